From an optimization exercise on the open Yosys and OpenROAD flow, aimed at small area, a short achievable clock period and few clock cycles; shortcuts taken in it are not production practice.
Where RTL was checked, it was by simulation tests only, not by an equivalence proof against the original.
Order is by start time. A run may have started before the one above it ended, and the first run may already hold edits.
The series may have gaps, and a smaller design here may also do less where the tests do not look.
The RTL of runs 3, 4, 12, 17 to 20, 23, 25 and 26 was laid out without a check of its function.
In runs 10 to 32 the design's own scripts or RTL, not TritonCTS, make the clock network.
The clock port is modelled as an ideal driver, which makes a skipped or thinned clock tree look cheaper than it is; a real chip needs a root buffer or a tree.

--- flow/config.mk ---
export PLATFORM = sky130hd
export DESIGN_NAME = ELA
export DESIGN_NICKNAME = ELA
export VERILOG_FILES = /design/flow/design.v
export SDC_FILE = /design/flow/constraint.sdc
export NUM_CORES = 4
export LEC_CHECK = 0
export CAP_MARGIN = 40
export CORE_MARGIN = 2
export CORE_UTILIZATION = 20
export GPL_ROUTABILITY_DRIVEN = 1
export PLACE_DENSITY = 0.35
export SLEW_MARGIN = 40
--- flow/constraint.sdc ---
create_clock -name core_clock -period 13.0 [get_ports {clk}]
set_input_delay 2.6000 -clock core_clock [delete_from_list [all_inputs] [get_ports {clk}]]
set_output_delay 2.6000 -clock core_clock [all_outputs]
set_load 0.01 [all_outputs]
--- flow/design.v ---
`timescale 1ns/10ps
module ELA(clk, rst, ready, in_data, data_rd, req, wen, addr, data_wr, done);
	input				clk;
	input				rst;
	input				ready;
	input		[7:0]	in_data;
	input		[7:0]	data_rd;
	output 	reg			req;
	output 	reg			wen;
	output 	reg	[12:0]	addr;
	output 	reg	[7:0]	data_wr;
	output 	reg			done;
localparam S_IDLE = 3'd0, S_ARR = 3'd1, S_PRO = 3'd2, S_TRI = 3'd3, S_DONE = 3'd4;
reg [2:0] st;
reg [6:0] col;
reg [1:0] sub;
reg [4:0] row;
reg [7:0] Ua, Ub, La, Lb, Lc, bestd;
wire arr = (st == S_ARR);
wire pro = (st == S_PRO);
wire tri_ = (st == S_TRI);
wire c127 = (col == 7'd127);
always @(posedge clk or posedge rst) begin
  if (rst) begin
    st <= S_IDLE; col <= 7'd0; sub <= 2'd0; row <= 5'd0;
    req <= 1'b0; wen <= 1'b0; done <= 1'b0;
  end else begin
    req <= 1'b0;
    case (st)
      S_IDLE: if (ready) begin st <= S_ARR; req <= 1'b1; end
      S_ARR: begin
        col <= col + 7'd1;
        if (c127) begin
          if (row == 5'd0) begin row <= 5'd1; req <= 1'b1; end
          else st <= S_PRO;
        end
      end
      S_PRO: begin
        sub <= sub + 2'd1;
        if (sub == 2'd3) st <= S_TRI;
      end
      S_TRI: begin
        if (c127) begin
          sub <= 2'd0; col <= 7'd0;
          if (row == 5'd31) st <= S_DONE;
          else begin st <= S_ARR; row <= row + 5'd1; req <= 1'b1; end
        end else if (sub == 2'd2) begin
          sub <= 2'd0; col <= col + 7'd1;
        end else sub <= sub + 2'd1;
      end
      default: ;
    endcase
    wen  <= arr | (tri_ & (sub == 2'd2 | c127));
    done <= (st == S_DONE);
  end
end
reg [6:0] off;
always @(*) begin
  off = 7'd0;
  if (pro) off = {6'd0, sub == 2'd2};
  else if (tri_) begin
    if (sub == 2'd0) off = {6'd0, ~c127};
    else if (sub == 2'd1) off = 7'd2;
  end
end
wire urow = (pro & sub == 2'd0) | (tri_ & (sub != 2'd1));
wire orow = tri_ & (sub == 2'd2 | c127);
always @(posedge clk) begin
  addr <= {(urow ? row - 5'd1 : row), orow, col + off};
end
wire [7:0] opa = (sub == 2'd1) ? Ua : Ub;
wire [7:0] opb = (sub == 2'd0) ? Lb : (sub == 2'd1) ? Lc : La;
wire [8:0] dif = {1'b0, opa} - {1'b0, opb};
wire [7:0] d = dif[8] ? -dif[7:0] : dif[7:0];
wire [8:0] sum = {1'b0, opa} + {1'b0, opb};
wire take = (sub == 2'd0) | ((col != 7'd0) & (d < bestd));
always @(posedge clk) begin
  if (take) bestd <= d;
  if (arr) data_wr <= in_data;
  else if (take) data_wr <= sum[8:1];
  if (sub == 2'd1) begin Ua <= Ub; Ub <= data_rd; end
  if (sub[1]) begin La <= Lb; Lb <= Lc; Lc <= data_rd; end
end
endmodule
--- flow/run.sh ---
#!/bin/bash
# synth_recipe.tcl (not shown) runs the flow's synth.tcl, then flattens the netlist and writes it again
# the make line also repeats each setting of config.mk as NAME=value (left out here)
make -C /OpenROAD-flow-scripts/flow DESIGN_CONFIG=/design/flow/config.mk WORK_HOME=/design/flow/orfs CLKGATE_MAP_FILE= SYNTH_SCRIPT=/design/flow/synth_recipe.tcl finish
==> results.py, run 1 <==
metrics = {
    "outcome": {
        "status": "timing/DRC/antenna clean",
    },
    "detailed_routing": {
        "ant_nets": 0,
        "detail_route.vias_per_cell": 3.93,
        "dr_total_vias": 2885,
        "drtIter0Drc": 164,
        "wl_per_cell_um": 13.0,
        "drt_pass1_iterations": 4,
        "wl_um": 9530,
        "drc": 0,
    },
    "sta": {
        "worst_slew_pin_slew_ps": 598,
        "report.final.setup_viol": 0,
        "timing.max_slew.rel_slack_pct": 60.2,
        "highest_achievable_clock_rate_ghz": 0.181,
        "final-max-slew-violation-count": 0,
        "fin_crit_ps": 5540,
        "fin_tns_setup_ps": 0,
        "final_hold_vios": 0,
        "finalCritPeriodShare_pct": 42.6,
        "timing.clock.skew_ps": 11.4,
        "grt_setup_unrepaired": "false",
    },
    "global_route": {
        "groute.usage.overall_pct": 8.51,
        "antenna_violations_before_repair": 0,
        "global_route.overflow_total": 0,
        "grt_max_degree": 33,
        "first_global_vias": 3099,
        "grt_pass1_wl_um": 16000,
    },
    "run": {
        "max_cap_violations": 0,
    },
    "worst_setup_path": {
        "critical_path_required_ps": 13040,
        "cp_max_fo": 32,
        "largest_incremental_delay_on_the_critical_path_ps": 730,
        "r2r_setup_slack_ps": 7460,
        "crit_reg_reg_startpoint": "sub[1]",
        "regToRegEndpoint": "data_wr[1]",
        "critical_path_sink": "data_wr[1]",
        "worst_setup_path_start_kind": "flop",
        "cp_slowest_cell": "sky130_fd_sc_hd__dfrtp_2",
        "end_kind": "flop",
        "crit_arrival_ps": 5580,
        "crit_path_cell_trace": "inv_1, ha_1, buf_4, mux2i_1, o21ai_0, inv_1, fa_1, nor2b_2, o31ai_1, xnor2_1, and3_1, nor2_1, xnor2_1, ha_1, a21oi_1, nor2b_1, o21ai_0, o211ai_1, nand2_1, or2_2",
        "critical_path_launch_point": "sub[1]",
        "path_class": "flop to flop",
        "r2r.worst_path.cells": 20,
    },
    "layout": {
        "fin_nets": 502,
        "synth_to_final_area_change_pct": 22.2,
        "layout.filler_cells": 2344,
        "design_area_mm2": 0.00563,
        "post_layout_nonfiller_instances": 735,
        "finish.utilization_pct": 24.9,
        "antenna-diode-count": 0,
        "drive_gt1_share_pct": 10.2,
    },
    "logic_synthesis": {
        "synth_top_flop_cell": "sky130_fd_sc_hd__edfxtp_1",
        "yosysWarningCount": 1,
        "synth_top_cell_by_area": "sky130_fd_sc_hd__edfxtp_1",
        "yosysSeqAreaShare_pct": 53.0,
        "synth.avg_cell_area_um2": 11.5,
        "synth.ff_latch_count": 89,
        "proportion_of_synthesized_flip_flops_having_asynchronous_set_or_reset_pct": 22.5,
        "synth_top_area_share_pct": 36.5,
        "yosys.cell_count.top_type": "sky130_fd_sc_hd__edfxtp_1",
        "yosysUniqueCellTypes": 51,
        "post_synth_most_frequent_cells": "sky130_fd_sc_hd__edfxtp_1 (56), sky130_fd_sc_hd__inv_1 (39), sky130_fd_sc_hd__ha_1 (35), sky130_fd_sc_hd__nand2_1 (35), sky130_fd_sc_hd__o21ai_0 (27)",
        "synthCells": 401,
        "syn_nets": 458,
        "number_of_enable_type_register_cells_in_the_synthesized_netlist": 56,
        "synthTopCellsByArea": "sky130_fd_sc_hd__edfxtp_1 (37%), sky130_fd_sc_hd__dfrtp_1 (11%), sky130_fd_sc_hd__ha_1 (9.5%)",
        "synth_area_mm2": 0.00461,
    },
    "cts": {
        "clkSlewWorstSetupHoldPaths_ps": 70,
        "cts_hold_buf": 0,
        "tritoncts_num_sinks": 89,
        "clock_latency_ps": 350,
        "cts_buffer_depth": 2,
        "post_cts_buffers": 0,
        "ctsHtreeMaxLevel": 3,
        "tritoncts.num_buffers": 9,
        "post_cts_resized": 0,
        "cts_root_buf": "sky130_fd_sc_hd__clkbuf_16",
        "cts_tree": "built",
    },
    "placed_design": {
        "detailed_place_hpwl_um": 7080,
        "placedInstanceArea_mm2": 0.00535,
        "finalWeightedCongestion": 0.725,
        "dp_cells": 719,
        "buffer_ports.inserted": 42,
    },
    "die": {
        "die_width_um": 156,
        "die_area_mm2": 0.0243,
        "coreArea_mm2": 0.0226,
        "io_pins": 43,
        "die_height_um": 156,
        "initial_utilization_pct": 20.3,
        "placementRows": 55,
    },
    "hold_path": {
        "hold_class": "flop to flop",
        "hold-path-cell-count": 0,
    },
}
cells by family (layout without fill, tap and decap cells):
group           after synthesis  after routing  synth area share, %
compound gates               77             77                 10.9
xor+xnor                     31             31                 5.89
fa+ha+maj                    38             38                 10.8
buf+inv                      50             99                 4.21
flops                        89             89                 53.0
mux                          20             20                 4.64
simple gates                 96             96                 10.5
worst max-delay path, delay by kind of cell, from the launching register on:
kind	cells	cell delay [ps]
AO/OA/AOI/OAI	5	1090
multiplexers	1	160
adder cells (fa/ha/maj)	3	1000
AND/OR/NAND/NOR	6	1120
XOR/XNOR	2	470
flip-flops	1	730
buffers and inverters	3	620
registers in the layout, indices dropped and copies added (netlist names):
| signal | count |
|---|---|
| data_wr | 8 |
| row | 5 |
| addr | 13 |
| done | 1 |
| wen | 1 |
| sub | 2 |
| bestd | 8 |
| Ua | 8 |
| Lb | 8 |
| st | 3 |
| La | 8 |
| Ub | 8 |
| col | 7 |
| Lc | 8 |
| req | 1 |
per-stage QoR:
| stage | hold slack [ps] | setup WS [ps] |
|---|---|---|
| after floorplan | 422 | 7410 |
| after global placement | 433 | 7160 |
| after detailed placement | 433 | 7320 |
| after CTS | 446 | 7320 |
| after global routing | 456 | 6800 |
| final | 442 | 7460 |
final cells by class:
class                      instances  area (um^2)  area share, %
clock buffer                       9          225           4.00
clock inverter                     7         53.8          0.955
inverter                          39          146           2.60
multi-input combinational        262         1970           35.0
sequential                        89         2440           43.4
tap                              285          357           6.33
timing repair buffer              44          435           7.73
metal layers:
metal | track usage (%) | wire length, um
met1 | 11.3 | 4880
met2 | 13.1 | 4180
met3 | 2.11 | 277
met4 | 3.80 | 182
met5 | 0 | 0
layout by cell type, fill, tap and decap left out, types with 2 or more instances in the layout:
cell	count
sky130_fd_sc_hd__clkbuf_16	9
sky130_fd_sc_hd__xor2_1	9
sky130_fd_sc_hd__and2_1	2
sky130_fd_sc_hd__a31oi_1	5
sky130_fd_sc_hd__nor2b_1	5
sky130_fd_sc_hd__nor2_4	2
sky130_fd_sc_hd__nor3_1	5
sky130_fd_sc_hd__mux2_2	10
sky130_fd_sc_hd__clkinv_4	2
sky130_fd_sc_hd__buf_4	2
sky130_fd_sc_hd__o21bai_1	3
sky130_fd_sc_hd__nor2_1	20
sky130_fd_sc_hd__nand2_1	35
sky130_fd_sc_hd__a21oi_2	2
sky130_fd_sc_hd__o31ai_1	2
sky130_fd_sc_hd__dfxtp_1	13
sky130_fd_sc_hd__edfxtp_1	56
sky130_fd_sc_hd__dfrtp_1	19
sky130_fd_sc_hd__a21oi_1	19
sky130_fd_sc_hd__a21o_1	3
sky130_fd_sc_hd__and3_1	4
sky130_fd_sc_hd__nand4_1	2
sky130_fd_sc_hd__nand2b_1	8
sky130_fd_sc_hd__clkdlybuf4s50_1	42
sky130_fd_sc_hd__o211ai_1	2
sky130_fd_sc_hd__inv_1	38
sky130_fd_sc_hd__nor4_1	2
sky130_fd_sc_hd__mux2i_1	9
sky130_fd_sc_hd__o21ai_0	27
sky130_fd_sc_hd__xnor2_1	22
sky130_fd_sc_hd__nand3_1	4
sky130_fd_sc_hd__ha_1	35
sky130_fd_sc_hd__nor2_2	2
sky130_fd_sc_hd__inv_6	3
sky130_fd_sc_hd__fa_1	3
sky130_fd_sc_hd__o41ai_1	2
worst min-delay path by stage:
stage / endpoint / slack (ps) / from
2_1_floorplan: Ua[0] / 420 / Ub[0]
6_report: Ua[6] / 440 / Ub[6]
5_1_grt: La[4] / 460 / Lb[4]
4_1_cts: Ua[6] / 450 / Ub[6]
3_5_place_dp: Ua[6] / 430 / Ub[6]
3_3_place_gp: Ua[6] / 430 / Ub[6]
Testbench counts, summed over its fixed seeds: cycles 128,512.
Power of run 1 is left out: the tool's default activity adds up to more than one toggle a clock period on the data nets, which glitch-free logic cannot reach.
==> run 2, diff against run 1 <==
--- a/flow/design.v
+++ b/flow/design.v
@@ -17,3 +17,3 @@
 reg [4:0] row;
-reg [7:0] Ua, Ub, La, Lb, Lc, bestd;
+reg [7:0] bestd;   
 wire arr = (st == S_ARR);
@@ -59,3 +59,3 @@
   off = 7'd0;
-  if (pro) off = {6'd0, sub == 2'd2};
+  if (pro) off = {6'd0, sub == 2'd2};   
   else if (tri_) begin
@@ -65,3 +65,3 @@
 end
-wire urow = (pro & sub == 2'd0) | (tri_ & (sub != 2'd1));
+wire urow = (pro & sub == 2'd1) | (tri_ & (sub != 2'd1));
 wire orow = tri_ & (sub == 2'd2 | c127);
@@ -70,7 +70,9 @@
 end
-wire [7:0] opa = (sub == 2'd1) ? Ua : Ub;
-wire [7:0] opb = (sub == 2'd0) ? Lb : (sub == 2'd1) ? Lc : La;
-wire [8:0] dif = {1'b0, opa} - {1'b0, opb};
+reg [7:0] UA, UB, LA, LB, LC;
+wire u_swap = tri_ & (sub == 2'd0);
+wire u_load = (tri_ & (sub == 2'd1)) | (pro & (sub == 2'd2));
+wire l_ins  = pro | (tri_ & (sub == 2'd2));
+wire [8:0] dif = {1'b0, UA} - {1'b0, LA};
 wire [7:0] d = dif[8] ? -dif[7:0] : dif[7:0];
-wire [8:0] sum = {1'b0, opa} + {1'b0, opb};
+wire [8:0] sum = {1'b0, UA} + {1'b0, LA};
 wire take = (sub == 2'd0) | ((col != 7'd0) & (d < bestd));
@@ -80,4 +82,6 @@
   else if (take) data_wr <= sum[8:1];
-  if (sub == 2'd1) begin Ua <= Ub; Ub <= data_rd; end
-  if (sub[1]) begin La <= Lb; Lb <= Lc; Lc <= data_rd; end
+  if (u_swap) begin UA <= UB; UB <= UA; end
+  else if (u_load) UA <= data_rd;
+  if (l_ins) begin LA <= LC; LB <= data_rd; LC <= LB; end
+  else begin LA <= LB; LB <= LC; LC <= LA; end
 end
==> run 2 against run 1 <==
Compared with the run above: still clean on timing, DRC and antenna; first-iteration DRC count fell by 23%; sequential share of layout area fell by 4.2 points; utilization barely moved; flip-flop and latch count did not move; via count rose by 5.9%; maximum frequency rose by 40%; non-clock buffer count rose by 1; highest routed layer unchanged.
==> results.py, run 2 <==
metrics = {
    "layout": {
        "flip_flop_count_of_the_largest_register_all_copies_and_words_added": 13,
        "layout_common_cells": "sky130_fd_sc_hd__inv_1 (44), sky130_fd_sc_hd__clkdlybuf4s50_1 (42), sky130_fd_sc_hd__dfxtp_1 (37)",
        "layout.filler_cells": 2390,
        "synth_to_final_area_change_pct": 22.2,
        "fin_nets": 520,
        "design_area_mm2": 0.00562,
        "antenna-diode-count": 0,
        "largest_register": "addr",
        "layout.cells.most_common": "sky130_fd_sc_hd__inv_1",
        "drive_gt1_share_pct": 14.6,
    },
    "hold_path": {
        "hold_class": "flop to flop",
    },
    "worst_setup_path": {
        "end_kind": "flop",
        "cpLargestDelayFamily": "compound AO/OA/AOI/OAI gates",
        "cp_slowest_cell": "sky130_fd_sc_hd__nand2b_1",
        "cp_max_fo": 8,
        "timing.critical_path.mode_cell": "sky130_fd_sc_hd__o21ai_0",
        "path_class": "flop to flop",
        "crit_path_cell_trace": "inv_1, ha_1, inv_1, fa_1, a211oi_2, o21ai_0, a21oi_1, o21bai_2, mux2_2, ha_1, a21boi_0, o21a_1, o21ai_0, a21oi_1, o21ai_0, nand2b_1",
        "crit_arrival_ps": 3950,
        "r2r_setup_slack_ps": 9040,
        "critical_path_required_ps": 12990,
        "cp_num_buf_inv": 2,
        "largest_incremental_delay_on_the_critical_path_ps": 430,
        "worst_setup_path_start_kind": "flop",
    },
    "logic_synthesis": {
        "synthTopCellsByArea": "sky130_fd_sc_hd__edfxtp_1 (21%), sky130_fd_sc_hd__dfxtp_1 (16%), sky130_fd_sc_hd__dfrtp_1 (11%)",
        "number_of_enable_type_register_cells_in_the_synthesized_netlist": 32,
        "synth_top_flop_cell": "sky130_fd_sc_hd__dfxtp_1",
        "yosys.cell_count.top_type": "sky130_fd_sc_hd__inv_1",
        "synth_top_area_share_pct": 20.9,
        "synthCells": 418,
        "yosysWarningCount": 1,
        "synth.avg_cell_area_um2": 11.0,
        "post_synth_most_frequent_cells": "sky130_fd_sc_hd__inv_1 (45), sky130_fd_sc_hd__dfxtp_1 (37), sky130_fd_sc_hd__ha_1 (36)",
        "synth_area_mm2": 0.00460,
        "synth.ff_latch_count": 89,
        "yosysUniqueCellTypes": 57,
        "proportion_of_synthesized_flip_flops_having_asynchronous_set_or_reset_pct": 22.5,
        "yosysSeqAreaShare_pct": 47.9,
        "syn_nets": 476,
        "synth_top_cell_by_area": "sky130_fd_sc_hd__edfxtp_1",
    },
    "sta": {
        "timing.max_slew.rel_slack_pct": 62.8,
        "final_hold_vios": 0,
        "final-max-slew-violation-count": 0,
        "grt_setup_unrepaired": "false",
        "fin_tns_setup_ps": 0,
        "finalCritPeriodShare_pct": 30.5,
        "highest_achievable_clock_rate_ghz": 0.252,
        "timing.clock.skew_ps": 8.04,
        "worst_slew_pin_slew_ps": 558,
        "setup_ws_ps": 9040,
        "fin_worst_hold_slack_ps": 472,
        "report.final.setup_viol": 0,
        "fin_crit_ps": 3960,
    },
    "detailed_routing": {
        "drtIter0Drc": 126,
        "detail_route.vias_per_cell": 4.06,
        "wl_um": 10200,
        "drt_pass1_iterations": 4,
        "wl_per_cell_um": 13.6,
        "drc": 0,
        "ant_nets": 0,
        "dr_total_vias": 3055,
    },
    "cts": {
        "clock_latency_ps": 350,
        "post_cts_buffers": 0,
        "cts_buffer_depth": 2,
        "tritoncts.num_buffers": 9,
        "ctsHtreeMaxLevel": 3,
        "cts_tree": "built",
        "cts_hold_buf": 0,
        "cts_root_buf": "sky130_fd_sc_hd__clkbuf_16",
        "clkSlewWorstSetupHoldPaths_ps": 60,
        "tritoncts_num_sinks": 89,
        "post_cts_resized": 0,
    },
    "die": {
        "io_pins": 43,
        "die_width_um": 156,
        "die_area_mm2": 0.0242,
        "coreArea_mm2": 0.0226,
        "die_height_um": 156,
        "initial_utilization_pct": 20.3,
        "placementRows": 55,
    },
    "placed_design": {
        "buffer_ports.inserted": 42,
        "pre_cts_ws_ps": 9050,
        "detailed_place_hpwl_um": 7910,
        "placedInstanceArea_mm2": 0.00532,
        "finalWeightedCongestion": 0.782,
    },
    "run": {
        "max_cap_violations": 0,
    },
    "global_route": {
        "groute.usage.overall_pct": 9.05,
        "grt_max_degree": 25,
        "grt_pass1_wl_um": 16600,
        "global_route.overflow_total": 0,
        "antenna_violations_before_repair": 0,
        "first_global_vias": 3107,
    },
    "outcome": {
        "status": "timing/DRC/antenna clean",
    },
}
[run 2: cell types whose count changed in the layout (fill, tap and decap cells not counted), sizes merged, moves of 3 or more]
| cell | before | now |
|---|---|---|
| edfxtp | 56 | 32 |
| a21o | 4 | 0 |
| mux2i | 9 | 3 |
| nor2b | 6 | 2 |
| mux2 | 11 | 33 |
| or3 | 0 | 3 |
| o21a | 0 | 3 |
| nand3 | 4 | 8 |
| nand2 | 35 | 29 |
| inv | 42 | 46 |
| dfxtp | 13 | 37 |
[run 2: path summary, 6_finish.rpt]
path                             from    endpoint  cells after the start
worst min-delay path            LB[4]       LC[4]                      1
min in group asynchronous         rst      col[2]                      2
worst max-delay path            UA[0]  data_wr[2]                     16
worst max register to register  UA[0]  data_wr[2]                     16
worst min register to register  LB[4]       LC[4]                      1
max in group asynchronous         rst       st[1]                      2
[run 2: cells by family (layout without fill, tap and decap cells)]
logic type	after synthesis	count (layout)	share of synthesized area [%]
buf+inv	57	106	5.38
compound gates	75	75	11.0
mux	36	36	8.73
flops	89	89	47.9
xor+xnor	29	29	5.52
simple gates	93	93	10.4
fa+ha+maj	39	39	11.1
[run 2: cell type report]
cell class / count / area [um^2] / share of cell area (%)
sequential: 89 / 2200 / 39.2
multi-input combinational: 272 / 2150 / 38.3
timing repair buffer: 45 / 443 / 7.88
tap: 285 / 357 / 6.34
clock buffer: 11 / 243 / 4.32
inverter: 45 / 169 / 3.00
clock inverter: 5 / 55.1 / 0.979
[run 2: per-stage QoR]
stage	instances	utilization, %
after floorplan	418	-
after CTS	752	24.8
final	752	24.8
after detailed placement	736	23.5
after global placement	736	23.5
after global routing	752	24.8
[run 2: routing by layer]
layer	part of all wire, %	routed length (um)	track usage (%)
met5	0	0	0
met1	50	5130	12.2
met4	2.0	204	4.63
met3	3.1	315	1.92
met2	45	4590	13.6
Testbench counts for the RTL of run 2, summed over its fixed seeds: cycles 128,512.
Power of run 2 is not shown: the default activity estimate is doubtful for this run.
==> run 3, diff against run 2 <==
==> flow/design.v (replaced) <==
`timescale 1ns/10ps
module ELA(clk, rst, ready, in_data, data_rd, req, wen, addr, data_wr, done);
	input				clk;
	input				rst;
	input				ready;
	input		[7:0]	in_data;
	input		[7:0]	data_rd;
	output 	reg			req;
	output 	reg			wen;
	output 	reg	[12:0]	addr;
	output 	reg	[7:0]	data_wr;
	output 	reg			done;
localparam S_IDLE = 3'd0, S_ARR = 3'd1, S_PRO = 3'd2, S_TRI = 3'd3, S_DONE = 3'd4;
reg [2:0] st;
reg [6:0] col;    
reg [1:0] sub;
reg [4:0] row;    
wire [4:0] row1 = row + 5'd1;
wire arr  = (st == S_ARR);
wire pro  = (st == S_PRO);
wire tri_ = (st == S_TRI);
wire c127 = (col == 7'd127);
wire c0   = (col == 7'd0);
wire last_arr = arr & c127 & (row != 5'd31);   
always @(posedge clk or posedge rst) begin
  if (rst) begin
    st <= S_IDLE; col <= 7'd0; sub <= 2'd0; row <= 5'd31;
    req <= 1'b0; wen <= 1'b0; done <= 1'b0;
  end else begin
    req <= 1'b0;
    case (st)
      S_IDLE: if (ready) begin st <= S_ARR; req <= 1'b1; end
      S_ARR: begin
        if (last_arr) st <= S_PRO;
        else begin
          col <= col + 7'd1;
          if (c127) begin row <= row1; req <= 1'b1; end
        end
      end
      S_PRO: begin
        sub <= sub + 2'd1;
        if (sub == 2'd3) st <= S_TRI;
      end
      S_TRI: begin
        sub <= (sub == 2'd2) ? 2'd0 : sub + 2'd1;
        if (sub == 2'd0) col <= col + 7'd1;
        if (sub == 2'd2 && c127) begin
          col <= 7'd0;
          if (row == 5'd30) st <= S_DONE;
          else begin st <= S_ARR; row <= row1; req <= 1'b1; end
        end
      end
      default: ;
    endcase
    wen  <= (arr & ~last_arr) | (pro & sub == 2'd0) | (tri_ & sub == 2'd2);
    done <= (st == S_DONE);
  end
end
reg [6:0] acol;
reg       urow, orow;
always @(*) begin
  acol = col; urow = 1'b0; orow = 1'b0;
  if (last_arr) acol = 7'd0;                           
  else if (pro) begin
    case (sub)
      2'd0: acol = 7'd127;                             
      2'd1: begin acol = 7'd0; urow = 1'b1; end        
      default: acol = 7'd1;                            
    endcase
  end else if (tri_) begin
    if (sub == 2'd2) begin                             
      urow = 1'b1; orow = 1'b1;
    end else begin                                     
      acol = {col[6:1] + 6'd1, col[0]};
      urow = (sub == 2'd0);
    end
  end
end
always @(posedge clk) begin
  addr <= {(urow ? row : row1), orow, acol};
end
reg [7:0] UA, UB, LA, LB, LC, bestd;
wire u_ld = (tri_ & (sub == 2'd1)) | (pro & (sub == 2'd2));
wire l_ld = (tri_ & (sub == 2'd2)) | (pro & (sub == 2'd0 | sub == 2'd3));
wire [8:0] dif = {1'b0, UA} - {1'b0, LA};
wire [7:0] d = dif[8] ? -dif[7:0] : dif[7:0];
wire [8:0] sum = {1'b0, UA} + {1'b0, LA};
wire take = tri_ & ((sub == 2'd0) |
                    (sub == 2'd1 & (c0 | c127 | d <= bestd)) |
                    (sub == 2'd2 & ~c0 & ~c127 & d < bestd));
always @(posedge clk) begin
  if (take) bestd <= d;
  if (arr) data_wr <= in_data;
  else if (take) data_wr <= sum[8:1];
  UB <= UA;
  UA <= u_ld ? data_rd : UB;
  if (l_ld) LA <= data_rd;
  else begin LA <= LB; LB <= LC; LC <= LA; end
end
endmodule
==> flow/flow/run.sh (new file) <==
#!/bin/bash
export BUFFER_PORTS_ARGS="-buffer_cell sky130_fd_sc_hd__buf_2"
export CTS_ARGS="-sink_clustering_enable -repair_clock_nets -dont_use_dummy_load -sink_clustering_size 60 -sink_clustering_max_diameter 200"
bash standard.sh > standard.log 2>&1
==> flow/standard.sh (new file) <==
#!/bin/bash
# synth_recipe.tcl (not shown) runs the flow's synth.tcl, then flattens the netlist and writes it again
# the make line also repeats each setting of config.mk as NAME=value (left out here)
make -C /OpenROAD-flow-scripts/flow DESIGN_CONFIG=/design/flow/config.mk WORK_HOME=/design/flow/orfs CLKGATE_MAP_FILE= SYNTH_SCRIPT=/design/flow/synth_recipe.tcl "${@:-finish}"
--- a/flow/config.mk
+++ b/flow/config.mk
@@ -9,5 +9,5 @@
 export CORE_MARGIN = 2
-export CORE_UTILIZATION = 20
+export CORE_UTILIZATION = 50
 export GPL_ROUTABILITY_DRIVEN = 1
-export PLACE_DENSITY = 0.35
+export PLACE_DENSITY = 0.6
 export SLEW_MARGIN = 40
removed: flow/run.sh
==> run 3 against run 2 <==
Compared with the run above: utilization is 32 points higher; die area is 60% lower; via count is 1.2% lower; critical endpoint is now bestd[1].
==> results.py, run 3 <==
metrics = {
    "placed_design": {
        "finalWeightedCongestion": 0.862,
        "detailed_place_hpwl_um": 6170,
        "buffer_ports.inserted": 42,
    },
    "global_route": {
        "first_global_vias": 3045,
        "global_route.overflow_total": 0,
        "grt_max_degree": 25,
        "grt_pass1_wl_um": 14400,
        "groute.usage.overall_pct": 18.8,
        "antenna_violations_before_repair": 0,
    },
    "logic_synthesis": {
        "yosysSeqAreaShare_pct": 49.7,
        "synth_top_area_share_pct": 21.6,
        "synth.avg_cell_area_um2": 10.7,
        "synth_area_mm2": 0.00444,
        "number_of_enable_type_register_cells_in_the_synthesized_netlist": 32,
        "synth.ff_latch_count": 89,
        "synth_top_flop_cell": "sky130_fd_sc_hd__dfxtp_1",
        "yosysUniqueCellTypes": 57,
        "synthTopCellsByArea": "sky130_fd_sc_hd__edfxtp_1 (22%), sky130_fd_sc_hd__dfxtp_1 (17%), sky130_fd_sc_hd__ha_1 (10%)",
        "proportion_of_synthesized_flip_flops_having_asynchronous_set_or_reset_pct": 22.5,
        "yosys.cell_count.top_type": "sky130_fd_sc_hd__inv_1",
        "synth_top_cell_by_area": "sky130_fd_sc_hd__edfxtp_1",
        "yosysWarningCount": 1,
        "synthCells": 414,
        "syn_nets": 471,
        "post_synth_most_frequent_cells": "sky130_fd_sc_hd__inv_1 (38), sky130_fd_sc_hd__dfxtp_1 (37), sky130_fd_sc_hd__ha_1 (36)",
    },
    "sta": {
        "fin_crit_ps": 4440,
        "timing.clock.skew_ps": 29.3,
        "final_hold_vios": 0,
        "fin_tns_setup_ps": 0,
        "timing.max_slew.rel_slack_pct": 45.6,
        "final-max-slew-violation-count": 0,
        "report.final.setup_viol": 0,
        "grt_setup_unrepaired": "false",
        "finalCritPeriodShare_pct": 34.2,
        "highest_achievable_clock_rate_ghz": 0.225,
        "worst_slew_pin_slew_ps": 816,
    },
    "worst_setup_path": {
        "critical_path_required_ps": 12970,
        "cp_max_fo": 8,
        "end_kind": "flop",
        "cpLargestDelayFamily": "compound AO/OA/AOI/OAI gates",
        "cp_num_buf_inv": 2,
        "crit_arrival_ps": 4410,
        "cp_slowest_cell": "sky130_fd_sc_hd__a221oi_2",
        "worst_setup_path_start_kind": "flop",
        "path_class": "flop to flop",
        "largest_incremental_delay_on_the_critical_path_ps": 740,
        "crit_path_cell_trace": "inv_1, ha_1, inv_1, fa_1, a211oi_1, o21ai_0, a21oi_1, o21bai_1, mux2_2, ha_1, nor2b_1, o21a_1, o21a_1, o21ai_0, a31oi_1, a221oi_2",
    },
    "die": {
        "io_pins": 43,
        "die_height_um": 98.2,
        "coreArea_mm2": 0.00868,
        "die_area_mm2": 0.00965,
        "placementRows": 34,
        "die_width_um": 98.2,
        "initial_utilization_pct": 51.2,
    },
    "run": {
        "max_cap_violations": 0,
    },
    "layout": {
        "synth_to_final_area_change_pct": 10.2,
        "finish.utilization_pct": 56.4,
        "layout.cells.most_common": "sky130_fd_sc_hd__buf_2",
        "flip_flop_count_of_the_largest_register_all_copies_and_words_added": 13,
        "layout_common_cells": "sky130_fd_sc_hd__buf_2 (42), sky130_fd_sc_hd__inv_1 (38), sky130_fd_sc_hd__dfxtp_1 (37)",
        "antenna-diode-count": 0,
        "layout.filler_cells": 805,
        "largest_register": "addr",
        "fin_nets": 516,
        "drive_gt1_share_pct": 20.1,
    },
    "cts": {
        "cts_hold_buf": 0,
        "post_cts_buffers": 0,
        "clkSlewWorstSetupHoldPaths_ps": 80,
        "ctsHtreeMaxLevel": 3,
        "clock_latency_ps": 360,
        "cts_tree": "built",
        "tritoncts_num_sinks": 89,
        "post_cts_resized": 0,
        "cts_root_buf": "sky130_fd_sc_hd__clkbuf_8",
        "tritoncts.num_buffers": 9,
        "cts_buffer_depth": 2,
    },
    "detailed_routing": {
        "wl_per_cell_um": 14.6,
        "ant_nets": 0,
        "drc": 0,
        "wl_um": 8270,
        "drtIter0Drc": 93,
        "drt_pass1_iterations": 4,
        "detail_route.vias_per_cell": 5.34,
        "dr_total_vias": 3017,
    },
    "outcome": {
        "status": "timing/DRC/antenna clean",
    },
    "hold_path": {
        "hold_class": "flop to flop",
    },
}
run 3: path summary, 6_finish.rpt:
kind                       startpoint  endpoint  slack (ps)  cells past startpoint
setup / recovery                UA[0]  bestd[1]        8560                     16
hold / removal                  UA[0]     UB[0]         380                      0
setup reg to reg                UA[0]  bestd[1]        8560                     16
hold reg to reg                 UA[0]     UB[0]         380                      0
max in group asynchronous         rst    row[4]       10310                      3
min in group asynchronous         rst    col[2]        2170                      2
run 3: cell families after synthesis:
kind of cell	after synthesis	share of synthesized area, %
compound gates	79	11.1
fa+ha+maj	38	11.0
flops	89	49.7
mux	23	5.75
xor+xnor	29	5.72
buf+inv	50	4.51
simple gates	106	12.1
run 3: metal layers:
metal	global-route usage, %	routed length (um)	part of all wire, %
met5	0	0	0
met4	8.32	206	2.5
met3	3.72	263	3.2
met2	31.8	4100	50
met1	23.4	3700	45
run 3: worst reg2reg max path: stages, from the launching register on:
cell and delay [ps]:
sky130_fd_sc_hd__dfxtp_1 330, sky130_fd_sc_hd__inv_1 60, sky130_fd_sc_hd__ha_1 150, sky130_fd_sc_hd__inv_1 50, sky130_fd_sc_hd__fa_1 400, sky130_fd_sc_hd__a211oi_1 330, sky130_fd_sc_hd__o21ai_0 150, sky130_fd_sc_hd__a21oi_1 150
sky130_fd_sc_hd__o21bai_1 170, sky130_fd_sc_hd__mux2_2 340, sky130_fd_sc_hd__ha_1 290, sky130_fd_sc_hd__nor2b_1 130, sky130_fd_sc_hd__o21a_1 160, sky130_fd_sc_hd__o21a_1 160, sky130_fd_sc_hd__o21ai_0 260, sky130_fd_sc_hd__a31oi_1 180
sky130_fd_sc_hd__a221oi_2 740
run 3: layout make-up:
cell class                      count  area [um^2]  share of cell area (%)
Clock buffer                        9          124                    2.53
Multi-Input combinational cell    275         2040                    41.7
Timing Repair Buffer               46          244                    4.98
Sequential cell                    89         2210                    45.1
Tap cell                          108          135                    2.76
Inverter                           38          143                    2.91
run 3: per-stage QoR:
stage               setup WS (ps)  cells  instance area (um^2)  hold WS, ps
floorplan                    8810    414                  4440          355
CTS                          8540    565                  4890          380
global placement             8330    555                  4750          360
global route                 8110    565                  4890          393
finish                       8560    565                  4890          381
detailed placement           8580    556                  4770          364
Power of run 3 is not shown: the default activity estimate is doubtful for this run.
==> run 4, diff against run 3 <==
==> flow/design.v (replaced) <==
`timescale 1ns/10ps
module ELA(clk, rst, ready, in_data, data_rd, req, wen, addr, data_wr, done);
	input				clk;
	input				rst;
	input				ready;
	input		[7:0]	in_data;
	input		[7:0]	data_rd;
	output 	reg			req;
	output 	reg			wen;
	output 	reg	[12:0]	addr;
	output 	reg	[7:0]	data_wr;
	output 	reg			done;
localparam S_IDLE = 3'd0, S_ARR = 3'd1, S_PRO = 3'd2, S_TRI = 3'd3, S_DONE = 3'd4;
reg [2:0] st;
reg [1:0] sub;
wire [4:0] R = addr[12:8];
wire       o = addr[7];
wire [6:0] C = addr[6:0];
wire arr  = (st == S_ARR);
wire pro  = (st == S_PRO);
wire tri_ = (st == S_TRI);
wire arr_end  = arr & (C == 7'd126);
wire last_arr = arr_end & (R != 5'd0);                
wire tri_end  = tri_ & (sub == 2'd2) & (C == 7'd1);   
always @(posedge clk or posedge rst) begin
  if (rst) begin
    st <= S_IDLE; sub <= 2'd0;
    req <= 1'b0; wen <= 1'b0; done <= 1'b0;
  end else begin
    req <= 1'b0;
    case (st)
      S_IDLE: if (ready) begin st <= S_ARR; req <= 1'b1; end
      S_ARR: begin
        if (last_arr) st <= S_PRO;
        else if (arr_end) req <= 1'b1;
      end
      S_PRO: begin
        sub <= sub + 2'd1;
        if (sub == 2'd3) st <= S_TRI;
      end
      S_TRI: begin
        sub <= (sub == 2'd2) ? 2'd0 : sub + 2'd1;
        if (tri_end) begin
          if (R == 5'd31) st <= S_DONE;
          else begin st <= S_ARR; req <= 1'b1; end
        end
      end
      default: ;
    endcase
    wen  <= (arr & ~last_arr) | (pro & sub == 2'd1) |
            (tri_ & sub == 2'd0 & C != 7'd1) | tri_end;
    done <= (st == S_DONE);
  end
end
reg [4:0] dR;
reg [6:0] dC;
reg       nO;
always @(*) begin
  dR = 5'd0; dC = 7'd0; nO = o;
  case (st)
    S_ARR: begin
      dC = last_arr ? 7'd2 : 7'd1;
      if (req) begin dR = {4'd0, 1'b1} + {4'd0, o}; nO = 1'b0; end
    end
    S_PRO: case (sub)
      2'd0: dR = -5'd1;
      2'd1: begin dR = 5'd1; dC = -7'd1; end
      2'd2: dC = 7'd2;
      default: dR = -5'd1;
    endcase
    S_TRI: case (sub)
      2'd0: begin dC = -7'd2; nO = 1'b1; end
      2'd1: begin dR = 5'd1; dC = 7'd3; nO = 1'b0; end
      default: begin
        dR = -5'd1;
        if (C == 7'd1) begin dC = -7'd2; nO = 1'b1; end
      end
    endcase
    default: ;
  endcase
end
always @(posedge clk or posedge rst) begin
  if (rst) addr <= {5'd31, 1'b0, 7'd127};
  else addr <= {R + dR, nO, C + dC};
end
reg [7:0] UA, UB, LA, LB, LC;
reg [7:0] dq, aq, bestd;
wire u_ld = (tri_ & (sub == 2'd0)) | (pro & (sub == 2'd1));
wire l_ld = (tri_ & (sub == 2'd2)) | (pro & (sub == 2'd0 | sub == 2'd3));
wire [8:0] dif = {1'b0, UA} - {1'b0, LA};
wire [8:0] sum = {1'b0, UA} + {1'b0, LA};
wire lt = dq < bestd;
wire le = dq <= bestd;
wire take = tri_ & ((sub == 2'd1) |
                    (sub == 2'd2 & (C == 7'd1 | C == 7'd2 | le)) |
                    (sub == 2'd0 & C != 7'd2 & lt));
always @(posedge clk) begin
  dq <= dif[8] ? -dif[7:0] : dif[7:0];
  aq <= sum[8:1];
  if (take) bestd <= dq;
  if (arr) data_wr <= in_data;
  else if (take) data_wr <= aq;
  UA <= UB;
  UB <= u_ld ? data_rd : UA;
  if (l_ld) LA <= data_rd;
  else begin LA <= LB; LB <= LC; LC <= LA; end
end
endmodule
==> run 4 against run 3 <==
Compared with the run above: die area increased by 0.51%; still clean on timing, DRC and antenna; hold slack got worse by 53 ps; final area increased by 0.66%; worst setup slack improved by 740 ps; clock skew decreased by 14 ps; global-route usage decreased by 1.8 points.
==> results.py, run 4 <==
metrics = {
    "cts": {
        "post_cts_resized": 0,
        "tritoncts.num_buffers": 9,
        "cts_hold_buf": 0,
        "ctsHtreeMaxLevel": 3,
        "clkSlewWorstSetupHoldPaths_ps": 70,
        "cts_buffer_depth": 2,
        "clock_latency_ps": 350,
        "tritoncts_num_sinks": 93,
        "post_cts_buffers": 0,
        "cts_tree": "built",
        "cts_root_buf": "sky130_fd_sc_hd__clkbuf_8",
    },
    "worst_setup_path": {
        "worst_setup_path_start_kind": "flop",
        "end_kind": "output port",
        "cp_slowest_cell": "sky130_fd_sc_hd__dfstp_2",
        "path_class": "flop to output port",
        "crit_arrival_ps": 1100,
        "critical_path_required_ps": 10400,
        "cp_num_buf_inv": 1,
        "cpLargestDelayFamily": "flip-flops",
        "largest_incremental_delay_on_the_critical_path_ps": 610,
        "crit_path_cell_trace": "buf_2",
        "cp_max_fo": 6,
    },
    "layout": {
        "flip_flop_count_of_the_largest_register_all_copies_and_words_added": 13,
        "post_layout_nonfiller_instances": 535,
        "sequential_cell_area_mm2": 0.00230,
        "antenna-diode-count": 0,
        "synth_to_final_area_change_pct": 10.4,
        "layout.filler_cells": 778,
        "multi_input_comb_area_mm2": 0.00199,
        "fin_nets": 493,
        "largest_register": "addr",
        "layout.cells.most_common": "sky130_fd_sc_hd__buf_2",
        "layout_common_cells": "sky130_fd_sc_hd__buf_2 (42), sky130_fd_sc_hd__ha_1 (41), sky130_fd_sc_hd__dfxtp_1 (40), sky130_fd_sc_hd__inv_1 (40)",
        "drive_gt1_share_pct": 20.8,
    },
    "global_route": {
        "first_global_vias": 2844,
        "groute.usage.overall_pct": 17.0,
        "antenna_violations_before_repair": 0,
        "grt_max_degree": 22,
        "use_met3_pct": 2.48,
        "grt_pass1_wl_um": 13200,
        "global_route.overflow_total": 0,
        "grt.met2_usage_pct": 28.8,
        "busiest_layer_in_global_routing": "met2",
        "globalRouteMet1Util_pct": 22.0,
    },
    "die": {
        "coreArea_mm2": 0.00868,
        "die_area_mm2": 0.00970,
        "placementRows": 34,
        "io_pins": 43,
        "die_width_um": 98.5,
        "initial_utilization_pct": 51.4,
        "die_height_um": 98.5,
    },
    "sta": {
        "grt_setup_unrepaired": "false",
        "setup_ws_ps": 9300,
        "timing.max_slew.rel_slack_pct": 61.9,
        "report.final.setup_viol": 0,
        "highest_achievable_clock_rate_ghz": 0.270,
        "timing.clock.skew_ps": 15.5,
        "final-max-slew-violation-count": 0,
        "final_hold_vios": 0,
        "fin_tns_setup_ps": 0,
        "worst_slew_pin_slew_ps": 571,
        "fin_crit_ps": 3700,
        "finalCritPeriodShare_pct": 28.5,
    },
    "logic_synthesis": {
        "synth.ff_latch_count": 93,
        "synth_top_flop_cell": "sky130_fd_sc_hd__dfxtp_1",
        "synth.avg_cell_area_um2": 11.7,
        "yosysWarningCount": 1,
        "synthCells": 381,
        "syn_nets": 445,
        "proportion_of_synthesized_flip_flops_having_asynchronous_set_or_reset_pct": 22.6,
        "yosysSeqAreaShare_pct": 51.6,
        "synth_area_mm2": 0.00446,
        "synth_top_area_share_pct": 21.5,
        "post_synth_most_frequent_cells": "sky130_fd_sc_hd__ha_1 (41), sky130_fd_sc_hd__inv_1 (41), sky130_fd_sc_hd__dfxtp_1 (40)",
        "synth_top_cell_by_area": "sky130_fd_sc_hd__edfxtp_1",
        "synthTopCellsByArea": "sky130_fd_sc_hd__edfxtp_1 (22%), sky130_fd_sc_hd__dfxtp_1 (18%), sky130_fd_sc_hd__ha_1 (11%)",
        "number_of_enable_type_register_cells_in_the_synthesized_netlist": 32,
        "yosysUniqueCellTypes": 53,
    },
    "detailed_routing": {
        "ant_nets": 0,
        "detail_route.vias_per_cell": 5.23,
        "drc": 0,
        "drtIter0Drc": 53,
        "dr_total_vias": 2800,
        "drt_pass1_iterations": 4,
        "wl_per_cell_um": 14.5,
        "wl_um": 7760,
    },
    "placed_design": {
        "finalWeightedCongestion": 0.832,
        "detailed_place_hpwl_um": 5890,
        "dp_cells": 526,
        "pre_cts_ws_ps": 9650,
        "buffer_ports.inserted": 42,
    },
    "outcome": {
        "status": "timing/DRC/antenna clean",
    },
    "run": {
        "max_cap_violations": 0,
    },
    "hold_path": {
        "hold_class": "flop to flop",
    },
}
## run 4: per-stage QoR
step	instance area (um^2)	utilization, %	hold WS [ps]
6_report	4930	56.8	328
5_1_grt	4930	56.8	330
4_1_cts	4930	56.8	329
3_5_place_dp	4800	55.3	312
3_3_place_gp	4790	55.2	311
2_1_floorplan	4460	-	310
## run 4: routing by layer
layer  vias up  wire length, um
li1       1415                -
met1      1332             3640
met3        14              203
met5         -                0
met4         0              164
met2        39             3760
## run 4: area by class of cell
type,instances,share of cell area (%)
Tap cell,108,2.74
Inverter,42,3.20
Multi-Input combinational cell,240,40.4
Timing Repair Buffer,43,4.42
Sequential cell,93,46.7
Clock buffer,9,2.51
## run 4: worst reg2reg max path, cell delays in order (launching register included)
cell	delay, ps
sky130_fd_sc_hd__dfrtp_1	460
sky130_fd_sc_hd__inv_1	130
sky130_fd_sc_hd__ha_1	260
sky130_fd_sc_hd__o311a_1	390
sky130_fd_sc_hd__a221oi_1	440
sky130_fd_sc_hd__fa_1	310
sky130_fd_sc_hd__nor2b_1	60
sky130_fd_sc_hd__o21ai_0	240
sky130_fd_sc_hd__a21boi_1	140
sky130_fd_sc_hd__o21a_1	190
sky130_fd_sc_hd__nor2_1	120
sky130_fd_sc_hd__xnor3_1	230
## run 4: final timing paths
check / startpoint / to / slack, ps / cells past startpoint
worst max-delay path: addr[1] / addr[1] / 9300 / 1
worst min-delay path: UB[2] / UA[2] / 330 / 0
worst max register to register: sub[1] / addr[6] / 9970 / 11
worst min register to register: UB[2] / UA[2] / 330 / 0
max in group asynchronous: rst / addr[0] / 10390 / 2
min in group asynchronous: rst / st[0] / 2260 / 2
## run 4: logic make-up after synthesis
family | Yosys count | share of synthesized area, %
adder cells (fa/ha/maj) | 45 | 13.3
multiplexers | 29 | 7.29
buffers and inverters | 48 | 4.15
AND/OR/NAND/NOR | 67 | 7.18
AO/OA/AOI/OAI | 73 | 11.1
flip-flops | 93 | 51.6
XOR/XNOR | 26 | 5.41
Power of run 4 is not shown: the default activity estimate is doubtful for this run.
==> run 5, diff against run 4 <==
--- a/flow/design.v
+++ b/flow/design.v
@@ -81,4 +81,4 @@
 end
-always @(posedge clk or posedge rst) begin
-  if (rst) addr <= {5'd31, 1'b0, 7'd127};
+always @(posedge clk) begin
+  if (st == S_IDLE) addr <= {5'd31, 1'b0, 7'd127};
   else addr <= {R + dR, nO, C + dC};
==> flow/flow/run.sh (replaced) <==
#!/bin/bash
export BUFFER_PORTS_ARGS="-buffer_cell sky130_fd_sc_hd__buf_2"
export CTS_ARGS="-sink_clustering_enable -repair_clock_nets -dont_use_dummy_load -sink_clustering_size 110 -sink_clustering_max_diameter 1000 -buf_list sky130_fd_sc_hd__clkbuf_16"
bash standard.sh > standard.log 2>&1
==> run 5 against run 4 <==
Compared with the run above: still clean on timing, DRC and antenna; critical path type unchanged; worst setup slack better by 43 ps; hold slack worse by 16 ps; critical endpoint is now addr[6]; synthesized area is 0.42% higher; synthesized cell count is 7.1% higher; final cell count is 4.5% higher; flip-flop and latch count stayed put; clock-buffer cell count stayed put.
==> results.py, run 5 <==
metrics = {
    "outcome": {
        "status": "timing/DRC/antenna clean",
    },
    "placed_design": {
        "detailed_place_hpwl_um": 6120,
        "buffer_ports.inserted": 42,
        "finalWeightedCongestion": 0.898,
    },
    "die": {
        "placementRows": 34,
        "initial_utilization_pct": 51.4,
        "die_width_um": 98.7,
        "io_pins": 43,
        "die_area_mm2": 0.00974,
        "die_height_um": 98.7,
        "coreArea_mm2": 0.00872,
    },
    "worst_setup_path": {
        "crit_reg_reg_startpoint": "addr[2]",
        "worst_setup_path_start_kind": "flop",
        "cp_max_fo": 8,
        "end_kind": "output port",
        "critical_path_launch_point": "addr[6]",
        "largest_incremental_delay_on_the_critical_path_ps": 530,
        "cp_num_buf_inv": 1,
        "cpLargestDelayFamily": "flip-flops",
        "critical_path_cell_count": 1,
        "path_class": "flop to output port",
        "cp_slowest_cell": "sky130_fd_sc_hd__dfxtp_1",
        "crit_arrival_ps": 1060,
        "r2r.worst_path.cells": 11,
        "critical_path_required_ps": 10400,
        "crit_path_cell_trace": "buf_2",
    },
    "global_route": {
        "grt_max_degree": 17,
        "groute.usage.overall_pct": 17.5,
        "global_route.overflow_total": 0,
        "first_global_vias": 2975,
        "antenna_violations_before_repair": 0,
        "grt_pass1_wl_um": 13500,
    },
    "sta": {
        "highest_achievable_clock_rate_ghz": 0.273,
        "report.final.setup_viol": 0,
        "final-max-slew-violation-count": 0,
        "fin_crit_ps": 3660,
        "finalCritPeriodShare_pct": 28.1,
        "final_hold_vios": 0,
        "fin_tns_setup_ps": 0,
        "worst_slew_pin_slew_ps": 592,
        "grt_setup_unrepaired": "false",
        "timing.max_slew.rel_slack_pct": 60.5,
        "timing.clock.skew_ps": 17.4,
    },
    "detailed_routing": {
        "wl_um": 8060,
        "detail_route.vias_per_cell": 5.19,
        "drtIter0Drc": 159,
        "ant_nets": 0,
        "drt_pass1_iterations": 4,
        "dr_total_vias": 2901,
        "wl_per_cell_um": 14.4,
        "drc": 0,
    },
    "cts": {
        "clock_latency_ps": 330,
        "clkSlewWorstSetupHoldPaths_ps": 70,
        "cts_root_buf": "sky130_fd_sc_hd__clkbuf_16",
        "ctsHtreeMaxLevel": 3,
        "post_cts_resized": 0,
        "cts_hold_buf": 0,
        "tritoncts_num_sinks": 93,
        "post_cts_buffers": 0,
        "cts_tree": "built",
        "tritoncts.num_buffers": 9,
        "cts_buffer_depth": 2,
    },
    "logic_synthesis": {
        "synth_top_area_share_pct": 23.7,
        "synthTopCellsByArea": "sky130_fd_sc_hd__dfxtp_1 (24%), sky130_fd_sc_hd__edfxtp_1 (21%), sky130_fd_sc_hd__ha_1 (11%)",
        "synth_top_cell_by_area": "sky130_fd_sc_hd__dfxtp_1",
        "post_synth_most_frequent_cells": "sky130_fd_sc_hd__dfxtp_1 (53), sky130_fd_sc_hd__ha_1 (41), sky130_fd_sc_hd__inv_1 (39)",
        "proportion_of_synthesized_flip_flops_having_asynchronous_set_or_reset_pct": 8.60,
        "number_of_enable_type_register_cells_in_the_synthesized_netlist": 32,
        "yosys.cell_count.top_type": "sky130_fd_sc_hd__dfxtp_1",
        "syn_nets": 472,
        "yosysUniqueCellTypes": 48,
        "synthCells": 408,
        "yosysWarningCount": 1,
        "synth.ff_latch_count": 93,
        "synth.avg_cell_area_um2": 11.0,
        "synth_area_mm2": 0.00448,
        "yosysSeqAreaShare_pct": 49.6,
        "synth_top_flop_cell": "sky130_fd_sc_hd__dfxtp_1",
    },
    "run": {
        "max_cap_violations": 0,
    },
    "hold_path": {
        "hold-path-cell-count": 0,
        "hold_path.startpoint": "UB[5]",
        "hold_class": "flop to flop",
    },
    "layout": {
        "layout_common_cells": "sky130_fd_sc_hd__dfxtp_1 (53), sky130_fd_sc_hd__buf_2 (42), sky130_fd_sc_hd__ha_1 (41)",
        "fin_nets": 517,
        "largest_register": "addr",
        "layout.cells.most_common": "sky130_fd_sc_hd__dfxtp_1",
        "drive_gt1_share_pct": 18.6,
        "synth_to_final_area_change_pct": 12.4,
        "flip_flop_count_of_the_largest_register_all_copies_and_words_added": 13,
        "layout.filler_cells": 754,
        "antenna-diode-count": 0,
    },
}
run 5: worst paths after layout:
path / slack [ps] / to
setup / recovery: 9340 / addr[6]
hold / removal: 310 / UA[5]
setup reg to reg: 9750 / addr[6]
hold reg to reg: 310 / UA[5]
max in group asynchronous: 10520 / sub[1]
min in group asynchronous: 2220 / req
run 5: layout make-up:
cell class	instances	area, um^2	share of cell area, %
sequential	93	2220	44.1
multi-input combinational	267	2090	41.5
clock buffer	9	225	4.47
timing repair buffer	43	218	4.32
inverter	39	146	2.91
tap	108	135	2.68
run 5: layer usage:
layer / up-vias / wire (um) / GRT usage (%)
li1: 1503 / - / -
met1: 1338 / 3650 / 21.7
met2: 52 / 3990 / 30.0
met3: 8 / 322 / 4.33
met4: 0 / 95 / 6.11
met5: - / 0 / 0
run 5: logic make-up after synthesis:
kind of cell    Yosys count  share of synthesized area (%)
flops                    93                           49.6
fa+ha+maj                45                           13.2
compound gates           76                           11.2
xor+xnor                 25                           4.88
mux                      26                           6.45
simple gates             95                           10.5
buf+inv                  48                           4.16
run 5: stage by stage:
stage               hold WS (ps)  utilization, %  std cells  worst slack (ps)  instance area (um^2)
finish                       312            57.8        559              9340                  5040
global route                 335            57.8        559              9270                  5040
CTS                          317            57.8        559              9330                  5040
detailed placement           315            55.2        550              9700                  4810
global placement             311            55.0        550              9610                  4800
floorplan                    310               -        408              9900                  4480
Testbench counts for the RTL of run 5, summed over its fixed seeds: cycles 129,008.
Power of run 5 is not shown: the default activity estimate is doubtful for this run.
==> run 6, diff against run 5 <==
==> flow/flow/run.sh (replaced) <==
#!/bin/bash
export BUFFER_PORTS_ARGS="-buffer_cell sky130_fd_sc_hd__buf_2"
export CTS_ARGS="-repair_clock_nets -dont_use_dummy_load -buf_list sky130_fd_sc_hd__clkbuf_16 -root_buf sky130_fd_sc_hd__clkbuf_16"
bash standard.sh > standard.log 2>&1
==> run 6 against run 5 <==
Compared with the run above: hold slack unchanged; utilization stayed put; critical path depth unchanged; first-iteration DRC count did not move; flip-flop and latch count stayed put; synthesized cell count stayed put; final area unchanged; maximum frequency is the same; register-to-register slack is essentially flat; sequential share of layout area stayed put; clock-buffer cell count unchanged.
==> results.py, run 6 <==
metrics = {
    "outcome": {
        "status": "timing/DRC/antenna clean",
    },
    "logic_synthesis": {
        "post_synth_most_frequent_cells": "sky130_fd_sc_hd__dfxtp_1 (53), sky130_fd_sc_hd__ha_1 (41), sky130_fd_sc_hd__inv_1 (39)",
        "synth_top_area_share_pct": 23.7,
        "synth.avg_cell_area_um2": 11.0,
        "synthTopCellsByArea": "sky130_fd_sc_hd__dfxtp_1 (24%), sky130_fd_sc_hd__edfxtp_1 (21%), sky130_fd_sc_hd__ha_1 (11%)",
        "yosys.cell_count.top_type": "sky130_fd_sc_hd__dfxtp_1",
        "synth_area_mm2": 0.00448,
        "syn_nets": 472,
        "yosysSeqAreaShare_pct": 49.6,
        "synthCells": 408,
        "yosysUniqueCellTypes": 48,
        "number_of_enable_type_register_cells_in_the_synthesized_netlist": 32,
        "yosysWarningCount": 1,
        "synth_top_cell_by_area": "sky130_fd_sc_hd__dfxtp_1",
        "synth_top_flop_cell": "sky130_fd_sc_hd__dfxtp_1",
        "synth.ff_latch_count": 93,
        "proportion_of_synthesized_flip_flops_having_asynchronous_set_or_reset_pct": 8.60,
    },
    "detailed_routing": {
        "ant_nets": 0,
        "detail_route.vias_per_cell": 5.19,
        "wl_per_cell_um": 14.4,
        "drtIter0Drc": 159,
        "wl_um": 8060,
        "drt_pass1_iterations": 4,
        "drc": 0,
        "dr_total_vias": 2901,
    },
    "die": {
        "initial_utilization_pct": 51.4,
        "die_height_um": 98.7,
        "die_width_um": 98.7,
        "placementRows": 34,
        "io_pins": 43,
        "coreArea_mm2": 0.00872,
        "die_area_mm2": 0.00974,
    },
    "layout": {
        "flip_flop_count_of_the_largest_register_all_copies_and_words_added": 13,
        "largest_register": "addr",
        "layout.filler_cells": 754,
        "fin_nets": 517,
        "synth_to_final_area_change_pct": 12.4,
        "drive_gt1_share_pct": 18.6,
        "antenna-diode-count": 0,
        "layout.cells.most_common": "sky130_fd_sc_hd__dfxtp_1",
        "layout_common_cells": "sky130_fd_sc_hd__dfxtp_1 (53), sky130_fd_sc_hd__buf_2 (42), sky130_fd_sc_hd__ha_1 (41)",
    },
    "global_route": {
        "grt_pass1_wl_um": 13500,
        "first_global_vias": 2975,
        "global_route.overflow_total": 0,
        "groute.usage.overall_pct": 17.5,
        "antenna_violations_before_repair": 0,
        "grt_max_degree": 17,
    },
    "worst_setup_path": {
        "end_kind": "output port",
        "cpLargestDelayFamily": "flip-flops",
        "cp_max_fo": 8,
        "crit_path_cell_trace": "buf_2",
        "cp_slowest_cell": "sky130_fd_sc_hd__dfxtp_1",
        "cp_num_buf_inv": 1,
        "worst_setup_path_start_kind": "flop",
        "crit_arrival_ps": 1060,
        "largest_incremental_delay_on_the_critical_path_ps": 530,
        "path_class": "flop to output port",
        "critical_path_required_ps": 10400,
    },
    "sta": {
        "finalCritPeriodShare_pct": 28.1,
        "timing.clock.skew_ps": 17.4,
        "report.final.setup_viol": 0,
        "timing.max_slew.rel_slack_pct": 60.5,
        "fin_crit_ps": 3660,
        "worst_slew_pin_slew_ps": 592,
        "highest_achievable_clock_rate_ghz": 0.273,
        "final_hold_vios": 0,
        "setup_ws_ps": 9340,
        "final-max-slew-violation-count": 0,
        "fin_tns_setup_ps": 0,
        "grt_setup_unrepaired": "false",
    },
    "placed_design": {
        "pre_cts_ws_ps": 9700,
        "detailed_place_hpwl_um": 6120,
        "finalWeightedCongestion": 0.898,
        "buffer_ports.inserted": 42,
    },
    "run": {
        "max_cap_violations": 0,
    },
    "cts": {
        "ctsHtreeMaxLevel": 3,
        "cts_buffer_depth": 2,
        "post_cts_resized": 0,
        "cts_root_buf": "sky130_fd_sc_hd__clkbuf_16",
        "post_cts_buffers": 0,
        "clkSlewWorstSetupHoldPaths_ps": 70,
        "clock_latency_ps": 330,
        "cts_tree": "built",
        "tritoncts.num_buffers": 9,
        "cts_hold_buf": 0,
        "tritoncts_num_sinks": 93,
    },
    "hold_path": {
        "hold_class": "flop to flop",
    },
}
run 6: through the flow:
| stage | util, % | cells | instance area (um^2) | hold slack, ps |
|---|---|---|---|---|
| final | 57.8 | 559 | 5040 | 312 |
| after detailed placement | 55.2 | 550 | 4810 | 315 |
| after global routing | 57.8 | 559 | 5040 | 335 |
| after floorplan | - | 408 | 4480 | 310 |
| after CTS | 57.8 | 559 | 5040 | 317 |
| after global placement | 55.0 | 550 | 4800 | 311 |
run 6: final cells by class:
type | instances | area [um^2] | area share, %
well taps | 108 | 135 | 2.68
multi-input cells | 267 | 2090 | 41.5
clock buffers | 9 | 225 | 4.47
repair buffers | 43 | 218 | 4.32
flip-flops and latches | 93 | 2220 | 44.1
inverters | 39 | 146 | 2.91
run 6: path summary, 6_finish.rpt:
path / from / cells past startpoint / endpoint / slack (ps)
worst max-delay path: addr[6] / 1 / addr[6] / 9340
worst min-delay path: UB[5] / 0 / UA[5] / 310
worst max register to register: addr[2] / 11 / addr[6] / 9750
worst min register to register: UB[5] / 0 / UA[5] / 310
max in group asynchronous: rst / 2 / sub[1] / 10520
min in group asynchronous: rst / 2 / req / 2220
run 6: cells by family after synthesis:
logic type	share of synthesized area, %
buf+inv	4.16
simple gates	10.5
mux	6.45
fa+ha+maj	13.2
xor+xnor	4.88
compound gates	11.2
flops	49.6
run 6: routing by layer:
| layer | wire [um] | vias to the layer above | track usage, % | share of wire [%] |
|---|---|---|---|---|
| met5 | 0 | - | 0 | 0 |
| met4 | 95 | 0 | 6.11 | 1.2 |
| met2 | 3990 | 52 | 30.0 | 49 |
| met3 | 322 | 8 | 4.33 | 4.0 |
| met1 | 3650 | 1338 | 21.7 | 45 |
| li1 | - | 1503 | - | - |
Power of run 6 is not shown: the default activity estimate is doubtful for this run.
==> run 7, diff against run 6 <==
==> flow/flow/run.sh (replaced) <==
#!/bin/bash
export BUFFER_PORTS_ARGS="-buffer_cell sky130_fd_sc_hd__buf_2"
export CTS_ARGS="-sink_clustering_enable -repair_clock_nets -dont_use_dummy_load -sink_clustering_size 110 -sink_clustering_max_diameter 1000 -sink_buffer_max_cap_derate 1.0 -buf_list sky130_fd_sc_hd__clkbuf_16"
bash standard.sh > standard.log 2>&1
==> run 7 against run 6 <==
Compared with the run above: worst setup slack unchanged; hold slack unchanged; first-iteration DRC count unchanged; final area unchanged; register-to-register slack about the same; critical path type unchanged.
==> results.py, run 7 <==
metrics = {
    "worst_setup_path": {
        "crit_arrival_ps": 1060,
        "cp_slowest_cell": "sky130_fd_sc_hd__dfxtp_1",
        "regToRegEndpoint": "addr[6]",
        "largest_incremental_delay_on_the_critical_path_ps": 530,
        "end_kind": "output port",
        "worst_setup_path_start_kind": "flop",
        "critical_path_required_ps": 10400,
        "path_class": "flop to output port",
        "cp_max_fo": 8,
        "r2r_setup_slack_ps": 9750,
        "cp_num_buf_inv": 1,
        "crit_reg_reg_startpoint": "addr[2]",
        "r2r.worst_path.cells": 11,
        "cpLargestDelayFamily": "flip-flops",
        "crit_path_cell_trace": "buf_2",
        "critical_path_launch_point": "addr[6]",
    },
    "global_route": {
        "grt_pass1_wl_um": 13500,
        "global_route.overflow_total": 0,
        "use_met3_pct": 4.33,
        "first_global_vias": 2975,
        "grt.met2_usage_pct": 30.0,
        "globalRouteMet1Util_pct": 21.7,
        "busiest_layer_in_global_routing": "met2",
        "groute.usage.overall_pct": 17.5,
        "antenna_violations_before_repair": 0,
        "grt_max_degree": 17,
    },
    "placed_design": {
        "finalWeightedCongestion": 0.898,
        "detailed_place_hpwl_um": 6120,
        "placedInstanceArea_mm2": 0.00481,
        "buffer_ports.inserted": 42,
    },
    "sta": {
        "final_hold_vios": 0,
        "highest_achievable_clock_rate_ghz": 0.273,
        "finalCritPeriodShare_pct": 28.1,
        "final-max-slew-violation-count": 0,
        "worst_slew_pin_slew_ps": 592,
        "fin_tns_setup_ps": 0,
        "report.final.setup_viol": 0,
        "grt_setup_unrepaired": "false",
        "timing.clock.skew_ps": 17.4,
        "fin_crit_ps": 3660,
        "timing.max_slew.rel_slack_pct": 60.5,
    },
    "logic_synthesis": {
        "synth_area_mm2": 0.00448,
        "synth_top_flop_cell": "sky130_fd_sc_hd__dfxtp_1",
        "yosysSeqAreaShare_pct": 49.6,
        "number_of_enable_type_register_cells_in_the_synthesized_netlist": 32,
        "syn_nets": 472,
        "synth_top_cell_by_area": "sky130_fd_sc_hd__dfxtp_1",
        "synth.ff_latch_count": 93,
        "yosysWarningCount": 1,
        "synthCells": 408,
        "synthTopCellsByArea": "sky130_fd_sc_hd__dfxtp_1 (24%), sky130_fd_sc_hd__edfxtp_1 (21%), sky130_fd_sc_hd__ha_1 (11%)",
        "proportion_of_synthesized_flip_flops_having_asynchronous_set_or_reset_pct": 8.60,
        "yosysUniqueCellTypes": 48,
        "yosys.cell_count.top_type": "sky130_fd_sc_hd__dfxtp_1",
        "synth_top_area_share_pct": 23.7,
        "post_synth_most_frequent_cells": "sky130_fd_sc_hd__dfxtp_1 (53), sky130_fd_sc_hd__ha_1 (41), sky130_fd_sc_hd__inv_1 (39)",
        "synth.avg_cell_area_um2": 11.0,
    },
    "detailed_routing": {
        "ant_nets": 0,
        "drc": 0,
        "detail_route.vias_per_cell": 5.19,
        "dr_total_vias": 2901,
        "drtIter0Drc": 159,
        "wl_per_cell_um": 14.4,
        "drt_pass1_iterations": 4,
        "wl_um": 8060,
    },
    "die": {
        "io_pins": 43,
        "die_width_um": 98.7,
        "coreArea_mm2": 0.00872,
        "placementRows": 34,
        "initial_utilization_pct": 51.4,
        "die_area_mm2": 0.00974,
        "die_height_um": 98.7,
    },
    "layout": {
        "drive_gt1_share_pct": 18.6,
        "synth_to_final_area_change_pct": 12.4,
        "layout_common_cells": "sky130_fd_sc_hd__dfxtp_1 (53), sky130_fd_sc_hd__buf_2 (42), sky130_fd_sc_hd__ha_1 (41)",
        "flip_flop_count_of_the_largest_register_all_copies_and_words_added": 13,
        "largest_register": "addr",
        "layout.cells.most_common": "sky130_fd_sc_hd__dfxtp_1",
        "antenna-diode-count": 0,
        "fin_nets": 517,
        "design_area_mm2": 0.00504,
    },
    "run": {
        "max_cap_violations": 0,
    },
    "cts": {
        "cts_tree": "built",
        "post_cts_resized": 0,
        "clock_latency_ps": 330,
        "tritoncts_num_sinks": 93,
        "post_cts_buffers": 0,
        "tritoncts.num_buffers": 9,
        "cts_root_buf": "sky130_fd_sc_hd__clkbuf_16",
        "cts_buffer_depth": 2,
        "ctsHtreeMaxLevel": 3,
        "cts_hold_buf": 0,
        "clkSlewWorstSetupHoldPaths_ps": 70,
    },
    "hold_path": {
        "hold_class": "flop to flop",
        "holdPathEnd": "UA[5]",
        "hold_path.startpoint": "UB[5]",
        "hold-path-cell-count": 0,
    },
    "outcome": {
        "status": "timing/DRC/antenna clean",
    },
}
==> run 7: through the flow <==
step,worst slack [ps],std cells,utilization (%),hold WS [ps]
2_1_floorplan,9900,408,-,310
3_5_place_dp,9700,550,55.2,315
3_3_place_gp,9610,550,55.0,311
4_1_cts,9330,559,57.8,317
6_report,9340,559,57.8,312
5_1_grt,9270,559,57.8,335
==> run 7: cell families (layout without fill, tap and decap cells) <==
family          Yosys count  count (layout)  share of synthesized area, %
compound gates           76              76                          11.2
xor+xnor                 25              25                          4.88
fa+ha+maj                45              45                          13.2
mux                      26              26                          6.45
simple gates             95              95                          10.5
flops                    93              93                          49.6
buf+inv                  48              91                          4.16
==> run 7: area by class of cell <==
| cell class | instances | area [um^2] |
|---|---|---|
| tap | 108 | 135 |
| clock buffer | 9 | 225 |
| fill | 754 | 3680 |
| inverter | 39 | 146 |
| sequential | 93 | 2220 |
| multi-input combinational | 267 | 2090 |
| timing repair buffer | 43 | 218 |
==> run 7: worst max path at each step <==
stage                 end  slack [ps]  depth (start not counted)
2_1_floorplan  data_wr[0]        9900                          1
3_3_place_gp      addr[6]        9610                         13
3_5_place_dp      addr[6]        9700                          1
4_1_cts           addr[6]        9330                          1
5_1_grt           addr[6]        9270                          1
6_report          addr[6]        9340                          1
==> run 7: layer usage <==
layer | share of wire (%) | routed length [um]
met3 | 4.0 | 322
met5 | 0 | 0
met2 | 49 | 3990
met4 | 1.2 | 95
met1 | 45 | 3650
Power of run 7 is not shown: the default activity estimate is doubtful for this run.
==> run 8, diff against run 7 <==
==> flow/flow/run.sh (replaced) <==
#!/bin/bash
export BUFFER_PORTS_ARGS="-buffer_cell sky130_fd_sc_hd__buf_2"
export CTS_ARGS="-sink_clustering_enable -repair_clock_nets -dont_use_dummy_load -sink_clustering_size 110 -sink_clustering_max_diameter 1000 -sink_clustering_levels 1 -buf_list sky130_fd_sc_hd__clkbuf_16"
bash standard.sh > standard.log 2>&1
==> run 8 against run 7 <==
Compared with the run above: final cell count is the same; non-clock buffer count is the same; utilization stayed put; global-route usage unchanged; clock-buffer cell count is the same; hold slack is the same; critical endpoint unchanged.
==> results.py, run 8 <==
metrics = {
    "logic_synthesis": {
        "synth.avg_cell_area_um2": 11.0,
        "synth_top_cell_by_area": "sky130_fd_sc_hd__dfxtp_1",
        "syn_nets": 472,
        "proportion_of_synthesized_flip_flops_having_asynchronous_set_or_reset_pct": 8.60,
        "synth.ff_latch_count": 93,
        "number_of_enable_type_register_cells_in_the_synthesized_netlist": 32,
        "yosysSeqAreaShare_pct": 49.6,
        "synth_top_area_share_pct": 23.7,
        "post_synth_most_frequent_cells": "sky130_fd_sc_hd__dfxtp_1 (53), sky130_fd_sc_hd__ha_1 (41), sky130_fd_sc_hd__inv_1 (39)",
        "synthTopCellsByArea": "sky130_fd_sc_hd__dfxtp_1 (24%), sky130_fd_sc_hd__edfxtp_1 (21%), sky130_fd_sc_hd__ha_1 (11%)",
        "yosysWarningCount": 1,
        "synth_area_mm2": 0.00448,
        "yosys.cell_count.top_type": "sky130_fd_sc_hd__dfxtp_1",
        "synthCells": 408,
        "synth_top_flop_cell": "sky130_fd_sc_hd__dfxtp_1",
        "yosysUniqueCellTypes": 48,
    },
    "die": {
        "die_area_mm2": 0.00974,
        "coreArea_mm2": 0.00872,
        "die_height_um": 98.7,
        "die_width_um": 98.7,
        "io_pins": 43,
        "initial_utilization_pct": 51.4,
        "placementRows": 34,
    },
    "cts": {
        "tritoncts.num_buffers": 9,
        "cts_hold_buf": 0,
        "ctsHtreeMaxLevel": 3,
        "post_cts_resized": 0,
        "post_cts_buffers": 0,
        "cts_tree": "built",
        "tritoncts_num_sinks": 93,
        "clkSlewWorstSetupHoldPaths_ps": 70,
        "cts_buffer_depth": 2,
        "cts_root_buf": "sky130_fd_sc_hd__clkbuf_16",
        "clock_latency_ps": 330,
    },
    "outcome": {
        "status": "timing/DRC/antenna clean",
    },
    "detailed_routing": {
        "drc": 0,
        "drtIter0Drc": 159,
        "wl_um": 8060,
        "dr_total_vias": 2901,
        "detail_route.vias_per_cell": 5.19,
        "drt_pass1_iterations": 4,
        "ant_nets": 0,
        "wl_per_cell_um": 14.4,
    },
    "placed_design": {
        "buffer_ports.inserted": 42,
        "placedInstanceArea_mm2": 0.00481,
        "detailed_place_hpwl_um": 6120,
        "finalWeightedCongestion": 0.898,
    },
    "worst_setup_path": {
        "crit_arrival_ps": 1060,
        "cp_slowest_cell": "sky130_fd_sc_hd__dfxtp_1",
        "worst_setup_path_start_kind": "flop",
        "cp_num_buf_inv": 1,
        "crit_path_cell_trace": "buf_2",
        "cp_max_fo": 8,
        "path_class": "flop to output port",
        "r2r.worst_path.cells": 11,
        "cpLargestDelayFamily": "flip-flops",
        "end_kind": "output port",
        "largest_incremental_delay_on_the_critical_path_ps": 530,
        "critical_path_cell_count": 1,
        "critical_path_required_ps": 10400,
    },
    "global_route": {
        "global_route.overflow_total": 0,
        "grt_max_degree": 17,
        "grt_pass1_wl_um": 13500,
        "groute.usage.overall_pct": 17.5,
        "first_global_vias": 2975,
        "antenna_violations_before_repair": 0,
    },
    "sta": {
        "timing.clock.skew_ps": 17.4,
        "highest_achievable_clock_rate_ghz": 0.273,
        "timing.max_slew.rel_slack_pct": 60.5,
        "finalCritPeriodShare_pct": 28.1,
        "fin_tns_setup_ps": 0,
        "fin_crit_ps": 3660,
        "final-max-slew-violation-count": 0,
        "fin_worst_hold_slack_ps": 312,
        "final_hold_vios": 0,
        "report.final.setup_viol": 0,
        "grt_setup_unrepaired": "false",
        "worst_slew_pin_slew_ps": 592,
    },
    "hold_path": {
        "hold-path-cell-count": 0,
        "hold_class": "flop to flop",
    },
    "layout": {
        "fin_nets": 517,
        "layout.cells.most_common": "sky130_fd_sc_hd__dfxtp_1",
        "finish.utilization_pct": 57.8,
        "synth_to_final_area_change_pct": 12.4,
        "flip_flop_count_of_the_largest_register_all_copies_and_words_added": 13,
        "layout_common_cells": "sky130_fd_sc_hd__dfxtp_1 (53), sky130_fd_sc_hd__buf_2 (42), sky130_fd_sc_hd__ha_1 (41)",
        "antenna-diode-count": 0,
        "drive_gt1_share_pct": 18.6,
        "largest_register": "addr",
        "design_area_mm2": 0.00504,
    },
    "run": {
        "max_cap_violations": 0,
    },
}
==> run 8: cell families after synthesis <==
group | after synthesis | share of synthesized area, %
AO/OA/AOI/OAI | 76 | 11.2
XOR/XNOR | 25 | 4.88
adder cells (fa/ha/maj) | 45 | 13.2
buffers and inverters | 48 | 4.16
flip-flops | 93 | 49.6
multiplexers | 26 | 6.45
AND/OR/NAND/NOR | 95 | 10.5
==> run 8: final cells by class <==
cell class              instances  area [um^2]
clock buffers                   9          225
fillers                       754         3680
inverters                      39          146
multi-input cells             267         2090
flip-flops and latches         93         2220
well taps                     108          135
repair buffers                 43          218
==> run 8: layer usage <==
metal	GRT usage (%)	vias up	share of wire, %
met5	0	-	0
met2	30.0	52	49
li1	-	1503	-
met4	6.11	0	1.2
met3	4.33	8	4.0
met1	21.7	1338	45
==> run 8: final timing paths <==
| path | startpoint | end | slack, ps |
|---|---|---|---|
| min in group asynchronous | rst | req | 2220 |
| worst max-delay path | addr[6] | addr[6] | 9340 |
| max in group asynchronous | rst | sub[1] | 10520 |
| worst min-delay path | UB[5] | UA[5] | 310 |
| worst min register to register | UB[5] | UA[5] | 310 |
| worst max register to register | addr[2] | addr[6] | 9750 |
==> run 8: per-stage QoR <==
stage,setup slack (ps),instances
finish,9340,559
CTS,9330,559
detailed placement,9700,550
global placement,9610,550
floorplan,9900,408
global route,9270,559
Power of run 8 is not shown: the default activity estimate is doubtful for this run.
==> run 9, diff against run 8 <==
==> flow/flow/run.sh (replaced) <==
#!/bin/bash
export BUFFER_PORTS_ARGS="-buffer_cell sky130_fd_sc_hd__buf_2"
export CTS_ARGS="-sink_clustering_enable -repair_clock_nets -dont_use_dummy_load -sink_clustering_size 60 -sink_clustering_max_diameter 200"
bash standard.sh > standard.log 2>&1
==> run 9 against run 8 <==
Compared with the run above: hold slack worse by 2.7 ps; critical path type unchanged; largest cell class unchanged; final area shrank 2.0%; register-to-register slack hardly changed; synthesized area unchanged.
==> results.py, run 9 <==
metrics = {
    "outcome": {
        "status": "timing/DRC/antenna clean",
    },
    "logic_synthesis": {
        "yosys-mux-area-fraction_pct": 6.45,
        "parity_gate_share_of_the_synthesized_area_counting_xor_and_xnor_cells_pct": 4.88,
        "synthTopCellsByArea": "sky130_fd_sc_hd__dfxtp_1 (24%), sky130_fd_sc_hd__edfxtp_1 (21%), sky130_fd_sc_hd__ha_1 (11%)",
        "synth_top_family_by_area": "adder cells",
        "synth.ff_latch_count": 93,
        "synthCells": 408,
        "yosysUniqueCellTypes": 48,
        "yosysSeqAreaShare_pct": 49.6,
        "number_of_enable_type_register_cells_in_the_synthesized_netlist": 32,
        "post_synth_fa_ha_maj_area_fraction_pct": 13.2,
        "synth-compound-area-share_pct": 11.2,
        "yosys.cell_count.top_type": "sky130_fd_sc_hd__dfxtp_1",
        "synth_simple_gate_area_share_pct": 10.5,
        "synth.avg_cell_area_um2": 11.0,
        "syn_nets": 472,
        "synth_top_cell_by_area": "sky130_fd_sc_hd__dfxtp_1",
        "synth_area_mm2": 0.00448,
        "post_synth_most_frequent_cells": "sky130_fd_sc_hd__dfxtp_1 (53), sky130_fd_sc_hd__ha_1 (41), sky130_fd_sc_hd__inv_1 (39)",
        "synth_top_area_share_pct": 23.7,
        "proportion_of_synthesized_flip_flops_having_asynchronous_set_or_reset_pct": 8.60,
        "yosysWarningCount": 1,
        "synth_top_flop_cell": "sky130_fd_sc_hd__dfxtp_1",
    },
    "die": {
        "die_area_mm2": 0.00974,
        "coreArea_mm2": 0.00872,
        "placementRows": 34,
        "die_width_um": 98.7,
        "initial_utilization_pct": 51.4,
        "die_height_um": 98.7,
        "io_pins": 43,
    },
    "worst_setup_path": {
        "largest_incremental_delay_on_the_critical_path_ps": 530,
        "r2r_setup_slack_ps": 9750,
        "r2r.worst_path.cells": 11,
        "end_kind": "output port",
        "critical_path_cell_count": 1,
        "cpLargestDelayFamily": "flip-flops",
        "critical_path_required_ps": 10400,
        "crit_reg_reg_startpoint": "addr[3]",
        "critical_path_launch_point": "addr[6]",
        "worst_setup_path_start_kind": "flop",
        "cp_slowest_cell": "sky130_fd_sc_hd__dfxtp_1",
        "crit_arrival_ps": 1080,
        "regToRegEndpoint": "addr[6]",
        "crit_path_cell_trace": "buf_2",
        "cp_num_buf_inv": 1,
        "critical_path_sink": "addr[6]",
        "cp_max_fo": 8,
        "path_class": "flop to output port",
    },
    "cts": {
        "cts_root_buf": "sky130_fd_sc_hd__clkbuf_8",
        "ctsHtreeMaxLevel": 3,
        "post_cts_buffers": 0,
        "clock_latency_ps": 360,
        "tritoncts_num_sinks": 93,
        "cts_buffer_depth": 2,
        "tritoncts.num_buffers": 9,
        "post_cts_resized": 0,
        "clkSlewWorstSetupHoldPaths_ps": 100,
        "cts_hold_buf": 0,
        "cts_tree": "built",
    },
    "detailed_routing": {
        "drt_pass1_iterations": 4,
        "wl_um": 7950,
        "wl_per_cell_um": 14.2,
        "ant_nets": 0,
        "detail_route.vias_per_cell": 5.20,
        "drtIter0Drc": 115,
        "dr_total_vias": 2907,
        "drc": 0,
    },
    "global_route": {
        "antenna_violations_before_repair": 0,
        "groute.usage.overall_pct": 17.5,
        "global_route.overflow_total": 0,
        "grt_max_degree": 17,
        "grt_pass1_wl_um": 13400,
        "first_global_vias": 2968,
    },
    "sta": {
        "final_hold_vios": 0,
        "timing.clock.skew_ps": 26.7,
        "finalCritPeriodShare_pct": 28.3,
        "highest_achievable_clock_rate_ghz": 0.272,
        "report.final.setup_viol": 0,
        "fin_crit_ps": 3680,
        "final-max-slew-violation-count": 0,
        "worst_slew_pin_slew_ps": 600,
        "fin_tns_setup_ps": 0,
        "timing.max_slew.rel_slack_pct": 60.0,
        "grt_setup_unrepaired": "false",
    },
    "hold_path": {
        "hold_class": "flop to flop",
    },
    "placed_design": {
        "buffer_ports.inserted": 42,
        "finalWeightedCongestion": 0.898,
        "detailed_place_hpwl_um": 6120,
    },
    "layout": {
        "multi_input_comb_area_mm2": 0.00209,
        "synth_to_final_area_change_pct": 10.1,
        "sequential_cell_area_mm2": 0.00222,
        "largest_register": "addr",
        "layout_common_cells": "sky130_fd_sc_hd__dfxtp_1 (53), sky130_fd_sc_hd__buf_2 (42), sky130_fd_sc_hd__ha_1 (41)",
        "antenna-diode-count": 0,
        "layout.cells.most_common": "sky130_fd_sc_hd__dfxtp_1",
        "layout.filler_cells": 765,
        "fin_nets": 517,
        "flip_flop_count_of_the_largest_register_all_copies_and_words_added": 13,
        "drive_gt1_share_pct": 18.6,
    },
    "run": {
        "max_cap_violations": 0,
    },
}
run 9: area by class of cell:
type	instances	share of cell area (%)
multi-input combinational	267	42.4
sequential	93	45.0
inverter	39	2.97
tap	108	2.74
clock buffer	9	2.51
timing repair buffer	43	4.41
run 9: how the worst min path moves through the flow:
stage               startpoint  slack, ps     to  depth (start not counted)
finish                   UB[5]        310  UA[5]                          0
global route             UB[5]        330  UA[5]                          0
CTS                      UB[5]        310  UA[5]                          0
detailed placement       UB[7]        310  UA[7]                          0
global placement         UB[7]        310  UA[7]                          0
floorplan                UB[0]        310  UA[0]                          0
run 9: routing by layer:
metal | vias to the layer above | GRT usage [%] | share of wire (%)
met1 | 1334 | 21.6 | 45
met3 | 13 | 3.90 | 4.4
li1 | 1498 | - | -
met4 | 0 | 6.74 | 1.7
met2 | 62 | 29.8 | 49
met5 | - | 0 | 0
run 9: logic make-up after synthesis:
family,Yosys count
buffers and inverters,48
xor gates and xnor gates,25
AOI/OAI and AO/OA,76
DFF,93
and+or+nand+nor,95
muxes,26
adders and majority gates,45
run 9: through the flow:
stage | cell area (um^2) | setup WS (ps) | hold slack [ps] | std cells | util [%]
final | 4940 | 9320 | 310 | 559 | 56.6
after CTS | 4940 | 9290 | 313 | 559 | 56.6
after detailed placement | 4810 | 9700 | 315 | 550 | 55.2
after global routing | 4940 | 9230 | 329 | 559 | 56.6
after floorplan | 4480 | 9900 | 310 | 408 | -
after global placement | 4800 | 9610 | 311 | 550 | 55.0
Power of run 9 is not shown: the default activity estimate is doubtful for this run.
==> run 10, diff against run 9 <==
==> flow/flow/run.sh (replaced) <==
#!/bin/bash
# The standard layout with two changes:
#  - port buffers are buf_2 cells (BUFFER_PORTS_ARGS);
#  - the clock tree is one level: the clock port drives four clkbuf_16 cells,
#    each driving the flip-flops of one quarter of the die
#    (flow/cts.tcl), instead of TritonCTS's two-level H-tree.
# Each tool's output goes to a log file of its own in this folder.
set -euo pipefail
export BUFFER_PORTS_ARGS="-buffer_cell sky130_fd_sc_hd__buf_2"
bash standard.sh place > place.log 2>&1
RES=$PWD/orfs/results/$FLOW_PLATFORM/ELA/base
RES=$RES openroad -no_init -exit flow/cts.tcl > cts.log 2>&1
cp $RES/4_1_cts.odb $RES/4_cts.odb
cp $RES/4_cts.sdc.tmp $RES/4_cts.sdc
bash standard.sh finish > finish.log 2>&1
==> flow/flow/cts.tcl (new file) <==
# One-level clock tree: split the clock sinks into four quadrant groups, give each
# group a clkbuf_16 at its centroid, legalize, and write the CTS results that
# the rest of the ORFS flow reads.
set plat $::env(FLOW_HOME)/platforms/$::env(FLOW_PLATFORM)
read_liberty $plat/lib/sky130_fd_sc_hd__tt_025C_1v80.lib
read_db $::env(RES)/3_place.odb
read_sdc $::env(RES)/3_place.sdc
source $plat/setRC.tcl

set db [ord::get_db]
set block [ord::get_db_block]
set master [$db findMaster sky130_fd_sc_hd__clkbuf_16]
set clk [$block findNet clk]
set sinks {}
foreach it [$clk getITerms] {
  set inst [$it getInst]
  set bb [$inst getBBox]
  lappend sinks [list [expr {([$bb xMin] + [$bb xMax]) / 2}] [expr {([$bb yMin] + [$bb yMax]) / 2}] $it]
}
# groups: split by x into two halves, then each half by y into two
set sinks [lsort -integer -index 0 $sinks]
set n [llength $sinks]
set h [expr {$n / 2}]
set groups {}
foreach half [list [lrange $sinks 0 [expr {$h - 1}]] [lrange $sinks $h end]] {
  set half [lsort -integer -index 1 $half]
  set m [llength $half]
  set q [expr {$m / 2}]
  lappend groups [lrange $half 0 [expr {$q - 1}]] [lrange $half $q end]
}
puts "clock sinks: $n"
set g 0
foreach grp $groups {
  set sx 0; set sy 0
  foreach s $grp { incr sx [lindex $s 0]; incr sy [lindex $s 1] }
  set cx [expr {$sx / [llength $grp]}]
  set cy [expr {$sy / [llength $grp]}]
  set buf [odb::dbInst_create $block $master "clkbuf_leaf_$g"]
  set net [odb::dbNet_create $block "clknet_leaf_$g"]
  $net setSigType CLOCK
  foreach s $grp {
    set it [lindex $s 2]
    $it disconnect
    $it connect $net
  }
  [$buf findITerm A] connect $clk
  [$buf findITerm X] connect $net
  $buf setLocation $cx $cy
  $buf setPlacementStatus PLACED
  puts "buffer $g: [llength $grp] sinks at $cx $cy"
  incr g
}
$clk setSigType CLOCK
set_propagated_clock [all_clocks]
detailed_placement
estimate_parasitics -placement
report_clock_skew
repair_timing -hold -verbose
detailed_placement
check_placement -verbose
report_checks -path_delay max -group_path_count 3 -format end
write_db $::env(RES)/4_1_cts.odb
write_sdc -no_timestamp $::env(RES)/4_cts.sdc.tmp
==> run 10 against run 9 <==
Compared with the run above: largest cell class unchanged; final area down 0.48%; sequential share of layout area up 0.22 points; register-to-register slack worse by 20 ps; global-route usage decreased by 1.5 points; wire length is 1.9% lower; still clean; clock skew down 19 ps.
==> results.py, run 10 <==
metrics = {
    "outcome": {
        "status": "timing/DRC/antenna clean",
    },
    "die": {
        "coreArea_mm2": 0.00872,
        "die_height_um": 98.7,
        "initial_utilization_pct": 51.4,
        "io_pins": 43,
        "die_area_mm2": 0.00974,
        "die_width_um": 98.7,
        "placementRows": 34,
    },
    "detailed_routing": {
        "drc": 0,
        "detail_route.vias_per_cell": 5.16,
        "wl_um": 7800,
        "drtIter0Drc": 103,
        "ant_nets": 0,
        "wl_per_cell_um": 14.1,
        "drt_pass1_iterations": 4,
        "dr_total_vias": 2857,
    },
    "logic_synthesis": {
        "synthTopCellsByArea": "sky130_fd_sc_hd__dfxtp_1 (24%), sky130_fd_sc_hd__edfxtp_1 (21%), sky130_fd_sc_hd__ha_1 (11%)",
        "post_synth_most_frequent_cells": "sky130_fd_sc_hd__dfxtp_1 (53), sky130_fd_sc_hd__ha_1 (41), sky130_fd_sc_hd__inv_1 (39)",
        "synth_top_flop_cell": "sky130_fd_sc_hd__dfxtp_1",
        "yosys.cell_count.top_type": "sky130_fd_sc_hd__dfxtp_1",
        "synth_top_cell_by_area": "sky130_fd_sc_hd__dfxtp_1",
        "yosysUniqueCellTypes": 48,
        "synth_area_mm2": 0.00448,
        "proportion_of_synthesized_flip_flops_having_asynchronous_set_or_reset_pct": 8.60,
        "synth_top_area_share_pct": 23.7,
        "synth.avg_cell_area_um2": 11.0,
        "yosysWarningCount": 1,
        "synthCells": 408,
        "yosysSeqAreaShare_pct": 49.6,
        "synth.ff_latch_count": 93,
        "syn_nets": 472,
        "number_of_enable_type_register_cells_in_the_synthesized_netlist": 32,
    },
    "sta": {
        "final-max-slew-violation-count": 0,
        "final_hold_vios": 0,
        "grt_setup_unrepaired": "false",
        "fin_tns_setup_ps": 0,
        "fin_crit_ps": 3470,
        "highest_achievable_clock_rate_ghz": 0.288,
        "report.final.setup_viol": 0,
        "finalCritPeriodShare_pct": 26.7,
        "worst_slew_pin_slew_ps": 592,
        "timing.max_slew.rel_slack_pct": 60.5,
        "timing.clock.skew_ps": 8.11,
    },
    "global_route": {
        "global_route.overflow_total": 0,
        "antenna_violations_before_repair": 0,
        "grt_max_degree": 25,
        "grt_pass1_wl_um": 13000,
        "groute.usage.overall_pct": 16.0,
        "first_global_vias": 2909,
    },
    "worst_setup_path": {
        "cpLargestDelayFamily": "flip-flops",
        "path_class": "flop to output port",
        "cp_slowest_cell": "sky130_fd_sc_hd__dfxtp_1",
        "largest_incremental_delay_on_the_critical_path_ps": 520,
        "r2r_setup_slack_ps": 9730,
        "cp_num_buf_inv": 1,
        "worst_setup_path_start_kind": "flop",
        "cp_max_fo": 8,
        "crit_arrival_ps": 870,
        "end_kind": "output port",
        "critical_path_required_ps": 10400,
        "crit_path_cell_trace": "buf_2",
    },
    "layout": {
        "synth_to_final_area_change_pct": 9.57,
        "drive_gt1_share_pct": 17.7,
        "layout.filler_cells": 762,
        "post_layout_nonfiller_instances": 554,
        "flip_flop_count_of_the_largest_register_all_copies_and_words_added": 13,
        "fin_nets": 512,
        "largest_register": "addr",
        "layout.cells.most_common": "sky130_fd_sc_hd__dfxtp_1",
        "antenna-diode-count": 0,
        "layout_common_cells": "sky130_fd_sc_hd__dfxtp_1 (53), sky130_fd_sc_hd__buf_2 (42), sky130_fd_sc_hd__ha_1 (41)",
    },
    "cts": {
        "clock_latency_ps": 160,
        "clkSlewWorstSetupHoldPaths_ps": 90,
    },
    "run": {
        "max_cap_violations": 0,
    },
    "placed_design": {
        "detailed_place_hpwl_um": 6120,
        "finalWeightedCongestion": 0.898,
        "buffer_ports.inserted": 42,
        "dp_cells": 550,
    },
    "hold_path": {
        "hold_class": "flop to flop",
    },
}
## run 10: metal layers
metal  routed length, um  track usage (%)  part of all wire [%]  vias to the layer above
met2                3910             30.0                    50                       50
met4                 136             2.21                   1.7                        0
li1                    -                -                     -                     1491
met1                3470             20.3                    45                     1309
met3                 275             1.56                   3.5                        7
met5                   0                0                     0                        -
## run 10: worst paths after layout
kind	startpoint	endpoint	depth (start not counted)
worst max-delay path	addr[6]	addr[6]	1
worst max register to register	addr[2]	addr[6]	11
max in group asynchronous	rst	st[2]	2
worst min-delay path	UB[2]	UA[2]	0
worst min register to register	UB[2]	UA[2]	0
min in group asynchronous	rst	sub[1]	2
## run 10: cell type report
| cell class | count | area, um^2 | area share, % |
|---|---|---|---|
| buffer | 4 | 100 | 2.04 |
| inverter | 39 | 146 | 2.98 |
| multi-input combinational | 267 | 2090 | 42.6 |
| sequential | 93 | 2220 | 45.2 |
| tap | 108 | 135 | 2.75 |
| timing repair buffer | 43 | 218 | 4.43 |
## run 10: cells by family after synthesis
kind of cell	after synthesis	share of synthesized area, %
fa+ha+maj	45	13.2
buf+inv	48	4.16
xor+xnor	25	4.88
flops	93	49.6
simple gates	95	10.5
mux	26	6.45
compound gates	76	11.2
## run 10: per-stage QoR
stage	instance area, um^2	util, %	setup slack [ps]	hold slack, ps
final	4910	56.3	9530	333
after global routing	4910	56.3	9450	347
after detailed placement	4810	55.2	9700	315
after global placement	4800	55.0	9610	311
after floorplan	4480	-	9900	310
Power of run 10 is not shown: the default activity estimate is doubtful for this run.
==> run 11, diff against run 10 <==
--- a/flow/flow/cts.tcl
+++ b/flow/flow/cts.tcl
@@ -11,2 +11,19 @@
 set block [ord::get_db_block]
+
+# Flip-flops that drive an output port's buffer and also internal logic get
+# the 4x drive strength of their cell, so the output path stays short.
+foreach bt [$block getBTerms] {
+  if {[$bt getIoType] ne "OUTPUT"} continue
+  set obuf [[lindex [[$bt getNet] getITerms] 0] getInst]
+  set q [[$obuf findITerm A] getNet]
+  foreach it [$q getITerms] {
+    if {![$it isOutputSignal]} continue
+    set ff [$it getInst]
+    set mname [[$ff getMaster] getName]
+    if {[llength [$q getITerms]] > 2 && [regexp {^(sky130_fd_sc_hd__df[a-z]+p)_1$} $mname -> base]} {
+      puts "upsize [$ff getName] $mname -> ${base}_4"
+      $ff swapMaster [$db findMaster ${base}_4]
+    }
+  }
+}
 set master [$db findMaster sky130_fd_sc_hd__clkbuf_16]
==> run 11 against run 10 <==
Compared with the run above: die area did not move; via count rose by 0.14%; hold slack barely moved; largest cell class unchanged; global-route usage rose by 0.070 points; wire length rose by 0.53%; still clean on timing, DRC and antenna; flip-flop and latch count did not move; worst setup slack improved by 63 ps; register-to-register slack improved by 20 ps; sequential share of layout area rose by 0.58 points; critical path depth did not move.
==> results.py, run 11 <==
metrics = {
    "outcome": {
        "status": "timing/DRC/antenna clean",
    },
    "logic_synthesis": {
        "synth_area_mm2": 0.00448,
        "post_synth_most_frequent_cells": "sky130_fd_sc_hd__dfxtp_1 (53), sky130_fd_sc_hd__ha_1 (41), sky130_fd_sc_hd__inv_1 (39)",
        "synth_top_flop_cell": "sky130_fd_sc_hd__dfxtp_1",
        "synth.avg_cell_area_um2": 11.0,
        "yosys.cell_count.top_type": "sky130_fd_sc_hd__dfxtp_1",
        "yosysUniqueCellTypes": 48,
        "synth_top_area_share_pct": 23.7,
        "proportion_of_synthesized_flip_flops_having_asynchronous_set_or_reset_pct": 8.60,
        "synthTopCellsByArea": "sky130_fd_sc_hd__dfxtp_1 (24%), sky130_fd_sc_hd__edfxtp_1 (21%), sky130_fd_sc_hd__ha_1 (11%)",
        "synthCells": 408,
        "number_of_enable_type_register_cells_in_the_synthesized_netlist": 32,
        "synth.ff_latch_count": 93,
        "yosysWarningCount": 1,
        "yosysSeqAreaShare_pct": 49.6,
        "syn_nets": 472,
        "synth_top_cell_by_area": "sky130_fd_sc_hd__dfxtp_1",
    },
    "die": {
        "placementRows": 34,
        "io_pins": 43,
        "die_area_mm2": 0.00974,
        "die_height_um": 98.7,
        "initial_utilization_pct": 51.4,
        "coreArea_mm2": 0.00872,
        "die_width_um": 98.7,
    },
    "hold_path": {
        "hold_path.startpoint": "UB[2]",
        "holdPathEnd": "UA[2]",
        "hold_class": "flop to flop",
        "hold-path-cell-count": 0,
    },
    "detailed_routing": {
        "met3WireLength_um": 304,
        "drt_pass1_iterations": 4,
        "detail_route.vias_per_cell": 5.16,
        "dr_total_vias": 2861,
        "drtIter0Drc": 84,
        "wl_um": 7840,
        "wl_met1_um": 3480,
        "route.top_layer_used": "met4",
        "drc": 0,
        "wl_met2_um": 3920,
        "ant_nets": 0,
        "wl_per_cell_um": 14.1,
    },
    "cts": {
        "clkSlewWorstSetupHoldPaths_ps": 90,
        "clock_latency_ps": 150,
    },
    "placed_design": {
        "finalWeightedCongestion": 0.898,
        "pre_cts_ws_ps": 9700,
        "buffer_ports.inserted": 42,
        "detailed_place_hpwl_um": 6120,
    },
    "layout": {
        "layout.cells.most_common": "sky130_fd_sc_hd__buf_2",
        "multi_input_comb_area_mm2": 0.00209,
        "synth_to_final_area_change_pct": 10.7,
        "sequential_cell_area_mm2": 0.00227,
        "drive_gt1_share_pct": 20.9,
        "layout_common_cells": "sky130_fd_sc_hd__buf_2 (42), sky130_fd_sc_hd__ha_1 (41), sky130_fd_sc_hd__dfxtp_1 (40)",
        "largest_register": "addr",
        "fin_nets": 512,
        "antenna-diode-count": 0,
        "flip_flop_count_of_the_largest_register_all_copies_and_words_added": 13,
        "layout.filler_cells": 756,
    },
    "global_route": {
        "first_global_vias": 2899,
        "groute.usage.overall_pct": 16.0,
        "grt_pass1_wl_um": 13100,
        "antenna_violations_before_repair": 0,
        "grt_max_degree": 25,
        "global_route.overflow_total": 0,
    },
    "sta": {
        "worst_slew_pin_slew_ps": 603,
        "grt_setup_unrepaired": "false",
        "highest_achievable_clock_rate_ghz": 0.293,
        "final-max-slew-violation-count": 0,
        "finalCritPeriodShare_pct": 26.2,
        "report.final.setup_viol": 0,
        "fin_tns_setup_ps": 0,
        "final_hold_vios": 0,
        "timing.clock.skew_ps": 8.27,
        "fin_crit_ps": 3410,
        "setup_ws_ps": 9590,
        "timing.max_slew.rel_slack_pct": 59.7,
    },
    "worst_setup_path": {
        "cp_slowest_cell": "sky130_fd_sc_hd__dfrtp_4",
        "critical_path_cell_count": 1,
        "critical_path_launch_point": "req",
        "crit_arrival_ps": 810,
        "largest_incremental_delay_on_the_critical_path_ps": 510,
        "cp_max_fo": 4,
        "r2r.worst_path.cells": 11,
        "cp_num_buf_inv": 1,
        "end_kind": "output port",
        "path_class": "flop to output port",
        "crit_reg_reg_startpoint": "addr[2]",
        "crit_path_cell_trace": "buf_2",
        "worst_setup_path_start_kind": "flop",
        "r2r_setup_slack_ps": 9750,
        "cpLargestDelayFamily": "flip-flops",
        "regToRegEndpoint": "addr[6]",
        "critical_path_required_ps": 10400,
    },
    "run": {
        "max_cap_violations": 0,
    },
}
## run 11: worst max-delay path by stage
stage / end / slack, ps
global route: addr[6] / 9460
finish: req / 9590
global placement: addr[6] / 9610
detailed placement: addr[6] / 9700
floorplan: data_wr[0] / 9900
## run 11: cell type report
cell class                      instances  area share [%]
Buffer                                  4            2.02
Inverter                               39            2.95
Multi-Input combinational cell        267            42.1
Sequential cell                        93            45.8
Tap cell                              108            2.72
Timing Repair Buffer                   43            4.39
## run 11: cell families after synthesis
family | count (synthesis) | synth area share (%)
and+or+nand+nor | 95 | 10.5
buffers and inverters | 48 | 4.16
AOI/OAI and AO/OA | 76 | 11.2
xor gates and xnor gates | 25 | 4.88
adders and majority gates | 45 | 13.2
DFF | 93 | 49.6
muxes | 26 | 6.45
## run 11: worst reg2reg max path, cell delays in order (launching register included)
cell                       delay [ps]
sky130_fd_sc_hd__dfxtp_4          360
sky130_fd_sc_hd__or4_4            560
sky130_fd_sc_hd__nor4b_4          440
sky130_fd_sc_hd__a21oi_2          130
sky130_fd_sc_hd__o21ai_4          210
sky130_fd_sc_hd__ha_1             300
sky130_fd_sc_hd__nor2b_1          150
sky130_fd_sc_hd__o21a_1           190
sky130_fd_sc_hd__o21a_1           180
sky130_fd_sc_hd__o311ai_0         380
sky130_fd_sc_hd__xnor2_1          160
sky130_fd_sc_hd__nand2_1           60
## run 11: layer usage
layer | global-route usage, % | vias to the layer above
met1 | 20.5 | 1315
met2 | 30.1 | 49
met4 | 2.21 | 0
met3 | 1.56 | 7
li1 | - | 1490
met5 | 0 | -
## run 11: metrics by stage
step | utilization [%] | std cells | hold slack [ps] | cell area [um^2]
floorplan | - | 408 | 310 | 4480
global placement | 55.0 | 550 | 311 | 4800
detailed placement | 55.2 | 550 | 315 | 4810
global route | 56.9 | 554 | 347 | 4960
finish | 56.9 | 554 | 333 | 4960
Power of run 11 is not shown: the default activity estimate is doubtful for this run.
==> run 12, diff against run 11 <==
--- a/flow/design.v
+++ b/flow/design.v
@@ -62,3 +62,3 @@
       dC = last_arr ? 7'd2 : 7'd1;
-      if (req) begin dR = {4'd0, 1'b1} + {4'd0, o}; nO = 1'b0; end
+      if (C == 7'd127) begin dR = {4'd0, 1'b1} + {4'd0, o}; nO = 1'b0; end
     end
--- a/flow/flow/cts.tcl
+++ b/flow/flow/cts.tcl
@@ -13,3 +13,3 @@
 # Flip-flops that drive an output port's buffer and also internal logic get
-# the 4x drive strength of their cell, so the output path stays short.
+# the 2x drive strength of their cell, so the output path stays short.
 foreach bt [$block getBTerms] {
@@ -23,4 +23,4 @@
     if {[llength [$q getITerms]] > 2 && [regexp {^(sky130_fd_sc_hd__df[a-z]+p)_1$} $mname -> base]} {
-      puts "upsize [$ff getName] $mname -> ${base}_4"
-      $ff swapMaster [$db findMaster ${base}_4]
+      puts "upsize [$ff getName] $mname -> ${base}_2"
+      $ff swapMaster [$db findMaster ${base}_2]
     }
==> run 12 against run 11 <==
Compared with the run above: die area rose by 0.56%; still clean on timing, DRC and antenna; worst setup slack got worse by 120 ps; wire length increased by 2.1%; critical endpoint is now addr[6].
==> results.py, run 12 <==
metrics = {
    "run": {
        "max_cap_violations": 0,
    },
    "die": {
        "coreArea_mm2": 0.00872,
        "io_pins": 43,
        "placementRows": 34,
        "die_height_um": 99.0,
        "die_width_um": 99.0,
        "die_area_mm2": 0.00979,
        "initial_utilization_pct": 51.7,
    },
    "worst_setup_path": {
        "cp_num_buf_inv": 1,
        "end_kind": "flop",
        "worst_setup_path_start_kind": "flop",
        "largest_incremental_delay_on_the_critical_path_ps": 620,
        "path_class": "flop to flop",
        "crit_arrival_ps": 3590,
        "cp_max_fo": 15,
        "crit_path_cell_trace": "nand2b_1, nor2_2, nand2_1, o21ai_0, ha_1, inv_1, fa_1, nor2b_1, o21ai_0, a2111oi_0, a211oi_1, mux2i_1, o21a_1",
        "cpLargestDelayFamily": "simple AND/OR/NAND/NOR gates",
        "critical_path_required_ps": 13050,
        "timing.critical_path.mode_cell": "sky130_fd_sc_hd__o21ai_0",
        "cp_slowest_cell": "sky130_fd_sc_hd__dfrtp_1",
    },
    "logic_synthesis": {
        "synth.ff_latch_count": 93,
        "synth.avg_cell_area_um2": 10.9,
        "yosysSeqAreaShare_pct": 49.3,
        "synthTopCellsByArea": "sky130_fd_sc_hd__dfxtp_1 (24%), sky130_fd_sc_hd__edfxtp_1 (21%), sky130_fd_sc_hd__ha_1 (11%)",
        "synthCells": 413,
        "synth_top_flop_cell": "sky130_fd_sc_hd__dfxtp_1",
        "syn_nets": 477,
        "number_of_enable_type_register_cells_in_the_synthesized_netlist": 32,
        "yosysWarningCount": 1,
        "yosysUniqueCellTypes": 50,
        "synth_top_cell_by_area": "sky130_fd_sc_hd__dfxtp_1",
        "proportion_of_synthesized_flip_flops_having_asynchronous_set_or_reset_pct": 8.60,
        "synth_area_mm2": 0.00451,
        "yosys.cell_count.top_type": "sky130_fd_sc_hd__dfxtp_1",
        "post_synth_most_frequent_cells": "sky130_fd_sc_hd__dfxtp_1 (53), sky130_fd_sc_hd__inv_1 (46), sky130_fd_sc_hd__ha_1 (41)",
        "synth_top_area_share_pct": 23.5,
    },
    "cts": {
        "clkSlewWorstSetupHoldPaths_ps": 90,
        "clock_latency_ps": 160,
    },
    "sta": {
        "final-max-slew-violation-count": 0,
        "timing.clock.skew_ps": 8.88,
        "grt_setup_unrepaired": "false",
        "fin_tns_setup_ps": 0,
        "report.final.setup_viol": 0,
        "timing.max_slew.rel_slack_pct": 57.2,
        "worst_slew_pin_slew_ps": 641,
        "highest_achievable_clock_rate_ghz": 0.283,
        "final_hold_vios": 0,
        "fin_crit_ps": 3530,
        "finalCritPeriodShare_pct": 27.2,
    },
    "global_route": {
        "global_route.overflow_total": 0,
        "groute.usage.overall_pct": 16.5,
        "first_global_vias": 2822,
        "antenna_violations_before_repair": 0,
        "grt_pass1_wl_um": 13500,
        "grt_max_degree": 25,
    },
    "layout": {
        "flip_flop_count_of_the_largest_register_all_copies_and_words_added": 13,
        "largest_register": "addr",
        "drive_gt1_share_pct": 21.3,
        "layout_common_cells": "sky130_fd_sc_hd__inv_1 (46), sky130_fd_sc_hd__buf_2 (42), sky130_fd_sc_hd__ha_1 (41)",
        "antenna-diode-count": 0,
        "fin_nets": 517,
        "synth_to_final_area_change_pct": 9.91,
        "layout.cells.most_common": "sky130_fd_sc_hd__inv_1",
    },
    "detailed_routing": {
        "dr_total_vias": 2902,
        "wl_um": 8000,
        "ant_nets": 0,
        "drc": 0,
        "detail_route.vias_per_cell": 5.19,
        "wl_per_cell_um": 14.3,
        "drtIter0Drc": 74,
        "drt_pass1_iterations": 4,
    },
    "placed_design": {
        "buffer_ports.inserted": 42,
        "detailed_place_hpwl_um": 6320,
        "finalWeightedCongestion": 0.921,
    },
    "hold_path": {
        "hold_class": "flop to flop",
    },
    "outcome": {
        "status": "timing/DRC/antenna clean",
    },
}
-- run 12: cell count changes after synthesis, moves of 3 or more --
cell and change:
sky130_fd_sc_hd__a221oi_1 -3, sky130_fd_sc_hd__nand3_1 +3, sky130_fd_sc_hd__inv_1 +7, sky130_fd_sc_hd__nor3_1 -6, sky130_fd_sc_hd__nor2_1 -4
-- run 12: path summary, 6_finish.rpt --
check                      depth (start not counted)      end  slack [ps]  start
max                                               13  addr[6]        9470  st[0]
min                                                0    UA[3]         330  UB[3]
max reg2reg                                       13  addr[6]        9470  st[0]
min reg2reg                                        0    UA[3]         330  UB[3]
max in group asynchronous                          2    st[0]       10390    rst
min in group asynchronous                          2   sub[1]        2370    rst
-- run 12: cell type report --
| type | instances | area [um^2] |
|---|---|---|
| Timing Repair Buffer | 43 | 218 |
| Tap cell | 108 | 135 |
| Fill cell | 764 | 3760 |
| Buffer | 4 | 100 |
| Multi-Input combinational cell | 265 | 2090 |
| Inverter | 46 | 173 |
| Sequential cell | 93 | 2240 |
-- run 12: routing by layer --
layer	vias up	GRT usage, %	routed length, um
met4	0	1.90	72
met2	42	30.9	4110
met3	7	0.851	214
met1	1346	21.6	3610
met5	-	0	0
li1	1507	-	-
-- run 12: stage by stage --
step	worst slack (ps)	util [%]	cells	hold WS (ps)	area, um^2
final	9470	56.8	559	331	4960
after global routing	9150	56.8	559	341	4960
after detailed placement	9500	55.5	555	312	4840
after global placement	9350	55.3	555	310	4820
after floorplan	9850	-	413	310	4510
-- run 12: cells by family (layout without fill, tap and decap cells) --
| kind of cell | after synthesis | after routing | synth area share, % |
|---|---|---|---|
| multiplexers | 29 | 29 | 7.13 |
| adder cells (fa/ha/maj) | 45 | 45 | 13.2 |
| flip-flops | 93 | 93 | 49.3 |
| AO/OA/AOI/OAI | 79 | 79 | 11.3 |
| buffers and inverters | 55 | 93 | 4.69 |
| XOR/XNOR | 23 | 23 | 4.47 |
| AND/OR/NAND/NOR | 89 | 89 | 9.93 |
Power of run 12 is not shown: the default activity estimate is doubtful for this run.
==> run 13, diff against run 12 <==
==> flow/design.v (replaced) <==
`timescale 1ns/10ps
module ELA(clk, rst, ready, in_data, data_rd, req, wen, addr, data_wr, done);
	input				clk;
	input				rst;
	input				ready;
	input		[7:0]	in_data;
	input		[7:0]	data_rd;
	output 	reg			req;
	output 	reg			wen;
	output 	reg	[12:0]	addr;
	output 	reg	[7:0]	data_wr;
	output 	reg			done;
reg idle, arr, pro, tri_, dne;
reg [1:0] sub;
wire [4:0] R = addr[12:8];
wire       o = addr[7];
wire [6:0] C = addr[6:0];
wire arr_end  = arr & (C == 7'd126);
wire last_arr = arr_end & (R != 5'd0);                
wire tri_end  = tri_ & (sub == 2'd2) & (C == 7'd1);   
always @(posedge clk or posedge rst) begin
  if (rst) begin
    idle <= 1'b1; arr <= 1'b0; pro <= 1'b0; tri_ <= 1'b0; dne <= 1'b0;
    sub <= 2'd0;
    req <= 1'b0; wen <= 1'b0; done <= 1'b0;
  end else begin
    req <= 1'b0;
    if (idle & ready) begin idle <= 1'b0; arr <= 1'b1; req <= 1'b1; end
    if (arr) begin
      if (last_arr) begin arr <= 1'b0; pro <= 1'b1; end
      else if (arr_end) req <= 1'b1;
    end
    if (pro) begin
      sub <= sub + 2'd1;
      if (sub == 2'd3) begin pro <= 1'b0; tri_ <= 1'b1; end
    end
    if (tri_) begin
      sub <= (sub == 2'd2) ? 2'd0 : sub + 2'd1;
      if (tri_end) begin
        tri_ <= 1'b0;
        if (R == 5'd31) dne <= 1'b1;
        else begin arr <= 1'b1; req <= 1'b1; end
      end
    end
    wen  <= (arr & ~last_arr) | (pro & sub == 2'd1) |
            (tri_ & sub == 2'd0 & C != 7'd1) | tri_end;
    done <= dne;
  end
end
reg [4:0] dR;
reg [6:0] dC;
reg       nO;
always @(*) begin
  dR = 5'd0; dC = 7'd0; nO = o;
  if (arr) begin
    dC = last_arr ? 7'd2 : 7'd1;
    if (C == 7'd127) begin dR = {4'd0, 1'b1} + {4'd0, o}; nO = 1'b0; end
  end
  if (pro) case (sub)
    2'd0: dR = -5'd1;
    2'd1: begin dR = 5'd1; dC = -7'd1; end
    2'd2: dC = 7'd2;
    default: dR = -5'd1;
  endcase
  if (tri_) case (sub)
    2'd0: begin dC = -7'd2; nO = 1'b1; end
    2'd1: begin dR = 5'd1; dC = 7'd3; nO = 1'b0; end
    default: begin
      dR = -5'd1;
      if (C == 7'd1) begin dC = -7'd2; nO = 1'b1; end
    end
  endcase
end
always @(posedge clk) begin
  if (idle) addr <= {5'd31, 1'b0, 7'd127};
  else addr <= {R + dR, nO, C + dC};
end
reg [7:0] UA, UB, LA, LB, LC;
reg [7:0] dq, aq, bestd;
wire u_ld = (tri_ & (sub == 2'd0)) | (pro & (sub == 2'd1));
wire l_ld = (tri_ & (sub == 2'd2)) | (pro & (sub == 2'd0 | sub == 2'd3));
wire [8:0] dif = {1'b0, UA} - {1'b0, LA};
wire [8:0] sum = {1'b0, UA} + {1'b0, LA};
wire lt = dq < bestd;
wire le = dq <= bestd;
wire take = tri_ & ((sub == 2'd1) |
                    (sub == 2'd2 & (C == 7'd1 | C == 7'd2 | le)) |
                    (sub == 2'd0 & C != 7'd2 & lt));
always @(posedge clk) begin
  dq <= dif[8] ? -dif[7:0] : dif[7:0];
  aq <= sum[8:1];
  if (take) bestd <= dq;
  if (arr) data_wr <= in_data;
  else if (take) data_wr <= aq;
  UA <= UB;
  UB <= u_ld ? data_rd : UA;
  if (l_ld) LA <= data_rd;
  else begin LA <= LB; LB <= LC; LC <= LA; end
end
endmodule
--- a/flow/flow/cts.tcl
+++ b/flow/flow/cts.tcl
@@ -13,3 +13,3 @@
 # Flip-flops that drive an output port's buffer and also internal logic get
-# the 2x drive strength of their cell, so the output path stays short.
+# the 4x drive strength of their cell, so the output path stays short.
 foreach bt [$block getBTerms] {
@@ -23,4 +23,4 @@
     if {[llength [$q getITerms]] > 2 && [regexp {^(sky130_fd_sc_hd__df[a-z]+p)_1$} $mname -> base]} {
-      puts "upsize [$ff getName] $mname -> ${base}_2"
-      $ff swapMaster [$db findMaster ${base}_2]
+      puts "upsize [$ff getName] $mname -> ${base}_4"
+      $ff swapMaster [$db findMaster ${base}_4]
     }
==> run 13 against run 12 <==
Compared with the run above: global-route usage fell by 0.33 points; synthesized area fell by 0.36%; utilization fell by 0.33 points; register-to-register slack improved by 290 ps; sequential share of layout area rose by 2.0 points; final cell count fell by 1.4%; die area fell by 0.34%.
==> results.py, run 13 <==
metrics = {
    "outcome": {
        "status": "timing/DRC/antenna clean",
    },
    "logic_synthesis": {
        "yosys.cell_count.top_type": "sky130_fd_sc_hd__dfxtp_1",
        "number_of_enable_type_register_cells_in_the_synthesized_netlist": 32,
        "synth.ff_latch_count": 95,
        "post_synth_fa_ha_maj_area_fraction_pct": 12.9,
        "synth_top_cell_by_area": "sky130_fd_sc_hd__dfxtp_1",
        "yosysUniqueCellTypes": 55,
        "synth.avg_cell_area_um2": 11.0,
        "syn_nets": 470,
        "yosys-mux-area-fraction_pct": 4.71,
        "synth_top_area_share_pct": 23.6,
        "synth_area_mm2": 0.00449,
        "parity_gate_share_of_the_synthesized_area_counting_xor_and_xnor_cells_pct": 5.26,
        "synth_top_family_by_area": "adder cells",
        "proportion_of_synthesized_flip_flops_having_asynchronous_set_or_reset_pct": 10.5,
        "yosysSeqAreaShare_pct": 50.6,
        "synthCells": 407,
        "synthTopCellsByArea": "sky130_fd_sc_hd__dfxtp_1 (24%), sky130_fd_sc_hd__edfxtp_1 (21%), sky130_fd_sc_hd__ha_1 (11%)",
        "synth_simple_gate_area_share_pct": 12.4,
        "yosysWarningCount": 1,
        "post_synth_most_frequent_cells": "sky130_fd_sc_hd__dfxtp_1 (53), sky130_fd_sc_hd__ha_1 (40), sky130_fd_sc_hd__nand2_1 (39)",
        "synth-compound-area-share_pct": 9.55,
        "synth_top_flop_cell": "sky130_fd_sc_hd__dfxtp_1",
    },
    "detailed_routing": {
        "wl_per_cell_um": 14.0,
        "detail_route.vias_per_cell": 5.22,
        "ant_nets": 0,
        "wl_um": 7710,
        "drt_pass1_iterations": 4,
        "drc": 0,
        "drtIter0Drc": 119,
        "dr_total_vias": 2876,
    },
    "sta": {
        "finalCritPeriodShare_pct": 25.5,
        "report.final.setup_viol": 0,
        "fin_crit_ps": 3310,
        "final-max-slew-violation-count": 0,
        "timing.max_slew.rel_slack_pct": 64.4,
        "fin_tns_setup_ps": 0,
        "highest_achievable_clock_rate_ghz": 0.302,
        "final_hold_vios": 0,
        "worst_slew_pin_slew_ps": 534,
        "grt_setup_unrepaired": "false",
        "timing.clock.skew_ps": 9.17,
    },
    "worst_setup_path": {
        "largest_incremental_delay_on_the_critical_path_ps": 400,
        "cp_num_buf_inv": 1,
        "worst_setup_path_start_kind": "flop",
        "cp_slowest_cell": "sky130_fd_sc_hd__edfxtp_1",
        "crit_path_cell_trace": "buf_2",
        "cp_max_fo": 1,
        "end_kind": "output port",
        "path_class": "flop to output port",
        "cpLargestDelayFamily": "flip-flops",
        "critical_path_required_ps": 10400,
        "crit_arrival_ps": 710,
    },
    "global_route": {
        "grt_max_degree": 25,
        "antenna_violations_before_repair": 0,
        "first_global_vias": 2846,
        "global_route.overflow_total": 0,
        "grt_pass1_wl_um": 13200,
        "groute.usage.overall_pct": 16.1,
    },
    "die": {
        "placementRows": 34,
        "die_height_um": 98.8,
        "initial_utilization_pct": 51.5,
        "coreArea_mm2": 0.00872,
        "io_pins": 43,
        "die_width_um": 98.8,
        "die_area_mm2": 0.00976,
    },
    "layout": {
        "flip_flop_count_of_the_largest_register_all_copies_and_words_added": 13,
        "largest_register": "addr",
        "antenna-diode-count": 0,
        "layout.cells.most_common": "sky130_fd_sc_hd__buf_2",
        "drive_gt1_share_pct": 17.8,
        "layout_common_cells": "sky130_fd_sc_hd__buf_2 (42), sky130_fd_sc_hd__dfxtp_1 (40), sky130_fd_sc_hd__ha_1 (40)",
        "synth_to_final_area_change_pct": 9.66,
        "fin_nets": 508,
    },
    "cts": {
        "clkSlewWorstSetupHoldPaths_ps": 90,
        "clock_latency_ps": 160,
    },
    "placed_design": {
        "detailed_place_hpwl_um": 6000,
        "buffer_ports.inserted": 42,
        "finalWeightedCongestion": 0.832,
    },
    "hold_path": {
        "hold_class": "flop to flop",
    },
    "run": {
        "max_cap_violations": 0,
    },
}
-- run 13: cell count changes after synthesis, moves of 7 or more --
cell and change:
sky130_fd_sc_hd__a21oi_1 -7, sky130_fd_sc_hd__inv_1 -10, sky130_fd_sc_hd__mux2_1 +9, sky130_fd_sc_hd__mux2_2 -17
sky130_fd_sc_hd__nand2_1 +19, sky130_fd_sc_hd__o21ai_0 -14
-- run 13: final cells by class --
| class | count | area, um^2 |
|---|---|---|
| fill | 766 | 3790 |
| sequential | 95 | 2320 |
| multi-input combinational | 264 | 2020 |
| timing repair buffer | 42 | 210 |
| inverter | 38 | 143 |
| tap | 108 | 135 |
| buffer | 4 | 100 |
-- run 13: worst paths after layout --
path	startpoint	endpoint	slack (ps)	cells after the start
setup / recovery	data_wr[2]	data_wr[2]	9690	1
hold / removal	UB[1]	UA[1]	330	0
setup reg to reg	arr	addr[6]	9760	14
hold reg to reg	UB[1]	UA[1]	330	0
max in group asynchronous	rst	idle	10280	2
min in group asynchronous	rst	pro	2400	2
-- run 13: routing by layer --
layer,vias up,track usage (%),share of wire (%)
met1,1355,21.0,43
met3,9,0.780,3.1
li1,1465,-,-
met2,47,30.1,52
met4,0,2.53,1.7
met5,-,0,0
-- run 13: cell families after synthesis --
group / Yosys count
and+or+nand+nor: 110
DFF: 95
AOI/OAI and AO/OA: 64
buffers and inverters: 48
adders and majority gates: 44
xor gates and xnor gates: 27
muxes: 19
-- run 13: metrics by stage --
| step | std cells | utilization, % | hold WS (ps) | setup WS (ps) | instance area [um^2] |
|---|---|---|---|---|---|
| 2_1_floorplan | 407 | - | 310 | 9900 | 4490 |
| 5_1_grt | 551 | 56.5 | 339 | 9510 | 4930 |
| 6_report | 551 | 56.5 | 334 | 9690 | 4930 |
| 3_5_place_dp | 547 | 54.8 | 314 | 9730 | 4780 |
| 3_3_place_gp | 547 | 54.8 | 310 | 9750 | 4780 |
Testbench counts for the RTL of run 13, summed over its fixed seeds: cycles 129,008.
Power of run 13 is not shown: the default activity estimate is doubtful for this run.
==> run 14, diff against run 13 <==
--- a/flow/flow/cts.tcl
+++ b/flow/flow/cts.tcl
@@ -13,3 +13,3 @@
 # Flip-flops that drive an output port's buffer and also internal logic get
-# the 4x drive strength of their cell, so the output path stays short.
+# the 2x drive strength of their cell, so the output path stays short.
 foreach bt [$block getBTerms] {
@@ -23,4 +23,4 @@
     if {[llength [$q getITerms]] > 2 && [regexp {^(sky130_fd_sc_hd__df[a-z]+p)_1$} $mname -> base]} {
-      puts "upsize [$ff getName] $mname -> ${base}_4"
-      $ff swapMaster [$db findMaster ${base}_4]
+      puts "upsize [$ff getName] $mname -> ${base}_2"
+      $ff swapMaster [$db findMaster ${base}_2]
     }
==> run 14 against run 13 <==
Compared with the run above: via count is 0.17% lower; register-to-register slack is essentially flat; synthesized cell count did not move; first-iteration DRC count is 0.84% lower; final cell count did not move; synthesized area unchanged; worst setup slack worse by 25 ps; hold slack is essentially flat; clock skew increased by 1.6 ps; die area did not move; maximum frequency is 0.76% lower.
==> results.py, run 14 <==
metrics = {
    "layout": {
        "drive_gt1_share_pct": 17.8,
        "layout.filler_cells": 774,
        "flip_flop_count_of_the_largest_register_all_copies_and_words_added": 13,
        "largest_register": "addr",
        "layout_common_cells": "sky130_fd_sc_hd__buf_2 (42), sky130_fd_sc_hd__dfxtp_1 (40), sky130_fd_sc_hd__ha_1 (40)",
        "antenna-diode-count": 0,
        "layout.cells.most_common": "sky130_fd_sc_hd__buf_2",
        "synth_to_final_area_change_pct": 8.94,
        "fin_nets": 508,
    },
    "logic_synthesis": {
        "synth_top_flop_cell": "sky130_fd_sc_hd__dfxtp_1",
        "synth_area_mm2": 0.00449,
        "yosysSeqAreaShare_pct": 50.6,
        "synth.ff_latch_count": 95,
        "post_synth_most_frequent_cells": "sky130_fd_sc_hd__dfxtp_1 (53), sky130_fd_sc_hd__ha_1 (40), sky130_fd_sc_hd__nand2_1 (39)",
        "yosysWarningCount": 1,
        "syn_nets": 470,
        "synth.avg_cell_area_um2": 11.0,
        "synthCells": 407,
        "yosysUniqueCellTypes": 55,
        "proportion_of_synthesized_flip_flops_having_asynchronous_set_or_reset_pct": 10.5,
        "yosys.cell_count.top_type": "sky130_fd_sc_hd__dfxtp_1",
        "number_of_enable_type_register_cells_in_the_synthesized_netlist": 32,
        "synth_top_area_share_pct": 23.6,
        "synthTopCellsByArea": "sky130_fd_sc_hd__dfxtp_1 (24%), sky130_fd_sc_hd__edfxtp_1 (21%), sky130_fd_sc_hd__ha_1 (11%)",
        "synth_top_cell_by_area": "sky130_fd_sc_hd__dfxtp_1",
    },
    "worst_setup_path": {
        "end_kind": "output port",
        "critical_path_cell_count": 1,
        "crit_reg_reg_startpoint": "arr",
        "cp_num_buf_inv": 1,
        "r2r.worst_path.cells": 14,
        "largest_incremental_delay_on_the_critical_path_ps": 420,
        "worst_setup_path_start_kind": "flop",
        "cp_slowest_cell": "sky130_fd_sc_hd__dfxtp_2",
        "cp_max_fo": 6,
        "critical_path_launch_point": "addr[1]",
        "critical_path_sink": "addr[1]",
        "path_class": "flop to output port",
        "crit_path_cell_trace": "buf_2",
        "regToRegEndpoint": "addr[6]",
        "cpLargestDelayFamily": "flip-flops",
        "crit_arrival_ps": 740,
        "critical_path_required_ps": 10400,
        "r2r_setup_slack_ps": 9750,
    },
    "sta": {
        "timing.clock.skew_ps": 10.8,
        "setup_ws_ps": 9660,
        "fin_tns_setup_ps": 0,
        "grt_setup_unrepaired": "false",
        "finalCritPeriodShare_pct": 25.7,
        "report.final.setup_viol": 0,
        "fin_worst_hold_slack_ps": 334,
        "fin_crit_ps": 3340,
        "timing.max_slew.rel_slack_pct": 64.0,
        "worst_slew_pin_slew_ps": 540,
        "final_hold_vios": 0,
        "final-max-slew-violation-count": 0,
        "highest_achievable_clock_rate_ghz": 0.299,
    },
    "die": {
        "die_height_um": 98.8,
        "die_width_um": 98.8,
        "io_pins": 43,
        "placementRows": 34,
        "die_area_mm2": 0.00976,
        "initial_utilization_pct": 51.5,
        "coreArea_mm2": 0.00872,
    },
    "detailed_routing": {
        "drt_pass1_iterations": 4,
        "dr_total_vias": 2871,
        "detail_route.vias_per_cell": 5.21,
        "drc": 0,
        "wl_per_cell_um": 14.0,
        "ant_nets": 0,
        "drtIter0Drc": 118,
        "wl_um": 7720,
    },
    "global_route": {
        "groute.usage.overall_pct": 16.1,
        "antenna_violations_before_repair": 0,
        "global_route.overflow_total": 0,
        "grt_pass1_wl_um": 13200,
        "grt_max_degree": 25,
        "first_global_vias": 2844,
    },
    "outcome": {
        "status": "timing/DRC/antenna clean",
    },
    "placed_design": {
        "finalWeightedCongestion": 0.832,
        "detailed_place_hpwl_um": 6000,
        "buffer_ports.inserted": 42,
        "pre_cts_ws_ps": 9730,
    },
    "run": {
        "max_cap_violations": 0,
    },
    "cts": {
        "clock_latency_ps": 160,
        "clkSlewWorstSetupHoldPaths_ps": 90,
    },
    "hold_path": {
        "hold_class": "flop to flop",
    },
}
-- run 14: logic make-up after synthesis --
kind of cell	Yosys count	share of synthesized area, %
mux	19	4.71
xor+xnor	27	5.26
simple gates	110	12.4
flops	95	50.6
fa+ha+maj	44	12.9
buf+inv	48	4.51
compound gates	64	9.55
-- run 14: final cells by class --
class                      count  area [um^2]  area share (%)
sequential                    95         2290            46.8
multi-input combinational    264         2020            41.2
timing repair buffer          42          210            4.29
inverter                      38          143            2.91
tap                          108          135            2.76
buffer                         4          100            2.04
-- run 14: stage by stage --
stage          cells  cell area [um^2]  util [%]
3_5_place_dp     547              4780      54.8
6_report         551              4890      56.1
2_1_floorplan    407              4490         -
5_1_grt          551              4890      56.1
3_3_place_gp     547              4780      54.8
-- run 14: how the worst min path moves through the flow --
stage	to	depth (start not counted)	startpoint
final	UA[1]	0	UB[1]
after global routing	UA[1]	0	UB[1]
after detailed placement	UA[1]	0	UB[1]
after global placement	UA[4]	0	UB[4]
after floorplan	UA[0]	0	UB[0]
-- run 14: routing by layer --
metal | GRT usage (%) | routed length, um | vias to the layer above
li1 | - | - | 1466
met1 | 21.0 | 3370 | 1349
met2 | 30.0 | 4020 | 47
met3 | 0.780 | 199 | 9
met4 | 2.53 | 129 | 0
met5 | 0 | 0 | -
Power of run 14 is not shown: the default activity estimate is doubtful for this run.
==> run 15, diff against run 14 <==
--- a/flow/flow/run.sh
+++ b/flow/flow/run.sh
@@ -2,3 +2,4 @@
 # The standard layout with two changes:
-#  - port buffers are buf_2 cells (BUFFER_PORTS_ARGS);
+#  - port buffers are buf_2 cells (BUFFER_PORTS_ARGS), turned into buf_1 on the
+#    inputs by flow/cts.tcl;
 #  - the clock tree is one level: the clock port drives four clkbuf_16 cells,
--- a/flow/flow/cts.tcl
+++ b/flow/flow/cts.tcl
@@ -13,3 +13,3 @@
 # Flip-flops that drive an output port's buffer and also internal logic get
-# the 2x drive strength of their cell, so the output path stays short.
+# the 4x drive strength of their cell, so the output path stays short.
 foreach bt [$block getBTerms] {
@@ -23,4 +23,4 @@
     if {[llength [$q getITerms]] > 2 && [regexp {^(sky130_fd_sc_hd__df[a-z]+p)_1$} $mname -> base]} {
-      puts "upsize [$ff getName] $mname -> ${base}_2"
-      $ff swapMaster [$db findMaster ${base}_2]
+      puts "upsize [$ff getName] $mname -> ${base}_4"
+      $ff swapMaster [$db findMaster ${base}_4]
     }
@@ -28,2 +28,16 @@
 }
+# Input port buffers only drive internal logic: use the 1x buffer for them.
+foreach bt [$block getBTerms] {
+  if {[$bt getIoType] ne "INPUT"} continue
+  set n [$bt getNet]
+  if {$n eq "NULL"} continue
+  foreach it [$n getITerms] {
+    set b [$it getInst]
+    if {[[$b getMaster] getName] eq "sky130_fd_sc_hd__buf_2"} {
+      puts "input buffer [$b getName] -> buf_1"
+      $b swapMaster [$db findMaster sky130_fd_sc_hd__buf_1]
+    }
+  }
+}
+
 set master [$db findMaster sky130_fd_sc_hd__clkbuf_16]
==> run 15 against run 14 <==
Compared with the run above: synthesized area unchanged; hold slack hardly changed; clock skew shrank 1.7 ps; final area is 0.20% higher; first-iteration DRC count grew 5.1%; die area is the same; synthesized cell count is the same.
==> results.py, run 15 <==
metrics = {
    "logic_synthesis": {
        "number_of_enable_type_register_cells_in_the_synthesized_netlist": 32,
        "yosysWarningCount": 1,
        "synth_top_area_share_pct": 23.6,
        "synthCells": 407,
        "proportion_of_synthesized_flip_flops_having_asynchronous_set_or_reset_pct": 10.5,
        "synth_top_cell_by_area": "sky130_fd_sc_hd__dfxtp_1",
        "synth.avg_cell_area_um2": 11.0,
        "synthTopCellsByArea": "sky130_fd_sc_hd__dfxtp_1 (24%), sky130_fd_sc_hd__edfxtp_1 (21%), sky130_fd_sc_hd__ha_1 (11%)",
        "post_synth_most_frequent_cells": "sky130_fd_sc_hd__dfxtp_1 (53), sky130_fd_sc_hd__ha_1 (40), sky130_fd_sc_hd__nand2_1 (39)",
        "yosysUniqueCellTypes": 55,
        "yosysSeqAreaShare_pct": 50.6,
        "synth.ff_latch_count": 95,
        "syn_nets": 470,
        "synth_area_mm2": 0.00449,
        "synth_top_flop_cell": "sky130_fd_sc_hd__dfxtp_1",
        "yosys.cell_count.top_type": "sky130_fd_sc_hd__dfxtp_1",
    },
    "detailed_routing": {
        "drt_pass1_iterations": 4,
        "ant_nets": 0,
        "drtIter0Drc": 124,
        "wl_per_cell_um": 14.0,
        "drc": 0,
        "wl_um": 7720,
        "dr_total_vias": 2876,
        "detail_route.vias_per_cell": 5.22,
    },
    "die": {
        "die_area_mm2": 0.00976,
        "io_pins": 43,
        "die_height_um": 98.8,
        "coreArea_mm2": 0.00872,
        "initial_utilization_pct": 51.5,
        "placementRows": 34,
        "die_width_um": 98.8,
    },
    "hold_path": {
        "holdPathEnd": "UA[1]",
        "hold_path.startpoint": "UB[1]",
        "hold-path-cell-count": 0,
        "hold_class": "flop to flop",
    },
    "layout": {
        "post_layout_nonfiller_instances": 551,
        "layout_common_cells": "sky130_fd_sc_hd__dfxtp_1 (40), sky130_fd_sc_hd__ha_1 (40), sky130_fd_sc_hd__nand2_1 (39)",
        "multi_input_comb_area_mm2": 0.00202,
        "sequential_cell_area_mm2": 0.00232,
        "largest_register": "addr",
        "drive_gt1_share_pct": 13.8,
        "antenna-diode-count": 0,
        "layout.filler_cells": 771,
        "synth_to_final_area_change_pct": 9.16,
        "fin_nets": 508,
        "design_area_mm2": 0.00490,
        "flip_flop_count_of_the_largest_register_all_copies_and_words_added": 13,
    },
    "global_route": {
        "antenna_violations_before_repair": 0,
        "grt_pass1_wl_um": 13200,
        "first_global_vias": 2846,
        "global_route.overflow_total": 0,
        "groute.usage.overall_pct": 16.1,
        "grt_max_degree": 25,
    },
    "outcome": {
        "status": "timing/DRC/antenna clean",
    },
    "worst_setup_path": {
        "cp_slowest_cell": "sky130_fd_sc_hd__edfxtp_1",
        "path_class": "flop to output port",
        "crit_path_cell_trace": "buf_2",
        "crit_reg_reg_startpoint": "arr",
        "cp_num_buf_inv": 1,
        "r2r_setup_slack_ps": 9760,
        "worst_setup_path_start_kind": "flop",
        "crit_arrival_ps": 730,
        "cpLargestDelayFamily": "flip-flops",
        "regToRegEndpoint": "addr[6]",
        "r2r.worst_path.cells": 14,
        "critical_path_required_ps": 10400,
        "cp_max_fo": 1,
        "end_kind": "output port",
        "largest_incremental_delay_on_the_critical_path_ps": 410,
    },
    "run": {
        "max_cap_violations": 0,
    },
    "placed_design": {
        "finalWeightedCongestion": 0.832,
        "detailed_place_hpwl_um": 6000,
        "placedInstanceArea_mm2": 0.00478,
        "buffer_ports.inserted": 42,
        "dp_cells": 547,
    },
    "cts": {
        "clock_latency_ps": 160,
        "clkSlewWorstSetupHoldPaths_ps": 90,
    },
    "sta": {
        "fin_tns_setup_ps": 0,
        "final-max-slew-violation-count": 0,
        "final_hold_vios": 0,
        "fin_crit_ps": 3330,
        "timing.clock.skew_ps": 9.09,
        "finalCritPeriodShare_pct": 25.6,
        "report.final.setup_viol": 0,
        "worst_slew_pin_slew_ps": 537,
        "grt_setup_unrepaired": "false",
        "highest_achievable_clock_rate_ghz": 0.300,
        "timing.max_slew.rel_slack_pct": 64.2,
    },
}
[run 15: cell counts after synthesis]
No cell type changed its count.
[run 15: worst max path at each step]
stage,startpoint,to,slack [ps],cells past startpoint
finish,data_wr[2],data_wr[2],9670,1
global route,arr,addr[6],9510,14
detailed placement,addr[1],addr[1],9730,1
global placement,addr[1],addr[1],9750,1
floorplan,in_data[0],data_wr[0],9900,1
[run 15: stage by stage]
step / worst slack (ps) / utilization (%) / hold WS (ps)
final: 9670 / 56.2 / 334
after global routing: 9510 / 56.2 / 339
after detailed placement: 9730 / 54.8 / 314
after global placement: 9750 / 54.8 / 310
after floorplan: 9900 / - / 310
[run 15: routing by layer]
layer / wire [um] / vias to the layer above / track usage (%)
met3: 216 / 9 / 0.780
met5: 0 / - / 0
li1: - / 1466 / -
met4: 133 / 0 / 2.53
met1: 3310 / 1353 / 21.0
met2: 4050 / 48 / 30.1
[run 15: area by class of cell]
class                      instances  area share, %
sequential                        95           47.3
inverter                          38           2.91
multi-input combinational        264           41.1
timing repair buffer              42           3.83
tap                              108           2.76
buffer                             4           2.04
[run 15: logic make-up (layout without fill, tap and decap cells)]
group	after synthesis	in the layout	synth area share, %
flip-flops	95	95	50.6
buffers and inverters	48	84	4.51
AND/OR/NAND/NOR	110	110	12.4
multiplexers	19	19	4.71
XOR/XNOR	27	27	5.26
adder cells (fa/ha/maj)	44	44	12.9
AO/OA/AOI/OAI	64	64	9.55
Power of run 15 is not shown: the default activity estimate is doubtful for this run.
==> run 16, diff against run 15 <==
--- a/flow/config.mk
+++ b/flow/config.mk
@@ -9,5 +9,5 @@
 export CORE_MARGIN = 2
-export CORE_UTILIZATION = 50
+export CORE_UTILIZATION = 70
 export GPL_ROUTABILITY_DRIVEN = 1
-export PLACE_DENSITY = 0.6
+export PLACE_DENSITY = 0.8
 export SLEW_MARGIN = 40
==> run 16 against run 15 <==
Compared with the run above: highest routed layer unchanged; flip-flop and latch count unchanged; critical path type unchanged; largest cell class unchanged; hold slack got worse by 0.94 ps; sequential share of layout area increased by 0.38 points.
==> results.py, run 16 <==
metrics = {
    "outcome": {
        "status": "timing/DRC/antenna clean",
    },
    "layout": {
        "layout_common_cells": "sky130_fd_sc_hd__dfxtp_1 (40), sky130_fd_sc_hd__ha_1 (40), sky130_fd_sc_hd__nand2_1 (39)",
        "flip_flop_count_of_the_largest_register_all_copies_and_words_added": 13,
        "finish.utilization_pct": 77.5,
        "antenna-diode-count": 0,
        "largest_register": "addr",
        "drive_gt1_share_pct": 13.8,
        "synth_to_final_area_change_pct": 8.30,
        "sequential_cell_area_mm2": 0.00232,
        "fin_nets": 508,
        "multi_input_comb_area_mm2": 0.00202,
        "layout.filler_cells": 451,
    },
    "sta": {
        "report.final.setup_viol": 0,
        "final-max-slew-violation-count": 0,
        "fin_tns_setup_ps": 0,
        "finalCritPeriodShare_pct": 25.3,
        "grt_setup_unrepaired": "false",
        "highest_achievable_clock_rate_ghz": 0.304,
        "timing.clock.skew_ps": 10.5,
        "final_hold_vios": 0,
        "timing.max_slew.rel_slack_pct": 61.3,
        "fin_crit_ps": 3290,
        "worst_slew_pin_slew_ps": 580,
    },
    "logic_synthesis": {
        "number_of_enable_type_register_cells_in_the_synthesized_netlist": 32,
        "yosys-mux-area-fraction_pct": 4.71,
        "yosysUniqueCellTypes": 55,
        "synth_top_family_by_area": "adder cells",
        "post_synth_most_frequent_cells": "sky130_fd_sc_hd__dfxtp_1 (53), sky130_fd_sc_hd__ha_1 (40), sky130_fd_sc_hd__nand2_1 (39)",
        "synth_area_mm2": 0.00449,
        "yosysWarningCount": 1,
        "syn_nets": 470,
        "post_synth_fa_ha_maj_area_fraction_pct": 12.9,
        "parity_gate_share_of_the_synthesized_area_counting_xor_and_xnor_cells_pct": 5.26,
        "synthCells": 407,
        "synth_simple_gate_area_share_pct": 12.4,
        "synth.ff_latch_count": 95,
        "synth.avg_cell_area_um2": 11.0,
        "synthTopCellsByArea": "sky130_fd_sc_hd__dfxtp_1 (24%), sky130_fd_sc_hd__edfxtp_1 (21%), sky130_fd_sc_hd__ha_1 (11%)",
        "yosys.cell_count.top_type": "sky130_fd_sc_hd__dfxtp_1",
        "yosysSeqAreaShare_pct": 50.6,
        "proportion_of_synthesized_flip_flops_having_asynchronous_set_or_reset_pct": 10.5,
        "synth_top_area_share_pct": 23.6,
        "synth-compound-area-share_pct": 9.55,
        "synth_top_cell_by_area": "sky130_fd_sc_hd__dfxtp_1",
        "synth_top_flop_cell": "sky130_fd_sc_hd__dfxtp_1",
    },
    "detailed_routing": {
        "drc": 0,
        "ant_nets": 0,
        "detail_route.vias_per_cell": 5.48,
        "drtIter0Drc": 165,
        "wl_um": 7490,
        "dr_total_vias": 2852,
        "drt_pass1_iterations": 4,
        "wl_per_cell_um": 14.4,
    },
    "global_route": {
        "first_global_vias": 2649,
        "grt_pass1_wl_um": 12700,
        "global_route.overflow_total": 0,
        "grt_max_degree": 25,
        "groute.usage.overall_pct": 21.4,
        "antenna_violations_before_repair": 0,
    },
    "placed_design": {
        "buffer_ports.inserted": 42,
        "finalWeightedCongestion": 0.951,
        "detailed_place_hpwl_um": 5710,
    },
    "die": {
        "die_width_um": 84.1,
        "initial_utilization_pct": 71.6,
        "coreArea_mm2": 0.00628,
        "placementRows": 29,
        "io_pins": 43,
        "die_area_mm2": 0.00708,
        "die_height_um": 84.1,
    },
    "worst_setup_path": {
        "largest_incremental_delay_on_the_critical_path_ps": 400,
        "cp_slowest_cell": "sky130_fd_sc_hd__dfxtp_4",
        "cpLargestDelayFamily": "flip-flops",
        "cp_num_buf_inv": 1,
        "end_kind": "output port",
        "crit_path_cell_trace": "buf_2",
        "cp_max_fo": 6,
        "critical_path_required_ps": 10400,
        "worst_setup_path_start_kind": "flop",
        "path_class": "flop to output port",
        "crit_arrival_ps": 690,
    },
    "hold_path": {
        "hold_class": "flop to flop",
    },
    "run": {
        "max_cap_violations": 0,
    },
    "cts": {
        "clkSlewWorstSetupHoldPaths_ps": 90,
        "clock_latency_ps": 150,
    },
}
[run 16: cell counts in the layout (fill, tap and decap cells not counted)]
No cell type changed its count.
[run 16: metal layers]
| layer | track usage, % | vias to the layer above | part of all wire [%] |
|---|---|---|---|
| met3 | 1.38 | 9 | 4.4 |
| met4 | 2.35 | 0 | 1.4 |
| met1 | 34.1 | 1326 | 50 |
| met5 | 0 | - | 0 |
| li1 | - | 1462 | - |
| met2 | 33.5 | 55 | 44 |
[run 16: logic make-up after synthesis]
kind of cell               count (synthesis)
buffers and inverters                     48
AOI/OAI and AO/OA                         64
muxes                                     19
adders and majority gates                 44
DFF                                       95
and+or+nand+nor                          110
xor gates and xnor gates                  27
[run 16: worst paths after layout]
check	from	to	slack, ps	cells after the start
worst max-delay path	addr[1]	addr[1]	9710	1
min in group asynchronous	rst	req	2380	2
worst min-delay path	UB[3]	UA[3]	330	0
worst min register to register	UB[3]	UA[3]	330	0
max in group asynchronous	rst	idle	10300	2
worst max register to register	addr[3]	addr[6]	9770	12
[run 16: layout make-up]
type | instances | share of cell area [%]
Buffer | 4 | 2.06
Inverter | 38 | 2.93
Multi-Input combinational cell | 264 | 41.5
Sequential cell | 95 | 47.7
Tap cell | 77 | 1.98
Timing Repair Buffer | 42 | 3.86
[run 16: through the flow]
stage	setup WS [ps]	std cells	hold slack (ps)	cell area (um^2)
6_report	9710	520	333	4870
5_1_grt	9410	520	337	4870
3_5_place_dp	9730	516	313	4740
3_3_place_gp	9760	516	310	4740
2_1_floorplan	9900	407	310	4490
Power of run 16 is not shown: the default activity estimate is doubtful for this run.
==> run 17, diff against run 16 <==
--- a/flow/design.v
+++ b/flow/design.v
@@ -12,3 +12,3 @@
 	output 	reg			done;
-reg idle, arr, pro, tri_, dne;
+reg idle, arr, pro, tri_;
 reg [1:0] sub;
@@ -22,3 +22,3 @@
   if (rst) begin
-    idle <= 1'b1; arr <= 1'b0; pro <= 1'b0; tri_ <= 1'b0; dne <= 1'b0;
+    idle <= 1'b1; arr <= 1'b0; pro <= 1'b0; tri_ <= 1'b0;
     sub <= 2'd0;
@@ -40,9 +40,7 @@
         tri_ <= 1'b0;
-        if (R == 5'd31) dne <= 1'b1;
-        else begin arr <= 1'b1; req <= 1'b1; end
+        if (R != 5'd31) begin arr <= 1'b1; req <= 1'b1; end
       end
     end
-    wen  <= (arr & ~last_arr) | (pro & sub == 2'd1) |
-            (tri_ & sub == 2'd0 & C != 7'd1) | tri_end;
-    done <= dne;
+    wen  <= (arr & ~last_arr) | (pro & sub == 2'd0) | (tri_ & sub == 2'd2);
+    done <= ~(idle | arr | pro | tri_);
   end
@@ -59,15 +57,12 @@
   if (pro) case (sub)
-    2'd0: dR = -5'd1;
-    2'd1: begin dR = 5'd1; dC = -7'd1; end
-    2'd2: dC = 7'd2;
-    default: dR = -5'd1;
-  endcase
+      2'd0: dC = -7'd1;
+      2'd1: begin dR = -5'd1; dC = 7'd1; end
+      2'd2: begin dR = 5'd1; dC = 7'd1; end
+      default: begin dR = -5'd1; dC = -7'd2; nO = 1'b1; end
+    endcase
   if (tri_) case (sub)
-    2'd0: begin dC = -7'd2; nO = 1'b1; end
-    2'd1: begin dR = 5'd1; dC = 7'd3; nO = 1'b0; end
-    default: begin
-      dR = -5'd1;
-      if (C == 7'd1) begin dC = -7'd2; nO = 1'b1; end
-    end
-  endcase
+      2'd0: begin dC = 7'd2; nO = 1'b0; end
+      2'd1: begin dR = 5'd1; dC = 7'd1; end
+      default: begin dR = -5'd1; dC = -7'd2; nO = 1'b1; end
+    endcase
 end
@@ -77,21 +72,19 @@
 end
-reg [7:0] UA, UB, LA, LB, LC;
-reg [7:0] dq, aq, bestd;
-wire u_ld = (tri_ & (sub == 2'd0)) | (pro & (sub == 2'd1));
+wire edge1 = (C[6:1] == 6'd0);                           
+wire edge2 = (C[6:2] == 5'd0) & (C[1] ^ C[0]);           
+reg [7:0] UA, UB, LA, LB, LC, bestd;
+wire u_ld = (tri_ & (sub == 2'd1)) | (pro & (sub == 2'd2));
 wire l_ld = (tri_ & (sub == 2'd2)) | (pro & (sub == 2'd0 | sub == 2'd3));
 wire [8:0] dif = {1'b0, UA} - {1'b0, LA};
+wire [7:0] d = dif[8] ? -dif[7:0] : dif[7:0];
 wire [8:0] sum = {1'b0, UA} + {1'b0, LA};
-wire lt = dq < bestd;
-wire le = dq <= bestd;
-wire take = tri_ & ((sub == 2'd1) |
-                    (sub == 2'd2 & (C == 7'd1 | C == 7'd2 | le)) |
-                    (sub == 2'd0 & C != 7'd2 & lt));
+wire take = tri_ & ((sub == 2'd0) |
+                    (sub == 2'd1 & (edge1 | d <= bestd)) |
+                    (sub == 2'd2 & ~edge2 & d < bestd));
 always @(posedge clk) begin
-  dq <= dif[8] ? -dif[7:0] : dif[7:0];
-  aq <= sum[8:1];
-  if (take) bestd <= dq;
+  if (take) bestd <= d;
   if (arr) data_wr <= in_data;
-  else if (take) data_wr <= aq;
-  UA <= UB;
-  UB <= u_ld ? data_rd : UA;
+  else if (take) data_wr <= sum[8:1];
+  UB <= UA;
+  UA <= u_ld ? data_rd : UB;
   if (l_ld) LA <= data_rd;
==> run 17 against run 16 <==
Compared with the run above: critical path depth is 13 higher; worst setup slack worse by 850 ps; clock skew is 2.1 ps lower; utilization is 3.2 points higher; highest routed layer unchanged; critical path type is now flop to flop; global-route usage is 4.2 points higher.
==> results.py, run 17 <==
metrics = {
    "global_route": {
        "first_global_vias": 2767,
        "global_route.overflow_total": 0,
        "grt_max_degree": 25,
        "antenna_violations_before_repair": 0,
        "groute.usage.overall_pct": 25.6,
        "grt_pass1_wl_um": 13100,
    },
    "detailed_routing": {
        "wl_per_cell_um": 16.0,
        "detail_route.vias_per_cell": 5.77,
        "dr_total_vias": 2914,
        "drt_pass1_iterations": 4,
        "drc": 0,
        "drtIter0Drc": 207,
        "wl_um": 8070,
        "ant_nets": 0,
    },
    "worst_setup_path": {
        "critical_path_required_ps": 12800,
        "path_class": "flop to flop",
        "crit_arrival_ps": 3950,
        "end_kind": "flop",
        "worst_setup_path_start_kind": "flop",
        "cp_max_fo": 9,
    },
    "sta": {
        "report.final.setup_viol": 0,
        "worst_slew_pin_slew_ps": 674,
        "fin_worst_hold_slack_ps": 383,
        "timing.max_slew.rel_slack_pct": 55.1,
        "timing.clock.skew_ps": 8.42,
        "finalCritPeriodShare_pct": 31.9,
        "grt_setup_unrepaired": "false",
        "final_hold_vios": 0,
        "fin_crit_ps": 4150,
        "final-max-slew-violation-count": 0,
        "fin_tns_setup_ps": 0,
        "highest_achievable_clock_rate_ghz": 0.241,
    },
    "layout": {
        "antenna-diode-count": 0,
        "largest_register": "addr",
        "synth_to_final_area_change_pct": 9.50,
        "flip_flop_count_of_the_largest_register_all_copies_and_words_added": 13,
        "layout.cells.most_common": "sky130_fd_sc_hd__nand2_1",
        "design_area_mm2": 0.00450,
        "drive_gt1_share_pct": 14.1,
        "fin_nets": 501,
        "layout_common_cells": "sky130_fd_sc_hd__nand2_1 (45), sky130_fd_sc_hd__ha_1 (43), sky130_fd_sc_hd__inv_1 (33)",
        "finish.utilization_pct": 80.7,
    },
    "placed_design": {
        "placedInstanceArea_mm2": 0.00436,
        "finalWeightedCongestion": 0.856,
        "buffer_ports.inserted": 42,
        "detailed_place_hpwl_um": 6040,
    },
    "logic_synthesis": {
        "proportion_of_synthesized_flip_flops_having_asynchronous_set_or_reset_pct": 11.5,
        "yosysWarningCount": 1,
        "synthTopCellsByArea": "sky130_fd_sc_hd__edfxtp_1 (23%), sky130_fd_sc_hd__dfxtp_1 (18%), sky130_fd_sc_hd__ha_1 (13%)",
        "syn_nets": 463,
        "synth_area_mm2": 0.00411,
        "yosysSeqAreaShare_pct": 46.9,
        "post_synth_most_frequent_cells": "sky130_fd_sc_hd__nand2_1 (45), sky130_fd_sc_hd__ha_1 (43), sky130_fd_sc_hd__dfxtp_1 (37)",
        "synth_top_area_share_pct": 23.4,
        "synthCells": 397,
        "yosys.cell_count.top_type": "sky130_fd_sc_hd__nand2_1",
        "yosysUniqueCellTypes": 54,
        "synth.ff_latch_count": 78,
        "synth_top_flop_cell": "sky130_fd_sc_hd__dfxtp_1",
        "synth_top_cell_by_area": "sky130_fd_sc_hd__edfxtp_1",
        "synth.avg_cell_area_um2": 10.3,
        "number_of_enable_type_register_cells_in_the_synthesized_netlist": 32,
    },
    "die": {
        "initial_utilization_pct": 73.7,
        "die_area_mm2": 0.00650,
        "die_height_um": 80.6,
        "io_pins": 43,
        "placementRows": 27,
        "coreArea_mm2": 0.00557,
        "die_width_um": 80.6,
    },
    "cts": {
        "clkSlewWorstSetupHoldPaths_ps": 80,
        "clock_latency_ps": 150,
    },
    "outcome": {
        "status": "timing/DRC/antenna clean",
    },
    "hold_path": {
        "hold_class": "flop to flop",
    },
    "run": {
        "max_cap_violations": 0,
    },
}
## run 17: cell count changes in the layout (fill, tap and decap cells not counted), moves of 4 or more
cell / previous run / this run
sky130_fd_sc_hd__o31ai_1: 4 / 0
sky130_fd_sc_hd__dfxtp_1: 40 / 24
sky130_fd_sc_hd__mux2_1: 9 / 0
sky130_fd_sc_hd__nand2_1: 39 / 45
sky130_fd_sc_hd__o21ai_0: 4 / 13
sky130_fd_sc_hd__a211oi_1: 4 / 0
sky130_fd_sc_hd__xnor2_1: 19 / 24
sky130_fd_sc_hd__a21oi_1: 15 / 22
sky130_fd_sc_hd__xor2_1: 8 / 3
## run 17: path summary, 6_finish.rpt
| kind | startpoint | end | slack (ps) | cells past startpoint |
|---|---|---|---|---|
| setup / recovery | UA[0] | data_wr[6] | 8850 | 14 |
| hold / removal | UA[2] | UB[2] | 380 | 0 |
| setup reg to reg | UA[0] | data_wr[6] | 8850 | 14 |
| hold reg to reg | UA[2] | UB[2] | 380 | 0 |
| max in group asynchronous | rst | idle | 10330 | 2 |
| min in group asynchronous | rst | done | 2370 | 2 |
## run 17: worst max-delay path: stages (launching register included)
cell	delay, ps
sky130_fd_sc_hd__dfxtp_1	370
sky130_fd_sc_hd__inv_1	60
sky130_fd_sc_hd__ha_1	230
sky130_fd_sc_hd__fa_1	440
sky130_fd_sc_hd__xor2_1	300
sky130_fd_sc_hd__nand3_1	160
sky130_fd_sc_hd__nor3_1	230
sky130_fd_sc_hd__a31oi_1	140
sky130_fd_sc_hd__xnor2_1	220
sky130_fd_sc_hd__ha_1	300
sky130_fd_sc_hd__a21oi_1	140
sky130_fd_sc_hd__o21ai_0	100
sky130_fd_sc_hd__nor4_1	300
sky130_fd_sc_hd__o21a_1	400
sky130_fd_sc_hd__or2_1	410
## run 17: cell type report
| cell class | instances | area (um^2) |
|---|---|---|
| buffer | 4 | 100 |
| fill | 381 | 1070 |
| inverter | 34 | 128 |
| multi-input combinational | 274 | 2010 |
| sequential | 78 | 1980 |
| tap | 72 | 90.1 |
| timing repair buffer | 43 | 199 |
## run 17: cell families (layout without fill, tap and decap cells)
group           after synthesis  after routing  synth area share [%]
fa+ha+maj                    47             47                  15.0
flops                        78             78                  46.9
xor+xnor                     27             27                  5.76
simple gates                116            116                  13.7
buf+inv                      45             81                  4.26
mux                           9              9                  2.47
compound gates               75             75                  11.8
## run 17: per-stage QoR
step / std cells / setup slack, ps
floorplan: 397 / 9400
global placement: 500 / 9110
detailed placement: 500 / 8910
global route: 505 / 8550
finish: 505 / 8850
## run 17: layer usage
metal  wire [um]  vias to the layer above  share of wire (%)  global-route usage (%)
met1        3810                     1388                 47                    37.4
met3         363                        6                4.5                    1.01
met4          74                        0               0.92                    2.37
li1            -                     1440                  -                       -
met5           0                        -                  0                       0
met2        3820                       80                 47                    44.3
Power of run 17 is not shown: the default activity estimate is doubtful for this run.
==> run 18, diff against run 17 <==
--- a/flow/design.v
+++ b/flow/design.v
@@ -43,3 +43,4 @@
     end
-    wen  <= (arr & ~last_arr) | (pro & sub == 2'd0) | (tri_ & sub == 2'd2);
+    wen  <= (arr & ~last_arr) | (pro & sub == 2'd1) |
+            (tri_ & sub == 2'd0 & C != 7'd1) | tri_end;
     done <= ~(idle | arr | pro | tri_);
@@ -57,12 +58,15 @@
   if (pro) case (sub)
-      2'd0: dC = -7'd1;
-      2'd1: begin dR = -5'd1; dC = 7'd1; end
-      2'd2: begin dR = 5'd1; dC = 7'd1; end
-      default: begin dR = -5'd1; dC = -7'd2; nO = 1'b1; end
-    endcase
+    2'd0: dR = -5'd1;
+    2'd1: begin dR = 5'd1; dC = -7'd1; end
+    2'd2: dC = 7'd2;
+    default: dR = -5'd1;
+  endcase
   if (tri_) case (sub)
-      2'd0: begin dC = 7'd2; nO = 1'b0; end
-      2'd1: begin dR = 5'd1; dC = 7'd1; end
-      default: begin dR = -5'd1; dC = -7'd2; nO = 1'b1; end
-    endcase
+    2'd0: begin dC = -7'd2; nO = 1'b1; end
+    2'd1: begin dR = 5'd1; dC = 7'd3; nO = 1'b0; end
+    default: begin
+      dR = -5'd1;
+      if (C == 7'd1) begin dC = -7'd2; nO = 1'b1; end
+    end
+  endcase
 end
@@ -72,19 +76,21 @@
 end
-wire edge1 = (C[6:1] == 6'd0);                           
-wire edge2 = (C[6:2] == 5'd0) & (C[1] ^ C[0]);           
-reg [7:0] UA, UB, LA, LB, LC, bestd;
-wire u_ld = (tri_ & (sub == 2'd1)) | (pro & (sub == 2'd2));
+reg [7:0] UA, UB, LA, LB, LC;
+reg [7:0] dq, aq, bestd;
+wire u_ld = (tri_ & (sub == 2'd0)) | (pro & (sub == 2'd1));
 wire l_ld = (tri_ & (sub == 2'd2)) | (pro & (sub == 2'd0 | sub == 2'd3));
 wire [8:0] dif = {1'b0, UA} - {1'b0, LA};
-wire [7:0] d = dif[8] ? -dif[7:0] : dif[7:0];
 wire [8:0] sum = {1'b0, UA} + {1'b0, LA};
-wire take = tri_ & ((sub == 2'd0) |
-                    (sub == 2'd1 & (edge1 | d <= bestd)) |
-                    (sub == 2'd2 & ~edge2 & d < bestd));
+wire lt = dq < bestd;
+wire le = dq <= bestd;
+wire take = tri_ & ((sub == 2'd1) |
+                    (sub == 2'd2 & (C == 7'd1 | C == 7'd2 | le)) |
+                    (sub == 2'd0 & C != 7'd2 & lt));
 always @(posedge clk) begin
-  if (take) bestd <= d;
+  dq <= dif[8] ? -dif[7:0] : dif[7:0];
+  aq <= sum[8:1];
+  if (take) bestd <= dq;
   if (arr) data_wr <= in_data;
-  else if (take) data_wr <= sum[8:1];
-  UB <= UA;
-  UA <= u_ld ? data_rd : UB;
+  else if (take) data_wr <= aq;
+  UA <= UB;
+  UB <= u_ld ? data_rd : UA;
   if (l_ld) LA <= data_rd;
==> run 18 against run 17 <==
Compared with the run above: via count grew 0.24%; critical path depth shrank 2; utilization shrank 3.1 points; die area grew 8.2%; maximum frequency grew 15%; synthesized cell count grew 2.8%; register-to-register slack gained 550 ps; flip-flop and latch count grew 16; still clean on timing, DRC and antenna; hold slack lost 51 ps; final area grew 7.6%; worst setup slack gained 550 ps.
==> results.py, run 18 <==
metrics = {
    "layout": {
        "drive_gt1_share_pct": 16.2,
        "layout.filler_cells": 454,
        "layout_common_cells": "sky130_fd_sc_hd__dfxtp_1 (40), sky130_fd_sc_hd__nand2_1 (40), sky130_fd_sc_hd__ha_1 (40)",
        "flip_flop_count_of_the_largest_register_all_copies_and_words_added": 13,
        "antenna-diode-count": 0,
        "largest_register": "addr",
        "post_layout_nonfiller_instances": 522,
        "synth_to_final_area_change_pct": 8.43,
        "fin_nets": 510,
    },
    "sta": {
        "highest_achievable_clock_rate_ghz": 0.278,
        "grt_setup_unrepaired": "false",
        "worst_slew_pin_slew_ps": 720,
        "finalCritPeriodShare_pct": 27.6,
        "fin_tns_setup_ps": 0,
        "timing.max_slew.rel_slack_pct": 51.7,
        "fin_crit_ps": 3590,
        "final-max-slew-violation-count": 0,
        "report.final.setup_viol": 0,
        "final_hold_vios": 0,
        "timing.clock.skew_ps": 14.5,
    },
    "global_route": {
        "antenna_violations_before_repair": 0,
        "use_met3_pct": 2.47,
        "grt.met2_usage_pct": 41.1,
        "globalRouteMet1Util_pct": 34.3,
        "global_route.overflow_total": 0,
        "first_global_vias": 2922,
        "groute.usage.overall_pct": 23.9,
        "grt_pass1_wl_um": 13800,
        "busiest_layer_in_global_routing": "met2",
        "grt_max_degree": 25,
    },
    "placed_design": {
        "finalWeightedCongestion": 0.862,
        "dp_cells": 518,
        "buffer_ports.inserted": 42,
        "detailed_place_hpwl_um": 6070,
    },
    "logic_synthesis": {
        "syn_nets": 471,
        "post_synth_most_frequent_cells": "sky130_fd_sc_hd__dfxtp_1 (53), sky130_fd_sc_hd__ha_1 (40), sky130_fd_sc_hd__nand2_1 (40)",
        "post_synth_fa_ha_maj_area_fraction_pct": 13.0,
        "synth.avg_cell_area_um2": 10.9,
        "parity_gate_share_of_the_synthesized_area_counting_xor_and_xnor_cells_pct": 5.30,
        "synth_area_mm2": 0.00447,
        "synth_top_flop_cell": "sky130_fd_sc_hd__dfxtp_1",
        "synth_top_family_by_area": "adder cells",
        "synth-compound-area-share_pct": 9.53,
        "synth_top_cell_by_area": "sky130_fd_sc_hd__dfxtp_1",
        "synth_top_area_share_pct": 23.8,
        "yosys.cell_count.top_type": "sky130_fd_sc_hd__dfxtp_1",
        "synth.ff_latch_count": 94,
        "yosysUniqueCellTypes": 55,
        "number_of_enable_type_register_cells_in_the_synthesized_netlist": 32,
        "synthTopCellsByArea": "sky130_fd_sc_hd__dfxtp_1 (24%), sky130_fd_sc_hd__edfxtp_1 (22%), sky130_fd_sc_hd__ha_1 (11%)",
        "yosysSeqAreaShare_pct": 50.4,
        "yosys-mux-area-fraction_pct": 4.96,
        "synth_simple_gate_area_share_pct": 12.2,
        "synthCells": 408,
        "yosysWarningCount": 1,
        "proportion_of_synthesized_flip_flops_having_asynchronous_set_or_reset_pct": 9.57,
    },
    "worst_setup_path": {
        "cpLargestDelayFamily": "simple AND/OR/NAND/NOR gates",
        "path_class": "flop to flop",
        "crit_path_cell_trace": "or4_4, nor4b_2, o21ai_0, a21o_1, ha_1, fa_1, a21o_1, a21oi_1, or4b_2, nand4_1, xnor2_1, nand2b_1",
        "cp_max_fo": 6,
        "crit_reg_reg_startpoint": "addr[3]",
        "critical_path_required_ps": 13050,
        "crit_arrival_ps": 3650,
        "cp_slowest_cell": "sky130_fd_sc_hd__or4_4",
        "r2r_setup_slack_ps": 9410,
        "r2r.worst_path.cells": 12,
        "timing.critical_path.mode_cell": "sky130_fd_sc_hd__a21o_1",
        "cp_num_buf_inv": 0,
        "regToRegEndpoint": "addr[6]",
        "worst_setup_path_start_kind": "flop",
        "largest_incremental_delay_on_the_critical_path_ps": 540,
        "end_kind": "flop",
    },
    "detailed_routing": {
        "drc": 0,
        "ant_nets": 0,
        "wl_per_cell_um": 15.6,
        "drtIter0Drc": 152,
        "detail_route.vias_per_cell": 5.60,
        "dr_total_vias": 2921,
        "wl_um": 8150,
        "drt_pass1_iterations": 4,
    },
    "die": {
        "io_pins": 43,
        "initial_utilization_pct": 71.6,
        "die_height_um": 83.9,
        "coreArea_mm2": 0.00624,
        "placementRows": 29,
        "die_width_um": 83.9,
        "die_area_mm2": 0.00703,
    },
    "hold_path": {
        "hold_class": "flop to flop",
        "hold_path.startpoint": "UB[4]",
        "hold-path-cell-count": 0,
        "holdPathEnd": "UA[4]",
    },
    "cts": {
        "clkSlewWorstSetupHoldPaths_ps": 90,
        "clock_latency_ps": 160,
    },
    "outcome": {
        "status": "timing/DRC/antenna clean",
    },
    "run": {
        "max_cap_violations": 0,
    },
}
==> run 18: changes by cell type in the layout (fill, tap and decap cells not counted), moves of 4 or more <==
cell                       previous run  this run
sky130_fd_sc_hd__a21oi_1             22        17
sky130_fd_sc_hd__o31ai_1              0         4
sky130_fd_sc_hd__xnor2_1             24        17
sky130_fd_sc_hd__nand2b_1            15        11
sky130_fd_sc_hd__o21ai_1              7         1
sky130_fd_sc_hd__mux2_2               9        17
sky130_fd_sc_hd__inv_1               33        38
sky130_fd_sc_hd__xor2_1               3        10
sky130_fd_sc_hd__nand2_1             45        40
sky130_fd_sc_hd__dfxtp_1             24        40
==> run 18: cells by family (layout without fill, tap and decap cells) <==
family                     Yosys count  count (layout)
muxes                               20              20
and+or+nand+nor                    110             110
DFF                                 94              94
AOI/OAI and AO/OA                   65              65
adders and majority gates           44              44
xor gates and xnor gates            27              27
buffers and inverters               48              85
==> run 18: worst max path at each step <==
stage	startpoint	end	slack (ps)	depth (start not counted)
detailed placement	addr[3]	addr[6]	9560	12
global route	arr	addr[6]	9070	14
floorplan	addr[3]	addr[6]	9870	12
global placement	addr[3]	addr[6]	9650	11
finish	addr[3]	addr[6]	9410	12
==> run 18: layout make-up <==
| class | instances | area [um^2] | share of cell area, % |
|---|---|---|---|
| repair buffers | 42 | 188 | 3.88 |
| plain buffers | 4 | 100 | 2.07 |
| well taps | 77 | 96.3 | 1.99 |
| multi-input cells | 266 | 2010 | 41.6 |
| flip-flops and latches | 94 | 2300 | 47.4 |
| inverters | 39 | 146 | 3.02 |
==> run 18: through the flow <==
step	cell area (um^2)	hold WS [ps]	setup slack, ps	util, %
6_report	4840	332	9410	77.6
5_1_grt	4840	337	9070	77.6
3_5_place_dp	4720	312	9560	75.6
3_3_place_gp	4710	310	9650	75.5
2_1_floorplan	4470	310	9870	-
==> run 18: layer usage <==
layer	vias up	routed length (um)
met2	49	3950
li1	1474	-
met4	0	91
met1	1391	3780
met3	7	337
met5	-	0
Power of run 18 is not shown: the default activity estimate is doubtful for this run.
==> run 19, diff against run 18 <==
--- a/flow/design.v
+++ b/flow/design.v
@@ -17,5 +17,12 @@
 wire [6:0] C = addr[6:0];
+reg flast, ftend, fk0;
 wire arr_end  = arr & (C == 7'd126);
-wire last_arr = arr_end & (R != 5'd0);                
-wire tri_end  = tri_ & (sub == 2'd2) & (C == 7'd1);   
+wire last_arr = arr & flast;                          
+wire tri_end  = tri_ & (sub == 2'd2) & ftend;         
+wire nreq = (idle & ready) | (arr_end & (R == 5'd0)) | (tri_end & (R != 5'd31));
+always @(posedge clk) begin
+  flast <= (C == 7'd125) & (R != 5'd0);
+  ftend <= (sub == 2'd1) & (C == 7'd126);
+  fk0   <= nreq;
+end
 always @(posedge clk or posedge rst) begin
@@ -26,8 +33,5 @@
   end else begin
-    req <= 1'b0;
-    if (idle & ready) begin idle <= 1'b0; arr <= 1'b1; req <= 1'b1; end
-    if (arr) begin
-      if (last_arr) begin arr <= 1'b0; pro <= 1'b1; end
-      else if (arr_end) req <= 1'b1;
-    end
+    req <= nreq;
+    if (idle & ready) begin idle <= 1'b0; arr <= 1'b1; end
+    if (last_arr) begin arr <= 1'b0; pro <= 1'b1; end
     if (pro) begin
@@ -40,3 +44,3 @@
         tri_ <= 1'b0;
-        if (R != 5'd31) begin arr <= 1'b1; req <= 1'b1; end
+        if (R != 5'd31) arr <= 1'b1;
       end
@@ -55,3 +59,3 @@
     dC = last_arr ? 7'd2 : 7'd1;
-    if (C == 7'd127) begin dR = {4'd0, 1'b1} + {4'd0, o}; nO = 1'b0; end
+    if (fk0) begin dR = {4'd0, 1'b1} + {4'd0, o}; nO = 1'b0; end
   end
@@ -68,3 +72,3 @@
       dR = -5'd1;
-      if (C == 7'd1) begin dC = -7'd2; nO = 1'b1; end
+      if (ftend) begin dC = -7'd2; nO = 1'b1; end
     end
==> run 19 against run 18 <==
Compared with the run above: die area is 1.0% higher; register-to-register slack improved by 430 ps; final area rose by 1.3%; highest routed layer unchanged.
==> results.py, run 19 <==
metrics = {
    "outcome": {
        "status": "timing/DRC/antenna clean",
    },
    "logic_synthesis": {
        "synth_simple_gate_area_share_pct": 11.1,
        "synth_top_family_by_area": "adder cells",
        "number_of_enable_type_register_cells_in_the_synthesized_netlist": 32,
        "synth_top_area_share_pct": 24.8,
        "parity_gate_share_of_the_synthesized_area_counting_xor_and_xnor_cells_pct": 5.02,
        "yosys.cell_count.top_type": "sky130_fd_sc_hd__dfxtp_1",
        "proportion_of_synthesized_flip_flops_having_asynchronous_set_or_reset_pct": 9.28,
        "synth.avg_cell_area_um2": 10.9,
        "synth.ff_latch_count": 97,
        "yosys-mux-area-fraction_pct": 4.68,
        "synthTopCellsByArea": "sky130_fd_sc_hd__dfxtp_1 (25%), sky130_fd_sc_hd__edfxtp_1 (21%), sky130_fd_sc_hd__ha_1 (11%)",
        "synth_area_mm2": 0.00451,
        "yosysUniqueCellTypes": 54,
        "yosysSeqAreaShare_pct": 51.1,
        "synth-compound-area-share_pct": 10.7,
        "post_synth_fa_ha_maj_area_fraction_pct": 12.9,
        "synthCells": 414,
        "synth_top_flop_cell": "sky130_fd_sc_hd__dfxtp_1",
        "yosysWarningCount": 1,
        "post_synth_most_frequent_cells": "sky130_fd_sc_hd__dfxtp_1 (56), sky130_fd_sc_hd__nand2_1 (44), sky130_fd_sc_hd__ha_1 (40), sky130_fd_sc_hd__inv_1 (40), sky130_fd_sc_hd__edfxtp_1 (32)",
        "syn_nets": 477,
        "synth_top_cell_by_area": "sky130_fd_sc_hd__dfxtp_1",
    },
    "detailed_routing": {
        "ant_nets": 0,
        "dr_total_vias": 2936,
        "detail_route.vias_per_cell": 5.55,
        "drc": 0,
        "wl_per_cell_um": 15.1,
        "drt_pass1_iterations": 4,
        "drtIter0Drc": 89,
        "wl_um": 7980,
    },
    "die": {
        "die_height_um": 84.3,
        "die_width_um": 84.3,
        "placementRows": 29,
        "io_pins": 43,
        "initial_utilization_pct": 71.9,
        "die_area_mm2": 0.00711,
        "coreArea_mm2": 0.00628,
    },
    "worst_setup_path": {
        "end_kind": "output port",
        "critical_path_required_ps": 10400,
        "crit_path_cell_trace": "buf_2",
        "critical_path_launch_point": "data_wr[1]",
        "cp_num_buf_inv": 1,
        "cp_max_fo": 1,
        "r2r.worst_path.cells": 14,
        "crit_arrival_ps": 720,
        "worst_setup_path_start_kind": "flop",
        "cpLargestDelayFamily": "flip-flops",
        "r2r_setup_slack_ps": 9840,
        "crit_reg_reg_startpoint": "sub[1]",
        "cp_slowest_cell": "sky130_fd_sc_hd__edfxtp_1",
        "path_class": "flop to output port",
        "largest_incremental_delay_on_the_critical_path_ps": 400,
        "critical_path_cell_count": 1,
    },
    "global_route": {
        "first_global_vias": 2828,
        "global_route.overflow_total": 0,
        "grt_pass1_wl_um": 13300,
        "antenna_violations_before_repair": 0,
        "grt_max_degree": 26,
        "groute.usage.overall_pct": 22.6,
    },
    "run": {
        "max_cap_violations": 0,
    },
    "sta": {
        "highest_achievable_clock_rate_ghz": 0.301,
        "report.final.setup_viol": 0,
        "grt_setup_unrepaired": "false",
        "timing.max_slew.rel_slack_pct": 51.2,
        "fin_tns_setup_ps": 0,
        "final-max-slew-violation-count": 0,
        "timing.clock.skew_ps": 10.5,
        "finalCritPeriodShare_pct": 25.5,
        "worst_slew_pin_slew_ps": 727,
        "final_hold_vios": 0,
        "fin_crit_ps": 3320,
    },
    "layout": {
        "drive_gt1_share_pct": 17.0,
        "largest_register": "addr",
        "synth_to_final_area_change_pct": 8.65,
        "flip_flop_count_of_the_largest_register_all_copies_and_words_added": 13,
        "fin_nets": 517,
        "layout.cells.most_common": "sky130_fd_sc_hd__nand2_1",
        "antenna-diode-count": 0,
        "layout_common_cells": "sky130_fd_sc_hd__nand2_1 (44), sky130_fd_sc_hd__dfxtp_1 (43), sky130_fd_sc_hd__inv_1 (40), sky130_fd_sc_hd__ha_1 (40), sky130_fd_sc_hd__edfxtp_1 (32)",
    },
    "hold_path": {
        "hold_class": "flop to flop",
        "hold-path-cell-count": 0,
        "hold_path.startpoint": "UB[3]",
    },
    "cts": {
        "clock_latency_ps": 160,
        "clkSlewWorstSetupHoldPaths_ps": 90,
    },
    "placed_design": {
        "finalWeightedCongestion": 0.853,
        "detailed_place_hpwl_um": 6010,
        "buffer_ports.inserted": 42,
    },
}
[run 19: path summary, 6_finish.rpt]
check,endpoint
worst max-delay path,data_wr[1]
worst min-delay path,UA[3]
worst max register to register,addr[6]
worst min register to register,UA[3]
max in group asynchronous,idle
min in group asynchronous,sub[0]
[run 19: metrics by stage]
step	worst slack (ps)	hold WS [ps]	utilization (%)	cells	area, um^2
2_1_floorplan	9900	310	-	414	4510
3_3_place_gp	9800	310	76.0	524	4770
3_5_place_dp	9770	312	76.1	525	4780
5_1_grt	9560	340	78.1	529	4900
6_report	9680	333	78.1	529	4900
[run 19: logic make-up (layout without fill, tap and decap cells)]
kind of cell / count (synthesis) / in the layout
mux: 19 / 19
buf+inv: 51 / 89
flops: 97 / 97
fa+ha+maj: 44 / 44
simple gates: 107 / 107
compound gates: 71 / 71
xor+xnor: 25 / 25
[run 19: per-layer routing]
layer / GRT usage [%] / part of all wire, % / vias to the layer above / wire (um)
met2: 40.9 / 51 / 51 / 4040
li1: - / - / 1482 / -
met3: 1.28 / 2.8 / 9 / 220
met5: 0 / 0 / - / 0
met1: 29.5 / 45 / 1394 / 3570
met4: 6.30 / 1.8 / 0 / 147
[run 19: final cells by class]
type	count	area [um^2]
Sequential cell	97	2360
Multi-Input combinational cell	266	2000
Buffer	4	100
Tap cell	77	96.3
Timing Repair Buffer	43	193
Inverter	42	158
Fill cell	453	1370
Power of run 19 is not shown: the default activity estimate is doubtful for this run.
==> run 20, diff against run 19 <==
--- a/flow/flow/run.sh
+++ b/flow/flow/run.sh
@@ -2,3 +2,3 @@
 # The standard layout with two changes:
-#  - port buffers are buf_2 cells (BUFFER_PORTS_ARGS), turned into buf_1 on the
+#  - port buffers are buf_4 cells (BUFFER_PORTS_ARGS), turned into buf_1 on the
 #    inputs by flow/cts.tcl;
@@ -9,3 +9,3 @@
 set -euo pipefail
-export BUFFER_PORTS_ARGS="-buffer_cell sky130_fd_sc_hd__buf_2"
+export BUFFER_PORTS_ARGS="-buffer_cell sky130_fd_sc_hd__buf_4"
 bash standard.sh place > place.log 2>&1
--- a/flow/flow/cts.tcl
+++ b/flow/flow/cts.tcl
@@ -35,3 +35,3 @@
     set b [$it getInst]
-    if {[[$b getMaster] getName] eq "sky130_fd_sc_hd__buf_2"} {
+    if {[string match "sky130_fd_sc_hd__buf_*" [[$b getMaster] getName]]} {
       puts "input buffer [$b getName] -> buf_1"
==> run 20 against run 19 <==
Compared with the run above: final area increased by 1.5%; highest routed layer unchanged; maximum frequency decreased by 0.23%; die area unchanged; critical endpoint is now data_wr[3]; still clean on timing, DRC and antenna; hold slack got worse by 1.1 ps; synthesized area unchanged; worst setup slack got worse by 7.5 ps; critical path type unchanged.
==> results.py, run 20 <==
metrics = {
    "logic_synthesis": {
        "post_synth_most_frequent_cells": "sky130_fd_sc_hd__dfxtp_1 (56), sky130_fd_sc_hd__nand2_1 (44), sky130_fd_sc_hd__ha_1 (40), sky130_fd_sc_hd__inv_1 (40), sky130_fd_sc_hd__edfxtp_1 (32)",
        "synthCells": 414,
        "yosysUniqueCellTypes": 54,
        "yosys.cell_count.top_type": "sky130_fd_sc_hd__dfxtp_1",
        "yosysWarningCount": 1,
        "proportion_of_synthesized_flip_flops_having_asynchronous_set_or_reset_pct": 9.28,
        "synthTopCellsByArea": "sky130_fd_sc_hd__dfxtp_1 (25%), sky130_fd_sc_hd__edfxtp_1 (21%), sky130_fd_sc_hd__ha_1 (11%)",
        "synth_area_mm2": 0.00451,
        "synth.ff_latch_count": 97,
        "synth.avg_cell_area_um2": 10.9,
        "syn_nets": 477,
        "number_of_enable_type_register_cells_in_the_synthesized_netlist": 32,
        "synth_top_cell_by_area": "sky130_fd_sc_hd__dfxtp_1",
        "synth_top_flop_cell": "sky130_fd_sc_hd__dfxtp_1",
        "synth_top_area_share_pct": 24.8,
        "yosysSeqAreaShare_pct": 51.1,
    },
    "sta": {
        "grt_setup_unrepaired": "false",
        "finalCritPeriodShare_pct": 25.6,
        "final-max-slew-violation-count": 0,
        "fin_crit_ps": 3330,
        "setup_ws_ps": 9670,
        "highest_achievable_clock_rate_ghz": 0.301,
        "timing.clock.skew_ps": 10.6,
        "report.final.setup_viol": 0,
        "worst_slew_pin_slew_ps": 743,
        "fin_tns_setup_ps": 0,
        "final_hold_vios": 0,
        "timing.max_slew.rel_slack_pct": 50.2,
    },
    "global_route": {
        "groute.usage.overall_pct": 23.1,
        "grt_max_degree": 26,
        "globalRouteMet1Util_pct": 29.9,
        "first_global_vias": 2962,
        "antenna_violations_before_repair": 0,
        "busiest_layer_in_global_routing": "met2",
        "use_met3_pct": 0.983,
        "grt.met2_usage_pct": 43.1,
        "global_route.overflow_total": 0,
        "grt_pass1_wl_um": 13600,
    },
    "worst_setup_path": {
        "largest_incremental_delay_on_the_critical_path_ps": 410,
        "cp_max_fo": 1,
        "r2r_setup_slack_ps": 9820,
        "cpLargestDelayFamily": "flip-flops",
        "critical_path_cell_count": 1,
        "crit_path_cell_trace": "buf_4",
        "critical_path_required_ps": 10400,
        "end_kind": "output port",
        "crit_arrival_ps": 730,
        "worst_setup_path_start_kind": "flop",
        "r2r.worst_path.cells": 14,
        "cp_num_buf_inv": 1,
        "cp_slowest_cell": "sky130_fd_sc_hd__edfxtp_1",
        "path_class": "flop to output port",
    },
    "cts": {
        "clkSlewWorstSetupHoldPaths_ps": 90,
        "clock_latency_ps": 160,
    },
    "detailed_routing": {
        "detail_route.vias_per_cell": 5.59,
        "drc": 0,
        "drtIter0Drc": 88,
        "wl_per_cell_um": 15.3,
        "dr_total_vias": 2962,
        "wl_um": 8100,
        "drt_pass1_iterations": 4,
        "ant_nets": 0,
    },
    "die": {
        "placementRows": 29,
        "die_width_um": 84.3,
        "initial_utilization_pct": 71.9,
        "die_height_um": 84.3,
        "die_area_mm2": 0.00711,
        "coreArea_mm2": 0.00628,
        "io_pins": 43,
    },
    "layout": {
        "flip_flop_count_of_the_largest_register_all_copies_and_words_added": 13,
        "layout_common_cells": "sky130_fd_sc_hd__nand2_1 (44), sky130_fd_sc_hd__dfxtp_1 (43), sky130_fd_sc_hd__inv_1 (40), sky130_fd_sc_hd__ha_1 (40), sky130_fd_sc_hd__edfxtp_1 (32)",
        "drive_gt1_share_pct": 17.0,
        "sequential_cell_area_mm2": 0.00236,
        "multi_input_comb_area_mm2": 0.00200,
        "synth_to_final_area_change_pct": 10.2,
        "fin_nets": 518,
        "antenna-diode-count": 0,
        "design_area_mm2": 0.00498,
        "layout.filler_cells": 419,
        "largest_register": "addr",
        "layout.cells.most_common": "sky130_fd_sc_hd__nand2_1",
    },
    "placed_design": {
        "finalWeightedCongestion": 0.858,
        "placedInstanceArea_mm2": 0.00488,
        "pre_cts_ws_ps": 9760,
        "buffer_ports.inserted": 42,
        "detailed_place_hpwl_um": 6090,
    },
    "run": {
        "max_cap_violations": 0,
    },
    "outcome": {
        "status": "timing/DRC/antenna clean",
    },
    "hold_path": {
        "hold_class": "flop to flop",
        "hold-path-cell-count": 0,
    },
}
[run 20: cell counts after synthesis]
No cell type changed its count.
[run 20: stage by stage]
stage	instances	hold WS [ps]	util, %
after detailed placement	525	312	77.8
after floorplan	414	310	-
after global routing	530	339	79.3
after global placement	524	310	77.7
final	530	331	79.3
[run 20: layer usage]
metal / wire length [um] / share of wire, %
met1: 3410 / 42
met2: 4160 / 51
met3: 336 / 4.2
met4: 189 / 2.3
met5: 0 / 0
[run 20: layout make-up]
cell class	instances	area share [%]
buffer	4	2.01
inverter	42	3.17
multi-input combinational	266	40.2
sequential	97	47.4
tap	77	1.94
timing repair buffer	44	5.31
[run 20: final timing paths]
path,startpoint,to
max in group asynchronous,rst,idle
setup / recovery,data_wr[3],data_wr[3]
setup reg to reg,sub[1],addr[6]
hold reg to reg,UB[4],UA[4]
hold / removal,UB[4],UA[4]
min in group asynchronous,rst,arr
[run 20: kinds of logic after synthesis]
| family | after synthesis | share of synthesized area (%) |
|---|---|---|
| adders and majority gates | 44 | 12.9 |
| DFF | 97 | 51.1 |
| muxes | 19 | 4.68 |
| xor gates and xnor gates | 25 | 5.02 |
| AOI/OAI and AO/OA | 71 | 10.7 |
| buffers and inverters | 51 | 4.55 |
| and+or+nand+nor | 107 | 11.1 |
Power of run 20 is not shown: the default activity estimate is doubtful for this run.
==> run 21, diff against run 20 <==
--- a/flow/design.v
+++ b/flow/design.v
@@ -12,3 +12,3 @@
 	output 	reg			done;
-reg idle, arr, pro, tri_;
+reg idle, arr, pro, tri_, dne;
 reg [1:0] sub;
@@ -17,15 +17,8 @@
 wire [6:0] C = addr[6:0];
-reg flast, ftend, fk0;
 wire arr_end  = arr & (C == 7'd126);
-wire last_arr = arr & flast;                          
-wire tri_end  = tri_ & (sub == 2'd2) & ftend;         
-wire nreq = (idle & ready) | (arr_end & (R == 5'd0)) | (tri_end & (R != 5'd31));
-always @(posedge clk) begin
-  flast <= (C == 7'd125) & (R != 5'd0);
-  ftend <= (sub == 2'd1) & (C == 7'd126);
-  fk0   <= nreq;
-end
+wire last_arr = arr_end & (R != 5'd0);                
+wire tri_end  = tri_ & (sub == 2'd2) & (C == 7'd1);   
 always @(posedge clk or posedge rst) begin
   if (rst) begin
-    idle <= 1'b1; arr <= 1'b0; pro <= 1'b0; tri_ <= 1'b0;
+    idle <= 1'b1; arr <= 1'b0; pro <= 1'b0; tri_ <= 1'b0; dne <= 1'b0;
     sub <= 2'd0;
@@ -33,5 +26,8 @@
   end else begin
-    req <= nreq;
-    if (idle & ready) begin idle <= 1'b0; arr <= 1'b1; end
-    if (last_arr) begin arr <= 1'b0; pro <= 1'b1; end
+    req <= 1'b0;
+    if (idle & ready) begin idle <= 1'b0; arr <= 1'b1; req <= 1'b1; end
+    if (arr) begin
+      if (last_arr) begin arr <= 1'b0; pro <= 1'b1; end
+      else if (arr_end) req <= 1'b1;
+    end
     if (pro) begin
@@ -44,3 +40,4 @@
         tri_ <= 1'b0;
-        if (R != 5'd31) arr <= 1'b1;
+        if (R == 5'd31) dne <= 1'b1;
+        else begin arr <= 1'b1; req <= 1'b1; end
       end
@@ -49,3 +46,3 @@
             (tri_ & sub == 2'd0 & C != 7'd1) | tri_end;
-    done <= ~(idle | arr | pro | tri_);
+    done <= dne;
   end
@@ -59,3 +56,3 @@
     dC = last_arr ? 7'd2 : 7'd1;
-    if (fk0) begin dR = {4'd0, 1'b1} + {4'd0, o}; nO = 1'b0; end
+    if (C == 7'd127) begin dR = {4'd0, 1'b1} + {4'd0, o}; nO = 1'b0; end
   end
@@ -72,3 +69,3 @@
       dR = -5'd1;
-      if (ftend) begin dC = -7'd2; nO = 1'b1; end
+      if (C == 7'd1) begin dC = -7'd2; nO = 1'b1; end
     end
--- a/flow/flow/run.sh
+++ b/flow/flow/run.sh
@@ -2,3 +2,3 @@
 # The standard layout with two changes:
-#  - port buffers are buf_4 cells (BUFFER_PORTS_ARGS), turned into buf_1 on the
+#  - port buffers are buf_2 cells (BUFFER_PORTS_ARGS), turned into buf_1 on the
 #    inputs by flow/cts.tcl;
@@ -9,3 +9,3 @@
 set -euo pipefail
-export BUFFER_PORTS_ARGS="-buffer_cell sky130_fd_sc_hd__buf_4"
+export BUFFER_PORTS_ARGS="-buffer_cell sky130_fd_sc_hd__buf_2"
 bash standard.sh place > place.log 2>&1
--- a/flow/flow/cts.tcl
+++ b/flow/flow/cts.tcl
@@ -35,3 +35,3 @@
     set b [$it getInst]
-    if {[string match "sky130_fd_sc_hd__buf_*" [[$b getMaster] getName]]} {
+    if {[[$b getMaster] getName] eq "sky130_fd_sc_hd__buf_2"} {
       puts "input buffer [$b getName] -> buf_1"
--- a/flow/config.mk
+++ b/flow/config.mk
@@ -7,2 +7,3 @@
 export LEC_CHECK = 0
+export ABC_AREA = 1
 export CAP_MARGIN = 40
==> run 21 against run 20 <==
Compared with the run above: via count grew 16%; clock skew is 3.8 ps higher; maximum frequency is 0.85% lower; first-iteration DRC count is 120% higher; flip-flop and latch count shrank 2; worst setup slack got worse by 28 ps; still clean on timing, DRC and antenna; synthesized area increased by 0.97%; critical path depth stayed put; die area increased by 0.93%; final cell count up 16%.
==> results.py, run 21 <==
metrics = {
    "outcome": {
        "status": "timing/DRC/antenna clean",
    },
    "global_route": {
        "groute.usage.overall_pct": 25.9,
        "grt_max_degree": 25,
        "grt_pass1_wl_um": 15300,
        "global_route.overflow_total": 0,
        "first_global_vias": 3475,
        "antenna_violations_before_repair": 0,
    },
    "worst_setup_path": {
        "crit_path_cell_trace": "buf_2",
        "regToRegEndpoint": "addr[6]",
        "worst_setup_path_start_kind": "flop",
        "path_class": "flop to output port",
        "crit_arrival_ps": 760,
        "largest_incremental_delay_on_the_critical_path_ps": 430,
        "cp_num_buf_inv": 1,
        "cpLargestDelayFamily": "flip-flops",
        "r2r.worst_path.cells": 17,
        "r2r_setup_slack_ps": 9870,
        "end_kind": "output port",
        "cp_slowest_cell": "sky130_fd_sc_hd__edfxtp_1",
        "cp_max_fo": 1,
        "crit_reg_reg_startpoint": "arr",
        "critical_path_required_ps": 10400,
    },
    "logic_synthesis": {
        "yosysSeqAreaShare_pct": 49.9,
        "synth_area_mm2": 0.00456,
        "yosysWarningCount": 1,
        "proportion_of_synthesized_flip_flops_having_asynchronous_set_or_reset_pct": 10.5,
        "synth.ff_latch_count": 95,
        "synth.avg_cell_area_um2": 9.13,
        "synth_top_area_share_pct": 23.3,
        "number_of_enable_type_register_cells_in_the_synthesized_netlist": 32,
        "synth_top_flop_cell": "sky130_fd_sc_hd__dfxtp_1",
        "yosysUniqueCellTypes": 41,
        "syn_nets": 562,
        "yosys-mux-area-fraction_pct": 1.48,
        "synth_top_cell_by_area": "sky130_fd_sc_hd__dfxtp_1",
        "parity_gate_share_of_the_synthesized_area_counting_xor_and_xnor_cells_pct": 3.05,
        "synthTopCellsByArea": "sky130_fd_sc_hd__dfxtp_1 (23%), sky130_fd_sc_hd__edfxtp_1 (21%), sky130_fd_sc_hd__nand2_1 (12%)",
        "synth_top_family_by_area": "simple AND/OR/NAND/NOR gates",
        "post_synth_fa_ha_maj_area_fraction_pct": 12.7,
        "yosys.cell_count.top_type": "sky130_fd_sc_hd__nand2_1",
        "post_synth_most_frequent_cells": "sky130_fd_sc_hd__nand2_1 (143), sky130_fd_sc_hd__inv_1 (61), sky130_fd_sc_hd__dfxtp_1 (53)",
        "synth_simple_gate_area_share_pct": 19.5,
        "synthCells": 499,
        "synth-compound-area-share_pct": 7.16,
    },
    "sta": {
        "timing.clock.skew_ps": 14.5,
        "finalCritPeriodShare_pct": 25.8,
        "grt_setup_unrepaired": "false",
        "fin_crit_ps": 3360,
        "final_hold_vios": 0,
        "report.final.setup_viol": 0,
        "worst_slew_pin_slew_ps": 530,
        "fin_tns_setup_ps": 0,
        "final-max-slew-violation-count": 0,
        "timing.max_slew.rel_slack_pct": 64.6,
        "highest_achievable_clock_rate_ghz": 0.298,
    },
    "detailed_routing": {
        "wl_per_cell_um": 14.7,
        "dr_total_vias": 3427,
        "wl_um": 9050,
        "detail_route.vias_per_cell": 5.55,
        "ant_nets": 0,
        "drtIter0Drc": 190,
        "drt_pass1_iterations": 5,
        "drc": 0,
    },
    "die": {
        "die_height_um": 84.7,
        "io_pins": 43,
        "placementRows": 29,
        "die_width_um": 84.7,
        "initial_utilization_pct": 72.2,
        "coreArea_mm2": 0.00631,
        "die_area_mm2": 0.00717,
    },
    "hold_path": {
        "hold_path.startpoint": "UB[0]",
        "holdPathEnd": "UA[0]",
        "hold-path-cell-count": 0,
        "hold_class": "flop to flop",
    },
    "layout": {
        "fin_nets": 605,
        "post_layout_nonfiller_instances": 617,
        "layout_common_cells": "sky130_fd_sc_hd__nand2_1 (143), sky130_fd_sc_hd__inv_1 (61), sky130_fd_sc_hd__dfxtp_1 (40), sky130_fd_sc_hd__ha_1 (40), sky130_fd_sc_hd__edfxtp_1 (32)",
        "layout.cells.most_common": "sky130_fd_sc_hd__nand2_1",
        "antenna-diode-count": 0,
        "flip_flop_count_of_the_largest_register_all_copies_and_words_added": 13,
        "drive_gt1_share_pct": 11.9,
        "layout.filler_cells": 450,
        "largest_register": "addr",
        "synth_to_final_area_change_pct": 8.92,
    },
    "placed_design": {
        "finalWeightedCongestion": 1.01,
        "buffer_ports.inserted": 42,
        "dp_cells": 613,
        "detailed_place_hpwl_um": 7060,
    },
    "cts": {
        "clock_latency_ps": 160,
        "clkSlewWorstSetupHoldPaths_ps": 100,
    },
    "run": {
        "max_cap_violations": 0,
    },
}
==> run 21: cell types whose count changed in the layout (fill, tap and decap cells not counted), sizes merged, moves of 4 or more <==
cell	delta
o21ai	-4
xnor2	-10
nor2	-4
o21bai	-4
inv	+27
nand4	+4
nor2b	-6
nand2	+100
nand3	+23
mux2	-11
and3	-4
nand2b	-5
==> run 21: per-layer routing <==
layer,share of wire (%),vias up,track usage (%)
li1,-,1707,-
met4,2.7,0,7.22
met5,0,-,0
met2,50,116,47.4
met3,4.7,21,1.57
met1,43,1583,33.2
==> run 21: cells by family after synthesis <==
group	Yosys count
muxes	6
AOI/OAI and AO/OA	53
xor gates and xnor gates	15
buffers and inverters	73
adders and majority gates	44
and+or+nand+nor	213
DFF	95
==> run 21: through the flow <==
stage	hold slack, ps	area, um^2	worst slack [ps]	util, %
detailed placement	314	4840	9820	76.6
global route	340	4960	9590	78.6
global placement	310	4840	9830	76.6
finish	331	4960	9640	78.6
floorplan	310	4560	9940	-
==> run 21: how the worst max path moves through the flow <==
stage / start / end / cells after the start / slack [ps]
after detailed placement: addr[1] / addr[1] / 1 / 9820
final: data_wr[5] / data_wr[5] / 1 / 9640
after floorplan: addr[7] / addr[7] / 1 / 9940
after global placement: addr[1] / addr[1] / 1 / 9830
after global routing: arr / addr[6] / 17 / 9590
==> run 21: final cells by class <==
class	count	area [um^2]	area share [%]
sequential	95	2320	46.8
inverter	68	255	5.14
buffer	4	100	2.02
timing repair buffer	42	188	3.78
tap	77	96.3	1.94
multi-input combinational	331	2000	40.3
Testbench counts for the RTL of run 21, summed over its fixed seeds: cycles 129,008.
Power of run 21 is not shown: the default activity estimate is doubtful for this run.
==> run 22, diff against run 21 <==
--- a/flow/config.mk
+++ b/flow/config.mk
@@ -7,8 +7,7 @@
 export LEC_CHECK = 0
-export ABC_AREA = 1
 export CAP_MARGIN = 40
 export CORE_MARGIN = 2
-export CORE_UTILIZATION = 70
+export CORE_UTILIZATION = 80
 export GPL_ROUTABILITY_DRIVEN = 1
-export PLACE_DENSITY = 0.8
+export PLACE_DENSITY = 0.9
 export SLEW_MARGIN = 40
==> run 22 against run 21 <==
Compared with the run above: final cell count down 17%; register-to-register slack worse by 430 ps; die area down 13%; synthesized area down 1.4%; largest cell class unchanged; critical path depth up 11; first-iteration DRC count up 63%; maximum frequency down 5.7%; via count down 10%; critical endpoint is now addr[6]; highest routed layer unchanged.
==> results.py, run 22 <==
metrics = {
    "sta": {
        "final_hold_vios": 0,
        "grt_setup_unrepaired": "false",
        "report.final.setup_viol": 0,
        "finalCritPeriodShare_pct": 27.4,
        "final-max-slew-violation-count": 0,
        "timing.max_slew.rel_slack_pct": 63.0,
        "worst_slew_pin_slew_ps": 554,
        "fin_tns_setup_ps": 0,
        "highest_achievable_clock_rate_ghz": 0.281,
        "fin_crit_ps": 3560,
        "timing.clock.skew_ps": 13.0,
    },
    "worst_setup_path": {
        "cp_max_fo": 6,
        "cp_num_buf_inv": 0,
        "r2r_setup_slack_ps": 9440,
        "crit_reg_reg_startpoint": "addr[3]",
        "crit_path_cell_trace": "or4_4, nor4b_4, o21ai_1, a21o_1, ha_1, fa_1, a21o_1, a21oi_1, or4b_1, nand4_1, xnor2_1, nand2b_1",
        "regToRegEndpoint": "addr[6]",
        "largest_incremental_delay_on_the_critical_path_ps": 570,
        "end_kind": "flop",
        "worst_setup_path_start_kind": "flop",
        "timing.critical_path.mode_cell": "sky130_fd_sc_hd__a21o_1",
        "cp_slowest_cell": "sky130_fd_sc_hd__or4_4",
        "cpLargestDelayFamily": "simple AND/OR/NAND/NOR gates",
        "path_class": "flop to flop",
        "critical_path_required_ps": 13040,
        "crit_arrival_ps": 3600,
        "r2r.worst_path.cells": 12,
    },
    "logic_synthesis": {
        "synth-compound-area-share_pct": 9.55,
        "synth_top_area_share_pct": 23.6,
        "proportion_of_synthesized_flip_flops_having_asynchronous_set_or_reset_pct": 10.5,
        "yosysUniqueCellTypes": 55,
        "post_synth_most_frequent_cells": "sky130_fd_sc_hd__dfxtp_1 (53), sky130_fd_sc_hd__ha_1 (40), sky130_fd_sc_hd__nand2_1 (39)",
        "yosysSeqAreaShare_pct": 50.6,
        "yosys-mux-area-fraction_pct": 4.71,
        "syn_nets": 470,
        "synthCells": 407,
        "synth.ff_latch_count": 95,
        "parity_gate_share_of_the_synthesized_area_counting_xor_and_xnor_cells_pct": 5.26,
        "synthTopCellsByArea": "sky130_fd_sc_hd__dfxtp_1 (24%), sky130_fd_sc_hd__edfxtp_1 (21%), sky130_fd_sc_hd__ha_1 (11%)",
        "synth_top_flop_cell": "sky130_fd_sc_hd__dfxtp_1",
        "synth_area_mm2": 0.00449,
        "post_synth_fa_ha_maj_area_fraction_pct": 12.9,
        "synth_top_cell_by_area": "sky130_fd_sc_hd__dfxtp_1",
        "synth.avg_cell_area_um2": 11.0,
        "synth_top_family_by_area": "adder cells",
        "yosysWarningCount": 1,
        "number_of_enable_type_register_cells_in_the_synthesized_netlist": 32,
        "yosys.cell_count.top_type": "sky130_fd_sc_hd__dfxtp_1",
        "synth_simple_gate_area_share_pct": 12.4,
    },
    "layout": {
        "layout_common_cells": "sky130_fd_sc_hd__dfxtp_1 (40), sky130_fd_sc_hd__ha_1 (40), sky130_fd_sc_hd__nand2_1 (39)",
        "design_area_mm2": 0.00486,
        "largest_register": "addr",
        "flip_flop_count_of_the_largest_register_all_copies_and_words_added": 13,
        "fin_nets": 508,
        "synth_to_final_area_change_pct": 8.16,
        "antenna-diode-count": 0,
        "finish.utilization_pct": 88.8,
        "drive_gt1_share_pct": 13.8,
        "layout.filler_cells": 249,
    },
    "run": {
        "max_cap_violations": 0,
    },
    "placed_design": {
        "detailed_place_hpwl_um": 6860,
        "buffer_ports.inserted": 42,
        "placedInstanceArea_mm2": 0.00473,
        "finalWeightedCongestion": 0.902,
    },
    "die": {
        "placementRows": 27,
        "die_width_um": 78.9,
        "die_area_mm2": 0.00623,
        "initial_utilization_pct": 82.1,
        "die_height_um": 78.9,
        "io_pins": 43,
        "coreArea_mm2": 0.00547,
    },
    "global_route": {
        "grt_pass1_wl_um": 15800,
        "busiest_layer_in_global_routing": "met2",
        "antenna_violations_before_repair": 0,
        "use_met3_pct": 3.18,
        "grt_max_degree": 25,
        "grt.met2_usage_pct": 55.6,
        "groute.usage.overall_pct": 32.4,
        "global_route.overflow_total": 0,
        "globalRouteMet1Util_pct": 44.6,
        "first_global_vias": 3166,
    },
    "detailed_routing": {
        "wl_per_cell_um": 18.9,
        "dr_total_vias": 3073,
        "detail_route.vias_per_cell": 5.97,
        "drtIter0Drc": 309,
        "drt_pass1_iterations": 5,
        "wl_um": 9750,
        "ant_nets": 0,
        "drc": 0,
    },
    "cts": {
        "clock_latency_ps": 160,
        "clkSlewWorstSetupHoldPaths_ps": 90,
    },
    "hold_path": {
        "holdPathEnd": "UA[2]",
        "hold_path.startpoint": "UB[2]",
        "hold_class": "flop to flop",
        "hold-path-cell-count": 0,
    },
    "outcome": {
        "status": "timing/DRC/antenna clean",
    },
}
==> run 22: cell types whose count changed after synthesis, moves of 6 or more <==
cell,before,now
sky130_fd_sc_hd__xnor2_1,6,19
sky130_fd_sc_hd__o21ai_0,11,4
sky130_fd_sc_hd__nand2_1,143,39
sky130_fd_sc_hd__nand2b_1,0,12
sky130_fd_sc_hd__nand4_1,8,2
sky130_fd_sc_hd__mux2_1,0,9
sky130_fd_sc_hd__inv_1,61,36
sky130_fd_sc_hd__nand3_1,30,5
==> run 22: kinds of logic (layout without fill, tap and decap cells) <==
family	count (synthesis)	in the layout
AO/OA/AOI/OAI	64	64
XOR/XNOR	27	27
adder cells (fa/ha/maj)	44	44
buffers and inverters	48	84
flip-flops	95	95
multiplexers	19	19
AND/OR/NAND/NOR	110	110
==> run 22: how the worst max path moves through the flow <==
stage	from	endpoint	slack (ps)	cells after the start
finish	addr[3]	addr[6]	9440	12
global route	arr	addr[6]	9300	14
detailed placement	addr[3]	addr[6]	9600	12
global placement	addr[1]	addr[1]	9740	1
floorplan	in_data[0]	data_wr[0]	9900	1
==> run 22: layer usage <==
layer | vias up | wire length, um
met4 | 0 | 289
met3 | 25 | 522
met1 | 1473 | 4150
li1 | 1460 | -
met2 | 115 | 4790
met5 | - | 0
==> run 22: layout make-up <==
type / count / area [um^2] / share of cell area [%]
sequential: 95 / 2320 / 47.8
multi-input combinational: 264 / 2020 / 41.5
timing repair buffer: 42 / 188 / 3.86
inverter: 38 / 143 / 2.94
buffer: 4 / 100 / 2.06
tap: 72 / 90.1 / 1.85
==> run 22: through the flow <==
stage / cells / worst slack [ps] / hold WS [ps]
after floorplan: 407 / 9900 / 310
after global placement: 511 / 9740 / 310
after detailed placement: 511 / 9600 / 315
after global routing: 515 / 9300 / 338
final: 515 / 9440 / 334
Power of run 22 is not shown: the default activity estimate is doubtful for this run.
==> run 23, diff against run 22 <==
--- a/flow/design.v
+++ b/flow/design.v
@@ -12,3 +12,3 @@
 	output 	reg			done;
-reg idle, arr, pro, tri_, dne;
+reg idle, arr, pro, tri_;
 reg [1:0] sub;
@@ -17,8 +17,15 @@
 wire [6:0] C = addr[6:0];
+reg flast, ftend, fk0;
 wire arr_end  = arr & (C == 7'd126);
-wire last_arr = arr_end & (R != 5'd0);                
-wire tri_end  = tri_ & (sub == 2'd2) & (C == 7'd1);   
+wire last_arr = arr & flast;                          
+wire tri_end  = tri_ & (sub == 2'd2) & ftend;         
+wire nreq = (idle & ready) | (arr_end & (R == 5'd0)) | (tri_end & (R != 5'd31));
+always @(posedge clk) begin
+  flast <= (C == 7'd125) & (R != 5'd0);
+  ftend <= (sub == 2'd1) & (C == 7'd126);
+  fk0   <= nreq;
+end
 always @(posedge clk or posedge rst) begin
   if (rst) begin
-    idle <= 1'b1; arr <= 1'b0; pro <= 1'b0; tri_ <= 1'b0; dne <= 1'b0;
+    idle <= 1'b1; arr <= 1'b0; pro <= 1'b0; tri_ <= 1'b0;
     sub <= 2'd0;
@@ -26,8 +33,5 @@
   end else begin
-    req <= 1'b0;
-    if (idle & ready) begin idle <= 1'b0; arr <= 1'b1; req <= 1'b1; end
-    if (arr) begin
-      if (last_arr) begin arr <= 1'b0; pro <= 1'b1; end
-      else if (arr_end) req <= 1'b1;
-    end
+    req <= nreq;
+    if (idle & ready) begin idle <= 1'b0; arr <= 1'b1; end
+    if (last_arr) begin arr <= 1'b0; pro <= 1'b1; end
     if (pro) begin
@@ -40,4 +44,3 @@
         tri_ <= 1'b0;
-        if (R == 5'd31) dne <= 1'b1;
-        else begin arr <= 1'b1; req <= 1'b1; end
+        if (R != 5'd31) arr <= 1'b1;
       end
@@ -46,3 +49,3 @@
             (tri_ & sub == 2'd0 & C != 7'd1) | tri_end;
-    done <= dne;
+    done <= ~(idle | arr | pro | tri_);
   end
@@ -56,3 +59,3 @@
     dC = last_arr ? 7'd2 : 7'd1;
-    if (C == 7'd127) begin dR = {4'd0, 1'b1} + {4'd0, o}; nO = 1'b0; end
+    if (fk0) begin dR = {4'd0, 1'b1} + {4'd0, o}; nO = 1'b0; end
   end
@@ -69,3 +72,3 @@
       dR = -5'd1;
-      if (C == 7'd1) begin dC = -7'd2; nO = 1'b1; end
+      if (ftend) begin dC = -7'd2; nO = 1'b1; end
     end
--- a/flow/flow/run.sh
+++ b/flow/flow/run.sh
@@ -4,2 +4,3 @@
 #    inputs by flow/cts.tcl;
+#  - output port buffers sit next to the flip-flops driving them (flow/cts.tcl);
 #  - the clock tree is one level: the clock port drives four clkbuf_16 cells,
--- a/flow/flow/cts.tcl
+++ b/flow/flow/cts.tcl
@@ -28,2 +28,18 @@
 }
+# Each output port buffer goes next to the flip-flop that drives it, so the
+# weak flip-flop output sees a short wire and the buffer drives the long one.
+foreach bt [$block getBTerms] {
+  if {[$bt getIoType] ne "OUTPUT"} continue
+  set obuf [[lindex [[$bt getNet] getITerms] 0] getInst]
+  set q [[$obuf findITerm A] getNet]
+  foreach it [$q getITerms] {
+    if {![$it isOutputSignal]} continue
+    set ff [$it getInst]
+    lassign [$ff getLocation] fx fy
+    set w [[$ff getMaster] getWidth]
+    $obuf setLocation [expr {$fx + $w}] $fy
+    puts "move [$obuf getName] next to [$ff getName]"
+  }
+}
+
 # Input port buffers only drive internal logic: use the 1x buffer for them.
--- a/flow/config.mk
+++ b/flow/config.mk
@@ -9,5 +9,5 @@
 export CORE_MARGIN = 2
-export CORE_UTILIZATION = 80
+export CORE_UTILIZATION = 70
 export GPL_ROUTABILITY_DRIVEN = 1
-export PLACE_DENSITY = 0.9
+export PLACE_DENSITY = 0.8
 export SLEW_MARGIN = 40
==> run 23 against run 22 <==
Compared with the run above: still clean on timing, DRC and antenna; clock skew decreased by 3.4 ps; final area up 0.93%; wire length shrank 19%; hold slack worse by 1.5 ps; global-route usage shrank 10 points; via count down 4.3%; die area grew 14%; first-iteration DRC count fell by 71%; highest routed layer unchanged.
==> results.py, run 23 <==
metrics = {
    "die": {
        "initial_utilization_pct": 71.9,
        "coreArea_mm2": 0.00628,
        "die_area_mm2": 0.00711,
        "die_height_um": 84.3,
        "io_pins": 43,
        "placementRows": 29,
        "die_width_um": 84.3,
    },
    "worst_setup_path": {
        "largest_incremental_delay_on_the_critical_path_ps": 370,
        "cp_slowest_cell": "sky130_fd_sc_hd__edfxtp_1",
        "critical_path_required_ps": 10400,
        "crit_arrival_ps": 680,
        "cpLargestDelayFamily": "flip-flops",
        "path_class": "flop to output port",
        "crit_path_cell_trace": "buf_2",
        "worst_setup_path_start_kind": "flop",
        "cp_num_buf_inv": 1,
        "cp_max_fo": 1,
        "end_kind": "output port",
    },
    "sta": {
        "grt_setup_unrepaired": "false",
        "fin_crit_ps": 3280,
        "final_hold_vios": 0,
        "timing.clock.skew_ps": 9.60,
        "report.final.setup_viol": 0,
        "timing.max_slew.rel_slack_pct": 50.0,
        "fin_tns_setup_ps": 0,
        "final-max-slew-violation-count": 0,
        "highest_achievable_clock_rate_ghz": 0.305,
        "finalCritPeriodShare_pct": 25.2,
        "worst_slew_pin_slew_ps": 745,
    },
    "hold_path": {
        "hold_class": "flop to flop",
    },
    "layout": {
        "layout.cells.most_common": "sky130_fd_sc_hd__nand2_1",
        "drive_gt1_share_pct": 17.0,
        "synth_to_final_area_change_pct": 8.65,
        "largest_register": "addr",
        "fin_nets": 517,
        "flip_flop_count_of_the_largest_register_all_copies_and_words_added": 13,
        "finish.utilization_pct": 78.1,
        "layout.filler_cells": 436,
        "antenna-diode-count": 0,
        "layout_common_cells": "sky130_fd_sc_hd__nand2_1 (44), sky130_fd_sc_hd__dfxtp_1 (43), sky130_fd_sc_hd__inv_1 (40), sky130_fd_sc_hd__ha_1 (40), sky130_fd_sc_hd__edfxtp_1 (32)",
    },
    "logic_synthesis": {
        "synth_top_area_share_pct": 24.8,
        "synth_top_cell_by_area": "sky130_fd_sc_hd__dfxtp_1",
        "synth_top_flop_cell": "sky130_fd_sc_hd__dfxtp_1",
        "number_of_enable_type_register_cells_in_the_synthesized_netlist": 32,
        "synth.avg_cell_area_um2": 10.9,
        "proportion_of_synthesized_flip_flops_having_asynchronous_set_or_reset_pct": 9.28,
        "synth_area_mm2": 0.00451,
        "syn_nets": 477,
        "synthTopCellsByArea": "sky130_fd_sc_hd__dfxtp_1 (25%), sky130_fd_sc_hd__edfxtp_1 (21%), sky130_fd_sc_hd__ha_1 (11%)",
        "synthCells": 414,
        "post_synth_most_frequent_cells": "sky130_fd_sc_hd__dfxtp_1 (56), sky130_fd_sc_hd__nand2_1 (44), sky130_fd_sc_hd__ha_1 (40), sky130_fd_sc_hd__inv_1 (40), sky130_fd_sc_hd__edfxtp_1 (32)",
        "yosys.cell_count.top_type": "sky130_fd_sc_hd__dfxtp_1",
        "synth.ff_latch_count": 97,
        "yosysWarningCount": 1,
        "yosysSeqAreaShare_pct": 51.1,
        "yosysUniqueCellTypes": 54,
    },
    "detailed_routing": {
        "wl_um": 7870,
        "drc": 0,
        "drt_pass1_iterations": 4,
        "detail_route.vias_per_cell": 5.56,
        "wl_met2_um": 3970,
        "met3WireLength_um": 266,
        "route.top_layer_used": "met4",
        "wl_per_cell_um": 14.9,
        "ant_nets": 0,
        "drtIter0Drc": 89,
        "dr_total_vias": 2941,
        "wl_met1_um": 3500,
    },
    "placed_design": {
        "buffer_ports.inserted": 42,
        "finalWeightedCongestion": 0.853,
        "detailed_place_hpwl_um": 6010,
    },
    "cts": {
        "clkSlewWorstSetupHoldPaths_ps": 90,
        "clock_latency_ps": 160,
    },
    "global_route": {
        "antenna_violations_before_repair": 0,
        "grt_max_degree": 26,
        "groute.usage.overall_pct": 22.4,
        "global_route.overflow_total": 0,
        "first_global_vias": 2831,
        "grt_pass1_wl_um": 13200,
    },
    "outcome": {
        "status": "timing/DRC/antenna clean",
    },
    "run": {
        "max_cap_violations": 0,
    },
}
-- run 23: cell count changes after synthesis, moves of 4 or more --
cell / change
sky130_fd_sc_hd__mux2_1: -8
sky130_fd_sc_hd__inv_1: +4
sky130_fd_sc_hd__o21ai_0: +11
sky130_fd_sc_hd__nand2_1: +5
sky130_fd_sc_hd__mux2_2: +8
sky130_fd_sc_hd__nand2b_1: -7
-- run 23: logic make-up (layout without fill, tap and decap cells) --
family | Yosys count | count (layout) | synth area share [%]
flops | 97 | 97 | 51.1
xor+xnor | 25 | 25 | 5.02
buf+inv | 51 | 89 | 4.55
fa+ha+maj | 44 | 44 | 12.9
simple gates | 107 | 107 | 11.1
mux | 19 | 19 | 4.68
compound gates | 71 | 71 | 10.7
-- run 23: cell type report --
cell class                      instances  area, um^2  share of cell area [%]
Sequential cell                        97        2360                    48.1
Inverter                               42         158                    3.21
Multi-Input combinational cell        266        2000                    40.8
Buffer                                  4         100                    2.04
Tap cell                               77        96.3                    1.96
Timing Repair Buffer                   43         193                    3.93
-- run 23: per-layer routing --
layer,up-vias,global-route usage (%)
li1,1488,-
met1,1391,29.2
met2,53,41.1
met3,9,1.87
met4,0,4.55
met5,-,0
-- run 23: path summary, 6_finish.rpt --
check	startpoint	endpoint	slack (ps)	cells after the start
max	data_wr[0]	data_wr[0]	9720	1
min	UB[3]	UA[3]	330	0
max reg2reg	sub[1]	addr[6]	9840	14
min reg2reg	UB[3]	UA[3]	330	0
max in group asynchronous	rst	idle	10330	2
min in group asynchronous	rst	sub[1]	2370	2
-- run 23: worst register-to-register path, cell delays in order, from the launching register on --
cell                       delay, ps
sky130_fd_sc_hd__dfrtp_1         450
sky130_fd_sc_hd__inv_1           140
sky130_fd_sc_hd__ha_1            420
sky130_fd_sc_hd__and3_1          210
sky130_fd_sc_hd__o21ai_0          80
sky130_fd_sc_hd__o21ai_0         120
sky130_fd_sc_hd__ha_1            220
sky130_fd_sc_hd__inv_1            60
sky130_fd_sc_hd__fa_1            370
sky130_fd_sc_hd__nor2b_1         140
sky130_fd_sc_hd__o21ai_1          90
sky130_fd_sc_hd__a21boi_1        180
sky130_fd_sc_hd__o21ai_0         120
sky130_fd_sc_hd__nand3_1         100
sky130_fd_sc_hd__or3b_1          330
-- run 23: through the flow --
step | setup WS, ps | instance area [um^2] | hold slack [ps] | std cells
6_report | 9720 | 4900 | 333 | 529
5_1_grt | 9540 | 4900 | 340 | 529
3_5_place_dp | 9770 | 4780 | 312 | 525
3_3_place_gp | 9800 | 4770 | 310 | 524
2_1_floorplan | 9900 | 4510 | 310 | 414
Power of run 23 is not shown: the default activity estimate is doubtful for this run.
==> run 24, diff against run 23 <==
--- a/flow/design.v
+++ b/flow/design.v
@@ -12,3 +12,3 @@
 	output 	reg			done;
-reg idle, arr, pro, tri_;
+reg idle, arr, pro, tri_, dne;
 reg [1:0] sub;
@@ -17,15 +17,8 @@
 wire [6:0] C = addr[6:0];
-reg flast, ftend, fk0;
 wire arr_end  = arr & (C == 7'd126);
-wire last_arr = arr & flast;                          
-wire tri_end  = tri_ & (sub == 2'd2) & ftend;         
-wire nreq = (idle & ready) | (arr_end & (R == 5'd0)) | (tri_end & (R != 5'd31));
-always @(posedge clk) begin
-  flast <= (C == 7'd125) & (R != 5'd0);
-  ftend <= (sub == 2'd1) & (C == 7'd126);
-  fk0   <= nreq;
-end
+wire last_arr = arr_end & (R != 5'd0);                
+wire tri_end  = tri_ & (sub == 2'd2) & (C == 7'd1);   
 always @(posedge clk or posedge rst) begin
   if (rst) begin
-    idle <= 1'b1; arr <= 1'b0; pro <= 1'b0; tri_ <= 1'b0;
+    idle <= 1'b1; arr <= 1'b0; pro <= 1'b0; tri_ <= 1'b0; dne <= 1'b0;
     sub <= 2'd0;
@@ -33,5 +26,8 @@
   end else begin
-    req <= nreq;
-    if (idle & ready) begin idle <= 1'b0; arr <= 1'b1; end
-    if (last_arr) begin arr <= 1'b0; pro <= 1'b1; end
+    req <= 1'b0;
+    if (idle & ready) begin idle <= 1'b0; arr <= 1'b1; req <= 1'b1; end
+    if (arr) begin
+      if (last_arr) begin arr <= 1'b0; pro <= 1'b1; end
+      else if (arr_end) req <= 1'b1;
+    end
     if (pro) begin
@@ -44,3 +40,4 @@
         tri_ <= 1'b0;
-        if (R != 5'd31) arr <= 1'b1;
+        if (R == 5'd31) dne <= 1'b1;
+        else begin arr <= 1'b1; req <= 1'b1; end
       end
@@ -49,3 +46,3 @@
             (tri_ & sub == 2'd0 & C != 7'd1) | tri_end;
-    done <= ~(idle | arr | pro | tri_);
+    done <= dne;
   end
@@ -59,3 +56,3 @@
     dC = last_arr ? 7'd2 : 7'd1;
-    if (fk0) begin dR = {4'd0, 1'b1} + {4'd0, o}; nO = 1'b0; end
+    if (C == 7'd127) begin dR = {4'd0, 1'b1} + {4'd0, o}; nO = 1'b0; end
   end
@@ -72,3 +69,3 @@
       dR = -5'd1;
-      if (ftend) begin dC = -7'd2; nO = 1'b1; end
+      if (C == 7'd1) begin dC = -7'd2; nO = 1'b1; end
     end
==> run 24 against run 23 <==
Compared with the run above: wire length fell by 2.6%; synthesized cell count down 1.7%; final area decreased by 0.79%; synthesized area fell by 0.47%; still clean on timing, DRC and antenna; flip-flop and latch count fell by 2; via count is 2.0% lower; global-route usage is 0.32 points lower; first-iteration DRC count up 76%; hold slack improved by 0.51 ps.
==> results.py, run 24 <==
metrics = {
    "die": {
        "placementRows": 29,
        "die_height_um": 84.1,
        "io_pins": 43,
        "die_area_mm2": 0.00708,
        "coreArea_mm2": 0.00628,
        "die_width_um": 84.1,
        "initial_utilization_pct": 71.6,
    },
    "global_route": {
        "antenna_violations_before_repair": 0,
        "global_route.overflow_total": 0,
        "grt_max_degree": 25,
        "first_global_vias": 2711,
        "groute.usage.overall_pct": 22.1,
        "grt_pass1_wl_um": 13100,
    },
    "layout": {
        "antenna-diode-count": 0,
        "drive_gt1_share_pct": 13.8,
        "synth_to_final_area_change_pct": 8.30,
        "layout_common_cells": "sky130_fd_sc_hd__dfxtp_1 (40), sky130_fd_sc_hd__ha_1 (40), sky130_fd_sc_hd__nand2_1 (39)",
        "flip_flop_count_of_the_largest_register_all_copies_and_words_added": 13,
        "largest_register": "addr",
        "fin_nets": 508,
    },
    "detailed_routing": {
        "dr_total_vias": 2881,
        "route.top_layer_used": "met4",
        "wl_per_cell_um": 14.7,
        "drc": 0,
        "wl_met2_um": 3410,
        "drtIter0Drc": 157,
        "drt_pass1_iterations": 4,
        "ant_nets": 0,
        "detail_route.vias_per_cell": 5.54,
        "wl_met1_um": 3750,
        "met3WireLength_um": 387,
        "wl_um": 7670,
    },
    "logic_synthesis": {
        "syn_nets": 470,
        "yosysSeqAreaShare_pct": 50.6,
        "synthTopCellsByArea": "sky130_fd_sc_hd__dfxtp_1 (24%), sky130_fd_sc_hd__edfxtp_1 (21%), sky130_fd_sc_hd__ha_1 (11%)",
        "synthCells": 407,
        "yosys.cell_count.top_type": "sky130_fd_sc_hd__dfxtp_1",
        "synth_top_cell_by_area": "sky130_fd_sc_hd__dfxtp_1",
        "synth_top_flop_cell": "sky130_fd_sc_hd__dfxtp_1",
        "yosysWarningCount": 1,
        "synth.avg_cell_area_um2": 11.0,
        "number_of_enable_type_register_cells_in_the_synthesized_netlist": 32,
        "synth_top_area_share_pct": 23.6,
        "synth.ff_latch_count": 95,
        "proportion_of_synthesized_flip_flops_having_asynchronous_set_or_reset_pct": 10.5,
        "post_synth_most_frequent_cells": "sky130_fd_sc_hd__dfxtp_1 (53), sky130_fd_sc_hd__ha_1 (40), sky130_fd_sc_hd__nand2_1 (39)",
        "yosysUniqueCellTypes": 55,
        "synth_area_mm2": 0.00449,
    },
    "cts": {
        "clock_latency_ps": 150,
        "clkSlewWorstSetupHoldPaths_ps": 90,
    },
    "worst_setup_path": {
        "critical_path_cell_count": 1,
        "crit_arrival_ps": 700,
        "critical_path_required_ps": 10400,
        "largest_incremental_delay_on_the_critical_path_ps": 400,
        "end_kind": "output port",
        "crit_path_cell_trace": "buf_2",
        "worst_setup_path_start_kind": "flop",
        "cp_slowest_cell": "sky130_fd_sc_hd__dfxtp_4",
        "cp_num_buf_inv": 1,
        "cp_max_fo": 6,
        "cpLargestDelayFamily": "flip-flops",
        "path_class": "flop to output port",
        "r2r.worst_path.cells": 12,
    },
    "sta": {
        "timing.clock.skew_ps": 10.5,
        "timing.max_slew.rel_slack_pct": 61.2,
        "report.final.setup_viol": 0,
        "worst_slew_pin_slew_ps": 581,
        "grt_setup_unrepaired": "false",
        "highest_achievable_clock_rate_ghz": 0.303,
        "fin_tns_setup_ps": 0,
        "final_hold_vios": 0,
        "final-max-slew-violation-count": 0,
        "fin_crit_ps": 3300,
        "finalCritPeriodShare_pct": 25.4,
    },
    "placed_design": {
        "detailed_place_hpwl_um": 5710,
        "finalWeightedCongestion": 0.951,
        "buffer_ports.inserted": 42,
    },
    "outcome": {
        "status": "timing/DRC/antenna clean",
    },
    "hold_path": {
        "hold-path-cell-count": 0,
        "hold_class": "flop to flop",
    },
    "run": {
        "max_cap_violations": 0,
    },
}
[run 24: metal layers]
layer | global-route usage (%) | vias to the layer above
met3 | 1.78 | 10
met1 | 34.7 | 1332
met4 | 2.93 | 0
met2 | 34.7 | 69
met5 | 0 | -
li1 | - | 1470
[run 24: metrics by stage]
step | instance area, um^2 | util (%) | cells | hold WS (ps) | setup slack [ps]
after floorplan | 4490 | - | 407 | 310 | 9900
after global placement | 4740 | 75.5 | 516 | 310 | 9760
after detailed placement | 4740 | 75.5 | 516 | 313 | 9730
after global routing | 4870 | 77.5 | 520 | 337 | 9410
final | 4870 | 77.5 | 520 | 333 | 9700
[run 24: layout make-up]
type	count	area (um^2)
fillers	445	1410
inverters	38	143
multi-input cells	264	2020
flip-flops and latches	95	2320
well taps	77	96.3
plain buffers	4	100
repair buffers	42	188
[run 24: cells by family (layout without fill, tap and decap cells)]
family,Yosys count,after routing,synth area share [%]
simple gates,110,110,12.4
flops,95,95,50.6
mux,19,19,4.71
buf+inv,48,84,4.51
compound gates,64,64,9.55
fa+ha+maj,44,44,12.9
xor+xnor,27,27,5.26
[run 24: path summary, 6_finish.rpt]
path / start / endpoint / slack (ps)
worst max-delay path: addr[1] / addr[1] / 9700
worst min-delay path: UB[3] / UA[3] / 330
worst max register to register: addr[3] / addr[6] / 9780
worst min register to register: UB[3] / UA[3] / 330
max in group asynchronous: rst / idle / 10290
min in group asynchronous: rst / req / 2390
Testbench counts for the RTL of run 24, summed over its fixed seeds: cycles 129,008.
Power of run 24 is not shown: the default activity estimate is doubtful for this run.
==> run 25, diff against run 24 <==
--- a/flow/design.v
+++ b/flow/design.v
@@ -45,3 +45,3 @@
     wen  <= (arr & ~last_arr) | (pro & sub == 2'd1) |
-            (tri_ & sub == 2'd0 & C != 7'd1) | tri_end;
+            (tri_ & sub == 2'd0) | tri_end;
     done <= dne;
==> run 25 against run 24 <==
Compared with the run above: global-route usage increased by 2.2 points; maximum frequency fell by 5.4%; sequential share of layout area is 0.23 points lower; flip-flop and latch count did not move; highest routed layer unchanged; die area down 0.11%; critical path type is now flop to flop; hold slack improved by 0.85 ps; synthesized area is 0.11% lower.
==> results.py, run 25 <==
metrics = {
    "detailed_routing": {
        "ant_nets": 0,
        "wl_per_cell_um": 15.9,
        "dr_total_vias": 2907,
        "drc": 0,
        "wl_um": 8330,
        "drt_pass1_iterations": 4,
        "drtIter0Drc": 112,
        "detail_route.vias_per_cell": 5.56,
    },
    "cts": {
        "clock_latency_ps": 160,
        "clkSlewWorstSetupHoldPaths_ps": 90,
    },
    "global_route": {
        "grt.met2_usage_pct": 46.7,
        "global_route.overflow_total": 0,
        "grt_max_degree": 25,
        "use_met3_pct": 1.19,
        "busiest_layer_in_global_routing": "met2",
        "antenna_violations_before_repair": 0,
        "grt_pass1_wl_um": 14100,
        "globalRouteMet1Util_pct": 31.3,
        "groute.usage.overall_pct": 24.3,
        "first_global_vias": 3072,
    },
    "logic_synthesis": {
        "synth_top_flop_cell": "sky130_fd_sc_hd__dfxtp_1",
        "synth.avg_cell_area_um2": 11.0,
        "synth.ff_latch_count": 95,
        "synth_top_cell_by_area": "sky130_fd_sc_hd__dfxtp_1",
        "proportion_of_synthesized_flip_flops_having_asynchronous_set_or_reset_pct": 10.5,
        "yosysWarningCount": 1,
        "yosysUniqueCellTypes": 50,
        "number_of_enable_type_register_cells_in_the_synthesized_netlist": 32,
        "synthTopCellsByArea": "sky130_fd_sc_hd__dfxtp_1 (24%), sky130_fd_sc_hd__edfxtp_1 (21%), sky130_fd_sc_hd__ha_1 (11%)",
        "yosys.cell_count.top_type": "sky130_fd_sc_hd__dfxtp_1",
        "syn_nets": 470,
        "synth_top_area_share_pct": 23.6,
        "yosysSeqAreaShare_pct": 50.7,
        "synth_area_mm2": 0.00449,
        "post_synth_most_frequent_cells": "sky130_fd_sc_hd__dfxtp_1 (53), sky130_fd_sc_hd__ha_1 (40), sky130_fd_sc_hd__inv_1 (39), sky130_fd_sc_hd__nand2_1 (39), sky130_fd_sc_hd__edfxtp_1 (32)",
        "synthCells": 407,
    },
    "sta": {
        "report.final.setup_viol": 0,
        "worst_slew_pin_slew_ps": 776,
        "fin_crit_ps": 3490,
        "final-max-slew-violation-count": 0,
        "highest_achievable_clock_rate_ghz": 0.287,
        "timing.max_slew.rel_slack_pct": 47.9,
        "timing.clock.skew_ps": 11.7,
        "finalCritPeriodShare_pct": 26.8,
        "fin_tns_setup_ps": 0,
        "grt_setup_unrepaired": "false",
        "final_hold_vios": 0,
    },
    "placed_design": {
        "buffer_ports.inserted": 42,
        "finalWeightedCongestion": 0.865,
        "detailed_place_hpwl_um": 6110,
    },
    "layout": {
        "multi_input_comb_area_mm2": 0.00201,
        "antenna-diode-count": 0,
        "flip_flop_count_of_the_largest_register_all_copies_and_words_added": 13,
        "drive_gt1_share_pct": 16.6,
        "fin_nets": 511,
        "synth_to_final_area_change_pct": 8.95,
        "layout_common_cells": "sky130_fd_sc_hd__dfxtp_1 (40), sky130_fd_sc_hd__ha_1 (40), sky130_fd_sc_hd__inv_1 (39), sky130_fd_sc_hd__nand2_1 (39), sky130_fd_sc_hd__edfxtp_1 (32)",
        "layout.filler_cells": 428,
        "sequential_cell_area_mm2": 0.00232,
        "largest_register": "addr",
    },
    "die": {
        "die_height_um": 84.1,
        "io_pins": 43,
        "initial_utilization_pct": 71.5,
        "die_area_mm2": 0.00707,
        "coreArea_mm2": 0.00628,
        "placementRows": 29,
        "die_width_um": 84.1,
    },
    "worst_setup_path": {
        "largest_incremental_delay_on_the_critical_path_ps": 680,
        "cp_max_fo": 12,
        "critical_path_cell_count": 14,
        "cpLargestDelayFamily": "simple AND/OR/NAND/NOR gates",
        "worst_setup_path_start_kind": "flop",
        "critical_path_required_ps": 13060,
        "path_class": "flop to flop",
        "r2r.worst_path.cells": 14,
        "crit_path_cell_trace": "nand4_1, nor4_1, o21ai_0, nand2_1, mux2i_1, a21o_1, ha_1, fa_1, a21o_1, a21oi_1, or4b_2, nand4_1, xnor2_1, nand2b_1",
        "end_kind": "flop",
        "crit_arrival_ps": 3550,
        "cp_num_buf_inv": 0,
        "cp_slowest_cell": "sky130_fd_sc_hd__dfrtp_1",
    },
    "run": {
        "max_cap_violations": 0,
    },
    "hold_path": {
        "hold_class": "flop to flop",
        "hold-path-cell-count": 0,
    },
    "outcome": {
        "status": "timing/DRC/antenna clean",
    },
}
-- run 25: cell count changes in the layout (fill, tap and decap cells not counted), moves of 3 or more --
cell,before,now
sky130_fd_sc_hd__mux2_1,9,0
sky130_fd_sc_hd__mux2_2,8,17
sky130_fd_sc_hd__inv_1,36,39
sky130_fd_sc_hd__a21oi_1,15,18
sky130_fd_sc_hd__o21a_1,2,5
sky130_fd_sc_hd__o21ai_0,4,9
sky130_fd_sc_hd__o21ai_1,6,1
-- run 25: final timing paths --
kind / from / slack (ps) / endpoint
max in group asynchronous: rst / 10290 / idle
min in group asynchronous: rst / 2390 / sub[0]
worst min register to register: UB[5] / 330 / UA[5]
worst max register to register: arr / 9510 / addr[6]
worst max-delay path: arr / 9510 / addr[6]
worst min-delay path: UB[5] / 330 / UA[5]
-- run 25: cell families (layout without fill, tap and decap cells) --
logic type | count (synthesis) | count (layout) | synth area share (%)
flip-flops | 95 | 95 | 50.7
AO/OA/AOI/OAI | 66 | 66 | 9.51
XOR/XNOR | 27 | 27 | 5.27
multiplexers | 20 | 20 | 4.93
buffers and inverters | 49 | 88 | 4.57
adder cells (fa/ha/maj) | 44 | 44 | 12.9
AND/OR/NAND/NOR | 106 | 106 | 12.1
-- run 25: per-layer routing --
metal / wire [um] / vias up
li1: - / 1478
met1: 3640 / 1365
met2: 4370 / 58
met3: 245 / 6
met4: 70 / 0
met5: 0 / -
-- run 25: per-stage QoR --
stage | worst slack [ps] | instances | cell area (um^2) | util (%) | hold slack, ps
2_1_floorplan | 9900 | 407 | 4490 | - | 310
6_report | 9510 | 523 | 4890 | 77.9 | 334
3_5_place_dp | 9600 | 518 | 4750 | 75.7 | 313
5_1_grt | 9240 | 523 | 4890 | 77.9 | 342
3_3_place_gp | 9730 | 517 | 4740 | 75.5 | 310
-- run 25: area by class of cell --
cell class / instances / share of cell area [%]
flip-flops and latches: 95 / 47.5
inverters: 40 / 3.07
multi-input cells: 263 / 41.2
repair buffers: 44 / 4.22
well taps: 77 / 1.97
plain buffers: 4 / 2.05
Power of run 25 is not shown: the default activity estimate is doubtful for this run.
==> run 26, diff against run 25 <==
--- a/flow/design.v
+++ b/flow/design.v
@@ -12,3 +12,3 @@
 	output 	reg			done;
-reg idle, arr, pro, tri_, dne;
+reg idle, arr, pro, tri_;
 reg [1:0] sub;
@@ -17,8 +17,15 @@
 wire [6:0] C = addr[6:0];
+reg flast, ftend, fk0;
 wire arr_end  = arr & (C == 7'd126);
-wire last_arr = arr_end & (R != 5'd0);                
-wire tri_end  = tri_ & (sub == 2'd2) & (C == 7'd1);   
+wire last_arr = arr & flast;                          
+wire tri_end  = tri_ & (sub == 2'd2) & ftend;         
+wire nreq = (idle & ready) | (arr_end & (R == 5'd0)) | (tri_end & (R != 5'd31));
+always @(posedge clk) begin
+  flast <= (C == 7'd125) & (R != 5'd0);
+  ftend <= (sub == 2'd1) & (C == 7'd126);
+  fk0   <= nreq;
+end
 always @(posedge clk or posedge rst) begin
   if (rst) begin
-    idle <= 1'b1; arr <= 1'b0; pro <= 1'b0; tri_ <= 1'b0; dne <= 1'b0;
+    idle <= 1'b1; arr <= 1'b0; pro <= 1'b0; tri_ <= 1'b0;
     sub <= 2'd0;
@@ -26,8 +33,5 @@
   end else begin
-    req <= 1'b0;
-    if (idle & ready) begin idle <= 1'b0; arr <= 1'b1; req <= 1'b1; end
-    if (arr) begin
-      if (last_arr) begin arr <= 1'b0; pro <= 1'b1; end
-      else if (arr_end) req <= 1'b1;
-    end
+    req <= nreq;
+    if (idle & ready) begin idle <= 1'b0; arr <= 1'b1; end
+    if (last_arr) begin arr <= 1'b0; pro <= 1'b1; end
     if (pro) begin
@@ -40,4 +44,3 @@
         tri_ <= 1'b0;
-        if (R == 5'd31) dne <= 1'b1;
-        else begin arr <= 1'b1; req <= 1'b1; end
+        if (R != 5'd31) arr <= 1'b1;
       end
@@ -46,3 +49,3 @@
             (tri_ & sub == 2'd0) | tri_end;
-    done <= dne;
+    done <= ~(idle | arr | pro | tri_);
   end
@@ -56,3 +59,3 @@
     dC = last_arr ? 7'd2 : 7'd1;
-    if (C == 7'd127) begin dR = {4'd0, 1'b1} + {4'd0, o}; nO = 1'b0; end
+    if (fk0) begin dR = {4'd0, 1'b1} + {4'd0, o}; nO = 1'b0; end
   end
@@ -69,3 +72,3 @@
       dR = -5'd1;
-      if (C == 7'd1) begin dC = -7'd2; nO = 1'b1; end
+      if (ftend) begin dC = -7'd2; nO = 1'b1; end
     end
==> run 26 against run 25 <==
Compared with the run above: final area is 0.87% lower; first-iteration DRC count is 22% higher; final cell count is 0.57% lower; critical path type unchanged.
==> results.py, run 26 <==
metrics = {
    "detailed_routing": {
        "wl_um": 8610,
        "drtIter0Drc": 137,
        "ant_nets": 0,
        "wl_per_cell_um": 16.6,
        "dr_total_vias": 2937,
        "drc": 0,
        "detail_route.vias_per_cell": 5.65,
        "drt_pass1_iterations": 4,
    },
    "logic_synthesis": {
        "syn_nets": 469,
        "synth.avg_cell_area_um2": 11.0,
        "synth.ff_latch_count": 97,
        "synth_top_flop_cell": "sky130_fd_sc_hd__dfxtp_1",
        "post_synth_fa_ha_maj_area_fraction_pct": 13.0,
        "synth_area_mm2": 0.00445,
        "yosys-mux-area-fraction_pct": 4.98,
        "proportion_of_synthesized_flip_flops_having_asynchronous_set_or_reset_pct": 9.28,
        "synth_simple_gate_area_share_pct": 10.6,
        "synthCells": 406,
        "synthTopCellsByArea": "sky130_fd_sc_hd__dfxtp_1 (25%), sky130_fd_sc_hd__edfxtp_1 (22%), sky130_fd_sc_hd__ha_1 (11%)",
        "post_synth_most_frequent_cells": "sky130_fd_sc_hd__dfxtp_1 (56), sky130_fd_sc_hd__nand2_1 (43), sky130_fd_sc_hd__ha_1 (40), sky130_fd_sc_hd__inv_1 (40), sky130_fd_sc_hd__edfxtp_1 (32)",
        "number_of_enable_type_register_cells_in_the_synthesized_netlist": 32,
        "yosysSeqAreaShare_pct": 51.9,
        "synth_top_area_share_pct": 25.2,
        "synth_top_cell_by_area": "sky130_fd_sc_hd__dfxtp_1",
        "synth-compound-area-share_pct": 9.84,
        "parity_gate_share_of_the_synthesized_area_counting_xor_and_xnor_cells_pct": 5.12,
        "yosys.cell_count.top_type": "sky130_fd_sc_hd__dfxtp_1",
        "yosysUniqueCellTypes": 50,
        "yosysWarningCount": 1,
        "synth_top_family_by_area": "adder cells",
    },
    "layout": {
        "synth_to_final_area_change_pct": 8.94,
        "drive_gt1_share_pct": 15.6,
        "layout_common_cells": "sky130_fd_sc_hd__dfxtp_1 (43), sky130_fd_sc_hd__nand2_1 (43), sky130_fd_sc_hd__inv_1 (40), sky130_fd_sc_hd__ha_1 (40), sky130_fd_sc_hd__edfxtp_1 (32)",
        "flip_flop_count_of_the_largest_register_all_copies_and_words_added": 13,
        "antenna-diode-count": 0,
        "largest_register": "addr",
        "fin_nets": 508,
    },
    "worst_setup_path": {
        "end_kind": "flop",
        "path_class": "flop to flop",
        "cp_max_fo": 8,
        "cpLargestDelayFamily": "adder cells",
        "critical_path_required_ps": 13050,
        "crit_path_cell_trace": "inv_1, ha_1, inv_1, mux2i_1, a21o_1, ha_1, inv_1, fa_1, nor2b_1, o21ai_0, a21boi_0, o21ai_0, nand3_1, or3b_2",
        "cp_num_buf_inv": 3,
        "worst_setup_path_start_kind": "flop",
        "largest_incremental_delay_on_the_critical_path_ps": 440,
        "crit_arrival_ps": 3410,
        "cp_slowest_cell": "sky130_fd_sc_hd__dfrtp_1",
        "timing.critical_path.mode_cell": "sky130_fd_sc_hd__inv_1",
    },
    "global_route": {
        "global_route.overflow_total": 0,
        "groute.usage.overall_pct": 24.3,
        "grt_max_degree": 26,
        "antenna_violations_before_repair": 0,
        "first_global_vias": 2953,
        "grt_pass1_wl_um": 13900,
    },
    "die": {
        "initial_utilization_pct": 71.3,
        "die_height_um": 83.7,
        "coreArea_mm2": 0.00624,
        "io_pins": 43,
        "die_width_um": 83.7,
        "placementRows": 29,
        "die_area_mm2": 0.00701,
    },
    "sta": {
        "timing.clock.skew_ps": 13.8,
        "fin_crit_ps": 3370,
        "final_hold_vios": 0,
        "fin_tns_setup_ps": 0,
        "worst_slew_pin_slew_ps": 732,
        "highest_achievable_clock_rate_ghz": 0.297,
        "final-max-slew-violation-count": 0,
        "grt_setup_unrepaired": "false",
        "timing.max_slew.rel_slack_pct": 51.2,
        "finalCritPeriodShare_pct": 25.9,
        "report.final.setup_viol": 0,
    },
    "outcome": {
        "status": "timing/DRC/antenna clean",
    },
    "cts": {
        "clock_latency_ps": 160,
        "clkSlewWorstSetupHoldPaths_ps": 100,
    },
    "placed_design": {
        "detailed_place_hpwl_um": 6430,
        "buffer_ports.inserted": 42,
        "finalWeightedCongestion": 0.829,
    },
    "run": {
        "max_cap_violations": 0,
    },
    "hold_path": {
        "hold_class": "flop to flop",
    },
}
[run 26: cell count changes after synthesis, sizes merged, moves of 3 or more]
cell | previous run | this run
dfxtp | 53 | 56
nand2 | 39 | 43
nand2b | 10 | 5
o21ai | 10 | 13
[run 26: layout make-up]
type                    instances  area [um^2]
inverters                      42          158
flip-flops and latches         97         2360
plain buffers                   4          100
well taps                      77         96.3
repair buffers                 42          188
fillers                       437         1390
multi-input cells             258         1950
[run 26: routing by layer]
layer / part of all wire, % / up-vias / wire, um / GRT usage [%]
li1: - / 1466 / - / -
met1: 41 / 1403 / 3540 / 30.5
met2: 53 / 49 / 4590 / 46.2
met3: 3.0 / 19 / 258 / 1.38
met4: 2.5 / 0 / 218 / 5.28
met5: 0 / - / 0 / 0
[run 26: path summary, 6_finish.rpt]
check | to | startpoint | cells past startpoint | slack (ps)
max | addr[6] | sub[1] | 14 | 9630
min | UA[5] | UB[5] | 0 | 330
max reg2reg | addr[6] | sub[1] | 14 | 9630
min reg2reg | UA[5] | UB[5] | 0 | 330
max in group asynchronous | idle | rst | 2 | 10320
min in group asynchronous | sub[1] | rst | 2 | 2370
[run 26: cell families after synthesis]
kind of cell    after synthesis
simple gates                101
flops                        97
compound gates               67
buf+inv                      51
fa+ha+maj                    44
xor+xnor                     26
mux                          20
[run 26: stage by stage]
step | instance area, um^2 | hold slack (ps) | cells | utilization (%) | setup slack, ps
floorplan | 4450 | 310 | 406 | - | 9900
global placement | 4710 | 310 | 516 | 75.5 | 9800
detailed placement | 4720 | 312 | 516 | 75.6 | 9690
global route | 4850 | 340 | 520 | 77.7 | 9370
finish | 4850 | 333 | 520 | 77.7 | 9630
Power of run 26 is not shown: the default activity estimate is doubtful for this run.
==> run 27, diff against run 26 <==
--- a/flow/design.v
+++ b/flow/design.v
@@ -14,2 +14,3 @@
 reg [1:0] sub;
+localparam [1:0] G0 = 2'b00, G1 = 2'b01, G2 = 2'b11, G3 = 2'b10;
 wire [4:0] R = addr[12:8];
@@ -20,3 +21,3 @@
 wire last_arr = arr & flast;                          
-wire tri_end  = tri_ & (sub == 2'd2) & ftend;         
+wire tri_end  = tri_ & (sub == G2) & ftend;         
 wire nreq = (idle & ready) | (arr_end & (R == 5'd0)) | (tri_end & (R != 5'd31));
@@ -24,3 +25,3 @@
   flast <= (C == 7'd125) & (R != 5'd0);
-  ftend <= (sub == 2'd1) & (C == 7'd126);
+  ftend <= (sub == G1) & (C == 7'd126);
   fk0   <= nreq;
@@ -37,7 +38,7 @@
     if (pro) begin
-      sub <= sub + 2'd1;
-      if (sub == 2'd3) begin pro <= 1'b0; tri_ <= 1'b1; end
+      sub <= {sub[0], ~sub[1]};
+      if (sub == G3) begin pro <= 1'b0; tri_ <= 1'b1; end
     end
     if (tri_) begin
-      sub <= (sub == 2'd2) ? 2'd0 : sub + 2'd1;
+      sub <= {sub[0] & ~sub[1], ~sub[1]};
       if (tri_end) begin
@@ -47,4 +48,4 @@
     end
-    wen  <= (arr & ~last_arr) | (pro & sub == 2'd1) |
-            (tri_ & sub == 2'd0) | tri_end;
+    wen  <= (arr & ~last_arr) | (pro & sub == G1) |
+            (tri_ & sub == G0) | tri_end;
     done <= ~(idle | arr | pro | tri_);
@@ -62,5 +63,5 @@
   if (pro) case (sub)
-    2'd0: dR = -5'd1;
-    2'd1: begin dR = 5'd1; dC = -7'd1; end
-    2'd2: dC = 7'd2;
+    G0: dR = -5'd1;
+    G1: begin dR = 5'd1; dC = -7'd1; end
+    G2: dC = 7'd2;
     default: dR = -5'd1;
@@ -68,4 +69,4 @@
   if (tri_) case (sub)
-    2'd0: begin dC = -7'd2; nO = 1'b1; end
-    2'd1: begin dR = 5'd1; dC = 7'd3; nO = 1'b0; end
+    G0: begin dC = -7'd2; nO = 1'b1; end
+    G1: begin dR = 5'd1; dC = 7'd3; nO = 1'b0; end
     default: begin
@@ -76,5 +77,6 @@
 end
+wire [4:0] Rb = idle ? 5'd31 : R;
+wire [6:0] Cb = idle ? 7'd127 : C;
 always @(posedge clk) begin
-  if (idle) addr <= {5'd31, 1'b0, 7'd127};
-  else addr <= {R + dR, nO, C + dC};
+  addr <= {Rb + dR, nO & ~idle, Cb + dC};
 end
@@ -82,4 +84,4 @@
 reg [7:0] dq, aq, bestd;
-wire u_ld = (tri_ & (sub == 2'd0)) | (pro & (sub == 2'd1));
-wire l_ld = (tri_ & (sub == 2'd2)) | (pro & (sub == 2'd0 | sub == 2'd3));
+wire u_ld = (tri_ & (sub == G0)) | (pro & (sub == G1));
+wire l_ld = (tri_ & (sub == G2)) | (pro & (sub == G0 | sub == G3));
 wire [8:0] dif = {1'b0, UA} - {1'b0, LA};
@@ -88,5 +90,5 @@
 wire le = dq <= bestd;
-wire take = tri_ & ((sub == 2'd1) |
-                    (sub == 2'd2 & (C == 7'd1 | C == 7'd2 | le)) |
-                    (sub == 2'd0 & C != 7'd2 & lt));
+wire take = tri_ & ((sub == G1) |
+                    (sub == G2 & (C == 7'd1 | C == 7'd2 | le)) |
+                    (sub == G0 & C != 7'd2 & lt));
 always @(posedge clk) begin
==> run 27 against run 26 <==
Compared with the run above: critical path type is now flop to output port; maximum frequency up 3.2%; sequential share of layout area down 0.14 points; still clean on timing, DRC and antenna; die area up 0.86%.
==> results.py, run 27 <==
metrics = {
    "logic_synthesis": {
        "yosys.cell_count.top_type": "sky130_fd_sc_hd__dfxtp_1",
        "syn_nets": 478,
        "synth.ff_latch_count": 97,
        "synthCells": 420,
        "synth.avg_cell_area_um2": 10.7,
        "synthTopCellsByArea": "sky130_fd_sc_hd__dfxtp_1 (25%), sky130_fd_sc_hd__edfxtp_1 (21%), sky130_fd_sc_hd__ha_1 (9.8%)",
        "yosysSeqAreaShare_pct": 51.4,
        "number_of_enable_type_register_cells_in_the_synthesized_netlist": 32,
        "post_synth_most_frequent_cells": "sky130_fd_sc_hd__dfxtp_1 (56), sky130_fd_sc_hd__inv_1 (44), sky130_fd_sc_hd__nand2_1 (43)",
        "synth_top_cell_by_area": "sky130_fd_sc_hd__dfxtp_1",
        "synth_top_flop_cell": "sky130_fd_sc_hd__dfxtp_1",
        "yosysUniqueCellTypes": 54,
        "synth_top_area_share_pct": 25.0,
        "yosysWarningCount": 1,
        "synth_area_mm2": 0.00449,
        "proportion_of_synthesized_flip_flops_having_asynchronous_set_or_reset_pct": 9.28,
    },
    "layout": {
        "layout.filler_cells": 425,
        "fin_nets": 513,
        "drive_gt1_share_pct": 17.0,
        "antenna-diode-count": 0,
        "layout.cells.most_common": "sky130_fd_sc_hd__inv_1",
        "layout_common_cells": "sky130_fd_sc_hd__inv_1 (44), sky130_fd_sc_hd__dfxtp_1 (43), sky130_fd_sc_hd__nand2_1 (43)",
        "largest_register": "addr",
        "flip_flop_count_of_the_largest_register_all_copies_and_words_added": 13,
        "design_area_mm2": 0.00486,
        "synth_to_final_area_change_pct": 8.28,
    },
    "sta": {
        "worst_slew_pin_slew_ps": 721,
        "timing.clock.skew_ps": 14.0,
        "final-max-slew-violation-count": 0,
        "fin_worst_hold_slack_ps": 331,
        "highest_achievable_clock_rate_ghz": 0.306,
        "fin_tns_setup_ps": 0,
        "report.final.setup_viol": 0,
        "fin_crit_ps": 3260,
        "timing.max_slew.rel_slack_pct": 51.6,
        "final_hold_vios": 0,
        "finalCritPeriodShare_pct": 25.1,
        "grt_setup_unrepaired": "false",
    },
    "worst_setup_path": {
        "critical_path_cell_count": 1,
        "cp_max_fo": 5,
        "largest_incremental_delay_on_the_critical_path_ps": 380,
        "crit_path_cell_trace": "buf_2",
        "r2r.worst_path.cells": 12,
        "cpLargestDelayFamily": "flip-flops",
        "end_kind": "output port",
        "path_class": "flop to output port",
        "critical_path_sink": "addr[6]",
        "critical_path_required_ps": 10400,
        "cp_slowest_cell": "sky130_fd_sc_hd__dfxtp_4",
        "worst_setup_path_start_kind": "flop",
        "critical_path_launch_point": "addr[6]",
        "r2r_setup_slack_ps": 9820,
        "cp_num_buf_inv": 1,
        "crit_reg_reg_startpoint": "arr",
        "regToRegEndpoint": "addr[6]",
        "crit_arrival_ps": 660,
    },
    "detailed_routing": {
        "detail_route.vias_per_cell": 5.49,
        "dr_total_vias": 2912,
        "wl_um": 7840,
        "drtIter0Drc": 130,
        "drt_pass1_iterations": 4,
        "ant_nets": 0,
        "drc": 0,
        "wl_per_cell_um": 14.8,
    },
    "die": {
        "die_height_um": 84.1,
        "die_width_um": 84.1,
        "die_area_mm2": 0.00707,
        "io_pins": 43,
        "placementRows": 29,
        "coreArea_mm2": 0.00628,
        "initial_utilization_pct": 71.5,
    },
    "global_route": {
        "antenna_violations_before_repair": 0,
        "global_route.overflow_total": 0,
        "first_global_vias": 2853,
        "grt_pass1_wl_um": 13300,
        "groute.usage.overall_pct": 22.7,
        "grt_max_degree": 26,
    },
    "placed_design": {
        "placedInstanceArea_mm2": 0.00473,
        "buffer_ports.inserted": 42,
        "detailed_place_hpwl_um": 5790,
        "finalWeightedCongestion": 0.835,
    },
    "run": {
        "max_cap_violations": 0,
    },
    "hold_path": {
        "hold_class": "flop to flop",
    },
    "cts": {
        "clock_latency_ps": 160,
        "clkSlewWorstSetupHoldPaths_ps": 90,
    },
    "outcome": {
        "status": "timing/DRC/antenna clean",
    },
}
-- run 27: cell count changes after synthesis, sizes merged, moves of 3 or more --
cell	change
nand2b	+3
inv	+4
or2	+7
mux2i	-3
o21ai	+3
ha	-5
buf	+3
nor3	+3
a21oi	+7
-- run 27: worst min-delay path by stage --
stage                     start  endpoint  slack [ps]  cells past startpoint
after floorplan           UB[0]     UA[0]         310                      0
after global placement    UB[1]     UA[1]         310                      0
after detailed placement  UB[3]     UA[3]         310                      0
after global routing      UB[1]     UA[1]         340                      0
final                     UB[1]     UA[1]         330                      0
-- run 27: area by class of cell --
cell class / count / area, um^2 / share of cell area [%]
sequential: 97 / 2360 / 48.5
multi-input combinational: 265 / 1950 / 40.1
timing repair buffer: 42 / 188 / 3.86
inverter: 45 / 169 / 3.47
buffer: 4 / 100 / 2.06
tap: 77 / 96.3 / 1.98
-- run 27: worst reg2reg max path: stages, from the launching register on --
cell and delay [ps]:
sky130_fd_sc_hd__dfrtp_1 760, sky130_fd_sc_hd__nand2b_1 230, sky130_fd_sc_hd__nand2b_1 200, sky130_fd_sc_hd__a222oi_1 460
sky130_fd_sc_hd__ha_1 260, sky130_fd_sc_hd__inv_1 60, sky130_fd_sc_hd__fa_1 400, sky130_fd_sc_hd__inv_1 70
sky130_fd_sc_hd__a21oi_1 60, sky130_fd_sc_hd__o21bai_1 220, sky130_fd_sc_hd__a21o_1 160, sky130_fd_sc_hd__a21oi_1 80
sky130_fd_sc_hd__xnor2_1 130
-- run 27: per-stage QoR --
stage	std cells	setup slack (ps)	util [%]
finish	530	9740	77.4
global route	530	9640	77.4
detailed placement	526	9790	75.4
global placement	526	9800	75.4
floorplan	420	9900	-
-- run 27: per-layer routing --
metal  vias to the layer above  track usage, %  share of wire (%)
li1                       1489               -                  -
met1                      1346            32.8                 46
met2                        69            39.5                 48
met3                         8            1.38                4.3
met4                         0            2.49                1.3
met5                         -               0                  0
-- run 27: cell families (layout without fill, tap and decap cells) --
| group | Yosys count | after routing | synth area share [%] |
|---|---|---|---|
| flip-flops | 97 | 97 | 51.4 |
| AO/OA/AOI/OAI | 73 | 73 | 10.8 |
| adder cells (fa/ha/maj) | 39 | 39 | 11.5 |
| XOR/XNOR | 27 | 27 | 5.43 |
| buffers and inverters | 58 | 91 | 5.21 |
| multiplexers | 15 | 15 | 3.76 |
| AND/OR/NAND/NOR | 111 | 111 | 11.8 |
Testbench counts for the RTL of run 27, summed over its fixed seeds: cycles 129,008.
Power of run 27 is not shown: the default activity estimate is doubtful for this run.
==> run 28, diff against run 27 <==
--- a/flow/flow/run.sh
+++ b/flow/flow/run.sh
@@ -1,5 +1,8 @@
 #!/bin/bash
-# The standard layout with two changes:
+# The standard layout (standard.sh) up to placement, then flow/cts.tcl in
+# place of ORFS's CTS step, then standard.sh for the rest. The changes:
 #  - port buffers are buf_2 cells (BUFFER_PORTS_ARGS), turned into buf_1 on the
 #    inputs by flow/cts.tcl;
+#  - flip-flops driving an output port and internal logic get a stronger
+#    drive (flow/cts.tcl);
 #  - output port buffers sit next to the flip-flops driving them (flow/cts.tcl);
--- a/flow/flow/cts.tcl
+++ b/flow/flow/cts.tcl
@@ -1,4 +1,9 @@
-# One-level clock tree: split the clock sinks into four quadrant groups, give each
-# group a clkbuf_16 at its centroid, legalize, and write the CTS results that
-# the rest of the ORFS flow reads.
+# Runs after ORFS placement and replaces its CTS step:
+#  - flip-flops that drive an output port buffer and internal logic get a
+#    stronger drive, and each output port buffer moves next to its flip-flop;
+#  - input port buffers become buf_1;
+#  - one-level clock tree: the clock sinks are split into four quadrant groups,
+#    each driven by a clkbuf_16 at its centroid, all four fed by the clock port;
+# then the design is legalized and the CTS results that the rest of the ORFS
+# flow reads are written.
 set plat $::env(FLOW_HOME)/platforms/$::env(FLOW_PLATFORM)
@@ -12,18 +17,2 @@
 
-# Flip-flops that drive an output port's buffer and also internal logic get
-# the 4x drive strength of their cell, so the output path stays short.
-foreach bt [$block getBTerms] {
-  if {[$bt getIoType] ne "OUTPUT"} continue
-  set obuf [[lindex [[$bt getNet] getITerms] 0] getInst]
-  set q [[$obuf findITerm A] getNet]
-  foreach it [$q getITerms] {
-    if {![$it isOutputSignal]} continue
-    set ff [$it getInst]
-    set mname [[$ff getMaster] getName]
-    if {[llength [$q getITerms]] > 2 && [regexp {^(sky130_fd_sc_hd__df[a-z]+p)_1$} $mname -> base]} {
-      puts "upsize [$ff getName] $mname -> ${base}_4"
-      $ff swapMaster [$db findMaster ${base}_4]
-    }
-  }
-}
 # Each output port buffer goes next to the flip-flop that drives it, so the
==> run 28 against run 27 <==
Compared with the run above: maximum frequency fell by 1.2%; critical endpoint unchanged; register-to-register slack improved by 60 ps; hold slack hardly changed; critical path type unchanged; critical path depth unchanged; flip-flop and latch count unchanged; sequential share of layout area is 0.52 points lower; still clean on timing, DRC and antenna; final cell count stayed put; via count down 0.82%.
==> results.py, run 28 <==
metrics = {
    "logic_synthesis": {
        "yosysUniqueCellTypes": 54,
        "synth_top_area_share_pct": 25.0,
        "synth_top_flop_cell": "sky130_fd_sc_hd__dfxtp_1",
        "post_synth_most_frequent_cells": "sky130_fd_sc_hd__dfxtp_1 (56), sky130_fd_sc_hd__inv_1 (44), sky130_fd_sc_hd__nand2_1 (43)",
        "yosysSeqAreaShare_pct": 51.4,
        "syn_nets": 478,
        "synthTopCellsByArea": "sky130_fd_sc_hd__dfxtp_1 (25%), sky130_fd_sc_hd__edfxtp_1 (21%), sky130_fd_sc_hd__ha_1 (9.8%)",
        "synthCells": 420,
        "synth_top_cell_by_area": "sky130_fd_sc_hd__dfxtp_1",
        "yosysWarningCount": 1,
        "yosys.cell_count.top_type": "sky130_fd_sc_hd__dfxtp_1",
        "synth.avg_cell_area_um2": 10.7,
        "number_of_enable_type_register_cells_in_the_synthesized_netlist": 32,
        "synth.ff_latch_count": 97,
        "synth_area_mm2": 0.00449,
        "proportion_of_synthesized_flip_flops_having_asynchronous_set_or_reset_pct": 9.28,
    },
    "worst_setup_path": {
        "crit_arrival_ps": 700,
        "path_class": "flop to output port",
        "end_kind": "output port",
        "largest_incremental_delay_on_the_critical_path_ps": 390,
        "critical_path_cell_count": 1,
        "cp_slowest_cell": "sky130_fd_sc_hd__dfxtp_1",
        "cp_max_fo": 5,
        "crit_path_cell_trace": "buf_2",
        "cpLargestDelayFamily": "flip-flops",
        "worst_setup_path_start_kind": "flop",
        "critical_path_launch_point": "addr[6]",
        "cp_num_buf_inv": 1,
        "r2r.worst_path.cells": 12,
        "critical_path_required_ps": 10400,
        "crit_reg_reg_startpoint": "arr",
    },
    "global_route": {
        "grt_pass1_wl_um": 13200,
        "grt_max_degree": 26,
        "groute.usage.overall_pct": 22.5,
        "first_global_vias": 2836,
        "global_route.overflow_total": 0,
        "antenna_violations_before_repair": 0,
    },
    "layout": {
        "sequential_cell_area_mm2": 0.00231,
        "drive_gt1_share_pct": 14.1,
        "design_area_mm2": 0.00481,
        "flip_flop_count_of_the_largest_register_all_copies_and_words_added": 13,
        "layout.filler_cells": 429,
        "largest_register": "addr",
        "fin_nets": 513,
        "layout.cells.most_common": "sky130_fd_sc_hd__dfxtp_1",
        "antenna-diode-count": 0,
        "layout_common_cells": "sky130_fd_sc_hd__dfxtp_1 (56), sky130_fd_sc_hd__inv_1 (44), sky130_fd_sc_hd__nand2_1 (43)",
        "synth_to_final_area_change_pct": 7.19,
        "multi_input_comb_area_mm2": 0.00195,
    },
    "hold_path": {
        "hold-path-cell-count": 0,
        "hold_path.startpoint": "UB[1]",
        "hold_class": "flop to flop",
    },
    "placed_design": {
        "placedInstanceArea_mm2": 0.00473,
        "finalWeightedCongestion": 0.835,
        "detailed_place_hpwl_um": 5790,
        "buffer_ports.inserted": 42,
        "pre_cts_ws_ps": 9790,
    },
    "die": {
        "die_area_mm2": 0.00707,
        "placementRows": 29,
        "die_height_um": 84.1,
        "coreArea_mm2": 0.00628,
        "die_width_um": 84.1,
        "initial_utilization_pct": 71.5,
        "io_pins": 43,
    },
    "sta": {
        "timing.max_slew.rel_slack_pct": 51.7,
        "highest_achievable_clock_rate_ghz": 0.303,
        "final_hold_vios": 0,
        "report.final.setup_viol": 0,
        "fin_tns_setup_ps": 0,
        "grt_setup_unrepaired": "false",
        "worst_slew_pin_slew_ps": 720,
        "fin_crit_ps": 3300,
        "timing.clock.skew_ps": 14.0,
        "setup_ws_ps": 9700,
        "final-max-slew-violation-count": 0,
        "finalCritPeriodShare_pct": 25.4,
    },
    "detailed_routing": {
        "wl_um": 7780,
        "ant_nets": 0,
        "wl_per_cell_um": 14.7,
        "drtIter0Drc": 123,
        "wl_met2_um": 3750,
        "dr_total_vias": 2888,
        "wl_met1_um": 3620,
        "met3WireLength_um": 315,
        "detail_route.vias_per_cell": 5.45,
        "drt_pass1_iterations": 4,
        "drc": 0,
        "route.top_layer_used": "met4",
    },
    "cts": {
        "clkSlewWorstSetupHoldPaths_ps": 90,
        "clock_latency_ps": 160,
    },
    "run": {
        "max_cap_violations": 0,
    },
    "outcome": {
        "status": "timing/DRC/antenna clean",
    },
}
[run 28: cell count changes in the layout (fill, tap and decap cells not counted)]
cell                      change
sky130_fd_sc_hd__dfxtp_1     +13
sky130_fd_sc_hd__dfxtp_4     -13
[run 28: worst paths after layout]
| kind | to | slack (ps) |
|---|---|---|
| max | addr[6] | 9700 |
| min | UA[1] | 330 |
| max reg2reg | addr[6] | 9880 |
| min reg2reg | UA[1] | 330 |
| max in group asynchronous | idle | 10330 |
| min in group asynchronous | sub[1] | 2370 |
[run 28: through the flow]
step	cells	hold WS (ps)	util (%)
floorplan	420	310	-
global placement	526	310	75.4
detailed placement	526	312	75.4
global route	530	340	76.7
finish	530	331	76.7
[run 28: layout make-up]
| class | instances | area share [%] |
|---|---|---|
| timing repair buffer | 42 | 3.90 |
| inverter | 45 | 3.51 |
| multi-input combinational | 265 | 40.5 |
| sequential | 97 | 48.0 |
| buffer | 4 | 2.08 |
| tap | 77 | 2.00 |
[run 28: logic make-up (layout without fill, tap and decap cells)]
logic type	count (synthesis)	in the layout	share of synthesized area [%]
and+or+nand+nor	111	111	11.8
buffers and inverters	58	91	5.21
adders and majority gates	39	39	11.5
AOI/OAI and AO/OA	73	73	10.8
muxes	15	15	3.76
xor gates and xnor gates	27	27	5.43
DFF	97	97	51.4
[run 28: metal layers]
| layer | GRT usage (%) | vias up |
|---|---|---|
| met3 | 1.38 | 6 |
| met2 | 39.4 | 52 |
| li1 | - | 1487 |
| met1 | 32.1 | 1343 |
| met5 | 0 | - |
| met4 | 2.35 | 0 |
[run 28: worst reg2reg max path: stages (launching register included)]
cell and delay, ps:
sky130_fd_sc_hd__dfrtp_1 760, sky130_fd_sc_hd__nand2b_1 230, sky130_fd_sc_hd__nand2b_1 200, sky130_fd_sc_hd__a222oi_1 430, sky130_fd_sc_hd__ha_1 250, sky130_fd_sc_hd__inv_1 60
sky130_fd_sc_hd__fa_1 400, sky130_fd_sc_hd__inv_1 70, sky130_fd_sc_hd__a21oi_1 60, sky130_fd_sc_hd__o21bai_1 200, sky130_fd_sc_hd__a21o_1 160, sky130_fd_sc_hd__a21oi_1 80
sky130_fd_sc_hd__xnor2_1 130
Power of run 28 is not shown: the default activity estimate is doubtful for this run.
==> run 29, diff against run 28 <==
--- a/flow/flow/cts.tcl
+++ b/flow/flow/cts.tcl
@@ -17,2 +17,18 @@
 
+# Flip-flops that drive an output port's buffer and also internal logic get
+# the 2x drive strength of their cell, so the output path stays short.
+foreach bt [$block getBTerms] {
+  if {[$bt getIoType] ne "OUTPUT"} continue
+  set obuf [[lindex [[$bt getNet] getITerms] 0] getInst]
+  set q [[$obuf findITerm A] getNet]
+  foreach it [$q getITerms] {
+    if {![$it isOutputSignal]} continue
+    set ff [$it getInst]
+    set mname [[$ff getMaster] getName]
+    if {[llength [$q getITerms]] > 2 && [regexp {^(sky130_fd_sc_hd__df[a-z]+p)_1$} $mname -> base]} {
+      puts "upsize [$ff getName] $mname -> ${base}_2"
+      $ff swapMaster [$db findMaster ${base}_2]
+    }
+  }
+}
 # Each output port buffer goes next to the flip-flop that drives it, so the
==> run 29 against run 28 <==
Compared with the run above: first-iteration DRC count increased by 14%; final cell count unchanged; clock skew about the same; global-route usage increased by 0.11 points; still clean on timing, DRC and antenna; utilization increased by 0.26 points; largest cell class unchanged; register-to-register slack about the same; worst setup slack improved by 39 ps; maximum frequency increased by 1.2%; via count increased by 0.17%.
==> results.py, run 29 <==
metrics = {
    "global_route": {
        "grt_max_degree": 26,
        "antenna_violations_before_repair": 0,
        "grt_pass1_wl_um": 13200,
        "groute.usage.overall_pct": 22.6,
        "first_global_vias": 2830,
        "global_route.overflow_total": 0,
    },
    "logic_synthesis": {
        "synthCells": 420,
        "synth_area_mm2": 0.00449,
        "synth_simple_gate_area_share_pct": 11.8,
        "yosysUniqueCellTypes": 54,
        "synth-compound-area-share_pct": 10.8,
        "proportion_of_synthesized_flip_flops_having_asynchronous_set_or_reset_pct": 9.28,
        "synth.ff_latch_count": 97,
        "parity_gate_share_of_the_synthesized_area_counting_xor_and_xnor_cells_pct": 5.43,
        "synth_top_area_share_pct": 25.0,
        "synthTopCellsByArea": "sky130_fd_sc_hd__dfxtp_1 (25%), sky130_fd_sc_hd__edfxtp_1 (21%), sky130_fd_sc_hd__ha_1 (9.8%)",
        "post_synth_most_frequent_cells": "sky130_fd_sc_hd__dfxtp_1 (56), sky130_fd_sc_hd__inv_1 (44), sky130_fd_sc_hd__nand2_1 (43)",
        "post_synth_fa_ha_maj_area_fraction_pct": 11.5,
        "yosys.cell_count.top_type": "sky130_fd_sc_hd__dfxtp_1",
        "synth_top_family_by_area": "simple AND/OR/NAND/NOR gates",
        "yosys-mux-area-fraction_pct": 3.76,
        "yosysSeqAreaShare_pct": 51.4,
        "yosysWarningCount": 1,
        "synth_top_flop_cell": "sky130_fd_sc_hd__dfxtp_1",
        "syn_nets": 478,
        "synth_top_cell_by_area": "sky130_fd_sc_hd__dfxtp_1",
        "number_of_enable_type_register_cells_in_the_synthesized_netlist": 32,
        "synth.avg_cell_area_um2": 10.7,
    },
    "layout": {
        "layout_common_cells": "sky130_fd_sc_hd__inv_1 (44), sky130_fd_sc_hd__dfxtp_1 (43), sky130_fd_sc_hd__nand2_1 (43)",
        "layout.filler_cells": 421,
        "layout.cells.most_common": "sky130_fd_sc_hd__inv_1",
        "antenna-diode-count": 0,
        "sequential_cell_area_mm2": 0.00232,
        "drive_gt1_share_pct": 17.0,
        "synth_to_final_area_change_pct": 7.55,
        "fin_nets": 513,
        "flip_flop_count_of_the_largest_register_all_copies_and_words_added": 13,
        "multi_input_comb_area_mm2": 0.00195,
        "post_layout_nonfiller_instances": 530,
        "largest_register": "addr",
    },
    "die": {
        "die_height_um": 84.1,
        "initial_utilization_pct": 71.5,
        "io_pins": 43,
        "die_width_um": 84.1,
        "die_area_mm2": 0.00707,
        "coreArea_mm2": 0.00628,
        "placementRows": 29,
    },
    "placed_design": {
        "buffer_ports.inserted": 42,
        "detailed_place_hpwl_um": 5790,
        "dp_cells": 526,
        "finalWeightedCongestion": 0.835,
    },
    "worst_setup_path": {
        "cpLargestDelayFamily": "flip-flops",
        "crit_arrival_ps": 660,
        "path_class": "flop to output port",
        "crit_path_cell_trace": "buf_2",
        "cp_slowest_cell": "sky130_fd_sc_hd__edfxtp_1",
        "worst_setup_path_start_kind": "flop",
        "largest_incremental_delay_on_the_critical_path_ps": 370,
        "critical_path_required_ps": 10400,
        "end_kind": "output port",
        "cp_max_fo": 1,
        "cp_num_buf_inv": 1,
    },
    "hold_path": {
        "hold_class": "flop to flop",
    },
    "detailed_routing": {
        "detail_route.vias_per_cell": 5.46,
        "wl_per_cell_um": 14.8,
        "drtIter0Drc": 140,
        "wl_um": 7840,
        "ant_nets": 0,
        "dr_total_vias": 2893,
        "drc": 0,
        "drt_pass1_iterations": 4,
    },
    "sta": {
        "final_hold_vios": 0,
        "final-max-slew-violation-count": 0,
        "worst_slew_pin_slew_ps": 722,
        "fin_crit_ps": 3260,
        "highest_achievable_clock_rate_ghz": 0.306,
        "report.final.setup_viol": 0,
        "timing.max_slew.rel_slack_pct": 51.6,
        "fin_tns_setup_ps": 0,
        "finalCritPeriodShare_pct": 25.1,
        "timing.clock.skew_ps": 13.7,
        "grt_setup_unrepaired": "false",
        "fin_worst_hold_slack_ps": 329,
    },
    "cts": {
        "clkSlewWorstSetupHoldPaths_ps": 90,
        "clock_latency_ps": 160,
    },
    "run": {
        "max_cap_violations": 0,
    },
    "outcome": {
        "status": "timing/DRC/antenna clean",
    },
}
## run 29: cell types whose count changed in the layout (fill, tap and decap cells not counted)
cell / previous run / this run
sky130_fd_sc_hd__dfxtp_1: 56 / 43
sky130_fd_sc_hd__dfxtp_2: 0 / 13
## run 29: final timing paths
path	start	end	slack, ps	cells past startpoint
max	data_wr[7]	data_wr[7]	9740	1
min	UB[1]	UA[1]	330	0
max reg2reg	arr	addr[6]	9880	12
min reg2reg	UB[1]	UA[1]	330	0
max in group asynchronous	rst	idle	10330	2
min in group asynchronous	rst	arr	2370	2
## run 29: cells by family (layout without fill, tap and decap cells)
kind of cell | after synthesis | count (layout)
AO/OA/AOI/OAI | 73 | 73
XOR/XNOR | 27 | 27
adder cells (fa/ha/maj) | 39 | 39
buffers and inverters | 58 | 91
flip-flops | 97 | 97
multiplexers | 15 | 15
AND/OR/NAND/NOR | 111 | 111
## run 29: cell type report
cell class              instances  share of cell area (%)
flip-flops and latches         97                    48.1
repair buffers                 42                    3.89
plain buffers                   4                    2.07
well taps                      77                    2.00
inverters                      45                    3.50
multi-input cells             265                    40.4
## run 29: stage by stage
step / worst slack (ps) / area (um^2) / util (%)
3_5_place_dp: 9790 / 4730 / 75.4
2_1_floorplan: 9900 / 4490 / -
3_3_place_gp: 9800 / 4730 / 75.4
5_1_grt: 9660 / 4830 / 76.9
6_report: 9740 / 4830 / 76.9
## run 29: per-layer routing
layer	part of all wire (%)	vias to the layer above	GRT usage [%]
met4	1.2	0	2.35
met2	48	58	39.3
met3	4.3	6	1.38
met1	47	1344	32.6
li1	-	1485	-
met5	0	-	0
Power of run 29 is not shown: the default activity estimate is doubtful for this run.
==> run 30, diff against run 29 <==
--- a/flow/design.v
+++ b/flow/design.v
@@ -18,12 +18,7 @@
 wire [6:0] C = addr[6:0];
-reg flast, ftend, fk0;
 wire arr_end  = arr & (C == 7'd126);
-wire last_arr = arr & flast;                          
-wire tri_end  = tri_ & (sub == G2) & ftend;         
+wire last_arr = arr_end & (R != 5'd0);                
+wire tri_end  = tri_ & (sub == G2) & (C == 7'd1);     
+wire fk0      = (C == 7'd127);                        
 wire nreq = (idle & ready) | (arr_end & (R == 5'd0)) | (tri_end & (R != 5'd31));
-always @(posedge clk) begin
-  flast <= (C == 7'd125) & (R != 5'd0);
-  ftend <= (sub == G1) & (C == 7'd126);
-  fk0   <= nreq;
-end
 always @(posedge clk or posedge rst) begin
@@ -73,3 +68,3 @@
       dR = -5'd1;
-      if (ftend) begin dC = -7'd2; nO = 1'b1; end
+      if (C == 7'd1) begin dC = -7'd2; nO = 1'b1; end
     end
==> run 30 against run 29 <==
Compared with the run above: critical path depth up 13; worst setup slack worse by 90 ps; sequential share of layout area about the same; utilization up 2.1 points.
==> results.py, run 30 <==
metrics = {
    "die": {
        "coreArea_mm2": 0.00596,
        "die_area_mm2": 0.00685,
        "io_pins": 43,
        "die_height_um": 82.7,
        "placementRows": 28,
        "die_width_um": 82.7,
        "initial_utilization_pct": 72.9,
    },
    "worst_setup_path": {
        "crit_reg_reg_startpoint": "arr",
        "cp_max_fo": 13,
        "crit_arrival_ps": 3440,
        "critical_path_required_ps": 13080,
        "r2r.worst_path.cells": 14,
        "regToRegEndpoint": "addr[6]",
        "path_class": "flop to flop",
        "r2r_setup_slack_ps": 9650,
        "end_kind": "flop",
        "worst_setup_path_start_kind": "flop",
    },
    "logic_synthesis": {
        "proportion_of_synthesized_flip_flops_having_asynchronous_set_or_reset_pct": 9.57,
        "yosysSeqAreaShare_pct": 51.8,
        "synth.avg_cell_area_um2": 10.7,
        "synthTopCellsByArea": "sky130_fd_sc_hd__dfxtp_1 (24%), sky130_fd_sc_hd__edfxtp_1 (22%), sky130_fd_sc_hd__ha_1 (10%)",
        "synthCells": 405,
        "synth_top_flop_cell": "sky130_fd_sc_hd__dfxtp_1",
        "post_synth_fa_ha_maj_area_fraction_pct": 11.9,
        "yosysUniqueCellTypes": 44,
        "synth_top_family_by_area": "adder cells",
        "post_synth_most_frequent_cells": "sky130_fd_sc_hd__dfxtp_1 (53), sky130_fd_sc_hd__inv_1 (38), sky130_fd_sc_hd__nand2_1 (37)",
        "synth.ff_latch_count": 94,
        "number_of_enable_type_register_cells_in_the_synthesized_netlist": 32,
        "yosys.cell_count.top_type": "sky130_fd_sc_hd__dfxtp_1",
        "yosys-mux-area-fraction_pct": 3.89,
        "parity_gate_share_of_the_synthesized_area_counting_xor_and_xnor_cells_pct": 5.65,
        "synth_simple_gate_area_share_pct": 11.2,
        "yosysWarningCount": 1,
        "synth_top_cell_by_area": "sky130_fd_sc_hd__dfxtp_1",
        "synth-compound-area-share_pct": 11.0,
        "syn_nets": 463,
        "synth_top_area_share_pct": 24.4,
        "synth_area_mm2": 0.00434,
    },
    "layout": {
        "layout_common_cells": "sky130_fd_sc_hd__dfxtp_1 (40), sky130_fd_sc_hd__inv_1 (38), sky130_fd_sc_hd__nand2_1 (37)",
        "synth_to_final_area_change_pct": 8.36,
        "drive_gt1_share_pct": 17.0,
        "flip_flop_count_of_the_largest_register_all_copies_and_words_added": 13,
        "antenna-diode-count": 0,
        "layout.cells.most_common": "sky130_fd_sc_hd__dfxtp_1",
        "fin_nets": 502,
        "largest_register": "addr",
    },
    "global_route": {
        "global_route.overflow_total": 0,
        "grt_pass1_wl_um": 13100,
        "antenna_violations_before_repair": 0,
        "first_global_vias": 2767,
        "grt_max_degree": 25,
        "groute.usage.overall_pct": 24.7,
    },
    "placed_design": {
        "detailed_place_hpwl_um": 5920,
        "buffer_ports.inserted": 42,
        "finalWeightedCongestion": 0.845,
    },
    "sta": {
        "highest_achievable_clock_rate_ghz": 0.298,
        "finalCritPeriodShare_pct": 25.8,
        "grt_setup_unrepaired": "false",
        "final_hold_vios": 0,
        "worst_slew_pin_slew_ps": 752,
        "timing.clock.skew_ps": 13.5,
        "final-max-slew-violation-count": 0,
        "timing.max_slew.rel_slack_pct": 49.5,
        "fin_crit_ps": 3350,
        "fin_tns_setup_ps": 0,
        "report.final.setup_viol": 0,
    },
    "detailed_routing": {
        "drt_pass1_iterations": 4,
        "drc": 0,
        "wl_per_cell_um": 15.7,
        "detail_route.vias_per_cell": 5.59,
        "ant_nets": 0,
        "dr_total_vias": 2890,
        "wl_um": 8100,
        "drtIter0Drc": 158,
    },
    "run": {
        "max_cap_violations": 0,
    },
    "hold_path": {
        "hold_path.startpoint": "UB[4]",
        "holdPathEnd": "UA[4]",
        "hold_class": "flop to flop",
        "hold-path-cell-count": 0,
    },
    "outcome": {
        "status": "timing/DRC/antenna clean",
    },
    "cts": {
        "clkSlewWorstSetupHoldPaths_ps": 90,
        "clock_latency_ps": 160,
    },
}
## run 30: cell types whose count changed after synthesis, moves of 3 or more
| cell | delta |
|---|---|
| sky130_fd_sc_hd__clkbuf_1 | -3 |
| sky130_fd_sc_hd__dfxtp_1 | -3 |
| sky130_fd_sc_hd__inv_1 | -6 |
| sky130_fd_sc_hd__nor2_1 | +6 |
| sky130_fd_sc_hd__nand2_1 | -6 |
| sky130_fd_sc_hd__o21bai_1 | +3 |
| sky130_fd_sc_hd__nand2b_1 | -3 |
## run 30: cells by family (layout without fill, tap and decap cells)
group / count (synthesis) / count (layout)
multiplexers: 15 / 15
AND/OR/NAND/NOR: 105 / 105
AO/OA/AOI/OAI: 74 / 74
buffers and inverters: 50 / 87
XOR/XNOR: 28 / 28
flip-flops: 94 / 94
adder cells (fa/ha/maj): 39 / 39
## run 30: final cells by class
class                   instances  area [um^2]
inverters                      39          146
fillers                       392         1250
well taps                      75         93.8
plain buffers                   4          100
repair buffers                 44          203
flip-flops and latches         94         2260
multi-input cells             261         1900
## run 30: metrics by stage
step,setup WS [ps],instance area (um^2),hold slack [ps],std cells,util (%)
finish,9650,4700,332,517,79.0
global route,9400,4700,339,517,79.0
detailed placement,9700,4610,312,513,77.4
global placement,9790,4600,310,512,77.3
floorplan,9900,4340,310,405,-
## run 30: worst max-delay path: stages, from the launching register on
cell	delay, ps
sky130_fd_sc_hd__dfrtp_1	700
sky130_fd_sc_hd__nand2_1	100
sky130_fd_sc_hd__nor2_1	150
sky130_fd_sc_hd__and3_1	200
sky130_fd_sc_hd__o21ai_0	130
sky130_fd_sc_hd__a31o_2	260
sky130_fd_sc_hd__a21o_1	170
sky130_fd_sc_hd__ha_1	220
sky130_fd_sc_hd__fa_1	410
sky130_fd_sc_hd__a21o_1	170
sky130_fd_sc_hd__a21oi_1	220
sky130_fd_sc_hd__o21bai_1	90
sky130_fd_sc_hd__a21oi_1	170
sky130_fd_sc_hd__xnor2_1	150
sky130_fd_sc_hd__xnor2_1	130
## run 30: how the worst max path moves through the flow
stage               start    endpoint  slack [ps]
2_1_floorplan  in_data[0]  data_wr[0]        9900
3_3_place_gp   in_data[5]  data_wr[5]        9790
3_5_place_dp          arr     addr[6]        9700
5_1_grt               arr     addr[6]        9400
6_report              arr     addr[6]        9650
## run 30: per-layer routing
| metal | track usage, % | share of wire, % | vias up |
|---|---|---|---|
| met2 | 42.6 | 47 | 68 |
| met1 | 34.9 | 47 | 1362 |
| met5 | 0 | 0 | - |
| met4 | 4.92 | 2.3 | 0 |
| met3 | 1.41 | 3.7 | 14 |
| li1 | - | - | 1446 |
Testbench counts for the RTL of run 30, summed over its fixed seeds: cycles 129,008.
Power of run 30 is not shown: the default activity estimate is doubtful for this run.
==> run 31, diff against run 30 <==
--- a/flow/flow/run.sh
+++ b/flow/flow/run.sh
@@ -5,4 +5,4 @@
 #    inputs by flow/cts.tcl;
-#  - flip-flops driving an output port and internal logic get a stronger
-#    drive (flow/cts.tcl);
+#  - flip-flops driving an output port and internal logic, or a fanout of 10
+#    or more, get a stronger drive (flow/cts.tcl);
 #  - output port buffers sit next to the flip-flops driving them (flow/cts.tcl);
--- a/flow/flow/cts.tcl
+++ b/flow/flow/cts.tcl
@@ -1,4 +1,5 @@
 # Runs after ORFS placement and replaces its CTS step:
-#  - flip-flops that drive an output port buffer and internal logic get a
-#    stronger drive, and each output port buffer moves next to its flip-flop;
+#  - flip-flops that drive an output port buffer and internal logic, or a
+#    fanout of 10 or more, get a stronger drive, and each output port buffer
+#    moves next to its flip-flop;
 #  - input port buffers become buf_1;
@@ -33,2 +34,17 @@
 }
+# Flip-flops whose output has a fanout of 10 or more get the 4x drive.
+foreach inst [$block getInsts] {
+  set mname [[$inst getMaster] getName]
+  if {![regexp {^(sky130_fd_sc_hd__df[a-z]+p)_1$} $mname -> base]} continue
+  foreach it [$inst getITerms] {
+    if {![$it isOutputSignal]} continue
+    set n [$it getNet]
+    if {$n eq "NULL"} continue
+    if {[llength [$n getITerms]] > 10} {
+      puts "upsize [$inst getName] $mname -> ${base}_4 (fanout [expr {[llength [$n getITerms]] - 1}])"
+      $inst swapMaster [$db findMaster ${base}_4]
+    }
+  }
+}
+
 # Each output port buffer goes next to the flip-flop that drives it, so the
==> run 31 against run 30 <==
Compared with the run above: global-route usage hardly changed; utilization is 0.25 points higher; flip-flop and latch count stayed put; wire length is 0.36% higher; synthesized area stayed put; synthesized cell count stayed put; worst setup slack better by 34 ps; sequential share of layout area is 0.17 points higher.
==> results.py, run 31 <==
metrics = {
    "die": {
        "placementRows": 28,
        "io_pins": 43,
        "coreArea_mm2": 0.00596,
        "initial_utilization_pct": 72.9,
        "die_height_um": 82.7,
        "die_width_um": 82.7,
        "die_area_mm2": 0.00685,
    },
    "sta": {
        "final-max-slew-violation-count": 0,
        "highest_achievable_clock_rate_ghz": 0.301,
        "report.final.setup_viol": 0,
        "timing.max_slew.rel_slack_pct": 50.5,
        "finalCritPeriodShare_pct": 25.5,
        "worst_slew_pin_slew_ps": 737,
        "timing.clock.skew_ps": 13.8,
        "fin_tns_setup_ps": 0,
        "final_hold_vios": 0,
        "fin_crit_ps": 3320,
        "grt_setup_unrepaired": "false",
    },
    "layout": {
        "drive_gt1_share_pct": 17.9,
        "layout_common_cells": "sky130_fd_sc_hd__dfxtp_1 (40), sky130_fd_sc_hd__inv_1 (38), sky130_fd_sc_hd__nand2_1 (37)",
        "sequential_cell_area_mm2": 0.00228,
        "layout.cells.most_common": "sky130_fd_sc_hd__dfxtp_1",
        "largest_register": "addr",
        "synth_to_final_area_change_pct": 8.71,
        "layout.filler_cells": 385,
        "flip_flop_count_of_the_largest_register_all_copies_and_words_added": 13,
        "post_layout_nonfiller_instances": 517,
        "antenna-diode-count": 0,
        "multi_input_comb_area_mm2": 0.00190,
        "fin_nets": 502,
    },
    "global_route": {
        "first_global_vias": 2778,
        "groute.usage.overall_pct": 24.7,
        "antenna_violations_before_repair": 0,
        "global_route.overflow_total": 0,
        "grt_pass1_wl_um": 13100,
        "grt_max_degree": 25,
    },
    "logic_synthesis": {
        "yosys.cell_count.top_type": "sky130_fd_sc_hd__dfxtp_1",
        "post_synth_most_frequent_cells": "sky130_fd_sc_hd__dfxtp_1 (53), sky130_fd_sc_hd__inv_1 (38), sky130_fd_sc_hd__nand2_1 (37)",
        "synth_top_flop_cell": "sky130_fd_sc_hd__dfxtp_1",
        "synth_top_cell_by_area": "sky130_fd_sc_hd__dfxtp_1",
        "number_of_enable_type_register_cells_in_the_synthesized_netlist": 32,
        "proportion_of_synthesized_flip_flops_having_asynchronous_set_or_reset_pct": 9.57,
        "synthTopCellsByArea": "sky130_fd_sc_hd__dfxtp_1 (24%), sky130_fd_sc_hd__edfxtp_1 (22%), sky130_fd_sc_hd__ha_1 (10%)",
        "yosysSeqAreaShare_pct": 51.8,
        "synth_top_area_share_pct": 24.4,
        "syn_nets": 463,
        "yosysUniqueCellTypes": 44,
        "synth_area_mm2": 0.00434,
        "yosysWarningCount": 1,
        "synthCells": 405,
        "synth.avg_cell_area_um2": 10.7,
        "synth.ff_latch_count": 94,
    },
    "worst_setup_path": {
        "cp_num_buf_inv": 1,
        "critical_path_launch_point": "addr[0]",
        "regToRegEndpoint": "addr[6]",
        "cp_max_fo": 6,
        "crit_path_cell_trace": "buf_2",
        "path_class": "flop to output port",
        "r2r_setup_slack_ps": 9850,
        "critical_path_required_ps": 10400,
        "r2r.worst_path.cells": 14,
        "critical_path_cell_count": 1,
        "end_kind": "output port",
        "worst_setup_path_start_kind": "flop",
        "cp_slowest_cell": "sky130_fd_sc_hd__dfxtp_2",
        "largest_incremental_delay_on_the_critical_path_ps": 390,
        "crit_arrival_ps": 720,
        "cpLargestDelayFamily": "flip-flops",
        "crit_reg_reg_startpoint": "arr",
        "critical_path_sink": "addr[0]",
    },
    "placed_design": {
        "detailed_place_hpwl_um": 5920,
        "finalWeightedCongestion": 0.845,
        "dp_cells": 513,
        "buffer_ports.inserted": 42,
    },
    "run": {
        "max_cap_violations": 0,
    },
    "detailed_routing": {
        "detail_route.vias_per_cell": 5.61,
        "wl_um": 8120,
        "dr_total_vias": 2899,
        "drc": 0,
        "ant_nets": 0,
        "wl_per_cell_um": 15.7,
        "drtIter0Drc": 144,
        "drt_pass1_iterations": 4,
    },
    "cts": {
        "clkSlewWorstSetupHoldPaths_ps": 100,
        "clock_latency_ps": 160,
    },
    "hold_path": {
        "hold_class": "flop to flop",
        "hold-path-cell-count": 0,
    },
    "outcome": {
        "status": "timing/DRC/antenna clean",
    },
}
run 31: cell count changes in the layout (fill, tap and decap cells not counted):
cell	delta
sky130_fd_sc_hd__dfrtp_1	-4
sky130_fd_sc_hd__dfrtp_4	+4
run 31: per-layer routing:
metal	track usage (%)	up-vias	share of wire (%)
met2	43.0	60	47
met3	1.41	18	3.5
met1	34.5	1375	47
met5	0	-	0
li1	-	1446	-
met4	4.92	0	2.8
run 31: final cells by class:
class	count	share of cell area, %
Sequential cell	94	48.3
Multi-Input combinational cell	261	40.2
Timing Repair Buffer	44	4.30
Inverter	39	3.10
Buffer	4	2.12
Tap cell	75	1.99
run 31: cells by family (layout without fill, tap and decap cells):
family                   after synthesis  count (layout)  synth area share, %
flip-flops                            94              94                 51.8
buffers and inverters                 50              87                 4.53
XOR/XNOR                              28              28                 5.65
multiplexers                          15              15                 3.89
AND/OR/NAND/NOR                      105             105                 11.2
AO/OA/AOI/OAI                         74              74                 11.0
adder cells (fa/ha/maj)               39              39                 11.9
run 31: per-stage QoR:
| step | worst slack [ps] | hold WS (ps) | instance area (um^2) | util [%] |
|---|---|---|---|---|
| floorplan | 9900 | 310 | 4340 | - |
| global placement | 9790 | 310 | 4600 | 77.3 |
| detailed placement | 9700 | 312 | 4610 | 77.4 |
| global route | 9630 | 339 | 4720 | 79.2 |
| finish | 9680 | 332 | 4720 | 79.2 |
run 31: worst min path at each step:
stage	start	endpoint	slack, ps
finish	UB[4]	UA[4]	330
global route	UB[7]	UA[7]	340
floorplan	UB[0]	UA[0]	310
detailed placement	UB[3]	UA[3]	310
global placement	UB[5]	UA[5]	310
Power of run 31 is not shown: the default activity estimate is doubtful for this run.
==> run 32, diff against run 31 <==
--- a/flow/flow/cts.tcl
+++ b/flow/flow/cts.tcl
@@ -19,3 +19,3 @@
 # Flip-flops that drive an output port's buffer and also internal logic get
-# the 2x drive strength of their cell, so the output path stays short.
+# the 4x drive strength of their cell, so the output path stays short.
 foreach bt [$block getBTerms] {
@@ -29,4 +29,4 @@
     if {[llength [$q getITerms]] > 2 && [regexp {^(sky130_fd_sc_hd__df[a-z]+p)_1$} $mname -> base]} {
-      puts "upsize [$ff getName] $mname -> ${base}_2"
-      $ff swapMaster [$db findMaster ${base}_2]
+      puts "upsize [$ff getName] $mname -> ${base}_4"
+      $ff swapMaster [$db findMaster ${base}_4]
     }
==> run 32 against run 31 <==
Compared with the run above: flip-flop and latch count did not move; register-to-register slack is essentially flat; final cell count unchanged; final area is 0.69% higher; synthesized area did not move; highest routed layer unchanged.
==> results.py, run 32 <==
metrics = {
    "detailed_routing": {
        "drc": 0,
        "wl_um": 8120,
        "dr_total_vias": 2901,
        "detail_route.vias_per_cell": 5.61,
        "drtIter0Drc": 120,
        "wl_per_cell_um": 15.7,
        "ant_nets": 0,
        "drt_pass1_iterations": 4,
    },
    "layout": {
        "layout.cells.most_common": "sky130_fd_sc_hd__dfxtp_1",
        "fin_nets": 502,
        "antenna-diode-count": 0,
        "largest_register": "addr",
        "sequential_cell_area_mm2": 0.00231,
        "layout_common_cells": "sky130_fd_sc_hd__dfxtp_1 (40), sky130_fd_sc_hd__inv_1 (38), sky130_fd_sc_hd__nand2_1 (37)",
        "layout.filler_cells": 375,
        "multi_input_comb_area_mm2": 0.00190,
        "drive_gt1_share_pct": 17.9,
        "finish.utilization_pct": 79.8,
        "flip_flop_count_of_the_largest_register_all_copies_and_words_added": 13,
        "synth_to_final_area_change_pct": 9.46,
    },
    "logic_synthesis": {
        "number_of_enable_type_register_cells_in_the_synthesized_netlist": 32,
        "synthCells": 405,
        "synth.avg_cell_area_um2": 10.7,
        "yosys-mux-area-fraction_pct": 3.89,
        "synth_top_area_share_pct": 24.4,
        "synth_simple_gate_area_share_pct": 11.2,
        "synth_top_family_by_area": "adder cells",
        "yosys.cell_count.top_type": "sky130_fd_sc_hd__dfxtp_1",
        "synth_top_flop_cell": "sky130_fd_sc_hd__dfxtp_1",
        "synth_top_cell_by_area": "sky130_fd_sc_hd__dfxtp_1",
        "post_synth_most_frequent_cells": "sky130_fd_sc_hd__dfxtp_1 (53), sky130_fd_sc_hd__inv_1 (38), sky130_fd_sc_hd__nand2_1 (37)",
        "post_synth_fa_ha_maj_area_fraction_pct": 11.9,
        "synth-compound-area-share_pct": 11.0,
        "yosysWarningCount": 1,
        "synthTopCellsByArea": "sky130_fd_sc_hd__dfxtp_1 (24%), sky130_fd_sc_hd__edfxtp_1 (22%), sky130_fd_sc_hd__ha_1 (10%)",
        "proportion_of_synthesized_flip_flops_having_asynchronous_set_or_reset_pct": 9.57,
        "yosysSeqAreaShare_pct": 51.8,
        "syn_nets": 463,
        "yosysUniqueCellTypes": 44,
        "synth_area_mm2": 0.00434,
        "parity_gate_share_of_the_synthesized_area_counting_xor_and_xnor_cells_pct": 5.65,
        "synth.ff_latch_count": 94,
    },
    "cts": {
        "clkSlewWorstSetupHoldPaths_ps": 90,
        "clock_latency_ps": 160,
    },
    "global_route": {
        "antenna_violations_before_repair": 0,
        "grt_pass1_wl_um": 13200,
        "first_global_vias": 2797,
        "global_route.overflow_total": 0,
        "grt_max_degree": 25,
        "groute.usage.overall_pct": 24.9,
    },
    "sta": {
        "fin_crit_ps": 3300,
        "final_hold_vios": 0,
        "timing.max_slew.rel_slack_pct": 50.4,
        "highest_achievable_clock_rate_ghz": 0.303,
        "final-max-slew-violation-count": 0,
        "finalCritPeriodShare_pct": 25.4,
        "report.final.setup_viol": 0,
        "timing.clock.skew_ps": 13.0,
        "worst_slew_pin_slew_ps": 739,
        "fin_tns_setup_ps": 0,
        "grt_setup_unrepaired": "false",
    },
    "outcome": {
        "status": "timing/DRC/antenna clean",
    },
    "worst_setup_path": {
        "crit_path_cell_trace": "buf_2",
        "largest_incremental_delay_on_the_critical_path_ps": 390,
        "worst_setup_path_start_kind": "flop",
        "r2r_setup_slack_ps": 9840,
        "critical_path_launch_point": "addr[0]",
        "cp_max_fo": 6,
        "end_kind": "output port",
        "path_class": "flop to output port",
        "critical_path_required_ps": 10400,
        "cpLargestDelayFamily": "flip-flops",
        "cp_num_buf_inv": 1,
        "crit_arrival_ps": 700,
        "crit_reg_reg_startpoint": "arr",
        "cp_slowest_cell": "sky130_fd_sc_hd__dfxtp_4",
    },
    "die": {
        "placementRows": 28,
        "die_height_um": 82.7,
        "io_pins": 43,
        "die_width_um": 82.7,
        "die_area_mm2": 0.00685,
        "initial_utilization_pct": 72.9,
        "coreArea_mm2": 0.00596,
    },
    "placed_design": {
        "finalWeightedCongestion": 0.845,
        "detailed_place_hpwl_um": 5920,
        "buffer_ports.inserted": 42,
    },
    "hold_path": {
        "hold_class": "flop to flop",
        "hold_path.startpoint": "UB[4]",
    },
    "run": {
        "max_cap_violations": 0,
    },
}
[run 32: cell counts after synthesis]
Identical to the previous run, type by type.
[run 32: metal layers]
| layer | part of all wire (%) | global-route usage, % | vias up | routed length [um] |
|---|---|---|---|---|
| met4 | 2.8 | 5.57 | 0 | 227 |
| met2 | 47 | 42.8 | 75 | 3850 |
| li1 | - | - | 1449 | - |
| met1 | 45 | 34.9 | 1359 | 3660 |
| met5 | 0 | 0 | - | 0 |
| met3 | 4.7 | 1.30 | 18 | 380 |
[run 32: cells by family after synthesis]
family                   Yosys count
multiplexers                      15
AND/OR/NAND/NOR                  105
flip-flops                        94
AO/OA/AOI/OAI                     74
XOR/XNOR                          28
buffers and inverters             50
adder cells (fa/ha/maj)           39
[run 32: worst paths after layout]
check,end,cells after the start
worst max-delay path,addr[0],1
worst min register to register,UA[4],0
min in group asynchronous,tri_,2
max in group asynchronous,idle,2
worst min-delay path,UA[4],0
worst max register to register,addr[6],14
[run 32: area by class of cell]
type	instances	share of cell area [%]
multi-input cells	261	39.9
inverters	39	3.08
repair buffers	44	4.27
flip-flops and latches	94	48.7
plain buffers	4	2.11
well taps	75	1.98
[run 32: stage by stage]
| step | setup slack, ps | hold WS, ps | cells | instance area (um^2) |
|---|---|---|---|---|
| 2_1_floorplan | 9900 | 310 | 405 | 4340 |
| 3_3_place_gp | 9790 | 310 | 512 | 4600 |
| 3_5_place_dp | 9700 | 312 | 513 | 4610 |
| 5_1_grt | 9620 | 339 | 517 | 4750 |
| 6_report | 9700 | 332 | 517 | 4750 |
Power of run 32 is not shown: the default activity estimate is doubtful for this run.

==> what the ideal ports hide <==
In the flow no input, the clock included, has a driving cell. The finished layouts below were timed again as built, in two steps. Step 1: set_driving_cell puts a clkbuf_16 on clk and a buf_2 on each other input, an assumption about the parent block. Step 2 times the ports against the registers' clock, not the clock port: input delays grow and output delays shrink by t, the midpoint of the rising clock arrivals with the driver on. Slacks: ideal ports / drivers / drivers and shift; pairs: ideal ports / drivers.
run	t, ns	setup slack, ns	worst setup path after step 2	pins driven straight from the clock port
run 1	0.389	7.461 / 7.461 / 7.461	register to register	1
run 2	0.388	9.039 / 9.039 / 9.039	register to register	1
run 3	0.382	8.558 / 8.558 / 8.558	register to register	1
run 4	0.377	9.299 / 9.267 / 9.644	register to output	1
run 5	0.361	9.343 / 9.307 / 9.668	register to output	1
run 6	0.361	9.343 / 9.307 / 9.668	register to output	1
run 7	0.361	9.343 / 9.307 / 9.668	register to output	1
run 8	0.361	9.343 / 9.307 / 9.668	register to output	1
run 9	0.377	9.317 / 9.286 / 9.663	register to output	1
run 10	0.230	9.526 / 9.447 / 9.677	register to output	4
run 11	0.230	9.589 / 9.510 / 9.740	register to output	4
run 12	0.225	9.468 / 9.468 / 9.468	register to register	4
run 13	0.230	9.686 / 9.609 / 9.757	register to register	4
run 14	0.229	9.661 / 9.585 / 9.753	register to register	4
run 15	0.230	9.671 / 9.594 / 9.758	register to register	4
run 16	0.228	9.706 / 9.626 / 9.770	register to register	4
run 17	0.219	8.851 / 8.851 / 8.851	register to register	4
run 18	0.230	9.406 / 9.406 / 9.406	register to register	4
run 19	0.230	9.680 / 9.601 / 9.793	input to register	4
run 20	0.228	9.672 / 9.596 / 9.788	input to register	4
run 21	0.231	9.644 / 9.564 / 9.795	register to output	4
run 22	0.228	9.440 / 9.440 / 9.440	register to register	4
run 23	0.227	9.718 / 9.642 / 9.791	input to register	4
run 24	0.229	9.702 / 9.620 / 9.784	register to register	4
run 25	0.228	9.513 / 9.513 / 9.513	register to register	4
run 26	0.234	9.633 / 9.624 / 9.633	register to register	4
run 27	0.227	9.736 / 9.661 / 9.801	input to register	4
run 28	0.229	9.696 / 9.617 / 9.802	input to register	4
run 29	0.229	9.735 / 9.656 / 9.803	input to register	4
run 30	0.230	9.646 / 9.605 / 9.646	register to register	4
run 31	0.231	9.680 / 9.601 / 9.796	input to register	4
run 32	0.231	9.704 / 9.625 / 9.785	input to register	4
After both steps every run listed still meets setup and hold.
